This design comes from an exercise in tuning for small area, a short achievable clock period and few clock cycles per item on the open sky130 flow, not from production work. RTL that was checked went through simulation tests only; none was proved equivalent to the original. The runs stand in the order in which they began. Some may have run side by side, so a run need not build on the results above it, and the first need not be the original design. Not every run is shown, and edits may drop behaviour that the tests do not exercise. No functional check of the RTL was part of runs 4 to 11, 14 and 20. The flow treats the clock pin as an ideal source, which a real chip does not have. No activity file was given, so power comes from the tool's default toggle rates.

## flow/run.sh

```bash
#!/bin/bash
# synth_recipe.tcl (not shown) runs the flow's synth.tcl, then flattens the netlist and writes it again
# the make line also repeats each setting of config.mk as NAME=value (left out here)
make -C /OpenROAD-flow-scripts/flow DESIGN_CONFIG=/design/flow/config.mk WORK_HOME=/design/flow/orfs CLKGATE_MAP_FILE= SYNTH_SCRIPT=/design/flow/synth_recipe.tcl finish
```

## flow/config.mk

```make
export PLATFORM = sky130hd
export DESIGN_NAME = dot_product_sequential
export DESIGN_NICKNAME = dot_product_sequential
export VERILOG_FILES = /design/flow/design.v
export SDC_FILE = /design/flow/constraint.sdc
export NUM_CORES = 4
export LEC_CHECK = 0
export CAP_MARGIN = 20
export CORE_MARGIN = 2
export CORE_UTILIZATION = 40
export SLEW_MARGIN = 20
```

## flow/constraint.sdc

```tcl
create_clock -name core_clock -period 15.0 [get_ports {clk}]
set_input_delay 3.0000 -clock core_clock [delete_from_list [all_inputs] [get_ports {clk}]]
set_output_delay 3.0000 -clock core_clock [all_outputs]
set_load 0.01 [all_outputs]
```

## flow/design.v

```verilog
module dot_product_sequential #(
    parameter WIDTH  = 16,  
    parameter N = 8    
)(
    input  wire clk,
    input  wire rst_n,
    input  wire input_valid,
    output reg  input_ready,
    input  wire [(WIDTH*N)-1:0] A_vec,
    input  wire [(WIDTH*N)-1:0] B_vec,
    output reg  [(2*WIDTH + $clog2(N)) - 1 : 0] result,
    output reg  output_valid
);
    reg [(WIDTH*N)-1:0] A_reg;
    reg [(WIDTH*N)-1:0] B_reg;
    reg [$clog2(N)-1:0] counter;
    reg [1:0] state;
    localparam STATE_IDLE    = 2'b00;
    localparam STATE_COMPUTE = 2'b01;
    localparam STATE_DONE    = 2'b10;
    wire signed [WIDTH-1:0] a_element;
    wire signed [WIDTH-1:0] b_element;
    assign a_element = A_reg[counter * WIDTH +: WIDTH];
    assign b_element = B_reg[counter * WIDTH +: WIDTH];
    always @(posedge clk or negedge rst_n) begin
        if (!rst_n) begin
            state        <= STATE_IDLE;
            input_ready  <= 1'b0;
            output_valid <= 1'b0;
            result  <= 0;
            counter      <= 0;
            A_reg <= 0; B_reg <= 0;
        end else begin
            case (state)
                STATE_IDLE: begin
                    output_valid <= 1'b0;
                    input_ready  <= 1'b1;
                    if (input_valid && input_ready) begin
                        A_reg       <= A_vec;
                        B_reg       <= B_vec;
                        input_ready <= 1'b0;  
                        result <= 0;     
                        counter     <= 0;
                        state       <= STATE_COMPUTE;
                    end
                end
                STATE_COMPUTE: begin
                    result <= result + (a_element * b_element);
                    if (counter == $clog2(N)'(N - 1)) begin 
                        state <= STATE_DONE;
                    end else begin
                        counter <= counter + 1;
                    end
                end
                STATE_DONE: begin
                    output_valid <= 1'b1;
                    state <= STATE_IDLE;
                end
                default: begin
                    state        <= STATE_IDLE;
                    output_valid <= 1'b0;
                    input_ready  <= 1'b0;  
                end
            endcase
        end
    end
endmodule
```

==> metrics.md, run 1 <==
| Metric | Value |
|---|---|
| Fin Setup TNS | 0 ps |
| FF-to-FF setup slack | 6360 ps |
| Period minus WS final | 8641 ps |
| RR Startpoint | counter[0] |
| Maxcap violations | 0 |
| WP buf/inv | 5 |
| Initial drt markers | 942 |
| GR Overflow Total | 0 |
| Post-Route WL | 60850 µm |
| Total iterations of the first detailed-routing run | 9 |
| Worst reg2reg path endpoint | result[32] |
| Initial antenna violation count | 11 |
| Util after Layout | 49.16% |
| Rel. slew slack | 23.65% |
| Yosys warnings | 1 |
| Final Hold Violating Endpoints | 0 |
| Syn-to-layout area delta | 21.97% |
| CP max FO | 35 |
| Starting Density | 40.31% |
| Clock Path Buffers | 3 |
| Setup Viol. Count Final | 0 |
| Hold Path Class | register to register |
| Critical Path RT | 15430 ps |
| Crit path max-delay family | adder cells |
| Filler cells | 5183 |
| Core Area | 56170 µm² |
| Post-CTS setup repair buffer count | 0 |
| Worst Path Arrival | 9070 ps |
| Number of synthesized flops with an enable pin | 0 |
| Post-Synthesis Cells | 1964 |
| Startpoint Class | register |
| Sequential-to-total area share from yosys stat | 32.94% |
| Clock sink total | 298 |
| Total Routing Usage GR | 21.38% |
| Die area | 58520 µm² |
| Hold bufs inserted after CTS | 0 |
| Max Freq | 0.1157 GHz |
| Most used flip-flop cell after synthesis | dfrtp_1 |
| Rows | 87 |
| Worst-path clk slew | 60 ps |
| Die boundary height | 241.9 µm |
| CP Class | register to register |
| Crit-path cells | buf_4 -> mux4_2 -> mux2i_1 -> nor2_1 -> fa_1 -> inv_1 -> fa_1 -> fa_1 -> inv_1 -> fa_1 -> fa_1 -> inv_1 -> fa_1 -> inv_1 -> ha_1 -> a21oi_1 -> a21boi_0 -> o21ai_1 -> a31oi_4 -> a21oi_2 -> a2111oi_4 -> nor4_1 -> o31ai_2 |
| Clock Skews | 15.77 ps |
| Worst r2r path cells | 23 |
| Avg Inst Size Synth | 11.53 µm² |
| RSZ-0062 raised after global routing | false |
| Syn Std Cell Area | 22640 µm² |
| H-tree depth | 2 |
| Synthesis-stage register bit count | 298 |
| Antenna-violating nets left | 0 |
| Post-CTS Resized | 0 |
| Final GP Congestion | 0.9261 |
| Syn Nets | 2564 |
| Crit end category | register |
| Port Buf Inserts | 295 |
| Slew @ Worst Pin | 1145 ps |
| Hold path cells | 1 |
| Crit path largest cell delay | 870 ps |
| Final instance area | 27610 µm² |
| Vias in the first global route | 16.71k |
| Worst path most repeated cell | fa_1 |
| Total number of vias | 15.27k |
| Min-delay src | A_reg[98] |
| Skew-Pair Late Insertion Delay | 560 ps |
| Inst Count DP | 2952 |
| CTS Buf Count | 35 |
| CTS tree | yes |
| Cell variety after synth | 65 |
| Largest net degree at the start of global routing | 189 |
| DP Area | 26390 µm² |
| Hold Path End | A_reg[98] |
| DP HPWL | 47340 µm |
| First-pass GRT wire length | 97840 µm |
| Outcome | finished clean |
| Final net count | 2833 |
| Post-synth ARST share | 100.0% |
| Slew Viols, Final | 0 |
| Mean routed wirelength per cell | 20.18 µm |
| Critical-path top delay cell | dfrtp_4 |
| Share of cells above drive strength 1 | 19.89% |
| Avg Vias per Cell | 5.064 |
| Die X | 241.9 µm |
| Non-filler instance count after layout | 3016 |
| Period utilization | 57.61% |
| Root Driver | clkbuf_16 |
| Residual DRC | 0 |
| Io pins | 296 |
[final cells by class]
cell class | instances | area [µm²] | area share, %
clock inverters | 16 | 239.0 | 0.8654
well taps | 756 | 945.9 | 3.425
multi-input cells | 1230 | 13550 | 49.08
repair buffers | 312 | 3105 | 11.25
clock buffers | 45 | 963.4 | 3.489
inverters | 356 | 1336 | 4.839
flip-flops and latches | 298 | 7463 | 27.03
diodes | 3 | 7.507 | 0.02719
[routing by layer]
layer	share of wire [%]	global-route usage, %	wire length, µm	vias up
li1	-	-	-	6929
met2	47	35.03	28590	421
met3	6.8	5.417	4110	107
met4	2.3	5.047	1379	18
met1	44	28.59	26640	7799
met5	0.22	0	131	-
[synthesized netlist by cell type (3+ instances only)]
cell type	count	area share, %
or3_1	3	0.083
nand2b_1	13	0.36
nand3_1	7	0.15
nor2b_1	5	0.14
nor2_1	114	1.9
xnor2_1	13	0.50
a21o_1	12	0.40
o21ai_1	6	0.13
fa_1	226	20
and3_1	8	0.22
nand2_1	178	3.0
and2_1	21	0.58
ha_1	115	6.4
a211oi_1	3	0.099
o31a_1	3	0.12
xor2_1	11	0.43
or2_2	3	0.083
a22o_1	7	0.27
nor3b_1	3	0.099
o211ai_2	3	0.17
nor4_1	3	0.083
mux2_2	283	14
mux2i_1	22	0.97
o21ai_0	32	0.71
clkbuf_1	58	0.96
mux4_2	64	6.4
o21bai_1	3	0.099
a21oi_1	26	0.57
inv_1	356	5.9
dfrtp_1	298	33
buf_2	21	0.46
[metrics by stage]
step	setup slack (ps)	hold slack, ps
finish	6359	501.2
global placement	6521	484.2
detailed placement	6385	490.3
global route	5926	511.5
floorplan	7976	475.2
CTS	6347	503.8
[worst max path at each step]
stage,depth (start not counted),slack [ps],startpoint,endpoint
2_1_floorplan,25,7980,counter[0],result[32]
3_3_place_gp,23,6520,counter[1],result[32]
3_5_place_dp,23,6390,counter[0],result[32]
4_1_cts,23,6350,counter[0],result[32]
5_1_grt,23,5930,counter[0],result[30]
6_report,23,6360,counter[0],result[32]
[placed cells by master (no fill, tap or decap), types with 32 or more instances in the layout]
cell	count
inv_1	356
dfrtp_1	295
clkdlybuf4s50_1	294
mux2_2	283
fa_1	226
nand2_1	178
ha_1	115
nor2_1	113
mux4_2	64
clkbuf_16	35
o21ai_0	32
[cell families after synthesis]
kind of cell,after synthesis,share of synthesized area (%)
mux,369,21.42
flops,298,32.94
buf+inv,436,7.345
xor+xnor,24,0.9285
simple gates,367,6.942
fa+ha+maj,341,26.34
compound gates,129,4.090
Testbench counts, summed over its fixed seeds: cycles 17,592, items 1,600.
Power of run 1 is left out: the tool's default activity adds up to more than one toggle a clock period on the data nets, which glitch-free logic cannot reach.
## Run 2: large edit since run 1, in outline
flow/design.v: 67 -> 12439 lines; modules unchanged: 0
  dot_product_sequential: edited, 67 -> 12439 lines, shown in part
==> module dot_product_sequential, changes in run 2, first 90 of 12485 lines <==
@@ -1,6 +1,6 @@
 module dot_product_sequential #(
-    parameter WIDTH  = 16,  
-    parameter N = 8    
+    parameter WIDTH = 16,
+    parameter N = 8
 )(
     input  wire clk,
     input  wire rst_n,
@@ -11,57 +11,12429 @@
     output reg  [(2*WIDTH + $clog2(N)) - 1 : 0] result,
     output reg  output_valid
 );
-    reg [(WIDTH*N)-1:0] A_reg;
-    reg [(WIDTH*N)-1:0] B_reg;
-    reg [$clog2(N)-1:0] counter;
-    reg [1:0] state;
-    localparam STATE_IDLE    = 2'b00;
-    localparam STATE_COMPUTE = 2'b01;
-    localparam STATE_DONE    = 2'b10;
-    wire signed [WIDTH-1:0] a_element;
-    wire signed [WIDTH-1:0] b_element;
-    assign a_element = A_reg[counter * WIDTH +: WIDTH];
-    assign b_element = B_reg[counter * WIDTH +: WIDTH];
+    reg [127:0] a_q, b_q;
+    always @(posedge clk) begin a_q <= A_vec; b_q <= B_vec; end
+    reg [284:0] s0;
+    wire p1;
+    wire p2;
+    wire p3;
+    wire p4;
+    wire p5;
+    wire p6;
+    wire p7;
+    wire p8;
+    wire p9;
+    wire p10;
+    wire p11;
+    wire p12;
+    wire p13;
+    wire p14;
+    wire p15;
+    wire p16;
+    wire p17;
+    wire p18;
+    wire p19;
+    wire p20;
+    wire p21;
+    wire p22;
+    wire p23;
+    wire p24;
+    wire p25;
+    wire p26;
+    wire p27;
+    wire p28;
+    wire p29;
+    wire p30;
+    wire p31;
+    wire p32;
+    wire p33;
+    wire p34;
+    wire p35;
+    wire p36;
+    wire p37;
+    wire p38;
+    wire p39;
+    wire p40;
+    wire p41;
+    wire p42;
+    wire p43;
+    wire p44;
+    wire p45;
+    wire p46;
+    wire p47;
+    wire p48;
+    wire p49;
+    wire p50;
+    wire p51;
+    wire p52;
+    wire p53;
+    wire p54;
+    wire p55;
+    wire p56;
+    wire p57;
+    wire p58;
+    wire p59;
+    wire p60;
+    wire p61;
+    wire p62;
+    wire p63;
removed: flow/run.sh
==> flow/flow/run.sh (new file) <==
#!/bin/bash
# Own layout flow: the standard layout, except that Yosys's "synth -run fine:" is called with
# -noabc, so the explicit full-adder structure of the RTL reaches extract_fa intact (abc -fast
# otherwise scrambles the polarity of the adder tree and extract_fa pads it with inverters).
# Every other step, including the final abc mapping, is the standard one.
set -euo pipefail
work=$(pwd)
sed 's/-nofsm -noshare/-nofsm -noshare -noabc/' synth_recipe.tcl > flow_synth.tcl
grep -q -- '-noabc' flow_synth.tcl
res=$work/orfs/results/$FLOW_PLATFORM/dot_product_sequential/base
bash standard.sh SYNTH_SCRIPT=$work/flow_synth.tcl $res/1_2_yosys.v > synth.log 2>&1
bash standard.sh > layout.log 2>&1
==> flow/standard.sh (new file) <==
#!/bin/bash
# synth_recipe.tcl (not shown) runs the flow's synth.tcl, then flattens the netlist and writes it again
# the make line also repeats each setting of config.mk as NAME=value (left out here)
make -C /OpenROAD-flow-scripts/flow DESIGN_CONFIG=/design/flow/config.mk WORK_HOME=/design/flow/orfs CLKGATE_MAP_FILE= SYNTH_SCRIPT=/design/flow/synth_recipe.tcl "${@:-finish}"
==> metrics.md, run 2 <==
| Metric | Value |
|---|---|
| Final net count | 7647 |
| Avg Vias per Cell | 5.350 |
| Largest net degree at the start of global routing | 17 |
| CP max FO | 5 |
| Worst path most repeated cell | fa_1 |
| Cell variety after synth | 52 |
| Period utilization | 33.39% |
| Share of cells above drive strength 1 | 3.869% |
| Synthesis-stage register bit count | 580 |
| Period minus WS final | 5009 ps |
| Total iterations of the first detailed-routing run | 5 |
| WP buf/inv | 0 |
| Top post-synthesis cells by count | and2_1 (2051), fa_1 (1981), dfxtp_1 (576) |
| Synth top area cells | fa_1 (59%), and2_1 (19%), dfxtp_1 (17%), clkbuf_1 (1.5%), ha_1 (1.1%) |
| Maxcap violations | 0 |
| Slew @ Worst Pin | 1056 ps |
| Die area | 171600 µm² |
| Mean routed wirelength per cell | 31.70 µm |
| Post-CTS setup repair buffer count | 0 |
| Biggest register | s0 |
| Yosys warnings | 1 |
| Clock Skews | 29.29 ps |
| Rel. slew slack | 29.52% |
| Count leader, synth | and2_1 |
| Rows | 150 |
| Initial antenna violation count | 5 |
| Hold Path Class | register to register |
| Crit path max-delay family | adder cells |
| Post-Route WL | 241200 µm |
| Die boundary height | 414.2 µm |
| Initial drt markers | 3563 |
| Post-Synthesis Cells | 5164 |
| Crit end category | register |
| Starting Density | 40.26% |
| Total Routing Usage GR | 28.70% |
| Setup Viol. Count Final | 0 |
| CP Class | register to register |
| Top Layer Used | met4 |
| Metal2 WL | 107100 µm |
| Number of synthesized flops with an enable pin | 0 |
| Vias in the first global route | 46.09k |
| Yosys top cell by area | fa_1 |
| Critical-path top delay cell | a21oi_1 |
| Most used flip-flop cell after synthesis | dfxtp_1 |
| Synth top area share | 58.91% |
| Syn Nets | 7464 |
| Syn-to-layout area delta | 11.57% |
| Minimum hold slack | 348.2 ps |
| Slew Viols, Final | 0 |
| Crit-path cells | fa_1 -> fa_1 -> fa_1 -> fa_1 -> ha_1 -> and3_1 -> and3_1 -> nand2b_1 -> a21oi_1 -> nor4_1 -> a311oi_1 |
| Residual DRC | 0 |
| Most frequent cells in the layout | and2_1 (2051), fa_1 (1981), dfxtp_1 (576), clkdlybuf4s50_1 (295), buf_4 (78) |
| Fin Setup TNS | 0 ps |
| Max Freq | 0.1996 GHz |
| M1 WL | 99040 µm |
| First-pass GRT wire length | 346500 µm |
| H-tree depth | 3 |
| RSZ-0062 raised after global routing | false |
| Hold bufs inserted after CTS | 0 |
| Crit path largest cell delay | 660 ps |
| Outcome | finished clean |
| Avg Inst Size Synth | 13.04 µm² |
| Core Area | 167200 µm² |
| Root Driver | clkbuf_16 |
| Port Buf Inserts | 295 |
| Die X | 414.2 µm |
| Antenna-violating nets left | 0 |
| Post-synth ARST share | 0.6897% |
| Syn Std Cell Area | 67320 µm² |
| GR Overflow Total | 0 |
| CTS tree | yes |
| Sequential-to-total area share from yosys stat | 17.28% |
| Final Hold Violating Endpoints | 0 |
| Worst Path Arrival | 5630 ps |
| Io pins | 296 |
| DP HPWL | 210500 µm |
| Detail Route met3 WL | 29970 µm |
| CTS Buf Count | 70 |
| Skew-Pair Late Insertion Delay | 740 ps |
| Post-CTS Resized | 0 |
| Worst-path clk slew | 60 ps |
| Critical Path RT | 15620 ps |
| Startpoint Class | register |
| Clock Path Buffers | 3 |
| Total number of vias | 40.71k |
| Clock sink total | 580 |
| Final GP Congestion | 0.9887 |
| Max FFs per register | 285 |
| Most common cell after layout, fill and taps aside | and2_1 |
==> run 2: changes by cell type in the layout (fill, tap and decap cells not counted), sizes merged, moves of 64 or more <==
cell / before / now
fa: 226 / 1981
and2: 21 / 2051
mux4: 64 / 0
nor2: 115 / 17
nand2: 178 / 22
dfxtp: 0 / 576
inv: 356 / 14
mux2: 283 / 0
dfrtp: 298 / 4
==> run 2: cell type report <==
type                            instances  area [µm²]
Fill cell                           15100       92110
Multi-Input combinational cell       4317       54680
Sequential cell                       580       11630
Timing Repair Buffer                  373        3538
Tap cell                             2204        2758
Clock buffer                           85        1898
Clock inverter                         42       571.8
Inverter                                5       18.77
Antenna cell                            3       7.507
==> run 2: kinds of logic (layout without fill, tap and decap cells) <==
logic type                 count (synthesis)  after routing  share of synthesized area (%)
and+or+nand+nor                         2140           2140                          19.77
adders and majority gates               2041           2041                          60.03
DFF                                      580            580                          17.28
buffers and inverters                    267            505                          1.491
AOI/OAI and AO/OA                        109            109                          1.091
xor gates and xnor gates                  26             26                         0.3383
other                                      1              4                       0.005570
==> run 2: metal layers <==
metal  track usage (%)  vias up
li1                  -    15960
met1             39.06    22520
met2             43.61     2000
met3             10.96      232
met4             6.420        0
met5                 0        -
==> run 2: path summary, 6_finish.rpt <==
path	start	end	slack, ps	cells after the start
min	vpipe[1]	output_valid	350	0
max in group asynchronous	rst_n	vpipe[0]	12380	1
max	s0[170]	result[28]	9990	11
max reg2reg	s0[170]	result[28]	9990	11
min reg2reg	vpipe[1]	output_valid	350	0
min in group asynchronous	rst_n	output_valid	2460	1
==> run 2: metrics by stage <==
stage / utilization, % / instance area [µm²] / cells / worst slack [ps]
6_report: 44.92 / 75110 / 7609 / 9991
3_5_place_dp: 43.43 / 72630 / 7479 / 9903
3_3_place_gp: 43.43 / 72630 / 7479 / 9897
4_1_cts: 44.91 / 75100 / 7606 / 9872
2_1_floorplan: - / 67320 / 5164 / 10790
5_1_grt: 44.91 / 75110 / 7608 / 9856
Testbench counts for the RTL of run 2, summed over its fixed seeds: cycles 1,616, items 1,600.
Power of run 2 is left out for the same reason.
--- run 3: outline of the changes from run 2 ---
flow/design.v: 12439 -> 12658 lines; modules unchanged: 0
  dot_product_sequential: edited, 12439 -> 12658 lines, shown in part
==> module dot_product_sequential, changes in run 3, first 38 of 1812 lines <==
@@ -13,7 +13,8 @@
 );
     reg [127:0] a_q, b_q;
     always @(posedge clk) begin a_q <= A_vec; b_q <= B_vec; end
-    reg [284:0] s0;
+    reg [400:0] s0;
+    reg [99:0] s1;
     wire p1;
     wire p2;
     wire p3;
@@ -11458,434 +11459,434 @@
     assign c5382 = (c5042 & c5044) | (c5042 & p256) | (c5044 & p256);
     assign s5383 = p512 ^ p768 ^ p1024;
     assign c5384 = (p512 & p768) | (p512 & p1024) | (p768 & p1024);
-    assign s5385 = s5045 ^ s5047 ^ p529;
-    assign c5386 = (s5045 & s5047) | (s5045 & p529) | (s5047 & p529);
-    assign s5387 = p770 ^ p785 ^ p1026;
-    assign c5388 = (p770 & p785) | (p770 & p1026) | (p785 & p1026);
-    assign s5389 = c5046 ^ c5048 ^ s5049;
-    assign c5390 = (c5046 & c5048) | (c5046 & s5049) | (c5048 & s5049);
-    assign s5391 = s5051 ^ s5053 ^ s5055;
-    assign c5392 = (s5051 & s5053) | (s5051 & s5055) | (s5053 & s5055);
-    assign s5393 = p1313 ^ p1539 ^ p1554;
-    assign c5394 = (p1313 & p1539) | (p1313 & p1554) | (p1539 & p1554);
-    assign s5395 = c5050 ^ c5052 ^ c5054;
-    assign c5396 = (c5050 & c5052) | (c5050 & c5054) | (c5052 & c5054);
-    assign s5397 = c5056 ^ s5057 ^ s5059;
-    assign c5398 = (c5056 & s5057) | (c5056 & s5059) | (s5057 & s5059);
-    assign s5399 = s5061 ^ s5063 ^ s5065;
-    assign c5400 = (s5061 & s5063) | (s5061 & s5065) | (s5063 & s5065);
-    assign s5401 = p1796 ^ p1811;
-    assign c5402 = p1796 & p1811;
-    assign s5403 = c5058 ^ c5060 ^ c5062;
-    assign c5404 = (c5058 & c5060) | (c5058 & c5062) | (c5060 & c5062);
-    assign s5405 = c5064 ^ c5066 ^ s5067;
-    assign c5406 = (c5064 & c5066) | (c5064 & s5067) | (c5066 & s5067);
-    assign s5407 = s5069 ^ s5071 ^ s5073;
-    assign c5408 = (s5069 & s5071) | (s5069 & s5073) | (s5071 & s5073);
==> metrics.md, run 3 <==
| Metric | Value |
|---|---|
| Syn Std Cell Area | 71520 µm² |
| CTS Buf Count | 92 |
| Filler cells | 16.03k |
| Max FFs per register | 401 |
| Startpoint Class | register |
| Vias in the first global route | 47.80k |
| Outcome | finished clean |
| Non-filler instance count after layout | 7976 |
| First-pass GRT wire length | 359400 µm |
| Tot Pwr | 18.29 mW |
| Most used flip-flop cell after synthesis | dfxtp_1 |
| Antenna-violating nets left | 0 |
| Post-CTS setup repair buffer count | 0 |
| Die boundary height | 426.8 µm |
| Port Buf Inserts | 295 |
| Initial antenna violation count | 9 |
| Yosys warnings | 1 |
| Root Driver | clkbuf_16 |
| Hold Path Class | register to register |
| Fin Setup TNS | 0 ps |
| Total Routing Usage GR | 28.34% |
| Top post-synthesis cells by count | and2_1 (2049), fa_1 (1981), dfxtp_1 (792) |
| LEAKAGE | 33.97 nW |
| DP Area | 76930 µm² |
| CP Class | register to output pin |
| Count leader, synth | and2_1 |
| Slew Viols, Final | 0 |
| Final GP Congestion | 0.9776 |
| Mean routed wirelength per cell | 31.59 µm |
| Crit end category | output pin |
| Residual DRC | 0 |
| Most common cell after layout, fill and taps aside | and2_1 |
| Critical Path RT | 12000 ps |
| WP buf/inv | 1 |
| Worst IR drop on VDD | 0.0002160 V |
| Avg Inst Size Synth | 13.37 µm² |
| Period utilization | 31.19% |
| Die X | 426.8 µm |
| Post-Place Setup Slack | 10640 ps |
| Total number of vias | 42.06k |
| Critical-path top delay cell | clkdlybuf4s50_1 |
| Rows | 155 |
| Syn Nets | 7648 |
| Number of synthesized flops with an enable pin | 0 |
| Maxcap violations | 0 |
| Clock Path Buffers | 3 |
| DP HPWL | 217400 µm |
| Crit path max-delay family | buffers and inverters |
| Slew @ Worst Pin | 1044 ps |
| Share of cells above drive strength 1 | 4.291% |
| Worst Path Arrival | 1680 ps |
| Initial drt markers | 3945 |
| Die area | 182200 µm² |
| Synth top area share | 55.45% |
| Post-Route WL | 252000 µm |
| Post-Synthesis Cells | 5348 |
| Final instance area | 80160 µm² |
| FF-to-FF setup slack | 10570 ps |
| RSZ-0062 raised after global routing | false |
| Period minus WS final | 4679 ps |
| Final Hold Violating Endpoints | 0 |
| Synthesis-stage register bit count | 797 |
| Inst Count DP | 7803 |
| Setup WS post-layout | 10320 ps |
| Post-CTS Resized | 0 |
| Sequential-to-total area share from yosys stat | 22.34% |
| Crit-path cells | clkdlybuf4s50_1 |
| Crit path largest cell delay | 560 ps |
| Most frequent cells in the layout | and2_1 (2049), fa_1 (1981), dfxtp_1 (792), clkdlybuf4s50_1 (295), clkbuf_16 (93) |
| CP max FO | 1 |
| Post-synth ARST share | 0.6274% |
| Power Density | 228.2 nW/µm² |
| H-tree depth | 3 |
| Yosys top cell by area | fa_1 |
| Hold bufs inserted after CTS | 0 |
| GR Overflow Total | 0 |
| Largest net degree at the start of global routing | 17 |
| Max Freq | 0.2137 GHz |
| Total iterations of the first detailed-routing run | 5 |
| Cell variety after synth | 50 |
| Avg Vias per Cell | 5.273 |
| Util after Layout | 45.02% |
| CTS tree | yes |
| Final net count | 7842 |
| Io pins | 296 |
| Setup Viol. Count Final | 0 |
| Skew-Pair Late Insertion Delay | 740 ps |
| Starting Density | 40.17% |
| Clock Skews | 35.90 ps |
| Rel. slew slack | 30.27% |
| Synth top area cells | fa_1 (55%), dfxtp_1 (22%), and2_1 (18%), clkbuf_1 (1.4%), ha_1 (1.0%) |
| Syn-to-layout area delta | 12.08% |
| Minimum hold slack | 323.3 ps |
| Biggest register | s0 |
| Worst-path clk slew | 60 ps |
| Clock sink total | 797 |
| Core Area | 178000 µm² |
[run 3: final cells by class]
| cell class | instances | area, µm² | share of cell area [%] |
|---|---|---|---|
| Timing Repair Buffer | 362 | 3456 | 4.311 |
| Sequential cell | 797 | 15980 | 19.94 |
| Inverter | 8 | 30.03 | 0.03746 |
| Clock buffer | 130 | 2746 | 3.426 |
| Multi-Input combinational cell | 4281 | 54510 | 68.01 |
| Tap cell | 2355 | 2947 | 3.676 |
| Antenna cell | 4 | 10.01 | 0.01249 |
| Clock inverter | 39 | 475.5 | 0.5931 |
[run 3: path summary, 6_finish.rpt]
| check | from | end | cells after the start |
|---|---|---|---|
| max in group asynchronous | rst_n | vpipe[2] | 1 |
| setup reg to reg | b_q[9] | s0[149] | 7 |
| setup / recovery | result[32] | result[32] | 1 |
| min in group asynchronous | rst_n | output_valid | 1 |
| hold / removal | s0[7] | s1[2] | 0 |
| hold reg to reg | s0[7] | s1[2] | 0 |
[run 3: kinds of logic (layout without fill, tap and decap cells)]
group           after synthesis  after routing  synth area share, %
xor+xnor                     30             30               0.3674
buf+inv                     270            539                1.431
simple gates               2103           2103                18.29
fa+ha+maj                  2041           2041                56.50
flops                       797            797                22.34
other cells                   1              5             0.005243
compound gates              106            106                1.065
[run 3: layer usage]
| layer | vias to the layer above | share of wire, % | global-route usage (%) | wire [µm] |
|---|---|---|---|---|
| met1 | 23310 | 42 | 39.02 | 104900 |
| li1 | 16530 | - | - | - |
| met2 | 1943 | 45 | 43.40 | 113100 |
| met4 | 8 | 1.8 | 5.411 | 4496 |
| met3 | 270 | 12 | 10.21 | 29410 |
| met5 | - | 0.018 | 0 | 45 |
[run 3: worst reg2reg max path: cells and delay by family, from the launching register on]
family | cells | cell delay, ps
fa+ha+maj | 6 | 3270
flops | 1 | 780
simple gates | 1 | 260
[run 3: power by group]
group          leakage, nW  internal (mW)  switching [mW]
clock                 1.58           1.39            1.01
sequential            6.72           3.08           0.578
combinational         25.7           5.29            6.95
total                 34.0           9.76            8.53
Testbench counts for the RTL of run 3, summed over its fixed seeds: cycles 1,624, items 1,600.
==> run 4: too many edits to list; what changed since run 3 <==
flow/design.v: 12658 -> 12439 lines; modules unchanged: 0
  dot_product_sequential: edited, 12658 -> 12439 lines, shown in part
==> module dot_product_sequential, changes in run 4, first 54 of 5915 lines <==
@@ -13,8 +13,7 @@
 );
     reg [127:0] a_q, b_q;
     always @(posedge clk) begin a_q <= A_vec; b_q <= B_vec; end
-    reg [400:0] s0;
-    reg [99:0] s1;
+    reg [284:0] s0;
     wire p1;
     wire p2;
     wire p3;
@@ -6075,2054 +6074,2054 @@
     wire c6058;
     wire s6059;
     wire c6060;
-    assign p1 = (a_q[0] & b_q[0]);
-    assign p2 = (a_q[0] & b_q[1]);
-    assign p3 = (a_q[0] & b_q[2]);
-    assign p4 = (a_q[0] & b_q[3]);
-    assign p5 = (a_q[0] & b_q[4]);
-    assign p6 = (a_q[0] & b_q[5]);
-    assign p7 = (a_q[0] & b_q[6]);
-    assign p8 = (a_q[0] & b_q[7]);
-    assign p9 = (a_q[0] & b_q[8]);
-    assign p10 = (a_q[0] & b_q[9]);
-    assign p11 = (a_q[0] & b_q[10]);
-    assign p12 = (a_q[0] & b_q[11]);
-    assign p13 = (a_q[0] & b_q[12]);
-    assign p14 = (a_q[0] & b_q[13]);
-    assign p15 = (a_q[0] & b_q[14]);
-    assign p16 = (a_q[0] & b_q[15]);
-    assign p17 = (a_q[1] & b_q[0]);
-    assign p18 = (a_q[1] & b_q[1]);
-    assign p19 = (a_q[1] & b_q[2]);
-    assign p20 = (a_q[1] & b_q[3]);
-    assign p21 = (a_q[1] & b_q[4]);
-    assign p22 = (a_q[1] & b_q[5]);
-    assign p23 = (a_q[1] & b_q[6]);
-    assign p24 = (a_q[1] & b_q[7]);
-    assign p25 = (a_q[1] & b_q[8]);
-    assign p26 = (a_q[1] & b_q[9]);
-    assign p27 = (a_q[1] & b_q[10]);
-    assign p28 = (a_q[1] & b_q[11]);
-    assign p29 = (a_q[1] & b_q[12]);
-    assign p30 = (a_q[1] & b_q[13]);
-    assign p31 = (a_q[1] & b_q[14]);
-    assign p32 = (a_q[1] & b_q[15]);
-    assign p33 = (a_q[2] & b_q[0]);
-    assign p34 = (a_q[2] & b_q[1]);
-    assign p35 = (a_q[2] & b_q[2]);
-    assign p36 = (a_q[2] & b_q[3]);
-    assign p37 = (a_q[2] & b_q[4]);
-    assign p38 = (a_q[2] & b_q[5]);
-    assign p39 = (a_q[2] & b_q[6]);
-    assign p40 = (a_q[2] & b_q[7]);
==> flow/flow/run.sh (replaced) <==
#!/bin/bash
# Own layout flow: the standard layout with these changes.
#  Synthesis (same script as the standard flow's, two changes):
#  1. Yosys's "synth -run fine:" runs with -noabc, so the explicit full-adder tree of the RTL reaches
#     extract_fa intact (abc -fast scrambles its polarity and extract_fa then pads it with inverters).
#  2. extract_fa extracts full adders only (-fa): the RTL's few half adders work on inverted bits,
#     and as ha cells they would need inverters on every pin.
#  Layout: the standard ORFS steps, with repair_timing asked for a setup margin (SETUP_SLACK_MARGIN),
#  so that it sizes the critical paths for a shorter period than the 15 ns clock. The SDC is the standard flow's.
set -euo pipefail
MARGIN=${MARGIN:-10.5}
work=$(pwd)
sed 's/extract_fa {\*}\[dont_use_extract_fa_args\]/extract_fa -fa/' $FLOW_HOME/scripts/synth.tcl > flow_synth_body.tcl
grep -q 'extract_fa -fa$' flow_synth_body.tcl
sed -e 's/-nofsm -noshare/-nofsm -noshare -noabc/' \
    -e "s|source \$::env(SCRIPTS_DIR)/synth.tcl|source $work/flow_synth_body.tcl|" synth_recipe.tcl > flow_synth.tcl
grep -q -- '-noabc' flow_synth.tcl
grep -q flow_synth_body flow_synth.tcl
res=$work/orfs/results/$FLOW_PLATFORM/dot_product_sequential/base
bash standard.sh SYNTH_SCRIPT=$work/flow_synth.tcl $res/1_2_yosys.v > synth.log 2>&1
bash standard.sh SETUP_SLACK_MARGIN=$MARGIN > layout.log 2>&1
==> metrics.md, run 4 <==
| Metric | Value |
|---|---|
| Outcome | finished clean |
| Synth top area cells | fa_1 (59%), and2_1 (19%), dfxtp_1 (17%), clkbuf_1 (1.5%), xor2_1 (0.64%) |
| Synthesis-stage register bit count | 580 |
| Final net count | 7713 |
| Most frequent cells in the layout | and2_1 (2027), fa_1 (1875), dfxtp_1 (426), clkdlybuf4s50_1 (258), dfxtp_4 (122) |
| Post-synth ARST share | 0.6897% |
| Initial antenna violation count | 17 |
| Number of synthesized flops with an enable pin | 0 |
| Setup Viol. Count Final | 0 |
| Die area | 172000 µm² |
| Period utilization | 32.24% |
| Initial drt markers | 4101 |
| Total iterations of the first detailed-routing run | 5 |
| Critical Path RT | 15590 ps |
| Max FFs per register | 285 |
| Core Area | 167400 µm² |
| Worst Path Arrival | 5430 ps |
| Fin Setup TNS | 0 ps |
| Hold bufs inserted after CTS | 0 |
| Avg Inst Size Synth | 12.91 µm² |
| Most common cell after layout, fill and taps aside | and2_1 |
| Minimum hold slack | 350.8 ps |
| First-pass GRT wire length | 352200 µm |
| Yosys top cell by area | fa_1 |
| DP HPWL | 207100 µm |
| Slew @ Worst Pin | 1201 ps |
| Post-Route WL | 245700 µm |
| H-tree depth | 3 |
| CTS tree | yes |
| Clock Path Buffers | 3 |
| Cell variety after synth | 61 |
| Total Routing Usage GR | 28.92% |
| Antenna-violating nets left | 0 |
| Top post-synthesis cells by count | and2_1 (2028), fa_1 (1981), dfxtp_1 (576) |
| Syn-to-layout area delta | 14.22% |
| Clock Skews | 30.81 ps |
| Yosys warnings | 1 |
| Biggest register | s0 |
| Die X | 414.8 µm |
| Final instance area | 77090 µm² |
| Total number of vias | 42.01k |
| Starting Density | 40.32% |
| Sequential-to-total area share from yosys stat | 17.23% |
| Vias in the first global route | 47.75k |
| Skew-Pair Late Insertion Delay | 720 ps |
| Syn Std Cell Area | 67500 µm² |
| Maxcap violations | 0 |
| Rows | 150 |
| Root Driver | clkbuf_16 |
| Residual DRC | 0 |
| Count leader, synth | and2_1 |
| DP Area | 72960 µm² |
| Slew Viols, Final | 0 |
| Share of cells above drive strength 1 | 10.71% |
| Post-Synthesis Cells | 5228 |
| Startpoint Class | register |
| Most used flip-flop cell after synthesis | dfxtp_1 |
| RSZ-0062 raised after global routing | true |
| Final Hold Violating Endpoints | 0 |
| Synth top area share | 58.75% |
| Max Freq | 0.2068 GHz |
| CP max FO | 3 |
| Hold Path Class | register to register |
| CP Class | register to register |
| Crit end category | register |
| Period minus WS final | 4836 ps |
| GR Overflow Total | 0 |
| CTS Buf Count | 75 |
| Util after Layout | 46.05% |
| Largest net degree at the start of global routing | 20 |
| Worst-path clk slew | 60 ps |
| Final GP Congestion | 0.9737 |
| Clock sink total | 580 |
| Io pins | 296 |
| Port Buf Inserts | 295 |
| Syn Nets | 7468 |
| Mean routed wirelength per cell | 31.75 µm |
| Die boundary height | 414.8 µm |
| Rel. slew slack | 19.96% |
| Avg Vias per Cell | 5.428 |
-- run 4: cell count changes after synthesis, sizes merged, moves of 7 or more --
cell   before   now
nor2       13    32
xnor2      23    41
maj3        0    24
a21o       22     5
nand2      18    72
xor2        7    49
a31oi       6    13
ha         60     0
or2         2     9
dfxtp     792   576
and2     2049  2030
-- run 4: logic make-up after synthesis --
kind of cell	count (synthesis)	synth area share, %
fa+ha+maj	2005	59.12
other cells	1	0.005556
flops	580	17.23
xor+xnor	90	1.168
simple gates	2181	19.87
compound gates	100	1.084
buf+inv	271	1.518
-- run 4: worst paths after layout --
check,slack (ps),depth (start not counted),end,start
min in group asynchronous,2500,1,vpipe[0],rst_n
worst min-delay path,350,0,output_valid,vpipe[1]
worst min register to register,350,0,output_valid,vpipe[1]
worst max register to register,10160,15,result[34],s0[13]
max in group asynchronous,12340,1,input_ready,rst_n
worst max-delay path,10160,15,result[34],s0[13]
-- run 4: worst max-delay path, stage by stage (launching register included) --
cell and delay [ps]:
dfxtp_2 320, fa_1 560, fa_1 450, fa_1 550, fa_2 470, fa_2 410, maj3_2 320, o211a_4 250
a211oi_4 200, buf_6 150, o31ai_4 80, a31o_4 310, a21oi_4 220, nor2_4 80, a221oi_2 240, nor3_1 80
-- run 4: layer usage --
metal	global-route usage (%)	vias up	share of wire [%]
li1	-	16270	-
met1	39.03	23120	40
met2	43.87	2280	44
met3	11.43	340	13
met4	6.668	4	2.2
met5	0	-	0.011
-- run 4: stage by stage --
step,setup WS [ps],cells
6_report,10160,7740
5_1_grt,10000,7734
4_1_cts,10050,7711
3_5_place_dp,9766,7560
3_3_place_gp,9775,7560
2_1_floorplan,10380,5228
-- run 4: area by class of cell --
type | instances | area [µm²]
Timing Repair Buffer | 435 | 4073
Clock inverter | 39 | 570.5
Fill cell | 15000 | 90320
Antenna cell | 6 | 15.01
Sequential cell | 580 | 12120
Clock buffer | 95 | 2053
Multi-Input combinational cell | 4377 | 55490
Inverter | 4 | 15.01
Tap cell | 2204 | 2758
-- run 4: what timing repair did --
item / 4_1_cts / 5_1_grt
endpoints found under the setup margin: 162 / 64
setup buffers: 17 / 23
gates resized for setup: 330 / 172
pin swaps: 51 / 60
hold endpoints to repair: 0 / 0
Power of run 4 is left out: the tool's default activity adds up to more than one toggle a clock period on the data nets, which glitch-free logic cannot reach.
==> run 5: too many edits to list; what changed since run 4 <==
flow/design.v: 12439 -> 12439 lines; modules unchanged: 0
  dot_product_sequential: edited, 12439 -> 12439 lines, shown in part
==> module dot_product_sequential, changes in run 5, first 52 of 4404 lines <==
@@ -6074,2054 +6074,2054 @@
     wire c6058;
     wire s6059;
     wire c6060;
-    assign p1 = a_q[0] & b_q[0];
-    assign p2 = a_q[0] & b_q[1];
-    assign p3 = a_q[0] & b_q[2];
-    assign p4 = a_q[0] & b_q[3];
-    assign p5 = a_q[0] & b_q[4];
-    assign p6 = a_q[0] & b_q[5];
-    assign p7 = a_q[0] & b_q[6];
-    assign p8 = a_q[0] & b_q[7];
-    assign p9 = a_q[0] & b_q[8];
-    assign p10 = a_q[0] & b_q[9];
-    assign p11 = a_q[0] & b_q[10];
-    assign p12 = a_q[0] & b_q[11];
-    assign p13 = a_q[0] & b_q[12];
-    assign p14 = a_q[0] & b_q[13];
-    assign p15 = a_q[0] & b_q[14];
-    assign p16 = a_q[0] & b_q[15];
-    assign p17 = a_q[1] & b_q[0];
-    assign p18 = a_q[1] & b_q[1];
-    assign p19 = a_q[1] & b_q[2];
-    assign p20 = a_q[1] & b_q[3];
-    assign p21 = a_q[1] & b_q[4];
-    assign p22 = a_q[1] & b_q[5];
-    assign p23 = a_q[1] & b_q[6];
-    assign p24 = a_q[1] & b_q[7];
-    assign p25 = a_q[1] & b_q[8];
-    assign p26 = a_q[1] & b_q[9];
-    assign p27 = a_q[1] & b_q[10];
-    assign p28 = a_q[1] & b_q[11];
-    assign p29 = a_q[1] & b_q[12];
-    assign p30 = a_q[1] & b_q[13];
-    assign p31 = a_q[1] & b_q[14];
-    assign p32 = a_q[1] & b_q[15];
-    assign p33 = a_q[2] & b_q[0];
-    assign p34 = a_q[2] & b_q[1];
-    assign p35 = a_q[2] & b_q[2];
-    assign p36 = a_q[2] & b_q[3];
-    assign p37 = a_q[2] & b_q[4];
-    assign p38 = a_q[2] & b_q[5];
-    assign p39 = a_q[2] & b_q[6];
-    assign p40 = a_q[2] & b_q[7];
-    assign p41 = a_q[2] & b_q[8];
-    assign p42 = a_q[2] & b_q[9];
-    assign p43 = a_q[2] & b_q[10];
-    assign p44 = a_q[2] & b_q[11];
-    assign p45 = a_q[2] & b_q[12];
-    assign p46 = a_q[2] & b_q[13];
-    assign p47 = a_q[2] & b_q[14];
-    assign p48 = a_q[2] & b_q[15];
==> metrics.md, run 5 <==
| Metric | Value |
|---|---|
| Sequential-to-total area share from yosys stat | 18.36% |
| Root Driver | clkbuf_16 |
| H-tree depth | 3 |
| Clock sink total | 580 |
| Final Hold Violating Endpoints | 0 |
| Synthesized-area fraction occupied by adder cells | 63.03% |
| Cell variety after synth | 59 |
| Synthesis-stage register bit count | 580 |
| Die boundary height | 402.0 µm |
| Period utilization | 35.33% |
| Outcome | finished clean |
| Die area | 161600 µm² |
| Simple-gate share of the synthesized area | 13.24% |
| Startpoint Class | register |
| Worst-path clk slew | 60 ps |
| RSZ-0062 raised after global routing | true |
| Largest net degree at the start of global routing | 23 |
| Share of cells above drive strength 1 | 13.24% |
| Die X | 402.0 µm |
| CP Class | register to register |
| First-pass GRT wire length | 338000 µm |
| Clock Skews | 49.66 ps |
| Critical-path top delay cell | fa_1 |
| Mux cell area share after synthesis | 0% |
| Initial drt markers | 4791 |
| Largest family of logic cells by synthesized area | adder cells |
| Syn-to-layout area delta | 16.73% |
| Post-synthesis compound-gate area fraction | 0.9182% |
| Top post-synthesis cells by count | nand2_1 (2073), fa_1 (1981), dfxtp_1 (576) |
| Syn Nets | 7719 |
| XOR/XNOR share of the synthesized area | 1.244% |
| Post-Synthesis Cells | 5479 |
| Crit-path cells | fa_1 -> fa_1 -> fa_1 -> fa_2 -> fa_2 -> a21oi_2 -> o31a_1 -> a22o_1 -> a22oi_2 -> o211a_4 -> nand2b_4 -> maj3_2 -> maj3_2 -> o41a_1 -> maj3_2 -> xor2_1 |
| Skew-Pair Late Insertion Delay | 720 ps |
| Syn Std Cell Area | 63370 µm² |
| CTS Buf Count | 68 |
| Rel. slew slack | 29.57% |
| Count leader, synth | nand2_1 |
| Most used flip-flop cell after synthesis | dfxtp_1 |
| Final net count | 7954 |
| Biggest register | s0 |
| Yosys top cell by area | fa_1 |
| Most common cell after layout, fill and taps aside | nand2_1 |
| Number of synthesized flops with an enable pin | 0 |
| Total Routing Usage GR | 29.39% |
| Final GP Congestion | 0.9969 |
| Detail Route met3 WL | 37230 µm |
| Worst Path Arrival | 5870 ps |
| CP max FO | 3 |
| Starting Density | 40.15% |
| Residual DRC | 0 |
| Total iterations of the first detailed-routing run | 7 |
| Io pins | 296 |
| GR Overflow Total | 0 |
| Maxcap violations | 0 |
| Hold Path Class | register to register |
| Crit path largest cell delay | 570 ps |
| Crit path max-delay family | adder cells |
| Slew Viols, Final | 0 |
| Synth top area cells | fa_1 (63%), dfxtp_1 (18%), nand2_1 (12%), clkbuf_1 (2.9%), xnor2_1 (0.68%) |
| Crit end category | register |
| Slew @ Worst Pin | 1055 ps |
| Rows | 146 |
| Clock Path Buffers | 3 |
| DP HPWL | 199200 µm |
| Hold bufs inserted after CTS | 0 |
| Avg Inst Size Synth | 11.57 µm² |
| Metal2 WL | 102400 µm |
| M1 WL | 88990 µm |
| Most frequent cells in the layout | nand2_1 (2073), fa_1 (1859), dfxtp_1 (460), clkdlybuf4s50_1 (258), buf_4 (245) |
| Mean routed wirelength per cell | 30.54 µm |
| Yosys warnings | 1 |
| Port Buf Inserts | 295 |
| Initial antenna violation count | 8 |
| Critical Path RT | 15570 ps |
| Max Freq | 0.1887 GHz |
| Post-synth ARST share | 0.6897% |
| Synth top area share | 62.58% |
| Avg Vias per Cell | 5.607 |
| Setup Viol. Count Final | 0 |
| Max FFs per register | 285 |
| Vias in the first global route | 48.27k |
| Fin Setup TNS | 0 ps |
| Period minus WS final | 5299 ps |
| Core Area | 157800 µm² |
| Post-Route WL | 239400 µm |
| Top Layer Used | met5 |
| WP buf/inv | 0 |
| Total number of vias | 43.96k |
| CTS tree | yes |
| Antenna-violating nets left | 0 |
## run 5: worst reg2reg max path, cell delays in order, from the launching register on
cell and delay [ps]:
dfxtp_2 320, fa_1 570, fa_1 440, fa_1 540
fa_2 460, fa_2 380, a21oi_2 130, o31a_1 160
a22o_1 210, a22oi_2 110, o211a_4 320, nand2b_4 150
maj3_2 320, maj3_2 310, o41a_1 310, maj3_2 310
xor2_1 150
## run 5: final timing paths
check | start | end | slack (ps) | depth (start not counted)
max reg2reg | s0[11] | result[20] | 9700 | 16
max | s0[11] | result[20] | 9700 | 16
max in group asynchronous | rst_n | output_valid | 12340 | 1
min reg2reg | vpipe[1] | output_valid | 350 | 0
min | vpipe[1] | output_valid | 350 | 0
min in group asynchronous | rst_n | vpipe[1] | 2500 | 1
## run 5: layer usage
| layer | GRT usage [%] | vias up |
|---|---|---|
| met3 | 14.46 | 635 |
| met1 | 37.76 | 23380 |
| met5 | 0 | - |
| met2 | 43.29 | 3234 |
| met4 | 9.873 | 4 |
| li1 | - | 16700 |
## run 5: stage by stage
stage / area [µm²] / setup slack, ps / utilization (%) / hold WS, ps / std cells
after floorplan: 63450 / 9850 / - / 331.2 / 5479
after global placement: 68310 / 9384 / 43.28 / 333.4 / 7510
after detailed placement: 68310 / 9378 / 43.28 / 335.6 / 7510
after CTS: 71670 / 9631 / 45.41 / 349.0 / 7672
after global routing: 73970 / 9498 / 46.86 / 356.4 / 7838
final: 73970 / 9701 / 46.87 / 346.5 / 7839
## run 5: kinds of logic (layout without fill, tap and decap cells)
kind of cell             after synthesis  after routing
adder cells (fa/ha/maj)             2008           2008
AO/OA/AOI/OAI                         85             85
AND/OR/NAND/NOR                     2177           2177
flip-flops                           580            580
XOR/XNOR                              90             90
other                                  1              3
buffers and inverters                538            824
## run 5: area by class of cell
cell class / count / area (µm²)
Fill cell: 14110 / 83860
Multi-Input combinational cell: 4361 / 50240
Sequential cell: 580 / 11960
Timing Repair Buffer: 657 / 6659
Tap cell: 2072 / 2592
Clock buffer: 93 / 1947
Clock inverter: 28 / 389.1
Inverter: 46 / 172.7
Antenna cell: 2 / 5.005
## run 5: what timing repair did
item                                    CTS  global route
endpoints found under the setup margin  169            84
cloned                                    0            10
buffers inserted                         41           155
resized for setup                       326           251
pin swaps                                54           121
Power of run 5 is left out for the same reason.
==> run 6, diff against run 5 <==
--- a/flow/design.v
+++ b/flow/design.v
@@ -12435,5 +12435,268 @@
             output_valid <= vpipe[1];
         end
     end
-    always @(posedge clk) result <= ~ra + ~rb;
+    wire [34:0] g0 = ~(ra | rb);
+    wire [34:0] p0 = ra ^ rb;
+    wire gl1_1 = g0[1] | (p0[1] & g0[0]);
+    wire gl1_2 = g0[2] | (p0[2] & g0[1]);
+    wire pl1_2 = p0[2] & p0[1];
+    wire gl1_3 = g0[3] | (p0[3] & g0[2]);
+    wire pl1_3 = p0[3] & p0[2];
+    wire gl1_4 = g0[4] | (p0[4] & g0[3]);
+    wire pl1_4 = p0[4] & p0[3];
+    wire gl1_5 = g0[5] | (p0[5] & g0[4]);
+    wire pl1_5 = p0[5] & p0[4];
+    wire gl1_6 = g0[6] | (p0[6] & g0[5]);
+    wire pl1_6 = p0[6] & p0[5];
+    wire gl1_7 = g0[7] | (p0[7] & g0[6]);
+    wire pl1_7 = p0[7] & p0[6];
+    wire gl1_8 = g0[8] | (p0[8] & g0[7]);
+    wire pl1_8 = p0[8] & p0[7];
+    wire gl1_9 = g0[9] | (p0[9] & g0[8]);
+    wire pl1_9 = p0[9] & p0[8];
+    wire gl1_10 = g0[10] | (p0[10] & g0[9]);
+    wire pl1_10 = p0[10] & p0[9];
+    wire gl1_11 = g0[11] | (p0[11] & g0[10]);
+    wire pl1_11 = p0[11] & p0[10];
+    wire gl1_12 = g0[12] | (p0[12] & g0[11]);
+    wire pl1_12 = p0[12] & p0[11];
+    wire gl1_13 = g0[13] | (p0[13] & g0[12]);
+    wire pl1_13 = p0[13] & p0[12];
+    wire gl1_14 = g0[14] | (p0[14] & g0[13]);
+    wire pl1_14 = p0[14] & p0[13];
+    wire gl1_15 = g0[15] | (p0[15] & g0[14]);
+    wire pl1_15 = p0[15] & p0[14];
+    wire gl1_16 = g0[16] | (p0[16] & g0[15]);
+    wire pl1_16 = p0[16] & p0[15];
+    wire gl1_17 = g0[17] | (p0[17] & g0[16]);
+    wire pl1_17 = p0[17] & p0[16];
+    wire gl1_18 = g0[18] | (p0[18] & g0[17]);
+    wire pl1_18 = p0[18] & p0[17];
+    wire gl1_19 = g0[19] | (p0[19] & g0[18]);
+    wire pl1_19 = p0[19] & p0[18];
+    wire gl1_20 = g0[20] | (p0[20] & g0[19]);
+    wire pl1_20 = p0[20] & p0[19];
+    wire gl1_21 = g0[21] | (p0[21] & g0[20]);
+    wire pl1_21 = p0[21] & p0[20];
+    wire gl1_22 = g0[22] | (p0[22] & g0[21]);
+    wire pl1_22 = p0[22] & p0[21];
+    wire gl1_23 = g0[23] | (p0[23] & g0[22]);
+    wire pl1_23 = p0[23] & p0[22];
+    wire gl1_24 = g0[24] | (p0[24] & g0[23]);
+    wire pl1_24 = p0[24] & p0[23];
+    wire gl1_25 = g0[25] | (p0[25] & g0[24]);
+    wire pl1_25 = p0[25] & p0[24];
+    wire gl1_26 = g0[26] | (p0[26] & g0[25]);
+    wire pl1_26 = p0[26] & p0[25];
+    wire gl1_27 = g0[27] | (p0[27] & g0[26]);
+    wire pl1_27 = p0[27] & p0[26];
+    wire gl1_28 = g0[28] | (p0[28] & g0[27]);
+    wire pl1_28 = p0[28] & p0[27];
+    wire gl1_29 = g0[29] | (p0[29] & g0[28]);
+    wire pl1_29 = p0[29] & p0[28];
+    wire gl1_30 = g0[30] | (p0[30] & g0[29]);
+    wire pl1_30 = p0[30] & p0[29];
+    wire gl1_31 = g0[31] | (p0[31] & g0[30]);
+    wire pl1_31 = p0[31] & p0[30];
+    wire gl1_32 = g0[32] | (p0[32] & g0[31]);
+    wire pl1_32 = p0[32] & p0[31];
+    wire gl1_33 = g0[33] | (p0[33] & g0[32]);
+    wire pl1_33 = p0[33] & p0[32];
+    wire gl1_34 = g0[34] | (p0[34] & g0[33]);
+    wire pl1_34 = p0[34] & p0[33];
+    wire gl2_2 = gl1_2 | (pl1_2 & g0[0]);
+    wire gl2_3 = gl1_3 | (pl1_3 & gl1_1);
+    wire gl2_4 = gl1_4 | (pl1_4 & gl1_2);
+    wire pl2_4 = pl1_4 & pl1_2;
+    wire gl2_5 = gl1_5 | (pl1_5 & gl1_3);
+    wire pl2_5 = pl1_5 & pl1_3;
+    wire gl2_6 = gl1_6 | (pl1_6 & gl1_4);
+    wire pl2_6 = pl1_6 & pl1_4;
+    wire gl2_7 = gl1_7 | (pl1_7 & gl1_5);
+    wire pl2_7 = pl1_7 & pl1_5;
+    wire gl2_8 = gl1_8 | (pl1_8 & gl1_6);
+    wire pl2_8 = pl1_8 & pl1_6;
+    wire gl2_9 = gl1_9 | (pl1_9 & gl1_7);
+    wire pl2_9 = pl1_9 & pl1_7;
+    wire gl2_10 = gl1_10 | (pl1_10 & gl1_8);
+    wire pl2_10 = pl1_10 & pl1_8;
+    wire gl2_11 = gl1_11 | (pl1_11 & gl1_9);
+    wire pl2_11 = pl1_11 & pl1_9;
+    wire gl2_12 = gl1_12 | (pl1_12 & gl1_10);
+    wire pl2_12 = pl1_12 & pl1_10;
+    wire gl2_13 = gl1_13 | (pl1_13 & gl1_11);
+    wire pl2_13 = pl1_13 & pl1_11;
+    wire gl2_14 = gl1_14 | (pl1_14 & gl1_12);
+    wire pl2_14 = pl1_14 & pl1_12;
+    wire gl2_15 = gl1_15 | (pl1_15 & gl1_13);
+    wire pl2_15 = pl1_15 & pl1_13;
+    wire gl2_16 = gl1_16 | (pl1_16 & gl1_14);
+    wire pl2_16 = pl1_16 & pl1_14;
+    wire gl2_17 = gl1_17 | (pl1_17 & gl1_15);
+    wire pl2_17 = pl1_17 & pl1_15;
+    wire gl2_18 = gl1_18 | (pl1_18 & gl1_16);
+    wire pl2_18 = pl1_18 & pl1_16;
+    wire gl2_19 = gl1_19 | (pl1_19 & gl1_17);
+    wire pl2_19 = pl1_19 & pl1_17;
+    wire gl2_20 = gl1_20 | (pl1_20 & gl1_18);
+    wire pl2_20 = pl1_20 & pl1_18;
+    wire gl2_21 = gl1_21 | (pl1_21 & gl1_19);
+    wire pl2_21 = pl1_21 & pl1_19;
+    wire gl2_22 = gl1_22 | (pl1_22 & gl1_20);
+    wire pl2_22 = pl1_22 & pl1_20;
+    wire gl2_23 = gl1_23 | (pl1_23 & gl1_21);
+    wire pl2_23 = pl1_23 & pl1_21;
+    wire gl2_24 = gl1_24 | (pl1_24 & gl1_22);
+    wire pl2_24 = pl1_24 & pl1_22;
+    wire gl2_25 = gl1_25 | (pl1_25 & gl1_23);
+    wire pl2_25 = pl1_25 & pl1_23;
+    wire gl2_26 = gl1_26 | (pl1_26 & gl1_24);
+    wire pl2_26 = pl1_26 & pl1_24;
+    wire gl2_27 = gl1_27 | (pl1_27 & gl1_25);
+    wire pl2_27 = pl1_27 & pl1_25;
+    wire gl2_28 = gl1_28 | (pl1_28 & gl1_26);
+    wire pl2_28 = pl1_28 & pl1_26;
+    wire gl2_29 = gl1_29 | (pl1_29 & gl1_27);
+    wire pl2_29 = pl1_29 & pl1_27;
+    wire gl2_30 = gl1_30 | (pl1_30 & gl1_28);
+    wire pl2_30 = pl1_30 & pl1_28;
+    wire gl2_31 = gl1_31 | (pl1_31 & gl1_29);
+    wire pl2_31 = pl1_31 & pl1_29;
+    wire gl2_32 = gl1_32 | (pl1_32 & gl1_30);
+    wire pl2_32 = pl1_32 & pl1_30;
+    wire gl2_33 = gl1_33 | (pl1_33 & gl1_31);
+    wire pl2_33 = pl1_33 & pl1_31;
+    wire gl2_34 = gl1_34 | (pl1_34 & gl1_32);
+    wire pl2_34 = pl1_34 & pl1_32;
+    wire gl3_4 = gl2_4 | (pl2_4 & g0[0]);
+    wire gl3_5 = gl2_5 | (pl2_5 & gl1_1);
+    wire gl3_6 = gl2_6 | (pl2_6 & gl2_2);
+    wire gl3_7 = gl2_7 | (pl2_7 & gl2_3);
+    wire gl3_8 = gl2_8 | (pl2_8 & gl2_4);
+    wire pl3_8 = pl2_8 & pl2_4;
+    wire gl3_9 = gl2_9 | (pl2_9 & gl2_5);
+    wire pl3_9 = pl2_9 & pl2_5;
+    wire gl3_10 = gl2_10 | (pl2_10 & gl2_6);
+    wire pl3_10 = pl2_10 & pl2_6;
+    wire gl3_11 = gl2_11 | (pl2_11 & gl2_7);
+    wire pl3_11 = pl2_11 & pl2_7;
+    wire gl3_12 = gl2_12 | (pl2_12 & gl2_8);
+    wire pl3_12 = pl2_12 & pl2_8;
+    wire gl3_13 = gl2_13 | (pl2_13 & gl2_9);
+    wire pl3_13 = pl2_13 & pl2_9;
+    wire gl3_14 = gl2_14 | (pl2_14 & gl2_10);
+    wire pl3_14 = pl2_14 & pl2_10;
+    wire gl3_15 = gl2_15 | (pl2_15 & gl2_11);
+    wire pl3_15 = pl2_15 & pl2_11;
+    wire gl3_16 = gl2_16 | (pl2_16 & gl2_12);
+    wire pl3_16 = pl2_16 & pl2_12;
+    wire gl3_17 = gl2_17 | (pl2_17 & gl2_13);
+    wire pl3_17 = pl2_17 & pl2_13;
+    wire gl3_18 = gl2_18 | (pl2_18 & gl2_14);
+    wire pl3_18 = pl2_18 & pl2_14;
+    wire gl3_19 = gl2_19 | (pl2_19 & gl2_15);
+    wire pl3_19 = pl2_19 & pl2_15;
+    wire gl3_20 = gl2_20 | (pl2_20 & gl2_16);
+    wire pl3_20 = pl2_20 & pl2_16;
+    wire gl3_21 = gl2_21 | (pl2_21 & gl2_17);
+    wire pl3_21 = pl2_21 & pl2_17;
+    wire gl3_22 = gl2_22 | (pl2_22 & gl2_18);
+    wire pl3_22 = pl2_22 & pl2_18;
+    wire gl3_23 = gl2_23 | (pl2_23 & gl2_19);
+    wire pl3_23 = pl2_23 & pl2_19;
+    wire gl3_24 = gl2_24 | (pl2_24 & gl2_20);
+    wire pl3_24 = pl2_24 & pl2_20;
+    wire gl3_25 = gl2_25 | (pl2_25 & gl2_21);
+    wire pl3_25 = pl2_25 & pl2_21;
+    wire gl3_26 = gl2_26 | (pl2_26 & gl2_22);
+    wire pl3_26 = pl2_26 & pl2_22;
+    wire gl3_27 = gl2_27 | (pl2_27 & gl2_23);
+    wire pl3_27 = pl2_27 & pl2_23;
+    wire gl3_28 = gl2_28 | (pl2_28 & gl2_24);
+    wire pl3_28 = pl2_28 & pl2_24;
+    wire gl3_29 = gl2_29 | (pl2_29 & gl2_25);
+    wire pl3_29 = pl2_29 & pl2_25;
+    wire gl3_30 = gl2_30 | (pl2_30 & gl2_26);
+    wire pl3_30 = pl2_30 & pl2_26;
+    wire gl3_31 = gl2_31 | (pl2_31 & gl2_27);
+    wire pl3_31 = pl2_31 & pl2_27;
+    wire gl3_32 = gl2_32 | (pl2_32 & gl2_28);
+    wire pl3_32 = pl2_32 & pl2_28;
+    wire gl3_33 = gl2_33 | (pl2_33 & gl2_29);
+    wire pl3_33 = pl2_33 & pl2_29;
+    wire gl3_34 = gl2_34 | (pl2_34 & gl2_30);
+    wire pl3_34 = pl2_34 & pl2_30;
+    wire gl4_8 = gl3_8 | (pl3_8 & g0[0]);
+    wire gl4_9 = gl3_9 | (pl3_9 & gl1_1);
+    wire gl4_10 = gl3_10 | (pl3_10 & gl2_2);
+    wire gl4_11 = gl3_11 | (pl3_11 & gl2_3);
+    wire gl4_12 = gl3_12 | (pl3_12 & gl3_4);
+    wire gl4_13 = gl3_13 | (pl3_13 & gl3_5);
+    wire gl4_14 = gl3_14 | (pl3_14 & gl3_6);
+    wire gl4_15 = gl3_15 | (pl3_15 & gl3_7);
+    wire gl4_16 = gl3_16 | (pl3_16 & gl3_8);
+    wire pl4_16 = pl3_16 & pl3_8;
+    wire gl4_17 = gl3_17 | (pl3_17 & gl3_9);
+    wire pl4_17 = pl3_17 & pl3_9;
+    wire gl4_18 = gl3_18 | (pl3_18 & gl3_10);
+    wire pl4_18 = pl3_18 & pl3_10;
+    wire gl4_19 = gl3_19 | (pl3_19 & gl3_11);
+    wire pl4_19 = pl3_19 & pl3_11;
+    wire gl4_20 = gl3_20 | (pl3_20 & gl3_12);
+    wire pl4_20 = pl3_20 & pl3_12;
+    wire gl4_21 = gl3_21 | (pl3_21 & gl3_13);
+    wire pl4_21 = pl3_21 & pl3_13;
+    wire gl4_22 = gl3_22 | (pl3_22 & gl3_14);
+    wire pl4_22 = pl3_22 & pl3_14;
+    wire gl4_23 = gl3_23 | (pl3_23 & gl3_15);
+    wire pl4_23 = pl3_23 & pl3_15;
+    wire gl4_24 = gl3_24 | (pl3_24 & gl3_16);
+    wire pl4_24 = pl3_24 & pl3_16;
+    wire gl4_25 = gl3_25 | (pl3_25 & gl3_17);
+    wire pl4_25 = pl3_25 & pl3_17;
+    wire gl4_26 = gl3_26 | (pl3_26 & gl3_18);
+    wire pl4_26 = pl3_26 & pl3_18;
+    wire gl4_27 = gl3_27 | (pl3_27 & gl3_19);
+    wire pl4_27 = pl3_27 & pl3_19;
+    wire gl4_28 = gl3_28 | (pl3_28 & gl3_20);
+    wire pl4_28 = pl3_28 & pl3_20;
+    wire gl4_29 = gl3_29 | (pl3_29 & gl3_21);
+    wire pl4_29 = pl3_29 & pl3_21;
+    wire gl4_30 = gl3_30 | (pl3_30 & gl3_22);
+    wire pl4_30 = pl3_30 & pl3_22;
+    wire gl4_31 = gl3_31 | (pl3_31 & gl3_23);
+    wire pl4_31 = pl3_31 & pl3_23;
+    wire gl4_32 = gl3_32 | (pl3_32 & gl3_24);
+    wire pl4_32 = pl3_32 & pl3_24;
+    wire gl4_33 = gl3_33 | (pl3_33 & gl3_25);
+    wire pl4_33 = pl3_33 & pl3_25;
+    wire gl4_34 = gl3_34 | (pl3_34 & gl3_26);
+    wire pl4_34 = pl3_34 & pl3_26;
+    wire gl5_16 = gl4_16 | (pl4_16 & g0[0]);
+    wire gl5_17 = gl4_17 | (pl4_17 & gl1_1);
+    wire gl5_18 = gl4_18 | (pl4_18 & gl2_2);
+    wire gl5_19 = gl4_19 | (pl4_19 & gl2_3);
+    wire gl5_20 = gl4_20 | (pl4_20 & gl3_4);
+    wire gl5_21 = gl4_21 | (pl4_21 & gl3_5);
+    wire gl5_22 = gl4_22 | (pl4_22 & gl3_6);
+    wire gl5_23 = gl4_23 | (pl4_23 & gl3_7);
+    wire gl5_24 = gl4_24 | (pl4_24 & gl4_8);
+    wire gl5_25 = gl4_25 | (pl4_25 & gl4_9);
+    wire gl5_26 = gl4_26 | (pl4_26 & gl4_10);
+    wire gl5_27 = gl4_27 | (pl4_27 & gl4_11);
+    wire gl5_28 = gl4_28 | (pl4_28 & gl4_12);
+    wire gl5_29 = gl4_29 | (pl4_29 & gl4_13);
+    wire gl5_30 = gl4_30 | (pl4_30 & gl4_14);
+    wire gl5_31 = gl4_31 | (pl4_31 & gl4_15);
+    wire gl5_32 = gl4_32 | (pl4_32 & gl4_16);
+    wire pl5_32 = pl4_32 & pl4_16;
+    wire gl5_33 = gl4_33 | (pl4_33 & gl4_17);
+    wire pl5_33 = pl4_33 & pl4_17;
+    wire gl5_34 = gl4_34 | (pl4_34 & gl4_18);
+    wire pl5_34 = pl4_34 & pl4_18;
+    wire gl6_32 = gl5_32 | (pl5_32 & g0[0]);
+    wire gl6_33 = gl5_33 | (pl5_33 & gl1_1);
+    wire gl6_34 = gl5_34 | (pl5_34 & gl2_2);
+    wire [34:0] cy = {gl6_33, gl6_32, gl5_31, gl5_30, gl5_29, gl5_28, gl5_27, gl5_26, gl5_25, gl5_24, gl5_23, gl5_22, gl5_21, gl5_20, gl5_19, gl5_18, gl5_17, gl5_16, gl4_15, gl4_14, gl4_13, gl4_12, gl4_11, gl4_10, gl4_9, gl4_8, gl3_7, gl3_6, gl3_5, gl3_4, gl2_3, gl2_2, gl1_1, g0[0], 1'b0};
+    always @(posedge clk) result <= p0 ^ cy;
 endmodule
--- a/flow/flow/run.sh
+++ b/flow/flow/run.sh
@@ -8,7 +8,7 @@
 #  Layout: the standard ORFS steps, with repair_timing asked for a setup margin (SETUP_SLACK_MARGIN),
 #  so that it sizes the critical paths for a shorter period than the 15 ns clock. The SDC is the standard flow's.
 set -euo pipefail
-MARGIN=${MARGIN:-10.5}
+MARGIN=${MARGIN:-10.7}
 work=$(pwd)
 sed 's/extract_fa {\*}\[dont_use_extract_fa_args\]/extract_fa -fa/' $FLOW_HOME/scripts/synth.tcl > flow_synth_body.tcl
 grep -q 'extract_fa -fa$' flow_synth_body.tcl
==> metrics.md, run 6 <==
| Metric | Value |
|---|---|
| Outcome | finished clean |
| Total iterations of the first detailed-routing run | 6 |
| H-tree depth | 3 |
| Fin Setup TNS | 0 ps |
| RSZ-0062 raised after global routing | true |
| Total Routing Usage GR | 31.62% |
| First-pass GRT wire length | 358900 µm |
| Die area | 161800 µm² |
| Worst-path clk slew | 60 ps |
| Crit end category | register |
| Die X | 402.2 µm |
| Initial drt markers | 5286 |
| Most frequent cells in the layout | nand2_1 (2026), fa_1 (1716), dfxtp_1 (431), buf_4 (357), fa_2 (265) |
| Synth top area share | 62.52% |
| Post-Route WL | 254400 µm |
| Max Freq | 0.2167 GHz |
| Syn Nets | 7743 |
| Avg Vias per Cell | 5.677 |
| Final net count | 8127 |
| Yosys top cell by area | fa_1 |
| Post-Synthesis Cells | 5503 |
| Sequential cell area | 11990 µm² |
| Slew @ Worst Pin | 840.5 ps |
| Core Area | 158000 µm² |
| Skew-Pair Late Insertion Delay | 740 ps |
| Rel. slew slack | 43.57% |
| Max FFs per register | 285 |
| Number of synthesized flops with an enable pin | 0 |
| Most common cell after layout, fill and taps aside | nand2_1 |
| Inst Count DP | 7552 |
| Initial antenna violation count | 14 |
| Critical Path RT | 15610 ps |
| Final GP Congestion | 1.014 |
| CTS tree | yes |
| Area of the multi-input gates | 50900 µm² |
| Clock Path Buffers | 3 |
| Maxcap violations | 0 |
| Period utilization | 30.76% |
| Filler cells | 13.75k |
| Period minus WS final | 4614 ps |
| Setup Viol. Count Final | 0 |
| Hold Path Class | register to register |
| Non-filler instance count after layout | 8024 |
| Clock sink total | 580 |
| Startpoint Class | register |
| Slew Viols, Final | 0 |
| Total number of vias | 45.55k |
| Yosys warnings | 1 |
| Final Hold Violating Endpoints | 0 |
| Avg Inst Size Synth | 11.53 µm² |
| Syn Std Cell Area | 63430 µm² |
| Most used flip-flop cell after synthesis | dfxtp_1 |
| Post-Place Setup Slack | 9830 ps |
| Post-synth ARST share | 0.6897% |
| Synthesis-stage register bit count | 580 |
| Antenna-violating nets left | 0 |
| Sequential-to-total area share from yosys stat | 18.34% |
| CP max FO | 3 |
| Biggest register | s0 |
| Min-delay src | vpipe[0] |
| Cell variety after synth | 58 |
| GR Overflow Total | 0 |
| Hold bufs inserted after CTS | 0 |
| Port Buf Inserts | 295 |
| Syn-to-layout area delta | 20.23% |
| CP Class | register to register |
| Worst Path Arrival | 5220 ps |
| DP HPWL | 200100 µm |
| Residual DRC | 0 |
| Mean routed wirelength per cell | 31.71 µm |
| Die boundary height | 402.2 µm |
| Worst setup path start | s0[11] |
| Count leader, synth | nand2_1 |
| Largest net degree at the start of global routing | 23 |
| Starting Density | 40.14% |
| Setup WS post-layout | 10390 ps |
| Root Driver | clkbuf_16 |
| Top post-synthesis cells by count | nand2_1 (2069), fa_1 (1981), dfxtp_1 (576) |
| Rows | 146 |
| CTS Buf Count | 71 |
| Share of cells above drive strength 1 | 19.61% |
| Clock Skews | 61.62 ps |
| Io pins | 296 |
| Vias in the first global route | 49.72k |
| RR Startpoint | s0[11] |
| Synth top area cells | fa_1 (63%), dfxtp_1 (18%), nand2_1 (12%), clkbuf_1 (2.9%), xor2_1 (0.62%) |
[run 6: changes by cell type in the layout (fill, tap and decap cells not counted), moves of 10 or more]
| cell | delta |
|---|---|
| buf_12 | +35 |
| dlygate4sd2_1 | -36 |
| nand4_1 | +10 |
| dfxtp_1 | -29 |
| dfxtp_2 | +31 |
| buf_4 | +112 |
| nand2_1 | -47 |
| nor2_1 | +17 |
| buf_2 | +29 |
| buf_8 | +12 |
| nand2_2 | +31 |
| nand2_4 | +12 |
| fa_2 | +143 |
| fa_1 | -143 |
[run 6: cell type report]
class | count | share of cell area [%]
clock inverter | 38 | 0.7728
antenna | 10 | 0.03281
sequential | 580 | 15.73
clock buffer | 90 | 2.541
tap | 2072 | 3.400
multi-input combinational | 4389 | 66.74
inverter | 43 | 0.2117
timing repair buffer | 802 | 10.58
[run 6: per-layer routing]
metal / vias to the layer above / routed length, µm / share of wire [%] / GRT usage, %
met3: 765 / 40680 / 16 / 15.23
met4: 14 / 15800 / 6.2 / 16.22
met1: 24090 / 88280 / 35 / 38.56
met5: - / 571 / 0.22 / 1.457
met2: 3560 / 109100 / 43 / 46.43
li1: 17120 / - / - / -
[run 6: cell families after synthesis]
logic type	after synthesis	share of synthesized area, %
AO/OA/AOI/OAI	100	1.053
XOR/XNOR	91	1.280
adder cells (fa/ha/maj)	1997	62.78
buffers and inverters	534	3.172
flip-flops	580	18.34
other	1	0.005912
AND/OR/NAND/NOR	2200	13.37
[run 6: critical path, stage by stage, from the launching register on]
cell      delay [ps]
dfxtp_1          310
fa_1             580
fa_1             460
fa_1             520
fa_1             530
inv_2             50
fa_2             360
o311ai_4         280
o211ai_1         230
o21ai_2          170
buf_6            140
a21oi_4           60
buf_12           160
a211o_4          280
and3_1           140
a311oi_1         230
[run 6: path summary, 6_finish.rpt]
check	endpoint	slack (ps)	cells past startpoint
max	result[30]	10390	15
min	vpipe[1]	350	0
max reg2reg	result[30]	10390	15
min reg2reg	vpipe[1]	350	0
max in group asynchronous	input_ready	12360	1
min in group asynchronous	output_valid	2480	1
[run 6: metrics by stage]
stage                     area [µm²]  utilization, %  hold slack, ps
final                          76260           48.26           350.5
after global routing           76250           48.26           366.3
after CTS                      74830           47.35           352.9
after floorplan                63810               -           331.2
after global placement         68430           43.31           336.0
after detailed placement       68430           43.31           339.7
[run 6: repair_timing]
item,CTS,global route
buffers inserted,258,73
endpoints found under the hold margin,0,0
endpoints found under the setup margin,191,121
pin swaps,171,146
resized for setup,758,267
cloned,0,3
Power of run 6 is left out for the same reason.
==> run 7, diff against run 6 <==
--- a/flow/design.v
+++ b/flow/design.v
@@ -13,7 +13,7 @@
 );
     reg [127:0] a_q, b_q;
     always @(posedge clk) begin a_q <= A_vec; b_q <= B_vec; end
-    reg [284:0] s0;
+    reg [193:0] s0;
     wire p1;
     wire p2;
     wire p3;
@@ -11692,318 +11692,318 @@
     assign c5616 = (s5379 & s5381) | (s5379 & s5383) | (s5381 & s5383);
     assign s5617 = p1280 ^ p1536 ^ p1792;
     assign c5618 = (p1280 & p1536) | (p1280 & p1792) | (p1536 & p1792);
-    assign s5619 = s0[0] ^ s0[1] ^ s0[2];
-    assign c5620 = (s0[0] & s0[1]) | (s0[0] & s0[2]) | (s0[1] & s0[2]);
-    assign s5621 = s0[8] ^ s0[9] ^ s0[10];
-    assign c5622 = (s0[8] & s0[9]) | (s0[8] & s0[10]) | (s0[9] & s0[10]);
-    assign s5623 = s0[11] ^ s0[12] ^ s0[13];
-    assign c5624 = (s0[11] & s0[12]) | (s0[11] & s0[13]) | (s0[12] & s0[13]);
-    assign s5625 = s0[17] ^ s0[18] ^ s0[19];
-    assign c5626 = (s0[17] & s0[18]) | (s0[17] & s0[19]) | (s0[18] & s0[19]);
-    assign s5627 = s0[20] ^ s0[21] ^ s0[22];
-    assign c5628 = (s0[20] & s0[21]) | (s0[20] & s0[22]) | (s0[21] & s0[22]);
-    assign s5629 = ~(s0[23] ^ s0[24]);
-    assign c5630 = s0[23] | s0[24];
-    assign s5631 = s0[26] ^ s0[27] ^ s0[28];
-    assign c5632 = (s0[26] & s0[27]) | (s0[26] & s0[28]) | (s0[27] & s0[28]);
-    assign s5633 = s0[29] ^ s0[30] ^ s0[31];
-    assign c5634 = (s0[29] & s0[30]) | (s0[29] & s0[31]) | (s0[30] & s0[31]);
-    assign s5635 = s0[32] ^ s0[33] ^ s0[34];
-    assign c5636 = (s0[32] & s0[33]) | (s0[32] & s0[34]) | (s0[33] & s0[34]);
-    assign s5637 = s0[35] ^ s0[36] ^ s0[37];
-    assign c5638 = (s0[35] & s0[36]) | (s0[35] & s0[37]) | (s0[36] & s0[37]);
-    assign s5639 = s0[38] ^ s0[39] ^ s0[40];
-    assign c5640 = (s0[38] & s0[39]) | (s0[38] & s0[40]) | (s0[39] & s0[40]);
-    assign s5641 = s0[41] ^ s0[42] ^ s0[43];
-    assign c5642 = (s0[41] & s0[42]) | (s0[41] & s0[43]) | (s0[42] & s0[43]);
-    assign s5643 = s0[44] ^ s0[45] ^ s0[46];
-    assign c5644 = (s0[44] & s0[45]) | (s0[44] & s0[46]) | (s0[45] & s0[46]);
-    assign s5645 = s0[47] ^ s0[48] ^ s0[49];
-    assign c5646 = (s0[47] & s0[48]) | (s0[47] & s0[49]) | (s0[48] & s0[49]);
-    assign s5647 = s0[50] ^ s0[51] ^ s0[52];
-    assign c5648 = (s0[50] & s0[51]) | (s0[50] & s0[52]) | (s0[51] & s0[52]);
-    assign s5649 = s0[53] ^ s0[54] ^ s0[55];
-    assign c5650 = (s0[53] & s0[54]) | (s0[53] & s0[55]) | (s0[54] & s0[55]);
-    assign s5651 = s0[56] ^ s0[57] ^ s0[58];
-    assign c5652 = (s0[56] & s0[57]) | (s0[56] & s0[58]) | (s0[57] & s0[58]);
-    assign s5653 = s0[59] ^ s0[60] ^ s0[61];
-    assign c5654 = (s0[59] & s0[60]) | (s0[59] & s0[61]) | (s0[60] & s0[61]);
-    assign s5655 = s0[62] ^ s0[63] ^ s0[64];
-    assign c5656 = (s0[62] & s0[63]) | (s0[62] & s0[64]) | (s0[63] & s0[64]);
-    assign s5657 = s0[65] ^ s0[66] ^ s0[67];
-    assign c5658 = (s0[65] & s0[66]) | (s0[65] & s0[67]) | (s0[66] & s0[67]);
-    assign s5659 = s0[68] ^ s0[69] ^ s0[70];
-    assign c5660 = (s0[68] & s0[69]) | (s0[68] & s0[70]) | (s0[69] & s0[70]);
-    assign s5661 = s0[71] ^ s0[72] ^ s0[73];
-    assign c5662 = (s0[71] & s0[72]) | (s0[71] & s0[73]) | (s0[72] & s0[73]);
-    assign s5663 = s0[74] ^ s0[75] ^ s0[76];
-    assign c5664 = (s0[74] & s0[75]) | (s0[74] & s0[76]) | (s0[75] & s0[76]);
-    assign s5665 = s0[77] ^ s0[78] ^ s0[79];
-    assign c5666 = (s0[77] & s0[78]) | (s0[77] & s0[79]) | (s0[78] & s0[79]);
-    assign s5667 = s0[80] ^ s0[81] ^ s0[82];
-    assign c5668 = (s0[80] & s0[81]) | (s0[80] & s0[82]) | (s0[81] & s0[82]);
-    assign s5669 = s0[83] ^ s0[84] ^ s0[85];
-    assign c5670 = (s0[83] & s0[84]) | (s0[83] & s0[85]) | (s0[84] & s0[85]);
-    assign s5671 = s0[86] ^ s0[87] ^ s0[88];
-    assign c5672 = (s0[86] & s0[87]) | (s0[86] & s0[88]) | (s0[87] & s0[88]);
-    assign s5673 = s0[89] ^ s0[90] ^ s0[91];
-    assign c5674 = (s0[89] & s0[90]) | (s0[89] & s0[91]) | (s0[90] & s0[91]);
-    assign s5675 = s0[92] ^ s0[93] ^ s0[94];
-    assign c5676 = (s0[92] & s0[93]) | (s0[92] & s0[94]) | (s0[93] & s0[94]);
-    assign s5677 = s0[95] ^ s0[96] ^ s0[97];
-    assign c5678 = (s0[95] & s0[96]) | (s0[95] & s0[97]) | (s0[96] & s0[97]);
-    assign s5679 = s0[98] ^ s0[99] ^ s0[100];
-    assign c5680 = (s0[98] & s0[99]) | (s0[98] & s0[100]) | (s0[99] & s0[100]);
-    assign s5681 = s0[101] ^ s0[102] ^ s0[103];
-    assign c5682 = (s0[101] & s0[102]) | (s0[101] & s0[103]) | (s0[102] & s0[103]);
-    assign s5683 = s0[104] ^ s0[105] ^ s0[106];
-    assign c5684 = (s0[104] & s0[105]) | (s0[104] & s0[106]) | (s0[105] & s0[106]);
-    assign s5685 = s0[107] ^ s0[108] ^ s0[109];
-    assign c5686 = (s0[107] & s0[108]) | (s0[107] & s0[109]) | (s0[108] & s0[109]);
-    assign s5687 = s0[110] ^ s0[111] ^ s0[112];
-    assign c5688 = (s0[110] & s0[111]) | (s0[110] & s0[112]) | (s0[111] & s0[112]);
-    assign s5689 = s0[113] ^ s0[114] ^ s0[115];
-    assign c5690 = (s0[113] & s0[114]) | (s0[113] & s0[115]) | (s0[114] & s0[115]);
-    assign s5691 = s0[116] ^ s0[117] ^ s0[118];
-    assign c5692 = (s0[116] & s0[117]) | (s0[116] & s0[118]) | (s0[117] & s0[118]);
-    assign s5693 = s0[119] ^ s0[120] ^ s0[121];
-    assign c5694 = (s0[119] & s0[120]) | (s0[119] & s0[121]) | (s0[120] & s0[121]);
-    assign s5695 = s0[122] ^ s0[123] ^ s0[124];
-    assign c5696 = (s0[122] & s0[123]) | (s0[122] & s0[124]) | (s0[123] & s0[124]);
-    assign s5697 = s0[125] ^ s0[126] ^ s0[127];
-    assign c5698 = (s0[125] & s0[126]) | (s0[125] & s0[127]) | (s0[126] & s0[127]);
-    assign s5699 = s0[128] ^ s0[129] ^ s0[130];
-    assign c5700 = (s0[128] & s0[129]) | (s0[128] & s0[130]) | (s0[129] & s0[130]);
-    assign s5701 = s0[131] ^ s0[132] ^ s0[133];
-    assign c5702 = (s0[131] & s0[132]) | (s0[131] & s0[133]) | (s0[132] & s0[133]);
-    assign s5703 = s0[134] ^ s0[135] ^ s0[136];
-    assign c5704 = (s0[134] & s0[135]) | (s0[134] & s0[136]) | (s0[135] & s0[136]);
-    assign s5705 = s0[137] ^ s0[138] ^ s0[139];
-    assign c5706 = (s0[137] & s0[138]) | (s0[137] & s0[139]) | (s0[138] & s0[139]);
-    assign s5707 = s0[140] ^ s0[141] ^ s0[142];
-    assign c5708 = (s0[140] & s0[141]) | (s0[140] & s0[142]) | (s0[141] & s0[142]);
-    assign s5709 = s0[143] ^ s0[144] ^ s0[145];
-    assign c5710 = (s0[143] & s0[144]) | (s0[143] & s0[145]) | (s0[144] & s0[145]);
-    assign s5711 = s0[146] ^ s0[147] ^ s0[148];
-    assign c5712 = (s0[146] & s0[147]) | (s0[146] & s0[148]) | (s0[147] & s0[148]);
-    assign s5713 = s0[149] ^ s0[150] ^ s0[151];
-    assign c5714 = (s0[149] & s0[150]) | (s0[149] & s0[151]) | (s0[150] & s0[151]);
-    assign s5715 = s0[152] ^ s0[153] ^ s0[154];
-    assign c5716 = (s0[152] & s0[153]) | (s0[152] & s0[154]) | (s0[153] & s0[154]);
-    assign s5717 = s0[155] ^ s0[156] ^ s0[157];
-    assign c5718 = (s0[155] & s0[156]) | (s0[155] & s0[157]) | (s0[156] & s0[157]);
-    assign s5719 = s0[158] ^ s0[159] ^ s0[160];
-    assign c5720 = (s0[158] & s0[159]) | (s0[158] & s0[160]) | (s0[159] & s0[160]);
-    assign s5721 = s0[161] ^ s0[162] ^ s0[163];
-    assign c5722 = (s0[161] & s0[162]) | (s0[161] & s0[163]) | (s0[162] & s0[163]);
-    assign s5723 = s0[164] ^ s0[165] ^ s0[166];
-    assign c5724 = (s0[164] & s0[165]) | (s0[164] & s0[166]) | (s0[165] & s0[166]);
-    assign s5725 = s0[167] ^ s0[168] ^ s0[169];
-    assign c5726 = (s0[167] & s0[168]) | (s0[167] & s0[169]) | (s0[168] & s0[169]);
-    assign s5727 = s0[170] ^ s0[171] ^ s0[172];
-    assign c5728 = (s0[170] & s0[171]) | (s0[170] & s0[172]) | (s0[171] & s0[172]);
-    assign s5729 = s0[173] ^ s0[174] ^ s0[175];
-    assign c5730 = (s0[173] & s0[174]) | (s0[173] & s0[175]) | (s0[174] & s0[175]);
-    assign s5731 = s0[176] ^ s0[177] ^ s0[178];
-    assign c5732 = (s0[176] & s0[177]) | (s0[176] & s0[178]) | (s0[177] & s0[178]);
-    assign s5733 = s0[179] ^ s0[180] ^ s0[181];
-    assign c5734 = (s0[179] & s0[180]) | (s0[179] & s0[181]) | (s0[180] & s0[181]);
-    assign s5735 = s0[182] ^ s0[183] ^ s0[184];
-    assign c5736 = (s0[182] & s0[183]) | (s0[182] & s0[184]) | (s0[183] & s0[184]);
-    assign s5737 = s0[185] ^ s0[186] ^ s0[187];
-    assign c5738 = (s0[185] & s0[186]) | (s0[185] & s0[187]) | (s0[186] & s0[187]);
-    assign s5739 = s0[188] ^ s0[189] ^ s0[190];
-    assign c5740 = (s0[188] & s0[189]) | (s0[188] & s0[190]) | (s0[189] & s0[190]);
-    assign s5741 = s0[191] ^ s0[192] ^ s0[193];
-    assign c5742 = (s0[191] & s0[192]) | (s0[191] & s0[193]) | (s0[192] & s0[193]);
-    assign s5743 = s0[194] ^ s0[195] ^ s0[196];
-    assign c5744 = (s0[194] & s0[195]) | (s0[194] & s0[196]) | (s0[195] & s0[196]);
-    assign s5745 = s0[197] ^ s0[198] ^ s0[199];
-    assign c5746 = (s0[197] & s0[198]) | (s0[197] & s0[199]) | (s0[198] & s0[199]);
-    assign s5747 = s0[200] ^ s0[201] ^ s0[202];
-    assign c5748 = (s0[200] & s0[201]) | (s0[200] & s0[202]) | (s0[201] & s0[202]);
-    assign s5749 = s0[203] ^ s0[204] ^ s0[205];
-    assign c5750 = (s0[203] & s0[204]) | (s0[203] & s0[205]) | (s0[204] & s0[205]);
-    assign s5751 = s0[206] ^ s0[207] ^ s0[208];
-    assign c5752 = (s0[206] & s0[207]) | (s0[206] & s0[208]) | (s0[207] & s0[208]);
-    assign s5753 = s0[209] ^ s0[210] ^ s0[211];
-    assign c5754 = (s0[209] & s0[210]) | (s0[209] & s0[211]) | (s0[210] & s0[211]);
-    assign s5755 = s0[212] ^ s0[213] ^ s0[214];
-    assign c5756 = (s0[212] & s0[213]) | (s0[212] & s0[214]) | (s0[213] & s0[214]);
-    assign s5757 = s0[215] ^ s0[216] ^ s0[217];
-    assign c5758 = (s0[215] & s0[216]) | (s0[215] & s0[217]) | (s0[216] & s0[217]);
-    assign s5759 = s0[218] ^ s0[219] ^ s0[220];
-    assign c5760 = (s0[218] & s0[219]) | (s0[218] & s0[220]) | (s0[219] & s0[220]);
-    assign s5761 = s0[221] ^ s0[222] ^ s0[223];
-    assign c5762 = (s0[221] & s0[222]) | (s0[221] & s0[223]) | (s0[222] & s0[223]);
-    assign s5763 = s0[224] ^ s0[225] ^ s0[226];
-    assign c5764 = (s0[224] & s0[225]) | (s0[224] & s0[226]) | (s0[225] & s0[226]);
-    assign s5765 = s0[227] ^ s0[228] ^ s0[229];
-    assign c5766 = (s0[227] & s0[228]) | (s0[227] & s0[229]) | (s0[228] & s0[229]);
-    assign s5767 = s0[230] ^ s0[231] ^ s0[232];
-    assign c5768 = (s0[230] & s0[231]) | (s0[230] & s0[232]) | (s0[231] & s0[232]);
-    assign s5769 = s0[233] ^ s0[234] ^ s0[235];
-    assign c5770 = (s0[233] & s0[234]) | (s0[233] & s0[235]) | (s0[234] & s0[235]);
-    assign s5771 = s0[236] ^ s0[237] ^ s0[238];
-    assign c5772 = (s0[236] & s0[237]) | (s0[236] & s0[238]) | (s0[237] & s0[238]);
-    assign s5773 = s0[239] ^ s0[240] ^ s0[241];
-    assign c5774 = (s0[239] & s0[240]) | (s0[239] & s0[241]) | (s0[240] & s0[241]);
-    assign s5775 = s0[242] ^ s0[243] ^ s0[244];
-    assign c5776 = (s0[242] & s0[243]) | (s0[242] & s0[244]) | (s0[243] & s0[244]);
-    assign s5777 = s0[245] ^ s0[246] ^ s0[247];
-    assign c5778 = (s0[245] & s0[246]) | (s0[245] & s0[247]) | (s0[246] & s0[247]);
-    assign s5779 = s0[248] ^ s0[249] ^ s0[250];
-    assign c5780 = (s0[248] & s0[249]) | (s0[248] & s0[250]) | (s0[249] & s0[250]);
-    assign s5781 = s0[251] ^ s0[252] ^ s0[253];
-    assign c5782 = (s0[251] & s0[252]) | (s0[251] & s0[253]) | (s0[252] & s0[253]);
-    assign s5783 = s0[254] ^ s0[255] ^ s0[256];
-    assign c5784 = (s0[254] & s0[255]) | (s0[254] & s0[256]) | (s0[255] & s0[256]);
-    assign s5785 = s0[257] ^ s0[258] ^ s0[259];
-    assign c5786 = (s0[257] & s0[258]) | (s0[257] & s0[259]) | (s0[258] & s0[259]);
-    assign s5787 = s0[260] ^ s0[261] ^ s0[262];
-    assign c5788 = (s0[260] & s0[261]) | (s0[260] & s0[262]) | (s0[261] & s0[262]);
-    assign s5789 = s0[263] ^ s0[264] ^ s0[265];
-    assign c5790 = (s0[263] & s0[264]) | (s0[263] & s0[265]) | (s0[264] & s0[265]);
-    assign s5791 = s0[266] ^ s0[267] ^ s0[268];
-    assign c5792 = (s0[266] & s0[267]) | (s0[266] & s0[268]) | (s0[267] & s0[268]);
-    assign s5793 = s0[269] ^ s0[270] ^ s0[271];
-    assign c5794 = (s0[269] & s0[270]) | (s0[269] & s0[271]) | (s0[270] & s0[271]);
-    assign s5795 = s0[272] ^ s0[273] ^ s0[274];
-    assign c5796 = (s0[272] & s0[273]) | (s0[272] & s0[274]) | (s0[273] & s0[274]);
-    assign s5797 = s0[275] ^ s0[276] ^ s0[277];
-    assign c5798 = (s0[275] & s0[276]) | (s0[275] & s0[277]) | (s0[276] & s0[277]);
-    assign s5799 = s0[278] ^ s0[279] ^ s0[280];
-    assign c5800 = (s0[278] & s0[279]) | (s0[278] & s0[280]) | (s0[279] & s0[280]);
-    assign s5801 = s0[281] ^ s0[282] ^ s0[283];
-    assign c5802 = (s0[281] & s0[282]) | (s0[281] & s0[283]) | (s0[282] & s0[283]);
-    assign s5803 = s5619 ^ s0[3] ^ s0[4];
-    assign c5804 = (s5619 & s0[3]) | (s5619 & s0[4]) | (s0[3] & s0[4]);
-    assign s5805 = c5620 ^ s5621 ^ s5623;
-    assign c5806 = (c5620 & s5621) | (c5620 & s5623) | (s5621 & s5623);
-    assign s5807 = ~(s0[14] ^ s0[15]);
-    assign c5808 = s0[14] | s0[15];
-    assign s5809 = c5622 ^ c5624 ^ s5625;
-    assign c5810 = (c5622 & c5624) | (c5622 & s5625) | (c5624 & s5625);
-    assign s5811 = s5627 ^ s5629 ^ s0[25];
-    assign c5812 = (s5627 & s5629) | (s5627 & s0[25]) | (s5629 & s0[25]);
-    assign s5813 = c5626 ^ c5628 ^ c5630;
-    assign c5814 = (c5626 & c5628) | (c5626 & c5630) | (c5628 & c5630);
-    assign s5815 = s5631 ^ s5633 ^ s5635;
-    assign c5816 = (s5631 & s5633) | (s5631 & s5635) | (s5633 & s5635);
-    assign s5817 = c5632 ^ c5634 ^ c5636;
-    assign c5818 = (c5632 & c5634) | (c5632 & c5636) | (c5634 & c5636);
-    assign s5819 = s5637 ^ s5639 ^ s5641;
-    assign c5820 = (s5637 & s5639) | (s5637 & s5641) | (s5639 & s5641);
-    assign s5821 = c5638 ^ c5640 ^ c5642;
-    assign c5822 = (c5638 & c5640) | (c5638 & c5642) | (c5640 & c5642);
-    assign s5823 = s5643 ^ s5645 ^ s5647;
-    assign c5824 = (s5643 & s5645) | (s5643 & s5647) | (s5645 & s5647);
-    assign s5825 = c5644 ^ c5646 ^ c5648;
-    assign c5826 = (c5644 & c5646) | (c5644 & c5648) | (c5646 & c5648);
-    assign s5827 = s5649 ^ s5651 ^ s5653;
-    assign c5828 = (s5649 & s5651) | (s5649 & s5653) | (s5651 & s5653);
-    assign s5829 = c5650 ^ c5652 ^ c5654;
-    assign c5830 = (c5650 & c5652) | (c5650 & c5654) | (c5652 & c5654);
-    assign s5831 = s5655 ^ s5657 ^ s5659;
-    assign c5832 = (s5655 & s5657) | (s5655 & s5659) | (s5657 & s5659);
-    assign s5833 = c5656 ^ c5658 ^ c5660;
-    assign c5834 = (c5656 & c5658) | (c5656 & c5660) | (c5658 & c5660);
-    assign s5835 = s5661 ^ s5663 ^ s5665;
-    assign c5836 = (s5661 & s5663) | (s5661 & s5665) | (s5663 & s5665);
-    assign s5837 = c5662 ^ c5664 ^ c5666;
-    assign c5838 = (c5662 & c5664) | (c5662 & c5666) | (c5664 & c5666);
-    assign s5839 = s5667 ^ s5669 ^ s5671;
-    assign c5840 = (s5667 & s5669) | (s5667 & s5671) | (s5669 & s5671);
-    assign s5841 = c5668 ^ c5670 ^ c5672;
-    assign c5842 = (c5668 & c5670) | (c5668 & c5672) | (c5670 & c5672);
-    assign s5843 = s5673 ^ s5675 ^ s5677;
-    assign c5844 = (s5673 & s5675) | (s5673 & s5677) | (s5675 & s5677);
-    assign s5845 = c5674 ^ c5676 ^ c5678;
-    assign c5846 = (c5674 & c5676) | (c5674 & c5678) | (c5676 & c5678);
-    assign s5847 = s5679 ^ s5681 ^ s5683;
-    assign c5848 = (s5679 & s5681) | (s5679 & s5683) | (s5681 & s5683);
-    assign s5849 = c5680 ^ c5682 ^ c5684;
-    assign c5850 = (c5680 & c5682) | (c5680 & c5684) | (c5682 & c5684);
-    assign s5851 = s5685 ^ s5687 ^ s5689;
-    assign c5852 = (s5685 & s5687) | (s5685 & s5689) | (s5687 & s5689);
-    assign s5853 = c5686 ^ c5688 ^ c5690;
-    assign c5854 = (c5686 & c5688) | (c5686 & c5690) | (c5688 & c5690);
-    assign s5855 = s5691 ^ s5693 ^ s5695;
-    assign c5856 = (s5691 & s5693) | (s5691 & s5695) | (s5693 & s5695);
-    assign s5857 = c5692 ^ c5694 ^ c5696;
-    assign c5858 = (c5692 & c5694) | (c5692 & c5696) | (c5694 & c5696);
-    assign s5859 = s5697 ^ s5699 ^ s5701;
-    assign c5860 = (s5697 & s5699) | (s5697 & s5701) | (s5699 & s5701);
-    assign s5861 = c5698 ^ c5700 ^ c5702;
-    assign c5862 = (c5698 & c5700) | (c5698 & c5702) | (c5700 & c5702);
-    assign s5863 = s5703 ^ s5705 ^ s5707;
-    assign c5864 = (s5703 & s5705) | (s5703 & s5707) | (s5705 & s5707);
-    assign s5865 = c5704 ^ c5706 ^ c5708;
-    assign c5866 = (c5704 & c5706) | (c5704 & c5708) | (c5706 & c5708);
-    assign s5867 = s5709 ^ s5711 ^ s5713;
-    assign c5868 = (s5709 & s5711) | (s5709 & s5713) | (s5711 & s5713);
-    assign s5869 = c5710 ^ c5712 ^ c5714;
-    assign c5870 = (c5710 & c5712) | (c5710 & c5714) | (c5712 & c5714);
-    assign s5871 = s5715 ^ s5717 ^ s5719;
-    assign c5872 = (s5715 & s5717) | (s5715 & s5719) | (s5717 & s5719);
-    assign s5873 = c5716 ^ c5718 ^ c5720;
-    assign c5874 = (c5716 & c5718) | (c5716 & c5720) | (c5718 & c5720);
-    assign s5875 = s5721 ^ s5723 ^ s5725;
-    assign c5876 = (s5721 & s5723) | (s5721 & s5725) | (s5723 & s5725);
-    assign s5877 = c5722 ^ c5724 ^ c5726;
-    assign c5878 = (c5722 & c5724) | (c5722 & c5726) | (c5724 & c5726);
-    assign s5879 = s5727 ^ s5729 ^ s5731;
-    assign c5880 = (s5727 & s5729) | (s5727 & s5731) | (s5729 & s5731);
-    assign s5881 = c5728 ^ c5730 ^ c5732;
-    assign c5882 = (c5728 & c5730) | (c5728 & c5732) | (c5730 & c5732);
-    assign s5883 = s5733 ^ s5735 ^ s5737;
-    assign c5884 = (s5733 & s5735) | (s5733 & s5737) | (s5735 & s5737);
-    assign s5885 = c5734 ^ c5736 ^ c5738;
-    assign c5886 = (c5734 & c5736) | (c5734 & c5738) | (c5736 & c5738);
-    assign s5887 = s5739 ^ s5741 ^ s5743;
-    assign c5888 = (s5739 & s5741) | (s5739 & s5743) | (s5741 & s5743);
-    assign s5889 = c5740 ^ c5742 ^ c5744;
-    assign c5890 = (c5740 & c5742) | (c5740 & c5744) | (c5742 & c5744);
-    assign s5891 = s5745 ^ s5747 ^ s5749;
-    assign c5892 = (s5745 & s5747) | (s5745 & s5749) | (s5747 & s5749);
-    assign s5893 = c5746 ^ c5748 ^ c5750;
-    assign c5894 = (c5746 & c5748) | (c5746 & c5750) | (c5748 & c5750);
-    assign s5895 = s5751 ^ s5753 ^ s5755;
-    assign c5896 = (s5751 & s5753) | (s5751 & s5755) | (s5753 & s5755);
-    assign s5897 = c5752 ^ c5754 ^ c5756;
-    assign c5898 = (c5752 & c5754) | (c5752 & c5756) | (c5754 & c5756);
-    assign s5899 = s5757 ^ s5759 ^ s5761;
-    assign c5900 = (s5757 & s5759) | (s5757 & s5761) | (s5759 & s5761);
-    assign s5901 = c5758 ^ c5760 ^ c5762;
-    assign c5902 = (c5758 & c5760) | (c5758 & c5762) | (c5760 & c5762);
-    assign s5903 = s5763 ^ s5765 ^ s5767;
-    assign c5904 = (s5763 & s5765) | (s5763 & s5767) | (s5765 & s5767);
-    assign s5905 = c5764 ^ c5766 ^ c5768;
-    assign c5906 = (c5764 & c5766) | (c5764 & c5768) | (c5766 & c5768);
-    assign s5907 = s5769 ^ s5771 ^ s5773;
-    assign c5908 = (s5769 & s5771) | (s5769 & s5773) | (s5771 & s5773);
-    assign s5909 = c5770 ^ c5772 ^ c5774;
-    assign c5910 = (c5770 & c5772) | (c5770 & c5774) | (c5772 & c5774);
-    assign s5911 = s5775 ^ s5777 ^ s5779;
-    assign c5912 = (s5775 & s5777) | (s5775 & s5779) | (s5777 & s5779);
-    assign s5913 = c5776 ^ c5778 ^ c5780;
-    assign c5914 = (c5776 & c5778) | (c5776 & c5780) | (c5778 & c5780);
-    assign s5915 = s5781 ^ s5783 ^ s5785;
-    assign c5916 = (s5781 & s5783) | (s5781 & s5785) | (s5783 & s5785);
-    assign s5917 = c5782 ^ c5784 ^ c5786;
-    assign c5918 = (c5782 & c5784) | (c5782 & c5786) | (c5784 & c5786);
-    assign s5919 = s5787 ^ s5789 ^ s5791;
-    assign c5920 = (s5787 & s5789) | (s5787 & s5791) | (s5789 & s5791);
-    assign s5921 = c5788 ^ c5790 ^ c5792;
-    assign c5922 = (c5788 & c5790) | (c5788 & c5792) | (c5790 & c5792);
-    assign s5923 = s5793 ^ s5795 ^ s5797;
-    assign c5924 = (s5793 & s5795) | (s5793 & s5797) | (s5795 & s5797);
-    assign s5925 = c5794 ^ c5796 ^ c5798;
-    assign c5926 = (c5794 & c5796) | (c5794 & c5798) | (c5796 & c5798);
-    assign s5927 = s5799 ^ s5801 ^ s0[284];
-    assign c5928 = (s5799 & s5801) | (s5799 & s0[284]) | (s5801 & s0[284]);
-    assign s5929 = ~(s5803 ^ s0[5]);
-    assign c5930 = s5803 | s0[5];
+    assign s5619 = p1 ^ p257 ^ p513;
+    assign c5620 = (p1 & p257) | (p1 & p513) | (p257 & p513);
+    assign s5621 = s5385 ^ s5387 ^ p1041;
+    assign c5622 = (s5385 & s5387) | (s5385 & p1041) | (s5387 & p1041);
+    assign s5623 = p1282 ^ p1297 ^ p1538;
+    assign c5624 = (p1282 & p1297) | (p1282 & p1538) | (p1297 & p1538);
+    assign s5625 = c5386 ^ c5388 ^ s5389;
+    assign c5626 = (c5386 & c5388) | (c5386 & s5389) | (c5388 & s5389);
+    assign s5627 = s5391 ^ s5393 ^ p1569;
+    assign c5628 = (s5391 & s5393) | (s5391 & p1569) | (s5393 & p1569);
+    assign s5629 = ~(p1795 ^ p1810);
+    assign c5630 = p1795 | p1810;
+    assign s5631 = c5390 ^ c5392 ^ c5394;
+    assign c5632 = (c5390 & c5392) | (c5390 & c5394) | (c5392 & c5394);
+    assign s5633 = s5395 ^ s5397 ^ s5399;
+    assign c5634 = (s5395 & s5397) | (s5395 & s5399) | (s5397 & s5399);
+    assign s5635 = s5401 ^ p1826 ^ p1841;
+    assign c5636 = (s5401 & p1826) | (s5401 & p1841) | (p1826 & p1841);
+    assign s5637 = c5396 ^ c5398 ^ c5400;
+    assign c5638 = (c5396 & c5398) | (c5396 & c5400) | (c5398 & c5400);
+    assign s5639 = c5402 ^ s5403 ^ s5405;
+    assign c5640 = (c5402 & s5403) | (c5402 & s5405) | (s5403 & s5405);
+    assign s5641 = s5407 ^ s5409 ^ p1857;
+    assign c5642 = (s5407 & s5409) | (s5407 & p1857) | (s5409 & p1857);
+    assign s5643 = c5404 ^ c5406 ^ c5408;
+    assign c5644 = (c5404 & c5406) | (c5404 & c5408) | (c5406 & c5408);
+    assign s5645 = c5410 ^ s5411 ^ s5413;
+    assign c5646 = (c5410 & s5411) | (c5410 & s5413) | (s5411 & s5413);
+    assign s5647 = s5415 ^ s5417 ^ p1873;
+    assign c5648 = (s5415 & s5417) | (s5415 & p1873) | (s5417 & p1873);
+    assign s5649 = c5412 ^ c5414 ^ c5416;
+    assign c5650 = (c5412 & c5414) | (c5412 & c5416) | (c5414 & c5416);
+    assign s5651 = c5418 ^ s5419 ^ s5421;
+    assign c5652 = (c5418 & s5419) | (c5418 & s5421) | (s5419 & s5421);
+    assign s5653 = s5423 ^ s5425 ^ p1889;
+    assign c5654 = (s5423 & s5425) | (s5423 & p1889) | (s5425 & p1889);
+    assign s5655 = c5420 ^ c5422 ^ c5424;
+    assign c5656 = (c5420 & c5422) | (c5420 & c5424) | (c5422 & c5424);
+    assign s5657 = c5426 ^ s5427 ^ s5429;
+    assign c5658 = (c5426 & s5427) | (c5426 & s5429) | (s5427 & s5429);
+    assign s5659 = s5431 ^ s5433 ^ p1905;
+    assign c5660 = (s5431 & s5433) | (s5431 & p1905) | (s5433 & p1905);
+    assign s5661 = c5428 ^ c5430 ^ c5432;
+    assign c5662 = (c5428 & c5430) | (c5428 & c5432) | (c5430 & c5432);
+    assign s5663 = c5434 ^ s5435 ^ s5437;
+    assign c5664 = (c5434 & s5435) | (c5434 & s5437) | (s5435 & s5437);
+    assign s5665 = s5439 ^ s5441 ^ s4031;
+    assign c5666 = (s5439 & s5441) | (s5439 & s4031) | (s5441 & s4031);
+    assign s5667 = c5436 ^ c5438 ^ c5440;
+    assign c5668 = (c5436 & c5438) | (c5436 & c5440) | (c5438 & c5440);
+    assign s5669 = c5442 ^ s5443 ^ s5445;
+    assign c5670 = (c5442 & s5443) | (c5442 & s5445) | (s5443 & s5445);
+    assign s5671 = s5447 ^ s5449 ^ s4059;
+    assign c5672 = (s5447 & s5449) | (s5447 & s4059) | (s5449 & s4059);
+    assign s5673 = c5444 ^ c5446 ^ c5448;
+    assign c5674 = (c5444 & c5446) | (c5444 & c5448) | (c5446 & c5448);
+    assign s5675 = c5450 ^ s5451 ^ s5453;
+    assign c5676 = (c5450 & s5451) | (c5450 & s5453) | (s5451 & s5453);
+    assign s5677 = s5455 ^ s5457 ^ s4087;
+    assign c5678 = (s5455 & s5457) | (s5455 & s4087) | (s5457 & s4087);
+    assign s5679 = c5452 ^ c5454 ^ c5456;
+    assign c5680 = (c5452 & c5454) | (c5452 & c5456) | (c5454 & c5456);
+    assign s5681 = c5458 ^ s5459 ^ s5461;
+    assign c5682 = (c5458 & s5459) | (c5458 & s5461) | (s5459 & s5461);
+    assign s5683 = s5463 ^ s5465 ^ s4115;
+    assign c5684 = (s5463 & s5465) | (s5463 & s4115) | (s5465 & s4115);
+    assign s5685 = c5460 ^ c5462 ^ c5464;
+    assign c5686 = (c5460 & c5462) | (c5460 & c5464) | (c5462 & c5464);
+    assign s5687 = c5466 ^ s5467 ^ s5469;
+    assign c5688 = (c5466 & s5467) | (c5466 & s5469) | (s5467 & s5469);
+    assign s5689 = s5471 ^ s5473 ^ s4143;
+    assign c5690 = (s5471 & s5473) | (s5471 & s4143) | (s5473 & s4143);
+    assign s5691 = c5468 ^ c5470 ^ c5472;
+    assign c5692 = (c5468 & c5470) | (c5468 & c5472) | (c5470 & c5472);
+    assign s5693 = c5474 ^ s5475 ^ s5477;
+    assign c5694 = (c5474 & s5475) | (c5474 & s5477) | (s5475 & s5477);
+    assign s5695 = s5479 ^ s5481 ^ s4171;
+    assign c5696 = (s5479 & s5481) | (s5479 & s4171) | (s5481 & s4171);
+    assign s5697 = c5476 ^ c5478 ^ c5480;
+    assign c5698 = (c5476 & c5478) | (c5476 & c5480) | (c5478 & c5480);
+    assign s5699 = c5482 ^ s5483 ^ s5485;
+    assign c5700 = (c5482 & s5483) | (c5482 & s5485) | (s5483 & s5485);
+    assign s5701 = s5487 ^ s5489 ^ s4199;
+    assign c5702 = (s5487 & s5489) | (s5487 & s4199) | (s5489 & s4199);
+    assign s5703 = c5484 ^ c5486 ^ c5488;
+    assign c5704 = (c5484 & c5486) | (c5484 & c5488) | (c5486 & c5488);
+    assign s5705 = c5490 ^ s5491 ^ s5493;
+    assign c5706 = (c5490 & s5491) | (c5490 & s5493) | (s5491 & s5493);
+    assign s5707 = s5495 ^ s5497 ^ s4227;
+    assign c5708 = (s5495 & s5497) | (s5495 & s4227) | (s5497 & s4227);
+    assign s5709 = c5492 ^ c5494 ^ c5496;
+    assign c5710 = (c5492 & c5494) | (c5492 & c5496) | (c5494 & c5496);
+    assign s5711 = c5498 ^ s5499 ^ s5501;
+    assign c5712 = (c5498 & s5499) | (c5498 & s5501) | (s5499 & s5501);
+    assign s5713 = s5503 ^ s5505 ^ s4255;
+    assign c5714 = (s5503 & s5505) | (s5503 & s4255) | (s5505 & s4255);
+    assign s5715 = c5500 ^ c5502 ^ c5504;
+    assign c5716 = (c5500 & c5502) | (c5500 & c5504) | (c5502 & c5504);
+    assign s5717 = c5506 ^ s5507 ^ s5509;
+    assign c5718 = (c5506 & s5507) | (c5506 & s5509) | (s5507 & s5509);
+    assign s5719 = s5511 ^ s5513 ^ s4283;
+    assign c5720 = (s5511 & s5513) | (s5511 & s4283) | (s5513 & s4283);
+    assign s5721 = c5508 ^ c5510 ^ c5512;
+    assign c5722 = (c5508 & c5510) | (c5508 & c5512) | (c5510 & c5512);
+    assign s5723 = c5514 ^ s5515 ^ s5517;
+    assign c5724 = (c5514 & s5515) | (c5514 & s5517) | (s5515 & s5517);
+    assign s5725 = s5519 ^ s5521 ^ s4311;
+    assign c5726 = (s5519 & s5521) | (s5519 & s4311) | (s5521 & s4311);
+    assign s5727 = c5516 ^ c5518 ^ c5520;
+    assign c5728 = (c5516 & c5518) | (c5516 & c5520) | (c5518 & c5520);
+    assign s5729 = c5522 ^ s5523 ^ s5525;
+    assign c5730 = (c5522 & s5523) | (c5522 & s5525) | (s5523 & s5525);
+    assign s5731 = s5527 ^ s5529 ^ s4339;
+    assign c5732 = (s5527 & s5529) | (s5527 & s4339) | (s5529 & s4339);
+    assign s5733 = c5524 ^ c5526 ^ c5528;
+    assign c5734 = (c5524 & c5526) | (c5524 & c5528) | (c5526 & c5528);
+    assign s5735 = c5530 ^ s5531 ^ s5533;
+    assign c5736 = (c5530 & s5531) | (c5530 & s5533) | (s5531 & s5533);
+    assign s5737 = s5535 ^ s5537 ^ s4367;
+    assign c5738 = (s5535 & s5537) | (s5535 & s4367) | (s5537 & s4367);
+    assign s5739 = c5532 ^ c5534 ^ c5536;
+    assign c5740 = (c5532 & c5534) | (c5532 & c5536) | (c5534 & c5536);
+    assign s5741 = c5538 ^ s5539 ^ s5541;
+    assign c5742 = (c5538 & s5539) | (c5538 & s5541) | (s5539 & s5541);
+    assign s5743 = s5543 ^ s5545 ^ s4395;
+    assign c5744 = (s5543 & s5545) | (s5543 & s4395) | (s5545 & s4395);
+    assign s5745 = c5540 ^ c5542 ^ c5544;
+    assign c5746 = (c5540 & c5542) | (c5540 & c5544) | (c5542 & c5544);
+    assign s5747 = c5546 ^ s5547 ^ s5549;
+    assign c5748 = (c5546 & s5547) | (c5546 & s5549) | (s5547 & s5549);
+    assign s5749 = s5551 ^ s5553 ^ s4423;
+    assign c5750 = (s5551 & s5553) | (s5551 & s4423) | (s5553 & s4423);
+    assign s5751 = c5548 ^ c5550 ^ c5552;
+    assign c5752 = (c5548 & c5550) | (c5548 & c5552) | (c5550 & c5552);
+    assign s5753 = c5554 ^ s5555 ^ s5557;
+    assign c5754 = (c5554 & s5555) | (c5554 & s5557) | (s5555 & s5557);
+    assign s5755 = s5559 ^ s5561 ^ s4451;
+    assign c5756 = (s5559 & s5561) | (s5559 & s4451) | (s5561 & s4451);
+    assign s5757 = c5556 ^ c5558 ^ c5560;
+    assign c5758 = (c5556 & c5558) | (c5556 & c5560) | (c5558 & c5560);
+    assign s5759 = c5562 ^ s5563 ^ s5565;
+    assign c5760 = (c5562 & s5563) | (c5562 & s5565) | (s5563 & s5565);
+    assign s5761 = s5567 ^ s5569 ^ s4479;
+    assign c5762 = (s5567 & s5569) | (s5567 & s4479) | (s5569 & s4479);
+    assign s5763 = c5564 ^ c5566 ^ c5568;
+    assign c5764 = (c5564 & c5566) | (c5564 & c5568) | (c5566 & c5568);
+    assign s5765 = c5570 ^ s5571 ^ s5573;
+    assign c5766 = (c5570 & s5571) | (c5570 & s5573) | (s5571 & s5573);
+    assign s5767 = s5575 ^ s5577 ^ s4507;
+    assign c5768 = (s5575 & s5577) | (s5575 & s4507) | (s5577 & s4507);
+    assign s5769 = c5572 ^ c5574 ^ c5576;
+    assign c5770 = (c5572 & c5574) | (c5572 & c5576) | (c5574 & c5576);
+    assign s5771 = c5578 ^ s5579 ^ s5581;
+    assign c5772 = (c5578 & s5579) | (c5578 & s5581) | (s5579 & s5581);
+    assign s5773 = s5583 ^ s5585 ^ s4535;
+    assign c5774 = (s5583 & s5585) | (s5583 & s4535) | (s5585 & s4535);
+    assign s5775 = c5580 ^ c5582 ^ c5584;
+    assign c5776 = (c5580 & c5582) | (c5580 & c5584) | (c5582 & c5584);
+    assign s5777 = c5586 ^ s5587 ^ s5589;
+    assign c5778 = (c5586 & s5587) | (c5586 & s5589) | (s5587 & s5589);
+    assign s5779 = s5591 ^ s5593 ^ p2045;
+    assign c5780 = (s5591 & s5593) | (s5591 & p2045) | (s5593 & p2045);
+    assign s5781 = c5588 ^ c5590 ^ c5592;
+    assign c5782 = (c5588 & c5590) | (c5588 & c5592) | (c5590 & c5592);
+    assign s5783 = c5594 ^ s5595 ^ s5597;
+    assign c5784 = (c5594 & s5595) | (c5594 & s5597) | (s5595 & s5597);
+    assign s5785 = s5599 ^ s5601 ^ p2046;
+    assign c5786 = (s5599 & s5601) | (s5599 & p2046) | (s5601 & p2046);
+    assign s5787 = c5596 ^ c5598 ^ c5600;
+    assign c5788 = (c5596 & c5598) | (c5596 & c5600) | (c5598 & c5600);
+    assign s5789 = c5602 ^ s5603 ^ s5605;
+    assign c5790 = (c5602 & s5603) | (c5602 & s5605) | (s5603 & s5605);
+    assign s5791 = s5607 ^ s5609 ^ p2047;
+    assign c5792 = (s5607 & s5609) | (s5607 & p2047) | (s5609 & p2047);
+    assign s5793 = c5604 ^ c5606 ^ c5608;
+    assign c5794 = (c5604 & c5606) | (c5604 & c5608) | (c5606 & c5608);
+    assign s5795 = c5610 ^ s5611 ^ s5613;
+    assign c5796 = (c5610 & s5611) | (c5610 & s5613) | (s5611 & s5613);
+    assign s5797 = s5615 ^ s5617 ^ p2048;
+    assign c5798 = (s5615 & s5617) | (s5615 & p2048) | (s5617 & p2048);
+    assign s5799 = c5612 ^ c5614 ^ c5616;
+    assign c5800 = (c5612 & c5614) | (c5612 & c5616) | (c5614 & c5616);
+    assign s5801 = c5618 ^ c5380 ^ c5382;
+    assign c5802 = (c5618 & c5380) | (c5618 & c5382) | (c5380 & c5382);
+    assign s5803 = s0[0] ^ s0[1] ^ s0[2];
+    assign c5804 = (s0[0] & s0[1]) | (s0[0] & s0[2]) | (s0[1] & s0[2]);
+    assign s5805 = s0[6] ^ s0[7] ^ s0[8];
+    assign c5806 = (s0[6] & s0[7]) | (s0[6] & s0[8]) | (s0[7] & s0[8]);
+    assign s5807 = ~(s0[9] ^ s0[10]);
+    assign c5808 = s0[9] | s0[10];
+    assign s5809 = s0[12] ^ s0[13] ^ s0[14];
+    assign c5810 = (s0[12] & s0[13]) | (s0[12] & s0[14]) | (s0[13] & s0[14]);
+    assign s5811 = s0[15] ^ s0[16] ^ s0[17];
+    assign c5812 = (s0[15] & s0[16]) | (s0[15] & s0[17]) | (s0[16] & s0[17]);
+    assign s5813 = s0[18] ^ s0[19] ^ s0[20];
+    assign c5814 = (s0[18] & s0[19]) | (s0[18] & s0[20]) | (s0[19] & s0[20]);
+    assign s5815 = s0[21] ^ s0[22] ^ s0[23];
+    assign c5816 = (s0[21] & s0[22]) | (s0[21] & s0[23]) | (s0[22] & s0[23]);
+    assign s5817 = s0[24] ^ s0[25] ^ s0[26];
+    assign c5818 = (s0[24] & s0[25]) | (s0[24] & s0[26]) | (s0[25] & s0[26]);
+    assign s5819 = s0[27] ^ s0[28] ^ s0[29];
+    assign c5820 = (s0[27] & s0[28]) | (s0[27] & s0[29]) | (s0[28] & s0[29]);
+    assign s5821 = s0[30] ^ s0[31] ^ s0[32];
+    assign c5822 = (s0[30] & s0[31]) | (s0[30] & s0[32]) | (s0[31] & s0[32]);
+    assign s5823 = s0[33] ^ s0[34] ^ s0[35];
+    assign c5824 = (s0[33] & s0[34]) | (s0[33] & s0[35]) | (s0[34] & s0[35]);
+    assign s5825 = s0[36] ^ s0[37] ^ s0[38];
+    assign c5826 = (s0[36] & s0[37]) | (s0[36] & s0[38]) | (s0[37] & s0[38]);
+    assign s5827 = s0[39] ^ s0[40] ^ s0[41];
+    assign c5828 = (s0[39] & s0[40]) | (s0[39] & s0[41]) | (s0[40] & s0[41]);
+    assign s5829 = s0[42] ^ s0[43] ^ s0[44];
+    assign c5830 = (s0[42] & s0[43]) | (s0[42] & s0[44]) | (s0[43] & s0[44]);
+    assign s5831 = s0[45] ^ s0[46] ^ s0[47];
+    assign c5832 = (s0[45] & s0[46]) | (s0[45] & s0[47]) | (s0[46] & s0[47]);
+    assign s5833 = s0[48] ^ s0[49] ^ s0[50];
+    assign c5834 = (s0[48] & s0[49]) | (s0[48] & s0[50]) | (s0[49] & s0[50]);
+    assign s5835 = s0[51] ^ s0[52] ^ s0[53];
+    assign c5836 = (s0[51] & s0[52]) | (s0[51] & s0[53]) | (s0[52] & s0[53]);
+    assign s5837 = s0[54] ^ s0[55] ^ s0[56];
+    assign c5838 = (s0[54] & s0[55]) | (s0[54] & s0[56]) | (s0[55] & s0[56]);
+    assign s5839 = s0[57] ^ s0[58] ^ s0[59];
+    assign c5840 = (s0[57] & s0[58]) | (s0[57] & s0[59]) | (s0[58] & s0[59]);
+    assign s5841 = s0[60] ^ s0[61] ^ s0[62];
+    assign c5842 = (s0[60] & s0[61]) | (s0[60] & s0[62]) | (s0[61] & s0[62]);
+    assign s5843 = s0[63] ^ s0[64] ^ s0[65];
+    assign c5844 = (s0[63] & s0[64]) | (s0[63] & s0[65]) | (s0[64] & s0[65]);
+    assign s5845 = s0[66] ^ s0[67] ^ s0[68];
+    assign c5846 = (s0[66] & s0[67]) | (s0[66] & s0[68]) | (s0[67] & s0[68]);
+    assign s5847 = s0[69] ^ s0[70] ^ s0[71];
+    assign c5848 = (s0[69] & s0[70]) | (s0[69] & s0[71]) | (s0[70] & s0[71]);
+    assign s5849 = s0[72] ^ s0[73] ^ s0[74];
+    assign c5850 = (s0[72] & s0[73]) | (s0[72] & s0[74]) | (s0[73] & s0[74]);
+    assign s5851 = s0[75] ^ s0[76] ^ s0[77];
+    assign c5852 = (s0[75] & s0[76]) | (s0[75] & s0[77]) | (s0[76] & s0[77]);
+    assign s5853 = s0[78] ^ s0[79] ^ s0[80];
+    assign c5854 = (s0[78] & s0[79]) | (s0[78] & s0[80]) | (s0[79] & s0[80]);
+    assign s5855 = s0[81] ^ s0[82] ^ s0[83];
+    assign c5856 = (s0[81] & s0[82]) | (s0[81] & s0[83]) | (s0[82] & s0[83]);
+    assign s5857 = s0[84] ^ s0[85] ^ s0[86];
+    assign c5858 = (s0[84] & s0[85]) | (s0[84] & s0[86]) | (s0[85] & s0[86]);
+    assign s5859 = s0[87] ^ s0[88] ^ s0[89];
+    assign c5860 = (s0[87] & s0[88]) | (s0[87] & s0[89]) | (s0[88] & s0[89]);
+    assign s5861 = s0[90] ^ s0[91] ^ s0[92];
+    assign c5862 = (s0[90] & s0[91]) | (s0[90] & s0[92]) | (s0[91] & s0[92]);
+    assign s5863 = s0[93] ^ s0[94] ^ s0[95];
+    assign c5864 = (s0[93] & s0[94]) | (s0[93] & s0[95]) | (s0[94] & s0[95]);
+    assign s5865 = s0[96] ^ s0[97] ^ s0[98];
+    assign c5866 = (s0[96] & s0[97]) | (s0[96] & s0[98]) | (s0[97] & s0[98]);
+    assign s5867 = s0[99] ^ s0[100] ^ s0[101];
+    assign c5868 = (s0[99] & s0[100]) | (s0[99] & s0[101]) | (s0[100] & s0[101]);
+    assign s5869 = s0[102] ^ s0[103] ^ s0[104];
+    assign c5870 = (s0[102] & s0[103]) | (s0[102] & s0[104]) | (s0[103] & s0[104]);
+    assign s5871 = s0[105] ^ s0[106] ^ s0[107];
+    assign c5872 = (s0[105] & s0[106]) | (s0[105] & s0[107]) | (s0[106] & s0[107]);
+    assign s5873 = s0[108] ^ s0[109] ^ s0[110];
+    assign c5874 = (s0[108] & s0[109]) | (s0[108] & s0[110]) | (s0[109] & s0[110]);
+    assign s5875 = s0[111] ^ s0[112] ^ s0[113];
+    assign c5876 = (s0[111] & s0[112]) | (s0[111] & s0[113]) | (s0[112] & s0[113]);
+    assign s5877 = s0[114] ^ s0[115] ^ s0[116];
+    assign c5878 = (s0[114] & s0[115]) | (s0[114] & s0[116]) | (s0[115] & s0[116]);
+    assign s5879 = s0[117] ^ s0[118] ^ s0[119];
+    assign c5880 = (s0[117] & s0[118]) | (s0[117] & s0[119]) | (s0[118] & s0[119]);
+    assign s5881 = s0[120] ^ s0[121] ^ s0[122];
+    assign c5882 = (s0[120] & s0[121]) | (s0[120] & s0[122]) | (s0[121] & s0[122]);
+    assign s5883 = s0[123] ^ s0[124] ^ s0[125];
+    assign c5884 = (s0[123] & s0[124]) | (s0[123] & s0[125]) | (s0[124] & s0[125]);
+    assign s5885 = s0[126] ^ s0[127] ^ s0[128];
+    assign c5886 = (s0[126] & s0[127]) | (s0[126] & s0[128]) | (s0[127] & s0[128]);
+    assign s5887 = s0[129] ^ s0[130] ^ s0[131];
+    assign c5888 = (s0[129] & s0[130]) | (s0[129] & s0[131]) | (s0[130] & s0[131]);
+    assign s5889 = s0[132] ^ s0[133] ^ s0[134];
+    assign c5890 = (s0[132] & s0[133]) | (s0[132] & s0[134]) | (s0[133] & s0[134]);
+    assign s5891 = s0[135] ^ s0[136] ^ s0[137];
+    assign c5892 = (s0[135] & s0[136]) | (s0[135] & s0[137]) | (s0[136] & s0[137]);
+    assign s5893 = s0[138] ^ s0[139] ^ s0[140];
+    assign c5894 = (s0[138] & s0[139]) | (s0[138] & s0[140]) | (s0[139] & s0[140]);
+    assign s5895 = s0[141] ^ s0[142] ^ s0[143];
+    assign c5896 = (s0[141] & s0[142]) | (s0[141] & s0[143]) | (s0[142] & s0[143]);
+    assign s5897 = s0[144] ^ s0[145] ^ s0[146];
+    assign c5898 = (s0[144] & s0[145]) | (s0[144] & s0[146]) | (s0[145] & s0[146]);
+    assign s5899 = s0[147] ^ s0[148] ^ s0[149];
+    assign c5900 = (s0[147] & s0[148]) | (s0[147] & s0[149]) | (s0[148] & s0[149]);
+    assign s5901 = s0[150] ^ s0[151] ^ s0[152];
+    assign c5902 = (s0[150] & s0[151]) | (s0[150] & s0[152]) | (s0[151] & s0[152]);
+    assign s5903 = s0[153] ^ s0[154] ^ s0[155];
+    assign c5904 = (s0[153] & s0[154]) | (s0[153] & s0[155]) | (s0[154] & s0[155]);
+    assign s5905 = s0[156] ^ s0[157] ^ s0[158];
+    assign c5906 = (s0[156] & s0[157]) | (s0[156] & s0[158]) | (s0[157] & s0[158]);
+    assign s5907 = s0[159] ^ s0[160] ^ s0[161];
+    assign c5908 = (s0[159] & s0[160]) | (s0[159] & s0[161]) | (s0[160] & s0[161]);
+    assign s5909 = s0[162] ^ s0[163] ^ s0[164];
+    assign c5910 = (s0[162] & s0[163]) | (s0[162] & s0[164]) | (s0[163] & s0[164]);
+    assign s5911 = s0[165] ^ s0[166] ^ s0[167];
+    assign c5912 = (s0[165] & s0[166]) | (s0[165] & s0[167]) | (s0[166] & s0[167]);
+    assign s5913 = s0[168] ^ s0[169] ^ s0[170];
+    assign c5914 = (s0[168] & s0[169]) | (s0[168] & s0[170]) | (s0[169] & s0[170]);
+    assign s5915 = s0[171] ^ s0[172] ^ s0[173];
+    assign c5916 = (s0[171] & s0[172]) | (s0[171] & s0[173]) | (s0[172] & s0[173]);
+    assign s5917 = s0[174] ^ s0[175] ^ s0[176];
+    assign c5918 = (s0[174] & s0[175]) | (s0[174] & s0[176]) | (s0[175] & s0[176]);
+    assign s5919 = s0[177] ^ s0[178] ^ s0[179];
+    assign c5920 = (s0[177] & s0[178]) | (s0[177] & s0[179]) | (s0[178] & s0[179]);
+    assign s5921 = s0[180] ^ s0[181] ^ s0[182];
+    assign c5922 = (s0[180] & s0[181]) | (s0[180] & s0[182]) | (s0[181] & s0[182]);
+    assign s5923 = s0[183] ^ s0[184] ^ s0[185];
+    assign c5924 = (s0[183] & s0[184]) | (s0[183] & s0[185]) | (s0[184] & s0[185]);
+    assign s5925 = s0[186] ^ s0[187] ^ s0[188];
+    assign c5926 = (s0[186] & s0[187]) | (s0[186] & s0[188]) | (s0[187] & s0[188]);
+    assign s5927 = s0[189] ^ s0[190] ^ s0[191];
+    assign c5928 = (s0[189] & s0[190]) | (s0[189] & s0[191]) | (s0[190] & s0[191]);
+    assign s5929 = ~(s5803 ^ s0[3]);
+    assign c5930 = s5803 | s0[3];
     assign s5931 = c5804 ^ s5805 ^ s5807;
     assign c5932 = (c5804 & s5805) | (c5804 & s5807) | (s5805 & s5807);
     assign s5933 = c5806 ^ c5808 ^ s5809;
@@ -12066,12 +12066,12 @@
     assign c5990 = (c5918 & c5920) | (c5918 & s5921) | (c5920 & s5921);
     assign s5991 = c5922 ^ c5924 ^ s5925;
     assign c5992 = (c5922 & c5924) | (c5922 & s5925) | (c5924 & s5925);
-    assign s5993 = c5926 ^ c5928 ^ c5800;
-    assign c5994 = (c5926 & c5928) | (c5926 & c5800) | (c5928 & c5800);
-    assign s5995 = ~(s5929 ^ s0[6]);
-    assign c5996 = s5929 | s0[6];
-    assign s5997 = c5930 ^ s5931 ^ s0[16];
-    assign c5998 = (c5930 & s5931) | (c5930 & s0[16]) | (s5931 & s0[16]);
+    assign s5993 = c5926 ^ c5928 ^ s0[192];
+    assign c5994 = (c5926 & c5928) | (c5926 & s0[192]) | (c5928 & s0[192]);
+    assign s5995 = ~(s5929 ^ s0[4]);
+    assign c5996 = s5929 | s0[4];
+    assign s5997 = c5930 ^ s5931 ^ s0[11];
+    assign c5998 = (c5930 & s5931) | (c5930 & s0[11]) | (s5931 & s0[11]);
     assign s5999 = c5932 ^ s5933 ^ s5811;
     assign c6000 = (c5932 & s5933) | (c5932 & s5811) | (s5933 & s5811);
     assign s6001 = c5934 ^ s5935 ^ s5815;
@@ -12132,297 +12132,206 @@
     assign c6056 = (c5988 & s5989) | (c5988 & s5923) | (s5989 & s5923);
     assign s6057 = c5990 ^ s5991 ^ s5927;
     assign c6058 = (c5990 & s5991) | (c5990 & s5927) | (s5991 & s5927);
-    assign s6059 = c5992 ^ s5993 ^ c5802;
-    assign c6060 = (c5992 & s5993) | (c5992 & c5802) | (s5993 & c5802);
+    assign s6059 = c5992 ^ s5993 ^ s0[193];
+    assign c6060 = (c5992 & s5993) | (c5992 & s0[193]) | (s5993 & s0[193]);
     always @(posedge clk) begin
-        s0[0] <= p1;
-        s0[1] <= p257;
-        s0[2] <= p513;
-        s0[3] <= p769;
-        s0[4] <= p1025;
-        s0[5] <= p1281;
-        s0[6] <= p1537;
-        s0[7] <= p1793;
-        s0[8] <= s5385;
-        s0[9] <= s5387;
-        s0[10] <= p1041;
-        s0[11] <= p1282;
-        s0[12] <= p1297;
-        s0[13] <= p1538;
-        s0[14] <= p1553;
-        s0[15] <= p1794;
-        s0[16] <= p1809;
-        s0[17] <= c5386;
-        s0[18] <= c5388;
-        s0[19] <= s5389;
-        s0[20] <= s5391;
-        s0[21] <= s5393;
-        s0[22] <= p1569;
-        s0[23] <= p1795;
-        s0[24] <= p1810;
-        s0[25] <= p1825;
-        s0[26] <= c5390;
-        s0[27] <= c5392;
-        s0[28] <= c5394;
-        s0[29] <= s5395;
-        s0[30] <= s5397;
-        s0[31] <= s5399;
-        s0[32] <= s5401;
-        s0[33] <= p1826;
-        s0[34] <= p1841;
-        s0[35] <= c5396;
-        s0[36] <= c5398;
-        s0[37] <= c5400;
-        s0[38] <= c5402;
-        s0[39] <= s5403;
-        s0[40] <= s5405;
-        s0[41] <= s5407;
-        s0[42] <= s5409;
-        s0[43] <= p1857;
-        s0[44] <= c5404;
-        s0[45] <= c5406;
-        s0[46] <= c5408;
-        s0[47] <= c5410;
-        s0[48] <= s5411;
-        s0[49] <= s5413;
-        s0[50] <= s5415;
-        s0[51] <= s5417;
-        s0[52] <= p1873;
-        s0[53] <= c5412;
-        s0[54] <= c5414;
-        s0[55] <= c5416;
-        s0[56] <= c5418;
-        s0[57] <= s5419;
-        s0[58] <= s5421;
-        s0[59] <= s5423;
-        s0[60] <= s5425;
-        s0[61] <= p1889;
-        s0[62] <= c5420;
-        s0[63] <= c5422;
-        s0[64] <= c5424;
-        s0[65] <= c5426;
-        s0[66] <= s5427;
-        s0[67] <= s5429;
-        s0[68] <= s5431;
-        s0[69] <= s5433;
-        s0[70] <= p1905;
-        s0[71] <= c5428;
-        s0[72] <= c5430;
-        s0[73] <= c5432;
-        s0[74] <= c5434;
-        s0[75] <= s5435;
-        s0[76] <= s5437;
-        s0[77] <= s5439;
-        s0[78] <= s5441;
-        s0[79] <= s4031;
-        s0[80] <= c5436;
-        s0[81] <= c5438;
-        s0[82] <= c5440;
-        s0[83] <= c5442;
-        s0[84] <= s5443;
-        s0[85] <= s5445;
-        s0[86] <= s5447;
-        s0[87] <= s5449;
-        s0[88] <= s4059;
-        s0[89] <= c5444;
-        s0[90] <= c5446;
-        s0[91] <= c5448;
-        s0[92] <= c5450;
-        s0[93] <= s5451;
-        s0[94] <= s5453;
-        s0[95] <= s5455;
-        s0[96] <= s5457;
-        s0[97] <= s4087;
-        s0[98] <= c5452;
-        s0[99] <= c5454;
-        s0[100] <= c5456;
-        s0[101] <= c5458;
-        s0[102] <= s5459;
-        s0[103] <= s5461;
-        s0[104] <= s5463;
-        s0[105] <= s5465;
-        s0[106] <= s4115;
-        s0[107] <= c5460;
-        s0[108] <= c5462;
-        s0[109] <= c5464;
-        s0[110] <= c5466;
-        s0[111] <= s5467;
-        s0[112] <= s5469;
-        s0[113] <= s5471;
-        s0[114] <= s5473;
-        s0[115] <= s4143;
-        s0[116] <= c5468;
-        s0[117] <= c5470;
-        s0[118] <= c5472;
-        s0[119] <= c5474;
-        s0[120] <= s5475;
-        s0[121] <= s5477;
-        s0[122] <= s5479;
-        s0[123] <= s5481;
-        s0[124] <= s4171;
-        s0[125] <= c5476;
-        s0[126] <= c5478;
-        s0[127] <= c5480;
-        s0[128] <= c5482;
-        s0[129] <= s5483;
-        s0[130] <= s5485;
-        s0[131] <= s5487;
-        s0[132] <= s5489;
-        s0[133] <= s4199;
-        s0[134] <= c5484;
-        s0[135] <= c5486;
-        s0[136] <= c5488;
-        s0[137] <= c5490;
-        s0[138] <= s5491;
-        s0[139] <= s5493;
-        s0[140] <= s5495;
-        s0[141] <= s5497;
-        s0[142] <= s4227;
-        s0[143] <= c5492;
-        s0[144] <= c5494;
-        s0[145] <= c5496;
-        s0[146] <= c5498;
-        s0[147] <= s5499;
-        s0[148] <= s5501;
-        s0[149] <= s5503;
-        s0[150] <= s5505;
-        s0[151] <= s4255;
-        s0[152] <= c5500;
-        s0[153] <= c5502;
-        s0[154] <= c5504;
-        s0[155] <= c5506;
-        s0[156] <= s5507;
-        s0[157] <= s5509;
-        s0[158] <= s5511;
-        s0[159] <= s5513;
-        s0[160] <= s4283;
-        s0[161] <= c5508;
-        s0[162] <= c5510;
-        s0[163] <= c5512;
-        s0[164] <= c5514;
-        s0[165] <= s5515;
-        s0[166] <= s5517;
-        s0[167] <= s5519;
-        s0[168] <= s5521;
-        s0[169] <= s4311;
-        s0[170] <= c5516;
-        s0[171] <= c5518;
-        s0[172] <= c5520;
-        s0[173] <= c5522;
-        s0[174] <= s5523;
-        s0[175] <= s5525;
-        s0[176] <= s5527;
-        s0[177] <= s5529;
-        s0[178] <= s4339;
-        s0[179] <= c5524;
-        s0[180] <= c5526;
-        s0[181] <= c5528;
-        s0[182] <= c5530;
-        s0[183] <= s5531;
-        s0[184] <= s5533;
-        s0[185] <= s5535;
-        s0[186] <= s5537;
-        s0[187] <= s4367;
-        s0[188] <= c5532;
-        s0[189] <= c5534;
-        s0[190] <= c5536;
-        s0[191] <= c5538;
-        s0[192] <= s5539;
-        s0[193] <= s5541;
-        s0[194] <= s5543;
-        s0[195] <= s5545;
-        s0[196] <= s4395;
-        s0[197] <= c5540;
-        s0[198] <= c5542;
-        s0[199] <= c5544;
-        s0[200] <= c5546;
-        s0[201] <= s5547;
-        s0[202] <= s5549;
-        s0[203] <= s5551;
-        s0[204] <= s5553;
-        s0[205] <= s4423;
-        s0[206] <= c5548;
-        s0[207] <= c5550;
-        s0[208] <= c5552;
-        s0[209] <= c5554;
-        s0[210] <= s5555;
-        s0[211] <= s5557;
-        s0[212] <= s5559;
-        s0[213] <= s5561;
-        s0[214] <= s4451;
-        s0[215] <= c5556;
-        s0[216] <= c5558;
-        s0[217] <= c5560;
-        s0[218] <= c5562;
-        s0[219] <= s5563;
-        s0[220] <= s5565;
-        s0[221] <= s5567;
-        s0[222] <= s5569;
-        s0[223] <= s4479;
-        s0[224] <= c5564;
-        s0[225] <= c5566;
-        s0[226] <= c5568;
-        s0[227] <= c5570;
-        s0[228] <= s5571;
-        s0[229] <= s5573;
-        s0[230] <= s5575;
-        s0[231] <= s5577;
-        s0[232] <= s4507;
-        s0[233] <= c5572;
-        s0[234] <= c5574;
-        s0[235] <= c5576;
-        s0[236] <= c5578;
-        s0[237] <= s5579;
-        s0[238] <= s5581;
-        s0[239] <= s5583;
-        s0[240] <= s5585;
-        s0[241] <= s4535;
-        s0[242] <= c5580;
-        s0[243] <= c5582;
-        s0[244] <= c5584;
-        s0[245] <= c5586;
-        s0[246] <= s5587;
-        s0[247] <= s5589;
-        s0[248] <= s5591;
-        s0[249] <= s5593;
-        s0[250] <= p2045;
-        s0[251] <= c5588;
-        s0[252] <= c5590;
-        s0[253] <= c5592;
-        s0[254] <= c5594;
-        s0[255] <= s5595;
-        s0[256] <= s5597;
-        s0[257] <= s5599;
-        s0[258] <= s5601;
-        s0[259] <= p2046;
-        s0[260] <= c5596;
-        s0[261] <= c5598;
-        s0[262] <= c5600;
-        s0[263] <= c5602;
-        s0[264] <= s5603;
-        s0[265] <= s5605;
-        s0[266] <= s5607;
-        s0[267] <= s5609;
-        s0[268] <= p2047;
-        s0[269] <= c5604;
-        s0[270] <= c5606;
-        s0[271] <= c5608;
-        s0[272] <= c5610;
-        s0[273] <= s5611;
-        s0[274] <= s5613;
-        s0[275] <= s5615;
-        s0[276] <= s5617;
-        s0[277] <= p2048;
-        s0[278] <= c5612;
-        s0[279] <= c5614;
-        s0[280] <= c5616;
-        s0[281] <= c5618;
-        s0[282] <= c5380;
-        s0[283] <= c5382;
-        s0[284] <= c5384;
+        s0[0] <= s5619;
+        s0[1] <= p769;
+        s0[2] <= p1025;
+        s0[3] <= p1281;
+        s0[4] <= p1537;
+        s0[5] <= p1793;
+        s0[6] <= c5620;
+        s0[7] <= s5621;
+        s0[8] <= s5623;
+        s0[9] <= p1553;
+        s0[10] <= p1794;
+        s0[11] <= p1809;
+        s0[12] <= c5622;
+        s0[13] <= c5624;
+        s0[14] <= s5625;
+        s0[15] <= s5627;
+        s0[16] <= s5629;
+        s0[17] <= p1825;
+        s0[18] <= c5626;
+        s0[19] <= c5628;
+        s0[20] <= c5630;
+        s0[21] <= s5631;
+        s0[22] <= s5633;
+        s0[23] <= s5635;
+        s0[24] <= c5632;
+        s0[25] <= c5634;
+        s0[26] <= c5636;
+        s0[27] <= s5637;
+        s0[28] <= s5639;
+        s0[29] <= s5641;
+        s0[30] <= c5638;
+        s0[31] <= c5640;
+        s0[32] <= c5642;
+        s0[33] <= s5643;
+        s0[34] <= s5645;
+        s0[35] <= s5647;
+        s0[36] <= c5644;
+        s0[37] <= c5646;
+        s0[38] <= c5648;
+        s0[39] <= s5649;
+        s0[40] <= s5651;
+        s0[41] <= s5653;
+        s0[42] <= c5650;
+        s0[43] <= c5652;
+        s0[44] <= c5654;
+        s0[45] <= s5655;
+        s0[46] <= s5657;
+        s0[47] <= s5659;
+        s0[48] <= c5656;
+        s0[49] <= c5658;
+        s0[50] <= c5660;
+        s0[51] <= s5661;
+        s0[52] <= s5663;
+        s0[53] <= s5665;
+        s0[54] <= c5662;
+        s0[55] <= c5664;
+        s0[56] <= c5666;
+        s0[57] <= s5667;
+        s0[58] <= s5669;
+        s0[59] <= s5671;
+        s0[60] <= c5668;
+        s0[61] <= c5670;
+        s0[62] <= c5672;
+        s0[63] <= s5673;
+        s0[64] <= s5675;
+        s0[65] <= s5677;
+        s0[66] <= c5674;
+        s0[67] <= c5676;
+        s0[68] <= c5678;
+        s0[69] <= s5679;
+        s0[70] <= s5681;
+        s0[71] <= s5683;
+        s0[72] <= c5680;
+        s0[73] <= c5682;
+        s0[74] <= c5684;
+        s0[75] <= s5685;
+        s0[76] <= s5687;
+        s0[77] <= s5689;
+        s0[78] <= c5686;
+        s0[79] <= c5688;
+        s0[80] <= c5690;
+        s0[81] <= s5691;
+        s0[82] <= s5693;
+        s0[83] <= s5695;
+        s0[84] <= c5692;
+        s0[85] <= c5694;
+        s0[86] <= c5696;
+        s0[87] <= s5697;
+        s0[88] <= s5699;
+        s0[89] <= s5701;
+        s0[90] <= c5698;
+        s0[91] <= c5700;
+        s0[92] <= c5702;
+        s0[93] <= s5703;
+        s0[94] <= s5705;
+        s0[95] <= s5707;
+        s0[96] <= c5704;
+        s0[97] <= c5706;
+        s0[98] <= c5708;
+        s0[99] <= s5709;
+        s0[100] <= s5711;
+        s0[101] <= s5713;
+        s0[102] <= c5710;
+        s0[103] <= c5712;
+        s0[104] <= c5714;
+        s0[105] <= s5715;
+        s0[106] <= s5717;
+        s0[107] <= s5719;
+        s0[108] <= c5716;
+        s0[109] <= c5718;
+        s0[110] <= c5720;
+        s0[111] <= s5721;
+        s0[112] <= s5723;
+        s0[113] <= s5725;
+        s0[114] <= c5722;
+        s0[115] <= c5724;
+        s0[116] <= c5726;
+        s0[117] <= s5727;
+        s0[118] <= s5729;
+        s0[119] <= s5731;
+        s0[120] <= c5728;
+        s0[121] <= c5730;
+        s0[122] <= c5732;
+        s0[123] <= s5733;
+        s0[124] <= s5735;
+        s0[125] <= s5737;
+        s0[126] <= c5734;
+        s0[127] <= c5736;
+        s0[128] <= c5738;
+        s0[129] <= s5739;
+        s0[130] <= s5741;
+        s0[131] <= s5743;
+        s0[132] <= c5740;
+        s0[133] <= c5742;
+        s0[134] <= c5744;
+        s0[135] <= s5745;
+        s0[136] <= s5747;
+        s0[137] <= s5749;
+        s0[138] <= c5746;
+        s0[139] <= c5748;
+        s0[140] <= c5750;
+        s0[141] <= s5751;
+        s0[142] <= s5753;
+        s0[143] <= s5755;
+        s0[144] <= c5752;
+        s0[145] <= c5754;
+        s0[146] <= c5756;
+        s0[147] <= s5757;
+        s0[148] <= s5759;
+        s0[149] <= s5761;
+        s0[150] <= c5758;
+        s0[151] <= c5760;
+        s0[152] <= c5762;
+        s0[153] <= s5763;
+        s0[154] <= s5765;
+        s0[155] <= s5767;
+        s0[156] <= c5764;
+        s0[157] <= c5766;
+        s0[158] <= c5768;
+        s0[159] <= s5769;
+        s0[160] <= s5771;
+        s0[161] <= s5773;
+        s0[162] <= c5770;
+        s0[163] <= c5772;
+        s0[164] <= c5774;
+        s0[165] <= s5775;
+        s0[166] <= s5777;
+        s0[167] <= s5779;
+        s0[168] <= c5776;
+        s0[169] <= c5778;
+        s0[170] <= c5780;
+        s0[171] <= s5781;
+        s0[172] <= s5783;
+        s0[173] <= s5785;
+        s0[174] <= c5782;
+        s0[175] <= c5784;
+        s0[176] <= c5786;
+        s0[177] <= s5787;
+        s0[178] <= s5789;
+        s0[179] <= s5791;
+        s0[180] <= c5788;
+        s0[181] <= c5790;
+        s0[182] <= c5792;
+        s0[183] <= s5793;
+        s0[184] <= s5795;
+        s0[185] <= s5797;
+        s0[186] <= c5794;
+        s0[187] <= c5796;
+        s0[188] <= c5798;
+        s0[189] <= s5799;
+        s0[190] <= s5801;
+        s0[191] <= c5384;
+        s0[192] <= c5800;
+        s0[193] <= c5802;
     end
     wire [34:0] ra = {1'b1, c6060, c6058, c6056, c6054, c6052, c6050, c6048, c6046, c6044, c6042, c6040, c6038, c6036, c6034, c6032, c6030, c6028, c6026, c6024, c6022, c6020, c6018, c6016, c6014, c6012, c6010, c6008, c6006, c6004, c6002, c6000, c5998, c5996, s5995};
-    wire [34:0] rb = {1'b1, c5994, s6059, s6057, s6055, s6053, s6051, s6049, s6047, s6045, s6043, s6041, s6039, s6037, s6035, s6033, s6031, s6029, s6027, s6025, s6023, s6021, s6019, s6017, s6015, s6013, s6011, s6009, s6007, s6005, s6003, s6001, s5999, s5997, s0[7]};
+    wire [34:0] rb = {1'b1, c5994, s6059, s6057, s6055, s6053, s6051, s6049, s6047, s6045, s6043, s6041, s6039, s6037, s6035, s6033, s6031, s6029, s6027, s6025, s6023, s6021, s6019, s6017, s6015, s6013, s6011, s6009, s6007, s6005, s6003, s6001, s5999, s5997, s0[5]};
     reg [1:0] vpipe;
     always @(posedge clk or negedge rst_n) begin
         if (!rst_n) begin
==> metrics.md, run 7 <==
| Metric | Value |
|---|---|
| Antenna-violating nets left | 0 |
| CP max FO | 3 |
| H-tree depth | 2 |
| Hold bufs inserted after CTS | 0 |
| Rel. slew slack | 36.33% |
| Io pins | 296 |
| Max Freq | 0.1993 GHz |
| CTS Buf Count | 60 |
| Yosys warnings | 1 |
| Share of cells above drive strength 1 | 26.53% |
| Non-filler instance count after layout | 7882 |
| Synth top area cells | fa_1 (65%), dfxtp_1 (16%), nand2_1 (13%), clkbuf_1 (3.0%), xnor2_1 (0.68%) |
| Port Buf Inserts | 295 |
| Number of synthesized flops with an enable pin | 0 |
| Initial antenna violation count | 12 |
| Largest family of logic cells by synthesized area | adder cells |
| Die area | 156600 µm² |
| Final GP Congestion | 1.035 |
| Worst-path clk slew | 70 ps |
| Starting Density | 40.36% |
| Setup Viol. Count Final | 0 |
| Yosys top cell by area | fa_1 |
| Top post-synthesis cells by count | nand2_1 (2052), fa_1 (1981), dfxtp_1 (485) |
| XOR/XNOR share of the synthesized area | 1.313% |
| Post-synth ARST share | 0.8180% |
| RSZ-0062 raised after global routing | true |
| Hold Path Class | register to register |
| Rows | 143 |
| Outcome | finished clean |
| Cell variety after synth | 54 |
| Hold Path End | vpipe[1] |
| Largest net degree at the start of global routing | 24 |
| Worst reg2reg path endpoint | result[28] |
| RR Startpoint | s0[18] |
| Most used flip-flop cell after synthesis | dfxtp_1 |
| Syn Nets | 7591 |
| Most frequent cells in the layout | nand2_1 (1951), fa_1 (1434), fa_2 (547), buf_4 (385), dfxtp_1 (345) |
| Avg Inst Size Synth | 11.47 µm² |
| Startpoint Class | register |
| Skew-Pair Late Insertion Delay | 710 ps |
| Worst r2r path cells | 18 |
| Die X | 395.7 µm |
| Sequential-to-total area share from yosys stat | 15.98% |
| Post-synthesis compound-gate area fraction | 0.7949% |
| Synth top area share | 64.61% |
| Syn Std Cell Area | 61390 µm² |
| Biggest register | s0 |
| Simple-gate share of the synthesized area | 13.59% |
| Fin Setup TNS | 0 ps |
| Total number of vias | 44.31k |
| Critical Path RT | 15610 ps |
| Vias in the first global route | 48.40k |
| Final net count | 8024 |
| Die boundary height | 395.7 µm |
| Clock Path Buffers | 3 |
| Initial drt markers | 5150 |
| First-pass GRT wire length | 347300 µm |
| Worst Path Arrival | 5620 ps |
| Clock sink total | 489 |
| Avg Vias per Cell | 5.622 |
| GR Overflow Total | 0 |
| CTS tree | yes |
| Slew Viols, Final | 0 |
| Synthesis-stage register bit count | 489 |
| Min-delay src | vpipe[0] |
| Hold path cells | 0 |
| Synthesized-area fraction occupied by adder cells | 65.08% |
| Post-Synthesis Cells | 5351 |
| Total Routing Usage GR | 31.41% |
| DP HPWL | 196700 µm |
| Slew @ Worst Pin | 953.7 ps |
| Clock Skews | 33.63 ps |
| Final Hold Violating Endpoints | 0 |
| Root Driver | clkbuf_16 |
| Mean routed wirelength per cell | 31.36 µm |
| Post-Route WL | 247200 µm |
| Total iterations of the first detailed-routing run | 6 |
| Inst Count DP | 7358 |
| Crit end category | register |
| Period utilization | 33.45% |
| Max FFs per register | 194 |
| FF-to-FF setup slack | 9980 ps |
| Residual DRC | 0 |
| Maxcap violations | 0 |
| Core Area | 152100 µm² |
| Most common cell after layout, fill and taps aside | nand2_1 |
| Count leader, synth | nand2_1 |
| Mux cell area share after synthesis | 0% |
| CP Class | register to register |
| Worst setup path start | s0[18] |
| Filler cells | 13.13k |
| Period minus WS final | 5017 ps |
| Syn-to-layout area delta | 23.40% |
==> run 7: cell types whose count changed after synthesis, sizes merged, moves of 5 or more <==
cell	previous run	this run
nand4	32	25
o31ai	10	4
a21oi	16	8
nor2	36	23
maj3	16	28
nand2	2069	2053
or3	1	6
o21ai	28	17
nor3	12	4
dfxtp	576	485
==> run 7: worst max-delay path by stage <==
stage	endpoint
3_5_place_dp	s0[101]
2_1_floorplan	result[18]
4_1_cts	result[18]
5_1_grt	result[18]
3_3_place_gp	result[28]
6_report	result[28]
==> run 7: what timing repair did <==
action                                  in CTS  in global routing
setup buffers                              237                151
endpoints found under the setup margin     191                149
pin swaps                                  259                226
endpoints found under the hold margin        0                  0
gates resized for setup                    862                241
cloned                                       2                  4
==> run 7: cell type report <==
type,instances,area (µm²),area share [%]
diodes,20,50.05,0.06607
clock buffers,78,1690,2.231
clock inverters,32,447.9,0.5913
inverters,40,150.1,0.1982
multi-input cells,4333,51770,68.34
flip-flops and latches,489,10190,13.45
well taps,2030,2540,3.353
repair buffers,860,8917,11.77
==> run 7: logic make-up after synthesis <==
family	count (synthesis)
other cells	1
compound gates	70
simple gates	2161
xor+xnor	92
buf+inv	529
flops	489
fa+ha+maj	2009
==> run 7: metal layers <==
| metal | part of all wire, % | wire length [µm] | vias up | GRT usage [%] |
|---|---|---|---|---|
| met1 | 35 | 87380 | 23510 | 39.15 |
| met5 | 0.016 | 39 | - | 0 |
| met3 | 15 | 38130 | 663 | 14.68 |
| li1 | - | - | 16750 | - |
| met4 | 5.8 | 14310 | 6 | 13.95 |
| met2 | 43 | 107400 | 3386 | 46.65 |
==> run 7: stage by stage <==
step / cell area [µm²] / hold WS (ps) / util, % / worst slack, ps
after global placement: 67200 / 337.6 / 44.19 / 9526
final: 75750 / 349.3 / 49.81 / 9983
after floorplan: 64960 / 331.2 / - / 10170
after global routing: 75750 / 369.8 / 49.81 / 9899
after CTS: 73680 / 351.2 / 48.44 / 10030
after detailed placement: 67200 / 343.4 / 44.19 / 9517
==> run 7: critical path, cell delays in order, from the launching register on <==
cell and delay, ps:
dfxtp_2 320, fa_2 580, fa_1 450, fa_2 510, buf_4 160, nor2_1 190, o311ai_4 120, or3_4 370
buf_4 150, a211oi_4 340, a2111oi_2 60, buf_4 180, a2111oi_4 210, a211oi_2 120, buf_4 160, maj3_2 320
maj3_2 340, o21ai_2 200, xnor2_2 150
Power of run 7 is left out for the same reason.
==> run 8, diff against run 7 <==
==> flow/design.v: back to that of run 6 <==
==> flow/flow/run.sh (replaced) <==
#!/bin/bash
# Own layout flow: the standard layout with these changes.
#  Synthesis (the standard flow's script, two changes):
#  1. Yosys's "synth -run fine:" runs with -noabc, so the explicit full-adder tree of the RTL reaches
#     extract_fa intact (abc -fast scrambles its polarity and extract_fa then pads it with inverters).
#  2. extract_fa extracts full adders only (-fa): the RTL's few half adders work on inverted bits,
#     and as ha cells they would need inverters on every pin.
#  Layout: the standard ORFS steps, with
#  - repair_timing asked for a setup margin (SETUP_SLACK_MARGIN), so that it sizes the critical
#    paths for a shorter period than the 15 ns clock (the SDC is the standard flow's, unchanged);
#  - every port still buffered, with a small buffer cell (BUFFER_PORTS_ARGS);
#  - optional power recovery (RECOVER_POWER) after global routing.
set -euo pipefail
MARGIN=${MARGIN:-10.7}
PORTBUF=${PORTBUF:-sky130_fd_sc_hd__buf_1}
RECOVER=${RECOVER:-0}
work=$(pwd)
sed 's/extract_fa {\*}\[dont_use_extract_fa_args\]/extract_fa -fa/' $FLOW_HOME/scripts/synth.tcl > flow_synth_body.tcl
grep -q 'extract_fa -fa$' flow_synth_body.tcl
sed -e 's/-nofsm -noshare/-nofsm -noshare -noabc/' \
    -e "s|source \$::env(SCRIPTS_DIR)/synth.tcl|source $work/flow_synth_body.tcl|" synth_recipe.tcl > flow_synth.tcl
grep -q -- '-noabc' flow_synth.tcl
grep -q flow_synth_body flow_synth.tcl
res=$work/orfs/results/$FLOW_PLATFORM/dot_product_sequential/base
bash standard.sh SYNTH_SCRIPT=$work/flow_synth.tcl $res/1_2_yosys.v > synth.log 2>&1
bash standard.sh SETUP_SLACK_MARGIN=$MARGIN "BUFFER_PORTS_ARGS=-buffer_cell $PORTBUF" \
  RECOVER_POWER=$RECOVER > layout.log 2>&1
--- a/flow/config.mk
+++ b/flow/config.mk
@@ -7,5 +7,5 @@
 export LEC_CHECK = 0
 export CAP_MARGIN = 20
 export CORE_MARGIN = 2
-export CORE_UTILIZATION = 40
+export CORE_UTILIZATION = 65
 export SLEW_MARGIN = 20
==> metrics.md, run 8 <==
| Metric | Value |
|---|---|
| Total Routing Usage GR | 48.71% |
| CTS tree | yes |
| Most used flip-flop cell after synthesis | dfxtp_1 |
| Slew Viols, Final | 0 |
| Number of synthesized flops with an enable pin | 0 |
| Io pins | 296 |
| Rel. slew slack | 31.32% |
| Filler cells | 6350 |
| Clock sink total | 580 |
| Count leader, synth | nand2_1 |
| Hold Path Class | register to register |
| Syn-to-layout area delta | 14.46% |
| Biggest register | s0 |
| H-tree depth | 3 |
| Starting Density | 65.59% |
| Port Buf Inserts | 295 |
| Synth top area cells | fa_1 (63%), dfxtp_1 (18%), nand2_1 (12%), clkbuf_1 (2.9%), xor2_1 (0.62%) |
| Total number of vias | 46.48k |
| Initial antenna violation count | 14 |
| Mean routed wirelength per cell | 34.06 µm |
| Syn Std Cell Area | 63430 µm² |
| Minimum hold slack | 347.5 ps |
| Die area | 100100 µm² |
| Worst r2r path cells | 10 |
| Outcome | finished clean |
| Largest net degree at the start of global routing | 23 |
| Max FFs per register | 285 |
| Maxcap violations | 0 |
| Crit end category | register |
| Sequential-to-total area share from yosys stat | 18.34% |
| Top post-synthesis cells by count | nand2_1 (2069), fa_1 (1981), dfxtp_1 (576) |
| Cell variety after synth | 58 |
| Yosys top cell by area | fa_1 |
| Synth top area share | 62.52% |
| Vias in the first global route | 47.53k |
| Die X | 316.4 µm |
| GR Overflow Total | 0 |
| Post-Route WL | 244700 µm |
| Period minus WS final | 4551 ps |
| First-pass GRT wire length | 333500 µm |
| Worst-path clk slew | 60 ps |
| Residual DRC | 0 |
| Avg Vias per Cell | 6.469 |
| Final GP Congestion | 1.078 |
| Total iterations of the first detailed-routing run | 9 |
| Post-synth ARST share | 0.6897% |
| Avg Inst Size Synth | 11.53 µm² |
| Fin Setup TNS | 0 ps |
| CP max FO | 5 |
| Initial drt markers | 6295 |
| Yosys warnings | 1 |
| Period utilization | 30.34% |
| RSZ-0062 raised after global routing | true |
| Skew-Pair Late Insertion Delay | 700 ps |
| CTS Buf Count | 69 |
| Antenna-violating nets left | 0 |
| Worst Path Arrival | 5100 ps |
| Syn Nets | 7743 |
| Critical Path RT | 15550 ps |
| Most common cell after layout, fill and taps aside | nand2_1 |
| Most frequent cells in the layout | nand2_1 (2051), fa_1 (1737), dfxtp_1 (418), buf_4 (358), buf_1 (295) |
| Clock Skews | 44.52 ps |
| Final Hold Violating Endpoints | 0 |
| Final net count | 8085 |
| Die boundary height | 316.4 µm |
| Clock Path Buffers | 3 |
| Slew @ Worst Pin | 1029 ps |
| Root Driver | clkbuf_16 |
| Post-Synthesis Cells | 5503 |
| Rows | 114 |
| Setup Viol. Count Final | 0 |
| DP HPWL | 189100 µm |
| Util after Layout | 75.07% |
| Core Area | 96710 µm² |
| Max Freq | 0.2197 GHz |
| Synthesis-stage register bit count | 580 |
| Share of cells above drive strength 1 | 17.96% |
| CP Class | register to register |
| Hold path cells | 0 |
| Hold bufs inserted after CTS | 0 |
| Startpoint Class | register |
## run 8: cell types whose count changed after synthesis, moves of 5 or more
cell     change
a21oi_1      +7
dfxtp_1     +91
maj3_2       -8
nand2_1     +17
nand4_1      +7
nor2_1      +13
nor3_1       +8
o21ai_0      +9
o31ai_1      +6
or3_1        -5
## run 8: worst paths after layout
path / from / end / slack (ps)
max in group asynchronous: rst_n / vpipe[0] / 12680
max reg2reg: b_q[20] / s0[177] / 10450
min in group asynchronous: rst_n / input_ready / 2140
min: vpipe[1] / output_valid / 350
max: b_q[20] / s0[177] / 10450
min reg2reg: vpipe[1] / output_valid / 350
## run 8: layer usage
| metal | track usage (%) | vias to the layer above | wire length (µm) |
|---|---|---|---|
| met4 | 14.83 | 22 | 13000 |
| met3 | 34.50 | 855 | 51970 |
| met5 | 2.699 | - | 984 |
| met1 | 63.31 | 23920 | 82140 |
| met2 | 64.76 | 4630 | 96640 |
| li1 | - | 17050 | - |
## run 8: area by class of cell
cell class              instances  area, µm²  share of cell area (%)
flip-flops and latches        580      12090                   16.65
clock inverters                38      471.7                  0.6497
clock buffers                  86       1883                   2.594
multi-input cells            4389      50830                   70.02
inverters                      43      161.4                  0.2223
repair buffers                762       5537                   7.626
well taps                    1276       1597                   2.199
diodes                         12      30.03                 0.04136
## run 8: per-stage QoR
| stage | setup WS (ps) | instance area (µm²) | cells |
|---|---|---|---|
| 2_1_floorplan | 10680 | 63810 | 5503 |
| 3_5_place_dp | 10070 | 65210 | 6705 |
| 4_1_cts | 10620 | 69930 | 6971 |
| 6_report | 10450 | 72600 | 7186 |
| 3_3_place_gp | 10100 | 65210 | 6705 |
| 5_1_grt | 10470 | 72570 | 7175 |
## run 8: repair_timing
action | in CTS | in global routing
pin swaps | 90 | 134
buffers inserted | 142 | 194
resized for setup | 481 | 297
endpoints found under the setup margin | 142 | 109
cloned | 0 | 9
## run 8: cells by family after synthesis
kind of cell / count (synthesis) / synth area share, %
adder cells (fa/ha/maj): 1997 / 62.78
AO/OA/AOI/OAI: 100 / 1.053
other: 1 / 0.005912
AND/OR/NAND/NOR: 2200 / 13.37
XOR/XNOR: 91 / 1.280
flip-flops: 580 / 18.34
buffers and inverters: 534 / 3.172
## run 8: critical path: stages (launching register included)
cell	delay, ps
dfxtp_4	410
buf_8	180
buf_4	120
nand2_1	60
fa_1	470
fa_1	600
fa_1	470
fa_2	670
fa_2	460
fa_2	550
fa_2	430
Power of run 8 is left out for the same reason.
==> run 9, diff against run 8 <==
--- a/flow/flow/run.sh
+++ b/flow/flow/run.sh
@@ -13,7 +13,7 @@
 set -euo pipefail
 MARGIN=${MARGIN:-10.7}
 PORTBUF=${PORTBUF:-sky130_fd_sc_hd__buf_1}
-RECOVER=${RECOVER:-0}
+RECOVER=${RECOVER:-50}
 work=$(pwd)
 sed 's/extract_fa {\*}\[dont_use_extract_fa_args\]/extract_fa -fa/' $FLOW_HOME/scripts/synth.tcl > flow_synth_body.tcl
 grep -q 'extract_fa -fa$' flow_synth_body.tcl
==> metrics.md, run 9 <==
| Metric | Value |
|---|---|
| Outcome | failed layout checks |
| SO Viols | capacitance limit, slew limit |
| Biggest register | s0 |
| Post-Route WL | 244600 µm |
| Die boundary height | 316.4 µm |
| CTS Buf Count | 69 |
| Rows | 114 |
| Sequential-to-total area share from yosys stat | 18.34% |
| Most used flip-flop cell after synthesis | dfxtp_1 |
| Initial antenna violation count | 14 |
| Total number of vias | 46.64k |
| RSZ-0062 raised after global routing | true |
| Worst Path Arrival | 5760 ps |
| Critical-path top delay cell | clkbuf_1 |
| Yosys top cell by area | fa_1 |
| First-pass GRT wire length | 333500 µm |
| Area of the multi-input gates | 50830 µm² |
| Maxcap violations | 1 |
| Syn-to-layout area delta | 14.31% |
| Yosys warnings | 1 |
| Final Hold Violating Endpoints | 0 |
| Fin Setup TNS | 0 ps |
| Count leader, synth | nand2_1 |
| Die X | 316.4 µm |
| Total Routing Usage GR | 48.71% |
| Share of cells above drive strength 1 | 17.55% |
| Crit end category | register |
| Number of synthesized flops with an enable pin | 0 |
| Vias in the first global route | 47.53k |
| Synthesis-stage register bit count | 580 |
| Synth top area share | 62.52% |
| Clock Path Buffers | 3 |
| Crit path largest cell delay | 1090 ps |
| Final GP Congestion | 1.078 |
| Top post-synthesis cells by count | nand2_1 (2069), fa_1 (1981), dfxtp_1 (576) |
| Final net count | 8085 |
| Io pins | 296 |
| Startpoint Class | register |
| Hold Path Class | register to register |
| GR Overflow Total | 0 |
| CTS tree | yes |
| Largest net degree at the start of global routing | 23 |
| Max Freq | 0.1931 GHz |
| CP max FO | 19 |
| Syn Std Cell Area | 63430 µm² |
| Avg Inst Size Synth | 11.53 µm² |
| Period utilization | 34.52% |
| Most frequent cells in the layout | nand2_1 (2051), fa_1 (1737), dfxtp_1 (425), buf_4 (344), buf_1 (294) |
| Initial drt markers | 6356 |
| Cell variety after synth | 58 |
| Post-Synthesis Cells | 5503 |
| H-tree depth | 3 |
| Total iterations of the first detailed-routing run | 9 |
| Slew @ Worst Pin | 1514 ps |
| Setup Viol. Count Final | 0 |
| Core Area | 96710 µm² |
| Synth top area cells | fa_1 (63%), dfxtp_1 (18%), nand2_1 (12%), clkbuf_1 (2.9%), xor2_1 (0.62%) |
| Clock sink total | 580 |
| Starting Density | 65.59% |
| Syn Nets | 7743 |
| Die area | 100100 µm² |
| CP Class | register to register |
| Antenna-violating nets left | 0 |
| Worst-path clk slew | 60 ps |
| Most common cell after layout, fill and taps aside | nand2_1 |
| Clock Skews | 45.98 ps |
| Rel. slew slack | -0.9120% |
| Port Buf Inserts | 295 |
| Skew-Pair Late Insertion Delay | 700 ps |
| Avg Vias per Cell | 6.493 |
| Post-synth ARST share | 0.6897% |
| Sequential cell area | 12080 µm² |
| Worst path most repeated cell | fa_1 |
| Root Driver | clkbuf_16 |
| Residual DRC | 0 |
| Slew Viols, Final | 20 |
| Mean routed wirelength per cell | 34.05 µm |
| Filler cells | 6375 |
| Critical Path RT | 15580 ps |
| Crit-path cells | clkbuf_1 -> nand2_1 -> fa_1 -> fa_1 -> fa_2 -> fa_1 -> fa_1 -> fa_2 |
| Period minus WS final | 5178 ps |
| DP HPWL | 189100 µm |
| Max FFs per register | 285 |
-- run 9: critical path: cells and delay by family, from the launching register on --
family	cells	cell delay, ps
buffers and inverters	1	1090
adder cells (fa/ha/maj)	6	3450
flip-flops	1	300
AND/OR/NAND/NOR	1	220
-- run 9: logic make-up (layout without fill, tap and decap cells) --
group / after synthesis / in the layout / share of synthesized area, %
fa+ha+maj: 1997 / 1997 / 62.78
buf+inv: 534 / 929 / 3.172
other cells: 1 / 9 / 0.005912
simple gates: 2200 / 2200 / 13.37
xor+xnor: 91 / 91 / 1.280
compound gates: 100 / 100 / 1.053
flops: 580 / 580 / 18.34
-- run 9: timing repair --
action                                 CTS  global route
setup endpoints to repair              142           109
endpoints found under the hold margin    0             0
setup buffers                          142           194
cloned                                   0             9
hold buffers                             0             0
gates resized for setup                481           297
pin swaps                               90           134
-- run 9: final timing paths --
kind / startpoint / endpoint / slack, ps / cells after the start
max in group asynchronous: rst_n / vpipe[0] / 12680 / 1
worst min-delay path: vpipe[1] / output_valid / 350 / 0
min in group asynchronous: rst_n / input_ready / 2140 / 1
worst max register to register: a_q[113] / s0[140] / 9820 / 8
worst max-delay path: a_q[113] / s0[140] / 9820 / 8
worst min register to register: vpipe[1] / output_valid / 350 / 0
-- run 9: per-stage QoR --
| stage | cells | utilization [%] | hold WS [ps] | setup slack, ps | cell area (µm²) |
|---|---|---|---|---|---|
| 6_report | 7182 | 74.97 | 347.5 | 9822 | 72500 |
| 5_1_grt | 7175 | 74.95 | 365.7 | 9825 | 72480 |
| 4_1_cts | 6971 | 72.31 | 350.4 | 10620 | 69930 |
| 3_5_place_dp | 6705 | 67.42 | 337.2 | 10070 | 65210 |
| 3_3_place_gp | 6705 | 67.42 | 344.6 | 10100 | 65210 |
| 2_1_floorplan | 5503 | - | 331.2 | 10680 | 63810 |
-- run 9: routing by layer --
metal / vias to the layer above / global-route usage, % / share of wire, %
met5: - / 2.699 / 0.23
met2: 4685 / 64.76 / 39
met3: 880 / 34.50 / 21
li1: 17050 / - / -
met1: 24000 / 63.31 / 34
met4: 18 / 14.83 / 5.3
-- run 9: final cells by class --
cell class	instances	share of cell area, %
multi-input cells	4389	70.11
flip-flops and latches	580	16.66
inverters	43	0.2226
clock inverters	38	0.6506
repair buffers	762	7.533
clock buffers	86	2.597
well taps	1276	2.202
diodes	8	0.02761
Power of run 9 is left out for the same reason.
==> run 10, diff against run 9 <==
--- a/flow/flow/run.sh
+++ b/flow/flow/run.sh
@@ -11,9 +11,9 @@
 #  - every port still buffered, with a small buffer cell (BUFFER_PORTS_ARGS);
 #  - optional power recovery (RECOVER_POWER) after global routing.
 set -euo pipefail
-MARGIN=${MARGIN:-10.7}
+MARGIN=${MARGIN:-0}
 PORTBUF=${PORTBUF:-sky130_fd_sc_hd__buf_1}
-RECOVER=${RECOVER:-50}
+RECOVER=${RECOVER:-0}
 work=$(pwd)
 sed 's/extract_fa {\*}\[dont_use_extract_fa_args\]/extract_fa -fa/' $FLOW_HOME/scripts/synth.tcl > flow_synth_body.tcl
 grep -q 'extract_fa -fa$' flow_synth_body.tcl
==> metrics.md, run 10 <==
| Metric | Value |
|---|---|
| Outcome | finished clean |
| Initial drt markers | 6024 |
| RSZ-0062 raised after global routing | false |
| Max Freq | 0.1920 GHz |
| Hold Path Class | register to register |
| Skew-Pair Late Insertion Delay | 690 ps |
| Synth top area cells | fa_1 (63%), dfxtp_1 (18%), nand2_1 (12%), clkbuf_1 (2.9%), xor2_1 (0.62%) |
| Avg Vias per Cell | 6.540 |
| First-pass GRT wire length | 331200 µm |
| Total Routing Usage GR | 48.29% |
| Avg Inst Size Synth | 11.53 µm² |
| Root Driver | clkbuf_16 |
| Final GP Congestion | 1.083 |
| Syn Nets | 7743 |
| Antenna-violating nets left | 0 |
| Period minus WS final | 5208 ps |
| Die boundary height | 316.4 µm |
| Metal2 WL | 92140 µm |
| Synthesis-stage register bit count | 580 |
| Startpoint Class | register |
| Residual DRC | 0 |
| Largest net degree at the start of global routing | 23 |
| Most used flip-flop cell after synthesis | dfxtp_1 |
| Crit end category | register |
| Total number of vias | 44.69k |
| Io pins | 296 |
| Sequential-to-total area share from yosys stat | 18.34% |
| Rel. slew slack | 17.91% |
| Post-CTS setup repair buffer count | 0 |
| Number of synthesized flops with an enable pin | 0 |
| Vias in the first global route | 47.55k |
| Post-CTS Resized | 0 |
| Syn Std Cell Area | 63430 µm² |
| Maxcap violations | 0 |
| Share of cells above drive strength 1 | 4.540% |
| Yosys warnings | 1 |
| Core Area | 96710 µm² |
| GR Overflow Total | 0 |
| Filler cells | 7152 |
| Worst Path Arrival | 5790 ps |
| H-tree depth | 3 |
| Cell variety after synth | 58 |
| Top post-synthesis cells by count | nand2_1 (2069), fa_1 (1981), dfxtp_1 (576) |
| Most frequent cells in the layout | nand2_1 (2069), fa_1 (1981), dfxtp_1 (575), buf_1 (295), buf_4 (125) |
| CP Class | register to register |
| Total iterations of the first detailed-routing run | 8 |
| CTS Buf Count | 66 |
| Synth top area share | 62.52% |
| CP max FO | 3 |
| Worst-path clk slew | 60 ps |
| CTS tree | yes |
| Post-Synthesis Cells | 5503 |
| Max FFs per register | 285 |
| Final Hold Violating Endpoints | 0 |
| Mean routed wirelength per cell | 34.16 µm |
| Initial antenna violation count | 8 |
| Starting Density | 65.59% |
| DP HPWL | 190400 µm |
| Hold bufs inserted after CTS | 0 |
| Slew @ Worst Pin | 1230 ps |
| M1 WL | 81360 µm |
| Top Layer Used | met5 |
| Yosys top cell by area | fa_1 |
| Period utilization | 34.72% |
| Count leader, synth | nand2_1 |
| Clock sink total | 580 |
| Most common cell after layout, fill and taps aside | nand2_1 |
| Detail Route met3 WL | 51560 µm |
| Critical Path RT | 15580 ps |
| Syn-to-layout area delta | 6.437% |
| Clock Path Buffers | 3 |
| Die X | 316.4 µm |
| Die area | 100100 µm² |
| Slew Viols, Final | 0 |
| Setup Viol. Count Final | 0 |
| Post-synth ARST share | 0.6897% |
| Port Buf Inserts | 295 |
| Clock Skews | 47.91 ps |
| Rows | 114 |
| Fin Setup TNS | 0 ps |
| Final net count | 7740 |
| Post-Route WL | 233400 µm |
| Biggest register | s0 |
## run 10: cell counts after synthesis
Identical to the previous run, type by type.
## run 10: metal layers
metal	GRT usage, %	up-vias
met4	13.13	18
met2	63.65	4255
met3	36.16	711
li1	-	16330
met5	2.888	-
met1	62.56	23370
## run 10: path summary, 6_finish.rpt
check	slack (ps)	cells after the start	endpoint	startpoint
worst max-delay path	9790	13	result[30]	s0[8]
worst min-delay path	350	0	vpipe[1]	vpipe[0]
worst max register to register	9790	13	result[30]	s0[8]
worst min register to register	350	0	vpipe[1]	vpipe[0]
max in group asynchronous	12650	1	output_valid	rst_n
min in group asynchronous	2160	1	input_ready	rst_n
## run 10: cell type report
type                            instances  area (µm²)  area share, %
Sequential cell                       580       11630          17.23
Clock inverter                         36       427.9         0.6338
Multi-Input combinational cell       4389       49790          73.74
Inverter                               43       161.4         0.2391
Timing Repair Buffer                  420        2046          3.030
Clock buffer                           83        1847          2.736
Antenna cell                            6       15.01        0.02224
Tap cell                             1276        1597          2.365
## run 10: stage by stage
| step | hold WS [ps] | setup WS (ps) | cells | area [µm²] | util, % |
|---|---|---|---|---|---|
| after global placement | 337.0 | 9879 | 6708 | 65220 | 67.44 |
| after detailed placement | 337.0 | 9850 | 6708 | 65220 | 67.44 |
| after floorplan | 331.2 | 10520 | 5503 | 63430 | - |
| after CTS | 353.9 | 9833 | 6827 | 67500 | 69.79 |
| final | 349.8 | 9792 | 6833 | 67510 | 69.81 |
| after global routing | 361.7 | 9544 | 6828 | 67500 | 69.80 |
## run 10: logic make-up after synthesis
kind of cell / count (synthesis) / share of synthesized area, %
and+or+nand+nor: 2200 / 13.37
AOI/OAI and AO/OA: 100 / 1.053
other: 1 / 0.005912
DFF: 580 / 18.34
adders and majority gates: 1997 / 62.78
xor gates and xnor gates: 91 / 1.280
buffers and inverters: 534 / 3.172
## run 10: critical path, stage by stage, from the launching register on
cell	delay (ps)
dfxtp_1	320
fa_1	560
fa_1	450
fa_1	480
fa_1	510
inv_1	70
fa_1	430
o311ai_1	500
o211ai_1	240
o21ai_1	600
a21oi_2	210
a211o_1	340
and3_1	160
a311oi_1	230
Power of run 10 is left out for the same reason.
==> run 11, diff against run 10 <==
--- a/flow/flow/run.sh
+++ b/flow/flow/run.sh
@@ -11,7 +11,7 @@
 #  - every port still buffered, with a small buffer cell (BUFFER_PORTS_ARGS);
 #  - optional power recovery (RECOVER_POWER) after global routing.
 set -euo pipefail
-MARGIN=${MARGIN:-0}
+MARGIN=${MARGIN:-10.3}
 PORTBUF=${PORTBUF:-sky130_fd_sc_hd__buf_1}
 RECOVER=${RECOVER:-0}
 work=$(pwd)
==> metrics.md, run 11 <==
| Metric | Value |
|---|---|
| Crit path max-delay family | adder cells |
| Setup Viol. Count Final | 0 |
| Die X | 316.4 µm |
| DP HPWL | 190400 µm |
| Worst path most repeated cell | fa_1 |
| CP max FO | 16 |
| Total Routing Usage GR | 48.38% |
| Skew-Pair Late Insertion Delay | 690 ps |
| Synth top area cells | fa_1 (63%), dfxtp_1 (18%), nand2_1 (12%), clkbuf_1 (2.9%), xor2_1 (0.62%) |
| H-tree depth | 3 |
| Fin Setup TNS | 0 ps |
| Hold bufs inserted after CTS | 0 |
| Initial drt markers | 6043 |
| Mean routed wirelength per cell | 34.22 µm |
| Syn Std Cell Area | 63430 µm² |
| RR Startpoint | a_q[125] |
| Max Freq | 0.2118 GHz |
| Maxcap violations | 0 |
| Share of cells above drive strength 1 | 6.964% |
| Largest net degree at the start of global routing | 23 |
| DP Area | 65220 µm² |
| Worst setup path start | a_q[125] |
| RSZ-0062 raised after global routing | true |
| Outcome | finished clean |
| Number of synthesized flops with an enable pin | 0 |
| Startpoint Class | register |
| Crit path largest cell delay | 1090 ps |
| Simple-gate share of the synthesized area | 13.37% |
| WP buf/inv | 0 |
| Synthesized-area fraction occupied by adder cells | 62.78% |
| Inst Count DP | 6708 |
| Synthesis-stage register bit count | 580 |
| Root Driver | clkbuf_16 |
| Io pins | 296 |
| CTS Buf Count | 66 |
| Post-synth ARST share | 0.6897% |
| GR Overflow Total | 0 |
| Syn Nets | 7743 |
| CTS tree | yes |
| Most common cell after layout, fill and taps aside | nand2_1 |
| Core Area | 96710 µm² |
| Period minus WS final | 4721 ps |
| Slew @ Worst Pin | 1263 ps |
| Max FFs per register | 285 |
| Critical Path End | s0[204] |
| Crit end category | register |
| Total number of vias | 44.80k |
| Antenna-violating nets left | 0 |
| Starting Density | 65.59% |
| Worst-path clk slew | 60 ps |
| FF-to-FF setup slack | 10280 ps |
| Count leader, synth | nand2_1 |
| Critical Path RT | 15550 ps |
| Top post-synthesis cells by count | nand2_1 (2069), fa_1 (1981), dfxtp_1 (576) |
| Slew Viols, Final | 0 |
| Final net count | 7746 |
| Worst reg2reg path endpoint | s0[204] |
| Period utilization | 31.47% |
| Critical-path top delay cell | dfxtp_1 |
| CP Class | register to register |
| Non-filler instance count after layout | 6840 |
| XOR/XNOR share of the synthesized area | 1.280% |
| Final GP Congestion | 1.083 |
| Sequential-to-total area share from yosys stat | 18.34% |
| Avg Vias per Cell | 6.550 |
| Filler cells | 7098 |
| Vias in the first global route | 47.67k |
| Residual DRC | 0 |
| Die area | 100100 µm² |
| Die boundary height | 316.4 µm |
| Final Hold Violating Endpoints | 0 |
| Post-Synthesis Cells | 5503 |
| Final instance area | 67930 µm² |
| Most used flip-flop cell after synthesis | dfxtp_1 |
| Rel. slew slack | 15.69% |
| Hold Path Class | register to register |
| Crit-path cells | nand2_1 -> fa_1 -> fa_1 -> fa_1 -> fa_1 -> fa_1 -> fa_1 |
| Synth top area share | 62.52% |
| Minimum hold slack | 350.7 ps |
| Post-Route WL | 234100 µm |
| Avg Inst Size Synth | 11.53 µm² |
| Initial antenna violation count | 10 |
| Yosys warnings | 1 |
| First-pass GRT wire length | 331700 µm |
| Clock Skews | 46.36 ps |
| Cell variety after synth | 58 |
| Total iterations of the first detailed-routing run | 8 |
| Post-synthesis compound-gate area fraction | 1.053% |
| Yosys top cell by area | fa_1 |
| Largest family of logic cells by synthesized area | adder cells |
| Rows | 114 |
| Worst r2r path cells | 7 |
| Most frequent cells in the layout | nand2_1 (2069), fa_1 (1970), dfxtp_1 (469), buf_1 (295), buf_4 (131) |
| Worst Path Arrival | 5270 ps |
| Clock sink total | 580 |
| Port Buf Inserts | 295 |
| Syn-to-layout area delta | 7.092% |
| Clock Path Buffers | 3 |
| Critical path depth | 7 |
| Mux cell area share after synthesis | 0% |
| Biggest register | s0 |
-- run 11: cell count changes in the layout (fill, tap and decap cells not counted), moves of 2 or more --
cell / delta
dfxtp_2: +57
o41ai_2: +2
fa_1: -11
buf_4: +6
o41ai_1: -2
fa_2: +11
dfxtp_4: +49
dfxtp_1: -106
xor2_1: -3
xor2_2: +3
-- run 11: how the worst min path moves through the flow --
stage,to,cells past startpoint,slack (ps),startpoint
2_1_floorplan,output_valid,0,330,vpipe[1]
3_3_place_gp,vpipe[1],0,340,vpipe[0]
3_5_place_dp,vpipe[1],0,340,vpipe[0]
4_1_cts,vpipe[1],0,350,vpipe[0]
5_1_grt,vpipe[1],0,360,vpipe[0]
6_report,vpipe[1],0,350,vpipe[0]
-- run 11: layout make-up --
type                    count  area (µm²)  share of cell area [%]
flip-flops and latches    580       11890                   17.50
inverters                  43       161.4                  0.2376
diodes                      7       17.52                 0.02579
repair buffers            426        2091                   3.078
clock inverters            36       427.9                  0.6300
well taps                1276        1597                   2.350
multi-input cells        4389       49900                   73.46
clock buffers              83        1847                   2.719
-- run 11: logic make-up after synthesis --
kind of cell / after synthesis
buf+inv: 534
other cells: 1
xor+xnor: 91
compound gates: 100
fa+ha+maj: 1997
simple gates: 2200
flops: 580
-- run 11: timing repair --
action                     4_1_cts  5_1_grt
buffers inserted                 3        3
pin swaps                        2        4
setup endpoints to repair      105       49
gates resized for setup        102       80
gates cloned                     0        0
-- run 11: metrics by stage --
stage | util (%) | setup WS [ps]
after CTS | 69.96 | 10280
after detailed placement | 67.44 | 9850
after global routing | 70.22 | 10150
after global placement | 67.44 | 9879
final | 70.24 | 10280
after floorplan | - | 10520
-- run 11: routing by layer --
metal | vias to the layer above | track usage [%] | share of wire, %
li1 | 16340 | - | -
met5 | - | 2.888 | 0.32
met4 | 20 | 13.33 | 3.3
met1 | 23570 | 62.54 | 35
met2 | 4201 | 63.82 | 40
met3 | 678 | 36.23 | 22
Power of run 11 is left out for the same reason.
==> run 12, diff against run 11 <==
--- a/flow/design.v
+++ b/flow/design.v
@@ -13,7 +13,8 @@
 );
     reg [127:0] a_q, b_q;
     always @(posedge clk) begin a_q <= A_vec; b_q <= B_vec; end
-    reg [284:0] s0;
+    reg [400:0] s0;
+    reg [67:0] s1;
     wire p1;
     wire p2;
     wire p3;
@@ -11458,434 +11459,434 @@
     assign c5382 = (c5042 & c5044) | (c5042 & p256) | (c5044 & p256);
     assign s5383 = p512 ^ p768 ^ p1024;
     assign c5384 = (p512 & p768) | (p512 & p1024) | (p768 & p1024);
-    assign s5385 = s5045 ^ s5047 ^ p529;
-    assign c5386 = (s5045 & s5047) | (s5045 & p529) | (s5047 & p529);
-    assign s5387 = p770 ^ p785 ^ p1026;
-    assign c5388 = (p770 & p785) | (p770 & p1026) | (p785 & p1026);
-    assign s5389 = c5046 ^ c5048 ^ s5049;
-    assign c5390 = (c5046 & c5048) | (c5046 & s5049) | (c5048 & s5049);
-    assign s5391 = s5051 ^ s5053 ^ s5055;
-    assign c5392 = (s5051 & s5053) | (s5051 & s5055) | (s5053 & s5055);
-    assign s5393 = p1313 ^ p1539 ^ p1554;
-    assign c5394 = (p1313 & p1539) | (p1313 & p1554) | (p1539 & p1554);
-    assign s5395 = c5050 ^ c5052 ^ c5054;
-    assign c5396 = (c5050 & c5052) | (c5050 & c5054) | (c5052 & c5054);
-    assign s5397 = c5056 ^ s5057 ^ s5059;
-    assign c5398 = (c5056 & s5057) | (c5056 & s5059) | (s5057 & s5059);
-    assign s5399 = s5061 ^ s5063 ^ s5065;
-    assign c5400 = (s5061 & s5063) | (s5061 & s5065) | (s5063 & s5065);
-    assign s5401 = ~(p1796 ^ p1811);
-    assign c5402 = p1796 | p1811;
-    assign s5403 = c5058 ^ c5060 ^ c5062;
-    assign c5404 = (c5058 & c5060) | (c5058 & c5062) | (c5060 & c5062);
-    assign s5405 = c5064 ^ c5066 ^ s5067;
-    assign c5406 = (c5064 & c5066) | (c5064 & s5067) | (c5066 & s5067);
-    assign s5407 = s5069 ^ s5071 ^ s5073;
-    assign c5408 = (s5069 & s5071) | (s5069 & s5073) | (s5071 & s5073);
-    assign s5409 = s5075 ^ s5077 ^ p1842;
-    assign c5410 = (s5075 & s5077) | (s5075 & p1842) | (s5077 & p1842);
-    assign s5411 = c5068 ^ c5070 ^ c5072;
-    assign c5412 = (c5068 & c5070) | (c5068 & c5072) | (c5070 & c5072);
-    assign s5413 = c5074 ^ c5076 ^ c5078;
-    assign c5414 = (c5074 & c5076) | (c5074 & c5078) | (c5076 & c5078);
-    assign s5415 = s5079 ^ s5081 ^ s5083;
-    assign c5416 = (s5079 & s5081) | (s5079 & s5083) | (s5081 & s5083);
-    assign s5417 = s5085 ^ s5087 ^ s5089;
-    assign c5418 = (s5085 & s5087) | (s5085 & s5089) | (s5087 & s5089);
-    assign s5419 = c5080 ^ c5082 ^ c5084;
-    assign c5420 = (c5080 & c5082) | (c5080 & c5084) | (c5082 & c5084);
-    assign s5421 = c5086 ^ c5088 ^ c5090;
-    assign c5422 = (c5086 & c5088) | (c5086 & c5090) | (c5088 & c5090);
-    assign s5423 = s5091 ^ s5093 ^ s5095;
-    assign c5424 = (s5091 & s5093) | (s5091 & s5095) | (s5093 & s5095);
-    assign s5425 = s5097 ^ s5099 ^ s5101;
-    assign c5426 = (s5097 & s5099) | (s5097 & s5101) | (s5099 & s5101);
-    assign s5427 = c5092 ^ c5094 ^ c5096;
-    assign c5428 = (c5092 & c5094) | (c5092 & c5096) | (c5094 & c5096);
-    assign s5429 = c5098 ^ c5100 ^ c5102;
-    assign c5430 = (c5098 & c5100) | (c5098 & c5102) | (c5100 & c5102);
-    assign s5431 = s5103 ^ s5105 ^ s5107;
-    assign c5432 = (s5103 & s5105) | (s5103 & s5107) | (s5105 & s5107);
-    assign s5433 = s5109 ^ s5111 ^ s5113;
-    assign c5434 = (s5109 & s5111) | (s5109 & s5113) | (s5111 & s5113);
-    assign s5435 = c5104 ^ c5106 ^ c5108;
-    assign c5436 = (c5104 & c5106) | (c5104 & c5108) | (c5106 & c5108);
-    assign s5437 = c5110 ^ c5112 ^ c5114;
-    assign c5438 = (c5110 & c5112) | (c5110 & c5114) | (c5112 & c5114);
-    assign s5439 = s5115 ^ s5117 ^ s5119;
-    assign c5440 = (s5115 & s5117) | (s5115 & s5119) | (s5117 & s5119);
-    assign s5441 = s5121 ^ s5123 ^ s5125;
-    assign c5442 = (s5121 & s5123) | (s5121 & s5125) | (s5123 & s5125);
-    assign s5443 = c5116 ^ c5118 ^ c5120;
-    assign c5444 = (c5116 & c5118) | (c5116 & c5120) | (c5118 & c5120);
-    assign s5445 = c5122 ^ c5124 ^ c5126;
-    assign c5446 = (c5122 & c5124) | (c5122 & c5126) | (c5124 & c5126);
-    assign s5447 = s5127 ^ s5129 ^ s5131;
-    assign c5448 = (s5127 & s5129) | (s5127 & s5131) | (s5129 & s5131);
-    assign s5449 = s5133 ^ s5135 ^ s5137;
-    assign c5450 = (s5133 & s5135) | (s5133 & s5137) | (s5135 & s5137);
-    assign s5451 = c5128 ^ c5130 ^ c5132;
-    assign c5452 = (c5128 & c5130) | (c5128 & c5132) | (c5130 & c5132);
-    assign s5453 = c5134 ^ c5136 ^ c5138;
-    assign c5454 = (c5134 & c5136) | (c5134 & c5138) | (c5136 & c5138);
-    assign s5455 = s5139 ^ s5141 ^ s5143;
-    assign c5456 = (s5139 & s5141) | (s5139 & s5143) | (s5141 & s5143);
-    assign s5457 = s5145 ^ s5147 ^ s5149;
-    assign c5458 = (s5145 & s5147) | (s5145 & s5149) | (s5147 & s5149);
-    assign s5459 = c5140 ^ c5142 ^ c5144;
-    assign c5460 = (c5140 & c5142) | (c5140 & c5144) | (c5142 & c5144);
-    assign s5461 = c5146 ^ c5148 ^ c5150;
-    assign c5462 = (c5146 & c5148) | (c5146 & c5150) | (c5148 & c5150);
-    assign s5463 = s5151 ^ s5153 ^ s5155;
-    assign c5464 = (s5151 & s5153) | (s5151 & s5155) | (s5153 & s5155);
-    assign s5465 = s5157 ^ s5159 ^ s5161;
-    assign c5466 = (s5157 & s5159) | (s5157 & s5161) | (s5159 & s5161);
-    assign s5467 = c5152 ^ c5154 ^ c5156;
-    assign c5468 = (c5152 & c5154) | (c5152 & c5156) | (c5154 & c5156);
-    assign s5469 = c5158 ^ c5160 ^ c5162;
-    assign c5470 = (c5158 & c5160) | (c5158 & c5162) | (c5160 & c5162);
-    assign s5471 = s5163 ^ s5165 ^ s5167;
-    assign c5472 = (s5163 & s5165) | (s5163 & s5167) | (s5165 & s5167);
-    assign s5473 = s5169 ^ s5171 ^ s5173;
-    assign c5474 = (s5169 & s5171) | (s5169 & s5173) | (s5171 & s5173);
-    assign s5475 = c5164 ^ c5166 ^ c5168;
-    assign c5476 = (c5164 & c5166) | (c5164 & c5168) | (c5166 & c5168);
-    assign s5477 = c5170 ^ c5172 ^ c5174;
-    assign c5478 = (c5170 & c5172) | (c5170 & c5174) | (c5172 & c5174);
-    assign s5479 = s5175 ^ s5177 ^ s5179;
-    assign c5480 = (s5175 & s5177) | (s5175 & s5179) | (s5177 & s5179);
-    assign s5481 = s5181 ^ s5183 ^ s5185;
-    assign c5482 = (s5181 & s5183) | (s5181 & s5185) | (s5183 & s5185);
-    assign s5483 = c5176 ^ c5178 ^ c5180;
-    assign c5484 = (c5176 & c5178) | (c5176 & c5180) | (c5178 & c5180);
-    assign s5485 = c5182 ^ c5184 ^ c5186;
-    assign c5486 = (c5182 & c5184) | (c5182 & c5186) | (c5184 & c5186);
-    assign s5487 = s5187 ^ s5189 ^ s5191;
-    assign c5488 = (s5187 & s5189) | (s5187 & s5191) | (s5189 & s5191);
-    assign s5489 = s5193 ^ s5195 ^ s5197;
-    assign c5490 = (s5193 & s5195) | (s5193 & s5197) | (s5195 & s5197);
-    assign s5491 = c5188 ^ c5190 ^ c5192;
-    assign c5492 = (c5188 & c5190) | (c5188 & c5192) | (c5190 & c5192);
-    assign s5493 = c5194 ^ c5196 ^ c5198;
-    assign c5494 = (c5194 & c5196) | (c5194 & c5198) | (c5196 & c5198);
-    assign s5495 = s5199 ^ s5201 ^ s5203;
-    assign c5496 = (s5199 & s5201) | (s5199 & s5203) | (s5201 & s5203);
-    assign s5497 = s5205 ^ s5207 ^ s5209;
-    assign c5498 = (s5205 & s5207) | (s5205 & s5209) | (s5207 & s5209);
-    assign s5499 = c5200 ^ c5202 ^ c5204;
-    assign c5500 = (c5200 & c5202) | (c5200 & c5204) | (c5202 & c5204);
-    assign s5501 = c5206 ^ c5208 ^ c5210;
-    assign c5502 = (c5206 & c5208) | (c5206 & c5210) | (c5208 & c5210);
-    assign s5503 = s5211 ^ s5213 ^ s5215;
-    assign c5504 = (s5211 & s5213) | (s5211 & s5215) | (s5213 & s5215);
-    assign s5505 = s5217 ^ s5219 ^ s5221;
-    assign c5506 = (s5217 & s5219) | (s5217 & s5221) | (s5219 & s5221);
-    assign s5507 = c5212 ^ c5214 ^ c5216;
-    assign c5508 = (c5212 & c5214) | (c5212 & c5216) | (c5214 & c5216);
-    assign s5509 = c5218 ^ c5220 ^ c5222;
-    assign c5510 = (c5218 & c5220) | (c5218 & c5222) | (c5220 & c5222);
-    assign s5511 = s5223 ^ s5225 ^ s5227;
-    assign c5512 = (s5223 & s5225) | (s5223 & s5227) | (s5225 & s5227);
-    assign s5513 = s5229 ^ s5231 ^ s5233;
-    assign c5514 = (s5229 & s5231) | (s5229 & s5233) | (s5231 & s5233);
-    assign s5515 = c5224 ^ c5226 ^ c5228;
-    assign c5516 = (c5224 & c5226) | (c5224 & c5228) | (c5226 & c5228);
-    assign s5517 = c5230 ^ c5232 ^ c5234;
-    assign c5518 = (c5230 & c5232) | (c5230 & c5234) | (c5232 & c5234);
-    assign s5519 = s5235 ^ s5237 ^ s5239;
-    assign c5520 = (s5235 & s5237) | (s5235 & s5239) | (s5237 & s5239);
-    assign s5521 = s5241 ^ s5243 ^ s5245;
-    assign c5522 = (s5241 & s5243) | (s5241 & s5245) | (s5243 & s5245);
-    assign s5523 = c5236 ^ c5238 ^ c5240;
-    assign c5524 = (c5236 & c5238) | (c5236 & c5240) | (c5238 & c5240);
-    assign s5525 = c5242 ^ c5244 ^ c5246;
-    assign c5526 = (c5242 & c5244) | (c5242 & c5246) | (c5244 & c5246);
-    assign s5527 = s5247 ^ s5249 ^ s5251;
-    assign c5528 = (s5247 & s5249) | (s5247 & s5251) | (s5249 & s5251);
-    assign s5529 = s5253 ^ s5255 ^ s5257;
-    assign c5530 = (s5253 & s5255) | (s5253 & s5257) | (s5255 & s5257);
-    assign s5531 = c5248 ^ c5250 ^ c5252;
-    assign c5532 = (c5248 & c5250) | (c5248 & c5252) | (c5250 & c5252);
-    assign s5533 = c5254 ^ c5256 ^ c5258;
-    assign c5534 = (c5254 & c5256) | (c5254 & c5258) | (c5256 & c5258);
-    assign s5535 = s5259 ^ s5261 ^ s5263;
-    assign c5536 = (s5259 & s5261) | (s5259 & s5263) | (s5261 & s5263);
-    assign s5537 = s5265 ^ s5267 ^ s5269;
-    assign c5538 = (s5265 & s5267) | (s5265 & s5269) | (s5267 & s5269);
-    assign s5539 = c5260 ^ c5262 ^ c5264;
-    assign c5540 = (c5260 & c5262) | (c5260 & c5264) | (c5262 & c5264);
-    assign s5541 = c5266 ^ c5268 ^ c5270;
-    assign c5542 = (c5266 & c5268) | (c5266 & c5270) | (c5268 & c5270);
-    assign s5543 = s5271 ^ s5273 ^ s5275;
-    assign c5544 = (s5271 & s5273) | (s5271 & s5275) | (s5273 & s5275);
-    assign s5545 = s5277 ^ s5279 ^ s5281;
-    assign c5546 = (s5277 & s5279) | (s5277 & s5281) | (s5279 & s5281);
-    assign s5547 = c5272 ^ c5274 ^ c5276;
-    assign c5548 = (c5272 & c5274) | (c5272 & c5276) | (c5274 & c5276);
-    assign s5549 = c5278 ^ c5280 ^ c5282;
-    assign c5550 = (c5278 & c5280) | (c5278 & c5282) | (c5280 & c5282);
-    assign s5551 = s5283 ^ s5285 ^ s5287;
-    assign c5552 = (s5283 & s5285) | (s5283 & s5287) | (s5285 & s5287);
-    assign s5553 = s5289 ^ s5291 ^ s5293;
-    assign c5554 = (s5289 & s5291) | (s5289 & s5293) | (s5291 & s5293);
-    assign s5555 = c5284 ^ c5286 ^ c5288;
-    assign c5556 = (c5284 & c5286) | (c5284 & c5288) | (c5286 & c5288);
-    assign s5557 = c5290 ^ c5292 ^ c5294;
-    assign c5558 = (c5290 & c5292) | (c5290 & c5294) | (c5292 & c5294);
-    assign s5559 = s5295 ^ s5297 ^ s5299;
-    assign c5560 = (s5295 & s5297) | (s5295 & s5299) | (s5297 & s5299);
-    assign s5561 = s5301 ^ s5303 ^ s5305;
-    assign c5562 = (s5301 & s5303) | (s5301 & s5305) | (s5303 & s5305);
-    assign s5563 = c5296 ^ c5298 ^ c5300;
-    assign c5564 = (c5296 & c5298) | (c5296 & c5300) | (c5298 & c5300);
-    assign s5565 = c5302 ^ c5304 ^ c5306;
-    assign c5566 = (c5302 & c5304) | (c5302 & c5306) | (c5304 & c5306);
-    assign s5567 = s5307 ^ s5309 ^ s5311;
-    assign c5568 = (s5307 & s5309) | (s5307 & s5311) | (s5309 & s5311);
-    assign s5569 = s5313 ^ s5315 ^ s5317;
-    assign c5570 = (s5313 & s5315) | (s5313 & s5317) | (s5315 & s5317);
-    assign s5571 = c5308 ^ c5310 ^ c5312;
-    assign c5572 = (c5308 & c5310) | (c5308 & c5312) | (c5310 & c5312);
-    assign s5573 = c5314 ^ c5316 ^ c5318;
-    assign c5574 = (c5314 & c5316) | (c5314 & c5318) | (c5316 & c5318);
-    assign s5575 = s5319 ^ s5321 ^ s5323;
-    assign c5576 = (s5319 & s5321) | (s5319 & s5323) | (s5321 & s5323);
-    assign s5577 = s5325 ^ s5327 ^ s5329;
-    assign c5578 = (s5325 & s5327) | (s5325 & s5329) | (s5327 & s5329);
-    assign s5579 = c5320 ^ c5322 ^ c5324;
-    assign c5580 = (c5320 & c5322) | (c5320 & c5324) | (c5322 & c5324);
-    assign s5581 = c5326 ^ c5328 ^ c5330;
-    assign c5582 = (c5326 & c5328) | (c5326 & c5330) | (c5328 & c5330);
-    assign s5583 = s5331 ^ s5333 ^ s5335;
-    assign c5584 = (s5331 & s5333) | (s5331 & s5335) | (s5333 & s5335);
-    assign s5585 = s5337 ^ s5339 ^ s5341;
-    assign c5586 = (s5337 & s5339) | (s5337 & s5341) | (s5339 & s5341);
-    assign s5587 = c5332 ^ c5334 ^ c5336;
-    assign c5588 = (c5332 & c5334) | (c5332 & c5336) | (c5334 & c5336);
-    assign s5589 = c5338 ^ c5340 ^ c5342;
-    assign c5590 = (c5338 & c5340) | (c5338 & c5342) | (c5340 & c5342);
-    assign s5591 = s5343 ^ s5345 ^ s5347;
-    assign c5592 = (s5343 & s5345) | (s5343 & s5347) | (s5345 & s5347);
-    assign s5593 = s5349 ^ s5351 ^ s5353;
-    assign c5594 = (s5349 & s5351) | (s5349 & s5353) | (s5351 & s5353);
-    assign s5595 = c5344 ^ c5346 ^ c5348;
-    assign c5596 = (c5344 & c5346) | (c5344 & c5348) | (c5346 & c5348);
-    assign s5597 = c5350 ^ c5352 ^ c5354;
-    assign c5598 = (c5350 & c5352) | (c5350 & c5354) | (c5352 & c5354);
-    assign s5599 = s5355 ^ s5357 ^ s5359;
-    assign c5600 = (s5355 & s5357) | (s5355 & s5359) | (s5357 & s5359);
-    assign s5601 = s5361 ^ s5363 ^ s5365;
-    assign c5602 = (s5361 & s5363) | (s5361 & s5365) | (s5363 & s5365);
-    assign s5603 = c5356 ^ c5358 ^ c5360;
-    assign c5604 = (c5356 & c5358) | (c5356 & c5360) | (c5358 & c5360);
-    assign s5605 = c5362 ^ c5364 ^ c5366;
-    assign c5606 = (c5362 & c5364) | (c5362 & c5366) | (c5364 & c5366);
-    assign s5607 = s5367 ^ s5369 ^ s5371;
-    assign c5608 = (s5367 & s5369) | (s5367 & s5371) | (s5369 & s5371);
-    assign s5609 = s5373 ^ s5375 ^ s5377;
-    assign c5610 = (s5373 & s5375) | (s5373 & s5377) | (s5375 & s5377);
-    assign s5611 = c5368 ^ c5370 ^ c5372;
-    assign c5612 = (c5368 & c5370) | (c5368 & c5372) | (c5370 & c5372);
-    assign s5613 = c5374 ^ c5376 ^ c5378;
-    assign c5614 = (c5374 & c5376) | (c5374 & c5378) | (c5376 & c5378);
-    assign s5615 = s5379 ^ s5381 ^ s5383;
-    assign c5616 = (s5379 & s5381) | (s5379 & s5383) | (s5381 & s5383);
-    assign s5617 = p1280 ^ p1536 ^ p1792;
-    assign c5618 = (p1280 & p1536) | (p1280 & p1792) | (p1536 & p1792);
+    assign s5385 = s0[8] ^ s0[9] ^ s0[10];
+    assign c5386 = (s0[8] & s0[9]) | (s0[8] & s0[10]) | (s0[9] & s0[10]);
+    assign s5387 = s0[11] ^ s0[12] ^ s0[13];
+    assign c5388 = (s0[11] & s0[12]) | (s0[11] & s0[13]) | (s0[12] & s0[13]);
+    assign s5389 = s0[21] ^ s0[22] ^ s0[23];
+    assign c5390 = (s0[21] & s0[22]) | (s0[21] & s0[23]) | (s0[22] & s0[23]);
+    assign s5391 = s0[24] ^ s0[25] ^ s0[26];
+    assign c5392 = (s0[24] & s0[25]) | (s0[24] & s0[26]) | (s0[25] & s0[26]);
+    assign s5393 = s0[27] ^ s0[28] ^ s0[29];
+    assign c5394 = (s0[27] & s0[28]) | (s0[27] & s0[29]) | (s0[28] & s0[29]);
+    assign s5395 = s0[34] ^ s0[35] ^ s0[36];
+    assign c5396 = (s0[34] & s0[35]) | (s0[34] & s0[36]) | (s0[35] & s0[36]);
+    assign s5397 = s0[37] ^ s0[38] ^ s0[39];
+    assign c5398 = (s0[37] & s0[38]) | (s0[37] & s0[39]) | (s0[38] & s0[39]);
+    assign s5399 = s0[40] ^ s0[41] ^ s0[42];
+    assign c5400 = (s0[40] & s0[41]) | (s0[40] & s0[42]) | (s0[41] & s0[42]);
+    assign s5401 = ~(s0[43] ^ s0[44]);
+    assign c5402 = s0[43] | s0[44];
+    assign s5403 = s0[47] ^ s0[48] ^ s0[49];
+    assign c5404 = (s0[47] & s0[48]) | (s0[47] & s0[49]) | (s0[48] & s0[49]);
+    assign s5405 = s0[50] ^ s0[51] ^ s0[52];
+    assign c5406 = (s0[50] & s0[51]) | (s0[50] & s0[52]) | (s0[51] & s0[52]);
+    assign s5407 = s0[53] ^ s0[54] ^ s0[55];
+    assign c5408 = (s0[53] & s0[54]) | (s0[53] & s0[55]) | (s0[54] & s0[55]);
+    assign s5409 = s0[56] ^ s0[57] ^ s0[58];
+    assign c5410 = (s0[56] & s0[57]) | (s0[56] & s0[58]) | (s0[57] & s0[58]);
+    assign s5411 = s0[60] ^ s0[61] ^ s0[62];
+    assign c5412 = (s0[60] & s0[61]) | (s0[60] & s0[62]) | (s0[61] & s0[62]);
+    assign s5413 = s0[63] ^ s0[64] ^ s0[65];
+    assign c5414 = (s0[63] & s0[64]) | (s0[63] & s0[65]) | (s0[64] & s0[65]);
+    assign s5415 = s0[66] ^ s0[67] ^ s0[68];
+    assign c5416 = (s0[66] & s0[67]) | (s0[66] & s0[68]) | (s0[67] & s0[68]);
+    assign s5417 = s0[69] ^ s0[70] ^ s0[71];
+    assign c5418 = (s0[69] & s0[70]) | (s0[69] & s0[71]) | (s0[70] & s0[71]);
+    assign s5419 = s0[73] ^ s0[74] ^ s0[75];
+    assign c5420 = (s0[73] & s0[74]) | (s0[73] & s0[75]) | (s0[74] & s0[75]);
+    assign s5421 = s0[76] ^ s0[77] ^ s0[78];
+    assign c5422 = (s0[76] & s0[77]) | (s0[76] & s0[78]) | (s0[77] & s0[78]);
+    assign s5423 = s0[79] ^ s0[80] ^ s0[81];
+    assign c5424 = (s0[79] & s0[80]) | (s0[79] & s0[81]) | (s0[80] & s0[81]);
+    assign s5425 = s0[82] ^ s0[83] ^ s0[84];
+    assign c5426 = (s0[82] & s0[83]) | (s0[82] & s0[84]) | (s0[83] & s0[84]);
+    assign s5427 = s0[86] ^ s0[87] ^ s0[88];
+    assign c5428 = (s0[86] & s0[87]) | (s0[86] & s0[88]) | (s0[87] & s0[88]);
+    assign s5429 = s0[89] ^ s0[90] ^ s0[91];
+    assign c5430 = (s0[89] & s0[90]) | (s0[89] & s0[91]) | (s0[90] & s0[91]);
+    assign s5431 = s0[92] ^ s0[93] ^ s0[94];
+    assign c5432 = (s0[92] & s0[93]) | (s0[92] & s0[94]) | (s0[93] & s0[94]);
+    assign s5433 = s0[95] ^ s0[96] ^ s0[97];
+    assign c5434 = (s0[95] & s0[96]) | (s0[95] & s0[97]) | (s0[96] & s0[97]);
+    assign s5435 = s0[99] ^ s0[100] ^ s0[101];
+    assign c5436 = (s0[99] & s0[100]) | (s0[99] & s0[101]) | (s0[100] & s0[101]);
+    assign s5437 = s0[102] ^ s0[103] ^ s0[104];
+    assign c5438 = (s0[102] & s0[103]) | (s0[102] & s0[104]) | (s0[103] & s0[104]);
+    assign s5439 = s0[105] ^ s0[106] ^ s0[107];
+    assign c5440 = (s0[105] & s0[106]) | (s0[105] & s0[107]) | (s0[106] & s0[107]);
+    assign s5441 = s0[108] ^ s0[109] ^ s0[110];
+    assign c5442 = (s0[108] & s0[109]) | (s0[108] & s0[110]) | (s0[109] & s0[110]);
+    assign s5443 = s0[112] ^ s0[113] ^ s0[114];
+    assign c5444 = (s0[112] & s0[113]) | (s0[112] & s0[114]) | (s0[113] & s0[114]);
+    assign s5445 = s0[115] ^ s0[116] ^ s0[117];
+    assign c5446 = (s0[115] & s0[116]) | (s0[115] & s0[117]) | (s0[116] & s0[117]);
+    assign s5447 = s0[118] ^ s0[119] ^ s0[120];
+    assign c5448 = (s0[118] & s0[119]) | (s0[118] & s0[120]) | (s0[119] & s0[120]);
+    assign s5449 = s0[121] ^ s0[122] ^ s0[123];
+    assign c5450 = (s0[121] & s0[122]) | (s0[121] & s0[123]) | (s0[122] & s0[123]);
+    assign s5451 = s0[125] ^ s0[126] ^ s0[127];
+    assign c5452 = (s0[125] & s0[126]) | (s0[125] & s0[127]) | (s0[126] & s0[127]);
+    assign s5453 = s0[128] ^ s0[129] ^ s0[130];
+    assign c5454 = (s0[128] & s0[129]) | (s0[128] & s0[130]) | (s0[129] & s0[130]);
+    assign s5455 = s0[131] ^ s0[132] ^ s0[133];
+    assign c5456 = (s0[131] & s0[132]) | (s0[131] & s0[133]) | (s0[132] & s0[133]);
+    assign s5457 = s0[134] ^ s0[135] ^ s0[136];
+    assign c5458 = (s0[134] & s0[135]) | (s0[134] & s0[136]) | (s0[135] & s0[136]);
+    assign s5459 = s0[138] ^ s0[139] ^ s0[140];
+    assign c5460 = (s0[138] & s0[139]) | (s0[138] & s0[140]) | (s0[139] & s0[140]);
+    assign s5461 = s0[141] ^ s0[142] ^ s0[143];
+    assign c5462 = (s0[141] & s0[142]) | (s0[141] & s0[143]) | (s0[142] & s0[143]);
+    assign s5463 = s0[144] ^ s0[145] ^ s0[146];
+    assign c5464 = (s0[144] & s0[145]) | (s0[144] & s0[146]) | (s0[145] & s0[146]);
+    assign s5465 = s0[147] ^ s0[148] ^ s0[149];
+    assign c5466 = (s0[147] & s0[148]) | (s0[147] & s0[149]) | (s0[148] & s0[149]);
+    assign s5467 = s0[151] ^ s0[152] ^ s0[153];
+    assign c5468 = (s0[151] & s0[152]) | (s0[151] & s0[153]) | (s0[152] & s0[153]);
+    assign s5469 = s0[154] ^ s0[155] ^ s0[156];
+    assign c5470 = (s0[154] & s0[155]) | (s0[154] & s0[156]) | (s0[155] & s0[156]);
+    assign s5471 = s0[157] ^ s0[158] ^ s0[159];
+    assign c5472 = (s0[157] & s0[158]) | (s0[157] & s0[159]) | (s0[158] & s0[159]);
+    assign s5473 = s0[160] ^ s0[161] ^ s0[162];
+    assign c5474 = (s0[160] & s0[161]) | (s0[160] & s0[162]) | (s0[161] & s0[162]);
+    assign s5475 = s0[164] ^ s0[165] ^ s0[166];
+    assign c5476 = (s0[164] & s0[165]) | (s0[164] & s0[166]) | (s0[165] & s0[166]);
+    assign s5477 = s0[167] ^ s0[168] ^ s0[169];
+    assign c5478 = (s0[167] & s0[168]) | (s0[167] & s0[169]) | (s0[168] & s0[169]);
+    assign s5479 = s0[170] ^ s0[171] ^ s0[172];
+    assign c5480 = (s0[170] & s0[171]) | (s0[170] & s0[172]) | (s0[171] & s0[172]);
+    assign s5481 = s0[173] ^ s0[174] ^ s0[175];
+    assign c5482 = (s0[173] & s0[174]) | (s0[173] & s0[175]) | (s0[174] & s0[175]);
+    assign s5483 = s0[177] ^ s0[178] ^ s0[179];
+    assign c5484 = (s0[177] & s0[178]) | (s0[177] & s0[179]) | (s0[178] & s0[179]);
+    assign s5485 = s0[180] ^ s0[181] ^ s0[182];
+    assign c5486 = (s0[180] & s0[181]) | (s0[180] & s0[182]) | (s0[181] & s0[182]);
+    assign s5487 = s0[183] ^ s0[184] ^ s0[185];
+    assign c5488 = (s0[183] & s0[184]) | (s0[183] & s0[185]) | (s0[184] & s0[185]);
+    assign s5489 = s0[186] ^ s0[187] ^ s0[188];
+    assign c5490 = (s0[186] & s0[187]) | (s0[186] & s0[188]) | (s0[187] & s0[188]);
+    assign s5491 = s0[190] ^ s0[191] ^ s0[192];
+    assign c5492 = (s0[190] & s0[191]) | (s0[190] & s0[192]) | (s0[191] & s0[192]);
+    assign s5493 = s0[193] ^ s0[194] ^ s0[195];
+    assign c5494 = (s0[193] & s0[194]) | (s0[193] & s0[195]) | (s0[194] & s0[195]);
+    assign s5495 = s0[196] ^ s0[197] ^ s0[198];
+    assign c5496 = (s0[196] & s0[197]) | (s0[196] & s0[198]) | (s0[197] & s0[198]);
+    assign s5497 = s0[199] ^ s0[200] ^ s0[201];
+    assign c5498 = (s0[199] & s0[200]) | (s0[199] & s0[201]) | (s0[200] & s0[201]);
+    assign s5499 = s0[203] ^ s0[204] ^ s0[205];
+    assign c5500 = (s0[203] & s0[204]) | (s0[203] & s0[205]) | (s0[204] & s0[205]);
+    assign s5501 = s0[206] ^ s0[207] ^ s0[208];
+    assign c5502 = (s0[206] & s0[207]) | (s0[206] & s0[208]) | (s0[207] & s0[208]);
+    assign s5503 = s0[209] ^ s0[210] ^ s0[211];
+    assign c5504 = (s0[209] & s0[210]) | (s0[209] & s0[211]) | (s0[210] & s0[211]);
+    assign s5505 = s0[212] ^ s0[213] ^ s0[214];
+    assign c5506 = (s0[212] & s0[213]) | (s0[212] & s0[214]) | (s0[213] & s0[214]);
+    assign s5507 = s0[216] ^ s0[217] ^ s0[218];
+    assign c5508 = (s0[216] & s0[217]) | (s0[216] & s0[218]) | (s0[217] & s0[218]);
+    assign s5509 = s0[219] ^ s0[220] ^ s0[221];
+    assign c5510 = (s0[219] & s0[220]) | (s0[219] & s0[221]) | (s0[220] & s0[221]);
+    assign s5511 = s0[222] ^ s0[223] ^ s0[224];
+    assign c5512 = (s0[222] & s0[223]) | (s0[222] & s0[224]) | (s0[223] & s0[224]);
+    assign s5513 = s0[225] ^ s0[226] ^ s0[227];
+    assign c5514 = (s0[225] & s0[226]) | (s0[225] & s0[227]) | (s0[226] & s0[227]);
+    assign s5515 = s0[229] ^ s0[230] ^ s0[231];
+    assign c5516 = (s0[229] & s0[230]) | (s0[229] & s0[231]) | (s0[230] & s0[231]);
+    assign s5517 = s0[232] ^ s0[233] ^ s0[234];
+    assign c5518 = (s0[232] & s0[233]) | (s0[232] & s0[234]) | (s0[233] & s0[234]);
+    assign s5519 = s0[235] ^ s0[236] ^ s0[237];
+    assign c5520 = (s0[235] & s0[236]) | (s0[235] & s0[237]) | (s0[236] & s0[237]);
+    assign s5521 = s0[238] ^ s0[239] ^ s0[240];
+    assign c5522 = (s0[238] & s0[239]) | (s0[238] & s0[240]) | (s0[239] & s0[240]);
+    assign s5523 = s0[242] ^ s0[243] ^ s0[244];
+    assign c5524 = (s0[242] & s0[243]) | (s0[242] & s0[244]) | (s0[243] & s0[244]);
+    assign s5525 = s0[245] ^ s0[246] ^ s0[247];
+    assign c5526 = (s0[245] & s0[246]) | (s0[245] & s0[247]) | (s0[246] & s0[247]);
+    assign s5527 = s0[248] ^ s0[249] ^ s0[250];
+    assign c5528 = (s0[248] & s0[249]) | (s0[248] & s0[250]) | (s0[249] & s0[250]);
+    assign s5529 = s0[251] ^ s0[252] ^ s0[253];
+    assign c5530 = (s0[251] & s0[252]) | (s0[251] & s0[253]) | (s0[252] & s0[253]);
+    assign s5531 = s0[255] ^ s0[256] ^ s0[257];
+    assign c5532 = (s0[255] & s0[256]) | (s0[255] & s0[257]) | (s0[256] & s0[257]);
+    assign s5533 = s0[258] ^ s0[259] ^ s0[260];
+    assign c5534 = (s0[258] & s0[259]) | (s0[258] & s0[260]) | (s0[259] & s0[260]);
+    assign s5535 = s0[261] ^ s0[262] ^ s0[263];
+    assign c5536 = (s0[261] & s0[262]) | (s0[261] & s0[263]) | (s0[262] & s0[263]);
+    assign s5537 = s0[264] ^ s0[265] ^ s0[266];
+    assign c5538 = (s0[264] & s0[265]) | (s0[264] & s0[266]) | (s0[265] & s0[266]);
+    assign s5539 = s0[268] ^ s0[269] ^ s0[270];
+    assign c5540 = (s0[268] & s0[269]) | (s0[268] & s0[270]) | (s0[269] & s0[270]);
+    assign s5541 = s0[271] ^ s0[272] ^ s0[273];
+    assign c5542 = (s0[271] & s0[272]) | (s0[271] & s0[273]) | (s0[272] & s0[273]);
+    assign s5543 = s0[274] ^ s0[275] ^ s0[276];
+    assign c5544 = (s0[274] & s0[275]) | (s0[274] & s0[276]) | (s0[275] & s0[276]);
+    assign s5545 = s0[277] ^ s0[278] ^ s0[279];
+    assign c5546 = (s0[277] & s0[278]) | (s0[277] & s0[279]) | (s0[278] & s0[279]);
+    assign s5547 = s0[281] ^ s0[282] ^ s0[283];
+    assign c5548 = (s0[281] & s0[282]) | (s0[281] & s0[283]) | (s0[282] & s0[283]);
+    assign s5549 = s0[284] ^ s0[285] ^ s0[286];
+    assign c5550 = (s0[284] & s0[285]) | (s0[284] & s0[286]) | (s0[285] & s0[286]);
+    assign s5551 = s0[287] ^ s0[288] ^ s0[289];
+    assign c5552 = (s0[287] & s0[288]) | (s0[287] & s0[289]) | (s0[288] & s0[289]);
+    assign s5553 = s0[290] ^ s0[291] ^ s0[292];
+    assign c5554 = (s0[290] & s0[291]) | (s0[290] & s0[292]) | (s0[291] & s0[292]);
+    assign s5555 = s0[294] ^ s0[295] ^ s0[296];
+    assign c5556 = (s0[294] & s0[295]) | (s0[294] & s0[296]) | (s0[295] & s0[296]);
+    assign s5557 = s0[297] ^ s0[298] ^ s0[299];
+    assign c5558 = (s0[297] & s0[298]) | (s0[297] & s0[299]) | (s0[298] & s0[299]);
+    assign s5559 = s0[300] ^ s0[301] ^ s0[302];
+    assign c5560 = (s0[300] & s0[301]) | (s0[300] & s0[302]) | (s0[301] & s0[302]);
+    assign s5561 = s0[303] ^ s0[304] ^ s0[305];
+    assign c5562 = (s0[303] & s0[304]) | (s0[303] & s0[305]) | (s0[304] & s0[305]);
+    assign s5563 = s0[307] ^ s0[308] ^ s0[309];
+    assign c5564 = (s0[307] & s0[308]) | (s0[307] & s0[309]) | (s0[308] & s0[309]);
+    assign s5565 = s0[310] ^ s0[311] ^ s0[312];
+    assign c5566 = (s0[310] & s0[311]) | (s0[310] & s0[312]) | (s0[311] & s0[312]);
+    assign s5567 = s0[313] ^ s0[314] ^ s0[315];
+    assign c5568 = (s0[313] & s0[314]) | (s0[313] & s0[315]) | (s0[314] & s0[315]);
+    assign s5569 = s0[316] ^ s0[317] ^ s0[318];
+    assign c5570 = (s0[316] & s0[317]) | (s0[316] & s0[318]) | (s0[317] & s0[318]);
+    assign s5571 = s0[320] ^ s0[321] ^ s0[322];
+    assign c5572 = (s0[320] & s0[321]) | (s0[320] & s0[322]) | (s0[321] & s0[322]);
+    assign s5573 = s0[323] ^ s0[324] ^ s0[325];
+    assign c5574 = (s0[323] & s0[324]) | (s0[323] & s0[325]) | (s0[324] & s0[325]);
+    assign s5575 = s0[326] ^ s0[327] ^ s0[328];
+    assign c5576 = (s0[326] & s0[327]) | (s0[326] & s0[328]) | (s0[327] & s0[328]);
+    assign s5577 = s0[329] ^ s0[330] ^ s0[331];
+    assign c5578 = (s0[329] & s0[330]) | (s0[329] & s0[331]) | (s0[330] & s0[331]);
+    assign s5579 = s0[333] ^ s0[334] ^ s0[335];
+    assign c5580 = (s0[333] & s0[334]) | (s0[333] & s0[335]) | (s0[334] & s0[335]);
+    assign s5581 = s0[336] ^ s0[337] ^ s0[338];
+    assign c5582 = (s0[336] & s0[337]) | (s0[336] & s0[338]) | (s0[337] & s0[338]);
+    assign s5583 = s0[339] ^ s0[340] ^ s0[341];
+    assign c5584 = (s0[339] & s0[340]) | (s0[339] & s0[341]) | (s0[340] & s0[341]);
+    assign s5585 = s0[342] ^ s0[343] ^ s0[344];
+    assign c5586 = (s0[342] & s0[343]) | (s0[342] & s0[344]) | (s0[343] & s0[344]);
+    assign s5587 = s0[346] ^ s0[347] ^ s0[348];
+    assign c5588 = (s0[346] & s0[347]) | (s0[346] & s0[348]) | (s0[347] & s0[348]);
+    assign s5589 = s0[349] ^ s0[350] ^ s0[351];
+    assign c5590 = (s0[349] & s0[350]) | (s0[349] & s0[351]) | (s0[350] & s0[351]);
+    assign s5591 = s0[352] ^ s0[353] ^ s0[354];
+    assign c5592 = (s0[352] & s0[353]) | (s0[352] & s0[354]) | (s0[353] & s0[354]);
+    assign s5593 = s0[355] ^ s0[356] ^ s0[357];
+    assign c5594 = (s0[355] & s0[356]) | (s0[355] & s0[357]) | (s0[356] & s0[357]);
+    assign s5595 = s0[359] ^ s0[360] ^ s0[361];
+    assign c5596 = (s0[359] & s0[360]) | (s0[359] & s0[361]) | (s0[360] & s0[361]);
+    assign s5597 = s0[362] ^ s0[363] ^ s0[364];
+    assign c5598 = (s0[362] & s0[363]) | (s0[362] & s0[364]) | (s0[363] & s0[364]);
+    assign s5599 = s0[365] ^ s0[366] ^ s0[367];
+    assign c5600 = (s0[365] & s0[366]) | (s0[365] & s0[367]) | (s0[366] & s0[367]);
+    assign s5601 = s0[368] ^ s0[369] ^ s0[370];
+    assign c5602 = (s0[368] & s0[369]) | (s0[368] & s0[370]) | (s0[369] & s0[370]);
+    assign s5603 = s0[372] ^ s0[373] ^ s0[374];
+    assign c5604 = (s0[372] & s0[373]) | (s0[372] & s0[374]) | (s0[373] & s0[374]);
+    assign s5605 = s0[375] ^ s0[376] ^ s0[377];
+    assign c5606 = (s0[375] & s0[376]) | (s0[375] & s0[377]) | (s0[376] & s0[377]);
+    assign s5607 = s0[378] ^ s0[379] ^ s0[380];
+    assign c5608 = (s0[378] & s0[379]) | (s0[378] & s0[380]) | (s0[379] & s0[380]);
+    assign s5609 = s0[381] ^ s0[382] ^ s0[383];
+    assign c5610 = (s0[381] & s0[382]) | (s0[381] & s0[383]) | (s0[382] & s0[383]);
+    assign s5611 = s0[385] ^ s0[386] ^ s0[387];
+    assign c5612 = (s0[385] & s0[386]) | (s0[385] & s0[387]) | (s0[386] & s0[387]);
+    assign s5613 = s0[388] ^ s0[389] ^ s0[390];
+    assign c5614 = (s0[388] & s0[389]) | (s0[388] & s0[390]) | (s0[389] & s0[390]);
+    assign s5615 = s0[391] ^ s0[392] ^ s0[393];
+    assign c5616 = (s0[391] & s0[392]) | (s0[391] & s0[393]) | (s0[392] & s0[393]);
+    assign s5617 = s0[394] ^ s0[395] ^ s0[396];
+    assign c5618 = (s0[394] & s0[395]) | (s0[394] & s0[396]) | (s0[395] & s0[396]);
     assign s5619 = s0[0] ^ s0[1] ^ s0[2];
     assign c5620 = (s0[0] & s0[1]) | (s0[0] & s0[2]) | (s0[1] & s0[2]);
-    assign s5621 = s0[8] ^ s0[9] ^ s0[10];
-    assign c5622 = (s0[8] & s0[9]) | (s0[8] & s0[10]) | (s0[9] & s0[10]);
-    assign s5623 = s0[11] ^ s0[12] ^ s0[13];
-    assign c5624 = (s0[11] & s0[12]) | (s0[11] & s0[13]) | (s0[12] & s0[13]);
-    assign s5625 = s0[17] ^ s0[18] ^ s0[19];
-    assign c5626 = (s0[17] & s0[18]) | (s0[17] & s0[19]) | (s0[18] & s0[19]);
-    assign s5627 = s0[20] ^ s0[21] ^ s0[22];
-    assign c5628 = (s0[20] & s0[21]) | (s0[20] & s0[22]) | (s0[21] & s0[22]);
-    assign s5629 = ~(s0[23] ^ s0[24]);
-    assign c5630 = s0[23] | s0[24];
-    assign s5631 = s0[26] ^ s0[27] ^ s0[28];
-    assign c5632 = (s0[26] & s0[27]) | (s0[26] & s0[28]) | (s0[27] & s0[28]);
-    assign s5633 = s0[29] ^ s0[30] ^ s0[31];
-    assign c5634 = (s0[29] & s0[30]) | (s0[29] & s0[31]) | (s0[30] & s0[31]);
-    assign s5635 = s0[32] ^ s0[33] ^ s0[34];
-    assign c5636 = (s0[32] & s0[33]) | (s0[32] & s0[34]) | (s0[33] & s0[34]);
-    assign s5637 = s0[35] ^ s0[36] ^ s0[37];
-    assign c5638 = (s0[35] & s0[36]) | (s0[35] & s0[37]) | (s0[36] & s0[37]);
-    assign s5639 = s0[38] ^ s0[39] ^ s0[40];
-    assign c5640 = (s0[38] & s0[39]) | (s0[38] & s0[40]) | (s0[39] & s0[40]);
-    assign s5641 = s0[41] ^ s0[42] ^ s0[43];
-    assign c5642 = (s0[41] & s0[42]) | (s0[41] & s0[43]) | (s0[42] & s0[43]);
-    assign s5643 = s0[44] ^ s0[45] ^ s0[46];
-    assign c5644 = (s0[44] & s0[45]) | (s0[44] & s0[46]) | (s0[45] & s0[46]);
-    assign s5645 = s0[47] ^ s0[48] ^ s0[49];
-    assign c5646 = (s0[47] & s0[48]) | (s0[47] & s0[49]) | (s0[48] & s0[49]);
-    assign s5647 = s0[50] ^ s0[51] ^ s0[52];
-    assign c5648 = (s0[50] & s0[51]) | (s0[50] & s0[52]) | (s0[51] & s0[52]);
-    assign s5649 = s0[53] ^ s0[54] ^ s0[55];
-    assign c5650 = (s0[53] & s0[54]) | (s0[53] & s0[55]) | (s0[54] & s0[55]);
-    assign s5651 = s0[56] ^ s0[57] ^ s0[58];
-    assign c5652 = (s0[56] & s0[57]) | (s0[56] & s0[58]) | (s0[57] & s0[58]);
-    assign s5653 = s0[59] ^ s0[60] ^ s0[61];
-    assign c5654 = (s0[59] & s0[60]) | (s0[59] & s0[61]) | (s0[60] & s0[61]);
-    assign s5655 = s0[62] ^ s0[63] ^ s0[64];
-    assign c5656 = (s0[62] & s0[63]) | (s0[62] & s0[64]) | (s0[63] & s0[64]);
-    assign s5657 = s0[65] ^ s0[66] ^ s0[67];
-    assign c5658 = (s0[65] & s0[66]) | (s0[65] & s0[67]) | (s0[66] & s0[67]);
-    assign s5659 = s0[68] ^ s0[69] ^ s0[70];
-    assign c5660 = (s0[68] & s0[69]) | (s0[68] & s0[70]) | (s0[69] & s0[70]);
-    assign s5661 = s0[71] ^ s0[72] ^ s0[73];
-    assign c5662 = (s0[71] & s0[72]) | (s0[71] & s0[73]) | (s0[72] & s0[73]);
-    assign s5663 = s0[74] ^ s0[75] ^ s0[76];
-    assign c5664 = (s0[74] & s0[75]) | (s0[74] & s0[76]) | (s0[75] & s0[76]);
-    assign s5665 = s0[77] ^ s0[78] ^ s0[79];
-    assign c5666 = (s0[77] & s0[78]) | (s0[77] & s0[79]) | (s0[78] & s0[79]);
-    assign s5667 = s0[80] ^ s0[81] ^ s0[82];
-    assign c5668 = (s0[80] & s0[81]) | (s0[80] & s0[82]) | (s0[81] & s0[82]);
-    assign s5669 = s0[83] ^ s0[84] ^ s0[85];
-    assign c5670 = (s0[83] & s0[84]) | (s0[83] & s0[85]) | (s0[84] & s0[85]);
-    assign s5671 = s0[86] ^ s0[87] ^ s0[88];
-    assign c5672 = (s0[86] & s0[87]) | (s0[86] & s0[88]) | (s0[87] & s0[88]);
-    assign s5673 = s0[89] ^ s0[90] ^ s0[91];
-    assign c5674 = (s0[89] & s0[90]) | (s0[89] & s0[91]) | (s0[90] & s0[91]);
-    assign s5675 = s0[92] ^ s0[93] ^ s0[94];
-    assign c5676 = (s0[92] & s0[93]) | (s0[92] & s0[94]) | (s0[93] & s0[94]);
-    assign s5677 = s0[95] ^ s0[96] ^ s0[97];
-    assign c5678 = (s0[95] & s0[96]) | (s0[95] & s0[97]) | (s0[96] & s0[97]);
-    assign s5679 = s0[98] ^ s0[99] ^ s0[100];
-    assign c5680 = (s0[98] & s0[99]) | (s0[98] & s0[100]) | (s0[99] & s0[100]);
-    assign s5681 = s0[101] ^ s0[102] ^ s0[103];
-    assign c5682 = (s0[101] & s0[102]) | (s0[101] & s0[103]) | (s0[102] & s0[103]);
-    assign s5683 = s0[104] ^ s0[105] ^ s0[106];
-    assign c5684 = (s0[104] & s0[105]) | (s0[104] & s0[106]) | (s0[105] & s0[106]);
-    assign s5685 = s0[107] ^ s0[108] ^ s0[109];
-    assign c5686 = (s0[107] & s0[108]) | (s0[107] & s0[109]) | (s0[108] & s0[109]);
-    assign s5687 = s0[110] ^ s0[111] ^ s0[112];
-    assign c5688 = (s0[110] & s0[111]) | (s0[110] & s0[112]) | (s0[111] & s0[112]);
-    assign s5689 = s0[113] ^ s0[114] ^ s0[115];
-    assign c5690 = (s0[113] & s0[114]) | (s0[113] & s0[115]) | (s0[114] & s0[115]);
-    assign s5691 = s0[116] ^ s0[117] ^ s0[118];
-    assign c5692 = (s0[116] & s0[117]) | (s0[116] & s0[118]) | (s0[117] & s0[118]);
-    assign s5693 = s0[119] ^ s0[120] ^ s0[121];
-    assign c5694 = (s0[119] & s0[120]) | (s0[119] & s0[121]) | (s0[120] & s0[121]);
-    assign s5695 = s0[122] ^ s0[123] ^ s0[124];
-    assign c5696 = (s0[122] & s0[123]) | (s0[122] & s0[124]) | (s0[123] & s0[124]);
-    assign s5697 = s0[125] ^ s0[126] ^ s0[127];
-    assign c5698 = (s0[125] & s0[126]) | (s0[125] & s0[127]) | (s0[126] & s0[127]);
-    assign s5699 = s0[128] ^ s0[129] ^ s0[130];
-    assign c5700 = (s0[128] & s0[129]) | (s0[128] & s0[130]) | (s0[129] & s0[130]);
-    assign s5701 = s0[131] ^ s0[132] ^ s0[133];
-    assign c5702 = (s0[131] & s0[132]) | (s0[131] & s0[133]) | (s0[132] & s0[133]);
-    assign s5703 = s0[134] ^ s0[135] ^ s0[136];
-    assign c5704 = (s0[134] & s0[135]) | (s0[134] & s0[136]) | (s0[135] & s0[136]);
-    assign s5705 = s0[137] ^ s0[138] ^ s0[139];
-    assign c5706 = (s0[137] & s0[138]) | (s0[137] & s0[139]) | (s0[138] & s0[139]);
-    assign s5707 = s0[140] ^ s0[141] ^ s0[142];
-    assign c5708 = (s0[140] & s0[141]) | (s0[140] & s0[142]) | (s0[141] & s0[142]);
-    assign s5709 = s0[143] ^ s0[144] ^ s0[145];
-    assign c5710 = (s0[143] & s0[144]) | (s0[143] & s0[145]) | (s0[144] & s0[145]);
-    assign s5711 = s0[146] ^ s0[147] ^ s0[148];
-    assign c5712 = (s0[146] & s0[147]) | (s0[146] & s0[148]) | (s0[147] & s0[148]);
-    assign s5713 = s0[149] ^ s0[150] ^ s0[151];
-    assign c5714 = (s0[149] & s0[150]) | (s0[149] & s0[151]) | (s0[150] & s0[151]);
-    assign s5715 = s0[152] ^ s0[153] ^ s0[154];
-    assign c5716 = (s0[152] & s0[153]) | (s0[152] & s0[154]) | (s0[153] & s0[154]);
-    assign s5717 = s0[155] ^ s0[156] ^ s0[157];
-    assign c5718 = (s0[155] & s0[156]) | (s0[155] & s0[157]) | (s0[156] & s0[157]);
-    assign s5719 = s0[158] ^ s0[159] ^ s0[160];
-    assign c5720 = (s0[158] & s0[159]) | (s0[158] & s0[160]) | (s0[159] & s0[160]);
-    assign s5721 = s0[161] ^ s0[162] ^ s0[163];
-    assign c5722 = (s0[161] & s0[162]) | (s0[161] & s0[163]) | (s0[162] & s0[163]);
-    assign s5723 = s0[164] ^ s0[165] ^ s0[166];
-    assign c5724 = (s0[164] & s0[165]) | (s0[164] & s0[166]) | (s0[165] & s0[166]);
-    assign s5725 = s0[167] ^ s0[168] ^ s0[169];
-    assign c5726 = (s0[167] & s0[168]) | (s0[167] & s0[169]) | (s0[168] & s0[169]);
-    assign s5727 = s0[170] ^ s0[171] ^ s0[172];
-    assign c5728 = (s0[170] & s0[171]) | (s0[170] & s0[172]) | (s0[171] & s0[172]);
-    assign s5729 = s0[173] ^ s0[174] ^ s0[175];
-    assign c5730 = (s0[173] & s0[174]) | (s0[173] & s0[175]) | (s0[174] & s0[175]);
-    assign s5731 = s0[176] ^ s0[177] ^ s0[178];
-    assign c5732 = (s0[176] & s0[177]) | (s0[176] & s0[178]) | (s0[177] & s0[178]);
-    assign s5733 = s0[179] ^ s0[180] ^ s0[181];
-    assign c5734 = (s0[179] & s0[180]) | (s0[179] & s0[181]) | (s0[180] & s0[181]);
-    assign s5735 = s0[182] ^ s0[183] ^ s0[184];
-    assign c5736 = (s0[182] & s0[183]) | (s0[182] & s0[184]) | (s0[183] & s0[184]);
-    assign s5737 = s0[185] ^ s0[186] ^ s0[187];
-    assign c5738 = (s0[185] & s0[186]) | (s0[185] & s0[187]) | (s0[186] & s0[187]);
-    assign s5739 = s0[188] ^ s0[189] ^ s0[190];
-    assign c5740 = (s0[188] & s0[189]) | (s0[188] & s0[190]) | (s0[189] & s0[190]);
-    assign s5741 = s0[191] ^ s0[192] ^ s0[193];
-    assign c5742 = (s0[191] & s0[192]) | (s0[191] & s0[193]) | (s0[192] & s0[193]);
-    assign s5743 = s0[194] ^ s0[195] ^ s0[196];
-    assign c5744 = (s0[194] & s0[195]) | (s0[194] & s0[196]) | (s0[195] & s0[196]);
-    assign s5745 = s0[197] ^ s0[198] ^ s0[199];
-    assign c5746 = (s0[197] & s0[198]) | (s0[197] & s0[199]) | (s0[198] & s0[199]);
-    assign s5747 = s0[200] ^ s0[201] ^ s0[202];
-    assign c5748 = (s0[200] & s0[201]) | (s0[200] & s0[202]) | (s0[201] & s0[202]);
-    assign s5749 = s0[203] ^ s0[204] ^ s0[205];
-    assign c5750 = (s0[203] & s0[204]) | (s0[203] & s0[205]) | (s0[204] & s0[205]);
-    assign s5751 = s0[206] ^ s0[207] ^ s0[208];
-    assign c5752 = (s0[206] & s0[207]) | (s0[206] & s0[208]) | (s0[207] & s0[208]);
-    assign s5753 = s0[209] ^ s0[210] ^ s0[211];
-    assign c5754 = (s0[209] & s0[210]) | (s0[209] & s0[211]) | (s0[210] & s0[211]);
-    assign s5755 = s0[212] ^ s0[213] ^ s0[214];
-    assign c5756 = (s0[212] & s0[213]) | (s0[212] & s0[214]) | (s0[213] & s0[214]);
-    assign s5757 = s0[215] ^ s0[216] ^ s0[217];
-    assign c5758 = (s0[215] & s0[216]) | (s0[215] & s0[217]) | (s0[216] & s0[217]);
-    assign s5759 = s0[218] ^ s0[219] ^ s0[220];
-    assign c5760 = (s0[218] & s0[219]) | (s0[218] & s0[220]) | (s0[219] & s0[220]);
-    assign s5761 = s0[221] ^ s0[222] ^ s0[223];
-    assign c5762 = (s0[221] & s0[222]) | (s0[221] & s0[223]) | (s0[222] & s0[223]);
-    assign s5763 = s0[224] ^ s0[225] ^ s0[226];
-    assign c5764 = (s0[224] & s0[225]) | (s0[224] & s0[226]) | (s0[225] & s0[226]);
-    assign s5765 = s0[227] ^ s0[228] ^ s0[229];
-    assign c5766 = (s0[227] & s0[228]) | (s0[227] & s0[229]) | (s0[228] & s0[229]);
-    assign s5767 = s0[230] ^ s0[231] ^ s0[232];
-    assign c5768 = (s0[230] & s0[231]) | (s0[230] & s0[232]) | (s0[231] & s0[232]);
-    assign s5769 = s0[233] ^ s0[234] ^ s0[235];
-    assign c5770 = (s0[233] & s0[234]) | (s0[233] & s0[235]) | (s0[234] & s0[235]);
-    assign s5771 = s0[236] ^ s0[237] ^ s0[238];
-    assign c5772 = (s0[236] & s0[237]) | (s0[236] & s0[238]) | (s0[237] & s0[238]);
-    assign s5773 = s0[239] ^ s0[240] ^ s0[241];
-    assign c5774 = (s0[239] & s0[240]) | (s0[239] & s0[241]) | (s0[240] & s0[241]);
-    assign s5775 = s0[242] ^ s0[243] ^ s0[244];
-    assign c5776 = (s0[242] & s0[243]) | (s0[242] & s0[244]) | (s0[243] & s0[244]);
-    assign s5777 = s0[245] ^ s0[246] ^ s0[247];
-    assign c5778 = (s0[245] & s0[246]) | (s0[245] & s0[247]) | (s0[246] & s0[247]);
-    assign s5779 = s0[248] ^ s0[249] ^ s0[250];
-    assign c5780 = (s0[248] & s0[249]) | (s0[248] & s0[250]) | (s0[249] & s0[250]);
-    assign s5781 = s0[251] ^ s0[252] ^ s0[253];
-    assign c5782 = (s0[251] & s0[252]) | (s0[251] & s0[253]) | (s0[252] & s0[253]);
-    assign s5783 = s0[254] ^ s0[255] ^ s0[256];
-    assign c5784 = (s0[254] & s0[255]) | (s0[254] & s0[256]) | (s0[255] & s0[256]);
-    assign s5785 = s0[257] ^ s0[258] ^ s0[259];
-    assign c5786 = (s0[257] & s0[258]) | (s0[257] & s0[259]) | (s0[258] & s0[259]);
-    assign s5787 = s0[260] ^ s0[261] ^ s0[262];
-    assign c5788 = (s0[260] & s0[261]) | (s0[260] & s0[262]) | (s0[261] & s0[262]);
-    assign s5789 = s0[263] ^ s0[264] ^ s0[265];
-    assign c5790 = (s0[263] & s0[264]) | (s0[263] & s0[265]) | (s0[264] & s0[265]);
-    assign s5791 = s0[266] ^ s0[267] ^ s0[268];
-    assign c5792 = (s0[266] & s0[267]) | (s0[266] & s0[268]) | (s0[267] & s0[268]);
-    assign s5793 = s0[269] ^ s0[270] ^ s0[271];
-    assign c5794 = (s0[269] & s0[270]) | (s0[269] & s0[271]) | (s0[270] & s0[271]);
-    assign s5795 = s0[272] ^ s0[273] ^ s0[274];
-    assign c5796 = (s0[272] & s0[273]) | (s0[272] & s0[274]) | (s0[273] & s0[274]);
-    assign s5797 = s0[275] ^ s0[276] ^ s0[277];
-    assign c5798 = (s0[275] & s0[276]) | (s0[275] & s0[277]) | (s0[276] & s0[277]);
-    assign s5799 = s0[278] ^ s0[279] ^ s0[280];
-    assign c5800 = (s0[278] & s0[279]) | (s0[278] & s0[280]) | (s0[279] & s0[280]);
-    assign s5801 = s0[281] ^ s0[282] ^ s0[283];
-    assign c5802 = (s0[281] & s0[282]) | (s0[281] & s0[283]) | (s0[282] & s0[283]);
+    assign s5621 = s5385 ^ s5387 ^ s0[14];
+    assign c5622 = (s5385 & s5387) | (s5385 & s0[14]) | (s5387 & s0[14]);
+    assign s5623 = s0[15] ^ s0[16] ^ s0[17];
+    assign c5624 = (s0[15] & s0[16]) | (s0[15] & s0[17]) | (s0[16] & s0[17]);
+    assign s5625 = c5386 ^ c5388 ^ s5389;
+    assign c5626 = (c5386 & c5388) | (c5386 & s5389) | (c5388 & s5389);
+    assign s5627 = s5391 ^ s5393 ^ s0[30];
+    assign c5628 = (s5391 & s5393) | (s5391 & s0[30]) | (s5393 & s0[30]);
+    assign s5629 = ~(s0[31] ^ s0[32]);
+    assign c5630 = s0[31] | s0[32];
+    assign s5631 = c5390 ^ c5392 ^ c5394;
+    assign c5632 = (c5390 & c5392) | (c5390 & c5394) | (c5392 & c5394);
+    assign s5633 = s5395 ^ s5397 ^ s5399;
+    assign c5634 = (s5395 & s5397) | (s5395 & s5399) | (s5397 & s5399);
+    assign s5635 = s5401 ^ s0[45] ^ s0[46];
+    assign c5636 = (s5401 & s0[45]) | (s5401 & s0[46]) | (s0[45] & s0[46]);
+    assign s5637 = c5396 ^ c5398 ^ c5400;
+    assign c5638 = (c5396 & c5398) | (c5396 & c5400) | (c5398 & c5400);
+    assign s5639 = c5402 ^ s5403 ^ s5405;
+    assign c5640 = (c5402 & s5403) | (c5402 & s5405) | (s5403 & s5405);
+    assign s5641 = s5407 ^ s5409 ^ s0[59];
+    assign c5642 = (s5407 & s5409) | (s5407 & s0[59]) | (s5409 & s0[59]);
+    assign s5643 = c5404 ^ c5406 ^ c5408;
+    assign c5644 = (c5404 & c5406) | (c5404 & c5408) | (c5406 & c5408);
+    assign s5645 = c5410 ^ s5411 ^ s5413;
+    assign c5646 = (c5410 & s5411) | (c5410 & s5413) | (s5411 & s5413);
+    assign s5647 = s5415 ^ s5417 ^ s0[72];
+    assign c5648 = (s5415 & s5417) | (s5415 & s0[72]) | (s5417 & s0[72]);
+    assign s5649 = c5412 ^ c5414 ^ c5416;
+    assign c5650 = (c5412 & c5414) | (c5412 & c5416) | (c5414 & c5416);
+    assign s5651 = c5418 ^ s5419 ^ s5421;
+    assign c5652 = (c5418 & s5419) | (c5418 & s5421) | (s5419 & s5421);
+    assign s5653 = s5423 ^ s5425 ^ s0[85];
+    assign c5654 = (s5423 & s5425) | (s5423 & s0[85]) | (s5425 & s0[85]);
+    assign s5655 = c5420 ^ c5422 ^ c5424;
+    assign c5656 = (c5420 & c5422) | (c5420 & c5424) | (c5422 & c5424);
+    assign s5657 = c5426 ^ s5427 ^ s5429;
+    assign c5658 = (c5426 & s5427) | (c5426 & s5429) | (s5427 & s5429);
+    assign s5659 = s5431 ^ s5433 ^ s0[98];
+    assign c5660 = (s5431 & s5433) | (s5431 & s0[98]) | (s5433 & s0[98]);
+    assign s5661 = c5428 ^ c5430 ^ c5432;
+    assign c5662 = (c5428 & c5430) | (c5428 & c5432) | (c5430 & c5432);
+    assign s5663 = c5434 ^ s5435 ^ s5437;
+    assign c5664 = (c5434 & s5435) | (c5434 & s5437) | (s5435 & s5437);
+    assign s5665 = s5439 ^ s5441 ^ s0[111];
+    assign c5666 = (s5439 & s5441) | (s5439 & s0[111]) | (s5441 & s0[111]);
+    assign s5667 = c5436 ^ c5438 ^ c5440;
+    assign c5668 = (c5436 & c5438) | (c5436 & c5440) | (c5438 & c5440);
+    assign s5669 = c5442 ^ s5443 ^ s5445;
+    assign c5670 = (c5442 & s5443) | (c5442 & s5445) | (s5443 & s5445);
+    assign s5671 = s5447 ^ s5449 ^ s0[124];
+    assign c5672 = (s5447 & s5449) | (s5447 & s0[124]) | (s5449 & s0[124]);
+    assign s5673 = c5444 ^ c5446 ^ c5448;
+    assign c5674 = (c5444 & c5446) | (c5444 & c5448) | (c5446 & c5448);
+    assign s5675 = c5450 ^ s5451 ^ s5453;
+    assign c5676 = (c5450 & s5451) | (c5450 & s5453) | (s5451 & s5453);
+    assign s5677 = s5455 ^ s5457 ^ s0[137];
+    assign c5678 = (s5455 & s5457) | (s5455 & s0[137]) | (s5457 & s0[137]);
+    assign s5679 = c5452 ^ c5454 ^ c5456;
+    assign c5680 = (c5452 & c5454) | (c5452 & c5456) | (c5454 & c5456);
+    assign s5681 = c5458 ^ s5459 ^ s5461;
+    assign c5682 = (c5458 & s5459) | (c5458 & s5461) | (s5459 & s5461);
+    assign s5683 = s5463 ^ s5465 ^ s0[150];
+    assign c5684 = (s5463 & s5465) | (s5463 & s0[150]) | (s5465 & s0[150]);
+    assign s5685 = c5460 ^ c5462 ^ c5464;
+    assign c5686 = (c5460 & c5462) | (c5460 & c5464) | (c5462 & c5464);
+    assign s5687 = c5466 ^ s5467 ^ s5469;
+    assign c5688 = (c5466 & s5467) | (c5466 & s5469) | (s5467 & s5469);
+    assign s5689 = s5471 ^ s5473 ^ s0[163];
+    assign c5690 = (s5471 & s5473) | (s5471 & s0[163]) | (s5473 & s0[163]);
+    assign s5691 = c5468 ^ c5470 ^ c5472;
+    assign c5692 = (c5468 & c5470) | (c5468 & c5472) | (c5470 & c5472);
+    assign s5693 = c5474 ^ s5475 ^ s5477;
+    assign c5694 = (c5474 & s5475) | (c5474 & s5477) | (s5475 & s5477);
+    assign s5695 = s5479 ^ s5481 ^ s0[176];
+    assign c5696 = (s5479 & s5481) | (s5479 & s0[176]) | (s5481 & s0[176]);
+    assign s5697 = c5476 ^ c5478 ^ c5480;
+    assign c5698 = (c5476 & c5478) | (c5476 & c5480) | (c5478 & c5480);
+    assign s5699 = c5482 ^ s5483 ^ s5485;
+    assign c5700 = (c5482 & s5483) | (c5482 & s5485) | (s5483 & s5485);
+    assign s5701 = s5487 ^ s5489 ^ s0[189];
+    assign c5702 = (s5487 & s5489) | (s5487 & s0[189]) | (s5489 & s0[189]);
+    assign s5703 = c5484 ^ c5486 ^ c5488;
+    assign c5704 = (c5484 & c5486) | (c5484 & c5488) | (c5486 & c5488);
+    assign s5705 = c5490 ^ s5491 ^ s5493;
+    assign c5706 = (c5490 & s5491) | (c5490 & s5493) | (s5491 & s5493);
+    assign s5707 = s5495 ^ s5497 ^ s0[202];
+    assign c5708 = (s5495 & s5497) | (s5495 & s0[202]) | (s5497 & s0[202]);
+    assign s5709 = c5492 ^ c5494 ^ c5496;
+    assign c5710 = (c5492 & c5494) | (c5492 & c5496) | (c5494 & c5496);
+    assign s5711 = c5498 ^ s5499 ^ s5501;
+    assign c5712 = (c5498 & s5499) | (c5498 & s5501) | (s5499 & s5501);
+    assign s5713 = s5503 ^ s5505 ^ s0[215];
+    assign c5714 = (s5503 & s5505) | (s5503 & s0[215]) | (s5505 & s0[215]);
+    assign s5715 = c5500 ^ c5502 ^ c5504;
+    assign c5716 = (c5500 & c5502) | (c5500 & c5504) | (c5502 & c5504);
+    assign s5717 = c5506 ^ s5507 ^ s5509;
+    assign c5718 = (c5506 & s5507) | (c5506 & s5509) | (s5507 & s5509);
+    assign s5719 = s5511 ^ s5513 ^ s0[228];
+    assign c5720 = (s5511 & s5513) | (s5511 & s0[228]) | (s5513 & s0[228]);
+    assign s5721 = c5508 ^ c5510 ^ c5512;
+    assign c5722 = (c5508 & c5510) | (c5508 & c5512) | (c5510 & c5512);
+    assign s5723 = c5514 ^ s5515 ^ s5517;
+    assign c5724 = (c5514 & s5515) | (c5514 & s5517) | (s5515 & s5517);
+    assign s5725 = s5519 ^ s5521 ^ s0[241];
+    assign c5726 = (s5519 & s5521) | (s5519 & s0[241]) | (s5521 & s0[241]);
+    assign s5727 = c5516 ^ c5518 ^ c5520;
+    assign c5728 = (c5516 & c5518) | (c5516 & c5520) | (c5518 & c5520);
+    assign s5729 = c5522 ^ s5523 ^ s5525;
+    assign c5730 = (c5522 & s5523) | (c5522 & s5525) | (s5523 & s5525);
+    assign s5731 = s5527 ^ s5529 ^ s0[254];
+    assign c5732 = (s5527 & s5529) | (s5527 & s0[254]) | (s5529 & s0[254]);
+    assign s5733 = c5524 ^ c5526 ^ c5528;
+    assign c5734 = (c5524 & c5526) | (c5524 & c5528) | (c5526 & c5528);
+    assign s5735 = c5530 ^ s5531 ^ s5533;
+    assign c5736 = (c5530 & s5531) | (c5530 & s5533) | (s5531 & s5533);
+    assign s5737 = s5535 ^ s5537 ^ s0[267];
+    assign c5738 = (s5535 & s5537) | (s5535 & s0[267]) | (s5537 & s0[267]);
+    assign s5739 = c5532 ^ c5534 ^ c5536;
+    assign c5740 = (c5532 & c5534) | (c5532 & c5536) | (c5534 & c5536);
+    assign s5741 = c5538 ^ s5539 ^ s5541;
+    assign c5742 = (c5538 & s5539) | (c5538 & s5541) | (s5539 & s5541);
+    assign s5743 = s5543 ^ s5545 ^ s0[280];
+    assign c5744 = (s5543 & s5545) | (s5543 & s0[280]) | (s5545 & s0[280]);
+    assign s5745 = c5540 ^ c5542 ^ c5544;
+    assign c5746 = (c5540 & c5542) | (c5540 & c5544) | (c5542 & c5544);
+    assign s5747 = c5546 ^ s5547 ^ s5549;
+    assign c5748 = (c5546 & s5547) | (c5546 & s5549) | (s5547 & s5549);
+    assign s5749 = s5551 ^ s5553 ^ s0[293];
+    assign c5750 = (s5551 & s5553) | (s5551 & s0[293]) | (s5553 & s0[293]);
+    assign s5751 = c5548 ^ c5550 ^ c5552;
+    assign c5752 = (c5548 & c5550) | (c5548 & c5552) | (c5550 & c5552);
+    assign s5753 = c5554 ^ s5555 ^ s5557;
+    assign c5754 = (c5554 & s5555) | (c5554 & s5557) | (s5555 & s5557);
+    assign s5755 = s5559 ^ s5561 ^ s0[306];
+    assign c5756 = (s5559 & s5561) | (s5559 & s0[306]) | (s5561 & s0[306]);
+    assign s5757 = c5556 ^ c5558 ^ c5560;
+    assign c5758 = (c5556 & c5558) | (c5556 & c5560) | (c5558 & c5560);
+    assign s5759 = c5562 ^ s5563 ^ s5565;
+    assign c5760 = (c5562 & s5563) | (c5562 & s5565) | (s5563 & s5565);
+    assign s5761 = s5567 ^ s5569 ^ s0[319];
+    assign c5762 = (s5567 & s5569) | (s5567 & s0[319]) | (s5569 & s0[319]);
+    assign s5763 = c5564 ^ c5566 ^ c5568;
+    assign c5764 = (c5564 & c5566) | (c5564 & c5568) | (c5566 & c5568);
+    assign s5765 = c5570 ^ s5571 ^ s5573;
+    assign c5766 = (c5570 & s5571) | (c5570 & s5573) | (s5571 & s5573);
+    assign s5767 = s5575 ^ s5577 ^ s0[332];
+    assign c5768 = (s5575 & s5577) | (s5575 & s0[332]) | (s5577 & s0[332]);
+    assign s5769 = c5572 ^ c5574 ^ c5576;
+    assign c5770 = (c5572 & c5574) | (c5572 & c5576) | (c5574 & c5576);
+    assign s5771 = c5578 ^ s5579 ^ s5581;
+    assign c5772 = (c5578 & s5579) | (c5578 & s5581) | (s5579 & s5581);
+    assign s5773 = s5583 ^ s5585 ^ s0[345];
+    assign c5774 = (s5583 & s5585) | (s5583 & s0[345]) | (s5585 & s0[345]);
+    assign s5775 = c5580 ^ c5582 ^ c5584;
+    assign c5776 = (c5580 & c5582) | (c5580 & c5584) | (c5582 & c5584);
+    assign s5777 = c5586 ^ s5587 ^ s5589;
+    assign c5778 = (c5586 & s5587) | (c5586 & s5589) | (s5587 & s5589);
+    assign s5779 = s5591 ^ s5593 ^ s0[358];
+    assign c5780 = (s5591 & s5593) | (s5591 & s0[358]) | (s5593 & s0[358]);
+    assign s5781 = c5588 ^ c5590 ^ c5592;
+    assign c5782 = (c5588 & c5590) | (c5588 & c5592) | (c5590 & c5592);
+    assign s5783 = c5594 ^ s5595 ^ s5597;
+    assign c5784 = (c5594 & s5595) | (c5594 & s5597) | (s5595 & s5597);
+    assign s5785 = s5599 ^ s5601 ^ s0[371];
+    assign c5786 = (s5599 & s5601) | (s5599 & s0[371]) | (s5601 & s0[371]);
+    assign s5787 = c5596 ^ c5598 ^ c5600;
+    assign c5788 = (c5596 & c5598) | (c5596 & c5600) | (c5598 & c5600);
+    assign s5789 = c5602 ^ s5603 ^ s5605;
+    assign c5790 = (c5602 & s5603) | (c5602 & s5605) | (s5603 & s5605);
+    assign s5791 = s5607 ^ s5609 ^ s0[384];
+    assign c5792 = (s5607 & s5609) | (s5607 & s0[384]) | (s5609 & s0[384]);
+    assign s5793 = c5604 ^ c5606 ^ c5608;
+    assign c5794 = (c5604 & c5606) | (c5604 & c5608) | (c5606 & c5608);
+    assign s5795 = c5610 ^ s5611 ^ s5613;
+    assign c5796 = (c5610 & s5611) | (c5610 & s5613) | (s5611 & s5613);
+    assign s5797 = s5615 ^ s5617 ^ s0[397];
+    assign c5798 = (s5615 & s5617) | (s5615 & s0[397]) | (s5617 & s0[397]);
+    assign s5799 = c5612 ^ c5614 ^ c5616;
+    assign c5800 = (c5612 & c5614) | (c5612 & c5616) | (c5614 & c5616);
+    assign s5801 = c5618 ^ s0[398] ^ s0[399];
+    assign c5802 = (c5618 & s0[398]) | (c5618 & s0[399]) | (s0[398] & s0[399]);
     assign s5803 = s5619 ^ s0[3] ^ s0[4];
     assign c5804 = (s5619 & s0[3]) | (s5619 & s0[4]) | (s0[3] & s0[4]);
     assign s5805 = c5620 ^ s5621 ^ s5623;
     assign c5806 = (c5620 & s5621) | (c5620 & s5623) | (s5621 & s5623);
-    assign s5807 = ~(s0[14] ^ s0[15]);
-    assign c5808 = s0[14] | s0[15];
+    assign s5807 = ~(s0[18] ^ s0[19]);
+    assign c5808 = s0[18] | s0[19];
     assign s5809 = c5622 ^ c5624 ^ s5625;
     assign c5810 = (c5622 & c5624) | (c5622 & s5625) | (c5624 & s5625);
-    assign s5811 = s5627 ^ s5629 ^ s0[25];
-    assign c5812 = (s5627 & s5629) | (s5627 & s0[25]) | (s5629 & s0[25]);
+    assign s5811 = s5627 ^ s5629 ^ s0[33];
+    assign c5812 = (s5627 & s5629) | (s5627 & s0[33]) | (s5629 & s0[33]);
     assign s5813 = c5626 ^ c5628 ^ c5630;
     assign c5814 = (c5626 & c5628) | (c5626 & c5630) | (c5628 & c5630);
     assign s5815 = s5631 ^ s5633 ^ s5635;
@@ -12000,8 +12001,8 @@
     assign c5924 = (s5793 & s5795) | (s5793 & s5797) | (s5795 & s5797);
     assign s5925 = c5794 ^ c5796 ^ c5798;
     assign c5926 = (c5794 & c5796) | (c5794 & c5798) | (c5796 & c5798);
-    assign s5927 = s5799 ^ s5801 ^ s0[284];
-    assign c5928 = (s5799 & s5801) | (s5799 & s0[284]) | (s5801 & s0[284]);
+    assign s5927 = s5799 ^ s5801 ^ s0[400];
+    assign c5928 = (s5799 & s5801) | (s5799 & s0[400]) | (s5801 & s0[400]);
     assign s5929 = ~(s5803 ^ s0[5]);
     assign c5930 = s5803 | s0[5];
     assign s5931 = c5804 ^ s5805 ^ s5807;
@@ -12070,8 +12071,8 @@
     assign c5994 = (c5926 & c5928) | (c5926 & c5800) | (c5928 & c5800);
     assign s5995 = ~(s5929 ^ s0[6]);
     assign c5996 = s5929 | s0[6];
-    assign s5997 = c5930 ^ s5931 ^ s0[16];
-    assign c5998 = (c5930 & s5931) | (c5930 & s0[16]) | (s5931 & s0[16]);
+    assign s5997 = c5930 ^ s5931 ^ s0[20];
+    assign c5998 = (c5930 & s5931) | (c5930 & s0[20]) | (s5931 & s0[20]);
     assign s5999 = c5932 ^ s5933 ^ s5811;
     assign c6000 = (c5932 & s5933) | (c5932 & s5811) | (s5933 & s5811);
     assign s6001 = c5934 ^ s5935 ^ s5815;
@@ -12143,296 +12144,482 @@
         s0[5] <= p1281;
         s0[6] <= p1537;
         s0[7] <= p1793;
-        s0[8] <= s5385;
-        s0[9] <= s5387;
-        s0[10] <= p1041;
-        s0[11] <= p1282;
-        s0[12] <= p1297;
-        s0[13] <= p1538;
-        s0[14] <= p1553;
-        s0[15] <= p1794;
-        s0[16] <= p1809;
-        s0[17] <= c5386;
-        s0[18] <= c5388;
-        s0[19] <= s5389;
-        s0[20] <= s5391;
-        s0[21] <= s5393;
-        s0[22] <= p1569;
-        s0[23] <= p1795;
-        s0[24] <= p1810;
-        s0[25] <= p1825;
-        s0[26] <= c5390;
-        s0[27] <= c5392;
-        s0[28] <= c5394;
-        s0[29] <= s5395;
-        s0[30] <= s5397;
-        s0[31] <= s5399;
-        s0[32] <= s5401;
-        s0[33] <= p1826;
-        s0[34] <= p1841;
-        s0[35] <= c5396;
-        s0[36] <= c5398;
-        s0[37] <= c5400;
-        s0[38] <= c5402;
-        s0[39] <= s5403;
-        s0[40] <= s5405;
-        s0[41] <= s5407;
-        s0[42] <= s5409;
-        s0[43] <= p1857;
-        s0[44] <= c5404;
-        s0[45] <= c5406;
-        s0[46] <= c5408;
-        s0[47] <= c5410;
-        s0[48] <= s5411;
-        s0[49] <= s5413;
-        s0[50] <= s5415;
-        s0[51] <= s5417;
-        s0[52] <= p1873;
-        s0[53] <= c5412;
-        s0[54] <= c5414;
-        s0[55] <= c5416;
-        s0[56] <= c5418;
-        s0[57] <= s5419;
-        s0[58] <= s5421;
-        s0[59] <= s5423;
-        s0[60] <= s5425;
-        s0[61] <= p1889;
-        s0[62] <= c5420;
-        s0[63] <= c5422;
-        s0[64] <= c5424;
-        s0[65] <= c5426;
-        s0[66] <= s5427;
-        s0[67] <= s5429;
-        s0[68] <= s5431;
-        s0[69] <= s5433;
-        s0[70] <= p1905;
-        s0[71] <= c5428;
-        s0[72] <= c5430;
-        s0[73] <= c5432;
-        s0[74] <= c5434;
-        s0[75] <= s5435;
-        s0[76] <= s5437;
-        s0[77] <= s5439;
-        s0[78] <= s5441;
-        s0[79] <= s4031;
-        s0[80] <= c5436;
-        s0[81] <= c5438;
-        s0[82] <= c5440;
-        s0[83] <= c5442;
-        s0[84] <= s5443;
-        s0[85] <= s5445;
-        s0[86] <= s5447;
-        s0[87] <= s5449;
-        s0[88] <= s4059;
-        s0[89] <= c5444;
-        s0[90] <= c5446;
-        s0[91] <= c5448;
-        s0[92] <= c5450;
-        s0[93] <= s5451;
-        s0[94] <= s5453;
-        s0[95] <= s5455;
-        s0[96] <= s5457;
-        s0[97] <= s4087;
-        s0[98] <= c5452;
-        s0[99] <= c5454;
-        s0[100] <= c5456;
-        s0[101] <= c5458;
-        s0[102] <= s5459;
-        s0[103] <= s5461;
-        s0[104] <= s5463;
-        s0[105] <= s5465;
-        s0[106] <= s4115;
-        s0[107] <= c5460;
-        s0[108] <= c5462;
-        s0[109] <= c5464;
-        s0[110] <= c5466;
-        s0[111] <= s5467;
-        s0[112] <= s5469;
-        s0[113] <= s5471;
-        s0[114] <= s5473;
-        s0[115] <= s4143;
-        s0[116] <= c5468;
-        s0[117] <= c5470;
-        s0[118] <= c5472;
-        s0[119] <= c5474;
-        s0[120] <= s5475;
-        s0[121] <= s5477;
-        s0[122] <= s5479;
-        s0[123] <= s5481;
-        s0[124] <= s4171;
-        s0[125] <= c5476;
-        s0[126] <= c5478;
-        s0[127] <= c5480;
-        s0[128] <= c5482;
-        s0[129] <= s5483;
-        s0[130] <= s5485;
-        s0[131] <= s5487;
-        s0[132] <= s5489;
-        s0[133] <= s4199;
-        s0[134] <= c5484;
-        s0[135] <= c5486;
-        s0[136] <= c5488;
-        s0[137] <= c5490;
-        s0[138] <= s5491;
-        s0[139] <= s5493;
-        s0[140] <= s5495;
-        s0[141] <= s5497;
-        s0[142] <= s4227;
-        s0[143] <= c5492;
-        s0[144] <= c5494;
-        s0[145] <= c5496;
-        s0[146] <= c5498;
-        s0[147] <= s5499;
-        s0[148] <= s5501;
-        s0[149] <= s5503;
-        s0[150] <= s5505;
-        s0[151] <= s4255;
-        s0[152] <= c5500;
-        s0[153] <= c5502;
-        s0[154] <= c5504;
-        s0[155] <= c5506;
-        s0[156] <= s5507;
-        s0[157] <= s5509;
-        s0[158] <= s5511;
-        s0[159] <= s5513;
-        s0[160] <= s4283;
-        s0[161] <= c5508;
-        s0[162] <= c5510;
-        s0[163] <= c5512;
-        s0[164] <= c5514;
-        s0[165] <= s5515;
-        s0[166] <= s5517;
-        s0[167] <= s5519;
-        s0[168] <= s5521;
-        s0[169] <= s4311;
-        s0[170] <= c5516;
-        s0[171] <= c5518;
-        s0[172] <= c5520;
-        s0[173] <= c5522;
-        s0[174] <= s5523;
-        s0[175] <= s5525;
-        s0[176] <= s5527;
-        s0[177] <= s5529;
-        s0[178] <= s4339;
-        s0[179] <= c5524;
-        s0[180] <= c5526;
-        s0[181] <= c5528;
-        s0[182] <= c5530;
-        s0[183] <= s5531;
-        s0[184] <= s5533;
-        s0[185] <= s5535;
-        s0[186] <= s5537;
-        s0[187] <= s4367;
-        s0[188] <= c5532;
-        s0[189] <= c5534;
-        s0[190] <= c5536;
-        s0[191] <= c5538;
-        s0[192] <= s5539;
-        s0[193] <= s5541;
-        s0[194] <= s5543;
-        s0[195] <= s5545;
-        s0[196] <= s4395;
-        s0[197] <= c5540;
-        s0[198] <= c5542;
-        s0[199] <= c5544;
-        s0[200] <= c5546;
-        s0[201] <= s5547;
-        s0[202] <= s5549;
-        s0[203] <= s5551;
-        s0[204] <= s5553;
-        s0[205] <= s4423;
-        s0[206] <= c5548;
-        s0[207] <= c5550;
-        s0[208] <= c5552;
-        s0[209] <= c5554;
-        s0[210] <= s5555;
-        s0[211] <= s5557;
-        s0[212] <= s5559;
-        s0[213] <= s5561;
-        s0[214] <= s4451;
-        s0[215] <= c5556;
-        s0[216] <= c5558;
-        s0[217] <= c5560;
-        s0[218] <= c5562;
-        s0[219] <= s5563;
-        s0[220] <= s5565;
-        s0[221] <= s5567;
-        s0[222] <= s5569;
-        s0[223] <= s4479;
-        s0[224] <= c5564;
-        s0[225] <= c5566;
-        s0[226] <= c5568;
-        s0[227] <= c5570;
-        s0[228] <= s5571;
-        s0[229] <= s5573;
-        s0[230] <= s5575;
-        s0[231] <= s5577;
-        s0[232] <= s4507;
-        s0[233] <= c5572;
-        s0[234] <= c5574;
-        s0[235] <= c5576;
-        s0[236] <= c5578;
-        s0[237] <= s5579;
-        s0[238] <= s5581;
-        s0[239] <= s5583;
-        s0[240] <= s5585;
-        s0[241] <= s4535;
-        s0[242] <= c5580;
-        s0[243] <= c5582;
-        s0[244] <= c5584;
-        s0[245] <= c5586;
-        s0[246] <= s5587;
-        s0[247] <= s5589;
-        s0[248] <= s5591;
-        s0[249] <= s5593;
-        s0[250] <= p2045;
-        s0[251] <= c5588;
-        s0[252] <= c5590;
-        s0[253] <= c5592;
-        s0[254] <= c5594;
-        s0[255] <= s5595;
-        s0[256] <= s5597;
-        s0[257] <= s5599;
-        s0[258] <= s5601;
-        s0[259] <= p2046;
-        s0[260] <= c5596;
-        s0[261] <= c5598;
-        s0[262] <= c5600;
-        s0[263] <= c5602;
-        s0[264] <= s5603;
-        s0[265] <= s5605;
-        s0[266] <= s5607;
-        s0[267] <= s5609;
-        s0[268] <= p2047;
-        s0[269] <= c5604;
-        s0[270] <= c5606;
-        s0[271] <= c5608;
-        s0[272] <= c5610;
-        s0[273] <= s5611;
-        s0[274] <= s5613;
-        s0[275] <= s5615;
-        s0[276] <= s5617;
-        s0[277] <= p2048;
-        s0[278] <= c5612;
-        s0[279] <= c5614;
-        s0[280] <= c5616;
-        s0[281] <= c5618;
-        s0[282] <= c5380;
-        s0[283] <= c5382;
-        s0[284] <= c5384;
+        s0[8] <= s5045;
+        s0[9] <= s5047;
+        s0[10] <= p529;
+        s0[11] <= p770;
+        s0[12] <= p785;
+        s0[13] <= p1026;
+        s0[14] <= p1041;
+        s0[15] <= p1282;
+        s0[16] <= p1297;
+        s0[17] <= p1538;
+        s0[18] <= p1553;
+        s0[19] <= p1794;
+        s0[20] <= p1809;
+        s0[21] <= c5046;
+        s0[22] <= c5048;
+        s0[23] <= s5049;
+        s0[24] <= s5051;
+        s0[25] <= s5053;
+        s0[26] <= s5055;
+        s0[27] <= p1313;
+        s0[28] <= p1539;
+        s0[29] <= p1554;
+        s0[30] <= p1569;
+        s0[31] <= p1795;
+        s0[32] <= p1810;
+        s0[33] <= p1825;
+        s0[34] <= c5050;
+        s0[35] <= c5052;
+        s0[36] <= c5054;
+        s0[37] <= c5056;
+        s0[38] <= s5057;
+        s0[39] <= s5059;
+        s0[40] <= s5061;
+        s0[41] <= s5063;
+        s0[42] <= s5065;
+        s0[43] <= p1796;
+        s0[44] <= p1811;
+        s0[45] <= p1826;
+        s0[46] <= p1841;
+        s0[47] <= c5058;
+        s0[48] <= c5060;
+        s0[49] <= c5062;
+        s0[50] <= c5064;
+        s0[51] <= c5066;
+        s0[52] <= s5067;
+        s0[53] <= s5069;
+        s0[54] <= s5071;
+        s0[55] <= s5073;
+        s0[56] <= s5075;
+        s0[57] <= s5077;
+        s0[58] <= p1842;
+        s0[59] <= p1857;
+        s0[60] <= c5068;
+        s0[61] <= c5070;
+        s0[62] <= c5072;
+        s0[63] <= c5074;
+        s0[64] <= c5076;
+        s0[65] <= c5078;
+        s0[66] <= s5079;
+        s0[67] <= s5081;
+        s0[68] <= s5083;
+        s0[69] <= s5085;
+        s0[70] <= s5087;
+        s0[71] <= s5089;
+        s0[72] <= p1873;
+        s0[73] <= c5080;
+        s0[74] <= c5082;
+        s0[75] <= c5084;
+        s0[76] <= c5086;
+        s0[77] <= c5088;
+        s0[78] <= c5090;
+        s0[79] <= s5091;
+        s0[80] <= s5093;
+        s0[81] <= s5095;
+        s0[82] <= s5097;
+        s0[83] <= s5099;
+        s0[84] <= s5101;
+        s0[85] <= p1889;
+        s0[86] <= c5092;
+        s0[87] <= c5094;
+        s0[88] <= c5096;
+        s0[89] <= c5098;
+        s0[90] <= c5100;
+        s0[91] <= c5102;
+        s0[92] <= s5103;
+        s0[93] <= s5105;
+        s0[94] <= s5107;
+        s0[95] <= s5109;
+        s0[96] <= s5111;
+        s0[97] <= s5113;
+        s0[98] <= p1905;
+        s0[99] <= c5104;
+        s0[100] <= c5106;
+        s0[101] <= c5108;
+        s0[102] <= c5110;
+        s0[103] <= c5112;
+        s0[104] <= c5114;
+        s0[105] <= s5115;
+        s0[106] <= s5117;
+        s0[107] <= s5119;
+        s0[108] <= s5121;
+        s0[109] <= s5123;
+        s0[110] <= s5125;
+        s0[111] <= s4031;
+        s0[112] <= c5116;
+        s0[113] <= c5118;
+        s0[114] <= c5120;
+        s0[115] <= c5122;
+        s0[116] <= c5124;
+        s0[117] <= c5126;
+        s0[118] <= s5127;
+        s0[119] <= s5129;
+        s0[120] <= s5131;
+        s0[121] <= s5133;
+        s0[122] <= s5135;
+        s0[123] <= s5137;
+        s0[124] <= s4059;
+        s0[125] <= c5128;
+        s0[126] <= c5130;
+        s0[127] <= c5132;
+        s0[128] <= c5134;
+        s0[129] <= c5136;
+        s0[130] <= c5138;
+        s0[131] <= s5139;
+        s0[132] <= s5141;
+        s0[133] <= s5143;
+        s0[134] <= s5145;
+        s0[135] <= s5147;
+        s0[136] <= s5149;
+        s0[137] <= s4087;
+        s0[138] <= c5140;
+        s0[139] <= c5142;
+        s0[140] <= c5144;
+        s0[141] <= c5146;
+        s0[142] <= c5148;
+        s0[143] <= c5150;
+        s0[144] <= s5151;
+        s0[145] <= s5153;
+        s0[146] <= s5155;
+        s0[147] <= s5157;
+        s0[148] <= s5159;
+        s0[149] <= s5161;
+        s0[150] <= s4115;
+        s0[151] <= c5152;
+        s0[152] <= c5154;
+        s0[153] <= c5156;
+        s0[154] <= c5158;
+        s0[155] <= c5160;
+        s0[156] <= c5162;
+        s0[157] <= s5163;
+        s0[158] <= s5165;
+        s0[159] <= s5167;
+        s0[160] <= s5169;
+        s0[161] <= s5171;
+        s0[162] <= s5173;
+        s0[163] <= s4143;
+        s0[164] <= c5164;
+        s0[165] <= c5166;
+        s0[166] <= c5168;
+        s0[167] <= c5170;
+        s0[168] <= c5172;
+        s0[169] <= c5174;
+        s0[170] <= s5175;
+        s0[171] <= s5177;
+        s0[172] <= s5179;
+        s0[173] <= s5181;
+        s0[174] <= s5183;
+        s0[175] <= s5185;
+        s0[176] <= s4171;
+        s0[177] <= c5176;
+        s0[178] <= c5178;
+        s0[179] <= c5180;
+        s0[180] <= c5182;
+        s0[181] <= c5184;
+        s0[182] <= c5186;
+        s0[183] <= s5187;
+        s0[184] <= s5189;
+        s0[185] <= s5191;
+        s0[186] <= s5193;
+        s0[187] <= s5195;
+        s0[188] <= s5197;
+        s0[189] <= s4199;
+        s0[190] <= c5188;
+        s0[191] <= c5190;
+        s0[192] <= c5192;
+        s0[193] <= c5194;
+        s0[194] <= c5196;
+        s0[195] <= c5198;
+        s0[196] <= s5199;
+        s0[197] <= s5201;
+        s0[198] <= s5203;
+        s0[199] <= s5205;
+        s0[200] <= s5207;
+        s0[201] <= s5209;
+        s0[202] <= s4227;
+        s0[203] <= c5200;
+        s0[204] <= c5202;
+        s0[205] <= c5204;
+        s0[206] <= c5206;
+        s0[207] <= c5208;
+        s0[208] <= c5210;
+        s0[209] <= s5211;
+        s0[210] <= s5213;
+        s0[211] <= s5215;
+        s0[212] <= s5217;
+        s0[213] <= s5219;
+        s0[214] <= s5221;
+        s0[215] <= s4255;
+        s0[216] <= c5212;
+        s0[217] <= c5214;
+        s0[218] <= c5216;
+        s0[219] <= c5218;
+        s0[220] <= c5220;
+        s0[221] <= c5222;
+        s0[222] <= s5223;
+        s0[223] <= s5225;
+        s0[224] <= s5227;
+        s0[225] <= s5229;
+        s0[226] <= s5231;
+        s0[227] <= s5233;
+        s0[228] <= s4283;
+        s0[229] <= c5224;
+        s0[230] <= c5226;
+        s0[231] <= c5228;
+        s0[232] <= c5230;
+        s0[233] <= c5232;
+        s0[234] <= c5234;
+        s0[235] <= s5235;
+        s0[236] <= s5237;
+        s0[237] <= s5239;
+        s0[238] <= s5241;
+        s0[239] <= s5243;
+        s0[240] <= s5245;
+        s0[241] <= s4311;
+        s0[242] <= c5236;
+        s0[243] <= c5238;
+        s0[244] <= c5240;
+        s0[245] <= c5242;
+        s0[246] <= c5244;
+        s0[247] <= c5246;
+        s0[248] <= s5247;
+        s0[249] <= s5249;
+        s0[250] <= s5251;
+        s0[251] <= s5253;
+        s0[252] <= s5255;
+        s0[253] <= s5257;
+        s0[254] <= s4339;
+        s0[255] <= c5248;
+        s0[256] <= c5250;
+        s0[257] <= c5252;
+        s0[258] <= c5254;
+        s0[259] <= c5256;
+        s0[260] <= c5258;
+        s0[261] <= s5259;
+        s0[262] <= s5261;
+        s0[263] <= s5263;
+        s0[264] <= s5265;
+        s0[265] <= s5267;
+        s0[266] <= s5269;
+        s0[267] <= s4367;
+        s0[268] <= c5260;
+        s0[269] <= c5262;
+        s0[270] <= c5264;
+        s0[271] <= c5266;
+        s0[272] <= c5268;
+        s0[273] <= c5270;
+        s0[274] <= s5271;
+        s0[275] <= s5273;
+        s0[276] <= s5275;
+        s0[277] <= s5277;
+        s0[278] <= s5279;
+        s0[279] <= s5281;
+        s0[280] <= s4395;
+        s0[281] <= c5272;
+        s0[282] <= c5274;
+        s0[283] <= c5276;
+        s0[284] <= c5278;
+        s0[285] <= c5280;
+        s0[286] <= c5282;
+        s0[287] <= s5283;
+        s0[288] <= s5285;
+        s0[289] <= s5287;
+        s0[290] <= s5289;
+        s0[291] <= s5291;
+        s0[292] <= s5293;
+        s0[293] <= s4423;
+        s0[294] <= c5284;
+        s0[295] <= c5286;
+        s0[296] <= c5288;
+        s0[297] <= c5290;
+        s0[298] <= c5292;
+        s0[299] <= c5294;
+        s0[300] <= s5295;
+        s0[301] <= s5297;
+        s0[302] <= s5299;
+        s0[303] <= s5301;
+        s0[304] <= s5303;
+        s0[305] <= s5305;
+        s0[306] <= s4451;
+        s0[307] <= c5296;
+        s0[308] <= c5298;
+        s0[309] <= c5300;
+        s0[310] <= c5302;
+        s0[311] <= c5304;
+        s0[312] <= c5306;
+        s0[313] <= s5307;
+        s0[314] <= s5309;
+        s0[315] <= s5311;
+        s0[316] <= s5313;
+        s0[317] <= s5315;
+        s0[318] <= s5317;
+        s0[319] <= s4479;
+        s0[320] <= c5308;
+        s0[321] <= c5310;
+        s0[322] <= c5312;
+        s0[323] <= c5314;
+        s0[324] <= c5316;
+        s0[325] <= c5318;
+        s0[326] <= s5319;
+        s0[327] <= s5321;
+        s0[328] <= s5323;
+        s0[329] <= s5325;
+        s0[330] <= s5327;
+        s0[331] <= s5329;
+        s0[332] <= s4507;
+        s0[333] <= c5320;
+        s0[334] <= c5322;
+        s0[335] <= c5324;
+        s0[336] <= c5326;
+        s0[337] <= c5328;
+        s0[338] <= c5330;
+        s0[339] <= s5331;
+        s0[340] <= s5333;
+        s0[341] <= s5335;
+        s0[342] <= s5337;
+        s0[343] <= s5339;
+        s0[344] <= s5341;
+        s0[345] <= s4535;
+        s0[346] <= c5332;
+        s0[347] <= c5334;
+        s0[348] <= c5336;
+        s0[349] <= c5338;
+        s0[350] <= c5340;
+        s0[351] <= c5342;
+        s0[352] <= s5343;
+        s0[353] <= s5345;
+        s0[354] <= s5347;
+        s0[355] <= s5349;
+        s0[356] <= s5351;
+        s0[357] <= s5353;
+        s0[358] <= p2045;
+        s0[359] <= c5344;
+        s0[360] <= c5346;
+        s0[361] <= c5348;
+        s0[362] <= c5350;
+        s0[363] <= c5352;
+        s0[364] <= c5354;
+        s0[365] <= s5355;
+        s0[366] <= s5357;
+        s0[367] <= s5359;
+        s0[368] <= s5361;
+        s0[369] <= s5363;
+        s0[370] <= s5365;
+        s0[371] <= p2046;
+        s0[372] <= c5356;
+        s0[373] <= c5358;
+        s0[374] <= c5360;
+        s0[375] <= c5362;
+        s0[376] <= c5364;
+        s0[377] <= c5366;
+        s0[378] <= s5367;
+        s0[379] <= s5369;
+        s0[380] <= s5371;
+        s0[381] <= s5373;
+        s0[382] <= s5375;
+        s0[383] <= s5377;
+        s0[384] <= p2047;
+        s0[385] <= c5368;
+        s0[386] <= c5370;
+        s0[387] <= c5372;
+        s0[388] <= c5374;
+        s0[389] <= c5376;
+        s0[390] <= c5378;
+        s0[391] <= s5379;
+        s0[392] <= s5381;
+        s0[393] <= s5383;
+        s0[394] <= p1280;
+        s0[395] <= p1536;
+        s0[396] <= p1792;
+        s0[397] <= p2048;
+        s0[398] <= c5380;
+        s0[399] <= c5382;
+        s0[400] <= c5384;
     end
-    wire [34:0] ra = {1'b1, c6060, c6058, c6056, c6054, c6052, c6050, c6048, c6046, c6044, c6042, c6040, c6038, c6036, c6034, c6032, c6030, c6028, c6026, c6024, c6022, c6020, c6018, c6016, c6014, c6012, c6010, c6008, c6006, c6004, c6002, c6000, c5998, c5996, s5995};
-    wire [34:0] rb = {1'b1, c5994, s6059, s6057, s6055, s6053, s6051, s6049, s6047, s6045, s6043, s6041, s6039, s6037, s6035, s6033, s6031, s6029, s6027, s6025, s6023, s6021, s6019, s6017, s6015, s6013, s6011, s6009, s6007, s6005, s6003, s6001, s5999, s5997, s0[7]};
-    reg [1:0] vpipe;
+    always @(posedge clk) begin
+        s1[0] <= s5995;
+        s1[1] <= s0[7];
+        s1[2] <= c5996;
+        s1[3] <= s5997;
+        s1[4] <= c5998;
+        s1[5] <= s5999;
+        s1[6] <= c6000;
+        s1[7] <= s6001;
+        s1[8] <= c6002;
+        s1[9] <= s6003;
+        s1[10] <= c6004;
+        s1[11] <= s6005;
+        s1[12] <= c6006;
+        s1[13] <= s6007;
+        s1[14] <= c6008;
+        s1[15] <= s6009;
+        s1[16] <= c6010;
+        s1[17] <= s6011;
+        s1[18] <= c6012;
+        s1[19] <= s6013;
+        s1[20] <= c6014;
+        s1[21] <= s6015;
+        s1[22] <= c6016;
+        s1[23] <= s6017;
+        s1[24] <= c6018;
+        s1[25] <= s6019;
+        s1[26] <= c6020;
+        s1[27] <= s6021;
+        s1[28] <= c6022;
+        s1[29] <= s6023;
+        s1[30] <= c6024;
+        s1[31] <= s6025;
+        s1[32] <= c6026;
+        s1[33] <= s6027;
+        s1[34] <= c6028;
+        s1[35] <= s6029;
+        s1[36] <= c6030;
+        s1[37] <= s6031;
+        s1[38] <= c6032;
+        s1[39] <= s6033;
+        s1[40] <= c6034;
+        s1[41] <= s6035;
+        s1[42] <= c6036;
+        s1[43] <= s6037;
+        s1[44] <= c6038;
+        s1[45] <= s6039;
+        s1[46] <= c6040;
+        s1[47] <= s6041;
+        s1[48] <= c6042;
+        s1[49] <= s6043;
+        s1[50] <= c6044;
+        s1[51] <= s6045;
+        s1[52] <= c6046;
+        s1[53] <= s6047;
+        s1[54] <= c6048;
+        s1[55] <= s6049;
+        s1[56] <= c6050;
+        s1[57] <= s6051;
+        s1[58] <= c6052;
+        s1[59] <= s6053;
+        s1[60] <= c6054;
+        s1[61] <= s6055;
+        s1[62] <= c6056;
+        s1[63] <= s6057;
+        s1[64] <= c6058;
+        s1[65] <= s6059;
+        s1[66] <= c6060;
+        s1[67] <= c5994;
+    end
+    wire [34:0] ra = {1'b1, s1[66], s1[64], s1[62], s1[60], s1[58], s1[56], s1[54], s1[52], s1[50], s1[48], s1[46], s1[44], s1[42], s1[40], s1[38], s1[36], s1[34], s1[32], s1[30], s1[28], s1[26], s1[24], s1[22], s1[20], s1[18], s1[16], s1[14], s1[12], s1[10], s1[8], s1[6], s1[4], s1[2], s1[0]};
+    wire [34:0] rb = {1'b1, s1[67], s1[65], s1[63], s1[61], s1[59], s1[57], s1[55], s1[53], s1[51], s1[49], s1[47], s1[45], s1[43], s1[41], s1[39], s1[37], s1[35], s1[33], s1[31], s1[29], s1[27], s1[25], s1[23], s1[21], s1[19], s1[17], s1[15], s1[13], s1[11], s1[9], s1[7], s1[5], s1[3], s1[1]};
+    reg [2:0] vpipe;
     always @(posedge clk or negedge rst_n) begin
         if (!rst_n) begin
             input_ready  <= 1'b0;
-            vpipe <= 2'b0;
+            vpipe <= 3'b0;
             output_valid <= 1'b0;
         end else begin
             input_ready  <= 1'b1;
-            vpipe <= {vpipe[0:0], input_valid & input_ready};
-            output_valid <= vpipe[1];
+            vpipe <= {vpipe[1:0], input_valid & input_ready};
+            output_valid <= vpipe[2];
         end
     end
     wire [34:0] g0 = ~(ra | rb);
--- a/flow/flow/run.sh
+++ b/flow/flow/run.sh
@@ -11,7 +11,7 @@
 #  - every port still buffered, with a small buffer cell (BUFFER_PORTS_ARGS);
 #  - optional power recovery (RECOVER_POWER) after global routing.
 set -euo pipefail
-MARGIN=${MARGIN:-10.3}
+MARGIN=${MARGIN:-10.4}
 PORTBUF=${PORTBUF:-sky130_fd_sc_hd__buf_1}
 RECOVER=${RECOVER:-0}
 work=$(pwd)
==> metrics.md, run 12 <==
| Metric | Value |
|---|---|
| Outcome | finished clean |
| Maxcap violations | 0 |
| Post-synthesis compound-gate area fraction | 1.052% |
| Sequential cell area | 15340 µm² |
| Util after Layout | 70.34% |
| Inst Count DP | 6954 |
| Period minus WS final | 4607 ps |
| Rows | 117 |
| Skew-Pair Late Insertion Delay | 700 ps |
| Most used flip-flop cell after synthesis | dfxtp_1 |
| Worst Path Arrival | 5150 ps |
| Final Hold Violating Endpoints | 0 |
| Area of the multi-input gates | 49760 µm² |
| Largest net degree at the start of global routing | 22 |
| DP HPWL | 197600 µm |
| Post-synth ARST share | 0.6536% |
| Syn Nets | 7923 |
| Starting Density | 65.74% |
| Post-Synthesis Cells | 5683 |
| Final net count | 7913 |
| Yosys top cell by area | fa_1 |
| Synth top area cells | fa_1 (59%), dfxtp_1 (23%), nand2_1 (12%), clkbuf_1 (2.7%), xnor2_1 (0.59%) |
| Clock Skews | 39.66 ps |
| Worst path most repeated cell | fa_1 |
| Biggest register | s0 |
| Die boundary height | 325.5 µm |
| CTS tree | yes |
| GR Overflow Total | 0 |
| Syn Std Cell Area | 67170 µm² |
| H-tree depth | 3 |
| Post-Route WL | 235600 µm |
| Max FFs per register | 401 |
| Synth top area share | 59.04% |
| Total number of vias | 45.27k |
| Fin Setup TNS | 0 ps |
| Slew @ Worst Pin | 1207 ps |
| Hold Path Class | register to register |
| Cell variety after synth | 60 |
| CTS Buf Count | 85 |
| Worst-path clk slew | 60 ps |
| Critical-path top delay cell | dfxtp_1 |
| Antenna-violating nets left | 0 |
| Startpoint Class | register |
| Crit end category | register |
| Crit-path cells | nand2_1 -> fa_1 -> fa_1 -> fa_1 -> fa_1 -> fa_1 -> fa_1 |
| Count leader, synth | nand2_1 |
| Hold path cells | 0 |
| Worst setup path start | b_q[11] |
| Sequential-to-total area share from yosys stat | 22.84% |
| Number of synthesized flops with an enable pin | 0 |
| Residual DRC | 0 |
| Critical Path End | s0[149] |
| CP max FO | 16 |
| Most common cell after layout, fill and taps aside | nand2_1 |
| CP Class | register to register |
| Die X | 325.5 µm |
| Vias in the first global route | 47.82k |
| Root Driver | clkbuf_16 |
| Top post-synthesis cells by count | nand2_1 (2072), fa_1 (1981), dfxtp_1 (760) |
| Setup Viol. Count Final | 0 |
| Worst reg2reg path endpoint | s0[149] |
| Mean routed wirelength per cell | 33.15 µm |
| Clock Path Buffers | 3 |
| Hold bufs inserted after CTS | 0 |
| RR Startpoint | b_q[11] |
| Io pins | 296 |
| Yosys warnings | 1 |
| First-pass GRT wire length | 337100 µm |
| Avg Vias per Cell | 6.372 |
| Post-CTS setup repair buffer count | 0 |
| Core Area | 102200 µm² |
| Rel. slew slack | 19.44% |
| Filler cells | 7479 |
| Non-filler instance count after layout | 7105 |
| Worst r2r path cells | 7 |
| Crit path largest cell delay | 840 ps |
| Critical Path RT | 15540 ps |
| Period utilization | 30.71% |
| Total iterations of the first detailed-routing run | 6 |
| Final GP Congestion | 1.035 |
| Syn-to-layout area delta | 6.994% |
| Largest family of logic cells by synthesized area | adder cells |
| Port Buf Inserts | 295 |
| Clock sink total | 765 |
| Max Freq | 0.2171 GHz |
| FF-to-FF setup slack | 10390 ps |
| Share of cells above drive strength 1 | 4.864% |
| Total Routing Usage GR | 45.74% |
| Synthesized-area fraction occupied by adder cells | 59.35% |
| Initial drt markers | 6074 |
| Simple-gate share of the synthesized area | 12.50% |
| XOR/XNOR share of the synthesized area | 1.183% |
| Synthesis-stage register bit count | 765 |
| Die area | 105900 µm² |
| Most frequent cells in the layout | nand2_1 (2072), fa_1 (1981), dfxtp_1 (757), buf_1 (295), buf_4 (107) |
| Initial antenna violation count | 11 |
| RSZ-0062 raised after global routing | false |
| Mux cell area share after synthesis | 0% |
| Avg Inst Size Synth | 11.82 µm² |
| Slew Viols, Final | 0 |
## run 12: what timing repair did
action | in CTS | in global routing
resized for setup | 0 | 2
endpoints found under the setup margin | 0 | 2
hold endpoints to repair | 0 | 0
## run 12: area by class of cell
class	count	share of cell area (%)
Antenna cell	1	0.003482
Clock buffer	106	3.308
Clock inverter	44	0.7886
Inverter	52	0.2716
Multi-Input combinational cell	4367	69.24
Sequential cell	765	21.35
Tap cell	1368	2.382
Timing Repair Buffer	402	2.658
## run 12: worst min path at each step
stage	from	end	slack (ps)
after floorplan	s0[7]	s1[1]	310
after global placement	s0[7]	s1[1]	310
after detailed placement	s0[7]	s1[1]	330
after CTS	s0[7]	s1[1]	340
after global routing	s0[7]	s1[1]	340
final	s0[7]	s1[1]	340
## run 12: cells by family (layout without fill, tap and decap cells)
kind of cell    count (synthesis)  count (layout)
buf+inv                       551             604
xor+xnor                       89              89
other cells                     1               2
fa+ha+maj                    2001            2001
compound gates                 98              98
simple gates                 2178            2178
flops                         765             765
## run 12: metrics by stage
step | hold slack (ps) | setup slack, ps | instance area, µm²
floorplan | 309.6 | 10980 | 67170
global placement | 311.0 | 10570 | 68920
detailed placement | 334.7 | 10570 | 68920
CTS | 344.2 | 10570 | 71870
global route | 343.8 | 10410 | 71870
finish | 345.0 | 10390 | 71870
## run 12: metal layers
layer  GRT usage [%]  part of all wire, %  up-vias
li1                -                    -    16860
met1           60.90                   35    23900
met2           61.46                   40     3969
met3           32.22                   22      518
met4           8.856                  2.3       26
met5           4.393                 0.32        -
## run 12: worst max-delay path: cells and delay by family (launching register included)
kind | cells | cell delay [ps]
adders and majority gates | 6 | 3440
DFF | 1 | 840
and+or+nand+nor | 1 | 200
Testbench counts for the RTL of run 12, summed over its fixed seeds: cycles 1,624, items 1,600.
Power of run 12 is not shown: the default activity estimate is doubtful for this run.
==> run 13, diff against run 12 <==
--- a/flow/flow/run.sh
+++ b/flow/flow/run.sh
@@ -11,7 +11,7 @@
 #  - every port still buffered, with a small buffer cell (BUFFER_PORTS_ARGS);
 #  - optional power recovery (RECOVER_POWER) after global routing.
 set -euo pipefail
-MARGIN=${MARGIN:-10.4}
+MARGIN=${MARGIN:-10.8}
 PORTBUF=${PORTBUF:-sky130_fd_sc_hd__buf_1}
 RECOVER=${RECOVER:-0}
 work=$(pwd)
==> metrics.md, run 13 <==
| Metric | Value |
|---|---|
| Outcome | finished clean |
| Die area | 105900 µm² |
| Crit-path cells | clkbuf_2 |
| Largest net degree at the start of global routing | 22 |
| Setup Viol. Count Final | 0 |
| Worst Path Arrival | 1170 ps |
| Total Routing Usage GR | 45.76% |
| Synth top area cells | fa_1 (59%), dfxtp_1 (23%), nand2_1 (12%), clkbuf_1 (2.7%), xnor2_1 (0.59%) |
| DP HPWL | 197600 µm |
| Area of the multi-input gates | 49770 µm² |
| Share of cells above drive strength 1 | 6.869% |
| Avg Inst Size Synth | 11.82 µm² |
| Worst r2r path cells | 6 |
| Total number of vias | 45.25k |
| Clock Skews | 40.56 ps |
| Initial drt markers | 5990 |
| Sequential cell area | 15500 µm² |
| Top post-synthesis cells by count | nand2_1 (2072), fa_1 (1981), dfxtp_1 (760) |
| Die boundary height | 325.5 µm |
| Rel. slew slack | 25.18% |
| Syn Std Cell Area | 67170 µm² |
| Die X | 325.5 µm |
| Number of synthesized flops with an enable pin | 0 |
| Port Buf Inserts | 295 |
| CP max FO | 2 |
| Max Freq | 0.2397 GHz |
| Vias in the first global route | 47.82k |
| Final Hold Violating Endpoints | 0 |
| Post-Route WL | 235800 µm |
| Post-CTS setup repair buffer count | 0 |
| Io pins | 296 |
| FF-to-FF setup slack | 10840 ps |
| Antenna-violating nets left | 0 |
| Avg Vias per Cell | 6.369 |
| Starting Density | 65.74% |
| Root Driver | clkbuf_16 |
| H-tree depth | 3 |
| Yosys warnings | 1 |
| Synth top area share | 59.04% |
| Period utilization | 27.81% |
| Critical path depth | 1 |
| GR Overflow Total | 0 |
| Hold path cells | 0 |
| Sequential-to-total area share from yosys stat | 22.84% |
| Crit path largest cell delay | 370 ps |
| CTS tree | yes |
| RR Startpoint | b_q[117] |
| Critical Path RT | 12000 ps |
| Core Area | 102200 µm² |
| Clock sink total | 765 |
| Period minus WS final | 4172 ps |
| Min-delay src | s0[7] |
| Yosys top cell by area | fa_1 |
| Max FFs per register | 401 |
| WP buf/inv | 1 |
| Startpoint Class | register |
| Most common cell after layout, fill and taps aside | nand2_1 |
| RSZ-0062 raised after global routing | true |
| Hold Path Class | register to register |
| Mean routed wirelength per cell | 33.19 µm |
| Initial antenna violation count | 9 |
| Cell variety after synth | 60 |
| Syn Nets | 7923 |
| Residual DRC | 0 |
| CTS Buf Count | 85 |
| Slew Viols, Final | 0 |
| CP Class | register to output pin |
| Post-Synthesis Cells | 5683 |
| Clock Path Buffers | 3 |
| First-pass GRT wire length | 337300 µm |
| Total iterations of the first detailed-routing run | 8 |
| Filler cells | 7441 |
| Maxcap violations | 0 |
| Hold Path End | s1[1] |
| Fin Setup TNS | 0 ps |
| Crit end category | output pin |
| Post-synth ARST share | 0.6536% |
| Slew @ Worst Pin | 1121 ps |
| Skew-Pair Late Insertion Delay | 700 ps |
| Worst-path clk slew | 60 ps |
| Count leader, synth | nand2_1 |
| Synthesis-stage register bit count | 765 |
| Most used flip-flop cell after synthesis | dfxtp_1 |
| Rows | 117 |
| Final GP Congestion | 1.035 |
| Critical-path top delay cell | dfrtp_1 |
| Biggest register | s0 |
| Final net count | 7913 |
| Most frequent cells in the layout | nand2_1 (2072), fa_1 (1978), dfxtp_1 (658), buf_1 (282), buf_4 (107) |
| Syn-to-layout area delta | 7.266% |
| Crit path max-delay family | flip-flops |
| Worst reg2reg path endpoint | s0[240] |
## run 13: cell counts after synthesis
No cell type changed its count.
## run 13: cells by family (layout without fill, tap and decap cells)
family	after synthesis	in the layout	share of synthesized area (%)
AO/OA/AOI/OAI	98	98	1.052
XOR/XNOR	89	89	1.183
adder cells (fa/ha/maj)	2001	2001	59.35
buffers and inverters	551	604	3.081
flip-flops	765	765	22.84
other	1	2	0.005583
AND/OR/NAND/NOR	2178	2178	12.50
## run 13: worst max-delay path by stage
stage / to / slack, ps / from
after floorplan: s0[175] / 10980 / a_q[0]
after global placement: s0[201] / 10570 / a_q[19]
after detailed placement: s0[291] / 10570 / a_q[4]
after CTS: input_ready / 10790 / input_ready
after global routing: input_ready / 10780 / input_ready
final: input_ready / 10830 / input_ready
## run 13: layout make-up
class	instances	share of cell area, %
Timing Repair Buffer	402	2.674
Inverter	52	0.2709
Tap cell	1368	2.375
Clock inverter	44	0.7866
Antenna cell	1	0.003473
Clock buffer	106	3.299
Multi-Input combinational cell	4367	69.08
Sequential cell	765	21.51
## run 13: per-layer routing
layer	GRT usage [%]	up-vias	wire, µm
met5	3.986	-	806
met4	8.876	24	5721
met3	31.99	504	51040
met2	61.61	3960	94540
met1	61.01	23900	83750
li1	-	16860	-
## run 13: stage by stage
stage               cell area [µm²]  util [%]  setup slack [ps]  hold slack [ps]  cells
global route                  72050     70.51             10780            343.8   7104
detailed placement            68920     67.45             10570            334.7   6954
CTS                           71990     70.46             10790            344.2   7104
global placement              68920     67.45             10570            311.0   6954
finish                        72050     70.52             10830            343.8   7105
floorplan                     67170         -             10980            309.6   5683
## run 13: timing repair
| action | CTS | global route |
|---|---|---|
| resized for setup | 101 | 30 |
| hold buffers | 0 | 0 |
| endpoints found under the setup margin | 138 | 41 |
Power of run 13 is not shown: the default activity estimate is doubtful for this run.
==> run 14: too many edits to list; what changed since run 13 <==
flow/design.v: 12889 -> 12665 lines; modules unchanged: 0
  dot_product_sequential: edited, 12889 -> 12665 lines, shown in part
==> module dot_product_sequential as of run 14, first 111 of 12665 lines <==
module dot_product_sequential #(
    parameter WIDTH = 16,
    parameter N = 8
)(
    input  wire clk,
    input  wire rst_n,
    input  wire input_valid,
    output reg  input_ready,
    input  wire [(WIDTH*N)-1:0] A_vec,
    input  wire [(WIDTH*N)-1:0] B_vec,
    output reg  [(2*WIDTH + $clog2(N)) - 1 : 0] result,
    output reg  output_valid
);
    reg [127:0] a_q, b_q;
    always @(posedge clk) begin a_q <= A_vec; b_q <= B_vec; end
    reg [211:0] s0;
    reg [64:0] s1;
    wire p1;
    wire p2;
    wire p3;
    wire p4;
    wire p5;
    wire p6;
    wire p7;
    wire p8;
    wire p9;
    wire p10;
    wire p11;
    wire p12;
    wire p13;
    wire p14;
    wire p15;
    wire p16;
    wire p17;
    wire p18;
    wire p19;
    wire p20;
    wire p21;
    wire p22;
    wire p23;
    wire p24;
    wire p25;
    wire p26;
    wire p27;
    wire p28;
    wire p29;
    wire p30;
    wire p31;
    wire p32;
    wire p33;
    wire p34;
    wire p35;
    wire p36;
    wire p37;
    wire p38;
    wire p39;
    wire p40;
    wire p41;
    wire p42;
    wire p43;
    wire p44;
    wire p45;
    wire p46;
    wire p47;
    wire p48;
    wire p49;
    wire p50;
    wire p51;
    wire p52;
    wire p53;
    wire p54;
    wire p55;
    wire p56;
    wire p57;
    wire p58;
    wire p59;
    wire p60;
    wire p61;
    wire p62;
    wire p63;
    wire p64;
    wire p65;
    wire p66;
    wire p67;
    wire p68;
    wire p69;
    wire p70;
    wire p71;
    wire p72;
    wire p73;
    wire p74;
    wire p75;
    wire p76;
    wire p77;
    wire p78;
    wire p79;
    wire p80;
    wire p81;
    wire p82;
    wire p83;
    wire p84;
    wire p85;
    wire p86;
    wire p87;
    wire p88;
    wire p89;
    wire p90;
    wire p91;
    wire p92;
    wire p93;
    wire p94;
==> metrics.md, run 14 <==
| Metric | Value |
|---|---|
| Max FFs per register | 212 |
| Area of the multi-input gates | 49530 µm² |
| Reported net switching power | 8.011 mW |
| Simple-gate share of the synthesized area | 13.04% |
| Mux cell area share after synthesis | 0% |
| Clock Path Buffers | 3 |
| Logic pwr share | 71.8% |
| Critical Path RT | 15580 ps |
| Io pins | 296 |
| Util after Layout | 69.83% |
| Outcome | finished clean |
| Period utilization | 28.59% |
| Root Driver | clkbuf_16 |
| Total number of vias | 47.52k |
| CP Class | register to register |
| Avg Inst Size Synth | 11.58 µm² |
| Syn Std Cell Area | 63070 µm² |
| Top post-synthesis cells by count | nand2_1 (2074), fa_1 (1983), dfxtp_1 (568) |
| Post-synth ARST share | 0.8726% |
| Sw Ratio | 49.42% |
| GR Overflow Total | 0 |
| Biggest register | s0 |
| Antenna-violating nets left | 0 |
| Crit path max-delay family | adder cells |
| Crit end category | register |
| Initial drt markers | 8015 |
| Clock Skews | 31.19 ps |
| Rel. slew slack | 39.56% |
| Die X | 315.5 µm |
| Total iterations of the first detailed-routing run | 9 |
| Hold Path Class | register to register |
| Sequential cell area | 11990 µm² |
| Most frequent cells in the layout | nand2_1 (2074), fa_1 (1960), dfxtp_1 (389), buf_1 (292), dfxtp_4 (109) |
| Cell-internal power | 8.199 mW |
| Clock power share | 10.5% |
| Most common cell after layout, fill and taps aside | nand2_1 |
| Skew-Pair Late Insertion Delay | 690 ps |
| Yosys top cell by area | fa_1 |
| Final net count | 7616 |
| Port Buf Inserts | 295 |
| Hold bufs inserted after CTS | 0 |
| LEAKAGE | 23.02 nW |
| Slew @ Worst Pin | 905.6 ps |
| Synthesis-stage register bit count | 573 |
| Residual DRC | 0 |
| Period minus WS final | 4288 ps |
| Starting Density | 65.41% |
| Core Area | 96420 µm² |
| Vias in the first global route | 51.08k |
| Crit path largest cell delay | 750 ps |
| Clock sink total | 573 |
| CTS Buf Count | 66 |
| Die area | 99540 µm² |
| Share of cells above drive strength 1 | 8.097% |
| Die boundary height | 315.5 µm |
| Largest family of logic cells by synthesized area | adder cells |
| Initial antenna violation count | 10 |
| Final GP Congestion | 1.123 |
| Max Freq | 0.2332 GHz |
| Synthesized-area fraction occupied by adder cells | 63.14% |
| Syn-to-layout area delta | 6.759% |
| Rows | 114 |
| Fin Setup TNS | 0 ps |
| Slew Viols, Final | 0 |
| Count leader, synth | nand2_1 |
| Syn Nets | 7690 |
| CP max FO | 16 |
| Avg Vias per Cell | 7.085 |
| Sequential-to-total area share from yosys stat | 18.23% |
| Post-Synthesis Cells | 5448 |
| Crit-path cells | nand2_1 -> fa_1 -> fa_1 -> fa_1 -> fa_1 -> fa_1 -> fa_1 |
| H-tree depth | 3 |
| DP HPWL | 211800 µm |
| Critical-path top delay cell | dfxtp_2 |
| Cell variety after synth | 65 |
| Worst path most repeated cell | fa_1 |
| CTS tree | yes |
| Maxcap violations | 0 |
| Post-Route WL | 275400 µm |
| RSZ-0062 raised after global routing | true |
| Number of synthesized flops with an enable pin | 0 |
| Largest net degree at the start of global routing | 17 |
| Startpoint Class | register |
| XOR/XNOR share of the synthesized area | 1.119% |
| Setup Viol. Count Final | 0 |
| Worst IR drop on VDD | 0.0002624 V |
| Worst Path Arrival | 4870 ps |
| Filler cells | 7093 |
| Synth top area cells | fa_1 (63%), dfxtp_1 (18%), nand2_1 (12%), clkbuf_1 (3.1%), xnor2_1 (0.58%) |
| First-pass GRT wire length | 384300 µm |
| Total Routing Usage GR | 57.99% |
| Yosys warnings | 1 |
| Worst-path clk slew | 60 ps |
| Most used flip-flop cell after synthesis | dfxtp_1 |
| Synth top area share | 62.94% |
| Final Hold Violating Endpoints | 0 |
| Mean routed wirelength per cell | 41.07 µm |
| Post-synthesis compound-gate area fraction | 1.109% |
| WP buf/inv | 0 |
| Sequential power share | 17.7% |
| Power Density | 240.7 nW/µm² |
-- run 14: cell types whose count changed after synthesis, sizes merged, moves of 8 or more --
| cell | change |
|---|---|
| clkbuf | +22 |
| dfxtp | -192 |
| maj3 | -8 |
| nand4 | -20 |
| and2 | -18 |
| or2 | +9 |
| nand3 | -8 |
| xor2 | -11 |
| inv | -13 |
-- run 14: repair_timing --
| action | in CTS | in global routing |
|---|---|---|
| gates resized for setup | 199 | 130 |
| hold endpoints to repair | 0 | 0 |
| setup endpoints to repair | 179 | 137 |
| buffers inserted | 0 | 7 |
-- run 14: cells by family (layout without fill, tap and decap cells) --
logic type      Yosys count  in the layout
simple gates           2150           2150
buf+inv                 560            534
xor+xnor                 78             78
fa+ha+maj              1995           1995
other cells               1             10
compound gates           91             91
flops                   573            573
-- run 14: final cells by class --
cell class / count / area share [%]
Inverter: 39 / 0.2174
Antenna cell: 9 / 0.03345
Clock inverter: 33 / 0.5816
Timing Repair Buffer: 379 / 2.761
Multi-Input combinational cell: 4315 / 73.56
Sequential cell: 573 / 17.81
Clock buffer: 83 / 2.666
Tap cell: 1276 / 2.371
-- run 14: power by group through the flow --
stage	clock network [mW]	registers (mW)	logic (mW)
2_1_floorplan	0	2.60	6.55
3_3_place_gp	0	2.86	10.6
3_5_place_dp	0	2.88	11.0
4_1_cts	1.70	2.85	11.1
5_1_grt	1.75	2.91	12.3
6_report	1.70	2.87	11.6
-- run 14: final timing paths --
| path | slack, ps | cells past startpoint | startpoint | end |
|---|---|---|---|---|
| max in group asynchronous | 12630 | 1 | rst_n | output_valid |
| worst max register to register | 10710 | 7 | a_q[109] | s0[124] |
| min in group asynchronous | 2150 | 1 | rst_n | vpipe[2] |
| worst min register to register | 320 | 0 | s0[1] | s1[1] |
| worst max-delay path | 10710 | 7 | a_q[109] | s0[124] |
| worst min-delay path | 320 | 0 | s0[1] | s1[1] |
-- run 14: through the flow --
step	area, µm²	hold slack, ps	instances	total power, mW	setup slack [ps]
final	67330	322.6	6707	16.21	10710
after global routing	67320	325.4	6700	16.97	10780
after CTS	66860	323.2	6691	15.65	10740
after detailed placement	64390	312.1	6575	13.85	10310
after global placement	64390	311.3	6575	13.51	10320
after floorplan	63070	309.6	5448	9.149	11060
-- run 14: layer usage --
metal | part of all wire, % | track usage, % | wire length, µm
met5 | 0.14 | 2.652 | 385
met4 | 14 | 57.02 | 39450
met3 | 18 | 34.77 | 48920
met2 | 39 | 76.88 | 108800
met1 | 28 | 62.79 | 77900
-- run 14: worst register-to-register path: cells and delay by family (launching register included) --
family / cells / cell delay, ps
adders and majority gates: 6 / 3290
DFF: 1 / 750
and+or+nand+nor: 1 / 170
==> run 15, diff against run 14 <==
--- a/flow/design.v
+++ b/flow/design.v
@@ -12401,265 +12401,98 @@
     wire [34:0] g0 = ~(ra | rb);
     wire [34:0] p0 = ra ^ rb;
     wire gl1_1 = g0[1] | (p0[1] & g0[0]);
-    wire gl1_2 = g0[2] | (p0[2] & g0[1]);
-    wire pl1_2 = p0[2] & p0[1];
+    wire pl1_1 = p0[1] & p0[0];
     wire gl1_3 = g0[3] | (p0[3] & g0[2]);
     wire pl1_3 = p0[3] & p0[2];
-    wire gl1_4 = g0[4] | (p0[4] & g0[3]);
-    wire pl1_4 = p0[4] & p0[3];
     wire gl1_5 = g0[5] | (p0[5] & g0[4]);
     wire pl1_5 = p0[5] & p0[4];
-    wire gl1_6 = g0[6] | (p0[6] & g0[5]);
-    wire pl1_6 = p0[6] & p0[5];
     wire gl1_7 = g0[7] | (p0[7] & g0[6]);
     wire pl1_7 = p0[7] & p0[6];
-    wire gl1_8 = g0[8] | (p0[8] & g0[7]);
-    wire pl1_8 = p0[8] & p0[7];
     wire gl1_9 = g0[9] | (p0[9] & g0[8]);
     wire pl1_9 = p0[9] & p0[8];
-    wire gl1_10 = g0[10] | (p0[10] & g0[9]);
-    wire pl1_10 = p0[10] & p0[9];
     wire gl1_11 = g0[11] | (p0[11] & g0[10]);
     wire pl1_11 = p0[11] & p0[10];
-    wire gl1_12 = g0[12] | (p0[12] & g0[11]);
-    wire pl1_12 = p0[12] & p0[11];
     wire gl1_13 = g0[13] | (p0[13] & g0[12]);
     wire pl1_13 = p0[13] & p0[12];
-    wire gl1_14 = g0[14] | (p0[14] & g0[13]);
-    wire pl1_14 = p0[14] & p0[13];
     wire gl1_15 = g0[15] | (p0[15] & g0[14]);
     wire pl1_15 = p0[15] & p0[14];
-    wire gl1_16 = g0[16] | (p0[16] & g0[15]);
-    wire pl1_16 = p0[16] & p0[15];
     wire gl1_17 = g0[17] | (p0[17] & g0[16]);
     wire pl1_17 = p0[17] & p0[16];
-    wire gl1_18 = g0[18] | (p0[18] & g0[17]);
-    wire pl1_18 = p0[18] & p0[17];
     wire gl1_19 = g0[19] | (p0[19] & g0[18]);
     wire pl1_19 = p0[19] & p0[18];
-    wire gl1_20 = g0[20] | (p0[20] & g0[19]);
-    wire pl1_20 = p0[20] & p0[19];
     wire gl1_21 = g0[21] | (p0[21] & g0[20]);
     wire pl1_21 = p0[21] & p0[20];
-    wire gl1_22 = g0[22] | (p0[22] & g0[21]);
-    wire pl1_22 = p0[22] & p0[21];
     wire gl1_23 = g0[23] | (p0[23] & g0[22]);
     wire pl1_23 = p0[23] & p0[22];
-    wire gl1_24 = g0[24] | (p0[24] & g0[23]);
-    wire pl1_24 = p0[24] & p0[23];
     wire gl1_25 = g0[25] | (p0[25] & g0[24]);
     wire pl1_25 = p0[25] & p0[24];
-    wire gl1_26 = g0[26] | (p0[26] & g0[25]);
-    wire pl1_26 = p0[26] & p0[25];
     wire gl1_27 = g0[27] | (p0[27] & g0[26]);
     wire pl1_27 = p0[27] & p0[26];
-    wire gl1_28 = g0[28] | (p0[28] & g0[27]);
-    wire pl1_28 = p0[28] & p0[27];
     wire gl1_29 = g0[29] | (p0[29] & g0[28]);
     wire pl1_29 = p0[29] & p0[28];
-    wire gl1_30 = g0[30] | (p0[30] & g0[29]);
-    wire pl1_30 = p0[30] & p0[29];
     wire gl1_31 = g0[31] | (p0[31] & g0[30]);
     wire pl1_31 = p0[31] & p0[30];
-    wire gl1_32 = g0[32] | (p0[32] & g0[31]);
-    wire pl1_32 = p0[32] & p0[31];
     wire gl1_33 = g0[33] | (p0[33] & g0[32]);
     wire pl1_33 = p0[33] & p0[32];
-    wire gl1_34 = g0[34] | (p0[34] & g0[33]);
-    wire pl1_34 = p0[34] & p0[33];
-    wire gl2_2 = gl1_2 | (pl1_2 & g0[0]);
     wire gl2_3 = gl1_3 | (pl1_3 & gl1_1);
-    wire gl2_4 = gl1_4 | (pl1_4 & gl1_2);
-    wire pl2_4 = pl1_4 & pl1_2;
-    wire gl2_5 = gl1_5 | (pl1_5 & gl1_3);
-    wire pl2_5 = pl1_5 & pl1_3;
-    wire gl2_6 = gl1_6 | (pl1_6 & gl1_4);
-    wire pl2_6 = pl1_6 & pl1_4;
+    wire pl2_3 = pl1_3 & pl1_1;
     wire gl2_7 = gl1_7 | (pl1_7 & gl1_5);
     wire pl2_7 = pl1_7 & pl1_5;
-    wire gl2_8 = gl1_8 | (pl1_8 & gl1_6);
-    wire pl2_8 = pl1_8 & pl1_6;
-    wire gl2_9 = gl1_9 | (pl1_9 & gl1_7);
-    wire pl2_9 = pl1_9 & pl1_7;
-    wire gl2_10 = gl1_10 | (pl1_10 & gl1_8);
-    wire pl2_10 = pl1_10 & pl1_8;
     wire gl2_11 = gl1_11 | (pl1_11 & gl1_9);
     wire pl2_11 = pl1_11 & pl1_9;
-    wire gl2_12 = gl1_12 | (pl1_12 & gl1_10);
-    wire pl2_12 = pl1_12 & pl1_10;
-    wire gl2_13 = gl1_13 | (pl1_13 & gl1_11);
-    wire pl2_13 = pl1_13 & pl1_11;
-    wire gl2_14 = gl1_14 | (pl1_14 & gl1_12);
-    wire pl2_14 = pl1_14 & pl1_12;
     wire gl2_15 = gl1_15 | (pl1_15 & gl1_13);
     wire pl2_15 = pl1_15 & pl1_13;
-    wire gl2_16 = gl1_16 | (pl1_16 & gl1_14);
-    wire pl2_16 = pl1_16 & pl1_14;
-    wire gl2_17 = gl1_17 | (pl1_17 & gl1_15);
-    wire pl2_17 = pl1_17 & pl1_15;
-    wire gl2_18 = gl1_18 | (pl1_18 & gl1_16);
-    wire pl2_18 = pl1_18 & pl1_16;
     wire gl2_19 = gl1_19 | (pl1_19 & gl1_17);
     wire pl2_19 = pl1_19 & pl1_17;
-    wire gl2_20 = gl1_20 | (pl1_20 & gl1_18);
-    wire pl2_20 = pl1_20 & pl1_18;
-    wire gl2_21 = gl1_21 | (pl1_21 & gl1_19);
-    wire pl2_21 = pl1_21 & pl1_19;
-    wire gl2_22 = gl1_22 | (pl1_22 & gl1_20);
-    wire pl2_22 = pl1_22 & pl1_20;
     wire gl2_23 = gl1_23 | (pl1_23 & gl1_21);
     wire pl2_23 = pl1_23 & pl1_21;
-    wire gl2_24 = gl1_24 | (pl1_24 & gl1_22);
-    wire pl2_24 = pl1_24 & pl1_22;
-    wire gl2_25 = gl1_25 | (pl1_25 & gl1_23);
-    wire pl2_25 = pl1_25 & pl1_23;
-    wire gl2_26 = gl1_26 | (pl1_26 & gl1_24);
-    wire pl2_26 = pl1_26 & pl1_24;
     wire gl2_27 = gl1_27 | (pl1_27 & gl1_25);
     wire pl2_27 = pl1_27 & pl1_25;
-    wire gl2_28 = gl1_28 | (pl1_28 & gl1_26);
-    wire pl2_28 = pl1_28 & pl1_26;
-    wire gl2_29 = gl1_29 | (pl1_29 & gl1_27);
-    wire pl2_29 = pl1_29 & pl1_27;
-    wire gl2_30 = gl1_30 | (pl1_30 & gl1_28);
-    wire pl2_30 = pl1_30 & pl1_28;
     wire gl2_31 = gl1_31 | (pl1_31 & gl1_29);
     wire pl2_31 = pl1_31 & pl1_29;
-    wire gl2_32 = gl1_32 | (pl1_32 & gl1_30);
-    wire pl2_32 = pl1_32 & pl1_30;
-    wire gl2_33 = gl1_33 | (pl1_33 & gl1_31);
-    wire pl2_33 = pl1_33 & pl1_31;
-    wire gl2_34 = gl1_34 | (pl1_34 & gl1_32);
-    wire pl2_34 = pl1_34 & pl1_32;
-    wire gl3_4 = gl2_4 | (pl2_4 & g0[0]);
-    wire gl3_5 = gl2_5 | (pl2_5 & gl1_1);
-    wire gl3_6 = gl2_6 | (pl2_6 & gl2_2);
     wire gl3_7 = gl2_7 | (pl2_7 & gl2_3);
-    wire gl3_8 = gl2_8 | (pl2_8 & gl2_4);
-    wire pl3_8 = pl2_8 & pl2_4;
-    wire gl3_9 = gl2_9 | (pl2_9 & gl2_5);
-    wire pl3_9 = pl2_9 & pl2_5;
-    wire gl3_10 = gl2_10 | (pl2_10 & gl2_6);
-    wire pl3_10 = pl2_10 & pl2_6;
-    wire gl3_11 = gl2_11 | (pl2_11 & gl2_7);
-    wire pl3_11 = pl2_11 & pl2_7;
-    wire gl3_12 = gl2_12 | (pl2_12 & gl2_8);
-    wire pl3_12 = pl2_12 & pl2_8;
-    wire gl3_13 = gl2_13 | (pl2_13 & gl2_9);
-    wire pl3_13 = pl2_13 & pl2_9;
-    wire gl3_14 = gl2_14 | (pl2_14 & gl2_10);
-    wire pl3_14 = pl2_14 & pl2_10;
+    wire pl3_7 = pl2_7 & pl2_3;
     wire gl3_15 = gl2_15 | (pl2_15 & gl2_11);
     wire pl3_15 = pl2_15 & pl2_11;
-    wire gl3_16 = gl2_16 | (pl2_16 & gl2_12);
-    wire pl3_16 = pl2_16 & pl2_12;
-    wire gl3_17 = gl2_17 | (pl2_17 & gl2_13);
-    wire pl3_17 = pl2_17 & pl2_13;
-    wire gl3_18 = gl2_18 | (pl2_18 & gl2_14);
-    wire pl3_18 = pl2_18 & pl2_14;
-    wire gl3_19 = gl2_19 | (pl2_19 & gl2_15);
-    wire pl3_19 = pl2_19 & pl2_15;
-    wire gl3_20 = gl2_20 | (pl2_20 & gl2_16);
-    wire pl3_20 = pl2_20 & pl2_16;
-    wire gl3_21 = gl2_21 | (pl2_21 & gl2_17);
-    wire pl3_21 = pl2_21 & pl2_17;
-    wire gl3_22 = gl2_22 | (pl2_22 & gl2_18);
-    wire pl3_22 = pl2_22 & pl2_18;
     wire gl3_23 = gl2_23 | (pl2_23 & gl2_19);
     wire pl3_23 = pl2_23 & pl2_19;
-    wire gl3_24 = gl2_24 | (pl2_24 & gl2_20);
-    wire pl3_24 = pl2_24 & pl2_20;
-    wire gl3_25 = gl2_25 | (pl2_25 & gl2_21);
-    wire pl3_25 = pl2_25 & pl2_21;
-    wire gl3_26 = gl2_26 | (pl2_26 & gl2_22);
-    wire pl3_26 = pl2_26 & pl2_22;
-    wire gl3_27 = gl2_27 | (pl2_27 & gl2_23);
-    wire pl3_27 = pl2_27 & pl2_23;
-    wire gl3_28 = gl2_28 | (pl2_28 & gl2_24);
-    wire pl3_28 = pl2_28 & pl2_24;
-    wire gl3_29 = gl2_29 | (pl2_29 & gl2_25);
-    wire pl3_29 = pl2_29 & pl2_25;
-    wire gl3_30 = gl2_30 | (pl2_30 & gl2_26);
-    wire pl3_30 = pl2_30 & pl2_26;
     wire gl3_31 = gl2_31 | (pl2_31 & gl2_27);
     wire pl3_31 = pl2_31 & pl2_27;
-    wire gl3_32 = gl2_32 | (pl2_32 & gl2_28);
-    wire pl3_32 = pl2_32 & pl2_28;
-    wire gl3_33 = gl2_33 | (pl2_33 & gl2_29);
-    wire pl3_33 = pl2_33 & pl2_29;
-    wire gl3_34 = gl2_34 | (pl2_34 & gl2_30);
-    wire pl3_34 = pl2_34 & pl2_30;
-    wire gl4_8 = gl3_8 | (pl3_8 & g0[0]);
-    wire gl4_9 = gl3_9 | (pl3_9 & gl1_1);
-    wire gl4_10 = gl3_10 | (pl3_10 & gl2_2);
-    wire gl4_11 = gl3_11 | (pl3_11 & gl2_3);
-    wire gl4_12 = gl3_12 | (pl3_12 & gl3_4);
-    wire gl4_13 = gl3_13 | (pl3_13 & gl3_5);
-    wire gl4_14 = gl3_14 | (pl3_14 & gl3_6);
     wire gl4_15 = gl3_15 | (pl3_15 & gl3_7);
-    wire gl4_16 = gl3_16 | (pl3_16 & gl3_8);
-    wire pl4_16 = pl3_16 & pl3_8;
-    wire gl4_17 = gl3_17 | (pl3_17 & gl3_9);
-    wire pl4_17 = pl3_17 & pl3_9;
-    wire gl4_18 = gl3_18 | (pl3_18 & gl3_10);
-    wire pl4_18 = pl3_18 & pl3_10;
-    wire gl4_19 = gl3_19 | (pl3_19 & gl3_11);
-    wire pl4_19 = pl3_19 & pl3_11;
-    wire gl4_20 = gl3_20 | (pl3_20 & gl3_12);
-    wire pl4_20 = pl3_20 & pl3_12;
-    wire gl4_21 = gl3_21 | (pl3_21 & gl3_13);
-    wire pl4_21 = pl3_21 & pl3_13;
-    wire gl4_22 = gl3_22 | (pl3_22 & gl3_14);
-    wire pl4_22 = pl3_22 & pl3_14;
-    wire gl4_23 = gl3_23 | (pl3_23 & gl3_15);
-    wire pl4_23 = pl3_23 & pl3_15;
-    wire gl4_24 = gl3_24 | (pl3_24 & gl3_16);
-    wire pl4_24 = pl3_24 & pl3_16;
-    wire gl4_25 = gl3_25 | (pl3_25 & gl3_17);
-    wire pl4_25 = pl3_25 & pl3_17;
-    wire gl4_26 = gl3_26 | (pl3_26 & gl3_18);
-    wire pl4_26 = pl3_26 & pl3_18;
-    wire gl4_27 = gl3_27 | (pl3_27 & gl3_19);
-    wire pl4_27 = pl3_27 & pl3_19;
-    wire gl4_28 = gl3_28 | (pl3_28 & gl3_20);
-    wire pl4_28 = pl3_28 & pl3_20;
-    wire gl4_29 = gl3_29 | (pl3_29 & gl3_21);
-    wire pl4_29 = pl3_29 & pl3_21;
-    wire gl4_30 = gl3_30 | (pl3_30 & gl3_22);
-    wire pl4_30 = pl3_30 & pl3_22;
+    wire pl4_15 = pl3_15 & pl3_7;
     wire gl4_31 = gl3_31 | (pl3_31 & gl3_23);
     wire pl4_31 = pl3_31 & pl3_23;
-    wire gl4_32 = gl3_32 | (pl3_32 & gl3_24);
-    wire pl4_32 = pl3_32 & pl3_24;
-    wire gl4_33 = gl3_33 | (pl3_33 & gl3_25);
-    wire pl4_33 = pl3_33 & pl3_25;
-    wire gl4_34 = gl3_34 | (pl3_34 & gl3_26);
-    wire pl4_34 = pl3_34 & pl3_26;
-    wire gl5_16 = gl4_16 | (pl4_16 & g0[0]);
-    wire gl5_17 = gl4_17 | (pl4_17 & gl1_1);
-    wire gl5_18 = gl4_18 | (pl4_18 & gl2_2);
-    wire gl5_19 = gl4_19 | (pl4_19 & gl2_3);
-    wire gl5_20 = gl4_20 | (pl4_20 & gl3_4);
-    wire gl5_21 = gl4_21 | (pl4_21 & gl3_5);
-    wire gl5_22 = gl4_22 | (pl4_22 & gl3_6);
-    wire gl5_23 = gl4_23 | (pl4_23 & gl3_7);
-    wire gl5_24 = gl4_24 | (pl4_24 & gl4_8);
-    wire gl5_25 = gl4_25 | (pl4_25 & gl4_9);
-    wire gl5_26 = gl4_26 | (pl4_26 & gl4_10);
-    wire gl5_27 = gl4_27 | (pl4_27 & gl4_11);
-    wire gl5_28 = gl4_28 | (pl4_28 & gl4_12);
-    wire gl5_29 = gl4_29 | (pl4_29 & gl4_13);
-    wire gl5_30 = gl4_30 | (pl4_30 & gl4_14);
     wire gl5_31 = gl4_31 | (pl4_31 & gl4_15);
-    wire gl5_32 = gl4_32 | (pl4_32 & gl4_16);
-    wire pl5_32 = pl4_32 & pl4_16;
-    wire gl5_33 = gl4_33 | (pl4_33 & gl4_17);
-    wire pl5_33 = pl4_33 & pl4_17;
-    wire gl5_34 = gl4_34 | (pl4_34 & gl4_18);
-    wire pl5_34 = pl4_34 & pl4_18;
-    wire gl6_32 = gl5_32 | (pl5_32 & g0[0]);
-    wire gl6_33 = gl5_33 | (pl5_33 & gl1_1);
-    wire gl6_34 = gl5_34 | (pl5_34 & gl2_2);
-    wire [34:0] cy = {gl6_33, gl6_32, gl5_31, gl5_30, gl5_29, gl5_28, gl5_27, gl5_26, gl5_25, gl5_24, gl5_23, gl5_22, gl5_21, gl5_20, gl5_19, gl5_18, gl5_17, gl5_16, gl4_15, gl4_14, gl4_13, gl4_12, gl4_11, gl4_10, gl4_9, gl4_8, gl3_7, gl3_6, gl3_5, gl3_4, gl2_3, gl2_2, gl1_1, g0[0], 1'b0};
+    wire pl5_31 = pl4_31 & pl4_15;
+    wire gl9_23 = gl3_23 | (pl3_23 & gl4_15);
+    wire gl10_11 = gl2_11 | (pl2_11 & gl3_7);
+    wire gl10_19 = gl2_19 | (pl2_19 & gl4_15);
+    wire gl10_27 = gl2_27 | (pl2_27 & gl9_23);
+    wire gl11_5 = gl1_5 | (pl1_5 & gl2_3);
+    wire gl11_9 = gl1_9 | (pl1_9 & gl3_7);
+    wire gl11_13 = gl1_13 | (pl1_13 & gl10_11);
+    wire gl11_17 = gl1_17 | (pl1_17 & gl4_15);
+    wire gl11_21 = gl1_21 | (pl1_21 & gl10_19);
+    wire gl11_25 = gl1_25 | (pl1_25 & gl9_23);
+    wire gl11_29 = gl1_29 | (pl1_29 & gl10_27);
+    wire gl11_33 = gl1_33 | (pl1_33 & gl5_31);
+    wire gl12_2 = g0[2] | (p0[2] & gl1_1);
+    wire gl12_4 = g0[4] | (p0[4] & gl2_3);
+    wire gl12_6 = g0[6] | (p0[6] & gl11_5);
+    wire gl12_8 = g0[8] | (p0[8] & gl3_7);
+    wire gl12_10 = g0[10] | (p0[10] & gl11_9);
+    wire gl12_12 = g0[12] | (p0[12] & gl10_11);
+    wire gl12_14 = g0[14] | (p0[14] & gl11_13);
+    wire gl12_16 = g0[16] | (p0[16] & gl4_15);
+    wire gl12_18 = g0[18] | (p0[18] & gl11_17);
+    wire gl12_20 = g0[20] | (p0[20] & gl10_19);
+    wire gl12_22 = g0[22] | (p0[22] & gl11_21);
+    wire gl12_24 = g0[24] | (p0[24] & gl9_23);
+    wire gl12_26 = g0[26] | (p0[26] & gl11_25);
+    wire gl12_28 = g0[28] | (p0[28] & gl10_27);
+    wire gl12_30 = g0[30] | (p0[30] & gl11_29);
+    wire gl12_32 = g0[32] | (p0[32] & gl5_31);
+    wire gl12_34 = g0[34] | (p0[34] & gl11_33);
+    wire [34:0] cy = {gl11_33, gl12_32, gl5_31, gl12_30, gl11_29, gl12_28, gl10_27, gl12_26, gl11_25, gl12_24, gl9_23, gl12_22, gl11_21, gl12_20, gl10_19, gl12_18, gl11_17, gl12_16, gl4_15, gl12_14, gl11_13, gl12_12, gl10_11, gl12_10, gl11_9, gl12_8, gl3_7, gl12_6, gl11_5, gl12_4, gl2_3, gl12_2, gl1_1, g0[0], 1'b0};
     always @(posedge clk) result <= p0 ^ cy;
 endmodule
==> metrics.md, run 15 <==
| Metric | Value |
|---|---|
| Detail Route met3 WL | 57560 µm |
| Post-Synthesis Cells | 5368 |
| Maxcap violations | 0 |
| Period minus WS final | 4264 ps |
| First-pass GRT wire length | 371300 µm |
| Clock sink total | 573 |
| Slew @ Worst Pin | 1234 ps |
| DP Area | 63900 µm² |
| Residual DRC | 0 |
| Power Density | 244.2 nW/µm² |
| Most used flip-flop cell after synthesis | dfxtp_1 |
| RSZ-0062 raised after global routing | true |
| Critical Path RT | 12000 ps |
| Period utilization | 28.43% |
| Io pins | 296 |
| Most frequent cells in the layout | nand2_1 (2061), fa_1 (1981), dfxtp_1 (375), buf_1 (271), dfxtp_4 (106) |
| Die X | 314.4 µm |
| Syn-to-layout area delta | 6.437% |
| Total Routing Usage GR | 56.13% |
| Clock Path Buffers | 3 |
| GR Overflow Total | 0 |
| Count leader, synth | nand2_1 |
| Minimum hold slack | 326.9 ps |
| Most common cell after layout, fill and taps aside | nand2_1 |
| Die area | 98850 µm² |
| Core Area | 95290 µm² |
| Post-Route WL | 267800 µm |
| Startpoint Class | register |
| Initial antenna violation count | 13 |
| Starting Density | 65.72% |
| Synthesis-stage register bit count | 573 |
| Vias in the first global route | 49.49k |
| Avg Vias per Cell | 6.993 |
| Yosys warnings | 1 |
| Filler cells | 6786 |
| Crit-path cells | clkbuf_2 |
| Crit path largest cell delay | 390 ps |
| Die boundary height | 314.4 µm |
| Slew Viols, Final | 0 |
| Final net count | 7537 |
| Avg Inst Size Synth | 11.67 µm² |
| Max FFs per register | 212 |
| DP HPWL | 213700 µm |
| Hold bufs inserted after CTS | 0 |
| Synth top area cells | fa_1 (64%), dfxtp_1 (18%), nand2_1 (12%), clkbuf_1 (3.1%), xnor2_1 (0.64%) |
| Rows | 113 |
| Final GP Congestion | 1.125 |
| Syn Nets | 7624 |
| Synth top area share | 63.84% |
| Mean routed wirelength per cell | 40.56 µm |
| Critical-path top delay cell | dfrtp_1 |
| Top Layer Used | met5 |
| CTS tree | yes |
| Root Driver | clkbuf_16 |
| Metal2 WL | 103900 µm |
| M1 WL | 82830 µm |
| Outcome | finished clean |
| Largest net degree at the start of global routing | 18 |
| Worst IR drop on VDD | 0.0002107 V |
| Util after Layout | 69.95% |
| Clock Skews | 52.54 ps |
| Share of cells above drive strength 1 | 8.141% |
| H-tree depth | 2 |
| Sequential-to-total area share from yosys stat | 18.36% |
| Final instance area | 66660 µm² |
| Initial drt markers | 7884 |
| CP Class | register to output pin |
| Max Freq | 0.2345 GHz |
| Worst Path Arrival | 1260 ps |
| WP buf/inv | 1 |
| Area of the multi-input gates | 49010 µm² |
| Fin Setup TNS | 0 ps |
| Rel. slew slack | 17.21% |
| Total number of vias | 46.18k |
| Yosys top cell by area | fa_1 |
| Total iterations of the first detailed-routing run | 15 |
| Top post-synthesis cells by count | nand2_1 (2061), fa_1 (1997), dfxtp_1 (568) |
| Antenna-violating nets left | 0 |
| Number of synthesized flops with an enable pin | 0 |
| Cell variety after synth | 44 |
| Hold Path Class | register to register |
| Sequential cell area | 12000 µm² |
| Syn Std Cell Area | 62630 µm² |
| CTS Buf Count | 61 |
| Post-synth ARST share | 0.8726% |
| Crit path max-delay family | flip-flops |
| Biggest register | s0 |
| Port Buf Inserts | 295 |
| Worst-path clk slew | 60 ps |
| Crit end category | output pin |
| Setup Viol. Count Final | 0 |
| LEAKAGE | 22.93 nW |
| Final Hold Violating Endpoints | 0 |
| CP max FO | 2 |
| Skew-Pair Late Insertion Delay | 740 ps |
## run 15: layer usage
metal	up-vias	track usage [%]
met5	-	18.42
met4	56	29.97
met3	1538	40.76
met2	5332	73.37
met1	23700	66.15
li1	15550	-
## run 15: through the flow
stage | worst slack (ps) | cells | total power [mW]
after detailed placement | 10310 | 6483 | 13.88
after floorplan | 11050 | 5368 | 8.968
after global placement | 10290 | 6483 | 13.50
after CTS | 10750 | 6596 | 15.65
final | 10740 | 6604 | 16.28
after global routing | 10730 | 6596 | 16.99
## run 15: repair_timing
| action | in CTS | in global routing |
|---|---|---|
| resized for setup | 212 | 134 |
| setup buffers | 0 | 0 |
| pin swaps | 0 | 1 |
| endpoints found under the setup margin | 192 | 135 |
## run 15: final timing paths
check                                 start           to  slack [ps]  cells past startpoint
worst max register to register      b_q[56]       s0[35]       10740                      8
worst min register to register        s0[4]        s1[4]         330                      0
max in group asynchronous             rst_n  input_ready       12680                      1
worst max-delay path            input_ready  input_ready       10740                      1
worst min-delay path                  s0[4]        s1[4]         330                      0
min in group asynchronous             rst_n     vpipe[2]        2110                      1
## run 15: cells by family after synthesis
logic type / share of synthesized area (%)
simple gates: 12.80
fa+ha+maj: 63.95
buf+inv: 3.446
flops: 18.36
xor+xnor: 0.8811
compound gates: 0.5574
other cells: 0.005988
## run 15: power by group
group | switching, mW | total (mW) | internal [mW]
logic | 6.86 | 11.8 | 4.94
clock network | 0.736 | 1.64 | 0.909
registers | 0.509 | 2.83 | 2.32
total | 8.10 | 16.3 | 8.18
## run 15: area by class of cell
cell class | count | share of cell area (%)
diodes | 8 | 0.03003
clock buffers | 74 | 2.438
clock inverters | 39 | 0.7621
inverters | 63 | 0.3548
multi-input cells | 4220 | 73.53
flip-flops and latches | 573 | 18.01
well taps | 1265 | 2.374
repair buffers | 362 | 2.506
Testbench counts for the RTL of run 15, summed over its fixed seeds: cycles 1,624, items 1,600.
==> run 16, diff against run 15 <==
--- a/flow/config.mk
+++ b/flow/config.mk
@@ -8,4 +8,6 @@
 export CAP_MARGIN = 20
 export CORE_MARGIN = 2
 export CORE_UTILIZATION = 65
+export CTS_CLUSTER_DIAMETER = 100
+export CTS_CLUSTER_SIZE = 22
 export SLEW_MARGIN = 20
==> metrics.md, run 16 <==
| Metric | Value |
|---|---|
| Antenna-violating nets left | 0 |
| Count leader, synth | nand2_1 |
| Worst IR drop on VDD | 0.0002147 V |
| Most used flip-flop cell after synthesis | dfxtp_1 |
| Rows | 113 |
| Die X | 314.4 µm |
| CP Class | register to register |
| Yosys warnings | 1 |
| GR Overflow Total | 0 |
| Period minus WS final | 4279 ps |
| Sequential-to-total area share from yosys stat | 18.36% |
| Max FFs per register | 212 |
| Worst-path clk slew | 90 ps |
| Period utilization | 28.52% |
| Max Freq | 0.2337 GHz |
| Non-filler instance count after layout | 6544 |
| Number of synthesized flops with an enable pin | 0 |
| Synthesis-stage register bit count | 573 |
| Setup Viol. Count Final | 0 |
| Top post-synthesis cells by count | nand2_1 (2061), fa_1 (1997), dfxtp_1 (568) |
| First-pass GRT wire length | 367600 µm |
| Outcome | finished clean |
| Critical Path RT | 15540 ps |
| Total Routing Usage GR | 55.53% |
| Biggest register | s0 |
| Share of cells above drive strength 1 | 6.751% |
| Synthesized-area fraction occupied by adder cells | 63.95% |
| Final GP Congestion | 1.125 |
| Synth top area cells | fa_1 (64%), dfxtp_1 (18%), nand2_1 (12%), clkbuf_1 (3.1%), xnor2_1 (0.64%) |
| Avg Vias per Cell | 7.021 |
| Total number of vias | 45.94k |
| Synth top area share | 63.84% |
| Skew-Pair Late Insertion Delay | 690 ps |
| Tot Pwr | 15.67 mW |
| Die area | 98850 µm² |
| RSZ-0062 raised after global routing | true |
| Vias in the first global route | 48.92k |
| Slew Viols, Final | 0 |
| Clock Path Buffers | 3 |
| CTS Buf Count | 37 |
| Final net count | 7513 |
| Post-Route WL | 265700 µm |
| Yosys top cell by area | fa_1 |
| Clock Skews | 59.19 ps |
| Io pins | 296 |
| Worst Path Arrival | 4820 ps |
| Most common cell after layout, fill and taps aside | nand2_1 |
| Most frequent cells in the layout | nand2_1 (2061), fa_1 (1981), dfxtp_1 (378), buf_1 (293), dfxtp_2 (104) |
| Post-synthesis compound-gate area fraction | 0.5574% |
| Avg Inst Size Synth | 11.67 µm² |
| Inst Count DP | 6483 |
| Rel. slew slack | 42.31% |
| Syn-to-layout area delta | 4.749% |
| CP max FO | 16 |
| Starting Density | 65.72% |
| CTS tree | yes |
| H-tree depth | 2 |
| Post-Synthesis Cells | 5368 |
| Slew @ Worst Pin | 857.5 ps |
| Post-CTS setup repair buffer count | 0 |
| Initial antenna violation count | 11 |
| Hold Path Class | register to register |
| Hold bufs inserted after CTS | 0 |
| Port Buf Inserts | 295 |
| Power Density | 238.9 nW/µm² |
| Mux cell area share after synthesis | 0% |
| Crit end category | register |
| Fin Setup TNS | 0 ps |
| Largest net degree at the start of global routing | 24 |
| Cell variety after synth | 44 |
| Syn Std Cell Area | 62630 µm² |
| LEAKAGE | 22.39 nW |
| Residual DRC | 0 |
| Die boundary height | 314.4 µm |
| Final Hold Violating Endpoints | 0 |
| Simple-gate share of the synthesized area | 12.80% |
| XOR/XNOR share of the synthesized area | 0.8811% |
| Total iterations of the first detailed-routing run | 14 |
| Maxcap violations | 0 |
| Post-synth ARST share | 0.8726% |
| Mean routed wirelength per cell | 40.60 µm |
| Startpoint Class | register |
| DP HPWL | 213700 µm |
| Core Area | 95290 µm² |
| Clock sink total | 573 |
| Largest family of logic cells by synthesized area | adder cells |
| Syn Nets | 7624 |
| Initial drt markers | 7599 |
| Root Driver | clkbuf_16 |
## run 16: cell counts after synthesis
Identical to the previous run, type by type.
## run 16: final cells by class
type                            instances  area (µm²)
Timing Repair Buffer                  362        1635
Fill cell                            6965       29690
Sequential cell                       573       11950
Inverter                               63       236.5
Clock buffer                           43       968.4
Antenna cell                            6       15.01
Tap cell                             1265        1583
Clock inverter                         12       197.7
Multi-Input combinational cell       4220       49020
## run 16: through the flow
step | setup WS, ps | hold WS [ps] | util [%] | cell area (µm²)
final | 10720 | 332.4 | 68.84 | 65600
after CTS | 10800 | 331.3 | 68.54 | 65320
after detailed placement | 10310 | 312.1 | 67.05 | 63900
after global routing | 10770 | 338.6 | 68.82 | 65590
after floorplan | 11050 | 309.6 | - | 62630
after global placement | 10290 | 310.7 | 67.05 | 63900
## run 16: timing repair
item | CTS | global route
resized for setup | 189 | 110
pin swaps | 0 | 1
endpoints found under the setup margin | 178 | 105
## run 16: kinds of logic (layout without fill, tap and decap cells)
kind of cell    Yosys count  count (layout)
simple gates           2106            2106
fa+ha+maj              2004            2004
buf+inv                 575             480
flops                   573             573
xor+xnor                 63              63
compound gates           46              46
other cells               1               7
## run 16: where the power goes
group          internal, mW  switching, mW
combinational          4.91           6.82
sequential             2.32          0.499
clock                 0.500          0.618
## run 16: worst max-delay path: stages (launching register included)
cell and delay (ps):
dfxtp_2 660, nand2_1 160, fa_1 690, fa_1 650, fa_1 540, fa_1 420
fa_1 600, fa_1 420
## run 16: final timing paths
| path | from | endpoint | slack, ps | cells after the start |
|---|---|---|---|---|
| worst max register to register | b_q[94] | s0[184] | 10720 | 7 |
| worst max-delay path | b_q[94] | s0[184] | 10720 | 7 |
| min in group asynchronous | rst_n | vpipe[0] | 2160 | 1 |
| worst min-delay path | s0[1] | s1[1] | 330 | 0 |
| worst min register to register | s0[1] | s1[1] | 330 | 0 |
| max in group asynchronous | rst_n | vpipe[2] | 12620 | 1 |
## run 16: layer usage
metal  up-vias  part of all wire, %  wire, µm  global-route usage [%]
li1      15460                    -         -                       -
met2      5393                   39    103100                   72.34
met5         -                 0.65      1724                   13.35
met4        36                  7.5     19860                   28.59
met1     23540                   31     82130                   65.44
met3      1518                   22     58880                   41.97
==> run 17, diff against run 16 <==
--- a/flow/flow/run.sh
+++ b/flow/flow/run.sh
@@ -11,7 +11,7 @@
 #  - every port still buffered, with a small buffer cell (BUFFER_PORTS_ARGS);
 #  - optional power recovery (RECOVER_POWER) after global routing.
 set -euo pipefail
-MARGIN=${MARGIN:-10.8}
+MARGIN=${MARGIN:-10.6}
 PORTBUF=${PORTBUF:-sky130_fd_sc_hd__buf_1}
 RECOVER=${RECOVER:-0}
 work=$(pwd)
==> metrics.md, run 17 <==
| Metric | Value |
|---|---|
| Number of synthesized flops with an enable pin | 0 |
| Initial drt markers | 7331 |
| Starting Density | 65.72% |
| CTS Buf Count | 37 |
| Io pins | 296 |
| Final Hold Violating Endpoints | 0 |
| Residual DRC | 0 |
| Cell-internal power | 7.724 mW |
| Clock power share | 7.1% |
| Vias in the first global route | 48.65k |
| Post-synth ARST share | 0.8726% |
| H-tree depth | 2 |
| Total iterations of the first detailed-routing run | 13 |
| Total Routing Usage GR | 55.40% |
| Mean routed wirelength per cell | 40.50 µm |
| Clock Path Buffers | 3 |
| Startpoint Class | register |
| Synth top area cells | fa_1 (64%), dfxtp_1 (18%), nand2_1 (12%), clkbuf_1 (3.1%), xnor2_1 (0.64%) |
| Share of cells above drive strength 1 | 5.936% |
| Count leader, synth | nand2_1 |
| LEAKAGE | 22.35 nW |
| GR Overflow Total | 0 |
| Final instance area | 65300 µm² |
| Syn-to-layout area delta | 4.269% |
| CP max FO | 16 |
| Sequential power share | 18.1% |
| Avg Vias per Cell | 6.998 |
| Setup Viol. Count Final | 0 |
| Top post-synthesis cells by count | nand2_1 (2061), fa_1 (1997), dfxtp_1 (568) |
| Power Density | 239.9 nW/µm² |
| First-pass GRT wire length | 366900 µm |
| CP Class | register to register |
| Die X | 314.4 µm |
| Clock sink total | 573 |
| Post-Place Setup Slack | 10310 ps |
| Max FFs per register | 212 |
| Logic pwr share | 74.8% |
| Skew-Pair Late Insertion Delay | 680 ps |
| CTS tree | yes |
| Crit end category | register |
| Syn Nets | 7624 |
| Final net count | 7513 |
| Post-Synthesis Cells | 5368 |
| Core Area | 95290 µm² |
| Hold path cells | 0 |
| Yosys warnings | 1 |
| Most used flip-flop cell after synthesis | dfxtp_1 |
| Setup WS post-layout | 10500 ps |
| Root Driver | clkbuf_16 |
| Antenna-violating nets left | 0 |
| Worst Path Arrival | 5040 ps |
| Worst-path clk slew | 90 ps |
| Period utilization | 30.02% |
| Max Freq | 0.2221 GHz |
| Sw Ratio | 50.69% |
| Synth top area share | 63.84% |
| Fin Setup TNS | 0 ps |
| Rows | 113 |
| Rel. slew slack | 31.67% |
| Syn Std Cell Area | 62630 µm² |
| Most frequent cells in the layout | nand2_1 (2061), fa_1 (1996), dfxtp_1 (404), buf_1 (295), dfxtp_2 (163) |
| Biggest register | s0 |
| Largest net degree at the start of global routing | 24 |
| DP Area | 63900 µm² |
| Post-Route WL | 265100 µm |
| Outcome | finished clean |
| Clock Skews | 61.83 ps |
| Avg Inst Size Synth | 11.67 µm² |
| Port Buf Inserts | 295 |
| Hold bufs inserted after CTS | 0 |
| Worst r2r path cells | 7 |
| DP HPWL | 213700 µm |
| Period minus WS final | 4504 ps |
| Util after Layout | 68.53% |
| Slew Viols, Final | 0 |
| Cell variety after synth | 44 |
| Critical Path RT | 15540 ps |
| Die area | 98850 µm² |
| Most common cell after layout, fill and taps aside | nand2_1 |
| Maxcap violations | 0 |
| Filler cells | 7024 |
| Hold Path Class | register to register |
| Final GP Congestion | 1.125 |
| Synthesis-stage register bit count | 573 |
| Die boundary height | 314.4 µm |
| Yosys top cell by area | fa_1 |
| Initial antenna violation count | 15 |
| Reported net switching power | 7.940 mW |
| Sequential-to-total area share from yosys stat | 18.36% |
| RSZ-0062 raised after global routing | false |
| Total number of vias | 45.81k |
| Slew @ Worst Pin | 1024 ps |
| Worst IR drop on VDD | 0.0002206 V |
==> run 17: cell counts after synthesis <==
Identical to the previous run, type by type.
==> run 17: worst paths after layout <==
kind	startpoint	to	slack, ps
worst max-delay path	a_q[73]	s0[184]	10500
max in group asynchronous	rst_n	vpipe[2]	12630
worst max register to register	a_q[73]	s0[184]	10500
min in group asynchronous	rst_n	vpipe[0]	2160
worst min-delay path	s0[1]	s1[1]	330
worst min register to register	s0[1]	s1[1]	330
==> run 17: cells by family (layout without fill, tap and decap cells) <==
logic type,Yosys count,count (layout),share of synthesized area [%]
AOI/OAI and AO/OA,46,46,0.5574
xor gates and xnor gates,63,63,0.8811
adders and majority gates,2004,2004,63.95
buffers and inverters,575,480,3.446
DFF,573,573,18.36
other,1,10,0.005988
and+or+nand+nor,2106,2106,12.80
==> run 17: worst max-delay path: stages, from the launching register on <==
cell and delay [ps]:
dfxtp_2 740, nand2_1 180, fa_1 890, fa_1 550
fa_1 500, fa_1 480, fa_1 580, fa_1 430
==> run 17: power groups by stage <==
stage,clock (mW),combinational [mW],sequential [mW]
floorplan,0,6.38,2.59
global placement,0,10.7,2.81
detailed placement,0,11.0,2.84
CTS,1.12,11.1,2.81
global route,1.17,12.4,2.87
finish,1.11,11.7,2.83
==> run 17: per-layer routing <==
| metal | GRT usage [%] | vias to the layer above | routed length, µm |
|---|---|---|---|
| met1 | 65.21 | 23530 | 82620 |
| met2 | 72.43 | 5226 | 102400 |
| met5 | 12.81 | - | 1760 |
| met4 | 27.93 | 46 | 20400 |
| li1 | - | 15470 | - |
| met3 | 42.07 | 1549 | 57960 |
==> run 17: repair_timing <==
item,4_1_cts,5_1_grt
pin swaps,0,0
buffers inserted,0,0
resized for setup,79,86
endpoints found under the setup margin,123,128
==> run 17: area by class of cell <==
| cell class | count | area [µm²] | share of cell area (%) |
|---|---|---|---|
| inverters | 63 | 236.5 | 0.3621 |
| diodes | 9 | 22.52 | 0.03449 |
| clock buffers | 43 | 968.4 | 1.483 |
| flip-flops and latches | 573 | 11700 | 17.92 |
| multi-input cells | 4220 | 48980 | 75.00 |
| well taps | 1265 | 1583 | 2.424 |
| repair buffers | 362 | 1610 | 2.466 |
| clock inverters | 12 | 197.7 | 0.3027 |
==> run 17: through the flow <==
stage	cells	hold WS [ps]	total power [mW]
after detailed placement	6483	312.1	13.88
final	6547	331.9	15.66
after global routing	6539	338.5	16.39
after floorplan	5368	309.6	8.968
after CTS	6538	331.3	15.01
after global placement	6483	310.7	13.50
==> run 18, diff against run 17 <==
--- a/flow/flow/run.sh
+++ b/flow/flow/run.sh
@@ -11,7 +11,7 @@
 #  - every port still buffered, with a small buffer cell (BUFFER_PORTS_ARGS);
 #  - optional power recovery (RECOVER_POWER) after global routing.
 set -euo pipefail
-MARGIN=${MARGIN:-10.6}
+MARGIN=${MARGIN:-10.8}
 PORTBUF=${PORTBUF:-sky130_fd_sc_hd__buf_1}
 RECOVER=${RECOVER:-0}
 work=$(pwd)
--- a/flow/config.mk
+++ b/flow/config.mk
@@ -7,7 +7,7 @@
 export LEC_CHECK = 0
 export CAP_MARGIN = 20
 export CORE_MARGIN = 2
-export CORE_UTILIZATION = 65
+export CORE_UTILIZATION = 70
 export CTS_CLUSTER_DIAMETER = 100
 export CTS_CLUSTER_SIZE = 22
 export SLEW_MARGIN = 20
==> metrics.md, run 18 <==
| Metric | Value |
|---|---|
| Worst Path Arrival | 4870 ps |
| Initial drt markers | 9034 |
| Crit path largest cell delay | 700 ps |
| Rows | 109 |
| Top post-synthesis cells by count | nand2_1 (2061), fa_1 (1997), dfxtp_1 (568) |
| Period minus WS final | 4337 ps |
| Worst r2r path cells | 7 |
| Max FFs per register | 212 |
| Power Density | 237.2 nW/µm² |
| Simple-gate share of the synthesized area | 12.80% |
| Slew @ Worst Pin | 822.3 ps |
| Die X | 303.1 µm |
| LEAKAGE | 22.47 nW |
| Clock Path Buffers | 3 |
| Worst path most repeated cell | fa_1 |
| Cell variety after synth | 44 |
| Avg Inst Size Synth | 11.67 µm² |
| Post-synth ARST share | 0.8726% |
| Share of cells above drive strength 1 | 6.752% |
| Total Routing Usage GR | 61.04% |
| Rel. slew slack | 45.17% |
| H-tree depth | 2 |
| CP Class | register to register |
| GR Overflow Total | 0 |
| Core Area | 88510 µm² |
| Hold bufs inserted after CTS | 0 |
| Critical Path RT | 15530 ps |
| FF-to-FF setup slack | 10660 ps |
| Post-CTS setup repair buffer count | 0 |
| Synthesized-area fraction occupied by adder cells | 63.95% |
| Syn Nets | 7624 |
| Count leader, synth | nand2_1 |
| Total number of vias | 48.17k |
| CTS tree | yes |
| First-pass GRT wire length | 373600 µm |
| Yosys top cell by area | fa_1 |
| Initial antenna violation count | 19 |
| Final net count | 7531 |
| Skew-Pair Late Insertion Delay | 700 ps |
| Critical Path End | s0[196] |
| RSZ-0062 raised after global routing | true |
| Syn Std Cell Area | 62630 µm² |
| Post-CTS Resized | 191 |
| Hold Path Class | register to register |
| Most frequent cells in the layout | nand2_1 (2061), fa_1 (1977), dfxtp_1 (397), buf_1 (293), dfxtp_4 (103) |
| Synth top area share | 63.84% |
| Vias in the first global route | 50.78k |
| Starting Density | 70.76% |
| Synthesis-stage register bit count | 573 |
| Filler cells | 5833 |
| Mux cell area share after synthesis | 0% |
| RR Startpoint | a_q[77] |
| Yosys warnings | 1 |
| Clock Skews | 72.76 ps |
| Post-synthesis compound-gate area fraction | 0.5574% |
| Largest net degree at the start of global routing | 24 |
| Syn-to-layout area delta | 4.853% |
| Worst-path clk slew | 90 ps |
| Setup Viol. Count Final | 0 |
| Sequential-to-total area share from yosys stat | 18.36% |
| Largest family of logic cells by synthesized area | adder cells |
| Slew Viols, Final | 0 |
| Crit end category | register |
| Io pins | 296 |
| CP max FO | 16 |
| Die area | 91880 µm² |
| Worst reg2reg path endpoint | s0[196] |
| Residual DRC | 0 |
| Total iterations of the first detailed-routing run | 17 |
| Util after Layout | 74.19% |
| Root Driver | clkbuf_16 |
| Fin Setup TNS | 0 ps |
| Synth top area cells | fa_1 (64%), dfxtp_1 (18%), nand2_1 (12%), clkbuf_1 (3.1%), xnor2_1 (0.64%) |
| Antenna-violating nets left | 0 |
| Most used flip-flop cell after synthesis | dfxtp_1 |
| Die boundary height | 303.1 µm |
| XOR/XNOR share of the synthesized area | 0.8811% |
| Mean routed wirelength per cell | 41.68 µm |
| Number of synthesized flops with an enable pin | 0 |
| Final Hold Violating Endpoints | 0 |
| Post-Synthesis Cells | 5368 |
| Avg Vias per Cell | 7.444 |
| Biggest register | s0 |
| Maxcap violations | 0 |
| CTS Buf Count | 36 |
| Critical-path top delay cell | dfxtp_2 |
| Startpoint Class | register |
| Minimum hold slack | 332.9 ps |
| Port Buf Inserts | 295 |
| Worst IR drop on VDD | 0.0003217 V |
| DP HPWL | 208800 µm |
| Final GP Congestion | 1.162 |
| Period utilization | 28.91% |
| Post-Route WL | 269700 µm |
| Tot Pwr | 15.57 mW |
| Worst setup path start | a_q[77] |
| Most common cell after layout, fill and taps aside | nand2_1 |
| Crit-path cells | nand2_1 -> fa_1 -> fa_1 -> fa_1 -> fa_1 -> fa_1 -> fa_1 |
| Clock sink total | 573 |
| Outcome | finished clean |
| Max Freq | 0.2306 GHz |
## run 18: cell counts after synthesis
No cell type changed its count.
## run 18: layout make-up
cell class	instances	area (µm²)	area share [%]
timing repair buffer	381	1841	2.803
clock inverter	11	167.7	0.2553
inverter	63	236.5	0.3601
antenna	19	47.55	0.07241
sequential	573	11970	18.23
clock buffer	39	922.1	1.404
multi-input combinational	4220	49030	74.66
tap	1165	1458	2.220
## run 18: how the worst min path moves through the flow
stage          start     to  slack, ps  cells past startpoint
2_1_floorplan  s0[0]  s1[0]        310                      0
3_3_place_gp   s0[4]  s1[4]        310                      0
3_5_place_dp   s0[1]  s1[1]        310                      0
4_1_cts        s0[1]  s1[1]        330                      0
5_1_grt        s0[0]  s1[0]        340                      0
6_report       s0[4]  s1[4]        330                      0
## run 18: report_power, final
group	total [mW]	leakage (nW)	internal, mW	switching (mW)
logic	11.7	17.1	4.90	6.79
clock network	1.07	0.531	0.464	0.602
registers	2.81	4.89	2.32	0.491
## run 18: critical path: cells and delay by family, from the launching register on
kind | cells | cell delay, ps
adders and majority gates | 6 | 3270
DFF | 1 | 700
and+or+nand+nor | 1 | 190
## run 18: stage by stage
step	std cells	setup slack [ps]	area [µm²]
after global placement	6402	10280	63920
after floorplan	5368	11050	62630
after global routing	6459	10760	65640
after detailed placement	6402	10350	63920
after CTS	6452	10780	65290
final	6471	10660	65670
## run 18: per-layer routing
metal / global-route usage (%) / part of all wire [%] / up-vias
met5: 23.96 / 1.2 / -
met4: 42.12 / 11 / 96
met3: 46.33 / 22 / 2326
met2: 78.33 / 38 / 6211
met1: 67.40 / 29 / 24020
li1: - / - / 15520
## run 18: cells by family (layout without fill, tap and decap cells)
family                   count (synthesis)  after routing
buffers and inverters                  575            494
AND/OR/NAND/NOR                       2106           2106
other                                    1             20
XOR/XNOR                                63             63
adder cells (fa/ha/maj)               2004           2004
AO/OA/AOI/OAI                           46             46
flip-flops                             573            573
==> run 19, diff against run 18 <==
--- a/flow/config.mk
+++ b/flow/config.mk
@@ -7,7 +7,8 @@
 export LEC_CHECK = 0
 export CAP_MARGIN = 20
 export CORE_MARGIN = 2
-export CORE_UTILIZATION = 70
+export CORE_UTILIZATION = 65
 export CTS_CLUSTER_DIAMETER = 100
 export CTS_CLUSTER_SIZE = 22
 export SLEW_MARGIN = 20
+export TNS_END_PERCENT = 5
==> metrics.md, run 19 <==
| Metric | Value |
|---|---|
| Outcome | finished clean |
| Sequential-to-total area share from yosys stat | 18.36% |
| Biggest register | s0 |
| RR Startpoint | b_q[93] |
| Util after Layout | 68.79% |
| RSZ-0062 raised after global routing | true |
| Worst-path clk slew | 90 ps |
| Maxcap violations | 0 |
| Critical Path RT | 15530 ps |
| Total number of vias | 46.22k |
| Initial antenna violation count | 17 |
| Top post-synthesis cells by count | nand2_1 (2061), fa_1 (1997), dfxtp_1 (568) |
| CTS tree | yes |
| Period utilization | 28.72% |
| Root Driver | clkbuf_16 |
| CP max FO | 16 |
| GR Overflow Total | 0 |
| WP buf/inv | 0 |
| Skew-Pair Late Insertion Delay | 690 ps |
| Synthesized-area fraction occupied by adder cells | 63.95% |
| Io pins | 296 |
| Most frequent cells in the layout | nand2_1 (2061), fa_1 (1985), dfxtp_1 (378), buf_1 (295), dfxtp_2 (121) |
| Worst IR drop on VDD | 0.0002178 V |
| Rows | 113 |
| FF-to-FF setup slack | 10690 ps |
| Non-filler instance count after layout | 6551 |
| Die boundary height | 314.4 µm |
| Clock Skews | 61.09 ps |
| H-tree depth | 2 |
| Post-synthesis compound-gate area fraction | 0.5574% |
| Residual DRC | 0 |
| Slew Viols, Final | 0 |
| Count leader, synth | nand2_1 |
| Startpoint Class | register |
| Met3 usage | 41.46% |
| Share of cells above drive strength 1 | 6.638% |
| CTS Buf Count | 37 |
| GRT Max-Usage Layer | met2 |
| XOR/XNOR share of the synthesized area | 0.8811% |
| Period minus WS final | 4307 ps |
| Antenna-violating nets left | 0 |
| Crit-path cells | nand2_1 -> fa_1 -> fa_1 -> fa_1 -> fa_1 -> fa_1 -> fa_1 |
| Mux cell area share after synthesis | 0% |
| Most common cell after layout, fill and taps aside | nand2_1 |
| Inst Count DP | 6483 |
| Filler cells | 6978 |
| Hold Path Class | register to register |
| Power Density | 239.1 nW/µm² |
| Syn Std Cell Area | 62630 µm² |
| Crit path largest cell delay | 680 ps |
| Die area | 98850 µm² |
| CP Class | register to register |
| Post-synth ARST share | 0.8726% |
| Largest net degree at the start of global routing | 24 |
| Max Freq | 0.2322 GHz |
| Post-Synthesis Cells | 5368 |
| Core Area | 95290 µm² |
| Most used flip-flop cell after synthesis | dfxtp_1 |
| Yosys top cell by area | fa_1 |
| Critical path depth | 7 |
| Worst r2r path cells | 7 |
| Crit end category | register |
| Avg Vias per Cell | 7.055 |
| Hold path cells | 0 |
| Rel. slew slack | 46.10% |
| Yosys warnings | 1 |
| Simple-gate share of the synthesized area | 12.80% |
| Syn Nets | 7624 |
| Synthesis-stage register bit count | 573 |
| LEAKAGE | 22.38 nW |
| Cell variety after synth | 44 |
| First-pass GRT wire length | 367600 µm |
| Min-delay src | s0[1] |
| Mean routed wirelength per cell | 40.55 µm |
| Setup Viol. Count Final | 0 |
| Critical-path top delay cell | dfxtp_2 |
| Starting Density | 65.72% |
| Met2 usage | 72.33% |
| Synth top area share | 63.84% |
| Worst path most repeated cell | fa_1 |
| Area of the multi-input gates | 49010 µm² |
| Initial drt markers | 7722 |
| Grt met1 use | 65.56% |
| Slew @ Worst Pin | 801.1 ps |
| Minimum hold slack | 332.1 ps |
| Final net count | 7513 |
| Crit path max-delay family | adder cells |
| Sequential cell area | 11910 µm² |
| Worst reg2reg path endpoint | s0[184] |
| Clock sink total | 573 |
| Post-CTS setup repair buffer count | 0 |
| Tot Pwr | 15.68 mW |
| Worst Path Arrival | 4840 ps |
| DP HPWL | 213700 µm |
| Port Buf Inserts | 295 |
| Worst setup path start | b_q[93] |
| Max FFs per register | 212 |
| Vias in the first global route | 48.75k |
| Total Routing Usage GR | 55.53% |
| Fin Setup TNS | 0 ps |
| Syn-to-layout area delta | 4.677% |
| Final GP Congestion | 1.125 |
| Hold Path End | s1[1] |
| Synth top area cells | fa_1 (64%), dfxtp_1 (18%), nand2_1 (12%), clkbuf_1 (3.1%), xnor2_1 (0.64%) |
| Largest family of logic cells by synthesized area | adder cells |
| Avg Inst Size Synth | 11.67 µm² |
| Post-Route WL | 265600 µm |
| Die X | 314.4 µm |
| Final Hold Violating Endpoints | 0 |
| Total iterations of the first detailed-routing run | 12 |
| Clock Path Buffers | 3 |
| Number of synthesized flops with an enable pin | 0 |
==> run 19: cell counts after synthesis <==
No cell type changed its count.
==> run 19: power by group <==
part           switching, mW  internal [mW]  total (mW)  leakage [nW]
Combinational           6.83           4.91        11.7          16.9
Clock                  0.615          0.500        1.12         0.569
Sequential             0.500           2.32        2.82          4.87
==> run 19: how the worst max path moves through the flow <==
stage | to | slack (ps)
floorplan | s0[134] | 11050
global placement | s0[132] | 10290
detailed placement | s0[132] | 10310
CTS | s0[60] | 10730
global route | s0[50] | 10760
finish | s0[184] | 10690
==> run 19: area by class of cell <==
cell class | instances | area share [%]
inverter | 63 | 0.3607
multi-input combinational | 4220 | 74.75
tap | 1265 | 2.414
antenna | 13 | 0.04962
clock buffer | 43 | 1.477
sequential | 573 | 18.16
timing repair buffer | 362 | 2.479
clock inverter | 12 | 0.3016
==> run 19: repair_timing <==
action / CTS / global route
setup endpoints to repair: 178 / 141
resized for setup: 173 / 101
hold buffers: 0 / 0
==> run 19: metrics by stage <==
stage / cell area [µm²] / setup slack [ps]
floorplan: 62630 / 11050
detailed placement: 63900 / 10310
global placement: 63900 / 10290
finish: 65560 / 10690
global route: 65530 / 10760
CTS: 65290 / 10730
==> run 19: cell families (layout without fill, tap and decap cells) <==
kind of cell,after synthesis,count (layout)
flip-flops,573,573
AND/OR/NAND/NOR,2106,2106
XOR/XNOR,63,63
adder cells (fa/ha/maj),2004,2004
AO/OA/AOI/OAI,46,46
buffers and inverters,575,480
other,1,14
==> run 19: per-layer routing <==
layer | vias to the layer above | share of wire, %
met5 | - | 1.1
met4 | 54 | 7.5
met2 | 5357 | 39
met1 | 23820 | 31
met3 | 1506 | 22
li1 | 15480 | -
==> run 20: too many edits to list; what changed since run 19 <==
flow/design.v: 12498 -> 12586 lines; modules unchanged: 0
  dot_product_sequential: edited, 12498 -> 12586 lines, shown in part
==> module dot_product_sequential as of run 20, first 111 of 12586 lines <==
module dot_product_sequential #(
    parameter WIDTH = 16,
    parameter N = 8
)(
    input  wire clk,
    input  wire rst_n,
    input  wire input_valid,
    output reg  input_ready,
    input  wire [(WIDTH*N)-1:0] A_vec,
    input  wire [(WIDTH*N)-1:0] B_vec,
    output reg  [(2*WIDTH + $clog2(N)) - 1 : 0] result,
    output reg  output_valid
);
    reg [127:0] a_q, b_q;
    always @(posedge clk) begin a_q <= A_vec; b_q <= B_vec; end
    reg [298:0] s0;
    reg [65:0] s1;
    wire p1;
    wire p2;
    wire p3;
    wire p4;
    wire p5;
    wire p6;
    wire p7;
    wire p8;
    wire p9;
    wire p10;
    wire p11;
    wire p12;
    wire p13;
    wire p14;
    wire p15;
    wire p16;
    wire p17;
    wire p18;
    wire p19;
    wire p20;
    wire p21;
    wire p22;
    wire p23;
    wire p24;
    wire p25;
    wire p26;
    wire p27;
    wire p28;
    wire p29;
    wire p30;
    wire p31;
    wire p32;
    wire p33;
    wire p34;
    wire p35;
    wire p36;
    wire p37;
    wire p38;
    wire p39;
    wire p40;
    wire p41;
    wire p42;
    wire p43;
    wire p44;
    wire p45;
    wire p46;
    wire p47;
    wire p48;
    wire p49;
    wire p50;
    wire p51;
    wire p52;
    wire p53;
    wire p54;
    wire p55;
    wire p56;
    wire p57;
    wire p58;
    wire p59;
    wire p60;
    wire p61;
    wire p62;
    wire p63;
    wire p64;
    wire p65;
    wire p66;
    wire p67;
    wire p68;
    wire p69;
    wire p70;
    wire p71;
    wire p72;
    wire p73;
    wire p74;
    wire p75;
    wire p76;
    wire p77;
    wire p78;
    wire p79;
    wire p80;
    wire p81;
    wire p82;
    wire p83;
    wire p84;
    wire p85;
    wire p86;
    wire p87;
    wire p88;
    wire p89;
    wire p90;
    wire p91;
    wire p92;
    wire p93;
    wire p94;
--- a/flow/config.mk
+++ b/flow/config.mk
@@ -11,4 +11,3 @@
 export CTS_CLUSTER_DIAMETER = 100
 export CTS_CLUSTER_SIZE = 22
 export SLEW_MARGIN = 20
-export TNS_END_PERCENT = 5
==> metrics.md, run 20 <==
| Metric | Value |
|---|---|
| Worst IR drop on VDD | 0.0004134 V |
| Clock Path Buffers | 3 |
| Slew @ Worst Pin | 1294 ps |
| Syn Nets | 7731 |
| Total Routing Usage GR | 55.30% |
| CP max FO | 16 |
| Startpoint Class | register |
| Biggest register | s0 |
| Post-Synthesis Cells | 5475 |
| Core Area | 98280 µm² |
| Total number of vias | 47.39k |
| H-tree depth | 2 |
| Starting Density | 65.59% |
| Worst-path clk slew | 90 ps |
| Final GP Congestion | 1.127 |
| Syn-to-layout area delta | 4.368% |
| Filler cells | 7226 |
| Clock Skews | 63.67 ps |
| Slew Viols, Final | 0 |
| Final net count | 7626 |
| Crit end category | register |
| Power Density | 248.4 nW/µm² |
| Post-CTS Resized | 13 |
| Die area | 101700 µm² |
| Top post-synthesis cells by count | nand2_1 (2064), fa_1 (1997), dfxtp_1 (656) |
| Rel. slew slack | 13.61% |
| Minimum hold slack | 331.2 ps |
| Outcome | finished clean |
| Synth top area share | 62.02% |
| Worst Path Arrival | 4820 ps |
| Skew-Pair Late Insertion Delay | 720 ps |
| Vias in the first global route | 50.13k |
| Root Driver | clkbuf_16 |
| Share of cells above drive strength 1 | 4.438% |
| Synth top area cells | fa_1 (62%), dfxtp_1 (20%), nand2_1 (12%), clkbuf_1 (3.0%), xnor2_1 (0.64%) |
| Tot Pwr | 16.71 mW |
| CP Class | register to register |
| Clock sink total | 661 |
| GR Overflow Total | 0 |
| Period utilization | 28.72% |
| M1 WL | 84570 µm |
| Most common cell after layout, fill and taps aside | nand2_1 |
| Total iterations of the first detailed-routing run | 12 |
| Period minus WS final | 4309 ps |
| Detail Route met3 WL | 54910 µm |
| Synthesis-stage register bit count | 661 |
| Most used flip-flop cell after synthesis | dfxtp_1 |
| Port Buf Inserts | 295 |
| Top Layer Used | met5 |
| Max FFs per register | 299 |
| Sequential-to-total area share from yosys stat | 20.57% |
| CTS tree | yes |
| Maxcap violations | 0 |
| First-pass GRT wire length | 377900 µm |
| Critical Path RT | 15510 ps |
| Mean routed wirelength per cell | 40.45 µm |
| Setup WS post-layout | 10690 ps |
| Largest net degree at the start of global routing | 24 |
| Number of synthesized flops with an enable pin | 0 |
| Post-CTS setup repair buffer count | 0 |
| Most frequent cells in the layout | nand2_1 (2064), fa_1 (1997), dfxtp_1 (573), buf_1 (293), dfxtp_2 (83) |
| Rows | 115 |
| Hold Path Class | register to register |
| Syn Std Cell Area | 64460 µm² |
| Die X | 318.9 µm |
| Metal2 WL | 103900 µm |
| Hold bufs inserted after CTS | 0 |
| DP Area | 65760 µm² |
| Final instance area | 67270 µm² |
| Post-Route WL | 270800 µm |
| Fin Setup TNS | 0 ps |
| Avg Vias per Cell | 7.078 |
| Avg Inst Size Synth | 11.77 µm² |
| Final Hold Violating Endpoints | 0 |
| Post-synth ARST share | 0.7564% |
| Yosys warnings | 1 |
| CTS Buf Count | 42 |
| Cell variety after synth | 45 |
| Initial antenna violation count | 27 |
| LEAKAGE | 23.23 nW |
| Io pins | 296 |
| Antenna-violating nets left | 0 |
| Initial drt markers | 7864 |
| Residual DRC | 0 |
| RSZ-0062 raised after global routing | true |
| Max Freq | 0.2321 GHz |
| Count leader, synth | nand2_1 |
| Post-Place Setup Slack | 10660 ps |
| Yosys top cell by area | fa_1 |
| DP HPWL | 212700 µm |
| Setup Viol. Count Final | 0 |
| Die boundary height | 318.9 µm |
[run 20: changes by cell type after synthesis, moves of 3 or more]
cell and change:
dfxtp_1 +88, inv_1 +16, nand2_1 +3, nor2_1 -5, o21a_1 +4, o21ai_0 +9, o21ai_1 -3, or2_1 -4
[run 20: cell families after synthesis]
family | Yosys count | synth area share, %
AOI/OAI and AO/OA | 51 | 0.5785
xor gates and xnor gates | 63 | 0.8560
adders and majority gates | 2004 | 62.13
buffers and inverters | 591 | 3.442
DFF | 661 | 20.57
other | 1 | 0.005818
and+or+nand+nor | 2104 | 12.42
[run 20: worst paths after layout]
check / slack (ps) / to / cells after the start / from
worst min register to register: 330 / s1[0] / 0 / s0[0]
worst max-delay path: 10690 / s0[59] / 6 / b_q[99]
worst max register to register: 10690 / s0[59] / 6 / b_q[99]
min in group asynchronous: 2160 / vpipe[0] / 1 / rst_n
max in group asynchronous: 12620 / input_ready / 1 / rst_n
worst min-delay path: 330 / s1[0] / 0 / s0[0]
[run 20: per-layer routing]
metal / vias up / GRT usage, %
met4: 59 / 36.35
met2: 5569 / 71.20
met1: 24140 / 64.57
li1: 15800 / -
met5: - / 9.409
met3: 1812 / 39.34
[run 20: per-stage QoR]
stage | cells | utilization [%]
2_1_floorplan | 5475 | -
4_1_cts | 6668 | 68.25
5_1_grt | 6676 | 68.41
3_5_place_dp | 6609 | 66.92
3_3_place_gp | 6608 | 66.89
6_report | 6695 | 68.45
[run 20: report_power, final]
part           internal, mW  switching, mW  total (mW)  leakage [nW]
clock                 0.539          0.714        1.25         0.633
sequential             2.71          0.614        3.32          5.59
combinational          5.22           6.91        12.1          17.0
[run 20: critical path: stages (launching register included)]
cell and delay, ps:
dfxtp_1 1170, nand2_1 180, fa_1 470, fa_1 660, fa_1 570, fa_1 470, fa_1 580
[run 20: layout make-up]
| class | count | area [µm²] | share of cell area (%) |
|---|---|---|---|
| Timing Repair Buffer | 363 | 1672 | 2.485 |
| Clock inverter | 15 | 229.0 | 0.3404 |
| Antenna cell | 23 | 57.56 | 0.08555 |
| Multi-Input combinational cell | 4223 | 48990 | 72.82 |
| Clock buffer | 44 | 1059 | 1.573 |
| Inverter | 79 | 296.5 | 0.4408 |
| Sequential cell | 661 | 13360 | 19.86 |
| Tap cell | 1287 | 1610 | 2.394 |
==> run 21, diff against run 20 <==
==> flow/design.v: back to that of run 15 <==
--- a/flow/config.mk
+++ b/flow/config.mk
@@ -10,4 +10,5 @@
 export CORE_UTILIZATION = 65
 export CTS_CLUSTER_DIAMETER = 100
 export CTS_CLUSTER_SIZE = 22
+export GPL_ROUTABILITY_DRIVEN = 0
 export SLEW_MARGIN = 20
==> metrics.md, run 21 <==
| Metric | Value |
|---|---|
| Crit path largest cell delay | 880 ps |
| Hold path cells | 0 |
| Crit end category | register |
| Setup Viol. Count Final | 0 |
| Synthesis-stage register bit count | 573 |
| Root Driver | clkbuf_16 |
| Met2 usage | 69.25% |
| Post-Place Setup Slack | 10430 ps |
| Worst setup path start | a_q[22] |
| Sequential cell area | 12010 µm² |
| Clock sink total | 573 |
| Hold Path Class | register to register |
| Port Buf Inserts | 295 |
| Count leader, synth | nand2_1 |
| Vias in the first global route | 48.20k |
| Min-delay src | s0[2] |
| Final net count | 7510 |
| RR Startpoint | a_q[22] |
| Crit-path cells | nand2_1 -> fa_1 -> fa_1 -> fa_1 -> fa_1 -> fa_1 -> fa_1 |
| Biggest register | s0 |
| GRT Max-Usage Layer | met2 |
| Worst IR drop on VDD | 0.0002661 V |
| Most used flip-flop cell after synthesis | dfxtp_1 |
| First-pass GRT wire length | 360300 µm |
| Share of cells above drive strength 1 | 6.686% |
| Max FFs per register | 212 |
| CTS Buf Count | 36 |
| Post-Synthesis Cells | 5368 |
| Initial drt markers | 7676 |
| Rows | 113 |
| DP HPWL | 208800 µm |
| Util after Layout | 68.84% |
| Worst Path Arrival | 4860 ps |
| Mean routed wirelength per cell | 39.56 µm |
| Residual DRC | 0 |
| Period minus WS final | 4279 ps |
| Die boundary height | 314.4 µm |
| Max Freq | 0.2337 GHz |
| Clock Skews | 51.80 ps |
| Syn Nets | 7624 |
| CP max FO | 16 |
| Largest net degree at the start of global routing | 24 |
| Synth top area cells | fa_1 (64%), dfxtp_1 (18%), nand2_1 (12%), clkbuf_1 (3.1%), xnor2_1 (0.64%) |
| Tot Pwr | 15.25 mW |
| CTS tree | yes |
| Post-Route WL | 258800 µm |
| Critical-path top delay cell | fa_1 |
| Worst reg2reg path endpoint | s0[70] |
| Setup WS post-layout | 10720 ps |
| Antenna-violating nets left | 0 |
| Syn Std Cell Area | 62630 µm² |
| Synth top area share | 63.84% |
| Die X | 314.4 µm |
| Critical Path RT | 15580 ps |
| CP Class | register to register |
| Top post-synthesis cells by count | nand2_1 (2061), fa_1 (1997), dfxtp_1 (568) |
| Core Area | 95290 µm² |
| Worst-path clk slew | 90 ps |
| Hold Path End | s1[2] |
| Clock Path Buffers | 3 |
| LEAKAGE | 22.36 nW |
| Io pins | 296 |
| Skew-Pair Late Insertion Delay | 680 ps |
| Yosys warnings | 1 |
| Power Density | 232.5 nW/µm² |
| H-tree depth | 2 |
| Met3 usage | 41.11% |
| Initial antenna violation count | 19 |
| Worst path most repeated cell | fa_1 |
| Sequential-to-total area share from yosys stat | 18.36% |
| Grt met1 use | 64.67% |
| Worst r2r path cells | 7 |
| Area of the multi-input gates | 49020 µm² |
| Startpoint Class | register |
| Rel. slew slack | 36.96% |
| Fin Setup TNS | 0 ps |
| Yosys top cell by area | fa_1 |
| GR Overflow Total | 0 |
| Filler cells | 7153 |
| Outcome | finished clean |
| Syn-to-layout area delta | 4.753% |
| FF-to-FF setup slack | 10720 ps |
| Maxcap violations | 0 |
| Avg Vias per Cell | 7.001 |
| Slew @ Worst Pin | 945.5 ps |
| Total iterations of the first detailed-routing run | 12 |
| RSZ-0062 raised after global routing | true |
| Most frequent cells in the layout | nand2_1 (2061), fa_1 (1978), dfxtp_1 (376), buf_1 (295), dfxtp_4 (111) |
| Die area | 98850 µm² |
| Total number of vias | 45.80k |
| Slew Viols, Final | 0 |
| Avg Inst Size Synth | 11.67 µm² |
| Total Routing Usage GR | 54.27% |
| Post-synth ARST share | 0.8726% |
| Period utilization | 28.52% |
| Final Hold Violating Endpoints | 0 |
| Cell variety after synth | 44 |
| Most common cell after layout, fill and taps aside | nand2_1 |
| Starting Density | 65.72% |
| Number of synthesized flops with an enable pin | 0 |
[run 21: worst max-delay path by stage]
stage,endpoint,slack (ps),cells after the start
after floorplan,s0[134],11050,9
after global placement,s0[162],10460,7
after detailed placement,s0[27],10430,7
after CTS,s0[51],10740,7
after global routing,s0[51],10750,7
final,s0[70],10720,7
[run 21: metrics by stage]
stage / area [µm²] / hold slack [ps] / instances
floorplan: 62630 / 309.6 / 5368
global placement: 63880 / 309.9 / 6480
detailed placement: 63890 / 313.2 / 6481
CTS: 65250 / 324.1 / 6530
global route: 65580 / 331.5 / 6533
finish: 65600 / 326.8 / 6542
[run 21: power by group]
| group | leakage [nW] | switching, mW | total (mW) | internal (mW) |
|---|---|---|---|---|
| combinational | 16.9 | 6.57 | 11.3 | 4.77 |
| sequential | 4.89 | 0.509 | 2.83 | 2.32 |
| clock | 0.543 | 0.595 | 1.09 | 0.496 |
[run 21: timing repair]
item,in CTS,in global routing
pin swaps,0,0
endpoints found under the setup margin,174,102
gates resized for setup,198,127
setup buffers,0,0
cloned,0,0
hold buffers,0,0
[run 21: logic make-up after synthesis]
logic type,Yosys count,synth area share (%)
xor+xnor,63,0.8811
simple gates,2106,12.80
buf+inv,575,3.446
flops,573,18.36
compound gates,46,0.5574
other cells,1,0.005988
fa+ha+maj,2004,63.95
[run 21: critical path, delay by kind of cell, from the launching register on]
family                     cells  cell delay, ps
and+or+nand+nor                1             170
adders and majority gates      6            3410
DFF                            1             600
[run 21: final cells by class]
cell class / instances / share of cell area (%)
multi-input cells: 4220 / 74.72
flip-flops and latches: 573 / 18.31
repair buffers: 360 / 2.460
well taps: 1265 / 2.413
clock buffers: 39 / 1.423
inverters: 63 / 0.3605
clock inverters: 10 / 0.2632
diodes: 12 / 0.04577
[run 21: routing by layer]
metal  up-vias  wire length [µm]
met4        80             19690
met2      5375             97740
met1     23450             80140
li1      15460                 -
met3      1439             58130
met5         -              3082
Testbench counts for the RTL of run 21, summed over its fixed seeds: cycles 1,624, items 1,600.
==> run 22, diff against run 21 <==
--- a/flow/flow/run.sh
+++ b/flow/flow/run.sh
@@ -9,11 +9,16 @@
 #  - repair_timing asked for a setup margin (SETUP_SLACK_MARGIN), so that it sizes the critical
 #    paths for a shorter period than the 15 ns clock (the SDC is the standard flow's, unchanged);
 #  - every port still buffered, with a small buffer cell (BUFFER_PORTS_ARGS);
-#  - optional power recovery (RECOVER_POWER) after global routing.
+#  - optionally (CTSREPAIR_SKIP=1) no timing repair right after CTS, so that the repair after
+#    global routing sees the skew below;
+#  - after CTS, flow/skew.tcl delays the clock of the internal s0 pipeline registers by one
+#    clock buffer (useful skew between internal register stages; see skew.tcl).
+# Each tool's output goes to its own log in this folder (synth.log, layout_cts.log, skew.log,
+# layout.log) besides ORFS's own logs under orfs/logs.
 set -euo pipefail
 MARGIN=${MARGIN:-10.8}
 PORTBUF=${PORTBUF:-sky130_fd_sc_hd__buf_1}
-RECOVER=${RECOVER:-0}
+CTSREPAIR_SKIP=${CTSREPAIR_SKIP:-1}
 work=$(pwd)
 sed 's/extract_fa {\*}\[dont_use_extract_fa_args\]/extract_fa -fa/' $FLOW_HOME/scripts/synth.tcl > flow_synth_body.tcl
 grep -q 'extract_fa -fa$' flow_synth_body.tcl
@@ -24,4 +29,6 @@
 res=$work/orfs/results/$FLOW_PLATFORM/dot_product_sequential/base
 bash standard.sh SYNTH_SCRIPT=$work/flow_synth.tcl $res/1_2_yosys.v > synth.log 2>&1
 bash standard.sh SETUP_SLACK_MARGIN=$MARGIN "BUFFER_PORTS_ARGS=-buffer_cell $PORTBUF" \
-  RECOVER_POWER=$RECOVER > layout.log 2>&1
+  SKIP_CTS_REPAIR_TIMING=$CTSREPAIR_SKIP cts > layout_cts.log 2>&1
+RESULTS=$res openroad -no_init -exit $work/flow/skew.tcl > skew.log 2>&1
+bash standard.sh SETUP_SLACK_MARGIN=$MARGIN "BUFFER_PORTS_ARGS=-buffer_cell $PORTBUF" > layout.log 2>&1
==> flow/flow/skew.tcl (new file) <==
# Useful skew for an internal pipeline register: after CTS, the clock of the s0 registers (the
# middle of the adder tree; neither inputs nor outputs touch them) is taken through one extra
# clock buffer per leaf clock net. This moves time from the s0 -> s1 stage, which has slack, to
# the a_q -> s0 stage. No register that captures an input or drives an output is touched.
set odb $::env(RESULTS)/4_cts.odb
read_db $odb
set block [ord::get_db_block]
set db [ord::get_db]
set groups [dict create]
foreach inst [$block getInsts] {
  if {[string match "s0*_DFF_P_" [$inst getName]]} {
    set it [$inst findITerm CLK]
    dict lappend groups [[$it getNet] getName] $inst
  }
}
set k 0
dict for {netname insts} $groups {
  set net [$block findNet $netname]
  set n [llength $insts]
  set mname [expr {$n > 8 ? "sky130_fd_sc_hd__clkbuf_16" : "sky130_fd_sc_hd__clkbuf_8"}]
  set master [$db findMaster $mname]
  # a small buffer in front of the one that drives the registers adds delay without loading the
  # leaf clock net
  set midnet [odb::dbNet_create $block "skew_clk_pre_$k"]
  $midnet setSigType CLOCK
  set pre [odb::dbInst_create $block [$db findMaster sky130_fd_sc_hd__clkbuf_2] "skew_clkbuf_pre_$k"]
  $pre setSourceType TIMING
  [$pre findITerm A] connect $net
  [$pre findITerm X] connect $midnet
  set newnet [odb::dbNet_create $block "skew_clk_$k"]
  $newnet setSigType CLOCK
  set buf [odb::dbInst_create $block $master "skew_clkbuf_$k"]
  $buf setSourceType TIMING
  [$buf findITerm A] connect $midnet
  [$buf findITerm X] connect $newnet
  set xs 0; set ys 0
  foreach inst $insts {
    set it [$inst findITerm CLK]
    $it disconnect
    $it connect $newnet
    set loc [$inst getLocation]
    set xs [expr {$xs + [lindex $loc 0]}]; set ys [expr {$ys + [lindex $loc 1]}]
  }
  $buf setLocation [expr {$xs / $n}] [expr {$ys / $n}]
  $buf setPlacementStatus PLACED
  $pre setLocation [expr {$xs / $n}] [expr {$ys / $n}]
  $pre setPlacementStatus PLACED
  puts "skew buffer $k ($mname) on $netname for $n s0 registers"
  incr k
}
global_connect
detailed_placement
check_placement -verbose
write_db $odb
--- a/flow/config.mk
+++ b/flow/config.mk
@@ -10,5 +10,4 @@
 export CORE_UTILIZATION = 65
 export CTS_CLUSTER_DIAMETER = 100
 export CTS_CLUSTER_SIZE = 22
-export GPL_ROUTABILITY_DRIVEN = 0
 export SLEW_MARGIN = 20
==> metrics.md, run 22 <==
| Metric | Value |
|---|---|
| Outcome | finished clean |
| Sw Ratio | 50.32% |
| Avg Inst Size Synth | 11.67 µm² |
| Biggest register | s0 |
| Cell-internal power | 7.963 mW |
| Cell variety after synth | 44 |
| Logic pwr share | 73.6% |
| Initial drt markers | 7618 |
| Syn Nets | 7624 |
| Worst-path clk slew | 90 ps |
| Most used flip-flop cell after synthesis | dfxtp_1 |
| Total number of vias | 46.06k |
| Yosys warnings | 1 |
| Die area | 98850 µm² |
| Setup Viol. Count Final | 0 |
| Port Buf Inserts | 295 |
| Area of the multi-input gates | 48970 µm² |
| Post-Synthesis Cells | 5368 |
| Final GP Congestion | 1.125 |
| Root Driver | clkbuf_16 |
| Initial antenna violation count | 11 |
| WP buf/inv | 0 |
| Synth top area cells | fa_1 (64%), dfxtp_1 (18%), nand2_1 (12%), clkbuf_1 (3.1%), xnor2_1 (0.64%) |
| Syn Std Cell Area | 62630 µm² |
| RSZ-0062 raised after global routing | false |
| Worst IR drop on VDD | 0.0002183 V |
| Mean routed wirelength per cell | 40.51 µm |
| Clock Path Buffers | 3 |
| Crit path max-delay family | adder cells |
| Synthesis-stage register bit count | 573 |
| Share of cells above drive strength 1 | 6.367% |
| Filler cells | 6949 |
| LEAKAGE | 22.62 nW |
| Count leader, synth | nand2_1 |
| Starting Density | 65.72% |
| Largest net degree at the start of global routing | 24 |
| Post-Route WL | 266600 µm |
| Vias in the first global route | 49.31k |
| H-tree depth | 2 |
| Final net count | 7549 |
| Critical-path top delay cell | dfxtp_1 |
| Yosys top cell by area | fa_1 |
| Residual DRC | 0 |
| Util after Layout | 69.01% |
| Fin Setup TNS | 0 ps |
| Rel. slew slack | 16.81% |
| Sequential power share | 17.7% |
| Most frequent cells in the layout | nand2_1 (2061), fa_1 (1996), dfxtp_1 (414), buf_1 (295), dfxtp_2 (154) |
| Die boundary height | 314.4 µm |
| Startpoint Class | register |
| Rows | 113 |
| Slew @ Worst Pin | 1239 ps |
| Total Routing Usage GR | 55.81% |
| Max FFs per register | 212 |
| Sequential-to-total area share from yosys stat | 18.36% |
| Avg Vias per Cell | 6.999 |
| Number of synthesized flops with an enable pin | 0 |
| CTS tree | yes |
| Crit-path cells | nand2_1 -> fa_1 -> fa_1 -> fa_1 -> fa_1 -> fa_1 -> fa_1 |
| Critical Path RT | 15750 ps |
| Final Hold Violating Endpoints | 0 |
| Power Density | 243.7 nW/µm² |
| Antenna-violating nets left | 0 |
| Crit end category | register |
| CTS Buf Count | 37 |
| Skew-Pair Late Insertion Delay | 930 ps |
| DP HPWL | 213700 µm |
| Syn-to-layout area delta | 5.005% |
| Total iterations of the first detailed-routing run | 14 |
| Die X | 314.4 µm |
| Clock Skews | 318.6 ps |
| Worst Path Arrival | 5120 ps |
| First-pass GRT wire length | 369500 µm |
| Crit path largest cell delay | 940 ps |
| Reported net switching power | 8.064 mW |
| CP max FO | 16 |
| Maxcap violations | 0 |
| Hold Path Class | register to register |
| Io pins | 296 |
| Clock power share | 8.7% |
| GR Overflow Total | 0 |
| Slew Viols, Final | 0 |
| Clock sink total | 573 |
| CP Class | register to register |
| Period minus WS final | 4363 ps |
| Synth top area share | 63.84% |
| Top post-synthesis cells by count | nand2_1 (2061), fa_1 (1997), dfxtp_1 (568) |
| Max Freq | 0.2292 GHz |
| Period utilization | 29.09% |
| Core Area | 95290 µm² |
| Post-synth ARST share | 0.8726% |
| Most common cell after layout, fill and taps aside | nand2_1 |
| Worst path most repeated cell | fa_1 |
| Sequential cell area | 11690 µm² |
## run 22: cell counts after synthesis
Identical to the previous run, type by type.
## run 22: worst paths after layout
kind / end / from / cells after the start / slack [ps]
worst max-delay path: s0[28] / b_q[64] / 7 / 10640
worst min-delay path: vpipe[2] / vpipe[1] / 0 / 360
worst max register to register: s0[28] / b_q[64] / 7 / 10640
worst min register to register: vpipe[2] / vpipe[1] / 0 / 360
max in group asynchronous: vpipe[2] / rst_n / 1 / 12620
min in group asynchronous: vpipe[0] / rst_n / 1 / 2160
## run 22: cells by family (layout without fill, tap and decap cells)
group	count (synthesis)	after routing	share of synthesized area [%]
xor+xnor	63	63	0.8811
flops	573	573	18.36
other cells	1	8	0.005988
compound gates	46	46	0.5574
buf+inv	575	516	3.446
fa+ha+maj	2004	2004	63.95
simple gates	2106	2106	12.80
## run 22: final cells by class
class | count | area share, %
timing repair buffer | 362 | 2.449
sequential | 573 | 17.77
inverter | 63 | 0.3596
clock inverter | 12 | 0.3006
tap | 1265 | 2.407
multi-input combinational | 4220 | 74.47
antenna | 7 | 0.02664
clock buffer | 79 | 2.209
## run 22: power by group through the flow
| stage | registers (mW) | clock network [mW] | logic, mW |
|---|---|---|---|
| after detailed placement | 2.84 | 0 | 11.0 |
| after global routing | 2.87 | 1.44 | 12.4 |
| final | 2.83 | 1.39 | 11.8 |
| after floorplan | 2.59 | 0 | 6.38 |
| after global placement | 2.81 | 0 | 10.7 |
| after CTS | 2.81 | 1.12 | 11.1 |
## run 22: routing by layer
| metal | vias up | share of wire (%) | global-route usage (%) |
|---|---|---|---|
| li1 | 15540 | - | - |
| met1 | 23690 | 31 | 65.21 |
| met2 | 5296 | 39 | 73.14 |
| met3 | 1483 | 22 | 41.61 |
| met4 | 52 | 7.6 | 29.26 |
| met5 | - | 1.0 | 16.73 |
## run 22: metrics by stage
| stage | hold WS [ps] | worst slack (ps) | total power [mW] | instance area [µm²] | instances |
|---|---|---|---|---|---|
| after global placement | 310.7 | 10290 | 13.50 | 63900 | 6483 |
| after global routing | 362.9 | 10800 | 16.70 | 65740 | 6574 |
| after detailed placement | 312.1 | 10310 | 13.88 | 63900 | 6483 |
| final | 356.3 | 10640 | 16.03 | 65760 | 6581 |
| after floorplan | 309.6 | 11050 | 8.968 | 62630 | 5368 |
| after CTS | 331.3 | 10260 | 15.01 | 65060 | 6538 |
==> run 23, diff against run 22 <==
--- a/flow/flow/run.sh
+++ b/flow/flow/run.sh
@@ -18,7 +18,7 @@
 set -euo pipefail
 MARGIN=${MARGIN:-10.8}
 PORTBUF=${PORTBUF:-sky130_fd_sc_hd__buf_1}
-CTSREPAIR_SKIP=${CTSREPAIR_SKIP:-1}
+CTSREPAIR_SKIP=${CTSREPAIR_SKIP:-0}
 work=$(pwd)
 sed 's/extract_fa {\*}\[dont_use_extract_fa_args\]/extract_fa -fa/' $FLOW_HOME/scripts/synth.tcl > flow_synth_body.tcl
 grep -q 'extract_fa -fa$' flow_synth_body.tcl
==> metrics.md, run 23 <==
| Metric | Value |
|---|---|
| Fin Setup TNS | 0 ps |
| Total iterations of the first detailed-routing run | 14 |
| Max Freq | 0.2386 GHz |
| Yosys top cell by area | fa_1 |
| Core Area | 95290 µm² |
| Hold Path Class | register to register |
| Avg Inst Size Synth | 11.67 µm² |
| Slew @ Worst Pin | 1228 ps |
| Final GP Congestion | 1.125 |
| Most frequent cells in the layout | nand2_1 (2061), fa_1 (1995), dfxtp_1 (389), buf_1 (295), dfxtp_2 (170) |
| CP max FO | 2 |
| Worst IR drop on VDD | 0.0002179 V |
| Final net count | 7549 |
| Crit path largest cell delay | 380 ps |
| Die boundary height | 314.4 µm |
| Slew Viols, Final | 0 |
| Count leader, synth | nand2_1 |
| Number of synthesized flops with an enable pin | 0 |
| Syn Std Cell Area | 62630 µm² |
| Startpoint Class | register |
| H-tree depth | 2 |
| GR Overflow Total | 0 |
| CTS Buf Count | 37 |
| Starting Density | 65.72% |
| Largest net degree at the start of global routing | 24 |
| Cell variety after synth | 44 |
| Clock Path Buffers | 3 |
| Clock sink total | 573 |
| Initial drt markers | 7640 |
| Biggest register | s0 |
| Die X | 314.4 µm |
| Synth top area share | 63.84% |
| Syn-to-layout area delta | 5.103% |
| Synthesis-stage register bit count | 573 |
| Crit end category | output pin |
| Top post-synthesis cells by count | nand2_1 (2061), fa_1 (1997), dfxtp_1 (568) |
| Hold bufs inserted after CTS | 0 |
| Most common cell after layout, fill and taps aside | nand2_1 |
| Total number of vias | 46.03k |
| Post-Synthesis Cells | 5368 |
| CTS tree | yes |
| Share of cells above drive strength 1 | 6.856% |
| Clock Skews | 324.4 ps |
| Worst Path Arrival | 1190 ps |
| Io pins | 296 |
| Skew-Pair Late Insertion Delay | 940 ps |
| Tot Pwr | 16.02 mW |
| Worst reg2reg path endpoint | s0[85] |
| CP Class | register to output pin |
| Sequential-to-total area share from yosys stat | 18.36% |
| Power Density | 243.4 nW/µm² |
| Period minus WS final | 4192 ps |
| Critical-path top delay cell | dfrtp_1 |
| Min-delay src | vpipe[1] |
| Root Driver | clkbuf_16 |
| Avg Vias per Cell | 6.993 |
| RR Startpoint | a_q[35] |
| Post-CTS Resized | 189 |
| Yosys warnings | 1 |
| Final Hold Violating Endpoints | 0 |
| Most used flip-flop cell after synthesis | dfxtp_1 |
| Crit path max-delay family | flip-flops |
| Post-Route WL | 266400 µm |
| Hold path cells | 0 |
| Residual DRC | 0 |
| Maxcap violations | 0 |
| Max FFs per register | 212 |
| Critical Path RT | 12000 ps |
| Initial antenna violation count | 12 |
| Setup Viol. Count Final | 0 |
| Crit-path cells | buf_1 |
| Post-CTS setup repair buffer count | 0 |
| Rows | 113 |
| Period utilization | 27.94% |
| Synth top area cells | fa_1 (64%), dfxtp_1 (18%), nand2_1 (12%), clkbuf_1 (3.1%), xnor2_1 (0.64%) |
| Mean routed wirelength per cell | 40.47 µm |
| Antenna-violating nets left | 0 |
| Worst r2r path cells | 7 |
| WP buf/inv | 1 |
| First-pass GRT wire length | 369800 µm |
| Syn Nets | 7624 |
| Rel. slew slack | 17.59% |
| RSZ-0062 raised after global routing | false |
| DP HPWL | 213700 µm |
| FF-to-FF setup slack | 10850 ps |
| Total Routing Usage GR | 55.86% |
| Hold Path End | vpipe[2] |
| Die area | 98850 µm² |
| Vias in the first global route | 49.34k |
| LEAKAGE | 22.63 nW |
| Port Buf Inserts | 295 |
| Worst-path clk slew | 90 ps |
| Post-synth ARST share | 0.8726% |
| Outcome | finished clean |
[run 23: final cells by class]
class / count / area [µm²]
sequential: 573 / 11740
fill: 6930 / 29470
clock buffer: 79 / 1453
antenna: 9 / 22.52
timing repair buffer: 362 / 1610
tap: 1265 / 1583
clock inverter: 12 / 197.7
multi-input combinational: 4220 / 48980
inverter: 63 / 236.5
[run 23: through the flow]
step	cell area [µm²]	hold slack, ps	util (%)	setup slack, ps	instances
after CTS	65320	331.3	68.54	10800	6538
final	65820	356.4	69.07	10810	6583
after detailed placement	63900	312.1	67.05	10310	6483
after global routing	65800	362.9	69.05	10810	6574
after floorplan	62630	309.6	-	11050	5368
after global placement	63900	310.7	67.05	10290	6483
[run 23: where the power goes]
| group | switching, mW | total [mW] | internal (mW) | leakage [nW] |
|---|---|---|---|---|
| Sequential | 0.503 | 2.83 | 2.33 | 4.85 |
| Combinational | 6.87 | 11.8 | 4.92 | 16.9 |
| Clock | 0.686 | 1.40 | 0.710 | 0.840 |
[run 23: cells by family (layout without fill, tap and decap cells)]
family | Yosys count | in the layout | share of synthesized area [%]
fa+ha+maj | 2004 | 2004 | 63.95
buf+inv | 575 | 516 | 3.446
other cells | 1 | 10 | 0.005988
compound gates | 46 | 46 | 0.5574
simple gates | 2106 | 2106 | 12.80
xor+xnor | 63 | 63 | 0.8811
flops | 573 | 573 | 18.36
[run 23: how the worst max path moves through the flow]
stage               slack [ps]          end         from  cells after the start
finish                   10810  input_ready  input_ready                      1
detailed placement       10310      s0[132]      b_q[15]                      7
CTS                      10800      s0[184]      a_q[75]                      7
floorplan                11050      s0[134]       b_q[9]                      9
global route             10810  input_ready  input_ready                      1
global placement         10290      s0[132]      b_q[15]                      7
[run 23: layer usage]
layer	vias up	wire length, µm	global-route usage [%]
met4	46	20510	29.96
met1	23620	82840	65.61
met2	5244	103200	72.83
met5	-	2479	16.01
li1	15550	-	-
met3	1579	57390	41.37

-- what the ideal ports hide --
How much do the figures lean on ideal ports? The routed layouts below were timed once more, with nothing changed but the port constraints. Step 1 sets driving cells, clkbuf_16 on the clock port and buf_2 on the other inputs (assumed; they add their load-dependent delay and slew). Step 2, shift: input delay + t, output delay - t, t = (earliest + latest rising clock arrival at the registers) / 2. This alone moves slack from input paths to output paths. Three values: ideal ports, drivers, drivers and shift; two values: the first two.
| run | shift t [ns] | slack for setup (ns) | worst hold slack (ns) | latest minus earliest clock arrival (ns) | worst slew at a driven data input, ns |
|---|---|---|---|---|---|
| run 1 | 0.606 | 6.359 / 6.359 / 6.359 | 0.501 / 0.501 / 0.501 | 0.016 / 0.016 | 0.09 |
| run 2 | 0.809 | 9.991 / 9.991 / 9.991 | 0.348 / 0.348 / 0.348 | 0.030 / 0.031 | 0.07 |
| run 3 | 0.797 | 10.322 / 10.244 / 10.569 | 0.323 / 0.323 / 0.323 | 0.040 / 0.040 | 0.05 |
| run 4 | 0.786 | 10.164 / 10.164 / 10.164 | 0.351 / 0.351 / 0.351 | 0.036 / 0.036 | 0.08 |
| run 5 | 0.776 | 9.701 / 9.701 / 9.701 | 0.347 / 0.347 / 0.347 | 0.050 / 0.050 | 0.13 |
| run 6 | 0.789 | 10.386 / 10.386 / 10.386 | 0.351 / 0.351 / 0.351 | 0.063 / 0.062 | 0.09 |
| run 7 | 0.778 | 9.983 / 9.983 / 9.983 | 0.349 / 0.349 / 0.349 | 0.034 / 0.034 | 0.10 |
| run 8 | 0.752 | 10.449 / 10.449 / 10.449 | 0.347 / 0.347 / 0.347 | 0.046 / 0.046 | 0.07 |
| run 9 | 0.749 | 9.822 / 9.822 / 9.822 | 0.347 / 0.347 / 0.347 | 0.046 / 0.046 | 0.07 |
| run 10 | 0.738 | 9.792 / 9.792 / 9.792 | 0.350 / 0.350 / 0.350 | 0.049 / 0.049 | 0.06 |
| run 11 | 0.737 | 10.279 / 10.279 / 10.279 | 0.351 / 0.351 / 0.351 | 0.046 / 0.046 | 0.06 |
| run 12 | 0.754 | 10.393 / 10.393 / 10.393 | 0.345 / 0.345 / 0.345 | 0.044 / 0.043 | 0.08 |
| run 13 | 0.756 | 10.828 / 10.755 / 10.836 | 0.344 / 0.344 / 0.344 | 0.041 / 0.042 | 0.08 |
| run 14 | 0.756 | 10.712 / 10.712 / 10.712 | 0.323 / 0.323 / 0.323 | 0.031 / 0.031 | 0.09 |
| run 15 | 0.799 | 10.736 / 10.654 / 10.741 | 0.327 / 0.327 / 0.327 | 0.054 / 0.054 | 0.07 |
| run 16 | 0.742 | 10.721 / 10.714 / 10.721 | 0.332 / 0.332 / 0.332 | 0.060 / 0.059 | 0.07 |
| run 17 | 0.735 | 10.497 / 10.497 / 10.497 | 0.332 / 0.332 / 0.332 | 0.062 / 0.062 | 0.07 |
| run 18 | 0.744 | 10.663 / 10.663 / 10.663 | 0.333 / 0.333 / 0.333 | 0.073 / 0.072 | 0.08 |
| run 19 | 0.740 | 10.693 / 10.693 / 10.693 | 0.332 / 0.332 / 0.332 | 0.061 / 0.061 | 0.07 |
| run 20 | 0.764 | 10.691 / 10.691 / 10.691 | 0.331 / 0.331 / 0.331 | 0.065 / 0.065 | 0.06 |
| run 21 | 0.730 | 10.721 / 10.721 / 10.721 | 0.327 / 0.327 / 0.327 | 0.055 / 0.055 | 0.08 |
| run 22 | 0.857 | 10.637 / 10.637 / 10.637 | 0.356 / 0.356 / 0.356 | 0.318 / 0.319 | 0.07 |
| run 23 | 0.863 | 10.808 / 10.727 / 10.846 | 0.356 / 0.356 / 0.356 | 0.324 / 0.324 | 0.07 |
In run 22 and run 23 the clock reaches the registers at very different times; t lies between them, and the last value is a rough guide only.
